From an optimization exercise on the open Yosys and OpenROAD flow, aimed at small area, a short achievable clock period and few clock cycles; shortcuts taken in it are not production practice.
At most, simulation tests tie the RTL to the original design; equivalence was not proved.
Order is by start time. A run may have started before the one above it ended, and the first run may already hold edits.
The series may have gaps, and a smaller design here may also do less where the tests do not look.
Function not checked in runs 6, 18 and 27 to 31: the RTL went through the layout flow alone.
No activity file was given, so power comes from the tool's default toggle rates.

==> design.v <==
module DirectMappedCache #( parameter       BLOCK_SIZE = 32,
                            parameter       NUM_OF_BLOCKS_PER_LINE = 4,
                            parameter       NUM_OF_CACHE_LINES = 4,
                            parameter       ADDRESS_SIZE = 32
                            )
(
input rst_n_i, clk_i, read_i, write_i, write_line_i, read_line_i,
input [ADDRESS_SIZE - 1: 0] address_i,
input [BLOCK_SIZE - 1: 0] data_i,
input [NUM_OF_BLOCKS_PER_LINE*BLOCK_SIZE - 1 : 0] line_i,  
output reg [BLOCK_SIZE - 1: 0] data_o,
output reg [NUM_OF_BLOCKS_PER_LINE*BLOCK_SIZE - 1 : 0] line_o,
output reg [ADDRESS_SIZE - 1: 0]                        address_o,
output reg hit_o, read_flush_o, read_fetch_o, write_flush_o, write_fetch_o
);
reg rst_n_reg, read_reg, write_reg, write_line_reg, read_line_reg;
reg [ADDRESS_SIZE - 1: 0] address_reg;
reg [BLOCK_SIZE - 1: 0] data_i_reg;
reg [NUM_OF_BLOCKS_PER_LINE*BLOCK_SIZE - 1 : 0] line_i_reg;
localparam BLOCK_OFFSET_LENGTH = $clog2(NUM_OF_BLOCKS_PER_LINE);
localparam INDEX_LENGTH = $clog2(NUM_OF_CACHE_LINES);
localparam TAG_LENGTH = ADDRESS_SIZE - BLOCK_OFFSET_LENGTH - INDEX_LENGTH;
localparam DIRTY_BIT = 1'b1;  
localparam VALID_BIT = 1'b1;  
localparam CACHE_LINE_LENGTH = DIRTY_BIT + VALID_BIT + TAG_LENGTH + NUM_OF_BLOCKS_PER_LINE * BLOCK_SIZE;
localparam DIRTY_BIT_INDEX = CACHE_LINE_LENGTH - 1;
localparam VALID_BIT_INDEX = CACHE_LINE_LENGTH - 1 - DIRTY_BIT;
localparam TAG_INDEX = CACHE_LINE_LENGTH -1 - DIRTY_BIT - VALID_BIT;
wire [BLOCK_OFFSET_LENGTH - 1: 0] block_offset;
wire [INDEX_LENGTH - 1: 0] index;
wire [TAG_LENGTH - 1: 0] tag;
reg  [CACHE_LINE_LENGTH - 1: 0] cache [NUM_OF_CACHE_LINES - 1: 0];  
integer i;
assign index = address_reg[INDEX_LENGTH + BLOCK_OFFSET_LENGTH - 1 -: INDEX_LENGTH];
assign block_offset = address_reg[BLOCK_OFFSET_LENGTH - 1 -: BLOCK_OFFSET_LENGTH];
assign tag = address_reg[ADDRESS_SIZE - 1 -: TAG_LENGTH];
always @(posedge clk_i) begin
     rst_n_reg <= rst_n_i;
     read_reg <= read_i;
     write_reg <= write_i;
     write_line_reg <= write_line_i;
     read_line_reg <= read_line_i;
     address_reg <= address_i;
     data_i_reg <= data_i;
     line_i_reg <= line_i;
end
always @(posedge clk_i ) begin  
    if(!rst_n_reg) begin
        hit_o <= 0;
        read_flush_o <= 0;
        read_fetch_o <= 0;
        write_flush_o <= 0;
        write_fetch_o <= 0;
        for(i = 0; i < NUM_OF_CACHE_LINES; i = i + 1) begin
            cache[i][VALID_BIT_INDEX] <= 0;
        end
    end
    hit_o <= 0;
    read_flush_o <= 0;
    read_fetch_o <= 0;
    write_flush_o <= 0;
    write_fetch_o <= 0;
    if(read_reg) begin 
        if(cache[index][VALID_BIT_INDEX] && cache[index][TAG_INDEX -: TAG_LENGTH] == tag) begin
            hit_o <= 1;
            data_o <= cache[index][block_offset*BLOCK_SIZE + BLOCK_SIZE - 1 -: BLOCK_SIZE];
        end
        else if(cache[index][VALID_BIT_INDEX] && cache[index][DIRTY_BIT_INDEX] && !(cache[index][TAG_INDEX -: TAG_LENGTH] == tag)) begin
            read_flush_o <= 1;
        end
        else if(cache[index][VALID_BIT_INDEX] && !cache[index][DIRTY_BIT_INDEX] && !(cache[index][TAG_INDEX -: TAG_LENGTH] == tag)) begin
            read_fetch_o <= 1;
        end
        else if(!cache[index][VALID_BIT_INDEX]) begin
            read_fetch_o <= 1;
        end
    end
    if(write_reg) begin
        if(cache[index][VALID_BIT_INDEX] && cache[index][TAG_INDEX -: TAG_LENGTH] == tag) begin
            hit_o <= 1;
            read_flush_o <= 0;
            read_fetch_o <= 0;
            write_flush_o <= 0;
            write_fetch_o <= 0;
            cache[index][ DIRTY_BIT_INDEX ] <= 1;
            cache[index][ block_offset*BLOCK_SIZE + BLOCK_SIZE - 1 -: BLOCK_SIZE] <= data_i_reg;
        end
        else if(cache[index][VALID_BIT_INDEX] && cache[index][DIRTY_BIT_INDEX] && !(cache[index][TAG_INDEX -: TAG_LENGTH] == tag)) begin
            hit_o <= 0;
            read_flush_o <= 0;
            read_fetch_o <= 0;
            write_flush_o <= 1;
            write_fetch_o <= 0;
        end
        else if(cache[index][VALID_BIT_INDEX] && !cache[index][DIRTY_BIT_INDEX] && !(cache[index][TAG_INDEX -: TAG_LENGTH] == tag)) begin
            hit_o <= 0;
            read_flush_o <= 0;
            read_fetch_o <= 0;
            write_flush_o <= 0;
            write_fetch_o <= 1;
        end
        else if(!cache[index][VALID_BIT_INDEX]) begin
            hit_o <= 0;
            read_flush_o <= 0;
            read_fetch_o <= 0;
            write_flush_o <= 0;
            write_fetch_o <= 1;
        end
        else begin
            hit_o <= 0;
            read_flush_o <= 0;
            read_fetch_o <= 0;
            write_flush_o <= 0;
            write_fetch_o <= 0;
        end
    end
    if(write_line_reg) begin
        cache[index] <= {1'b0, 1'b1, tag, line_i_reg};
    end
    if(read_line_reg) begin
        hit_o <= 1;
        read_flush_o <= 0;
        read_fetch_o <= 0;
        write_flush_o <= 0;
        write_fetch_o <= 0;
        line_o <= cache[index][(TAG_INDEX - TAG_LENGTH) -: NUM_OF_BLOCKS_PER_LINE*BLOCK_SIZE];
        address_o <= { cache[index][ TAG_INDEX -: TAG_LENGTH ], index, {BLOCK_OFFSET_LENGTH{1'b0}}};
    end
end
endmodule
module DMC_Controller #(
                            parameter       BLOCK_SIZE = 32,
                            parameter       NUM_OF_BLOCKS_PER_LINE = 4,
                            parameter       NUM_OF_CACHE_LINES = 4,
                            parameter       ADDRESS_SIZE = 32
)
(
input                                                   clk_i,
input                                                   rst_n_i,
input                                                   write_i,
input                                                   read_i,
input                                                   hit_i,
input                                                   start_from_CPU_i,
input                                                   read_flush_i,
input                                                   read_fetch_i,
input                                                   write_flush_i,
input                                                   write_fetch_i,
input       [ADDRESS_SIZE - 1: 0]                       address_from_CPU_i,
input       [ADDRESS_SIZE - 1: 0]                       address_from_cache_i,
input       [BLOCK_SIZE - 1: 0]                         data_from_CPU_i,
input       [BLOCK_SIZE - 1: 0]                         data_from_cache_i,
input       [BLOCK_SIZE - 1: 0]                         data_from_memory_i,
input       [NUM_OF_BLOCKS_PER_LINE*BLOCK_SIZE - 1: 0]  line_i,
output  reg [BLOCK_SIZE - 1: 0]                         data_to_CPU_o,
output  reg [BLOCK_SIZE - 1: 0]                         data_to_cache_o,
output  reg [BLOCK_SIZE - 1: 0]                         data_to_memory_o,
output  reg [NUM_OF_BLOCKS_PER_LINE*BLOCK_SIZE - 1: 0]  line_o,
output  reg [ADDRESS_SIZE - 1: 0]                       address_to_cache_o,
output  reg [ADDRESS_SIZE - 1: 0]                       address_to_memory_o,
output  reg                                             ready_to_CPU_o,
output  reg                                             mem_read_o,
output  reg                                             mem_write_o,
output  reg                                             read_o,
output  reg                                             read_line_o,
output  reg                                             write_o,
output  reg                                             write_line_o
        );
localparam HIT = 0;
localparam READ_FLUSH = 1;
localparam READ_FETCH = 2;
localparam WRITE_FLUSH = 3;
localparam WRITE_FETCH = 4;
localparam READY = 0;
localparam READ = 1;
localparam READ_RESPONSE = 2;
localparam WRITE = 3;
localparam WRITE_RESPONSE = 4;
localparam FLUSH_CACHE_LINE = 5;
localparam READ_LINE = 6;
localparam WRITE_TO_MEM = 7;
localparam READ_FROM_MEM = 8;
localparam WAIT_MEM_READ = 9;
localparam RECEIVE_FROM_MEM = 10;
localparam WRITE_LINE = 11;
reg [$clog2(NUM_OF_BLOCKS_PER_LINE): 0] block_count;
reg [NUM_OF_BLOCKS_PER_LINE*BLOCK_SIZE - 1: 0] local_line;
reg [ADDRESS_SIZE - 1: 0] address_reg, address_from_cache_reg;
reg [BLOCK_SIZE - 1: 0] data_from_CPU_reg, data_from_cache_reg;
reg read_reg, write_reg;
reg [5:0] state;
wire [4:0] response;  
wire [ADDRESS_SIZE - 1: 0] line_address = {address_reg[ADDRESS_SIZE - 1: $clog2(NUM_OF_BLOCKS_PER_LINE)], {$clog2(NUM_OF_BLOCKS_PER_LINE){1'b0}}};
integer i;
always@(posedge clk_i) begin
    if(!rst_n_i) begin
        state <= READY;
        ready_to_CPU_o <= 0;
        mem_read_o <= 0;
        mem_write_o <= 0;
        read_o <= 0;
        read_line_o <= 0;
        write_o <= 0;
        write_line_o <= 0;
    end
    else
    case(state)
        READY: begin
            data_to_CPU_o <= data_from_cache_reg;  
            ready_to_CPU_o <= 1;
            if(start_from_CPU_i) begin
                address_reg <= address_from_CPU_i;
                data_from_CPU_reg <= data_from_CPU_i;
                read_reg <= read_i;
                write_reg <= write_i;
                ready_to_CPU_o <= 0;
                block_count <= 0;
                if(read_i) begin
                    state <= READ;
                end
                else if(write_i) begin
                    state <= WRITE;
                end
                else begin  
                    state <= READY;
                    $display("START RECEIEVED FROM CPU WITH NO INSTRUCTION");
                end
            end
        end
        READ: begin
            read_o <= 1;
            address_to_cache_o <= address_reg;
            state <= READ_RESPONSE;
            write_line_o <= 0;
        end
        READ_RESPONSE: begin
            read_o <= 0;
            if(hit_i == 1) begin
                data_from_cache_reg <= data_from_cache_i;
                state <= READY;
            end
            else if(read_flush_i == 1) begin
                state <= FLUSH_CACHE_LINE;
            end
            else if(read_fetch_i == 1) begin
                state <= READ_FROM_MEM;
            end
            else begin
                state <= READ_RESPONSE;
            end
        end
        WRITE: begin
            data_to_cache_o <= data_from_CPU_reg;
            write_o <= 1;
            address_to_cache_o <= address_reg;
            write_line_o <= 0;
            state <= WRITE_RESPONSE;
        end
        WRITE_RESPONSE: begin
            write_o <= 0;
            if(hit_i == 1) begin
                state <= READY;
            end
            else if(write_flush_i == 1) begin
                state <= FLUSH_CACHE_LINE;
            end
            else if(write_fetch_i == 1) begin
                state <= READ_FROM_MEM;
            end
            else begin
                state <= WRITE_RESPONSE;
            end
        end
        FLUSH_CACHE_LINE: begin
            address_to_cache_o <= address_reg;
            read_line_o <= 1;
            state <= READ_LINE;
        end
        READ_LINE: begin
            read_line_o <= 0;
            if(hit_i == 1) begin
                local_line <= line_i;
                address_from_cache_reg <= address_from_cache_i;
                state <= WRITE_TO_MEM;
            end
        end
        WRITE_TO_MEM: begin
            block_count <= block_count + 1;
            if(block_count < NUM_OF_BLOCKS_PER_LINE) begin  
                mem_write_o <= 1;
                data_to_memory_o <= local_line[block_count*BLOCK_SIZE + BLOCK_SIZE  - 1 -: BLOCK_SIZE];   
                address_to_memory_o <= (address_from_cache_reg + block_count);
            end
            else begin
                block_count <= 0;
                mem_write_o <= 0;
                state <= READ_FROM_MEM;
            end
        end
        READ_FROM_MEM: begin
            mem_read_o <= 1;
            address_to_memory_o <= (line_address + block_count);
            state <= WAIT_MEM_READ;
        end
        WAIT_MEM_READ: begin
            mem_read_o <= 0;
            state <= RECEIVE_FROM_MEM;
        end
        RECEIVE_FROM_MEM: begin
            if(block_count < NUM_OF_BLOCKS_PER_LINE)
                local_line[(block_count * BLOCK_SIZE) + BLOCK_SIZE - 1 -: BLOCK_SIZE]  <= data_from_memory_i;
            block_count <= block_count + 1;
            if(block_count < NUM_OF_BLOCKS_PER_LINE) begin
                state <= READ_FROM_MEM;
            end
            else begin
                block_count <= 0;
                state <= WRITE_LINE;
            end
        end
        WRITE_LINE: begin
            line_o <= local_line;
            write_line_o <= 1;
            address_to_cache_o <= address_reg;
            if(read_reg) begin
                state <= READ;
            end
            else if(write_reg) begin
                state <= WRITE;
            end
            else begin
                $display("GOT TO WRITE_LINE WITH INVALID INSTRUCTION");
                state <= READY;
            end
        end
    endcase
end
endmodule
module dmc_top (
    input         clk_i,
    input         rst_n_i,
    input         start_i,
    input         read_i,
    input         write_i,
    input  [31:0] address_i,
    input  [31:0] data_i,
    output [31:0] data_o,
    output        ready_o,
    output        mem_read_o,
    output        mem_write_o,
    output [31:0] mem_address_o,
    output [31:0] mem_data_o,
    input  [31:0] mem_data_i
);
localparam BLOCK_SIZE = 32;
localparam NUM_OF_BLOCKS_PER_LINE = 4;
localparam NUM_OF_CACHE_LINES = 4;
localparam ADDRESS_SIZE = 32;
localparam LINE_SIZE = NUM_OF_BLOCKS_PER_LINE * BLOCK_SIZE;
wire hit, read_flush, read_fetch, write_flush, write_fetch;
wire cache_read, cache_write, cache_read_line, cache_write_line;
wire [BLOCK_SIZE - 1: 0]   data_from_cache, data_to_cache;
wire [ADDRESS_SIZE - 1: 0] address_from_cache, address_to_cache;
wire [LINE_SIZE - 1: 0]    line_from_cache, line_to_cache;
DMC_Controller #(.BLOCK_SIZE(BLOCK_SIZE), .NUM_OF_BLOCKS_PER_LINE(NUM_OF_BLOCKS_PER_LINE),
                 .NUM_OF_CACHE_LINES(NUM_OF_CACHE_LINES), .ADDRESS_SIZE(ADDRESS_SIZE)) controller (
    .clk_i(clk_i),
    .rst_n_i(rst_n_i),
    .write_i(write_i),
    .read_i(read_i),
    .hit_i(hit),
    .start_from_CPU_i(start_i),
    .read_flush_i(read_flush),
    .read_fetch_i(read_fetch),
    .write_flush_i(write_flush),
    .write_fetch_i(write_fetch),
    .address_from_CPU_i(address_i),
    .address_from_cache_i(address_from_cache),
    .data_from_CPU_i(data_i),
    .data_from_cache_i(data_from_cache),
    .data_from_memory_i(mem_data_i),
    .line_i(line_from_cache),
    .data_to_CPU_o(data_o),
    .data_to_cache_o(data_to_cache),
    .data_to_memory_o(mem_data_o),
    .line_o(line_to_cache),
    .address_to_cache_o(address_to_cache),
    .address_to_memory_o(mem_address_o),
    .ready_to_CPU_o(ready_o),
    .mem_read_o(mem_read_o),
    .mem_write_o(mem_write_o),
    .read_o(cache_read),
    .read_line_o(cache_read_line),
    .write_o(cache_write),
    .write_line_o(cache_write_line)
);
DirectMappedCache #(.BLOCK_SIZE(BLOCK_SIZE), .NUM_OF_BLOCKS_PER_LINE(NUM_OF_BLOCKS_PER_LINE),
                    .NUM_OF_CACHE_LINES(NUM_OF_CACHE_LINES), .ADDRESS_SIZE(ADDRESS_SIZE)) cache (
    .rst_n_i(rst_n_i),
    .clk_i(clk_i),
    .read_i(cache_read),
    .write_i(cache_write),
    .write_line_i(cache_write_line),
    .read_line_i(cache_read_line),
    .address_i(address_to_cache),
    .data_i(data_to_cache),
    .line_i(line_to_cache),
    .data_o(data_from_cache),
    .line_o(line_from_cache),
    .address_o(address_from_cache),
    .hit_o(hit),
    .read_flush_o(read_flush),
    .read_fetch_o(read_fetch),
    .write_flush_o(write_flush),
    .write_fetch_o(write_fetch)
);
endmodule
==> run.sh <==
#!/bin/bash
# synth_recipe.tcl (not shown) runs the flow's synth.tcl, then flattens the netlist and writes it again
# the make line also repeats each setting of config.mk as NAME=value (left out here)
make -C /OpenROAD-flow-scripts/flow DESIGN_CONFIG=/design/flow/config.mk WORK_HOME=/design/flow/orfs CLKGATE_MAP_FILE= SYNTH_SCRIPT=/design/flow/synth_recipe.tcl finish
==> config.mk <==
export PLATFORM = sky130hd
export DESIGN_NAME = dmc_top
export DESIGN_NICKNAME = dmc_top
export VERILOG_FILES = /design/flow/design.v
export SDC_FILE = /design/flow/constraint.sdc
export NUM_CORES = 4
export LEC_CHECK = 0
export CAP_MARGIN = 20
export CORE_MARGIN = 2
export CORE_UTILIZATION = 40
export SLEW_MARGIN = 20
==> constraint.sdc <==
create_clock -name core_clock -period 5.0 [get_ports {clk_i}]
set_input_delay 1.0000 -clock core_clock [delete_from_list [all_inputs] [get_ports {clk_i}]]
set_output_delay 1.0000 -clock core_clock [all_outputs]
set_load 0.01 [all_outputs]
==> results of run 1 <==
[cell type report]
class,instances,area [um2]
inverter,20,75.1
sequential,1582,45400
multi-input combinational,1257,11600
fill,11830,75300
clock buffer,225,4510
timing repair buffer,298,3030
clock inverter,77,882
tap,1903,2380
antenna,2,5.00
[per-layer routing]
layer / GRT usage (%) / up-vias
met4: 5.71 / 6
met5: 0 / -
met2: 31.5 / 1279
li1: - / 12672
met3: 4.32 / 220
met1: 28.7 / 15479
[Yosys cell counts, types with 22 or more instances]
cell type | n | area share (%)
a22oi_1 | 67 | 0.88
xor2_1 | 30 | 0.46
a21oi_1 | 111 | 0.97
mux2i_1 | 64 | 1.1
and2_1 | 34 | 0.37
clkbuf_1 | 116 | 0.76
nor3_1 | 25 | 0.22
buf_1 | 25 | 0.16
nand4_1 | 22 | 0.24
nor2b_1 | 29 | 0.32
a31oi_1 | 45 | 0.49
mux4_2 | 209 | 8.2
dfxtp_1 | 217 | 7.6
nand2_1 | 128 | 0.84
nand3_1 | 32 | 0.28
nor2_1 | 163 | 1.1
edfxtp_1 | 1365 | 71
a22o_1 | 129 | 2.0
xnor2_1 | 39 | 0.59
[through the flow]
step	setup TNS (ps)	power, W	setup WS [ps]	hold slack [ps]	cells
3_5_place_dp	0	0.0190	783	327	5059
2_1_floorplan	-99050	0.0174	-774	323	3022
6_report	0	0.0308	742	299	5364
4_1_cts	0	0.0311	736	312	5361
3_3_place_gp	0	0.0190	852	324	5059
5_1_grt	0	0.0319	423	304	5362
[path summary, 6_finish.rpt]
path | slack, ps | depth (start not counted) | end | from
max reg2reg | 740 | 7 | cache.cache[2][3] | cache.address_reg[2]
min | 300 | 0 | cache.data_i_reg[9] | controller.data_to_cache_o[9]
max | 740 | 7 | cache.cache[2][3] | cache.address_reg[2]
min reg2reg | 300 | 0 | cache.data_i_reg[9] | controller.data_to_cache_o[9]
[logic make-up after synthesis]
kind of cell	after synthesis	synth area share, %
buffers and inverters	183	1.27
adder cells (fa/ha/maj)	6	0.131
flip-flops	1582	78.9
AND/OR/NAND/NOR	486	3.97
multiplexers	276	9.38
AO/OA/AOI/OAI	420	5.25
XOR/XNOR	69	1.05
[critical path: stages (launching register included)]
cell     delay, ps
dfxtp_4        720
mux4_2         600
xnor2_1        210
nand4_1        180
nor4_2         780
a31oi_2        520
nor3_2         310
buf_4          480
[layout by cell type, fill, tap and decap left out, drive strengths merged, types with 4 or more instances in the layout]
cell type      count
nand4             22
a22o             129
buf               99
and2              34
o22ai              7
nand2b            11
and3              19
dfxtp            217
clkdlybuf4s50    199
nor2             163
inv               26
a22oi             67
nor4              10
a211oi            10
nand2            128
xnor2             39
mux4             209
clkbuf           225
nor3              25
edfxtp          1365
clkinvlp          10
nand3             32
a31oi             46
a21boi             7
mux2i             64
o21a               4
xor2              30
a21o               6
bufinv            12
nor2b             29
nand3b             4
a21oi            111
clkinv            49
ha                 6
o21ai             13
[where the power goes]
part           internal (W)  switching, W  leakage (nW)
Sequential           0.0150      0.000326          14.2
Combinational       0.00123       0.00210          5.40
Clock               0.00699       0.00515          2.61
Total                0.0233       0.00758          22.2
==> flow_summary.json, run 1 <==
{
  "maxCapViolCount": 0,
  "synth_seq_cells": 1582,
  "largest_reg_flops": 632,
  "drt-wirelength-per-cell_um": 27.6,
  "tightest_slew_ps": 1100,
  "crit_arrival_ps": 4630,
  "fmax_mhz": 235,
  "cts_buffers": 161,
  "drc": 0,
  "hp-class": "reg2reg",
  "grt_max_degree": 112,
  "core_um2": 143000,
  "clk_latency_ps": 800,
  "drt-total-wl_um": 148000,
  "cts_max_level": 4,
  "syn_area_um2": 57400,
  "clkSinkCount": 1582,
  "io_buffers": 199,
  "seq_area_frac_synth_pct": 78.9,
  "ant_nets": 0,
  "powerDensity_nw_per_um2": 455,
  "routed.top_layer": "met5",
  "ys_warn_count": 2,
  "critPathRequiredTime_ps": 5380,
  "clock_path_buffers": 3,
  "grt_pass1_wl_um": 211000,
  "grt_usage_pct": 20.2,
  "die_w_um": 383,
  "wl_met1_um": 63200,
  "syn_to_final_growth_pct": 18.2,
  "syn_inst": 3022,
  "initial_core_util_pct": 40.1,
  "die_area_um2": 147000,
  "ir_drop_v": 0.000278,
  "postCtsHoldBufs": 0,
  "dp_hpwl_um": 94200,
  "gr-total-overflow": 0,
  "synth.net_count": 3129,
  "root_buffer": "clkbuf_16",
  "dr_wl_met2_um": 69500,
  "post_dp_cell_area_um2": 62400,
  "p_leak_nw": 22.2,
  "ios": 200,
  "synth_ff_type": "edfxtp_1",
  "hold_viol_final": 0,
  "utilization_pct": 47.4,
  "skew_ps": 65.1,
  "setup_viol": 0,
  "slew_headroom_pct": 27.0,
  "place.gp.congestion": 0.808,
  "synth_cell_types": 66,
  "synth_area_per_cell_um2": 19.0,
  "drive_gt1_share_pct": 17.9,
  "cts_setup_buffers": 0,
  "synthArstFlopShare_pct": 0,
  "grt_pass1_vias": 29256,
  "run_status": "no timing/DRC/antenna violations",
  "clkTransAtPathRegs_ps": 60,
  "start_kind": "register",
  "routed_via_density": 5.53,
  "crit_fanout": 26,
  "drt-initial-drc-count": 3153,
  "die_h_um": 383,
  "worstSetupEndpointType": "register",
  "rsz0062_at_grt": "no",
  "final_area_um2": 67900,
  "path_class": "reg2reg",
  "dr_wl_met3_um": 11800,
  "first_pass_iters": 5,
  "floorplan.rows": 139,
  "antenna_found_initial": 6,
  "period_needed_ps": 4260,
  "via_count": 29656,
  "slew_violations": 0,
  "synth_edf_count": 1365,
  "min_period_over_period_pct": 85.2,
  "ctsResizeCount": 0,
  "cts_tree": "done",
  "layout.nets": 3427
}
Testbench counts, summed over its fixed seeds: cycles 63,208.
==> run 2: changes to the inputs <==
==> design.v (replaced) <==
module dmc_top (
    input         clk_i,
    input         rst_n_i,
    input         start_i,
    input         read_i,
    input         write_i,
    input  [31:0] address_i,
    input  [31:0] data_i,
    output [31:0] data_o,
    output        ready_o,
    output        mem_read_o,
    output        mem_write_o,
    output [31:0] mem_address_o,
    output [31:0] mem_data_o,
    input  [31:0] mem_data_i
);
reg [31:0] store [0:15];       
reg [27:0] tag   [0:3];
reg [3:0]  pres  [0:3];        
reg [3:0]  dirty;
reg        busy;               
reg [31:0] dreg;               
reg [31:0] wdat;               
reg        byp;                
reg        pw_v;
reg [3:0]  pw_a;               
reg        pw_mem;             
reg [27:0] ra_tag;
reg [3:0]  ra_a;
reg        ra_wr;
reg [3:0]  mm;                 
reg [1:0]  wp;                 
wire [1:0]  idx = address_i[3:2];
wire [27:0] tg  = address_i[31:4];
wire        req = !busy && start_i && (read_i || write_i);
wire        rd  = read_i;
wire        wr  = !read_i;
wire        valid = |pres[idx];
wire        thit  = valid && (tag[idx] == tg);
wire        dm    = valid && !thit && dirty[idx];
wire        present = thit && pres[idx][address_i[1:0]];
wire [31:0] wbus = pw_mem ? mem_data_i : wdat;
wire        fwd  = pw_v && (pw_a == address_i[3:0]);
wire [3:0]  rsel = busy ? {ra_a[3:2], wp} : address_i[3:0];
wire [31:0] rword = store[rsel];
wire        wb_read  = busy && (mm != 4'd0);
wire        wb_write = busy && (mm == 4'd0) && !(pw_v && pw_a[1:0] == wp);
wire [1:0]  mj = mm[0] ? 2'd0 : mm[1] ? 2'd1 : mm[2] ? 2'd2 : 2'd3;
assign ready_o       = !busy;
assign data_o        = byp ? mem_data_i : dreg;
assign mem_read_o    = !busy || wb_read;
assign mem_write_o   = wb_write;
assign mem_address_o = busy ? {tag[ra_a[3:2]], ra_a[3:2], wb_read ? mj : wp} : address_i;
assign mem_data_o    = rword;
integer k;
always @(posedge clk_i) begin
    if (pw_v)
        store[pw_a] <= wbus;
    if (req && rd)
        dreg <= fwd ? wbus : rword;
    else if (byp)
        dreg <= mem_data_i;
    if (req && wr)
        wdat <= data_i;
    else if (busy && byp)
        wdat <= mem_data_i;
    byp  <= req && rd && !present;
    pw_v <= 1'b0;
    if (req) begin
        ra_tag <= tg;
        ra_a   <= address_i[3:0];
        ra_wr  <= wr;
        if (dm) begin
            busy <= 1'b1;
            mm   <= ~pres[idx];
            wp   <= 2'd0;
        end else begin
            pw_v   <= wr || !present;
            pw_a   <= address_i[3:0];
            pw_mem <= rd;
            if (!thit) begin
                tag[idx]   <= tg;
                pres[idx]  <= 4'b0001 << address_i[1:0];
                dirty[idx] <= wr;
            end else begin
                pres[idx][address_i[1:0]] <= 1'b1;
                if (wr)
                    dirty[idx] <= 1'b1;
            end
        end
    end
    if (busy) begin
        if (wb_read) begin
            mm[mj] <= 1'b0;
            pw_v   <= 1'b1;
            pw_a   <= {ra_a[3:2], mj};
            pw_mem <= 1'b1;
        end else if (wb_write) begin
            wp <= wp + 2'd1;
            if (wp == 2'd3) begin
                busy <= 1'b0;
                tag[ra_a[3:2]]   <= ra_tag;
                pres[ra_a[3:2]]  <= 4'b0001 << ra_a[1:0];
                dirty[ra_a[3:2]] <= ra_wr;
                pw_v   <= 1'b1;
                pw_a   <= ra_a;
                pw_mem <= 1'b0;
            end
        end
    end
    if (!rst_n_i) begin
        busy <= 1'b0;
        byp  <= 1'b0;
        pw_v <= 1'b0;
        for (k = 0; k < 4; k = k + 1)
            pres[k] <= 4'd0;
    end
end
endmodule
==> run 2 against run 1 <==
Net effect: fmax fell by 11%; sequential power fell by 52%; clock power fell by about 50%; worst hold slack improved by 170 ps; utilization rose by 1.3 points; worst setup slack got worse by 540 ps; cell area fell by 43%; clock skew fell by 41 ps.
==> flow_summary.json, run 2 <==
{
  "run_status": "no timing/DRC/antenna violations",
  "crit_fanout": 23,
  "drc": 0,
  "worstSetupEndpointType": "output pin",
  "cp_common_cell": "clkdlybuf4s50_1",
  "slowest_stage": "clkdlybuf4s50_1",
  "syn_inst": 1858,
  "path_class": "in2out",
  "synth_largest_area_cell": "edfxtp_1",
  "min_period_over_period_pct": 95.9,
  "dp_cells": 3080,
  "routed_via_density": 5.57,
  "core_um2": 79000,
  "gr-total-overflow": 0,
  "final.fill_count": 6583,
  "synth_cell_types": 63,
  "die_area_um2": 82200,
  "final_cell_mix": "edfxtp_1, nand2_1, clkdlybuf4s50_1",
  "crit_arrival_ps": 3790,
  "crit_chain": "clkdlybuf4s50_1, mux2i_4, buf_12, buf_4, mux4_2, nand2_1, and3_1, a31oi_1, clkdlybuf4s50_1",
  "instances_no_fill": 3238,
  "synth_seq_cells": 757,
  "grt_usage_pct": 19.6,
  "critPathRequiredTime_ps": 4000,
  "start_kind": "primary input",
  "grt_max_degree": 48,
  "synth_edf_count": 689,
  "cts_buffers": 82,
  "die_w_um": 287,
  "synth_area_per_cell_um2": 17.2,
  "maxCapViolCount": 0,
  "cts_max_level": 3,
  "via_count": 18038,
  "io_buffers": 199,
  "slew_violations": 0,
  "slew_headroom_pct": 32.7,
  "fmax_mhz": 209,
  "ys_top_cells_by_count": "edfxtp_1, nand2_1, mux4_2, mux2_2",
  "drt-initial-drc-count": 1696,
  "layout.nets": 2225,
  "initial_core_util_pct": 40.5,
  "netSwitchingPower_w": 0.00365,
  "hold_viol_final": 0,
  "grt_pass1_vias": 18735,
  "die_h_um": 287,
  "p_leak_nw": 12.9,
  "seq_power_share_pct": 48.7,
  "root_buffer": "clkbuf_16",
  "clkTransAtPathRegs_ps": 60,
  "critPathMaxStageDelay_ps": 630,
  "antenna_found_initial": 4,
  "period_needed_ps": 4790,
  "drt-wirelength-per-cell_um": 24.9,
  "ir_drop_v": 0.000264,
  "skew_ps": 23.7,
  "hp-class": "reg2reg",
  "power_frac_comb_pct": 12.1,
  "synth.net_count": 1969,
  "rsz0062_at_grt": "no",
  "cts_setup_buffers": 0,
  "clkSinkCount": 757,
  "drt-total-wl_um": 80700,
  "tns_ps": 0,
  "ys_warn_count": 1,
  "synthTopCellsByArea": "edfxtp_1, mux4_2, mux2_2",
  "swShare_pct": 23.9,
  "synthArstFlopShare_pct": 0,
  "syn_area_um2": 32000,
  "yosysTopAreaCellShare_pct": 64.7,
  "clockPowerShare_pct": 39.2,
  "setup_viol": 0,
  "drive_gt1_share_pct": 25.5,
  "intPower_w": 0.0116,
  "final_common_cell": "edfxtp_1",
  "synth_most_common_cell": "edfxtp_1",
  "largest_reg_flops": 512,
  "dp_hpwl_um": 48200,
  "clock_path_buffers": 3,
  "powerDensity_nw_per_um2": 396,
  "first_pass_iters": 6,
  "tightest_slew_ps": 1010,
  "ios": 200,
  "postCtsHoldBufs": 0,
  "floorplan.rows": 103,
  "clk_latency_ps": 640,
  "seq_area_frac_synth_pct": 69.0,
  "syn_to_final_growth_pct": 20.5,
  "place.gp.congestion": 0.797,
  "cts_tree": "done",
  "synth_ff_type": "edfxtp_1",
  "ctsResizeCount": 0,
  "grt_pass1_wl_um": 120000,
  "ant_nets": 0
}
## run 2: cell count changes in the layout (fill, tap and decap cells not counted), moves of 32 or more
cell,change
nor2_1,-138
dfxtp_1,-148
and2_1,-32
edfxtp_1,-676
a22o_1,-129
a22oi_1,-67
a21oi_1,-91
mux2_2,+122
nand2_1,+161
clkbuf_16,-80
## run 2: path summary, 6_finish.rpt
kind / slack, ps / to / cells past startpoint / from
setup / recovery: 210 / mem_data_o[29] / 9 / address_i[0]
hold / removal: 460 / pres[2][0] / 1 / pres[2][0]
setup reg to reg: 1760 / pres[1][0] / 8 / busy
hold reg to reg: 460 / pres[2][0] / 1 / pres[2][0]
## run 2: worst max-delay path: cells and delay by family
| family | cells | cell delay [ps] |
|---|---|---|
| buffers and inverters | 4 | 1680 |
| AO/OA/AOI/OAI | 1 | 60 |
| multiplexers | 2 | 800 |
| AND/OR/NAND/NOR | 2 | 230 |
## run 2: power by group through the flow
stage               combinational (W)  sequential, W  clock, W
finish                        0.00185        0.00744   0.00599
CTS                           0.00187        0.00743   0.00612
global placement              0.00182        0.00755         0
floorplan                     0.00110        0.00749         0
detailed placement            0.00187        0.00756         0
global route                  0.00200        0.00745   0.00634
## run 2: cell type report
type | instances | area, um2 | area share, %
Inverter | 18 | 67.6 | 0.175
Antenna cell | 4 | 10.0 | 0.0260
Clock buffer | 113 | 2250 | 5.84
Sequential cell | 757 | 22100 | 57.3
Tap cell | 1050 | 1310 | 3.41
Timing Repair Buffer | 279 | 2780 | 7.21
Clock inverter | 41 | 434 | 1.13
Multi-Input combinational cell | 976 | 9610 | 24.9
## run 2: logic make-up after synthesis
logic type	after synthesis	share of synthesized area, %
DFF	757	69.0
and+or+nand+nor	415	5.77
muxes	353	18.9
AOI/OAI and AO/OA	167	3.34
buffers and inverters	125	1.67
xor gates and xnor gates	31	0.920
adders and majority gates	10	0.391
## run 2: per-layer routing
metal  global-route usage, %  part of all wire, %  routed length [um]  vias to the layer above
met5                       0                    0                   0                        -
met4                    7.03                  2.9                2360                        0
met3                    3.13                  5.4                4370                      131
met2                    32.0                   49               39400                      576
met1                    26.8                   43               34600                     9405
li1                        -                    -                   -                     7926
## run 2: per-stage QoR
stage | power [W] | hold slack [ps] | cell area, um2 | utilization [%] | setup slack [ps]
after floorplan | 0.00859 | 427 | 32000 | - | 312
after global placement | 0.00937 | 442 | 35800 | 45.3 | 187
after detailed placement | 0.00943 | 450 | 35800 | 45.3 | 193
after CTS | 0.0154 | 470 | 38500 | 48.7 | 126
after global routing | 0.0158 | 490 | 38500 | 48.8 | 47.7
final | 0.0153 | 464 | 38500 | 48.8 | 206
Testbench counts for the RTL of run 2, summed over its fixed seeds: cycles 8,719.
==> run 3: changes to the inputs <==
--- a/config.mk
+++ b/config.mk
@@ -5,7 +5,9 @@
 export SDC_FILE = /design/flow/constraint.sdc
 export NUM_CORES = 4
 export LEC_CHECK = 0
+export ABC_CLOCK_PERIOD_IN_PS = 2500
 export CAP_MARGIN = 20
 export CORE_MARGIN = 2
 export CORE_UTILIZATION = 40
+export SETUP_SLACK_MARGIN = 2.5
 export SLEW_MARGIN = 20
==> run 3 against run 2 <==
Net effect: still clean on timing, DRC and antenna; final cell count rose by 6.7%; worst hold slack got worse by 3.0 ps; global-route usage grew 2.6 points; routed wire length rose by 16%; utilization is 6.3 points higher; clock power barely moved; critical path type is now reg2out; critical endpoint is now mem_data_o[19]; largest cell class unchanged; largest power group unchanged; highest routed layer is now met5.
==> flow_summary.json, run 3 <==
{
  "multi_input_area_um2": 11100,
  "cts_max_level": 3,
  "grt_max_degree": 67,
  "skew_ps": 30.7,
  "grt_usage_pct": 22.3,
  "grt_pass1_vias": 20121,
  "slew_violations": 0,
  "final.fill_count": 6060,
  "postCtsHoldBufs": 0,
  "routed_via_density": 5.66,
  "gr-total-overflow": 0,
  "power_frac_comb_pct": 16.0,
  "final_area_um2": 43500,
  "worstHoldPathCells": 1,
  "grt_pass1_wl_um": 133000,
  "syn_area_um2": 32000,
  "period_needed_ps": 3930,
  "tns_ps": 0,
  "largest_reg_flops": 512,
  "cts_tree": "done",
  "final_common_cell": "edfxtp_1",
  "crit_arrival_ps": 2930,
  "clk_latency_ps": 630,
  "netSwitchingPower_w": 0.00387,
  "fmax_mhz": 254,
  "start_kind": "register",
  "antenna_found_initial": 4,
  "place.gp.congestion": 0.795,
  "drc": 0,
  "crit_chain": "buf_12, mux2i_4, buf_6, buf_12, buf_8, buf_12, mux4_2, nand2_1, and3_4, a31oi_2, buf_2",
  "clock_path_buffers": 3,
  "hp-class": "reg2reg",
  "rsz0062_at_grt": "yes",
  "drt-total-wl_um": 93400,
  "seqCellArea_um2": 22100,
  "initial_core_util_pct": 40.5,
  "die_w_um": 287,
  "clockPowerShare_pct": 37.3,
  "synth.net_count": 1969,
  "tightest_slew_ps": 1080,
  "cp_common_cell": "buf_12",
  "drt-initial-drc-count": 1773,
  "synthArstFlopShare_pct": 0,
  "via_count": 19573,
  "first_pass_iters": 5,
  "hold_viol_final": 0,
  "clkSinkCount": 757,
  "synth_largest_area_cell": "edfxtp_1",
  "drive_gt1_share_pct": 43.6,
  "synth_edf_count": 689,
  "ir_drop_v": 0.000261,
  "yosysTopAreaCellShare_pct": 64.7,
  "drt-wirelength-per-cell_um": 27.0,
  "die_area_um2": 82200,
  "synth_seq_cells": 757,
  "floorplan.rows": 103,
  "root_buffer": "clkbuf_16",
  "syn_inst": 1858,
  "crit_fanout": 7,
  "io_buffers": 199,
  "min_period_over_period_pct": 78.6,
  "path_class": "reg2out",
  "synth_cell_types": 63,
  "dp_hpwl_um": 47200,
  "swShare_pct": 24.3,
  "synth_most_common_cell": "edfxtp_1",
  "post_dp_cell_area_um2": 36300,
  "intPower_w": 0.0121,
  "seq_area_frac_synth_pct": 69.0,
  "powerDensity_nw_per_um2": 367,
  "synth_area_per_cell_um2": 17.2,
  "maxCapViolCount": 0,
  "die_h_um": 287,
  "p_leak_nw": 15.3,
  "synthTopCellsByArea": "edfxtp_1, mux4_2, mux2_2",
  "ys_warn_count": 1,
  "ios": 200,
  "r2r_cells": 9,
  "final_cell_mix": "edfxtp_1, nand2_1, mux4_2",
  "run_status": "no timing/DRC/antenna violations",
  "layout.nets": 2450,
  "critPathMaxStageDelay_ps": 500,
  "ant_nets": 0,
  "setup_viol": 0,
  "ys_top_cells_by_count": "edfxtp_1, nand2_1, mux4_2, mux2_2",
  "core_um2": 79000,
  "critPathRequiredTime_ps": 4000,
  "slowest_stage": "mux4_2",
  "worstSetupEndpointType": "output pin",
  "synth_ff_type": "edfxtp_1",
  "clkTransAtPathRegs_ps": 60,
  "seq_power_share_pct": 46.7,
  "cts_buffers": 82,
  "syn_to_final_growth_pct": 36.2,
  "slew_headroom_pct": 27.9
}
-- run 3: cell count changes in the layout (fill, tap and decap cells not counted), moves of 25 or more --
cell / change
buf_6: +175
o21ai_0: -31
and3_4: +30
a31oi_4: +25
nand2_1: -46
mux2_4: +60
mux2_2: -60
buf_16: +44
buf_12: +35
dlygate4sd2_1: +34
nand2_2: +41
a31oi_1: -33
clkdlybuf4s50_1: -134
and3_1: -30
-- run 3: cell type report --
| type | instances | share of cell area (%) |
|---|---|---|
| inverters | 18 | 0.247 |
| flip-flops and latches | 757 | 50.7 |
| multi-input cells | 982 | 25.4 |
| repair inverters | 1 | 0.0460 |
| clock inverters | 43 | 0.894 |
| clock buffers | 107 | 5.17 |
| diodes | 1 | 0.00575 |
| repair buffers | 497 | 14.5 |
| well taps | 1050 | 3.02 |
-- run 3: path summary, 6_finish.rpt --
kind | start | endpoint | slack (ps)
worst min register to register | pres[3][0] | pres[3][0] | 460
worst max register to register | pres[3][1] | tag[0][16] | 2100
worst min-delay path | pres[3][0] | pres[3][0] | 460
worst max-delay path | busy | mem_data_o[19] | 1070
-- run 3: worst max-delay path: cells and delay by family, from the launching register on --
kind | cells | cell delay, ps
AOI/OAI and AO/OA | 1 | 50
buffers and inverters | 6 | 850
DFF | 1 | 370
muxes | 2 | 780
and+or+nand+nor | 2 | 260
-- run 3: through the flow --
stage	hold slack (ps)	setup WS [ps]	power (W)	utilization, %	cells
6_report	461	1070	0.0160	55.1	3456
5_1_grt	485	1000	0.0165	55.1	3456
4_1_cts	462	1060	0.0159	53.4	3383
3_5_place_dp	444	238	0.00951	45.9	3062
3_3_place_gp	440	240	0.00946	45.9	3062
2_1_floorplan	427	1040	0.00874	-	1858
-- run 3: routing by layer --
metal | track usage (%) | part of all wire [%] | up-vias
li1 | - | - | 8409
met1 | 28.8 | 40 | 10208
met2 | 37.2 | 50 | 788
met3 | 4.54 | 7.1 | 164
met4 | 8.10 | 3.0 | 4
met5 | 0 | 0.029 | -
-- run 3: what timing repair did --
item	4_1_cts	5_1_grt
buffers inserted	129	64
setup endpoints to repair	628	384
pin swaps	66	51
cloned	42	7
resized for setup	800	177
-- run 3: logic make-up after synthesis --
kind of cell	synth area share [%]
AO/OA/AOI/OAI	3.34
XOR/XNOR	0.920
adder cells (fa/ha/maj)	0.391
buffers and inverters	1.67
flip-flops	69.0
multiplexers	18.9
AND/OR/NAND/NOR	5.77
-- run 3: power by group through the flow --
stage / combinational (W) / sequential (W) / clock [W]
floorplan: 0.00125 / 0.00749 / 0
detailed placement: 0.00194 / 0.00757 / 0
global route: 0.00272 / 0.00746 / 0.00631
CTS: 0.00236 / 0.00745 / 0.00606
finish: 0.00256 / 0.00745 / 0.00596
global placement: 0.00190 / 0.00756 / 0
==> run 4: changes to the inputs <==
==> design.v (replaced) <==
module dmc_top (
    input         clk_i,
    input         rst_n_i,
    input         start_i,
    input         read_i,
    input         write_i,
    input  [31:0] address_i,
    input  [31:0] data_i,
    output [31:0] data_o,
    output        ready_o,
    output        mem_read_o,
    output        mem_write_o,
    output [31:0] mem_address_o,
    output [31:0] mem_data_o,
    input  [31:0] mem_data_i
);
reg [127:0] line  [0:3];       
reg [27:0]  tag   [0:3];
reg [3:0]   pres  [0:3];       
reg [3:0]   dirty;
reg        busy;               
reg [31:0] dreg;               
reg [31:0] wdat;               
reg        byp;                
reg        pw_v;
reg [3:0]  pw_a;               
reg        pw_mem;             
reg [27:0] vtag;               
reg [3:0]  ra_a;               
reg [3:0]  mm;                 
reg [3:0]  av;                 
reg [1:0]  wp;                 
reg [31:0] mdo;                
reg        mv;                 
wire [1:0]  idx = address_i[3:2];
wire [27:0] tg  = address_i[31:4];
wire        req = !busy && start_i && (read_i || write_i);
wire        rd  = read_i;
wire        wr  = !read_i;
wire        valid   = |pres[idx];
wire        thit    = valid && (tag[idx] == tg);
wire        dm      = valid && !thit && dirty[idx];
wire        present = thit && pres[idx][address_i[1:0]];
wire [31:0] wbus = pw_mem ? mem_data_i : wdat;
wire        wb_read  = busy && (mm != 4'd0);
wire        wb_write = busy && (mm == 4'd0) && mv;
wire [1:0]  mj = mm[0] ? 2'd0 : mm[1] ? 2'd1 : mm[2] ? 2'd2 : 2'd3;
wire [1:0]  wp_next = wb_write ? wp + 2'd1 : wp;
wire [1:0]   lsel  = busy ? ra_a[3:2] : idx;
wire [1:0]   wsel  = busy ? wp_next : address_i[1:0];
wire [127:0] lword = line[lsel];
wire [31:0]  rword = lword[wsel*32 +: 32];
wire [3:0]   rtgt  = busy ? {ra_a[3:2], wp_next} : address_i[3:0];
wire         rfwd  = pw_v && (pw_a == rtgt);
wire         mfwd  = pw_v && (pw_a == {lsel, busy ? wp_next : 2'd0});
assign ready_o       = !busy;
assign data_o        = byp ? mem_data_i : dreg;
assign mem_read_o    = !busy || wb_read;
assign mem_write_o   = wb_write;
assign mem_address_o = busy ? {vtag, ra_a[3:2], wb_read ? mj : wp} : address_i;
assign mem_data_o    = mdo;
integer k;
always @(posedge clk_i) begin
    if (pw_v)
        line[pw_a[3:2]][pw_a[1:0]*32 +: 32] <= wbus;
    if (req && rd)
        dreg <= rfwd ? wbus : rword;
    else if (byp)
        dreg <= mem_data_i;
    if (req && wr)
        wdat <= data_i;
    else if (busy && byp)
        wdat <= mem_data_i;
    mdo <= mfwd ? wbus : busy ? rword : lword[31:0];
    byp  <= req && rd && !present;
    pw_v <= 1'b0;
    if (!busy) begin
        vtag <= tag[idx];
        ra_a <= address_i[3:0];
        mm   <= ~pres[idx];
        av   <= pres[idx];
        wp   <= 2'd0;
        mv   <= pres[idx][0];
    end
    if (req) begin
        if (dm)
            busy <= 1'b1;
        else begin
            pw_v   <= wr || !present;
            pw_a   <= address_i[3:0];
            pw_mem <= rd;
        end
        if (!thit) begin
            tag[idx]   <= tg;
            pres[idx]  <= 4'b0001 << address_i[1:0];
            dirty[idx] <= wr;
        end else begin
            pres[idx][address_i[1:0]] <= 1'b1;
            if (wr)
                dirty[idx] <= 1'b1;
        end
    end
    if (busy) begin
        if (pw_v)
            av[pw_a[1:0]] <= 1'b1;
        mv <= av[wp_next] || (pw_v && pw_a[1:0] == wp_next);
        if (wb_read) begin
            mm[mj] <= 1'b0;
            pw_v   <= 1'b1;
            pw_a   <= {ra_a[3:2], mj};
            pw_mem <= 1'b1;
        end else if (wb_write) begin
            wp <= wp + 2'd1;
            if (wp == 2'd3) begin
                busy   <= 1'b0;
                pw_v   <= 1'b1;
                pw_a   <= ra_a;
                pw_mem <= 1'b0;
            end
        end
    end
    if (!rst_n_i) begin
        busy <= 1'b0;
        byp  <= 1'b0;
        pw_v <= 1'b0;
        for (k = 0; k < 4; k = k + 1)
            pres[k] <= 4'd0;
    end
end
endmodule
--- a/config.mk
+++ b/config.mk
@@ -9,5 +9,5 @@
 export CAP_MARGIN = 20
 export CORE_MARGIN = 2
 export CORE_UTILIZATION = 40
-export SETUP_SLACK_MARGIN = 2.5
+export SETUP_SLACK_MARGIN = 3.0
 export SLEW_MARGIN = 20
==> run 4 against run 3 <==
Net effect: via count up 28%; area after synthesis increased by 6.2%; clock skew fell by 1.9 ps; critical path depth down 5; worst setup slack better by 730 ps; critical path type unchanged.
==> flow_summary.json, run 4 <==
{
  "holdPathEnd": "pres[2][0]",
  "synth_cell_types": 65,
  "core_um2": 83800,
  "dp_hpwl_um": 58400,
  "grt_usage_pct": 26.2,
  "initial_core_util_pct": 40.5,
  "synth.net_count": 2691,
  "grt_max_degree": 127,
  "synth_ff_type": "edfxtp_1",
  "tightest_slew_ps": 984,
  "synth_seq_cells": 791,
  "die_area_um2": 87200,
  "rsz0062_at_grt": "yes",
  "crit_arrival_ps": 2200,
  "antenna_found_initial": 4,
  "clock_path_buffers": 3,
  "tns_ps": 0,
  "clkSinkCount": 791,
  "cts_tree": "done",
  "die_h_um": 295,
  "cts_max_level": 3,
  "first_pass_iters": 7,
  "crit_fanout": 4,
  "seqCellArea_um2": 22800,
  "yosysTopAreaCellShare_pct": 61.2,
  "start_kind": "register",
  "multi_input_area_um2": 12100,
  "synth_area_per_cell_um2": 13.1,
  "syn_inst": 2585,
  "postCtsHoldBufs": 0,
  "seq_area_frac_synth_pct": 67.1,
  "r2r_cells": 15,
  "final_common_cell": "edfxtp_1",
  "via_count": 24969,
  "slew_violations": 0,
  "place.gp.congestion": 0.823,
  "gr-total-overflow": 0,
  "synth_edf_count": 692,
  "hp-class": "reg2reg",
  "synthTopCellsByArea": "edfxtp_1, nand2_1, dfxtp_1",
  "critPathRequiredTime_ps": 4000,
  "post-place-ws_ps": 690,
  "worst_slack_ps": 1800,
  "run_status": "no timing/DRC/antenna violations",
  "drt-wirelength-per-cell_um": 28.3,
  "fmax_mhz": 312,
  "largest_reg_flops": 512,
  "rr_endpoint": "mdo[28]",
  "powerDensity_nw_per_um2": 366,
  "skew_ps": 28.7,
  "ys_warn_count": 1,
  "clk_latency_ps": 660,
  "path_class": "reg2out",
  "min_from": "pres[2][0]",
  "drc": 0,
  "ios": 200,
  "r2r-start": "mm[2]",
  "ant_nets": 0,
  "syn_to_final_growth_pct": 36.3,
  "clkTransAtPathRegs_ps": 70,
  "drt-initial-drc-count": 2780,
  "routed_via_density": 5.88,
  "ir_drop_v": 0.000317,
  "grt_pass1_wl_um": 167000,
  "hold_viol_final": 0,
  "ys_top_cells_by_count": "edfxtp_1, nand2_1, nor2_1, and3_1, a31oi_1",
  "grt_pass1_vias": 24457,
  "slew_headroom_pct": 32.5,
  "cts_buffers": 83,
  "synth_largest_area_cell": "edfxtp_1",
  "layout.nets": 3149,
  "root_buffer": "clkbuf_16",
  "p_leak_nw": 17.7,
  "synth_most_common_cell": "edfxtp_1",
  "floorplan.rows": 106,
  "min_period_over_period_pct": 64.0,
  "syn_area_um2": 33900,
  "final.fill_count": 6596,
  "io_buffers": 199,
  "reg2reg_slack_ps": 1900,
  "final_cell_mix": "edfxtp_1, nand2_1, nor2_1",
  "synthArstFlopShare_pct": 0,
  "die_w_um": 295,
  "worstHoldPathCells": 2,
  "worstSetupEndpointType": "output pin",
  "drive_gt1_share_pct": 33.2,
  "period_needed_ps": 3200,
  "setup_viol": 0,
  "maxCapViolCount": 0,
  "startpoint": "mm[2]",
  "drt-total-wl_um": 120000
}
==> run 4: cell count changes after synthesis, moves of 65 or more <==
cell | before | now
and3_1 | 32 | 160
a31oi_1 | 36 | 135
nor2_1 | 23 | 197
mux4_2 | 189 | 33
mux2i_1 | 40 | 105
nand2_1 | 291 | 571
==> run 4: through the flow <==
step	hold WS (ps)	cell area [um2]	util, %	instances	power (W)
5_1_grt	488	46200	55.2	4248	0.0173
3_3_place_gp	439	37800	45.0	3803	0.00974
2_1_floorplan	425	34800	-	2585	0.00893
4_1_cts	453	44300	52.9	4158	0.0166
6_report	469	46200	55.2	4249	0.0169
3_5_place_dp	444	37800	45.0	3803	0.00978
==> run 4: worst max-delay path by stage <==
| stage | depth (start not counted) | to |
|---|---|---|
| after global routing | 6 | mem_address_o[0] |
| after global placement | 9 | tag[0][18] |
| final | 6 | mem_address_o[0] |
| after floorplan | 8 | tag[0][0] |
| after CTS | 6 | mem_address_o[0] |
| after detailed placement | 8 | tag[1][25] |
==> run 4: kinds of logic after synthesis <==
logic type / Yosys count / synth area share (%)
muxes: 297 / 10.6
DFF: 791 / 67.1
buffers and inverters: 195 / 2.68
xor gates and xnor gates: 36 / 0.973
adders and majority gates: 5 / 0.184
AOI/OAI and AO/OA: 271 / 5.81
and+or+nand+nor: 990 / 12.7
==> run 4: worst max-delay path: stages (launching register included) <==
cell and delay [ps]:
dfxtp_4 350, or4_4 550, nand2_4 100, nor3_2 50, a31oi_1 220, nand2_2 140, buf_6 150
==> run 4: repair_timing <==
| action | 4_1_cts | 5_1_grt |
|---|---|---|
| hold endpoints to repair | 0 | 0 |
| endpoints found under the setup margin | 1358 | 711 |
| resized for setup | 835 | 273 |
| pin swaps | 35 | 43 |
| buffers inserted | 150 | 77 |
| cloned | 49 | 13 |
==> run 4: area by class of cell <==
| type | count | area share [%] |
|---|---|---|
| clock inverters | 41 | 1.23 |
| diodes | 1 | 0.00541 |
| well taps | 1134 | 3.07 |
| multi-input cells | 1611 | 26.2 |
| flip-flops and latches | 791 | 49.4 |
| clock buffers | 115 | 5.03 |
| repair buffers | 536 | 14.8 |
| inverters | 20 | 0.222 |
==> run 4: metal layers <==
layer	up-vias	share of wire [%]	global-route usage, %
met5	-	0.025	0
met3	295	12	5.86
li1	10472	-	-
met4	4	4.5	9.87
met1	12609	38	35.2
met2	1589	45	41.7
==> run 4: where the power goes <==
group	leakage (nW)	internal [W]	switching, W	total [W]
clock network	1.41	0.00382	0.00269	0.00651
logic	9.11	0.00122	0.00153	0.00275
registers	7.14	0.00752	0.000126	0.00764
Testbench counts for the RTL of run 4, summed over its fixed seeds: cycles 8,719.
==> run 5: changes to the inputs <==
--- a/config.mk
+++ b/config.mk
@@ -9,5 +9,5 @@
 export CAP_MARGIN = 20
 export CORE_MARGIN = 2
 export CORE_UTILIZATION = 40
-export SETUP_SLACK_MARGIN = 3.0
+export SETUP_SLACK_MARGIN = 2.5
 export SLEW_MARGIN = 20
==> run 5 against run 4 <==
Net effect: area after synthesis stayed put; clock skew is 2.0 ps higher; first-iteration DRC count grew 9.6%; worst hold slack gained 4.6 ps; critical path depth rose by 2; global-route usage is 1.0 points higher; cell area is 2.2% lower; routed wire length is 3.1% higher; sequential power is essentially flat; sequential share of layout area increased by 1.0 points; worst setup slack worse by 16 ps.
==> flow_summary.json, run 5 <==
{
  "dp_hpwl_um": 58700,
  "die_w_um": 295,
  "critPathRequiredTime_ps": 4000,
  "seq_area_frac_synth_pct": 67.1,
  "swShare_pct": 26.1,
  "skew_ps": 30.7,
  "grt_max_degree": 56,
  "synth_largest_area_cell": "edfxtp_1",
  "place.gp.congestion": 0.801,
  "powerDensity_nw_per_um2": 365,
  "clkSinkCount": 791,
  "start_kind": "register",
  "drc": 0,
  "core_um2": 83800,
  "tightest_slew_ps": 1140,
  "grt_usage_pct": 27.3,
  "synthMuxAreaShare_pct": 10.6,
  "postCtsHoldBufs": 0,
  "ys_warn_count": 1,
  "ys_top_cells_by_count": "edfxtp_1, nand2_1, nor2_1, and3_1, a31oi_1",
  "crit_end": "mem_address_o[0]",
  "first_pass_iters": 8,
  "synth.net_count": 2691,
  "hp-class": "reg2reg",
  "initial_core_util_pct": 40.5,
  "p_leak_nw": 17.2,
  "grt_pass1_wl_um": 171000,
  "tns_ps": 0,
  "synth_area_per_cell_um2": 13.1,
  "synth_ff_type": "edfxtp_1",
  "cts_max_level": 3,
  "power.total_w": 0.0165,
  "yosys.area_share.adder_pct": 0.184,
  "final_cell_mix": "edfxtp_1, nand2_1, nor2_1",
  "synth_edf_count": 692,
  "die_area_um2": 87200,
  "synth_xor_area_share_pct": 0.973,
  "gr-total-overflow": 0,
  "synthTopCellsByArea": "edfxtp_1, nand2_1, dfxtp_1",
  "maxCapViolCount": 0,
  "clock_path_buffers": 3,
  "fmax_mhz": 311,
  "drt-initial-drc-count": 3048,
  "netSwitchingPower_w": 0.00432,
  "r2r-start": "mm[0]",
  "syn_to_final_growth_pct": 33.2,
  "rr_endpoint": "dreg[10]",
  "largest_reg_flops": 512,
  "setup_viol": 0,
  "syn_area_um2": 33900,
  "syn_inst": 2585,
  "worstHoldPathCells": 2,
  "slew_violations": 0,
  "crit_fanout": 3,
  "drt-wirelength-per-cell_um": 29.4,
  "slew_headroom_pct": 21.6,
  "ant_nets": 0,
  "period_needed_ps": 3220,
  "worstSetupEndpointType": "output pin",
  "run_status": "no timing/DRC/antenna violations",
  "via_count": 25110,
  "cts_buffers": 83,
  "floorplan.rows": 106,
  "root_buffer": "clkbuf_16",
  "synth_seq_cells": 791,
  "synthArstFlopShare_pct": 0,
  "synth-compound-area-share_pct": 5.81,
  "clockPowerShare_pct": 37.8,
  "synth-simple-area-share_pct": 12.7,
  "startpoint": "mm[0]",
  "crit_arrival_ps": 2220,
  "min_period_over_period_pct": 64.4,
  "hold_viol_final": 0,
  "synth_cell_types": 65,
  "die_h_um": 295,
  "reg2reg_slack_ps": 1890,
  "drt-total-wl_um": 124000,
  "clkTransAtPathRegs_ps": 60,
  "intPower_w": 0.0122,
  "synth_top_family_by_area": "simple AND/OR/NAND/NOR gates",
  "cts_tree": "done",
  "power_frac_comb_pct": 15.9,
  "clk_latency_ps": 670,
  "path_class": "reg2out",
  "ir_drop_v": 0.000302,
  "synth_most_common_cell": "edfxtp_1",
  "antenna_found_initial": 6,
  "layout.nets": 3118,
  "drive_gt1_share_pct": 29.7,
  "grt_pass1_vias": 24486,
  "routed_via_density": 5.96,
  "yosysTopAreaCellShare_pct": 61.2,
  "seq_power_share_pct": 46.3,
  "io_buffers": 199,
  "final_common_cell": "edfxtp_1",
  "rsz0062_at_grt": "yes",
  "ios": 200,
  "r2r_cells": 15
}
## run 5: cell counts after synthesis
Identical to the previous run, type by type.
## run 5: worst min path at each step
stage               slack, ps        from          to
floorplan                 430  pres[2][3]  pres[2][3]
global placement          440  pres[2][3]  pres[2][3]
detailed placement        440  pres[2][3]  pres[2][3]
CTS                       460  pres[2][3]  pres[2][3]
global route              490  pres[3][3]  pres[3][3]
finish                    470  pres[2][3]  pres[2][3]
## run 5: area by class of cell
type | instances | area (um2)
fill | 6703 | 38600
sequential | 791 | 22800
multi-input combinational | 1617 | 11800
timing repair buffer | 497 | 6390
clock buffer | 108 | 2230
tap | 1134 | 1420
clock inverter | 45 | 512
inverter | 20 | 114
timing repair inverter | 2 | 15.0
antenna | 1 | 2.50
## run 5: cell families (layout without fill, tap and decap cells)
logic type / Yosys count / after routing
other: 0 / 1
and+or+nand+nor: 990 / 1003
DFF: 791 / 791
xor gates and xnor gates: 36 / 36
adders and majority gates: 5 / 5
buffers and inverters: 195 / 672
muxes: 297 / 297
AOI/OAI and AO/OA: 271 / 276
## run 5: through the flow
| stage | util [%] | hold WS [ps] | instance area (um2) | setup slack (ps) | instances |
|---|---|---|---|---|---|
| 6_report | 53.9 | 473 | 45200 | 1780 | 4215 |
| 2_1_floorplan | - | 425 | 34200 | 1490 | 2585 |
| 4_1_cts | 52.2 | 464 | 43700 | 1820 | 4154 |
| 3_5_place_dp | 44.5 | 443 | 37300 | 652 | 3790 |
| 3_3_place_gp | 44.5 | 437 | 37300 | 715 | 3790 |
| 5_1_grt | 53.9 | 490 | 45200 | 1770 | 4214 |
## run 5: what timing repair did
item,4_1_cts,5_1_grt
setup buffers,155,49
endpoints found under the setup margin,882,512
cloned,56,11
resized for setup,731,201
pin swaps,79,49
## run 5: power by group through the flow
stage,clock network [W],registers [W],logic [W]
floorplan,0,0.00771,0.00114
global placement,0,0.00777,0.00192
detailed placement,0,0.00777,0.00196
CTS,0.00626,0.00764,0.00237
global route,0.00653,0.00766,0.00273
finish,0.00625,0.00765,0.00263
## run 5: routing by layer
layer | wire length (um) | vias up | part of all wire, % | global-route usage (%)
met5 | 41 | - | 0.033 | 0
met4 | 4230 | 2 | 3.4 | 8.88
met3 | 15600 | 295 | 13 | 7.59
met2 | 56700 | 1728 | 46 | 43.0
met1 | 47200 | 12665 | 38 | 36.5
li1 | - | 10420 | - | -
## run 5: critical path, cell delays in order (launching register included)
cell     delay, ps
dfxtp_4        350
buf_12         120
buf_12         120
nor4_4         310
buf_4          180
buf_6          100
a31oi_1         90
nand2_2        150
buf_6          130
==> run 6: changes to the inputs <==
==> design.v (replaced) <==
module dmc_top (
    input         clk_i,
    input         rst_n_i,
    input         start_i,
    input         read_i,
    input         write_i,
    input  [31:0] address_i,
    input  [31:0] data_i,
    output [31:0] data_o,
    output        ready_o,
    output        mem_read_o,
    output        mem_write_o,
    output [31:0] mem_address_o,
    output [31:0] mem_data_o,
    input  [31:0] mem_data_i
);
reg [127:0] line  [0:3];       
reg [27:0]  tag   [0:3];
reg [3:0]   pres  [0:3];       
reg [3:0]   dirty;
reg        busy;               
reg [31:0] dreg;               
reg [31:0] wdat;               
reg        byp;                
reg        pw_v;
reg [3:0]  pw_a;               
reg        pw_mem;             
reg [27:0] vtag;               
reg [3:0]  ra_a;               
reg [3:0]  mm;                 
reg [3:0]  av;                 
reg [1:0]  wp;                 
reg [31:0] mdo;                
reg        ord, owr;           
reg [1:0]  oj;                 
wire [1:0]  idx = address_i[3:2];
wire [1:0]  off = address_i[1:0];
wire [27:0] tg  = address_i[31:4];
wire        req = !busy && start_i && (read_i || write_i);
wire        rd  = read_i;
wire        wr  = !read_i;
wire [3:0]  match;
genvar g;
generate
    for (g = 0; g < 4; g = g + 1) begin : cmp
        assign match[g] = (tag[g] == tg);
    end
endgenerate
wire [3:0]  pi      = pres[idx];
wire        valid   = |pi;
wire        thit    = valid && match[idx];
wire        dm      = valid && !match[idx] && dirty[idx];
wire        present = thit && pi[off];
wire [31:0] wbus = pw_mem ? mem_data_i : wdat;
wire [1:0]   lsel  = busy ? ra_a[3:2] : idx;
wire [1:0]   wsel  = busy ? wp : off;
wire [127:0] lword = line[lsel];
wire [31:0]  rword = lword[wsel*32 +: 32];
wire         rfwd  = pw_v && (pw_a == address_i[3:0]);
wire [3:0]   mtgt  = busy ? {ra_a[3:2], wp} : {idx, 2'd0};
wire         mfwd  = pw_v && (pw_a == mtgt);
wire [3:0]  mi   = ~pi;
wire [1:0]  mij  = mi[0] ? 2'd0 : mi[1] ? 2'd1 : mi[2] ? 2'd2 : 2'd3;
wire [1:0]  mmj  = mm[0] ? 2'd0 : mm[1] ? 2'd1 : mm[2] ? 2'd2 : 2'd3;
wire        wavail = av[wp] || (pw_v && pw_a[1:0] == wp);
wire        last   = owr && oj == 2'd3;
assign ready_o       = !busy;
assign data_o        = byp ? mem_data_i : dreg;
assign mem_read_o    = !busy || ord;
assign mem_write_o   = owr;
assign mem_address_o = busy ? {vtag, ra_a[3:2], oj} : address_i;
assign mem_data_o    = mdo;
integer k;
always @(posedge clk_i) begin
    if (pw_v)
        line[pw_a[3:2]][pw_a[1:0]*32 +: 32] <= wbus;
    if (req && rd)
        dreg <= rfwd ? wbus : rword;
    else if (byp)
        dreg <= mem_data_i;
    if (req && wr)
        wdat <= data_i;
    else if (busy && byp)
        wdat <= mem_data_i;
    mdo <= mfwd ? wbus : busy ? rword : lword[31:0];
    byp  <= req && rd && !present;
    pw_v <= 1'b0;
    if (!busy) begin
        vtag <= tag[idx];
        ra_a <= address_i[3:0];
        av   <= pi;
        ord  <= mi != 4'd0;
        owr  <= req && dm && mi == 4'd0;
        oj   <= mi != 4'd0 ? mij : 2'd0;
        mm   <= mi & ~(4'd1 << mij);
        wp   <= mi != 4'd0 ? 2'd0 : 2'd1;
    end
    if (req) begin
        tag[idx] <= tg;
        if (dm)
            busy <= 1'b1;
        else begin
            pw_v   <= wr || !present;
            pw_a   <= address_i[3:0];
            pw_mem <= rd;
        end
        pres[idx]  <= (thit ? pi : 4'd0) | (4'd1 << off);
        dirty[idx] <= (thit && dirty[idx]) || wr;
    end
    if (busy) begin
        if (pw_v)
            av[pw_a[1:0]] <= 1'b1;
        if (ord) begin
            pw_v   <= 1'b1;
            pw_a   <= {ra_a[3:2], oj};
            pw_mem <= 1'b1;
        end
        if (last) begin
            busy   <= 1'b0;
            ord    <= 1'b0;
            owr    <= 1'b0;
            pw_v   <= 1'b1;
            pw_a   <= ra_a;
            pw_mem <= 1'b0;
        end else if (mm != 4'd0) begin
            ord    <= 1'b1;
            owr    <= 1'b0;
            oj     <= mmj;
            mm     <= mm & ~(4'd1 << mmj);
        end else if (wavail) begin
            ord    <= 1'b0;
            owr    <= 1'b1;
            oj     <= wp;
            wp     <= wp + 2'd1;
        end else begin
            ord    <= 1'b0;
            owr    <= 1'b0;
        end
    end
    if (!rst_n_i) begin
        busy <= 1'b0;
        byp  <= 1'b0;
        pw_v <= 1'b0;
        owr  <= 1'b0;
        for (k = 0; k < 4; k = k + 1)
            pres[k] <= 4'd0;
    end
end
endmodule
==> run 6 against run 5 <==
Net effect: worst setup slack improved by 280 ps; area after synthesis up 2.7%; cell area rose by 1.6%; routed wire length down 16%; fmax up 9.6%; power rose by 6.5%; combinational power is 25% higher; die area grew 2.6%; global-route usage decreased by 5.1 points; synthesized cell count decreased by 11%; first-iteration DRC count decreased by 44%.
==> flow_summary.json, run 6 <==
{
  "run_status": "no timing/DRC/antenna violations",
  "initial_core_util_pct": 40.2,
  "cts_tree": "done",
  "synth.net_count": 2411,
  "drt-initial-drc-count": 1708,
  "crit_fanout": 8,
  "p_leak_nw": 17.6,
  "r2r_cells": 13,
  "clockPowerShare_pct": 36.5,
  "ios": 200,
  "via_count": 21823,
  "dp_cells": 3542,
  "clock_path_buffers": 3,
  "synth_seq_cells": 794,
  "io_buffers": 199,
  "synthTopCellsByArea": "edfxtp_1, mux2i_1, dfxtp_1",
  "antenna_cells": 0,
  "maxCapViolCount": 0,
  "ir_drop_v": 0.000266,
  "critPathTopFamily": "multiplexers",
  "post-place-ws_ps": 818,
  "intPower_w": 0.0130,
  "ys_warn_count": 1,
  "antenna_found_initial": 4,
  "power_frac_comb_pct": 18.7,
  "netSwitchingPower_w": 0.00460,
  "start_kind": "register",
  "first_pass_iters": 5,
  "grt_pass1_wl_um": 147000,
  "core_um2": 86600,
  "drc": 0,
  "cts_buffers": 86,
  "die_area_um2": 89500,
  "synth_most_common_cell": "edfxtp_1",
  "period_needed_ps": 2940,
  "power.total_w": 0.0176,
  "setup_viol": 0,
  "grt_max_degree": 55,
  "worstHoldPathCells": 2,
  "ys_top_cells_by_count": "edfxtp_1, mux2i_1, nor2_1, mux2_2, dfxtp_1",
  "grt_pass1_vias": 22156,
  "clk_latency_ps": 650,
  "die_h_um": 299,
  "cp.buffers_inverters": 6,
  "crit_arrival_ps": 3460,
  "place.gp.congestion": 0.852,
  "tns_ps": 0,
  "min_period_over_period_pct": 58.7,
  "slew_headroom_pct": 28.6,
  "crit_chain": "buf_16, mux2_8, buf_12, buf_16, buf_16, buf_12, buf_16, mux2i_1, mux2i_1, mux2i_1, mux2_4, nor2_1, o22a_1",
  "worst_slack_ps": 2060,
  "dp_hpwl_um": 56700,
  "skew_ps": 28.4,
  "slew_violations": 0,
  "clkTransAtPathRegs_ps": 60,
  "seq_power_share_pct": 44.8,
  "yosysTopAreaCellShare_pct": 59.6,
  "drt-total-wl_um": 104000,
  "postCtsHoldBufs": 0,
  "cts_max_level": 3,
  "syn_inst": 2305,
  "root_buffer": "clkbuf_16",
  "synth_ff_type": "edfxtp_1",
  "syn_area_um2": 34800,
  "final_cell_mix": "edfxtp_1, mux2i_1, buf_4",
  "synth_edf_count": 692,
  "fmax_mhz": 341,
  "rsz0062_at_grt": "yes",
  "swShare_pct": 26.2,
  "drt-wirelength-per-cell_um": 26.4,
  "synthArstFlopShare_pct": 0,
  "seq_area_frac_synth_pct": 65.5,
  "slowest_stage": "dfxtp_4",
  "hold_viol_final": 0,
  "synth_area_per_cell_um2": 15.1,
  "tightest_slew_ps": 1040,
  "gr-total-overflow": 0,
  "critPathRequiredTime_ps": 5520,
  "worstSetupEndpointType": "register",
  "critPathMaxStageDelay_ps": 470,
  "ant_nets": 0,
  "synth_cell_types": 58,
  "cp_common_cell": "buf_16",
  "final_common_cell": "edfxtp_1",
  "hp-class": "reg2reg",
  "largest_reg_flops": 512,
  "drive_gt1_share_pct": 31.4,
  "path_class": "reg2reg",
  "powerDensity_nw_per_um2": 383,
  "layout.nets": 2832,
  "grt_usage_pct": 22.2,
  "cp.depth": 13,
  "floorplan.rows": 108,
  "syn_to_final_growth_pct": 31.9,
  "routed_via_density": 5.52,
  "instances_no_fill": 3955,
  "synth_largest_area_cell": "edfxtp_1",
  "clkSinkCount": 794,
  "die_w_um": 299
}
[run 6: changes by cell type in the layout (fill, tap and decap cells not counted), sizes merged, moves of 33 or more]
cell   change
xor2      +48
and3     -156
nand2    -547
mux2i    +380
a31oi    -132
a21o      +33
xnor2     +36
[run 6: final cells by class]
| cell class | count | area, um2 |
|---|---|---|
| clock buffer | 125 | 2510 |
| fill | 6925 | 40700 |
| clock inverter | 37 | 360 |
| timing repair buffer | 491 | 5890 |
| sequential | 794 | 22800 |
| multi-input combinational | 1340 | 12900 |
| tap | 1155 | 1450 |
| inverter | 13 | 67.6 |
[run 6: stage by stage]
stage	hold slack [ps]	area [um2]	utilization [%]
after CTS	524	44200	51.0
final	523	46000	53.1
after detailed placement	508	38400	44.3
after global placement	482	38400	44.3
after global routing	553	46000	53.1
after floorplan	432	35500	-
[run 6: worst paths after layout]
kind                            startpoint       end  slack, ps
worst min register to register       av[2]     av[2]        520
worst max-delay path                  busy  dreg[10]       2060
worst min-delay path                 av[2]     av[2]        520
worst max register to register        busy  dreg[10]       2060
[run 6: metal layers]
metal  GRT usage [%]  up-vias  share of wire [%]
met4            5.89        6                2.9
li1                -     9647                  -
met3            3.74      169                5.3
met1            28.2    11277                 41
met2            39.1      724                 51
met5               0        -              0.038
[run 6: tightest hold or removal path: cells and delay by family (launching register included)]
kind,cells,cell delay [ps]
AO/OA/AOI/OAI,2,160
flip-flops,1,320
[run 6: repair_timing]
action | CTS | global route
cloned | 41 | 19
setup endpoints to repair | 752 | 396
buffers inserted | 115 | 76
pin swaps | 36 | 77
resized for setup | 769 | 219
[run 6: cells by family (layout without fill, tap and decap cells)]
| group | Yosys count | in the layout | share of synthesized area (%) |
|---|---|---|---|
| xor gates and xnor gates | 120 | 120 | 3.02 |
| buffers and inverters | 182 | 666 | 2.37 |
| muxes | 644 | 650 | 20.2 |
| adders and majority gates | 5 | 5 | 0.180 |
| and+or+nand+nor | 333 | 337 | 4.25 |
| AOI/OAI and AO/OA | 227 | 228 | 4.51 |
| DFF | 794 | 794 | 65.5 |
[run 6: power by group through the flow]
stage,registers (W),clock network [W],logic [W]
2_1_floorplan,0.00794,0,0.00161
3_3_place_gp,0.00800,0,0.00247
3_5_place_dp,0.00802,0,0.00252
4_1_cts,0.00788,0.00652,0.00302
5_1_grt,0.00791,0.00678,0.00347
6_report,0.00788,0.00642,0.00329
==> run 7: changes to the inputs <==
==> design.v (replaced) <==
module dmc_top (
    input         clk_i,
    input         rst_n_i,
    input         start_i,
    input         read_i,
    input         write_i,
    input  [31:0] address_i,
    input  [31:0] data_i,
    output [31:0] data_o,
    output        ready_o,
    output        mem_read_o,
    output        mem_write_o,
    output [31:0] mem_address_o,
    output [31:0] mem_data_o,
    input  [31:0] mem_data_i
);
reg [31:0]  store [0:15];      
reg [27:0]  tag   [0:3];
reg [3:0]   pres  [0:3];       
reg [3:0]   dirty;
reg        busy;               
reg        rdy;                
reg        mrd;                
reg [31:0] dreg;               
reg [31:0] wdat;               
reg        byp;                
reg        pw_v;
reg [3:0]  pw_a;               
reg        pw_mem;             
reg [27:0] vtag;               
reg [3:0]  ra_a;               
reg [3:0]  mm;                 
reg [3:0]  av;                 
reg [1:0]  wp;                 
reg [15:0] wsel;               
reg [31:0] mdo;                
reg        ord, owr;           
reg [1:0]  oj;                 
wire [1:0]  idx = address_i[3:2];
wire [1:0]  off = address_i[1:0];
wire [27:0] tg  = address_i[31:4];
wire        req = rdy && start_i && (read_i || write_i);
wire        rd  = read_i;
wire        wr  = !read_i;
wire [3:0]  match;
wire [15:0] asel;
wire [15:0] sel;
genvar g;
generate
    for (g = 0; g < 4; g = g + 1) begin : cmp
        assign match[g] = (tag[g] == tg);
    end
    for (g = 0; g < 16; g = g + 1) begin : dec
        assign asel[g] = address_i[3:0] == g;
        assign sel[g]  = (rdy && asel[g]) || wsel[g];
    end
endgenerate
wire [3:0]  pi      = pres[idx];
wire        valid   = |pi;
wire        thit    = valid && match[idx];
wire        dm      = valid && !match[idx] && dirty[idx];
wire        present = thit && pi[off];
wire [31:0] wbus = pw_mem ? mem_data_i : wdat;
reg  [31:0] rword;
integer k;
always @(*) begin
    rword = 32'd0;
    for (k = 0; k < 16; k = k + 1)
        rword = rword | ({32{sel[k]}} & store[k]);
end
wire        rfwd   = pw_v && (pw_a == address_i[3:0]);
wire        mfwd   = pw_v && (pw_a == {ra_a[3:2], wp});
wire [3:0]  mi     = ~pi;
wire [1:0]  mij    = mi[0] ? 2'd0 : mi[1] ? 2'd1 : mi[2] ? 2'd2 : 2'd3;
wire [1:0]  mmj    = mm[0] ? 2'd0 : mm[1] ? 2'd1 : mm[2] ? 2'd2 : 2'd3;
wire        wavail = av[wp] || (pw_v && pw_a[1:0] == wp);
wire        last   = owr && oj == 2'd3;
wire        issue_w = !last && mm == 4'd0 && wavail;
wire [1:0]  wp_n   = issue_w ? wp + 2'd1 : wp;
assign ready_o       = rdy;
assign data_o        = byp ? mem_data_i : dreg;
assign mem_read_o    = mrd;
assign mem_write_o   = owr;
assign mem_address_o = busy ? {vtag, ra_a[3:2], oj} : address_i;
assign mem_data_o    = mdo;
always @(posedge clk_i) begin
    if (pw_v)
        store[pw_a] <= wbus;
    if (req && rd)
        dreg <= rfwd ? wbus : rword;
    else if (byp)
        dreg <= mem_data_i;
    if (req && wr)
        wdat <= data_i;
    else if (busy && byp)
        wdat <= mem_data_i;
    mdo <= mfwd ? wbus : rword;
    byp  <= req && rd && !present;
    pw_v <= 1'b0;
    if (!busy) begin
        vtag <= tag[idx];
        ra_a <= address_i[3:0];
        av   <= pi;
        ord  <= mi != 4'd0;
        mrd  <= !(req && dm) || mi != 4'd0;
        owr  <= 1'b0;
        oj   <= mij;
        mm   <= mi & ~(4'd1 << mij);
        wp   <= 2'd0;
        wsel <= (req && dm) ? 16'd1 << {idx, 2'd0} : 16'd0;
    end
    if (req) begin
        tag[idx] <= tg;
        if (dm) begin
            busy <= 1'b1;
            rdy  <= 1'b0;
        end else begin
            pw_v   <= wr || !present;
            pw_a   <= address_i[3:0];
            pw_mem <= rd;
        end
        pres[idx]  <= (thit ? pi : 4'd0) | (4'd1 << off);
        dirty[idx] <= (thit && dirty[idx]) || wr;
    end
    if (busy) begin
        if (pw_v)
            av[pw_a[1:0]] <= 1'b1;
        if (ord) begin
            pw_v   <= 1'b1;
            pw_a   <= {ra_a[3:2], oj};
            pw_mem <= 1'b1;
        end
        wp   <= wp_n;
        wsel <= last ? 16'd0 : 16'd1 << {ra_a[3:2], wp_n};
        if (last) begin
            busy   <= 1'b0;
            rdy    <= 1'b1;
            mrd    <= 1'b1;
            ord    <= 1'b0;
            owr    <= 1'b0;
            pw_v   <= 1'b1;
            pw_a   <= ra_a;
            pw_mem <= 1'b0;
        end else if (mm != 4'd0) begin
            ord    <= 1'b1;
            mrd    <= 1'b1;
            owr    <= 1'b0;
            oj     <= mmj;
            mm     <= mm & ~(4'd1 << mmj);
        end else begin
            ord    <= 1'b0;
            mrd    <= 1'b0;
            owr    <= issue_w;
            oj     <= wp;
        end
    end
    if (!rst_n_i) begin
        busy <= 1'b0;
        rdy  <= 1'b1;
        mrd  <= 1'b1;
        byp  <= 1'b0;
        pw_v <= 1'b0;
        owr  <= 1'b0;
        wsel <= 16'd0;
        for (k = 0; k < 4; k = k + 1)
            pres[k] <= 4'd0;
    end
end
endmodule
==> run 7 against run 6 <==
Net effect: via count down 5.5%; synthesized cell count down 15%; sequential share of layout area up 4.1 points; clock power about the same; utilization up 0.65 points; first-iteration DRC count up 45%; final cell count down 12%; clock skew up 19 ps; sequential power up 2%; combinational power down 29%; cell area down 6.2%; power down 4.5%; largest cell class unchanged.
==> flow_summary.json, run 7 <==
{
  "run_status": "no timing/DRC/antenna violations",
  "crit_fanout": 4,
  "path_class": "reg2out",
  "synth_most_common_cell": "edfxtp_1",
  "drt-initial-drc-count": 2478,
  "fmax_mhz": 346,
  "floorplan.rows": 104,
  "power_frac_comb_pct": 14.0,
  "antenna_found_initial": 3,
  "intPower_w": 0.0126,
  "drt-wirelength-per-cell_um": 29.7,
  "clk_latency_ps": 660,
  "slew_violations": 0,
  "initial_core_util_pct": 40.3,
  "p_leak_nw": 15.4,
  "cp.buffers_inverters": 4,
  "layout.nets": 2477,
  "postCtsHoldBufs": 0,
  "final_cell_mix": "edfxtp_1, buf_4, a22o_1",
  "grt_pass1_vias": 19936,
  "ys_warn_count": 1,
  "gr-total-overflow": 0,
  "clkTransAtPathRegs_ps": 60,
  "hold_viol_final": 0,
  "yosysTopAreaCellShare_pct": 64.2,
  "cts_max_level": 3,
  "start_kind": "register",
  "period_needed_ps": 2890,
  "syn_to_final_growth_pct": 33.3,
  "powerDensity_nw_per_um2": 390,
  "die_w_um": 288,
  "place.gp.congestion": 0.849,
  "synth_largest_area_cell": "edfxtp_1",
  "hp-class": "reg2reg",
  "seq_area_frac_synth_pct": 71.7,
  "r2r-start": "tag[0][4]",
  "netSwitchingPower_w": 0.00418,
  "post_dp_cell_area_um2": 36200,
  "critPathMaxStageDelay_ps": 390,
  "io_buffers": 199,
  "clock_path_buffers": 3,
  "critPathRequiredTime_ps": 4000,
  "min_from": "av[2]",
  "synth_area_per_cell_um2": 16.5,
  "grt_max_degree": 46,
  "core_um2": 80300,
  "cts_tree": "done",
  "drc": 0,
  "syn_area_um2": 32300,
  "swShare_pct": 24.8,
  "tightest_slew_ps": 913,
  "post-place-ws_ps": 583,
  "first_pass_iters": 6,
  "die_area_um2": 83200,
  "min_period_over_period_pct": 57.9,
  "synth_edf_count": 692,
  "largest_reg_flops": 512,
  "via_count": 20632,
  "slew_headroom_pct": 39.1,
  "seqCellArea_um2": 23200,
  "seq_power_share_pct": 47.9,
  "dp_cells": 3148,
  "crit_arrival_ps": 1890,
  "drive_gt1_share_pct": 36.8,
  "clkSinkCount": 812,
  "routed_via_density": 5.90,
  "synth.net_count": 2068,
  "cts_buffers": 85,
  "ys_top_cells_by_count": "edfxtp_1, a22o_1, a221oi_1, mux2_2, dfxtp_1",
  "worstSetupEndpointType": "output pin",
  "grt_pass1_wl_um": 144000,
  "instances_no_fill": 3499,
  "ios": 200,
  "skew_ps": 47.3,
  "die_h_um": 288,
  "final.fill_count": 6276,
  "slowest_stage": "dfxtp_4",
  "synth_cell_types": 60,
  "synthArstFlopShare_pct": 0,
  "root_buffer": "clkbuf_16",
  "grt_usage_pct": 24.1,
  "dp_hpwl_um": 53800,
  "ir_drop_v": 0.000246,
  "syn_inst": 1960,
  "cp_common_cell": "buf_6",
  "crit_chain": "buf_12, buf_16, buf_6, mux2_4, buf_6",
  "multi_input_area_um2": 10500,
  "maxCapViolCount": 0,
  "worst_slack_ps": 2110,
  "critPathTopFamily": "buffers and inverters",
  "final_area_um2": 43100,
  "setup_viol": 0,
  "ant_nets": 0,
  "synth_ff_type": "edfxtp_1",
  "synthTopCellsByArea": "edfxtp_1, dfxtp_1, mux2_2",
  "drt-total-wl_um": 104000,
  "final_common_cell": "edfxtp_1",
  "synth_seq_cells": 812,
  "tns_ps": 0,
  "rsz0062_at_grt": "yes",
  "startpoint": "byp",
  "clockPowerShare_pct": 38.1
}
run 7: worst register-to-register path, stage by stage, from the launching register on:
cell	delay (ps)
edfxtp_1	430
xor2_2	220
nor4_4	370
nand4_1	230
nor4_4	410
nor3_2	70
a21o_2	260
o21a_4	270
o41ai_4	230
run 7: repair_timing:
item	4_1_cts	5_1_grt
pin swaps	68	86
endpoints found under the setup margin	651	330
cloned	21	4
resized for setup	839	166
setup buffers	121	48
endpoints found under the hold margin	0	0
run 7: cell families (layout without fill, tap and decap cells):
family,Yosys count,in the layout,synth area share [%]
fa+ha+maj,7,7,0.271
mux,228,228,8.90
other cells,0,1,0
compound gates,394,395,9.88
xor+xnor,119,119,3.22
simple gates,217,220,3.72
buf+inv,183,657,2.33
flops,812,812,71.7
run 7: area by class of cell:
class / count / area share (%)
repair buffers: 448 / 11.8
diodes: 1 / 0.00580
clock inverters: 53 / 1.40
inverters: 53 / 0.548
flip-flops and latches: 812 / 53.8
multi-input cells: 969 / 24.3
clock buffers: 103 / 5.14
well taps: 1060 / 3.08
run 7: power groups by stage:
| stage | Sequential [W] | Clock (W) | Combinational, W |
|---|---|---|---|
| 6_report | 0.00806 | 0.00640 | 0.00235 |
| 5_1_grt | 0.00808 | 0.00671 | 0.00247 |
| 4_1_cts | 0.00805 | 0.00647 | 0.00217 |
| 3_5_place_dp | 0.00819 | 0 | 0.00188 |
| 3_3_place_gp | 0.00818 | 0 | 0.00185 |
| 2_1_floorplan | 0.00810 | 0 | 0.00107 |
run 7: final timing paths:
kind	to	slack, ps	cells after the start
setup / recovery	data_o[10]	2110	5
hold / removal	av[2]	490	2
setup reg to reg	dirty[3]	2320	8
hold reg to reg	av[2]	490	2
run 7: routing by layer:
layer / routed length, um / track usage, % / up-vias / part of all wire (%)
met5: 23 / 0 / - / 0.022
met4: 3140 / 6.31 / 4 / 3.0
met3: 9210 / 3.86 / 202 / 8.9
met2: 48400 / 38.8 / 1160 / 47
met1: 43000 / 34.1 / 10608 / 41
li1: - / - / 8658 / -
run 7: through the flow:
| stage | power (W) | utilization [%] | hold slack (ps) |
|---|---|---|---|
| 2_1_floorplan | 0.00917 | - | 443 |
| 3_3_place_gp | 0.0100 | 45.1 | 460 |
| 3_5_place_dp | 0.0101 | 45.1 | 480 |
| 4_1_cts | 0.0167 | 52.0 | 492 |
| 5_1_grt | 0.0173 | 53.7 | 507 |
| 6_report | 0.0168 | 53.7 | 492 |
Testbench counts for the RTL of run 7, summed over its fixed seeds: cycles 8,771.
==> run 8: changes to the inputs <==
--- a/config.mk
+++ b/config.mk
@@ -9,5 +9,5 @@
 export CAP_MARGIN = 20
 export CORE_MARGIN = 2
 export CORE_UTILIZATION = 40
-export SETUP_SLACK_MARGIN = 2.5
+export SETUP_SLACK_MARGIN = 2.0
 export SLEW_MARGIN = 20
==> run 8 against run 7 <==
Net effect: clock skew down 22 ps; routed wire length is 8.6% lower; utilization fell by 5.3 points; synthesized cell count unchanged; global-route usage down 2.0 points; die area stayed put; area after synthesis stayed put; critical path depth is 1 lower; non-clock buffer count decreased by 168; register-to-register slack got worse by 220 ps; clock power down 11%; via count is 5.9% lower.
==> flow_summary.json, run 8 <==
{
  "synthTopCellsByArea": "edfxtp_1, dfxtp_1, mux2_2",
  "antenna_cells": 0,
  "multi_input_area_um2": 9030,
  "synth_area_per_cell_um2": 16.5,
  "dr_wl_met3_um": 7630,
  "rsz0062_at_grt": "yes",
  "ant_nets": 0,
  "post_dp_cell_area_um2": 35900,
  "syn_area_um2": 32300,
  "grt_pass1_vias": 19639,
  "p_leak_nw": 13.2,
  "synth_edf_count": 692,
  "io_buffers": 199,
  "core_um2": 80300,
  "startpoint": "address_i[3]",
  "via_count": 19415,
  "dp_hpwl_um": 55300,
  "start_kind": "primary input",
  "layout.nets": 2303,
  "drc": 0,
  "ys_top_cells_by_count": "edfxtp_1, a22o_1, a221oi_1, mux2_2, dfxtp_1",
  "synth_largest_area_cell": "edfxtp_1",
  "tns_ps": 0,
  "clkSinkCount": 812,
  "place.gp.congestion": 0.805,
  "routed.top_layer": "met5",
  "synthArstFlopShare_pct": 0,
  "drt-wirelength-per-cell_um": 28.6,
  "clock_path_buffers": 3,
  "ir_drop_v": 0.000245,
  "path_class": "in2out",
  "final_cell_mix": "edfxtp_1, a22o_1, a221oi_1",
  "min_period_over_period_pct": 60.7,
  "cts_buffers": 80,
  "critPathRequiredTime_ps": 4000,
  "synth_seq_cells": 812,
  "initial_core_util_pct": 40.3,
  "syn_inst": 1960,
  "final_area_um2": 38800,
  "min_from": "av[2]",
  "crit_fanout": 9,
  "period_needed_ps": 3040,
  "die_w_um": 288,
  "maxCapViolCount": 0,
  "grt_max_degree": 46,
  "postCtsHoldBufs": 0,
  "grt_pass1_wl_um": 134000,
  "grt_usage_pct": 22.1,
  "dr_wl_met2_um": 45000,
  "fmax_mhz": 329,
  "setup_viol": 0,
  "antenna_found_initial": 3,
  "synth_cell_types": 60,
  "drive_gt1_share_pct": 22.0,
  "synth_most_common_cell": "edfxtp_1",
  "seq_area_frac_synth_pct": 71.7,
  "clk_latency_ps": 640,
  "die_area_um2": 83200,
  "seqCellArea_um2": 23200,
  "first_pass_iters": 6,
  "crit_arrival_ps": 2040,
  "clkTransAtPathRegs_ps": 60,
  "ios": 200,
  "r2r-start": "pw_a[3]",
  "final.fill_count": 6677,
  "tightest_slew_ps": 1130,
  "drt-total-wl_um": 94900,
  "floorplan.rows": 104,
  "final_common_cell": "edfxtp_1",
  "drt-initial-drc-count": 1921,
  "largest_reg_flops": 512,
  "die_h_um": 288,
  "skew_ps": 25.7,
  "gr-total-overflow": 0,
  "cts_max_level": 3,
  "slew_headroom_pct": 24.7,
  "hold_viol_final": 0,
  "hp-class": "reg2reg",
  "ys_warn_count": 1,
  "cts_tree": "done",
  "syn_to_final_growth_pct": 20.1,
  "wl_met1_um": 39700,
  "worstSetupEndpointType": "output pin",
  "routed_via_density": 5.85,
  "yosysTopAreaCellShare_pct": 64.2,
  "synth_ff_type": "edfxtp_1",
  "powerDensity_nw_per_um2": 402,
  "run_status": "no timing/DRC/antenna violations",
  "slew_violations": 0,
  "synth.net_count": 2068,
  "root_buffer": "clkbuf_16"
}
## run 8: report_power, final
group / internal (W) / switching (W)
Sequential: 0.00787 / 0.000184
Combinational: 0.000745 / 0.00113
Clock: 0.00316 / 0.00252
## run 8: per-stage QoR
step / hold WS, ps / total power (W) / cells / worst slack, ps / utilization (%)
after floorplan: 443 / 0.00913 / 1960 / 1850 / -
final: 486 / 0.0156 / 3317 / 1960 / 48.4
after global routing: 494 / 0.0161 / 3317 / 1870 / 48.4
after detailed placement: 468 / 0.0101 / 3144 / 747 / 44.7
after CTS: 481 / 0.0157 / 3303 / 1820 / 48.1
after global placement: 464 / 0.0100 / 3143 / 732 / 44.7
## run 8: final timing paths
path / end / cells past startpoint / slack, ps
setup / recovery: mem_address_o[3] / 4 / 1960
hold / removal: av[2] / 2 / 490
setup reg to reg: store[9][8] / 3 / 2100
hold reg to reg: av[2] / 2 / 490
## run 8: cells by family after synthesis
kind of cell             share of synthesized area (%)
AO/OA/AOI/OAI                                     9.88
XOR/XNOR                                          3.22
adder cells (fa/ha/maj)                          0.271
buffers and inverters                             2.33
flip-flops                                        71.7
multiplexers                                      8.90
AND/OR/NAND/NOR                                   3.72
## run 8: critical path: stages
cell             delay [ps]
buf_2                    90
inv_1                   190
o21ai_1                 200
clkdlybuf4s50_1         550
## run 8: what timing repair did
action                                  CTS  global route
pin swaps                                 8            27
gates resized for setup                 275            72
buffers inserted                         13            10
endpoints found under the setup margin  212           103
gates cloned                              2             3
## run 8: routing by layer
metal | GRT usage [%] | up-vias
li1 | - | 8309
met1 | 30.2 | 10123
met3 | 4.37 | 141
met4 | 6.63 | 6
met5 | 0 | -
met2 | 35.8 | 836
## run 8: area by class of cell
type,instances,area share (%)
Sequential cell,812,59.7
Multi-Input combinational cell,968,23.2
Timing Repair Buffer,280,6.86
Clock buffer,119,5.77
Tap cell,1060,3.41
Inverter,53,0.522
Clock inverter,25,0.493
==> run 9: changes to the inputs <==
--- a/design.v
+++ b/design.v
@@ -24,6 +24,7 @@
 reg [31:0] dreg;               
 reg [31:0] wdat;               
 reg        byp;                
+reg        nbyp;               
 reg        pw_v;
 reg [3:0]  pw_a;               
 reg        pw_mem;             
@@ -78,10 +79,10 @@
 wire        issue_w = !last && mm == 4'd0 && wavail;
 wire [1:0]  wp_n   = issue_w ? wp + 2'd1 : wp;
 assign ready_o       = rdy;
-assign data_o        = byp ? mem_data_i : dreg;
+assign data_o        = ({32{byp}} & mem_data_i) | ({32{nbyp}} & dreg);
 assign mem_read_o    = mrd;
 assign mem_write_o   = owr;
-assign mem_address_o = busy ? {vtag, ra_a[3:2], oj} : address_i;
+assign mem_address_o = ({32{rdy}} & address_i) | ({32{busy}} & {vtag, ra_a[3:2], oj});
 assign mem_data_o    = mdo;
 always @(posedge clk_i) begin
     if (pw_v)
@@ -96,6 +97,7 @@
         wdat <= mem_data_i;
     mdo <= mfwd ? wbus : rword;
     byp  <= req && rd && !present;
+    nbyp <= !(req && rd && !present);
     pw_v <= 1'b0;
     if (!busy) begin
         vtag <= tag[idx];
@@ -111,14 +113,13 @@
     end
     if (req) begin
         tag[idx] <= tg;
+        pw_a   <= address_i[3:0];
+        pw_mem <= rd;
         if (dm) begin
             busy <= 1'b1;
             rdy  <= 1'b0;
-        end else begin
-            pw_v   <= wr || !present;
-            pw_a   <= address_i[3:0];
-            pw_mem <= rd;
-        end
+        end else
+            pw_v <= wr || !present;
         pres[idx]  <= (thit ? pi : 4'd0) | (4'd1 << off);
         dirty[idx] <= (thit && dirty[idx]) || wr;
     end
@@ -159,6 +160,7 @@
         rdy  <= 1'b1;
         mrd  <= 1'b1;
         byp  <= 1'b0;
+        nbyp <= 1'b1;
         pw_v <= 1'b0;
         owr  <= 1'b0;
         wsel <= 16'd0;
==> run 9 against run 8 <==
Net effect: final cell count grew 0.60%; area after synthesis grew 1.2%; critical path depth shrank 1.
==> flow_summary.json, run 9 <==
{
  "dp_hpwl_um": 59900,
  "crit_arrival_ps": 1980,
  "tightest_slew_ps": 1120,
  "hp-class": "reg2reg",
  "ant_nets": 0,
  "synthTopCellsByArea": "edfxtp_1, dfxtp_1, a22o_1",
  "yosysTopAreaCellShare_pct": 66.4,
  "synth_seq_cells": 813,
  "final_area_um2": 39200,
  "min_period_over_period_pct": 59.6,
  "place.gp.congestion": 0.818,
  "netSwitchingPower_w": 0.00395,
  "clockPowerShare_pct": 38.6,
  "gr-total-overflow": 0,
  "syn_area_um2": 32700,
  "powerDensity_nw_per_um2": 411,
  "io_buffers": 199,
  "start_kind": "primary input",
  "synthArstFlopShare_pct": 0,
  "slowest_stage": "clkdlybuf4s50_1",
  "seq_power_share_pct": 50.0,
  "synth.net_count": 2096,
  "synth_most_common_cell": "edfxtp_1",
  "slew_headroom_pct": 25.0,
  "largest_reg_flops": 512,
  "ios": 200,
  "fmax_mhz": 336,
  "layout.nets": 2318,
  "syn_to_final_growth_pct": 19.7,
  "synth_largest_area_cell": "edfxtp_1",
  "cts_buffers": 82,
  "hold_viol_final": 0,
  "final_common_cell": "edfxtp_1",
  "drt-initial-drc-count": 2151,
  "final_cell_mix": "edfxtp_1, a22o_1, a221oi_1",
  "path_class": "in2out",
  "synth_edf_count": 724,
  "ir_drop_v": 0.000275,
  "maxCapViolCount": 0,
  "r2r-start": "rdy",
  "floorplan.rows": 104,
  "die_h_um": 290,
  "clk_latency_ps": 640,
  "critPathMaxStageDelay_ps": 480,
  "syn_inst": 1987,
  "dp_cells": 3167,
  "crit_fanout": 4,
  "skew_ps": 23.8,
  "crit_chain": "dlygate4sd2_1, a22o_1, clkdlybuf4s50_1",
  "grt_max_degree": 51,
  "instances_no_fill": 3337,
  "period_needed_ps": 2980,
  "ys_top_cells_by_count": "edfxtp_1, a22o_1, a221oi_1, dfxtp_1, xor2_1",
  "antenna_found_initial": 2,
  "power.total_w": 0.0161,
  "drive_gt1_share_pct": 19.1,
  "min_from": "av[2]",
  "synth_area_per_cell_um2": 16.5,
  "worstSetupEndpointType": "output pin",
  "startpoint": "mem_data_i[25]",
  "drc": 0,
  "first_pass_iters": 6,
  "clock_path_buffers": 3,
  "seq_area_frac_synth_pct": 71.9,
  "swShare_pct": 24.5,
  "clkTransAtPathRegs_ps": 50,
  "tns_ps": 0,
  "grt_pass1_vias": 19865,
  "setup_viol": 0,
  "synth_ff_type": "edfxtp_1",
  "postCtsHoldBufs": 0,
  "via_count": 19945,
  "root_buffer": "clkbuf_16",
  "core_um2": 80800,
  "die_w_um": 290,
  "grt_pass1_wl_um": 141000,
  "slew_violations": 0,
  "drt-wirelength-per-cell_um": 29.5,
  "critPathRequiredTime_ps": 4000,
  "grt_usage_pct": 23.0,
  "drt-total-wl_um": 98400,
  "p_leak_nw": 13.4,
  "intPower_w": 0.0121,
  "clkSinkCount": 813,
  "die_area_um2": 84100,
  "synth_cell_types": 66,
  "cts_tree": "done",
  "run_status": "no timing/DRC/antenna violations",
  "power_frac_comb_pct": 11.4,
  "ys_warn_count": 1,
  "routed_via_density": 5.98,
  "rsz0062_at_grt": "no",
  "post_dp_cell_area_um2": 36100,
  "initial_core_util_pct": 40.5,
  "cts_max_level": 3
}
[run 9: cell types whose count changed in the layout (fill, tap and decap cells not counted), moves of 17 or more]
cell           change
a211oi_1          +17
a21oi_1           +22
a22o_1            +57
clkbuf_1          -22
dfxtp_1           -33
dlygate4sd2_1     -17
edfxtp_1          +32
mux2_2            -28
mux2_4            -28
mux2i_1           -19
o21ai_0           -17
xnor2_1           -19
xor2_1            +23
[run 9: through the flow]
| stage | utilization (%) | setup slack, ps | hold slack [ps] |
|---|---|---|---|
| 3_5_place_dp | 44.7 | 922 | 472 |
| 6_report | 48.5 | 2020 | 482 |
| 5_1_grt | 48.5 | 2000 | 508 |
| 4_1_cts | 48.3 | 1880 | 481 |
| 2_1_floorplan | - | 1820 | 439 |
| 3_3_place_gp | 44.7 | 969 | 451 |
[run 9: layout make-up]
| cell class | count | area [um2] |
|---|---|---|
| Multi-Input combinational cell | 976 | 8550 |
| Antenna cell | 2 | 5.00 |
| Timing Repair Buffer | 282 | 2820 |
| Fill cell | 6682 | 41600 |
| Inverter | 54 | 216 |
| Clock inverter | 50 | 477 |
| Clock buffer | 100 | 2230 |
| Tap cell | 1060 | 1330 |
| Sequential cell | 813 | 23500 |
[run 9: path summary, 6_finish.rpt]
kind	to	slack, ps	depth (start not counted)
worst max register to register	dreg[17]	2080	10
worst max-delay path	data_o[25]	2020	3
worst min-delay path	av[2]	480	2
worst min register to register	av[2]	480	2
[run 9: metal layers]
metal  track usage, %  wire length [um]  up-vias
li1                 -                 -     8461
met1             31.6             41600    10415
met2             36.7             46100      919
met3             4.94              8150      150
met4             6.78              2620        0
met5                0                 0        -
[run 9: critical path, delay by kind of cell]
kind	cells	cell delay, ps
buffers and inverters	2	760
AOI/OAI and AO/OA	1	220
[run 9: kinds of logic (layout without fill, tap and decap cells)]
logic type / Yosys count / in the layout / share of synthesized area, %
simple gates: 221 / 221 / 3.83
fa+ha+maj: 8 / 8 / 0.306
flops: 813 / 813 / 71.9
buf+inv: 198 / 486 / 2.85
mux: 150 / 150 / 6.08
compound gates: 480 / 480 / 11.9
xor+xnor: 117 / 117 / 3.13
other cells: 0 / 2 / 0
[run 9: power by group through the flow]
| stage | Clock (W) | Combinational, W | Sequential, W |
|---|---|---|---|
| floorplan | 0 | 0.000970 | 0.00811 |
| global route | 0.00653 | 0.00193 | 0.00807 |
| finish | 0.00621 | 0.00183 | 0.00805 |
| global placement | 0 | 0.00176 | 0.00819 |
| CTS | 0.00627 | 0.00181 | 0.00805 |
| detailed placement | 0 | 0.00178 | 0.00820 |
[run 9: what timing repair did]
item                       CTS  global route
setup endpoints to repair  243            97
setup buffers               10             5
gates cloned                 3             0
resized for setup          272            33
pin swaps                    1             1
Testbench counts for the RTL of run 9, summed over its fixed seeds: cycles 8,771.
==> run 10: changes to the inputs <==
--- a/design.v
+++ b/design.v
@@ -24,7 +24,6 @@
 reg [31:0] dreg;               
 reg [31:0] wdat;               
 reg        byp;                
-reg        nbyp;               
 reg        pw_v;
 reg [3:0]  pw_a;               
 reg        pw_mem;             
@@ -79,10 +78,10 @@
 wire        issue_w = !last && mm == 4'd0 && wavail;
 wire [1:0]  wp_n   = issue_w ? wp + 2'd1 : wp;
 assign ready_o       = rdy;
-assign data_o        = ({32{byp}} & mem_data_i) | ({32{nbyp}} & dreg);
+assign data_o        = byp ? mem_data_i : dreg;
 assign mem_read_o    = mrd;
 assign mem_write_o   = owr;
-assign mem_address_o = ({32{rdy}} & address_i) | ({32{busy}} & {vtag, ra_a[3:2], oj});
+assign mem_address_o = busy ? {vtag, ra_a[3:2], oj} : address_i;
 assign mem_data_o    = mdo;
 always @(posedge clk_i) begin
     if (pw_v)
@@ -97,7 +96,6 @@
         wdat <= mem_data_i;
     mdo <= mfwd ? wbus : rword;
     byp  <= req && rd && !present;
-    nbyp <= !(req && rd && !present);
     pw_v <= 1'b0;
     if (!busy) begin
         vtag <= tag[idx];
@@ -113,13 +111,14 @@
     end
     if (req) begin
         tag[idx] <= tg;
-        pw_a   <= address_i[3:0];
-        pw_mem <= rd;
         if (dm) begin
             busy <= 1'b1;
             rdy  <= 1'b0;
-        end else
-            pw_v <= wr || !present;
+        end else begin
+            pw_v   <= wr || !present;
+            pw_a   <= address_i[3:0];
+            pw_mem <= rd;
+        end
         pres[idx]  <= (thit ? pi : 4'd0) | (4'd1 << off);
         dirty[idx] <= (thit && dirty[idx]) || wr;
     end
@@ -160,7 +159,6 @@
         rdy  <= 1'b1;
         mrd  <= 1'b1;
         byp  <= 1'b0;
-        nbyp <= 1'b1;
         pw_v <= 1'b0;
         owr  <= 1'b0;
         wsel <= 16'd0;
--- a/config.mk
+++ b/config.mk
@@ -9,5 +9,5 @@
 export CAP_MARGIN = 20
 export CORE_MARGIN = 2
 export CORE_UTILIZATION = 40
-export SETUP_SLACK_MARGIN = 2.0
+export SETUP_SLACK_MARGIN = 1.5
 export SLEW_MARGIN = 20
==> run 10 against run 9 <==
Net effect: still clean on timing, DRC and antenna; worst setup slack lost 540 ps; clock power shrank 3.4%; power shrank 1.2%; first-iteration DRC count grew 3.1%; largest cell class unchanged.
==> flow_summary.json, run 10 <==
{
  "top_usage_layer": "met2",
  "start_kind": "primary input",
  "die_h_um": 288,
  "crit_chain": "clkdlybuf4s50_1, mux2_2, clkdlybuf4s50_1",
  "grt_usage_pct": 22.1,
  "routed_via_density": 5.80,
  "antenna_cells": 0,
  "drt-wirelength-per-cell_um": 28.3,
  "netSwitchingPower_w": 0.00384,
  "swShare_pct": 24.2,
  "clk_latency_ps": 630,
  "p_leak_nw": 12.9,
  "postCtsHoldBufs": 0,
  "gr-total-overflow": 0,
  "drt-initial-drc-count": 2218,
  "synth_edf_count": 692,
  "crit_arrival_ps": 2520,
  "clkSinkCount": 812,
  "path_class": "in2out",
  "final_cell_mix": "edfxtp_1, clkdlybuf4s50_1, a22o_1",
  "ios": 200,
  "synth_most_common_cell": "edfxtp_1",
  "ys_top_cells_by_count": "edfxtp_1, a22o_1, a221oi_1, mux2_2, dfxtp_1",
  "synth_largest_area_cell": "edfxtp_1",
  "yosysTopAreaCellShare_pct": 64.2,
  "synthTopCellsByArea": "edfxtp_1, dfxtp_1, mux2_2",
  "met2_usage_pct": 35.8,
  "cts_max_level": 3,
  "floorplan.rows": 104,
  "cp.buffers_inverters": 2,
  "initial_core_util_pct": 40.3,
  "cts_buffers": 80,
  "r2r_cells": 8,
  "power_frac_comb_pct": 11.6,
  "cts_tree": "done",
  "ir_drop_v": 0.000271,
  "rsz0062_at_grt": "no",
  "intPower_w": 0.0120,
  "skew_ps": 33.1,
  "ys_warn_count": 1,
  "die_area_um2": 83200,
  "grt_max_degree": 66,
  "synth_ff_type": "edfxtp_1",
  "cp_common_cell": "clkdlybuf4s50_1",
  "synth_cell_types": 60,
  "slew_violations": 0,
  "seq_area_frac_synth_pct": 71.7,
  "synthArstFlopShare_pct": 0,
  "fmax_mhz": 284,
  "critPathRequiredTime_ps": 4000,
  "hold_viol_final": 0,
  "worstSetupEndpointType": "output pin",
  "grt_pass1_vias": 19053,
  "synth.net_count": 2068,
  "powerDensity_nw_per_um2": 413,
  "clkTransAtPathRegs_ps": 50,
  "ant_nets": 0,
  "final_common_cell": "edfxtp_1",
  "root_buffer": "clkbuf_16",
  "syn_to_final_growth_pct": 19.1,
  "grtUsageMet3_pct": 4.36,
  "syn_inst": 1960,
  "critPathTopFamily": "buffers and inverters",
  "crit_fanout": 3,
  "syn_area_um2": 32300,
  "final.fill_count": 6723,
  "place.gp.congestion": 0.803,
  "cp.depth": 3,
  "synth_area_per_cell_um2": 16.5,
  "clockPowerShare_pct": 37.8,
  "dp_hpwl_um": 56500,
  "tns_ps": 0,
  "hp-class": "reg2reg",
  "drt-total-wl_um": 93400,
  "tightest_slew_ps": 1160,
  "grt_pass1_wl_um": 133000,
  "seq_power_share_pct": 50.6,
  "clock_path_buffers": 3,
  "via_count": 19138,
  "slowest_stage": "clkdlybuf4s50_1",
  "layout.nets": 2283,
  "setup_viol": 0,
  "largest_reg_flops": 512,
  "maxCapViolCount": 0,
  "worstHoldPathCells": 2,
  "drive_gt1_share_pct": 18.2,
  "first_pass_iters": 5,
  "core_um2": 80300,
  "antenna_found_initial": 2,
  "period_needed_ps": 3520,
  "run_status": "no timing/DRC/antenna violations",
  "grt_use_met1_pct": 30.6,
  "die_w_um": 288,
  "io_buffers": 199,
  "min_period_over_period_pct": 70.4,
  "power.total_w": 0.0159,
  "drc": 0,
  "synth_seq_cells": 812,
  "critPathMaxStageDelay_ps": 640,
  "slew_headroom_pct": 22.7
}
-- run 10: cell types whose count changed in the layout (fill, tap and decap cells not counted), moves of 24 or more --
cell	change
o21ai_0	+40
mux2_2	+60
edfxtp_1	-32
clkdlybuf4s50_1	+74
a22o_1	-57
dlygate4sd2_1	-24
dfxtp_1	+33
-- run 10: worst register-to-register path: cells and delay by family, from the launching register on --
kind	cells	cell delay, ps
AOI/OAI and AO/OA	4	1070
DFF	1	480
and+or+nand+nor	2	610
buffers and inverters	1	360
muxes	1	260
-- run 10: worst paths after layout --
check	slack, ps	end	startpoint
worst max-delay path	1480	data_o[4]	mem_data_i[4]
worst min-delay path	480	av[2]	av[2]
worst max register to register	2150	dreg[25]	rdy
worst min register to register	480	av[2]	av[2]
-- run 10: metal layers --
metal | part of all wire (%) | wire [um]
met5 | 0.086 | 80
met4 | 1.9 | 1740
met3 | 7.9 | 7410
met2 | 48 | 44800
met1 | 42 | 39400
-- run 10: cells by family (layout without fill, tap and decap cells) --
group	Yosys count	after routing	share of synthesized area, %
AO/OA/AOI/OAI	394	394	9.88
multiplexers	228	228	8.90
buffers and inverters	183	465	2.33
AND/OR/NAND/NOR	217	217	3.72
XOR/XNOR	119	119	3.22
flip-flops	812	812	71.7
adder cells (fa/ha/maj)	7	7	0.271
-- run 10: what timing repair did --
action	CTS	global route
buffers inserted	0	1
pin swaps	0	2
resized for setup	32	13
setup endpoints to repair	86	57
-- run 10: layout make-up --
cell class / count / area (um2) / area share (%)
clock buffers: 97 / 2110 / 5.47
repair buffers: 263 / 2580 / 6.69
flip-flops and latches: 812 / 23200 / 60.2
inverters: 53 / 204 / 0.530
clock inverters: 52 / 509 / 1.32
multi-input cells: 965 / 8590 / 22.3
well taps: 1060 / 1330 / 3.44
-- run 10: per-stage QoR --
step	cells	area [um2]	utilization [%]	hold WS [ps]	setup WS, ps
after floorplan	1960	32400	-	443	1580
after global placement	3152	35800	44.6	460	803
after detailed placement	3152	35800	44.6	481	758
after CTS	3301	38400	47.9	488	1290
after global routing	3302	38500	48.0	502	1510
final	3302	38500	48.0	482	1480
-- run 10: power groups by stage --
stage | combinational (W) | clock, W | sequential (W)
2_1_floorplan | 0.000988 | 0 | 0.00810
3_3_place_gp | 0.00180 | 0 | 0.00818
3_5_place_dp | 0.00183 | 0 | 0.00819
4_1_cts | 0.00183 | 0.00608 | 0.00805
5_1_grt | 0.00196 | 0.00635 | 0.00807
6_report | 0.00184 | 0.00600 | 0.00805
Testbench counts for the RTL of run 10, summed over its fixed seeds: cycles 8,771.
==> run 11: changes to the inputs <==
--- a/design.v
+++ b/design.v
@@ -24,6 +24,7 @@
 reg [31:0] dreg;               
 reg [31:0] wdat;               
 reg        byp;                
+reg        nbyp;               
 reg        pw_v;
 reg [3:0]  pw_a;               
 reg        pw_mem;             
@@ -78,10 +79,10 @@
 wire        issue_w = !last && mm == 4'd0 && wavail;
 wire [1:0]  wp_n   = issue_w ? wp + 2'd1 : wp;
 assign ready_o       = rdy;
-assign data_o        = byp ? mem_data_i : dreg;
+assign data_o        = ({32{byp}} & mem_data_i) | ({32{nbyp}} & dreg);
 assign mem_read_o    = mrd;
 assign mem_write_o   = owr;
-assign mem_address_o = busy ? {vtag, ra_a[3:2], oj} : address_i;
+assign mem_address_o = ({32{rdy}} & address_i) | ({32{busy}} & {vtag, ra_a[3:2], oj});
 assign mem_data_o    = mdo;
 always @(posedge clk_i) begin
     if (pw_v)
@@ -96,6 +97,7 @@
         wdat <= mem_data_i;
     mdo <= mfwd ? wbus : rword;
     byp  <= req && rd && !present;
+    nbyp <= !(req && rd && !present);
     pw_v <= 1'b0;
     if (!busy) begin
         vtag <= tag[idx];
@@ -111,14 +113,13 @@
     end
     if (req) begin
         tag[idx] <= tg;
+        pw_a   <= address_i[3:0];
+        pw_mem <= rd;
         if (dm) begin
             busy <= 1'b1;
             rdy  <= 1'b0;
-        end else begin
-            pw_v   <= wr || !present;
-            pw_a   <= address_i[3:0];
-            pw_mem <= rd;
-        end
+        end else
+            pw_v <= wr || !present;
         pres[idx]  <= (thit ? pi : 4'd0) | (4'd1 << off);
         dirty[idx] <= (thit && dirty[idx]) || wr;
     end
@@ -159,6 +160,7 @@
         rdy  <= 1'b1;
         mrd  <= 1'b1;
         byp  <= 1'b0;
+        nbyp <= 1'b1;
         pw_v <= 1'b0;
         owr  <= 1'b0;
         wsel <= 16'd0;
==> config.mk (replaced) <==
export PLATFORM = sky130hd
export DESIGN_NAME = dmc_top
export DESIGN_NICKNAME = dmc_top
export VERILOG_FILES = /design/flow/design.v
export SDC_FILE = /design/flow/constraint.sdc
export NUM_CORES = 4
export LEC_CHECK = 0
export CAP_MARGIN = 20
export CORE_MARGIN = 2
export CORE_UTILIZATION = 60
export SETUP_SLACK_MARGIN = 2.0
export SLEW_MARGIN = 20
==> run 11 against run 10 <==
Net effect: non-clock buffer count increased by 21; cell area increased by 0.51%; sequential power about the same; routed wire length increased by 1.2%; still clean; final cell count decreased by 10%; global-route usage increased by 12 points; fmax increased by 16%.
==> flow_summary.json, run 11 <==
{
  "crit_arrival_ps": 3370,
  "dp_hpwl_um": 55600,
  "antenna_cells": 0,
  "synthTopCellsByArea": "edfxtp_1, dfxtp_1, a22o_1",
  "ys_top_cells_by_count": "edfxtp_1, a22o_1, a221oi_1, dfxtp_1, xor2_1",
  "critPathMaxStageDelay_ps": 480,
  "p_leak_nw": 13.4,
  "powerDensity_nw_per_um2": 412,
  "seq_power_share_pct": 50.5,
  "syn_area_um2": 32700,
  "synthMuxAreaShare_pct": 6.08,
  "io_buffers": 199,
  "yosysTopAreaCellShare_pct": 66.4,
  "drt-wirelength-per-cell_um": 31.9,
  "syn_to_final_growth_pct": 18.3,
  "ant_nets": 0,
  "tightest_slew_ps": 1130,
  "grt_pass1_wl_um": 136000,
  "rr_endpoint": "store[0][25]",
  "synth_cell_types": 66,
  "synth_xor_area_share_pct": 3.13,
  "hold_viol_final": 0,
  "drc": 0,
  "startpoint": "address_i[2]",
  "final_area_um2": 38700,
  "core_um2": 53900,
  "synth_ff_type": "edfxtp_1",
  "die_w_um": 238,
  "path_class": "in2reg",
  "setup_viol": 0,
  "synth-simple-area-share_pct": 3.83,
  "cts_max_level": 3,
  "antenna_found_initial": 0,
  "ios": 200,
  "final_common_cell": "edfxtp_1",
  "clock_path_buffers": 3,
  "synth_area_per_cell_um2": 16.5,
  "die_h_um": 238,
  "seq_area_frac_synth_pct": 71.9,
  "reg2reg_slack_ps": 2070,
  "syn_inst": 1987,
  "whs_ps": 466,
  "period_needed_ps": 3020,
  "min_from": "av[3]",
  "rsz0062_at_grt": "yes",
  "holdPathEnd": "av[3]",
  "synthArstFlopShare_pct": 0,
  "start_kind": "primary input",
  "crit_fanout": 10,
  "r2r_cells": 3,
  "first_pass_iters": 8,
  "drive_gt1_share_pct": 18.7,
  "final_cell_mix": "edfxtp_1, a22o_1, a221oi_1",
  "grt_max_degree": 65,
  "r2r-start": "pw_mem",
  "critPathRequiredTime_ps": 5350,
  "worstSetupEndpointType": "register",
  "slew_headroom_pct": 24.2,
  "post_dp_cell_area_um2": 35700,
  "synth_seq_cells": 813,
  "min_period_over_period_pct": 60.4,
  "largest_reg_flops": 512,
  "via_count": 20190,
  "slew_violations": 0,
  "ys_warn_count": 1,
  "clkTransAtPathRegs_ps": 60,
  "tns_ps": 0,
  "place.gp.congestion": 0.833,
  "yosys.area_share.adder_pct": 0.306,
  "postCtsHoldBufs": 0,
  "gr-total-overflow": 0,
  "synth_top_family_by_area": "compound AO/OA/AOI/OAI gates",
  "drt-total-wl_um": 94500,
  "initial_core_util_pct": 60.7,
  "power_frac_comb_pct": 11.5,
  "clockPowerShare_pct": 38.0,
  "run_status": "no timing/DRC/antenna violations",
  "worstHoldPathCells": 2,
  "die_area_um2": 56400,
  "cts_buffers": 82,
  "hp-class": "reg2reg",
  "synth.net_count": 2096,
  "swShare_pct": 24.1,
  "synth_most_common_cell": "edfxtp_1",
  "layout.nets": 2320,
  "synth_largest_area_cell": "edfxtp_1",
  "grt_usage_pct": 33.8,
  "skew_ps": 20.2,
  "grt_pass1_vias": 19513,
  "intPower_w": 0.0121,
  "routed_via_density": 6.81,
  "maxCapViolCount": 0,
  "synth-compound-area-share_pct": 11.9,
  "drt-initial-drc-count": 2509,
  "synth_edf_count": 724,
  "crit_chain": "buf_4, clkinvlp_4, ha_2, a21o_2, a22o_1, a221oi_1, and4_1, mux2_4, o21ai_1",
  "clk_latency_ps": 630,
  "fmax_mhz": 331,
  "floorplan.rows": 85,
  "netSwitchingPower_w": 0.00385,
  "clkSinkCount": 813,
  "cts_tree": "done",
  "slowest_stage": "and4_1",
  "ir_drop_v": 0.000337,
  "root_buffer": "clkbuf_16"
}
-- run 11: cell count changes after synthesis, sizes merged, moves of 19 or more --
cell	change
xnor2	-20
buf	+29
edfxtp	+32
a21oi	+22
mux2	-56
mux2i	-19
dfxtp	-31
o21ai	-27
a22o	+60
nand2	-19
-- run 11: power groups by stage --
stage | sequential (W) | clock [W] | combinational (W)
after floorplan | 0.00811 | 0 | 0.000970
after global placement | 0.00819 | 0 | 0.00173
after detailed placement | 0.00820 | 0 | 0.00176
after CTS | 0.00805 | 0.00610 | 0.00180
after global routing | 0.00807 | 0.00637 | 0.00194
final | 0.00805 | 0.00607 | 0.00184
-- run 11: area by class of cell --
| class | instances | area [um2] |
|---|---|---|
| repair buffers | 284 | 2860 |
| well taps | 696 | 871 |
| flip-flops and latches | 813 | 23500 |
| clock buffers | 108 | 2210 |
| multi-input cells | 976 | 8590 |
| fillers | 3445 | 15200 |
| inverters | 54 | 213 |
| clock inverters | 35 | 417 |
-- run 11: how the worst max path moves through the flow --
stage / end / depth (start not counted)
after detailed placement: dreg[31] / 9
after floorplan: dreg[19] / 12
after CTS: data_o[6] / 3
final: dreg[0] / 9
after global routing: dreg[18] / 11
after global placement: dreg[31] / 9
-- run 11: logic make-up after synthesis --
family | count (synthesis)
buf+inv | 198
simple gates | 221
xor+xnor | 117
compound gates | 480
fa+ha+maj | 8
flops | 813
mux | 150
-- run 11: through the flow --
| stage | power (W) | utilization, % | cells | setup WS [ps] |
|---|---|---|---|---|
| 3_3_place_gp | 0.00992 | 66.1 | 2804 | 891 |
| 5_1_grt | 0.0164 | 71.8 | 2966 | 1950 |
| 3_5_place_dp | 0.00996 | 66.2 | 2805 | 826 |
| 2_1_floorplan | 0.00908 | - | 1987 | 1820 |
| 6_report | 0.0160 | 71.8 | 2966 | 1980 |
| 4_1_cts | 0.0160 | 71.6 | 2965 | 1890 |
-- run 11: metal layers --
metal / share of wire (%) / wire, um / GRT usage [%] / vias to the layer above
met1: 43 / 41000 / 52.9 / 10366
met5: 0 / 0 / 0 / -
met3: 13 / 11900 / 9.16 / 108
met2: 43 / 40200 / 47.3 / 1250
li1: - / - / - / 8466
met4: 1.5 / 1410 / 8.31 / 0
-- run 11: worst max-delay path: cells and delay by family --
| family | cells | cell delay, ps |
|---|---|---|
| simple gates | 1 | 480 |
| mux | 1 | 220 |
| fa+ha+maj | 1 | 250 |
| buf+inv | 2 | 380 |
| compound gates | 4 | 1010 |
-- run 11: timing repair --
action / CTS / global route
setup endpoints to repair: 155 / 84
gates resized for setup: 256 / 55
setup buffers: 13 / 1
pin swaps: 4 / 1
gates cloned: 4 / 0
Testbench counts for the RTL of run 11, summed over its fixed seeds: cycles 8,771.
==> run 12: changes to the inputs <==
--- a/config.mk
+++ b/config.mk
@@ -7,6 +7,6 @@
 export LEC_CHECK = 0
 export CAP_MARGIN = 20
 export CORE_MARGIN = 2
-export CORE_UTILIZATION = 60
+export CORE_UTILIZATION = 75
 export SETUP_SLACK_MARGIN = 2.0
 export SLEW_MARGIN = 20
==> run 12 against run 11 <==
Net effect: utilization is 17 points higher; synthesized cell count stayed put; sequential cell count stayed put; die area is 20% lower; clock skew is 7.2 ps higher; highest routed layer is now met5.
==> flow_summary.json, run 12 <==
{
  "synth_area_per_cell_um2": 16.5,
  "r2r-start": "pw_a[2]",
  "crit_chain": "buf_2, buf_4, ha_2, a21o_1, buf_6, a22o_1, a221oi_1, and4_1, mux2_2, o21ai_1",
  "drt-initial-drc-count": 4129,
  "grt_max_degree": 66,
  "postCtsHoldBufs": 0,
  "root_buffer": "clkbuf_16",
  "setup_viol": 0,
  "first_pass_iters": 10,
  "drt-wirelength-per-cell_um": 35.7,
  "core_um2": 43100,
  "synth_edf_count": 724,
  "ios": 200,
  "place.gp.congestion": 0.893,
  "crit_fanout": 32,
  "synthMuxAreaShare_pct": 6.08,
  "path_class": "in2reg",
  "rsz0062_at_grt": "yes",
  "hp-class": "reg2reg",
  "fmax_mhz": 314,
  "synthTopCellsByArea": "edfxtp_1, dfxtp_1, a22o_1",
  "synth.net_count": 2096,
  "slew_headroom_pct": 32.5,
  "synth_seq_cells": 813,
  "antenna_found_initial": 2,
  "final.fill_count": 1654,
  "cts_tree": "done",
  "drc": 0,
  "ant_nets": 0,
  "largest_reg_flops": 512,
  "yosysTopAreaCellShare_pct": 66.4,
  "synth_ff_type": "edfxtp_1",
  "syn_inst": 1987,
  "die_area_um2": 45300,
  "tns_ps": 0,
  "critPathTopFamily": "compound AO/OA/AOI/OAI gates",
  "reg2reg_slack_ps": 1980,
  "rr_endpoint": "dreg[29]",
  "via_count": 21981,
  "synthArstFlopShare_pct": 0,
  "holdPathEnd": "av[2]",
  "slowest_stage": "a221oi_1",
  "die_w_um": 213,
  "min_period_over_period_pct": 63.8,
  "dp_hpwl_um": 54000,
  "run_status": "no timing/DRC/antenna violations",
  "min_from": "av[2]",
  "cts_max_level": 3,
  "drt-total-wl_um": 101000,
  "clock_path_buffers": 3,
  "hold_viol_final": 0,
  "synth_xor_area_share_pct": 3.13,
  "maxCapViolCount": 0,
  "synth_cell_types": 66,
  "drive_gt1_share_pct": 18.6,
  "grt_usage_pct": 44.5,
  "skew_ps": 27.4,
  "p_leak_nw": 13.2,
  "initial_core_util_pct": 76.0,
  "period_needed_ps": 3190,
  "worstHoldPathCells": 2,
  "yosys.area_share.adder_pct": 0.306,
  "syn_area_um2": 32700,
  "seq_area_frac_synth_pct": 71.9,
  "floorplan.rows": 76,
  "grt_pass1_vias": 21314,
  "ys_top_cells_by_count": "edfxtp_1, a22o_1, a221oi_1, dfxtp_1, xor2_1",
  "whs_ps": 487,
  "final_cell_mix": "edfxtp_1, a22o_1, a221oi_1",
  "critPathMaxStageDelay_ps": 460,
  "powerDensity_nw_per_um2": 413,
  "worstSetupEndpointType": "register",
  "synth_top_family_by_area": "compound AO/OA/AOI/OAI gates",
  "ys_warn_count": 1,
  "final_common_cell": "edfxtp_1",
  "critPathRequiredTime_ps": 5340,
  "synth_largest_area_cell": "edfxtp_1",
  "grt_pass1_wl_um": 142000,
  "layout.nets": 2302,
  "antenna_cells": 0,
  "syn_to_final_growth_pct": 16.6,
  "gr-total-overflow": 0,
  "clkSinkCount": 813,
  "cp.buffers_inverters": 3,
  "r2r_cells": 6,
  "crit_arrival_ps": 3530,
  "io_buffers": 199,
  "clkTransAtPathRegs_ps": 70,
  "synth-compound-area-share_pct": 11.9,
  "die_h_um": 213,
  "synth-simple-area-share_pct": 3.83,
  "routed_via_density": 7.75,
  "start_kind": "primary input",
  "tightest_slew_ps": 1010,
  "cts_buffers": 76,
  "clk_latency_ps": 620,
  "slew_violations": 0,
  "synth_most_common_cell": "edfxtp_1",
  "ir_drop_v": 0.000357
}
## run 12: worst max path at each step
stage / endpoint / cells after the start / start / slack, ps
after floorplan: dreg[19] / 12 / address_i[2] / 1820
after global placement: dreg[16] / 9 / address_i[1] / 1050
after detailed placement: dreg[16] / 9 / address_i[1] / 1000
after CTS: mem_address_o[6] / 3 / address_i[6] / 1830
after global routing: dreg[8] / 10 / address_i[2] / 1840
final: dreg[9] / 10 / address_i[2] / 1810
## run 12: area by class of cell
| type | instances | area (um2) | share of cell area (%) |
|---|---|---|---|
| clock buffers | 102 | 2100 | 5.51 |
| clock inverters | 34 | 310 | 0.813 |
| inverters | 54 | 226 | 0.594 |
| multi-input cells | 976 | 8640 | 22.7 |
| flip-flops and latches | 813 | 23500 | 61.7 |
| well taps | 585 | 732 | 1.92 |
| repair buffers | 272 | 2600 | 6.81 |
## run 12: where the power goes
| part | switching (W) | internal (W) |
|---|---|---|
| logic | 0.00120 | 0.000707 |
| clock network | 0.00255 | 0.00322 |
| registers | 0.000192 | 0.00787 |
## run 12: kinds of logic (layout without fill, tap and decap cells)
logic type	after synthesis	in the layout
DFF	813	813
AOI/OAI and AO/OA	480	480
and+or+nand+nor	221	221
buffers and inverters	198	462
muxes	150	150
xor gates and xnor gates	117	117
adders and majority gates	8	8
## run 12: per-stage QoR
step / std cells / area, um2 / utilization (%) / total power [W] / worst slack (ps)
2_1_floorplan: 1987 / 32900 / - / 0.00908 / 1820
3_3_place_gp: 2687 / 35500 / 82.3 / 0.00987 / 1050
3_5_place_dp: 2687 / 35500 / 82.3 / 0.00994 / 1000
4_1_cts: 2835 / 38000 / 88.3 / 0.0155 / 1830
5_1_grt: 2836 / 38100 / 88.6 / 0.0160 / 1840
6_report: 2836 / 38100 / 88.6 / 0.0157 / 1810
## run 12: worst register-to-register path, stage by stage, from the launching register on
cell      delay, ps
dfxtp_1         750
xor2_1          150
nor3_1          300
nand3_2         520
buf_4           460
a211oi_1        550
a21o_1          160
## run 12: what timing repair did
action,4_1_cts,5_1_grt
buffers inserted,11,1
endpoints found under the setup margin,236,102
pin swaps,3,1
resized for setup,253,68
cloned,1,0
hold endpoints to repair,0,0
## run 12: per-layer routing
layer  wire, um  GRT usage, %  share of wire (%)
met5         22             0              0.022
met4       4550          20.7                4.5
met2      45000          64.8                 44
met3      18000          14.7                 18
met1      33800          61.8                 33
==> run 13: changes to the inputs <==
==> flow/run.sh (new file) <==
#!/bin/bash
# The standard layout, with the ports buffered by plain buffers instead of the
# delay cells buffer_ports picks by default.
set -euo pipefail
export BUFFER_PORTS_ARGS="-buffer_cell sky130_fd_sc_hd__buf_4"
bash standard.sh > standard.log 2>&1
==> standard.sh (new file) <==
#!/bin/bash
# synth_recipe.tcl (not shown) runs the flow's synth.tcl, then flattens the netlist and writes it again
# the make line also repeats each setting of config.mk as NAME=value (left out here)
make -C /OpenROAD-flow-scripts/flow DESIGN_CONFIG=/design/flow/config.mk WORK_HOME=/design/flow/orfs CLKGATE_MAP_FILE= SYNTH_SCRIPT=/design/flow/synth_recipe.tcl "${@:-finish}"
--- a/config.mk
+++ b/config.mk
@@ -7,6 +7,6 @@
 export LEC_CHECK = 0
 export CAP_MARGIN = 20
 export CORE_MARGIN = 2
-export CORE_UTILIZATION = 75
+export CORE_UTILIZATION = 40
 export SETUP_SLACK_MARGIN = 2.0
 export SLEW_MARGIN = 20
removed: run.sh
==> run 13 against run 12 <==
Net effect: still clean on timing, DRC and antenna; utilization is 41 points lower; critical path depth stayed put; critical path type unchanged; clock-buffer cell count is 4 lower.
==> flow_summary.json, run 13 <==
{
  "run_status": "no timing/DRC/antenna violations",
  "synth_seq_cells": 813,
  "clockPowerShare_pct": 38.4,
  "synth.net_count": 2096,
  "synth_xor_area_share_pct": 3.13,
  "p_leak_nw": 13.2,
  "grt_max_degree": 51,
  "syn_to_final_growth_pct": 17.2,
  "utilization_pct": 47.5,
  "syn_inst": 1987,
  "synth_area_per_cell_um2": 16.5,
  "skew_ps": 15.5,
  "netSwitchingPower_w": 0.00388,
  "swShare_pct": 24.4,
  "cts_buffers": 82,
  "core_um2": 80800,
  "yosys.area_share.adder_pct": 0.306,
  "seq_power_share_pct": 50.6,
  "cts_max_level": 3,
  "crit_chain": "buf_4, clkinvlp_4, ha_4, a21o_1, buf_6, a22o_1, a221oi_1, and4_2, mux2_2, o21ai_1",
  "syn_area_um2": 32700,
  "io_buffers": 199,
  "grt_usage_pct": 22.5,
  "clkTransAtPathRegs_ps": 60,
  "clk_latency_ps": 640,
  "synth_ff_type": "edfxtp_1",
  "final.fill_count": 6718,
  "grt_pass1_vias": 19487,
  "path_class": "in2reg",
  "dp_cells": 3150,
  "final_cell_mix": "edfxtp_1, buf_4, a22o_1",
  "period_needed_ps": 2920,
  "final_common_cell": "edfxtp_1",
  "seq_area_frac_synth_pct": 71.9,
  "drt-initial-drc-count": 2244,
  "synth-compound-area-share_pct": 11.9,
  "slew_headroom_pct": 24.4,
  "ios": 200,
  "setup_viol": 0,
  "start_kind": "primary input",
  "die_w_um": 290,
  "intPower_w": 0.0120,
  "critPathRequiredTime_ps": 5360,
  "synthTopCellsByArea": "edfxtp_1, dfxtp_1, a22o_1",
  "slowest_stage": "and4_2",
  "dp_hpwl_um": 56700,
  "root_buffer": "clkbuf_16",
  "drc": 0,
  "instances_no_fill": 3302,
  "drt-total-wl_um": 96300,
  "synth_top_family_by_area": "compound AO/OA/AOI/OAI gates",
  "tns_ps": 0,
  "clock_path_buffers": 3,
  "largest_reg_flops": 512,
  "gr-total-overflow": 0,
  "die_h_um": 290,
  "fmax_mhz": 342,
  "tightest_slew_ps": 1130,
  "floorplan.rows": 104,
  "hp-class": "reg2reg",
  "maxCapViolCount": 0,
  "antenna_found_initial": 3,
  "synth_largest_area_cell": "edfxtp_1",
  "powerDensity_nw_per_um2": 415,
  "critPathMaxStageDelay_ps": 340,
  "crit_arrival_ps": 3280,
  "synthMuxAreaShare_pct": 6.08,
  "ir_drop_v": 0.000235,
  "crit_fanout": 32,
  "power.total_w": 0.0159,
  "synthArstFlopShare_pct": 0,
  "cp.buffers_inverters": 3,
  "synth_most_common_cell": "edfxtp_1",
  "drive_gt1_share_pct": 23.8,
  "rsz0062_at_grt": "yes",
  "routed_via_density": 5.94,
  "hold_viol_final": 0,
  "ys_warn_count": 1,
  "cts_tree": "done",
  "min_period_over_period_pct": 58.5,
  "place.gp.congestion": 0.805,
  "final_area_um2": 38300,
  "drt-wirelength-per-cell_um": 29.2,
  "clkSinkCount": 813,
  "slew_violations": 0,
  "postCtsHoldBufs": 0,
  "yosysTopAreaCellShare_pct": 66.4,
  "critPathTopFamily": "compound AO/OA/AOI/OAI gates",
  "ys_top_cells_by_count": "edfxtp_1, a22o_1, a221oi_1, dfxtp_1, xor2_1",
  "synth_edf_count": 724,
  "synth-simple-area-share_pct": 3.83,
  "layout.nets": 2285,
  "via_count": 19611,
  "power_frac_comb_pct": 11.0,
  "post_dp_cell_area_um2": 35600,
  "initial_core_util_pct": 40.5,
  "first_pass_iters": 5,
  "grt_pass1_wl_um": 139000,
  "synth_cell_types": 66,
  "worstSetupEndpointType": "register",
  "die_area_um2": 84100,
  "ant_nets": 0
}
run 13: cell counts after synthesis:
Identical to the previous run, type by type.
run 13: cell families (layout without fill, tap and decap cells):
kind of cell / Yosys count / in the layout
buffers and inverters: 198 / 451
other: 0 / 2
XOR/XNOR: 117 / 117
flip-flops: 813 / 813
AO/OA/AOI/OAI: 480 / 480
multiplexers: 150 / 150
AND/OR/NAND/NOR: 221 / 221
adder cells (fa/ha/maj): 8 / 8
run 13: area by class of cell:
class                   count  area [um2]  area share [%]
flip-flops and latches    813       23500            61.4
diodes                      2        5.00          0.0131
clock buffers              98        2190            5.72
multi-input cells         976        8520            22.2
inverters                  54         226           0.591
repair buffers            249        2080            5.43
clock inverters            50         458            1.19
well taps                1060        1330            3.46
run 13: power groups by stage:
stage,sequential (W),clock (W),combinational [W]
3_3_place_gp,0.00817,0,0.00169
2_1_floorplan,0.00811,0,0.000970
4_1_cts,0.00804,0.00618,0.00174
6_report,0.00804,0.00611,0.00175
5_1_grt,0.00806,0.00643,0.00186
3_5_place_dp,0.00818,0,0.00172
run 13: worst paths after layout:
check	startpoint	end	cells past startpoint	slack, ps
setup / recovery	address_i[2]	dreg[31]	10	2080
hold reg to reg	av[3]	av[3]	2	480
setup reg to reg	pw_a[2]	store[7][20]	3	2110
hold / removal	av[3]	av[3]	2	480
run 13: worst register-to-register path: cells and delay by family, from the launching register on:
kind,cells,cell delay (ps)
simple gates,2,1380
flops,1,760
buf+inv,1,440
run 13: metal layers:
| layer | track usage, % | vias up | wire (um) |
|---|---|---|---|
| met2 | 35.3 | 904 | 44800 |
| met5 | 0 | - | 0 |
| li1 | - | 8392 | - |
| met3 | 4.63 | 119 | 8240 |
| met4 | 5.72 | 0 | 1730 |
| met1 | 31.9 | 10196 | 41500 |
run 13: per-stage QoR:
step | hold slack (ps) | worst slack (ps)
3_3_place_gp | 458 | 1210
3_5_place_dp | 464 | 1170
6_report | 478 | 2080
5_1_grt | 493 | 1990
2_1_floorplan | 439 | 1820
4_1_cts | 472 | 2030
run 13: repair_timing:
action / 4_1_cts / 5_1_grt
pin swaps: 0 / 1
setup endpoints to repair: 207 / 20
resized for setup: 16 / 13
buffers inserted: 2 / 0
==> run 14: changes to the inputs <==
--- a/config.mk
+++ b/config.mk
@@ -8,5 +8,5 @@
 export CAP_MARGIN = 20
 export CORE_MARGIN = 2
 export CORE_UTILIZATION = 40
-export SETUP_SLACK_MARGIN = 2.0
+export SETUP_SLACK_MARGIN = 2.3
 export SLEW_MARGIN = 20
==> run 14 against run 13 <==
Net effect: still clean; sequential cell count unchanged; sequential power barely moved; non-clock buffer count grew 76; combinational power grew 9%; critical path depth shrank 7; worst setup slack better by 89 ps; routed wire length rose by 5.0%; utilization rose by 1.9 points; cell area up 4.0%; critical path type is now reg2reg.
==> flow_summary.json, run 14 <==
{
  "run_status": "no timing/DRC/antenna violations",
  "cts_buffers": 81,
  "instances_no_fill": 3381,
  "synth_most_common_cell": "edfxtp_1",
  "critPathMaxStageDelay_ps": 940,
  "die_h_um": 290,
  "drive_gt1_share_pct": 29.5,
  "core_um2": 80800,
  "crit_chain": "nand2b_1, nor2_4, buf_4",
  "start_kind": "register",
  "ant_nets": 0,
  "ys_warn_count": 1,
  "grt_usage_pct": 22.8,
  "crit_fanout": 21,
  "synthTopCellsByArea": "edfxtp_1, dfxtp_1, a22o_1",
  "drc": 0,
  "maxCapViolCount": 0,
  "hold_viol_final": 0,
  "die_area_um2": 84100,
  "antenna_found_initial": 0,
  "cp.depth": 3,
  "dp_hpwl_um": 58100,
  "crit_arrival_ps": 3140,
  "ys_top_cells_by_count": "edfxtp_1, a22o_1, a221oi_1, dfxtp_1, xor2_1",
  "root_buffer": "clkbuf_16",
  "synthArstFlopShare_pct": 0,
  "place.gp.congestion": 0.840,
  "rsz0062_at_grt": "yes",
  "die_w_um": 290,
  "worstHoldPathCells": 2,
  "drt-total-wl_um": 101000,
  "synth.net_count": 2096,
  "synth_cell_types": 66,
  "grt_pass1_vias": 19811,
  "layout.nets": 2364,
  "syn_to_final_growth_pct": 21.8,
  "critPathRequiredTime_ps": 5310,
  "drt-wirelength-per-cell_um": 29.9,
  "synth_ff_type": "edfxtp_1",
  "min_from": "av[1]",
  "r2r_cells": 3,
  "ir_drop_v": 0.000243,
  "via_count": 20423,
  "seq_area_frac_synth_pct": 71.9,
  "routed_via_density": 6.04,
  "io_buffers": 199,
  "slew_violations": 0,
  "clock_path_buffers": 3,
  "synth_area_per_cell_um2": 16.5,
  "synth_edf_count": 724,
  "startpoint": "pw_a[2]",
  "clk_latency_ps": 640,
  "critPathTopFamily": "simple AND/OR/NAND/NOR gates",
  "first_pass_iters": 7,
  "utilization_pct": 49.3,
  "fmax_mhz": 353,
  "clkSinkCount": 813,
  "drt-initial-drc-count": 2473,
  "slowest_stage": "nor2_4",
  "syn_inst": 1987,
  "synth_largest_area_cell": "edfxtp_1",
  "worstSetupEndpointType": "register",
  "clkTransAtPathRegs_ps": 60,
  "period_needed_ps": 2830,
  "r2r-start": "pw_a[2]",
  "p_leak_nw": 14.0,
  "min_period_over_period_pct": 56.7,
  "path_class": "reg2reg",
  "gr-total-overflow": 0,
  "cts_max_level": 3,
  "yosysTopAreaCellShare_pct": 66.4,
  "floorplan.rows": 104,
  "antenna_cells": 0,
  "initial_core_util_pct": 40.5,
  "final.fill_count": 6622,
  "grt_max_degree": 51,
  "grt_pass1_wl_um": 141000,
  "syn_area_um2": 32700,
  "tightest_slew_ps": 1170,
  "tns_ps": 0,
  "setup_viol": 0,
  "final_common_cell": "edfxtp_1",
  "cp.buffers_inverters": 1,
  "largest_reg_flops": 512,
  "hp-class": "reg2reg",
  "final_cell_mix": "edfxtp_1, buf_4, a22o_1",
  "synth_seq_cells": 813,
  "cts_tree": "done",
  "powerDensity_nw_per_um2": 404,
  "dp_cells": 3160,
  "ios": 200,
  "slew_headroom_pct": 21.8,
  "skew_ps": 32.3
}
run 14: cell counts after synthesis:
No cell type changed its count.
run 14: metal layers:
metal  GRT usage [%]  vias up  routed length, um
li1                -     8579                  -
met1            32.7    10658              42900
met2            36.1     1049              47300
met3            3.93      137               8840
met4            5.92        0               2070
met5               0        -                  0
run 14: power by group:
group / switching (W) / internal, W
combinational: 0.00116 / 0.000738
sequential: 0.000179 / 0.00787
clock: 0.00262 / 0.00353
total: 0.00396 / 0.0121
run 14: kinds of logic (layout without fill, tap and decap cells):
| group | Yosys count | after routing | share of synthesized area [%] |
|---|---|---|---|
| buffers and inverters | 198 | 528 | 2.85 |
| XOR/XNOR | 117 | 117 | 3.13 |
| adder cells (fa/ha/maj) | 8 | 8 | 0.306 |
| AND/OR/NAND/NOR | 221 | 222 | 3.83 |
| AO/OA/AOI/OAI | 480 | 483 | 11.9 |
| flip-flops | 813 | 813 | 71.9 |
| multiplexers | 150 | 150 | 6.08 |
run 14: per-stage QoR:
step / area [um2] / power [W] / hold WS (ps) / worst slack, ps
6_report: 39900 / 0.0161 / 469 / 2170
5_1_grt: 39900 / 0.0165 / 507 / 2130
2_1_floorplan: 32900 / 0.00908 / 439 / 1820
3_5_place_dp: 35600 / 0.00991 / 464 / 1160
4_1_cts: 39000 / 0.0161 / 472 / 2170
3_3_place_gp: 35600 / 0.00987 / 452 / 1230
run 14: tightest hold or removal path, delay by kind of cell (launching register included):
kind / cells / cell delay (ps)
flops: 1 / 310
compound gates: 1 / 70
buf+inv: 1 / 50
run 14: what timing repair did:
action | CTS | global route
endpoints found under the setup margin | 402 | 209
cloned | 6 | 8
resized for setup | 89 | 64
hold buffers | 0 | 0
buffers inserted | 18 | 40
pin swaps | 15 | 29
run 14: path summary, 6_finish.rpt:
| path | endpoint | slack [ps] |
|---|---|---|
| max | store[7][27] | 2170 |
| max reg2reg | store[7][27] | 2170 |
| min reg2reg | av[1] | 470 |
| min | av[1] | 470 |
run 14: final cells by class:
type	instances	area (um2)	area share, %
Clock buffer	106	2260	5.68
Clock inverter	43	445	1.12
Inverter	54	262	0.656
Multi-Input combinational cell	980	9050	22.7
Sequential cell	813	23500	59.0
Tap cell	1060	1330	3.33
Timing Repair Buffer	325	2980	7.49
==> run 15: changes to the inputs <==
--- a/config.mk
+++ b/config.mk
@@ -8,5 +8,5 @@
 export CAP_MARGIN = 20
 export CORE_MARGIN = 2
 export CORE_UTILIZATION = 40
-export SETUP_SLACK_MARGIN = 2.3
+export SETUP_SLACK_MARGIN = 2.6
 export SLEW_MARGIN = 20
==> run 15 against run 14 <==
Net effect: clock power is 3% lower; routed wire length rose by 13%; clock-buffer cell count is 4 higher; synthesized cell count did not move; first-iteration DRC count is 22% higher; critical path depth increased by 1; utilization grew 3.7 points; cell area is 7.6% higher.
==> flow_summary.json, run 15 <==
{
  "slew_headroom_pct": 40.3,
  "place.gp.congestion": 0.826,
  "antenna_found_initial": 2,
  "syn_inst": 1987,
  "synth_edf_count": 724,
  "syn_area_um2": 32700,
  "r2r_cells": 10,
  "synthTopCellsByArea": "edfxtp_1, dfxtp_1, a22o_1",
  "synth_seq_cells": 813,
  "setup_viol": 0,
  "clkTransAtPathRegs_ps": 60,
  "synthArstFlopShare_pct": 0,
  "p_leak_nw": 15.1,
  "floorplan.rows": 104,
  "crit_fanout": 4,
  "powerDensity_nw_per_um2": 382,
  "via_count": 21565,
  "seq_area_frac_synth_pct": 71.9,
  "die_w_um": 290,
  "run_status": "no timing/DRC/antenna violations",
  "synth.net_count": 2096,
  "crit_arrival_ps": 1710,
  "critPathTopFamily": "flip-flops",
  "core_um2": 80800,
  "postCtsHoldBufs": 0,
  "ios": 200,
  "initial_core_util_pct": 40.5,
  "yosysTopAreaCellShare_pct": 66.4,
  "grt_usage_pct": 25.6,
  "reg2reg_slack_ps": 2310,
  "grt_pass1_vias": 20790,
  "worstHoldPathCells": 2,
  "tns_ps": 0,
  "clk_latency_ps": 650,
  "whs_ps": 466,
  "min_period_over_period_pct": 54.2,
  "synth_most_common_cell": "edfxtp_1",
  "fmax_mhz": 369,
  "crit_chain": "buf_12, buf_6, a22o_4, buf_6",
  "io_buffers": 199,
  "layout.nets": 2457,
  "grt_max_degree": 39,
  "critPathMaxStageDelay_ps": 410,
  "cts_buffers": 81,
  "slowest_stage": "dfxtp_4",
  "r2r-start": "rdy",
  "synth_cell_types": 66,
  "clock_path_buffers": 3,
  "gr-total-overflow": 0,
  "die_h_um": 290,
  "worstSetupEndpointType": "output pin",
  "multi_input_area_um2": 10200,
  "first_pass_iters": 5,
  "root_buffer": "clkbuf_16",
  "synth_ff_type": "edfxtp_1",
  "grt_pass1_wl_um": 156000,
  "final_cell_mix": "edfxtp_1, buf_4, a22o_1",
  "ant_nets": 0,
  "synth_largest_area_cell": "edfxtp_1",
  "start_kind": "register",
  "holdPathEnd": "av[3]",
  "drive_gt1_share_pct": 38.7,
  "cts_max_level": 3,
  "cts_tree": "done",
  "slew_violations": 0,
  "cts_setup_buffers": 93,
  "period_needed_ps": 2710,
  "cp.buffers_inverters": 3,
  "cp_common_cell": "buf_6",
  "hp-class": "reg2reg",
  "drt-total-wl_um": 114000,
  "hold_viol_final": 0,
  "dp_hpwl_um": 57300,
  "rr_endpoint": "dreg[29]",
  "drc": 0,
  "ys_warn_count": 1,
  "drt-initial-drc-count": 3009,
  "startpoint": "byp",
  "syn_to_final_growth_pct": 31.0,
  "critPathRequiredTime_ps": 4000,
  "path_class": "reg2out",
  "largest_reg_flops": 512,
  "maxCapViolCount": 0,
  "ys_top_cells_by_count": "edfxtp_1, a22o_1, a221oi_1, dfxtp_1, xor2_1",
  "synth_area_per_cell_um2": 16.5,
  "min_from": "av[3]",
  "rsz0062_at_grt": "yes",
  "drt-wirelength-per-cell_um": 32.9,
  "skew_ps": 39.4,
  "ctsResizeCount": 345,
  "seqCellArea_um2": 23500,
  "routed_via_density": 6.21,
  "final_common_cell": "edfxtp_1",
  "tightest_slew_ps": 894,
  "ir_drop_v": 0.000232,
  "die_area_um2": 84100,
  "clkSinkCount": 813,
  "final.fill_count": 6304
}
-- run 15: cell count changes in the layout (fill, tap and decap cells not counted), sizes merged --
| cell | change |
|---|---|
| buf | +91 |
| bufinv | -1 |
| or2 | +1 |
| clkinvlp | -1 |
| diode | +1 |
| dlymetal6s2s | -1 |
| clkbuf | +8 |
| a21o | -2 |
| clkinv | -9 |
| inv | +4 |
-- run 15: report_power, final --
| part | total (W) | internal (W) | switching, W |
|---|---|---|---|
| Combinational | 0.00232 | 0.000991 | 0.00132 |
| Clock | 0.00600 | 0.00338 | 0.00262 |
| Sequential | 0.00806 | 0.00787 | 0.000192 |
| Total | 0.0164 | 0.0122 | 0.00413 |
-- run 15: through the flow --
| stage | area, um2 | util [%] | power (W) | setup slack, ps | instances |
|---|---|---|---|---|---|
| finish | 42900 | 53.1 | 0.0164 | 2290 | 3472 |
| global route | 42900 | 53.1 | 0.0168 | 2260 | 3472 |
| detailed placement | 35700 | 44.2 | 0.00992 | 1180 | 3158 |
| floorplan | 33200 | - | 0.00911 | 1840 | 1987 |
| global placement | 35700 | 44.1 | 0.00988 | 1230 | 3157 |
| CTS | 41500 | 51.4 | 0.0162 | 2260 | 3430 |
-- run 15: layout make-up --
cell class,instances,area share [%]
clock buffers,110,5.17
repair buffers,419,11.7
well taps,1060,3.09
flip-flops and latches,813,54.9
clock inverters,36,0.782
multi-input cells,979,23.7
diodes,1,0.00583
inverters,54,0.715
-- run 15: layer usage --
layer	vias to the layer above	GRT usage, %	share of wire, %
met5	-	0	0
met4	0	8.56	3.2
met3	199	5.48	10
met2	1365	39.9	46
met1	11231	35.8	40
li1	8770	-	-
-- run 15: worst max-delay path by stage --
| stage | end | slack [ps] | cells after the start |
|---|---|---|---|
| after global placement | dreg[15] | 1230 | 10 |
| final | data_o[15] | 2290 | 4 |
| after global routing | mem_address_o[27] | 2260 | 4 |
| after detailed placement | dreg[31] | 1180 | 10 |
| after floorplan | dreg[22] | 1840 | 12 |
| after CTS | data_o[22] | 2260 | 4 |
-- run 15: worst register-to-register path: stages, from the launching register on --
cell      delay, ps
dfxtp_4         360
buf_12          150
buf_6           120
and3b_2         260
a21o_4          320
buf_12          180
a22o_1          230
a221oi_2        270
and4_1          290
a211oi_2         90
a21o_1          180
-- run 15: cells by family (layout without fill, tap and decap cells) --
| kind of cell | Yosys count | after routing | synth area share (%) |
|---|---|---|---|
| and+or+nand+nor | 221 | 223 | 3.83 |
| DFF | 813 | 813 | 71.9 |
| buffers and inverters | 198 | 619 | 2.85 |
| xor gates and xnor gates | 117 | 117 | 3.13 |
| AOI/OAI and AO/OA | 480 | 481 | 11.9 |
| muxes | 150 | 150 | 6.08 |
| other | 0 | 1 | 0 |
| adders and majority gates | 8 | 8 | 0.306 |
==> run 16: changes to the inputs <==
==> flow/run.sh (replaced) <==
#!/bin/bash
# The standard layout, with the ports buffered by plain buffers instead of the
# delay cells buffer_ports picks by default.
set -euo pipefail
export BUFFER_PORTS_ARGS="-buffer_cell sky130_fd_sc_hd__buf_2"
bash standard.sh > standard.log 2>&1
--- a/config.mk
+++ b/config.mk
@@ -8,5 +8,5 @@
 export CAP_MARGIN = 20
 export CORE_MARGIN = 2
 export CORE_UTILIZATION = 40
-export SETUP_SLACK_MARGIN = 2.6
+export SETUP_SLACK_MARGIN = 2.0
 export SLEW_MARGIN = 20
==> run 16 against run 15 <==
Net effect: first-iteration DRC count shrank 27%; highest routed layer unchanged; power shrank 2.9%; area after synthesis is the same; clock-buffer cell count grew 6; cell area shrank 12%; worst hold slack gained 12 ps; synthesized cell count is the same.
==> flow_summary.json, run 16 <==
{
  "initial_core_util_pct": 40.5,
  "worstHoldPathCells": 2,
  "synthTopCellsByArea": "edfxtp_1, dfxtp_1, a22o_1",
  "synth_ff_type": "edfxtp_1",
  "drt-total-wl_um": 94300,
  "grt_max_degree": 45,
  "clkSinkCount": 813,
  "final_common_cell": "edfxtp_1",
  "synth_area_per_cell_um2": 16.5,
  "postCtsHoldBufs": 0,
  "synth_most_common_cell": "edfxtp_1",
  "power_frac_comb_pct": 10.3,
  "whs_ps": 478,
  "ios": 200,
  "grt_pass1_vias": 19455,
  "hp-class": "reg2reg",
  "p_leak_nw": 13.0,
  "clock_path_buffers": 3,
  "post-place-ws_ps": 1090,
  "maxCapViolCount": 0,
  "first_pass_iters": 5,
  "io_buffers": 199,
  "powerDensity_nw_per_um2": 420,
  "ys_warn_count": 1,
  "start_kind": "primary input",
  "cts_buffers": 81,
  "worst_slack_ps": 2040,
  "critPathRequiredTime_ps": 5420,
  "synth_edf_count": 724,
  "routed_via_density": 5.94,
  "synth_cell_types": 66,
  "fmax_mhz": 337,
  "tightest_slew_ps": 1160,
  "drc": 0,
  "seq_area_frac_synth_pct": 71.9,
  "synth.net_count": 2096,
  "syn_area_um2": 32700,
  "synth_largest_area_cell": "edfxtp_1",
  "dp_hpwl_um": 55600,
  "run_status": "no timing/DRC/antenna violations",
  "path_class": "in2reg",
  "die_w_um": 290,
  "intPower_w": 0.0120,
  "skew_ps": 38.3,
  "swShare_pct": 24.5,
  "syn_to_final_growth_pct": 15.7,
  "drive_gt1_share_pct": 24.4,
  "slew_violations": 0,
  "floorplan.rows": 104,
  "layout.nets": 2286,
  "die_h_um": 290,
  "gr-total-overflow": 0,
  "drt-initial-drc-count": 2192,
  "grt_pass1_wl_um": 136000,
  "crit_arrival_ps": 3390,
  "place.gp.congestion": 0.827,
  "antenna_found_initial": 2,
  "tns_ps": 0,
  "ir_drop_v": 0.000262,
  "synthArstFlopShare_pct": 0,
  "clkTransAtPathRegs_ps": 60,
  "slew_headroom_pct": 22.7,
  "cts_max_level": 3,
  "synth_seq_cells": 813,
  "via_count": 19659,
  "hold_viol_final": 0,
  "grt_usage_pct": 21.8,
  "crit_fanout": 10,
  "clockPowerShare_pct": 39.1,
  "root_buffer": "clkbuf_16",
  "min_period_over_period_pct": 59.3,
  "cts_tree": "done",
  "core_um2": 80800,
  "final_cell_mix": "edfxtp_1, buf_2, a22o_1",
  "ys_top_cells_by_count": "edfxtp_1, a22o_1, a221oi_1, dfxtp_1, xor2_1",
  "netSwitchingPower_w": 0.00389,
  "yosysTopAreaCellShare_pct": 66.4,
  "drt-wirelength-per-cell_um": 28.5,
  "r2r_cells": 7,
  "clk_latency_ps": 650,
  "setup_viol": 0,
  "rsz0062_at_grt": "yes",
  "die_area_um2": 84100,
  "seq_power_share_pct": 50.6,
  "syn_inst": 1987,
  "period_needed_ps": 2960,
  "worstSetupEndpointType": "register",
  "largest_reg_flops": 512,
  "ant_nets": 0
}
run 16: cell count changes in the layout (fill, tap and decap cells not counted), sizes merged:
cell / before / now
buf: 405 / 250
bufbuf: 5 / 0
bufinv: 8 / 6
clkbuf: 119 / 117
clkinv: 25 / 27
clkinvlp: 3 / 4
diode: 1 / 2
inv: 54 / 53
nor2: 55 / 54
o32a: 2 / 1
or2: 5 / 4
run 16: per-layer routing:
layer,wire [um],GRT usage (%),up-vias
met2,44200,34.8,915
li1,-,-,8416
met3,8190,4.96,132
met1,39800,30.0,10196
met4,2170,6.36,0
met5,0,0,-
run 16: cell families after synthesis:
group / after synthesis / synth area share [%]
flip-flops: 813 / 71.9
AND/OR/NAND/NOR: 221 / 3.83
buffers and inverters: 198 / 2.85
XOR/XNOR: 117 / 3.13
AO/OA/AOI/OAI: 480 / 11.9
adder cells (fa/ha/maj): 8 / 0.306
multiplexers: 150 / 6.08
run 16: repair_timing:
item | CTS | global route
endpoints found under the setup margin | 227 | 21
resized for setup | 21 | 14
hold endpoints to repair | 0 | 0
buffers inserted | 2 | 0
pin swaps | 0 | 0
run 16: through the flow:
stage	power, W	utilization [%]	std cells	instance area, um2
detailed placement	0.00979	43.3	3150	35000
global placement	0.00975	43.3	3150	35000
global route	0.0164	46.9	3308	37900
CTS	0.0160	46.8	3304	37800
finish	0.0159	46.9	3308	37900
floorplan	0.00908	-	1987	32900
run 16: worst max-delay path: stages:
cell and delay (ps):
buf_2 190, xor2_1 180, nor4_1 540, nand4_1 200
nor4_1 500, o32a_2 420, a21boi_4 120, o41ai_2 230
run 16: power by group through the flow:
stage / logic, W / registers (W) / clock network (W)
3_5_place_dp: 0.00161 / 0.00818 / 0
3_3_place_gp: 0.00158 / 0.00817 / 0
2_1_floorplan: 0.000970 / 0.00811 / 0
5_1_grt: 0.00175 / 0.00806 / 0.00655
4_1_cts: 0.00163 / 0.00804 / 0.00631
6_report: 0.00164 / 0.00804 / 0.00622
run 16: path summary, 6_finish.rpt:
| path | start | endpoint | slack [ps] |
|---|---|---|---|
| hold reg to reg | av[0] | av[0] | 480 |
| hold / removal | av[0] | av[0] | 480 |
| setup reg to reg | rdy | dreg[31] | 2080 |
| setup / recovery | address_i[31] | dirty[3] | 2040 |
run 16: area by class of cell:
type                       count  area, um2
fill                        6813      42900
sequential                   813      23500
multi-input combinational    976       8530
clock buffer                 116       2320
timing repair buffer         251       1520
tap                         1060       1330
clock inverter                36        419
inverter                      54        226
antenna                        2       5.00
==> run 17: changes to the inputs <==
==> flow/run.sh (replaced) <==
#!/bin/bash
# The standard layout, with the ports buffered by plain buffers instead of the
# delay cells buffer_ports picks by default.
set -euo pipefail
export BUFFER_PORTS_ARGS="-buffer_cell sky130_fd_sc_hd__buf_4"
bash standard.sh > standard.log 2>&1
--- a/config.mk
+++ b/config.mk
@@ -8,5 +8,6 @@
 export CAP_MARGIN = 20
 export CORE_MARGIN = 2
 export CORE_UTILIZATION = 40
+export CTS_BUF_LIST = sky130_fd_sc_hd__clkbuf_8
 export SETUP_SLACK_MARGIN = 2.0
 export SLEW_MARGIN = 20
==> run 17 against run 16 <==
Net effect: sequential cell count is the same; fmax grew 1.8%; critical path depth fell by 5; die area stayed put; worst setup slack better by 53 ps.
==> flow_summary.json, run 17 <==
{
  "run_status": "no timing/DRC/antenna violations",
  "syn_area_um2": 32700,
  "synth_most_common_cell": "edfxtp_1",
  "ys_top_cells_by_count": "edfxtp_1, a22o_1, a221oi_1, dfxtp_1, xor2_1",
  "period_needed_ps": 2910,
  "slew_headroom_pct": 25.3,
  "core_um2": 80800,
  "synth_area_per_cell_um2": 16.5,
  "ir_drop_v": 0.000178,
  "powerDensity_nw_per_um2": 395,
  "first_pass_iters": 7,
  "tns_ps": 0,
  "drt-total-wl_um": 97200,
  "worstSetupEndpointType": "output pin",
  "crit_arrival_ps": 1910,
  "synth_largest_area_cell": "edfxtp_1",
  "root_buffer": "clkbuf_8",
  "netSwitchingPower_w": 0.00388,
  "synth_edf_count": 724,
  "rr_endpoint": "store[7][20]",
  "largest_reg_flops": 512,
  "min_from": "av[3]",
  "intPower_w": 0.0112,
  "synth_cell_types": 66,
  "r2r_cells": 3,
  "ios": 200,
  "path_class": "reg2out",
  "die_w_um": 290,
  "r2r-start": "pw_a[2]",
  "maxCapViolCount": 0,
  "drt-wirelength-per-cell_um": 28.8,
  "min_period_over_period_pct": 58.2,
  "worstHoldPathCells": 2,
  "layout.nets": 2336,
  "drive_gt1_share_pct": 24.8,
  "swShare_pct": 25.8,
  "utilization_pct": 47.0,
  "antenna_found_initial": 4,
  "skew_ps": 42.6,
  "grt_max_degree": 51,
  "fmax_mhz": 344,
  "cts_buffers": 131,
  "synthTopCellsByArea": "edfxtp_1, dfxtp_1, a22o_1",
  "post-place-ws_ps": 1170,
  "dp_hpwl_um": 56700,
  "postCtsHoldBufs": 0,
  "clkSinkCount": 813,
  "synth_ff_type": "edfxtp_1",
  "syn_to_final_growth_pct": 16.1,
  "yosysTopAreaCellShare_pct": 66.4,
  "holdPathEnd": "av[3]",
  "die_h_um": 290,
  "top_usage_layer": "met2",
  "met2_usage_pct": 35.3,
  "ys_warn_count": 1,
  "final_common_cell": "edfxtp_1",
  "synth_seq_cells": 813,
  "tightest_slew_ps": 1120,
  "final.fill_count": 6830,
  "initial_core_util_pct": 40.5,
  "seqCellArea_um2": 23500,
  "clk_latency_ps": 790,
  "seq_power_share_pct": 53.5,
  "reg2reg_slack_ps": 2100,
  "seq_area_frac_synth_pct": 71.9,
  "synthArstFlopShare_pct": 0,
  "ant_nets": 0,
  "setup_viol": 0,
  "place.gp.congestion": 0.805,
  "final_cell_mix": "edfxtp_1, buf_4, a22o_1",
  "grt_use_met1_pct": 32.1,
  "worst_slack_ps": 2090,
  "critPathRequiredTime_ps": 4000,
  "grt_pass1_wl_um": 140000,
  "grt_usage_pct": 22.7,
  "cts_tree": "done",
  "grtUsageMet3_pct": 5.14,
  "startpoint": "byp",
  "syn_inst": 1987,
  "drt-initial-drc-count": 2315,
  "gr-total-overflow": 0,
  "start_kind": "register",
  "drc": 0,
  "crit_fanout": 34,
  "clockPowerShare_pct": 34.8,
  "slew_violations": 0,
  "multi_input_area_um2": 8510,
  "routed_via_density": 5.92,
  "power_frac_comb_pct": 11.7,
  "via_count": 20012,
  "clkTransAtPathRegs_ps": 60,
  "rsz0062_at_grt": "yes",
  "cts_max_level": 4,
  "synth.net_count": 2096,
  "grt_pass1_vias": 19726,
  "floorplan.rows": 104,
  "clock_path_buffers": 3,
  "hp-class": "reg2reg",
  "die_area_um2": 84100,
  "p_leak_nw": 13.2,
  "io_buffers": 199,
  "hold_viol_final": 0
}
[run 17: cell counts after synthesis]
No cell type changed its count.
[run 17: per-stage QoR]
stage,instances,hold slack (ps),cell area (um2),total power [W]
after floorplan,1987,439,32900,0.00908
after global placement,3148,458,35500,0.00986
after detailed placement,3150,464,35600,0.00990
after CTS,3373,432,37900,0.0151
after global routing,3379,461,38000,0.0155
final,3379,477,38000,0.0150
[run 17: worst max-delay path by stage]
stage | to | slack [ps]
after global routing | pres[0][0] | 1960
after floorplan | dreg[19] | 1820
after CTS | mem_address_o[2] | 1930
final | data_o[17] | 2090
after global placement | dirty[0] | 1210
after detailed placement | dirty[0] | 1170
[run 17: critical path, cell delays in order (launching register included)]
cell     delay (ps)
dfxtp_1         310
buf_4           390
a22o_1          260
buf_4           130
[run 17: what timing repair did]
action | in CTS | in global routing
setup endpoints to repair | 203 | 23
setup buffers | 1 | 3
gates resized for setup | 9 | 8
[run 17: metal layers]
metal	part of all wire (%)	wire length (um)
met2	47	45400
met1	43	42100
met3	8.2	7930
met5	0	0
met4	1.9	1810
[run 17: cell type report]
type	count	area share [%]
Sequential cell	813	61.9
Multi-Input combinational cell	976	22.4
Timing Repair Buffer	251	5.50
Clock buffer	137	4.96
Tap cell	1060	3.49
Clock inverter	85	1.15
Inverter	54	0.596
Antenna cell	3	0.0197
[run 17: logic make-up after synthesis]
family / after synthesis / share of synthesized area (%)
DFF: 813 / 71.9
and+or+nand+nor: 221 / 3.83
buffers and inverters: 198 / 2.85
muxes: 150 / 6.08
xor gates and xnor gates: 117 / 3.13
adders and majority gates: 8 / 0.306
AOI/OAI and AO/OA: 480 / 11.9
[run 17: power by group through the flow]
| stage | combinational [W] | sequential [W] | clock, W |
|---|---|---|---|
| floorplan | 0.000970 | 0.00811 | 0 |
| global placement | 0.00169 | 0.00817 | 0 |
| detailed placement | 0.00172 | 0.00818 | 0 |
| CTS | 0.00174 | 0.00804 | 0.00531 |
| global route | 0.00186 | 0.00806 | 0.00561 |
| finish | 0.00176 | 0.00804 | 0.00523 |
==> run 18: changes to the inputs <==
--- a/design.v
+++ b/design.v
@@ -56,11 +56,18 @@
         assign sel[g]  = (rdy && asel[g]) || wsel[g];
     end
 endgenerate
+wire [3:0]  lv, lh, ld, lp;
+generate
+    for (g = 0; g < 4; g = g + 1) begin : line_state
+        assign lv[g] = |pres[g];
+        assign lh[g] = lv[g] && match[g];
+        assign ld[g] = lv[g] && !match[g] && dirty[g];
+        assign lp[g] = lh[g] && pres[g][off];
+    end
+endgenerate
 wire [3:0]  pi      = pres[idx];
-wire        valid   = |pi;
-wire        thit    = valid && match[idx];
-wire        dm      = valid && !match[idx] && dirty[idx];
-wire        present = thit && pi[off];
+wire        dm      = ld[idx];
+wire        present = lp[idx];
 wire [31:0] wbus = pw_mem ? mem_data_i : wdat;
 reg  [31:0] rword;
 integer k;
@@ -120,8 +127,11 @@
             rdy  <= 1'b0;
         end else
             pw_v <= wr || !present;
-        pres[idx]  <= (thit ? pi : 4'd0) | (4'd1 << off);
-        dirty[idx] <= (thit && dirty[idx]) || wr;
+        for (k = 0; k < 4; k = k + 1)
+            if (idx == k) begin
+                pres[k]  <= (lh[k] ? pres[k] : 4'd0) | (4'd1 << off);
+                dirty[k] <= (lh[k] && dirty[k]) || wr;
+            end
     end
     if (busy) begin
         if (pw_v)
==> run 18 against run 17 <==
Net effect: area after synthesis shrank 0.43%; final cell count grew 2.0%; utilization grew 0.34 points.
==> flow_summary.json, run 18 <==
{
  "intPower_w": 0.0110,
  "syn_to_final_growth_pct": 17.1,
  "initial_core_util_pct": 40.5,
  "drive_gt1_share_pct": 24.1,
  "worst_slack_ps": 2060,
  "yosysTopAreaCellShare_pct": 66.7,
  "syn_area_um2": 32600,
  "cts_tree": "done",
  "skew_ps": 38.0,
  "clockPowerShare_pct": 38.2,
  "setup_viol": 0,
  "cts_max_level": 4,
  "die_area_um2": 83800,
  "drt-initial-drc-count": 2405,
  "grt_max_degree": 61,
  "gr-total-overflow": 0,
  "swShare_pct": 24.7,
  "synth_cell_types": 60,
  "critPathTopFamily": "simple AND/OR/NAND/NOR gates",
  "cts_buffers": 138,
  "postCtsHoldBufs": 0,
  "via_count": 20044,
  "ant_nets": 0,
  "rsz0062_at_grt": "no",
  "synth_edf_count": 724,
  "die_h_um": 289,
  "post_dp_cell_area_um2": 35500,
  "cp.buffers_inverters": 2,
  "first_pass_iters": 5,
  "grt_pass1_wl_um": 138000,
  "power.total_w": 0.0146,
  "slew_violations": 0,
  "slowest_stage": "nor3_1",
  "dp_cells": 3192,
  "final_area_um2": 38200,
  "io_buffers": 199,
  "synthTopCellsByArea": "edfxtp_1, dfxtp_1, a22o_1",
  "drt-wirelength-per-cell_um": 27.7,
  "grt_usage_pct": 22.7,
  "antenna_found_initial": 4,
  "syn_inst": 2017,
  "critPathMaxStageDelay_ps": 440,
  "synth_seq_cells": 813,
  "worstSetupEndpointType": "register",
  "crit_arrival_ps": 3450,
  "drc": 0,
  "clkSinkCount": 813,
  "grt_pass1_vias": 20286,
  "period_needed_ps": 2940,
  "synth_largest_area_cell": "edfxtp_1",
  "synthArstFlopShare_pct": 0,
  "cp_common_cell": "buf_4",
  "run_status": "no timing/DRC/antenna violations",
  "cp.depth": 9,
  "hp-class": "reg2reg",
  "critPathRequiredTime_ps": 5510,
  "netSwitchingPower_w": 0.00360,
  "final_cell_mix": "edfxtp_1, buf_4, a22oi_1",
  "routed_via_density": 5.81,
  "ir_drop_v": 0.000217,
  "seq_area_frac_synth_pct": 72.2,
  "powerDensity_nw_per_um2": 383,
  "synth_ff_type": "edfxtp_1",
  "dp_hpwl_um": 57500,
  "r2r_cells": 7,
  "synth_most_common_cell": "edfxtp_1",
  "largest_reg_flops": 512,
  "synth.net_count": 2118,
  "slew_headroom_pct": 22.7,
  "power_frac_comb_pct": 8.5,
  "ios": 200,
  "tightest_slew_ps": 1160,
  "start_kind": "primary input",
  "core_um2": 80500,
  "hold_viol_final": 0,
  "maxCapViolCount": 0,
  "clkTransAtPathRegs_ps": 60,
  "tns_ps": 0,
  "path_class": "in2reg",
  "clock_path_buffers": 3,
  "ys_top_cells_by_count": "edfxtp_1, a22oi_1, a22o_1, xnor2_1, dfxtp_1",
  "fmax_mhz": 340,
  "crit_fanout": 26,
  "seq_power_share_pct": 53.4,
  "ys_warn_count": 2,
  "worstHoldPathCells": 2,
  "crit_chain": "buf_4, nand3b_1, o21bai_4, buf_4, a22oi_1, nand4_1, nor3_1, nand2_1, a22o_1",
  "layout.nets": 2377,
  "die_w_um": 289,
  "post-place-ws_ps": 1230,
  "floorplan.rows": 104,
  "synth_area_per_cell_um2": 16.2,
  "final_common_cell": "edfxtp_1",
  "instances_no_fill": 3448,
  "min_period_over_period_pct": 58.8,
  "p_leak_nw": 13.1,
  "place.gp.congestion": 0.815,
  "clk_latency_ps": 790,
  "drt-total-wl_um": 95600,
  "root_buffer": "clkbuf_8"
}
==> run 18: changes by cell type after synthesis, sizes merged, moves of 17 or more <==
cell    previous run  this run
o21ai             37        12
nand4             12        49
a22o             191       148
xnor2             34       114
a221oi           129        57
a21o              35         4
nor4              23         6
xor2              83         8
nand2             38        74
mux2              68        36
nor2              54        71
and4              32        14
a22oi              1       158
==> run 18: path summary, 6_finish.rpt <==
path / start / to / slack, ps
worst max-delay path: address_i[0] / dreg[23] / 2060
worst min-delay path: av[1] / av[1] / 460
worst max register to register: tag[0][6] / pw_v / 2090
worst min register to register: av[1] / av[1] / 460
==> run 18: power by group through the flow <==
stage | clock, W | sequential [W] | combinational, W
global placement | 0 | 0.00793 | 0.00120
CTS | 0.00566 | 0.00780 | 0.00123
global route | 0.00598 | 0.00781 | 0.00132
floorplan | 0 | 0.00790 | 0.000679
finish | 0.00557 | 0.00780 | 0.00124
detailed placement | 0 | 0.00794 | 0.00122
==> run 18: per-layer routing <==
| metal | vias up | part of all wire, % | global-route usage [%] |
|---|---|---|---|
| met5 | - | 0.028 | 0 |
| met4 | 4 | 2.8 | 8.58 |
| met3 | 159 | 7.4 | 3.99 |
| met2 | 937 | 49 | 37.1 |
| met1 | 10313 | 41 | 30.3 |
| li1 | 8631 | - | - |
==> run 18: repair_timing <==
action	4_1_cts	5_1_grt
resized for setup	10	4
setup buffers	4	0
pin swaps	0	1
endpoints found under the setup margin	103	6
==> run 18: stage by stage <==
stage / utilization (%) / hold slack [ps]
finish: 47.4 / 461
global route: 47.4 / 470
CTS: 47.4 / 435
detailed placement: 44.0 / 453
global placement: 44.0 / 442
floorplan: - / 431
==> run 18: cell families after synthesis <==
family	Yosys count	synth area share, %
AO/OA/AOI/OAI	473	11.4
flip-flops	813	72.2
AND/OR/NAND/NOR	287	4.63
buffers and inverters	187	2.76
XOR/XNOR	122	3.28
multiplexers	135	5.71
==> run 18: layout make-up <==
class                      count  area (um2)
multi-input combinational   1017        8450
timing repair buffer         264        2110
clock inverter               107         614
clock buffer                 143        1970
tap                         1060        1330
sequential                   813       23500
antenna                        2        5.00
inverter                      42         158
fill                        6843       42400
==> run 18: tightest hold or removal path: stages, from the launching register on <==
cell,delay [ps]
dfxtp_1,310
inv_1,50
a31oi_1,60
==> run 19: changes to the inputs <==
--- a/design.v
+++ b/design.v
@@ -87,7 +87,7 @@
 wire [1:0]  wp_n   = issue_w ? wp + 2'd1 : wp;
 assign ready_o       = rdy;
 assign data_o        = ({32{byp}} & mem_data_i) | ({32{nbyp}} & dreg);
-assign mem_read_o    = mrd;
+assign mem_read_o    = (rdy && start_i && read_i) || mrd;
 assign mem_write_o   = owr;
 assign mem_address_o = ({32{rdy}} & address_i) | ({32{busy}} & {vtag, ra_a[3:2], oj});
 assign mem_data_o    = mdo;
@@ -111,7 +111,7 @@
         ra_a <= address_i[3:0];
         av   <= pi;
         ord  <= mi != 4'd0;
-        mrd  <= !(req && dm) || mi != 4'd0;
+        mrd  <= req && dm && mi != 4'd0;
         owr  <= 1'b0;
         oj   <= mij;
         mm   <= mi & ~(4'd1 << mij);
@@ -146,7 +146,7 @@
         if (last) begin
             busy   <= 1'b0;
             rdy    <= 1'b1;
-            mrd    <= 1'b1;
+            mrd    <= 1'b0;
             ord    <= 1'b0;
             owr    <= 1'b0;
             pw_v   <= 1'b1;
@@ -168,7 +168,7 @@
     if (!rst_n_i) begin
         busy <= 1'b0;
         rdy  <= 1'b1;
-        mrd  <= 1'b1;
+        mrd  <= 1'b0;
         byp  <= 1'b0;
         nbyp <= 1'b1;
         pw_v <= 1'b0;
==> flow/run.sh (replaced) <==
#!/bin/bash
# The standard layout, with the ports buffered by plain buffers instead of the
# delay cells buffer_ports picks by default.
set -euo pipefail
export BUFFER_PORTS_ARGS="-buffer_cell sky130_fd_sc_hd__buf_2"
bash standard.sh > standard.log 2>&1
==> run 19 against run 18 <==
Net effect: register-to-register slack got worse by 80 ps; clock power is 2% higher; non-clock buffer count increased by 13; critical path depth is 5 lower; critical endpoint is now mem_address_o[2]; combinational power rose by 3%; fmax is 1.6% lower; area after synthesis about the same; sequential power increased by 0.5%; highest routed layer is now met4; die area hardly changed.
==> flow_summary.json, run 19 <==
{
  "clk_latency_ps": 810,
  "final_cell_mix": "edfxtp_1, buf_2, clkbuf_8",
  "start_kind": "primary input",
  "initial_core_util_pct": 40.5,
  "die_h_um": 289,
  "p_leak_nw": 13.0,
  "ios": 200,
  "seq_area_frac_synth_pct": 72.2,
  "rsz0062_at_grt": "yes",
  "ys_warn_count": 2,
  "drive_gt1_share_pct": 25.4,
  "clock_path_buffers": 3,
  "via_count": 20359,
  "cts_buffers": 137,
  "instances_no_fill": 3470,
  "cts_max_level": 4,
  "root_buffer": "clkbuf_8",
  "tightest_slew_ps": 1120,
  "place.gp.congestion": 0.830,
  "hold_viol_final": 0,
  "synth_seq_cells": 813,
  "fmax_mhz": 335,
  "antenna_found_initial": 2,
  "first_pass_iters": 6,
  "slowest_stage": "buf_8",
  "drt-initial-drc-count": 2506,
  "die_area_um2": 83800,
  "syn_to_final_growth_pct": 16.4,
  "clkTransAtPathRegs_ps": 50,
  "io_buffers": 199,
  "dp_cells": 3203,
  "grt_pass1_vias": 20142,
  "dp_hpwl_um": 58200,
  "synth.net_count": 2123,
  "routed_via_density": 5.87,
  "slew_violations": 0,
  "synth_edf_count": 724,
  "path_class": "in2out",
  "cts_tree": "done",
  "powerDensity_nw_per_um2": 390,
  "cp_common_cell": "buf_2",
  "syn_area_um2": 32600,
  "power.total_w": 0.0148,
  "synth_most_common_cell": "edfxtp_1",
  "crit_fanout": 34,
  "crit_chain": "buf_2, buf_8, a22o_1, buf_2",
  "clkSinkCount": 813,
  "largest_reg_flops": 512,
  "ant_nets": 0,
  "synth_ff_type": "edfxtp_1",
  "syn_inst": 2022,
  "final.fill_count": 6871,
  "cp.buffers_inverters": 3,
  "drt-total-wl_um": 97900,
  "synth_cell_types": 58,
  "synthArstFlopShare_pct": 0,
  "ys_top_cells_by_count": "edfxtp_1, a22o_1, a22oi_1, xnor2_1, nand2_1",
  "final_common_cell": "edfxtp_1",
  "tns_ps": 0,
  "layout.nets": 2403,
  "critPathTopFamily": "buffers and inverters",
  "yosysTopAreaCellShare_pct": 66.7,
  "synth_area_per_cell_um2": 16.1,
  "grt_pass1_wl_um": 138000,
  "ir_drop_v": 0.000209,
  "drc": 0,
  "synth_largest_area_cell": "edfxtp_1",
  "skew_ps": 55.7,
  "crit_arrival_ps": 1990,
  "period_needed_ps": 2990,
  "critPathMaxStageDelay_ps": 410,
  "gr-total-overflow": 0,
  "setup_viol": 0,
  "floorplan.rows": 104,
  "die_w_um": 289,
  "slew_headroom_pct": 25.2,
  "critPathRequiredTime_ps": 4000,
  "maxCapViolCount": 0,
  "synthTopCellsByArea": "edfxtp_1, dfxtp_1, a22o_1",
  "min_period_over_period_pct": 59.7,
  "grt_usage_pct": 22.8,
  "grt_max_degree": 43,
  "drt-wirelength-per-cell_um": 28.2,
  "hp-class": "reg2reg",
  "core_um2": 80500,
  "run_status": "no timing/DRC/antenna violations",
  "worstSetupEndpointType": "output pin"
}
[run 19: path summary, 6_finish.rpt]
path,startpoint,end,slack (ps),cells past startpoint
worst max-delay path,address_i[2],mem_address_o[2],2010,4
worst min-delay path,av[0],av[0],460,2
worst max register to register,tag[3][13],mrd,2010,7
worst min register to register,av[0],av[0],460,2
[run 19: per-layer routing]
layer | track usage (%) | vias to the layer above | routed length (um)
met2 | 36.7 | 989 | 47200
met5 | 0 | - | 0
met3 | 4.35 | 178 | 7390
met4 | 7.58 | 0 | 2710
met1 | 31.0 | 10492 | 40600
li1 | - | 8700 | -
[run 19: timing repair]
action,4_1_cts,5_1_grt
pin swaps,0,6
gates resized for setup,19,14
setup endpoints to repair,181,15
hold buffers,0,0
gates cloned,0,3
buffers inserted,9,8
[run 19: cells by family (layout without fill, tap and decap cells)]
kind of cell	after synthesis	count (layout)	share of synthesized area, %
mux	166	166	6.77
flops	813	813	72.2
simple gates	307	307	4.86
xor+xnor	122	122	3.28
other cells	0	2	0
buf+inv	184	567	2.47
compound gates	430	433	10.4
[run 19: cell type report]
| type | instances | area (um2) | area share [%] |
|---|---|---|---|
| clock inverter | 104 | 663 | 1.75 |
| multi-input combinational | 1028 | 8630 | 22.7 |
| clock buffer | 141 | 1940 | 5.11 |
| antenna | 2 | 5.00 | 0.0132 |
| tap | 1060 | 1330 | 3.50 |
| timing repair buffer | 277 | 1680 | 4.42 |
| inverter | 45 | 169 | 0.445 |
| sequential | 813 | 23500 | 62.0 |
[run 19: per-stage QoR]
| stage | util, % | hold slack, ps | setup WS (ps) | area [um2] |
|---|---|---|---|---|
| detailed placement | 43.4 | 456 | 964 | 35000 |
| global placement | 43.4 | 441 | 942 | 35000 |
| finish | 47.1 | 464 | 2010 | 37900 |
| CTS | 46.9 | 439 | 1900 | 37800 |
| floorplan | - | 431 | 1370 | 32600 |
| global route | 47.1 | 462 | 1930 | 37900 |
[run 19: worst register-to-register path, cell delays in order (launching register included)]
cell and delay [ps]:
edfxtp_1 400, xnor2_1 320, nand4_1 220, nor4_1 840, a21oi_1 190, or4_4 620, nand2_2 130, a21oi_1 110
[run 19: power by group]
| part | leakage, nW | internal [W] | total (W) | switching, W |
|---|---|---|---|---|
| Clock | 1.51 | 0.00288 | 0.00567 | 0.00278 |
| Sequential | 7.34 | 0.00772 | 0.00784 | 0.000117 |
| Combinational | 4.18 | 0.000435 | 0.00128 | 0.000844 |
Testbench counts for the RTL of run 19, summed over its fixed seeds: cycles 8,771.
==> run 20: changes to the inputs <==
==> flow/run.sh (replaced) <==
#!/bin/bash
# The standard layout, with the ports buffered by plain buffers instead of the
# delay cells buffer_ports picks by default.
set -euo pipefail
export BUFFER_PORTS_ARGS="-buffer_cell sky130_fd_sc_hd__buf_4"
bash standard.sh > standard.log 2>&1
==> run 20 against run 19 <==
Net effect: clock skew fell by 8.2 ps; critical path depth is 5 higher; sequential cell count unchanged; power down 0.73%; synthesized cell count stayed put; largest power group unchanged; highest routed layer is now met5; critical endpoint is now dreg[13]; critical path type is now in2reg; via count fell by 1.4%; still clean.
==> flow_summary.json, run 20 <==
{
  "run_status": "no timing/DRC/antenna violations",
  "setup_viol": 0,
  "p_leak_nw": 13.1,
  "tightest_slew_ps": 1200,
  "synth_largest_area_cell": "edfxtp_1",
  "fmax_mhz": 329,
  "routed_via_density": 5.81,
  "syn_area_um2": 32600,
  "io_buffers": 199,
  "period_needed_ps": 3040,
  "grt_usage_pct": 22.9,
  "drt-initial-drc-count": 2374,
  "cp_common_cell": "buf_4",
  "synth.net_count": 2123,
  "instances_no_fill": 3459,
  "seq_area_frac_synth_pct": 72.2,
  "clock_path_buffers": 3,
  "clkTransAtPathRegs_ps": 60,
  "dp_hpwl_um": 58500,
  "drt-wirelength-per-cell_um": 28.0,
  "root_buffer": "clkbuf_8",
  "critPathRequiredTime_ps": 5620,
  "grt_max_degree": 62,
  "gr-total-overflow": 0,
  "critPathMaxStageDelay_ps": 920,
  "core_um2": 80500,
  "ys_warn_count": 2,
  "seq_power_share_pct": 53.4,
  "synth_cell_types": 58,
  "slew_violations": 0,
  "floorplan.rows": 104,
  "synth_area_per_cell_um2": 16.1,
  "post-place-ws_ps": 1140,
  "clk_latency_ps": 800,
  "first_pass_iters": 6,
  "start_kind": "primary input",
  "crit_chain": "buf_4, nor2_2, a31o_2, buf_4, a22o_1, a221oi_1, and4_1, mux2_2, o21ai_1",
  "drc": 0,
  "slowest_stage": "a31o_2",
  "synth_edf_count": 724,
  "dp_cells": 3198,
  "intPower_w": 0.0110,
  "drt-total-wl_um": 96900,
  "netSwitchingPower_w": 0.00368,
  "grt_pass1_vias": 19950,
  "die_area_um2": 83800,
  "clockPowerShare_pct": 37.6,
  "worst_slack_ps": 1960,
  "utilization_pct": 47.5,
  "path_class": "in2reg",
  "synth_most_common_cell": "edfxtp_1",
  "whs_ps": 465,
  "syn_to_final_growth_pct": 17.3,
  "cts_buffers": 138,
  "via_count": 20081,
  "tns_ps": 0,
  "synthTopCellsByArea": "edfxtp_1, dfxtp_1, a22o_1",
  "cts_max_level": 4,
  "final_common_cell": "edfxtp_1",
  "syn_inst": 2022,
  "die_w_um": 289,
  "ant_nets": 0,
  "slew_headroom_pct": 19.9,
  "powerDensity_nw_per_um2": 384,
  "postCtsHoldBufs": 0,
  "final_cell_mix": "edfxtp_1, buf_4, clkbuf_8",
  "worstSetupEndpointType": "register",
  "synth_ff_type": "edfxtp_1",
  "die_h_um": 289,
  "initial_core_util_pct": 40.5,
  "clkSinkCount": 813,
  "hold_viol_final": 0,
  "skew_ps": 47.5,
  "maxCapViolCount": 0,
  "ys_top_cells_by_count": "edfxtp_1, a22o_1, a22oi_1, xnor2_1, nand2_1",
  "cts_tree": "done",
  "rsz0062_at_grt": "yes",
  "yosysTopAreaCellShare_pct": 66.7,
  "grt_pass1_wl_um": 139000,
  "antenna_found_initial": 2,
  "ir_drop_v": 0.000199,
  "hp-class": "reg2reg",
  "drive_gt1_share_pct": 25.0,
  "layout.nets": 2391,
  "crit_arrival_ps": 3660,
  "swShare_pct": 25.1,
  "ios": 200,
  "place.gp.congestion": 0.863,
  "synthArstFlopShare_pct": 0,
  "power_frac_comb_pct": 9.0,
  "min_period_over_period_pct": 60.8,
  "synth_seq_cells": 813,
  "largest_reg_flops": 512,
  "crit_fanout": 26
}
==> run 20: cell counts after synthesis <==
Identical to the previous run, type by type.
==> run 20: what timing repair did <==
| action | in CTS | in global routing |
|---|---|---|
| cloned | 1 | 0 |
| setup endpoints to repair | 101 | 39 |
| pin swaps | 4 | 0 |
| setup buffers | 10 | 1 |
| resized for setup | 16 | 6 |
==> run 20: cell type report <==
class	count	area (um2)
diodes	1	2.50
clock buffers	142	1950
clock inverters	106	577
fillers	6841	42300
inverters	45	169
multi-input cells	1026	8550
flip-flops and latches	813	23500
well taps	1060	1330
repair buffers	266	2110
==> run 20: power groups by stage <==
stage / combinational, W / sequential (W) / clock, W
2_1_floorplan: 0.000721 / 0.00794 / 0
3_3_place_gp: 0.00128 / 0.00798 / 0
3_5_place_dp: 0.00130 / 0.00799 / 0
4_1_cts: 0.00131 / 0.00784 / 0.00562
5_1_grt: 0.00140 / 0.00786 / 0.00591
6_report: 0.00132 / 0.00784 / 0.00552
==> run 20: logic make-up after synthesis <==
group | synth area share [%]
xor gates and xnor gates | 3.28
and+or+nand+nor | 4.86
buffers and inverters | 2.47
DFF | 72.2
AOI/OAI and AO/OA | 10.4
muxes | 6.77
==> run 20: path summary, 6_finish.rpt <==
kind | to | startpoint | slack [ps] | cells past startpoint
max reg2reg | mrd | tag[0][15] | 2140 | 7
max | dreg[13] | address_i[3] | 1960 | 9
min reg2reg | av[1] | av[1] | 460 | 2
min | av[1] | av[1] | 460 | 2
==> run 20: layer usage <==
metal,up-vias,track usage [%],wire (um)
met3,117,4.72,8090
met5,-,0,11
met1,10309,32.1,41000
met4,2,6.20,1860
met2,999,36.2,45900
li1,8654,-,-
==> run 20: through the flow <==
| stage | power, W | cell area [um2] |
|---|---|---|
| after floorplan | 0.00866 | 32600 |
| after global placement | 0.00926 | 35500 |
| after detailed placement | 0.00928 | 35500 |
| after CTS | 0.0148 | 38200 |
| after global routing | 0.0152 | 38200 |
| final | 0.0147 | 38200 |
==> run 20: critical path, delay by kind of cell <==
kind / cells / cell delay, ps
muxes: 1 / 270
buffers and inverters: 2 / 500
and+or+nand+nor: 2 / 620
AOI/OAI and AO/OA: 4 / 1240
==> run 21: changes to the inputs <==
--- a/config.mk
+++ b/config.mk
@@ -8,6 +8,5 @@
 export CAP_MARGIN = 20
 export CORE_MARGIN = 2
 export CORE_UTILIZATION = 40
-export CTS_BUF_LIST = sky130_fd_sc_hd__clkbuf_8
 export SETUP_SLACK_MARGIN = 2.0
 export SLEW_MARGIN = 20
==> run 21 against run 20 <==
Net effect: clock power rose by 18%; power increased by 7.0%; sequential share of layout area decreased by 0.70 points; clock skew fell by 5.0 ps; non-clock buffer count rose by 2; global-route usage down 0.19 points; cell area grew 1.1%; register-to-register slack got worse by 50 ps; combinational power hardly changed; clock-buffer cell count is 33 lower; sequential cell count stayed put.
==> flow_summary.json, run 21 <==
{
  "run_status": "no timing/DRC/antenna violations",
  "cts_max_level": 3,
  "instances_no_fill": 3373,
  "die_h_um": 289,
  "start_kind": "primary input",
  "ir_drop_v": 0.000272,
  "rsz0062_at_grt": "yes",
  "powerDensity_nw_per_um2": 406,
  "place.gp.congestion": 0.863,
  "critPathRequiredTime_ps": 5340,
  "drt-wirelength-per-cell_um": 28.6,
  "drc": 0,
  "swShare_pct": 23.4,
  "p_leak_nw": 13.0,
  "utilization_pct": 48.0,
  "largest_reg_flops": 512,
  "dp_cells": 3198,
  "antenna_found_initial": 0,
  "final_common_cell": "edfxtp_1",
  "dp_hpwl_um": 58500,
  "gr-total-overflow": 0,
  "synth_cell_types": 58,
  "grt_pass1_vias": 19510,
  "synth_largest_area_cell": "edfxtp_1",
  "synthArstFlopShare_pct": 0,
  "syn_area_um2": 32600,
  "ys_warn_count": 2,
  "die_area_um2": 83800,
  "tns_ps": 0,
  "synth_ff_type": "edfxtp_1",
  "intPower_w": 0.0120,
  "worstSetupEndpointType": "register",
  "hold_viol_final": 0,
  "clock_path_buffers": 3,
  "min_period_over_period_pct": 59.7,
  "grt_max_degree": 62,
  "hp-class": "reg2reg",
  "syn_inst": 2022,
  "clockPowerShare_pct": 41.6,
  "via_count": 19931,
  "antenna_cells": 0,
  "crit_fanout": 14,
  "netSwitchingPower_w": 0.00368,
  "skew_ps": 42.5,
  "first_pass_iters": 6,
  "synth_seq_cells": 813,
  "worst_slack_ps": 2010,
  "root_buffer": "clkbuf_16",
  "crit_arrival_ps": 3330,
  "path_class": "in2reg",
  "seq_power_share_pct": 49.9,
  "synth.net_count": 2123,
  "ios": 200,
  "die_w_um": 289,
  "setup_viol": 0,
  "syn_to_final_growth_pct": 18.6,
  "clkTransAtPathRegs_ps": 60,
  "slew_headroom_pct": 20.4,
  "drt-total-wl_um": 96400,
  "synth_area_per_cell_um2": 16.1,
  "slew_violations": 0,
  "final.fill_count": 6734,
  "seq_area_frac_synth_pct": 72.2,
  "maxCapViolCount": 0,
  "synth_most_common_cell": "edfxtp_1",
  "clk_latency_ps": 660,
  "fmax_mhz": 335,
  "floorplan.rows": 104,
  "drive_gt1_share_pct": 24.3,
  "period_needed_ps": 2990,
  "ys_top_cells_by_count": "edfxtp_1, a22o_1, a22oi_1, xnor2_1, nand2_1",
  "layout.nets": 2341,
  "grt_pass1_wl_um": 137000,
  "cts_tree": "done",
  "ant_nets": 0,
  "post-place-ws_ps": 1140,
  "power_frac_comb_pct": 8.4,
  "initial_core_util_pct": 40.5,
  "synthTopCellsByArea": "edfxtp_1, dfxtp_1, a22o_1",
  "final_cell_mix": "edfxtp_1, buf_4, a22o_1, a22oi_1, xnor2_1",
  "core_um2": 80500,
  "clkSinkCount": 813,
  "routed_via_density": 5.91,
  "io_buffers": 199,
  "grt_usage_pct": 22.7,
  "cts_buffers": 86,
  "tightest_slew_ps": 1190,
  "drt-initial-drc-count": 2384,
  "synth_edf_count": 724,
  "yosysTopAreaCellShare_pct": 66.7
}
[run 21: cell counts after synthesis]
Identical to the previous run, type by type.
[run 21: worst paths after layout]
| path | startpoint | endpoint | slack (ps) | cells past startpoint |
|---|---|---|---|---|
| worst max-delay path | address_i[3] | dreg[26] | 2010 | 10 |
| worst min-delay path | av[1] | av[1] | 460 | 2 |
| worst max register to register | rdy | dreg[31] | 2090 | 8 |
| worst min register to register | av[1] | av[1] | 460 | 2 |
[run 21: cells by family after synthesis]
kind of cell    Yosys count  share of synthesized area (%)
xor+xnor                122                           3.28
simple gates            307                           4.86
buf+inv                 184                           2.47
flops                   813                           72.2
compound gates          430                           10.4
mux                     166                           6.77
[run 21: critical path: stages]
cell      delay (ps)
buf_4            210
nand2b_2         410
o21bai_4         120
buf_12           170
buf_4            160
a22oi_1          200
nand4_1          130
nor3_1           570
mux2_2           290
o21ai_1           50
[run 21: timing repair]
item / in CTS / in global routing
endpoints found under the setup margin: 119 / 40
buffers inserted: 13 / 0
hold buffers: 0 / 0
resized for setup: 12 / 12
pin swaps: 5 / 0
cloned: 1 / 0
[run 21: power by group through the flow]
| stage | clock, W | sequential (W) | combinational, W |
|---|---|---|---|
| 5_1_grt | 0.00688 | 0.00786 | 0.00141 |
| 3_3_place_gp | 0 | 0.00798 | 0.00128 |
| 6_report | 0.00654 | 0.00784 | 0.00132 |
| 2_1_floorplan | 0 | 0.00794 | 0.000721 |
| 4_1_cts | 0.00662 | 0.00784 | 0.00132 |
| 3_5_place_dp | 0 | 0.00799 | 0.00130 |
[run 21: layer usage]
metal | up-vias | global-route usage, % | wire [um]
met4 | 0 | 7.06 | 2890
met1 | 10210 | 32.0 | 40200
met3 | 173 | 4.32 | 8130
met2 | 1014 | 35.6 | 45200
met5 | - | 0 | 0
li1 | 8534 | - | -
[run 21: through the flow]
step           hold WS, ps  total power, W  cell area [um2]
2_1_floorplan          431         0.00866            32600
3_3_place_gp           446         0.00926            35500
3_5_place_dp           464         0.00928            35500
4_1_cts                471          0.0158            38600
5_1_grt                491          0.0161            38700
6_report               464          0.0157            38700
[run 21: final cells by class]
class / instances / area [um2] / area share [%]
clock buffers: 109 / 2330 / 6.03
clock inverters: 52 / 583 / 1.51
inverters: 45 / 173 / 0.447
multi-input cells: 1026 / 8580 / 22.2
flip-flops and latches: 813 / 23500 / 60.9
well taps: 1060 / 1330 / 3.43
repair buffers: 268 / 2130 / 5.52
==> run 22: changes to the inputs <==
--- a/config.mk
+++ b/config.mk
@@ -8,5 +8,6 @@
 export CAP_MARGIN = 20
 export CORE_MARGIN = 2
 export CORE_UTILIZATION = 40
-export SETUP_SLACK_MARGIN = 2.0
+export CTS_BUF_LIST = sky130_fd_sc_hd__clkbuf_8
+export SETUP_SLACK_MARGIN = 2.1
 export SLEW_MARGIN = 20
==> run 22 against run 21 <==
Net effect: clock-buffer cell count up 33; highest routed layer unchanged; cell area down 0.76%; still clean on timing, DRC and antenna; largest power group unchanged; largest cell class unchanged; via count up 1.7%; global-route usage up 0.32 points; worst hold slack about the same; non-clock buffer count up 5; synthesized cell count unchanged; routed wire length up 1.1%.
==> flow_summary.json, run 22 <==
{
  "run_status": "no timing/DRC/antenna violations",
  "place.gp.congestion": 0.863,
  "synth_area_per_cell_um2": 16.1,
  "antenna_found_initial": 1,
  "dp_hpwl_um": 58500,
  "final.fill_count": 6821,
  "die_area_um2": 83800,
  "period_needed_ps": 2870,
  "drt-wirelength-per-cell_um": 28.1,
  "ant_nets": 0,
  "synth_most_common_cell": "edfxtp_1",
  "fmax_mhz": 349,
  "routed_via_density": 5.84,
  "via_count": 20262,
  "min_period_over_period_pct": 57.3,
  "synth_edf_count": 724,
  "ys_warn_count": 2,
  "grt_pass1_vias": 20019,
  "floorplan.rows": 104,
  "synth_largest_area_cell": "edfxtp_1",
  "gr-total-overflow": 0,
  "hold_viol_final": 0,
  "rsz0062_at_grt": "yes",
  "yosysTopAreaCellShare_pct": 66.7,
  "root_buffer": "clkbuf_8",
  "grt_usage_pct": 23.0,
  "setup_viol": 0,
  "drt-initial-drc-count": 2410,
  "grt_max_degree": 62,
  "io_buffers": 199,
  "cts_tree": "done",
  "hp-class": "reg2reg",
  "ys_top_cells_by_count": "edfxtp_1, a22o_1, a22oi_1, xnor2_1, nand2_1",
  "slowest_stage": "buf_6",
  "critPathTopFamily": "buffers and inverters",
  "powerDensity_nw_per_um2": 383,
  "layout.nets": 2398,
  "critPathRequiredTime_ps": 4000,
  "slew_violations": 0,
  "path_class": "in2out",
  "cts_buffers": 138,
  "synth_cell_types": 58,
  "start_kind": "primary input",
  "power.total_w": 0.0147,
  "final_cell_mix": "edfxtp_1, buf_4, clkbuf_8",
  "slew_headroom_pct": 21.3,
  "p_leak_nw": 13.2,
  "synth.net_count": 2123,
  "die_w_um": 289,
  "synth_ff_type": "edfxtp_1",
  "critPathMaxStageDelay_ps": 350,
  "synth_seq_cells": 813,
  "initial_core_util_pct": 40.5,
  "synthArstFlopShare_pct": 0,
  "syn_inst": 2022,
  "clkSinkCount": 813,
  "final_common_cell": "edfxtp_1",
  "whs_ps": 464,
  "clkTransAtPathRegs_ps": 60,
  "cts_max_level": 4,
  "drc": 0,
  "skew_ps": 46.3,
  "synthTopCellsByArea": "edfxtp_1, dfxtp_1, a22o_1",
  "die_h_um": 289,
  "first_pass_iters": 6,
  "syn_area_um2": 32600,
  "cp.buffers_inverters": 3,
  "cp_common_cell": "buf_4",
  "worstSetupEndpointType": "output pin",
  "crit_chain": "buf_4, buf_6, a22o_1, buf_4",
  "drt-total-wl_um": 97400,
  "core_um2": 80500,
  "grt_pass1_wl_um": 139000,
  "postCtsHoldBufs": 0,
  "seq_area_frac_synth_pct": 72.2,
  "utilization_pct": 47.6,
  "crit_fanout": 30,
  "clk_latency_ps": 800,
  "maxCapViolCount": 0,
  "tightest_slew_ps": 1180,
  "clock_path_buffers": 3,
  "syn_to_final_growth_pct": 17.7,
  "ir_drop_v": 0.000207,
  "largest_reg_flops": 512,
  "drive_gt1_share_pct": 25.3,
  "ios": 200,
  "crit_arrival_ps": 1870,
  "tns_ps": 0
}
## run 22: cell count changes in the layout (fill, tap and decap cells not counted), sizes merged
cell	before	now
bufinv	9	2
clkbuf	109	142
clkinvlp	1	0
buf	268	272
inv	51	114
clkinv	36	35
diode	0	3
bufbuf	0	1
## run 22: report_power, final
| part | switching [W] | internal, W |
|---|---|---|
| Sequential | 0.000120 | 0.00772 |
| Combinational | 0.000830 | 0.000501 |
| Clock | 0.00273 | 0.00278 |
## run 22: worst register-to-register path, cell delays in order (launching register included)
cell and delay, ps:
dfxtp_1 740, nand2_1 390, nor2_4 860, buf_4 460
## run 22: layer usage
| metal | GRT usage [%] | vias up | share of wire [%] |
|---|---|---|---|
| met5 | 0 | - | 0 |
| met2 | 36.3 | 1028 | 47 |
| met1 | 32.2 | 10427 | 42 |
| met4 | 6.34 | 0 | 2.2 |
| met3 | 4.97 | 141 | 8.4 |
| li1 | - | 8666 | - |
## run 22: path summary, 6_finish.rpt
| path | start | endpoint | slack [ps] | cells after the start |
|---|---|---|---|---|
| setup reg to reg | pw_a[3] | store[14][0] | 2200 | 3 |
| setup / recovery | address_i[3] | mem_address_o[3] | 2130 | 4 |
| hold / removal | av[1] | av[1] | 460 | 2 |
| hold reg to reg | av[1] | av[1] | 460 | 2 |
## run 22: cell families after synthesis
logic type / after synthesis / share of synthesized area [%]
flops: 813 / 72.2
compound gates: 430 / 10.4
simple gates: 307 / 4.86
buf+inv: 184 / 2.47
mux: 166 / 6.77
xor+xnor: 122 / 3.28
## run 22: what timing repair did
action	4_1_cts	5_1_grt
pin swaps	3	0
gates cloned	2	0
buffers inserted	15	2
gates resized for setup	21	9
endpoints found under the setup margin	183	25
## run 22: per-stage QoR
| step | area (um2) | cells | worst slack (ps) |
|---|---|---|---|
| 5_1_grt | 38400 | 3466 | 2100 |
| 6_report | 38400 | 3468 | 2130 |
| 2_1_floorplan | 32600 | 2022 | 1370 |
| 4_1_cts | 38300 | 3463 | 2040 |
| 3_3_place_gp | 35500 | 3198 | 1210 |
| 3_5_place_dp | 35500 | 3198 | 1140 |
## run 22: final cells by class
| type | instances | area, um2 | share of cell area (%) |
|---|---|---|---|
| Antenna cell | 3 | 7.51 | 0.0196 |
| Clock buffer | 142 | 1950 | 5.09 |
| Clock inverter | 106 | 577 | 1.50 |
| Inverter | 45 | 169 | 0.440 |
| Multi-Input combinational cell | 1026 | 8580 | 22.4 |
| Sequential cell | 813 | 23500 | 61.3 |
| Tap cell | 1060 | 1330 | 3.46 |
| Timing Repair Buffer | 273 | 2220 | 5.79 |
==> run 23: changes to the inputs <==
--- a/design.v
+++ b/design.v
@@ -28,14 +28,15 @@
 reg        pw_v;
 reg [3:0]  pw_a;               
 reg        pw_mem;             
+reg        pw_dreg;            
 reg [27:0] vtag;               
 reg [3:0]  ra_a;               
+reg        ra_rd;              
 reg [3:0]  mm;                 
 reg [3:0]  av;                 
 reg [1:0]  wp;                 
-reg [15:0] wsel;               
 reg [31:0] mdo;                
-reg        ord, owr;           
+reg        owr;                
 reg [1:0]  oj;                 
 wire [1:0]  idx = address_i[3:2];
 wire [1:0]  off = address_i[1:0];
@@ -45,6 +46,7 @@
 wire        wr  = !read_i;
 wire [3:0]  match;
 wire [15:0] asel;
+wire [15:0] wsel;
 wire [15:0] sel;
 genvar g;
 generate
@@ -53,6 +55,7 @@
     end
     for (g = 0; g < 16; g = g + 1) begin : dec
         assign asel[g] = address_i[3:0] == g;
+        assign wsel[g] = busy && {ra_a[3:2], wp} == g;
         assign sel[g]  = (rdy && asel[g]) || wsel[g];
     end
 endgenerate
@@ -68,7 +71,7 @@
 wire [3:0]  pi      = pres[idx];
 wire        dm      = ld[idx];
 wire        present = lp[idx];
-wire [31:0] wbus = pw_mem ? mem_data_i : wdat;
+wire [31:0] wbus = pw_mem ? mem_data_i : pw_dreg ? dreg : wdat;
 reg  [31:0] rword;
 integer k;
 always @(*) begin
@@ -100,8 +103,6 @@
         dreg <= mem_data_i;
     if (req && wr)
         wdat <= data_i;
-    else if (busy && byp)
-        wdat <= mem_data_i;
     mdo <= mfwd ? wbus : rword;
     byp  <= req && rd && !present;
     nbyp <= !(req && rd && !present);
@@ -109,19 +110,19 @@
     if (!busy) begin
         vtag <= tag[idx];
         ra_a <= address_i[3:0];
+        ra_rd <= rd;
         av   <= pi;
-        ord  <= mi != 4'd0;
         mrd  <= req && dm && mi != 4'd0;
         owr  <= 1'b0;
         oj   <= mij;
         mm   <= mi & ~(4'd1 << mij);
         wp   <= 2'd0;
-        wsel <= (req && dm) ? 16'd1 << {idx, 2'd0} : 16'd0;
     end
     if (req) begin
         tag[idx] <= tg;
         pw_a   <= address_i[3:0];
         pw_mem <= rd;
+        pw_dreg <= 1'b0;
         if (dm) begin
             busy <= 1'b1;
             rdy  <= 1'b0;
@@ -136,30 +137,27 @@
     if (busy) begin
         if (pw_v)
             av[pw_a[1:0]] <= 1'b1;
-        if (ord) begin
+        if (mrd) begin
             pw_v   <= 1'b1;
             pw_a   <= {ra_a[3:2], oj};
             pw_mem <= 1'b1;
         end
         wp   <= wp_n;
-        wsel <= last ? 16'd0 : 16'd1 << {ra_a[3:2], wp_n};
         if (last) begin
             busy   <= 1'b0;
             rdy    <= 1'b1;
             mrd    <= 1'b0;
-            ord    <= 1'b0;
             owr    <= 1'b0;
             pw_v   <= 1'b1;
             pw_a   <= ra_a;
             pw_mem <= 1'b0;
+            pw_dreg <= ra_rd;
         end else if (mm != 4'd0) begin
-            ord    <= 1'b1;
             mrd    <= 1'b1;
             owr    <= 1'b0;
             oj     <= mmj;
             mm     <= mm & ~(4'd1 << mmj);
         end else begin
-            ord    <= 1'b0;
             mrd    <= 1'b0;
             owr    <= issue_w;
             oj     <= wp;
@@ -173,7 +171,6 @@
         nbyp <= 1'b1;
         pw_v <= 1'b0;
         owr  <= 1'b0;
-        wsel <= 16'd0;
         for (k = 0; k < 4; k = k + 1)
             pres[k] <= 4'd0;
     end
==> run 23 against run 22 <==
Net effect: still clean; final cell count is 0.37% higher; register-to-register slack got worse by 50 ps; clock power grew 1%; die area down 1.3%; clock skew is 1.8 ps lower; critical path type is now reg2out; largest cell class unchanged; largest power group unchanged; highest routed layer unchanged.
==> flow_summary.json, run 23 <==
{
  "run_status": "no timing/DRC/antenna violations",
  "ys_warn_count": 2,
  "initial_core_util_pct": 40.6,
  "grt_pass1_wl_um": 143000,
  "ios": 200,
  "drc": 0,
  "hold_viol_final": 0,
  "seq_area_frac_synth_pct": 72.2,
  "die_w_um": 288,
  "drive_gt1_share_pct": 25.1,
  "synth_seq_cells": 798,
  "via_count": 20497,
  "postCtsHoldBufs": 0,
  "first_pass_iters": 7,
  "syn_to_final_growth_pct": 19.8,
  "utilization_pct": 48.6,
  "start_kind": "register",
  "maxCapViolCount": 0,
  "grt_max_degree": 59,
  "synth.net_count": 2131,
  "drt-wirelength-per-cell_um": 29.2,
  "synthTopCellsByArea": "edfxtp_1, dfxtp_1, a22oi_1",
  "clkTransAtPathRegs_ps": 60,
  "synth_ff_type": "edfxtp_1",
  "gr-total-overflow": 0,
  "die_h_um": 288,
  "synth_most_common_cell": "edfxtp_1",
  "cts_max_level": 4,
  "yosysTopAreaCellShare_pct": 67.7,
  "synthArstFlopShare_pct": 0,
  "final_common_cell": "edfxtp_1",
  "slew_headroom_pct": 25.2,
  "syn_inst": 2026,
  "place.gp.congestion": 0.844,
  "drt-initial-drc-count": 2559,
  "powerDensity_nw_per_um2": 381,
  "p_leak_nw": 13.1,
  "slew_violations": 0,
  "final_area_um2": 38500,
  "path_class": "reg2out",
  "io_buffers": 199,
  "die_area_um2": 82700,
  "syn_area_um2": 32200,
  "post_dp_cell_area_um2": 35200,
  "period_needed_ps": 2860,
  "synth_cell_types": 60,
  "synth_largest_area_cell": "edfxtp_1",
  "ant_nets": 0,
  "clock_path_buffers": 3,
  "core_um2": 79300,
  "setup_viol": 0,
  "root_buffer": "clkbuf_8",
  "critPathRequiredTime_ps": 4000,
  "grt_usage_pct": 24.1,
  "ys_top_cells_by_count": "edfxtp_1, a22oi_1, a22o_1, nor2_1, nand2_1",
  "rsz0062_at_grt": "yes",
  "synth_edf_count": 725,
  "skew_ps": 44.6,
  "cts_buffers": 136,
  "clkSinkCount": 798,
  "final.fill_count": 6751,
  "tightest_slew_ps": 1120,
  "layout.nets": 2431,
  "final_cell_mix": "edfxtp_1, buf_4, a22oi_1",
  "antenna_found_initial": 6,
  "cts_tree": "done",
  "clk_latency_ps": 790,
  "worstSetupEndpointType": "output pin",
  "hp-class": "in2reg",
  "ir_drop_v": 0.000284,
  "crit_arrival_ps": 1860,
  "dp_hpwl_um": 58500,
  "synth_area_per_cell_um2": 15.9,
  "largest_reg_flops": 512,
  "crit_fanout": 5,
  "drt-total-wl_um": 102000,
  "floorplan.rows": 103,
  "fmax_mhz": 349,
  "min_period_over_period_pct": 57.3,
  "grt_pass1_vias": 20524,
  "tns_ps": 0,
  "routed_via_density": 5.89
}
## run 23: layout make-up
class	count	area [um2]	area share, %
Clock buffer	149	2050	5.32
Multi-Input combinational cell	1046	8480	22.0
Antenna cell	4	10.0	0.0260
Inverter	41	154	0.399
Tap cell	1050	1310	3.41
Clock inverter	90	500	1.30
Timing Repair Buffer	303	2770	7.18
Sequential cell	798	23300	60.3
## run 23: worst paths after layout
kind,depth (start not counted),endpoint,from,slack (ps)
hold / removal,1,wdat[7],data_i[7],380
setup / recovery,4,mem_address_o[25],rdy,2140
hold reg to reg,2,av[0],av[0],490
setup reg to reg,8,dreg[1],ra_a[3],2150
## run 23: worst max-delay path: stages, from the launching register on
cell and delay (ps):
dfxtp_4 370, buf_12 150, buf_12 140, a22o_1 250, buf_4 160
## run 23: metrics by stage
step,power [W],setup slack [ps],cells,hold slack (ps)
after detailed placement,0.00914,1130,3193,461
after floorplan,0.00851,1980,2026,439
after global routing,0.0152,2090,3480,348
after CTS,0.0147,1990,3458,312
after global placement,0.00912,1100,3191,455
final,0.0147,2140,3481,384
## run 23: repair_timing
item	in CTS	in global routing
endpoints found under the hold margin	0	0
gates resized for setup	23	16
buffers inserted	21	14
endpoints found under the setup margin	167	104
pin swaps	5	8
gates cloned	5	5
## run 23: logic make-up (layout without fill, tap and decap cells)
logic type                 Yosys count  after routing  share of synthesized area [%]
DFF                                798            798                           72.2
muxes                              122            122                           5.30
xor gates and xnor gates           121            121                           3.29
other                                0              4                              0
buffers and inverters              184            583                           2.64
adders and majority gates            4              4                          0.156
and+or+nand+nor                    322            323                           5.07
AOI/OAI and AO/OA                  475            476                           11.3
## run 23: layer usage
layer | track usage [%] | part of all wire [%] | vias up
met5 | 0 | 0 | -
li1 | - | - | 8723
met4 | 7.93 | 2.4 | 0
met1 | 33.2 | 41 | 10322
met2 | 36.1 | 45 | 1280
met3 | 7.60 | 11 | 172
## run 23: power breakdown
part | internal, W | switching (W)
registers | 0.00761 | 0.000136
logic | 0.000503 | 0.000849
clock network | 0.00294 | 0.00266
Testbench counts for the RTL of run 23, summed over its fixed seeds: cycles 8,771.
==> run 24: changes to the inputs <==
--- a/config.mk
+++ b/config.mk
@@ -8,6 +8,8 @@
 export CAP_MARGIN = 20
 export CORE_MARGIN = 2
 export CORE_UTILIZATION = 40
-export CTS_BUF_LIST = sky130_fd_sc_hd__clkbuf_8
-export SETUP_SLACK_MARGIN = 2.1
+export CTS_BUF_LIST = sky130_fd_sc_hd__clkbuf_16
+export CTS_CLUSTER_DIAMETER = 60
+export CTS_CLUSTER_SIZE = 24
+export SETUP_SLACK_MARGIN = 2.3
 export SLEW_MARGIN = 20
==> run 24 against run 23 <==
Net effect: critical path type is now reg2reg; first-iteration DRC count is 11% lower; still clean on timing, DRC and antenna; sequential share of layout area down 0.42 points; worst hold slack better by 98 ps; routed wire length fell by 4.8%; clock power down 4.8%; via count is 2.8% lower; highest routed layer is now met5.
==> flow_summary.json, run 24 <==
{
  "routed.top_layer": "met5",
  "dr_wl_met3_um": 9930,
  "place.gp.congestion": 0.834,
  "netSwitchingPower_w": 0.00364,
  "tns_ps": 0,
  "crit_fanout": 22,
  "synth_area_per_cell_um2": 15.9,
  "run_status": "no timing/DRC/antenna violations",
  "syn_to_final_growth_pct": 20.6,
  "final_cell_mix": "edfxtp_1, buf_4, a22oi_1",
  "maxCapViolCount": 0,
  "drc": 0,
  "crit_chain": "nand2b_1, nor2_4, buf_4",
  "ys_top_cells_by_count": "edfxtp_1, a22oi_1, a22o_1, nor2_1, nand2_1",
  "fmax_mhz": 359,
  "ant_nets": 0,
  "critPathMaxStageDelay_ps": 900,
  "skew_ps": 47.5,
  "drive_gt1_share_pct": 26.4,
  "dp_hpwl_um": 56400,
  "dr_wl_met2_um": 44100,
  "critPathRequiredTime_ps": 5310,
  "die_area_um2": 82700,
  "slowest_stage": "nor2_4",
  "setup_viol": 0,
  "synth_ff_type": "edfxtp_1",
  "final_common_cell": "edfxtp_1",
  "tightest_slew_ps": 1080,
  "synth_edf_count": 725,
  "gr-total-overflow": 0,
  "largest_reg_flops": 512,
  "die_w_um": 288,
  "synth_seq_cells": 798,
  "io_buffers": 199,
  "synthTopCellsByArea": "edfxtp_1, dfxtp_1, a22oi_1",
  "grt_max_degree": 46,
  "r2r_cells": 3,
  "post-place-ws_ps": 1190,
  "crit_arrival_ps": 3100,
  "r2r-start": "pw_a[2]",
  "drt-total-wl_um": 96800,
  "dp_cells": 3199,
  "p_leak_nw": 13.1,
  "synthArstFlopShare_pct": 0,
  "worstHoldPathCells": 2,
  "utilization_pct": 49.0,
  "cts_max_level": 2,
  "first_pass_iters": 5,
  "synth.net_count": 2131,
  "synth_largest_area_cell": "edfxtp_1",
  "clkTransAtPathRegs_ps": 90,
  "whs_ps": 482,
  "clk_latency_ps": 660,
  "min_period_over_period_pct": 55.7,
  "routed_via_density": 5.87,
  "wl_met1_um": 40200,
  "start_kind": "register",
  "rsz0062_at_grt": "yes",
  "drt-initial-drc-count": 2278,
  "slew_headroom_pct": 27.8,
  "startpoint": "pw_a[2]",
  "seq_area_frac_synth_pct": 72.2,
  "cts_buffers": 58,
  "period_needed_ps": 2790,
  "antenna_found_initial": 2,
  "ys_warn_count": 2,
  "power_frac_comb_pct": 9.7,
  "syn_area_um2": 32200,
  "seq_power_share_pct": 53.3,
  "grt_usage_pct": 22.9,
  "synth_cell_types": 60,
  "initial_core_util_pct": 40.6,
  "ir_drop_v": 0.000266,
  "clkSinkCount": 798,
  "ios": 200,
  "min_from": "av[0]",
  "root_buffer": "clkbuf_16",
  "via_count": 19919,
  "grt_pass1_vias": 19675,
  "clock_path_buffers": 3,
  "hold_viol_final": 0,
  "antenna_cells": 0,
  "core_um2": 79300,
  "slew_violations": 0,
  "worstSetupEndpointType": "register",
  "instances_no_fill": 3391,
  "grt_pass1_wl_um": 138000,
  "hp-class": "reg2reg",
  "intPower_w": 0.0108,
  "yosysTopAreaCellShare_pct": 67.7,
  "path_class": "reg2reg",
  "floorplan.rows": 103,
  "reg2reg_slack_ps": 2210,
  "synth_most_common_cell": "edfxtp_1",
  "postCtsHoldBufs": 0,
  "die_h_um": 288,
  "layout.nets": 2397,
  "drt-wirelength-per-cell_um": 28.5,
  "powerDensity_nw_per_um2": 372,
  "syn_inst": 2026,
  "worst_slack_ps": 2210,
  "swShare_pct": 25.2,
  "cts_tree": "done",
  "clockPowerShare_pct": 36.9
}
[run 24: path summary, 6_finish.rpt]
path                                      to
worst min register to register         av[0]
worst min-delay path                   av[0]
worst max-delay path            store[7][19]
worst max register to register  store[7][19]
[run 24: what timing repair did]
action	CTS	global route
gates cloned	7	2
endpoints found under the setup margin	224	99
gates resized for setup	38	25
pin swaps	15	9
setup buffers	46	28
hold endpoints to repair	0	0
[run 24: critical path: cells and delay by family, from the launching register on]
kind / cells / cell delay, ps
AND/OR/NAND/NOR: 2 / 1280
buffers and inverters: 1 / 420
flip-flops: 1 / 710
[run 24: area by class of cell]
type | instances | area (um2)
flip-flops and latches | 798 | 23300
clock buffers | 58 | 1450
well taps | 1050 | 1310
multi-input cells | 1046 | 8750
clock inverters | 51 | 734
repair buffers | 347 | 3150
fillers | 6596 | 40400
inverters | 41 | 154
[run 24: kinds of logic (layout without fill, tap and decap cells)]
group / count (synthesis) / after routing / synth area share [%]
compound gates: 475 / 476 / 11.3
xor+xnor: 121 / 121 / 3.29
fa+ha+maj: 4 / 4 / 0.156
buf+inv: 184 / 497 / 2.64
flops: 798 / 798 / 72.2
mux: 122 / 122 / 5.30
simple gates: 322 / 323 / 5.07
[run 24: metal layers]
layer	vias up	global-route usage, %
met5	-	0
met4	2	6.05
met3	151	5.08
met2	1083	35.5
met1	10047	32.7
li1	8636	-
[run 24: metrics by stage]
step	area [um2]	power, W
floorplan	32600	0.00855
global placement	35400	0.00913
detailed placement	35400	0.00915
CTS	38400	0.0145
global route	38800	0.0149
finish	38800	0.0144
[run 24: power groups by stage]
stage	sequential, W	clock (W)	combinational (W)
floorplan	0.00782	0	0.000725
global placement	0.00786	0	0.00127
detailed placement	0.00786	0	0.00129
CTS	0.00770	0.00542	0.00137
global route	0.00772	0.00565	0.00150
finish	0.00770	0.00533	0.00141
==> run 25: changes to the inputs <==
--- a/config.mk
+++ b/config.mk
@@ -9,7 +9,7 @@
 export CORE_MARGIN = 2
 export CORE_UTILIZATION = 40
 export CTS_BUF_LIST = sky130_fd_sc_hd__clkbuf_16
-export CTS_CLUSTER_DIAMETER = 60
-export CTS_CLUSTER_SIZE = 24
-export SETUP_SLACK_MARGIN = 2.3
+export CTS_CLUSTER_DIAMETER = 70
+export CTS_CLUSTER_SIZE = 30
+export SETUP_SLACK_MARGIN = 2.1
 export SLEW_MARGIN = 20
==> run 25 against run 24 <==
Net effect: power fell by 6.0%; worst setup slack got worse by 150 ps; cell area fell by 3.3%; highest routed layer is now met4.
==> flow_summary.json, run 25 <==
{
  "synth_top_family_by_area": "compound AO/OA/AOI/OAI gates",
  "floorplan.rows": 103,
  "grt_pass1_vias": 19569,
  "first_pass_iters": 5,
  "cts_max_level": 2,
  "die_w_um": 288,
  "fmax_mhz": 340,
  "synthArstFlopShare_pct": 0,
  "dp_hpwl_um": 58500,
  "tightest_slew_ps": 1060,
  "worst_slack_ps": 2060,
  "clkTransAtPathRegs_ps": 100,
  "synth.net_count": 2131,
  "run_status": "no timing/DRC/antenna violations",
  "slew_headroom_pct": 28.8,
  "cts_tree": "done",
  "skew_ps": 48.7,
  "drive_gt1_share_pct": 22.6,
  "die_area_um2": 82700,
  "syn_to_final_growth_pct": 16.6,
  "worstSetupEndpointType": "output pin",
  "die_h_um": 288,
  "crit_arrival_ps": 1940,
  "clk_latency_ps": 650,
  "synth-simple-area-share_pct": 5.07,
  "rsz0062_at_grt": "yes",
  "whs_ps": 493,
  "synth_largest_area_cell": "edfxtp_1",
  "cts_buffers": 46,
  "synth_edf_count": 725,
  "gr-total-overflow": 0,
  "hp-class": "reg2reg",
  "synth-compound-area-share_pct": 11.3,
  "seq_area_frac_synth_pct": 72.2,
  "grt_usage_pct": 23.2,
  "antenna_found_initial": 4,
  "slew_violations": 0,
  "root_buffer": "clkbuf_16",
  "ys_top_cells_by_count": "edfxtp_1, a22oi_1, a22o_1, nor2_1, nand2_1",
  "drc": 0,
  "initial_core_util_pct": 40.6,
  "setup_viol": 0,
  "io_buffers": 199,
  "synth_ff_type": "edfxtp_1",
  "ant_nets": 0,
  "start_kind": "register",
  "synth_seq_cells": 798,
  "final_common_cell": "edfxtp_1",
  "hold_viol_final": 0,
  "syn_inst": 2026,
  "period_needed_ps": 2940,
  "path_class": "reg2out",
  "grt_pass1_wl_um": 139000,
  "postCtsHoldBufs": 0,
  "layout.nets": 2338,
  "min_period_over_period_pct": 58.8,
  "ios": 200,
  "drt-wirelength-per-cell_um": 29.5,
  "synth_xor_area_share_pct": 3.29,
  "yosysTopAreaCellShare_pct": 67.7,
  "syn_area_um2": 32200,
  "largest_reg_flops": 512,
  "ys_warn_count": 2,
  "drt-total-wl_um": 98000,
  "clkSinkCount": 798,
  "drt-initial-drc-count": 2474,
  "yosys.area_share.adder_pct": 0.156,
  "ir_drop_v": 0.000364,
  "tns_ps": 0,
  "crit_fanout": 46,
  "synth_cell_types": 60,
  "routed_via_density": 5.99,
  "p_leak_nw": 12.4,
  "post-place-ws_ps": 1130,
  "via_count": 19920,
  "clock_path_buffers": 3,
  "final_cell_mix": "edfxtp_1, buf_4, a22oi_1",
  "synthTopCellsByArea": "edfxtp_1, dfxtp_1, a22oi_1",
  "synth_most_common_cell": "edfxtp_1",
  "grt_max_degree": 59,
  "critPathRequiredTime_ps": 4000,
  "core_um2": 79300,
  "synth_area_per_cell_um2": 15.9,
  "place.gp.congestion": 0.844,
  "maxCapViolCount": 0,
  "synthMuxAreaShare_pct": 5.30,
  "powerDensity_nw_per_um2": 362
}
-- run 25: cell counts after synthesis --
Identical to the previous run, type by type.
-- run 25: kinds of logic (layout without fill, tap and decap cells) --
kind of cell / count (synthesis) / count (layout)
xor gates and xnor gates: 121 / 121
buffers and inverters: 184 / 425
other: 0 / 3
adders and majority gates: 4 / 4
and+or+nand+nor: 322 / 324
DFF: 798 / 798
AOI/OAI and AO/OA: 475 / 476
muxes: 122 / 122
-- run 25: worst max-delay path, stage by stage (launching register included) --
cell and delay, ps:
dfxtp_4 410, buf_12 170, nand3_4 130, buf_8 300
nand2_1 90, buf_4 160
-- run 25: final cells by class --
class                   count  area [um2]
flip-flops and latches    798       23200
multi-input cells        1047        8480
repair buffers            299        2590
clock inverters            39         563
inverters                  41         154
clock buffers              46        1150
well taps                1050        1310
fillers                  6761       41700
diodes                      3        7.51
-- run 25: repair_timing --
item	4_1_cts	5_1_grt
setup buffers	18	19
setup endpoints to repair	184	70
gates resized for setup	19	16
pin swaps	9	6
gates cloned	3	2
-- run 25: metal layers --
layer,track usage (%),vias up,wire (um)
li1,-,8498,-
met1,32.8,10193,41200
met2,35.7,1075,44300
met3,5.87,154,9910
met4,6.32,0,2540
met5,0,-,0
-- run 25: path summary, 6_finish.rpt --
| kind | from | endpoint | slack (ps) | cells past startpoint |
|---|---|---|---|---|
| max | rdy | mem_read_o | 2060 | 5 |
| min | av[0] | av[0] | 490 | 2 |
| max reg2reg | pw_a[3] | store[13][9] | 2140 | 3 |
| min reg2reg | av[0] | av[0] | 490 | 2 |
-- run 25: through the flow --
stage          instances  util (%)  power, W  area (um2)
2_1_floorplan       2026         -   0.00851       32200
4_1_cts             3299      47.0    0.0136       37300
6_report            3323      47.3    0.0136       37500
3_5_place_dp        3193      44.4   0.00914       35200
5_1_grt             3322      47.3    0.0140       37500
3_3_place_gp        3191      44.3   0.00912       35200
-- run 25: power by group --
part           internal (W)  total (W)  switching [W]
clock network       0.00192    0.00452        0.00260
logic              0.000487    0.00132       0.000833
registers           0.00759    0.00773       0.000140
total                0.0100     0.0136        0.00357
==> run 26: changes to the inputs <==
--- a/config.mk
+++ b/config.mk
@@ -9,7 +9,7 @@
 export CORE_MARGIN = 2
 export CORE_UTILIZATION = 40
 export CTS_BUF_LIST = sky130_fd_sc_hd__clkbuf_16
-export CTS_CLUSTER_DIAMETER = 70
-export CTS_CLUSTER_SIZE = 30
+export CTS_CLUSTER_DIAMETER = 60
+export CTS_CLUSTER_SIZE = 24
 export SETUP_SLACK_MARGIN = 2.1
 export SLEW_MARGIN = 20
==> run 26 against run 25 <==
Net effect: worst hold slack lost 14 ps; non-clock buffer count grew 6; highest routed layer unchanged; largest power group unchanged; global-route usage grew 0.083 points; area after synthesis is the same.
==> flow_summary.json, run 26 <==
{
  "min_period_over_period_pct": 57.6,
  "die_w_um": 288,
  "syn_inst": 2026,
  "hold_viol_final": 0,
  "seqCellArea_um2": 23200,
  "yosysTopAreaCellShare_pct": 67.7,
  "whs_ps": 478,
  "worstHoldPathCells": 2,
  "fmax_mhz": 347,
  "reg2reg_slack_ps": 2170,
  "syn_area_um2": 32200,
  "tns_ps": 0,
  "powerDensity_nw_per_um2": 379,
  "critPathRequiredTime_ps": 4000,
  "cts_tree": "done",
  "antenna_found_initial": 4,
  "synth_most_common_cell": "edfxtp_1",
  "seq_area_frac_synth_pct": 72.2,
  "r2r-start": "pw_a[2]",
  "slowest_stage": "dfxtp_4",
  "place.gp.congestion": 0.844,
  "core_um2": 79300,
  "initial_core_util_pct": 40.6,
  "clk_latency_ps": 680,
  "rr_endpoint": "store[15][27]",
  "start_kind": "register",
  "synth_largest_area_cell": "edfxtp_1",
  "postCtsHoldBufs": 0,
  "routed_via_density": 5.98,
  "netSwitchingPower_w": 0.00378,
  "critPathMaxStageDelay_ps": 640,
  "seq_power_share_pct": 53.5,
  "r2r_cells": 3,
  "clkTransAtPathRegs_ps": 80,
  "synthTopCellsByArea": "edfxtp_1, dfxtp_1, a22oi_1",
  "wl_met1_um": 41800,
  "synthArstFlopShare_pct": 0,
  "io_buffers": 199,
  "via_count": 20076,
  "power_frac_comb_pct": 9.2,
  "drc": 0,
  "layout.nets": 2357,
  "skew_ps": 30.7,
  "swShare_pct": 26.2,
  "drt-wirelength-per-cell_um": 29.6,
  "maxCapViolCount": 0,
  "hp-class": "reg2reg",
  "holdPathEnd": "av[2]",
  "grt_usage_pct": 23.3,
  "worstSetupEndpointType": "output pin",
  "cp.buffers_inverters": 1,
  "cts_buffers": 60,
  "drt-total-wl_um": 99200,
  "ios": 200,
  "drive_gt1_share_pct": 23.6,
  "multi_input_area_um2": 8460,
  "synth_ff_type": "edfxtp_1",
  "floorplan.rows": 103,
  "dr_wl_met3_um": 10200,
  "crit_arrival_ps": 1880,
  "synth_seq_cells": 798,
  "largest_reg_flops": 512,
  "clock_path_buffers": 3,
  "tightest_slew_ps": 1140,
  "slew_headroom_pct": 24.0,
  "routed.top_layer": "met4",
  "dp_hpwl_um": 58500,
  "synth_cell_types": 60,
  "die_h_um": 288,
  "min_from": "av[2]",
  "synth.net_count": 2131,
  "first_pass_iters": 6,
  "grt_max_degree": 59,
  "synth_area_per_cell_um2": 15.9,
  "syn_to_final_growth_pct": 18.5,
  "ys_top_cells_by_count": "edfxtp_1, a22oi_1, a22o_1, nor2_1, nand2_1",
  "post-place-ws_ps": 1130,
  "cts_max_level": 2,
  "worst_slack_ps": 2120,
  "drt-initial-drc-count": 2432,
  "setup_viol": 0,
  "grt_pass1_wl_um": 139000,
  "path_class": "reg2out",
  "clockPowerShare_pct": 37.3,
  "final_common_cell": "edfxtp_1",
  "critPathTopFamily": "flip-flops",
  "crit_chain": "a22o_2, buf_4",
  "period_needed_ps": 2880,
  "crit_fanout": 18,
  "grt_pass1_vias": 19626,
  "final.fill_count": 6727,
  "ir_drop_v": 0.000347,
  "p_leak_nw": 12.7,
  "ant_nets": 0,
  "synth_edf_count": 725,
  "dr_wl_met2_um": 44800,
  "intPower_w": 0.0107,
  "run_status": "no timing/DRC/antenna violations",
  "gr-total-overflow": 0,
  "ys_warn_count": 2,
  "rsz0062_at_grt": "yes",
  "die_area_um2": 82700,
  "clkSinkCount": 798,
  "slew_violations": 0,
  "final_cell_mix": "edfxtp_1, buf_4, a22oi_1",
  "root_buffer": "clkbuf_16"
}
==> run 26: cell families (layout without fill, tap and decap cells) <==
family          Yosys count  after routing  synth area share (%)
xor+xnor                121            121                  3.29
buf+inv                 184            460                  2.64
flops                   798            798                  72.2
other cells               0              3                     0
mux                     122            122                  5.30
fa+ha+maj                 4              4                 0.156
simple gates            322            323                  5.07
compound gates          475            476                  11.3
==> run 26: per-layer routing <==
metal  up-vias  global-route usage, %
met1     10279                   33.1
met4         0                   6.55
li1       8564                      -
met3       140                   5.68
met5         -                      0
met2      1093                   35.7
==> run 26: worst max-delay path by stage <==
stage / cells after the start / from / to
final: 2 / byp / data_o[26]
after global routing: 3 / pw_a[2] / store[15][27]
after CTS: 5 / rdy / mem_read_o
after detailed placement: 9 / address_i[0] / dreg[25]
after global placement: 9 / address_i[0] / dreg[25]
after floorplan: 7 / address_i[3] / pres[1][3]
==> run 26: worst reg2reg max path, cell delays in order, from the launching register on <==
cell     delay, ps
dfxtp_1        720
nand2_1        390
nor2_4         950
buf_4          450
==> run 26: stage by stage <==
| step | power [W] | area, um2 | instances | utilization (%) |
|---|---|---|---|---|
| floorplan | 0.00851 | 32200 | 2026 | - |
| global placement | 0.00912 | 35200 | 3191 | 44.3 |
| detailed placement | 0.00914 | 35200 | 3193 | 44.4 |
| CTS | 0.0145 | 37800 | 3328 | 47.7 |
| global route | 0.0149 | 38100 | 3356 | 48.1 |
| finish | 0.0145 | 38100 | 3357 | 48.1 |
==> run 26: area by class of cell <==
type / instances / area share, %
diodes: 3 / 0.0197
clock buffers: 60 / 3.94
clock inverters: 54 / 1.96
inverters: 41 / 0.404
multi-input cells: 1046 / 22.2
flip-flops and latches: 798 / 61.0
well taps: 1050 / 3.45
repair buffers: 305 / 7.06
==> run 26: what timing repair did <==
| item | in CTS | in global routing |
|---|---|---|
| buffers inserted | 18 | 23 |
| resized for setup | 22 | 8 |
| endpoints found under the setup margin | 184 | 70 |
| gates cloned | 3 | 3 |
| pin swaps | 10 | 7 |
==> run 26: power groups by stage <==
stage | combinational, W | clock (W) | sequential [W]
3_3_place_gp | 0.00124 | 0 | 0.00788
5_1_grt | 0.00143 | 0.00569 | 0.00775
4_1_cts | 0.00129 | 0.00547 | 0.00773
2_1_floorplan | 0.000695 | 0 | 0.00782
3_5_place_dp | 0.00126 | 0 | 0.00789
6_report | 0.00134 | 0.00539 | 0.00773
==> run 27: changes to the inputs <==
--- a/design.v
+++ b/design.v
@@ -27,6 +27,7 @@
 reg        nbyp;               
 reg        pw_v;
 reg [3:0]  pw_a;               
+reg [15:0] pwe;                
 reg        pw_mem;             
 reg        pw_dreg;            
 reg [27:0] vtag;               
@@ -95,8 +96,9 @@
 assign mem_address_o = ({32{rdy}} & address_i) | ({32{busy}} & {vtag, ra_a[3:2], oj});
 assign mem_data_o    = mdo;
 always @(posedge clk_i) begin
-    if (pw_v)
-        store[pw_a] <= wbus;
+    for (k = 0; k < 16; k = k + 1)
+        if (pwe[k])
+            store[k] <= wbus;
     if (req && rd)
         dreg <= rfwd ? wbus : rword;
     else if (byp)
@@ -107,6 +109,7 @@
     byp  <= req && rd && !present;
     nbyp <= !(req && rd && !present);
     pw_v <= 1'b0;
+    pwe  <= 16'd0;
     if (!busy) begin
         vtag <= tag[idx];
         ra_a <= address_i[3:0];
@@ -126,8 +129,10 @@
         if (dm) begin
             busy <= 1'b1;
             rdy  <= 1'b0;
-        end else
+        end else begin
             pw_v <= wr || !present;
+            pwe  <= (wr || !present) ? asel : 16'd0;
+        end
         for (k = 0; k < 4; k = k + 1)
             if (idx == k) begin
                 pres[k]  <= (lh[k] ? pres[k] : 4'd0) | (4'd1 << off);
@@ -139,6 +144,7 @@
             av[pw_a[1:0]] <= 1'b1;
         if (mrd) begin
             pw_v   <= 1'b1;
+            pwe    <= 16'd1 << {ra_a[3:2], oj};
             pw_a   <= {ra_a[3:2], oj};
             pw_mem <= 1'b1;
         end
@@ -149,6 +155,7 @@
             mrd    <= 1'b0;
             owr    <= 1'b0;
             pw_v   <= 1'b1;
+            pwe    <= 16'd1 << ra_a;
             pw_a   <= ra_a;
             pw_mem <= 1'b0;
             pw_dreg <= ra_rd;
@@ -170,6 +177,7 @@
         byp  <= 1'b0;
         nbyp <= 1'b1;
         pw_v <= 1'b0;
+        pwe  <= 16'd0;
         owr  <= 1'b0;
         for (k = 0; k < 4; k = k + 1)
             pres[k] <= 4'd0;
--- a/config.mk
+++ b/config.mk
@@ -11,5 +11,5 @@
 export CTS_BUF_LIST = sky130_fd_sc_hd__clkbuf_16
 export CTS_CLUSTER_DIAMETER = 60
 export CTS_CLUSTER_SIZE = 24
-export SETUP_SLACK_MARGIN = 2.1
+export SETUP_SLACK_MARGIN = 2.4
 export SLEW_MARGIN = 20
==> run 27 against run 26 <==
Net effect: first-iteration DRC count up 28%; final cell count up 3.8%; still clean on timing, DRC and antenna; largest power group unchanged; sequential share of layout area down 2.7 points; highest routed layer unchanged; sequential power up 1%.
==> flow_summary.json, run 27 <==
{
  "largest_reg_flops": 512,
  "die_w_um": 290,
  "reg2reg_slack_ps": 2310,
  "syn_to_final_growth_pct": 23.4,
  "tns_ps": 0,
  "fmax_mhz": 361,
  "r2r-start": "ra_a[2]",
  "r2r_cells": 10,
  "synth_cell_types": 59,
  "holdPathEnd": "av[0]",
  "antenna_found_initial": 4,
  "critPathMaxStageDelay_ps": 380,
  "grt_pass1_vias": 20832,
  "min_period_over_period_pct": 55.4,
  "ys_warn_count": 3,
  "start_kind": "register",
  "via_count": 21737,
  "yosysTopAreaCellShare_pct": 66.4,
  "yosys.area_share.adder_pct": 0.153,
  "ys_top_cells_by_count": "edfxtp_1, a22oi_1, a22o_1, xnor2_1, nand2_1",
  "synth_area_per_cell_um2": 15.7,
  "grt_pass1_wl_um": 155000,
  "initial_core_util_pct": 40.6,
  "crit_arrival_ps": 1770,
  "ant_nets": 0,
  "synth.net_count": 2189,
  "cts_max_level": 2,
  "post-place-ws_ps": 963,
  "drt-initial-drc-count": 3109,
  "skew_ps": 44.9,
  "slowest_stage": "dfxtp_4",
  "slew_violations": 0,
  "critPathRequiredTime_ps": 4000,
  "ir_drop_v": 0.000268,
  "clkSinkCount": 814,
  "seq_area_frac_synth_pct": 71.9,
  "die_area_um2": 84200,
  "final_cell_mix": "edfxtp_1, buf_4, a22o_1",
  "path_class": "reg2out",
  "setup_viol": 0,
  "hold_viol_final": 0,
  "final_common_cell": "edfxtp_1",
  "dp_hpwl_um": 61900,
  "synth_seq_cells": 814,
  "synthTopCellsByArea": "edfxtp_1, dfxtp_1, a22o_1",
  "hp-class": "reg2reg",
  "core_um2": 80800,
  "min_from": "av[0]",
  "synth_ff_type": "edfxtp_1",
  "ios": 200,
  "power.total_w": 0.0140,
  "synth-compound-area-share_pct": 11.7,
  "rsz0062_at_grt": "yes",
  "synth_largest_area_cell": "edfxtp_1",
  "grt_max_degree": 39,
  "drt-total-wl_um": 111000,
  "syn_area_um2": 32800,
  "crit_fanout": 5,
  "powerDensity_nw_per_um2": 345,
  "cts_tree": "done",
  "layout.nets": 2488,
  "worstHoldPathCells": 2,
  "tightest_slew_ps": 983,
  "maxCapViolCount": 0,
  "drc": 0,
  "die_h_um": 290,
  "synthMuxAreaShare_pct": 4.38,
  "p_leak_nw": 13.8,
  "run_status": "no timing/DRC/antenna violations",
  "synth-simple-area-share_pct": 5.56,
  "gr-total-overflow": 0,
  "rr_endpoint": "dreg[12]",
  "drive_gt1_share_pct": 30.7,
  "clock_path_buffers": 3,
  "clkTransAtPathRegs_ps": 80,
  "cp_common_cell": "buf_12",
  "first_pass_iters": 5,
  "place.gp.congestion": 0.843,
  "slew_headroom_pct": 34.4,
  "period_needed_ps": 2770,
  "io_buffers": 199,
  "synth_xor_area_share_pct": 3.46,
  "routed_via_density": 6.24,
  "synth_edf_count": 725,
  "synth_top_family_by_area": "compound AO/OA/AOI/OAI gates",
  "startpoint": "rdy",
  "root_buffer": "clkbuf_16",
  "drt-wirelength-per-cell_um": 31.9,
  "floorplan.rows": 104,
  "synth_most_common_cell": "edfxtp_1",
  "cp.buffers_inverters": 4,
  "syn_inst": 2084,
  "worst_slack_ps": 2230,
  "worstSetupEndpointType": "output pin",
  "cts_buffers": 51,
  "synthArstFlopShare_pct": 0,
  "crit_chain": "buf_12, buf_12, buf_16, a22o_1, buf_4",
  "clk_latency_ps": 660,
  "grt_usage_pct": 25.5,
  "critPathTopFamily": "buffers and inverters"
}
-- run 27: changes by cell type in the layout (fill, tap and decap cells not counted), moves of 23 or more --
| cell | delta |
|---|---|
| a22oi_1 | -47 |
| mux2_2 | -27 |
| a221oi_2 | +30 |
| a221oi_1 | -26 |
| buf_6 | +73 |
| o21ai_1 | -24 |
| xor2_1 | -44 |
| xnor2_2 | +23 |
| a22oi_2 | +37 |
-- run 27: what timing repair did --
| action | in CTS | in global routing |
|---|---|---|
| pin swaps | 63 | 63 |
| gates cloned | 18 | 3 |
| endpoints found under the setup margin | 344 | 128 |
| hold buffers | 0 | 0 |
| buffers inserted | 79 | 35 |
| gates resized for setup | 172 | 92 |
-- run 27: cells by family (layout without fill, tap and decap cells) --
logic type,after synthesis,count (layout)
buf+inv,192,529
mux,97,97
xor+xnor,121,121
simple gates,343,343
fa+ha+maj,4,4
compound gates,513,516
flops,814,814
other cells,0,2
-- run 27: layer usage --
layer	vias up	global-route usage, %	share of wire (%)
li1	8966	-	-
met5	-	0	0
met4	0	8.74	3.2
met3	201	4.56	10
met1	11151	35.8	40
met2	1419	40.1	47
-- run 27: cell type report --
type	count	area, um2
well taps	1060	1330
inverters	42	158
clock buffers	52	1300
repair buffers	393	4050
multi-input cells	1081	9580
clock inverters	42	433
diodes	2	5.00
flip-flops and latches	814	23600
fillers	6668	40400
-- run 27: worst min-delay path: cells and delay by family (launching register included) --
kind             cells  cell delay, ps
AO/OA/AOI/OAI        1              90
AND/OR/NAND/NOR      1              70
flip-flops           1             330
-- run 27: worst max-delay path by stage --
stage,slack (ps),end,cells after the start
2_1_floorplan,2260,pwe[14],9
3_3_place_gp,1150,dreg[9],9
3_5_place_dp,960,pwe[11],8
4_1_cts,2210,mem_address_o[14],5
5_1_grt,2190,mem_address_o[14],5
6_report,2230,mem_address_o[14],5
-- run 27: metrics by stage --
stage / hold slack, ps / area, um2 / cells / utilization, %
detailed placement: 497 / 35900 / 3255 / 44.5
global placement: 473 / 35900 / 3254 / 44.4
floorplan: 439 / 33600 / 2084 / -
finish: 514 / 40500 / 3486 / 50.1
CTS: 503 / 39600 / 3446 / 49.0
global route: 507 / 40500 / 3486 / 50.1
-- run 27: power by group --
group	internal, W	switching (W)
Sequential	0.00769	0.000126
Clock	0.00208	0.00252
Combinational	0.000623	0.000934
Total	0.0104	0.00358
==> run 28: changes to the inputs <==
--- a/config.mk
+++ b/config.mk
@@ -11,5 +11,5 @@
 export CTS_BUF_LIST = sky130_fd_sc_hd__clkbuf_16
 export CTS_CLUSTER_DIAMETER = 60
 export CTS_CLUSTER_SIZE = 24
-export SETUP_SLACK_MARGIN = 2.4
+export SETUP_SLACK_MARGIN = 2.1
 export SLEW_MARGIN = 20
==> run 28 against run 27 <==
Net effect: synthesized cell count unchanged; routed wire length down 6.7%; sequential power about the same; final cell count down 2.2%; power down 0.68%; non-clock buffer count down 71; die area unchanged; first-iteration DRC count down 16%; global-route usage down 1.5 points; worst setup slack worse by 89 ps; critical path type unchanged; utilization down 2.8 points.
==> flow_summary.json, run 28 <==
{
  "rsz0062_at_grt": "no",
  "r2r_cells": 6,
  "dp_cells": 3269,
  "synth_seq_cells": 814,
  "slew_headroom_pct": 25.1,
  "ios": 200,
  "setup_viol": 0,
  "synth_most_common_cell": "edfxtp_1",
  "reg2reg_slack_ps": 2230,
  "final.fill_count": 6908,
  "cp_common_cell": "buf_4",
  "ys_warn_count": 3,
  "initial_core_util_pct": 40.6,
  "grt_max_degree": 59,
  "fmax_mhz": 350,
  "multi_input_area_um2": 8660,
  "instances_no_fill": 3411,
  "crit_fanout": 12,
  "crit_chain": "buf_12, buf_4, a22o_1, buf_4",
  "post_dp_cell_area_um2": 35700,
  "via_count": 20847,
  "drt-wirelength-per-cell_um": 30.5,
  "worst_slack_ps": 2140,
  "post-place-ws_ps": 974,
  "hold_viol_final": 0,
  "die_w_um": 290,
  "die_h_um": 290,
  "clock_path_buffers": 3,
  "drc": 0,
  "clkSinkCount": 814,
  "r2r-start": "ra_a[3]",
  "gr-total-overflow": 0,
  "antenna_cells": 0,
  "cts_tree": "done",
  "final_cell_mix": "edfxtp_1, buf_4, a22oi_1",
  "syn_inst": 2084,
  "start_kind": "register",
  "postCtsHoldBufs": 0,
  "critPathRequiredTime_ps": 4000,
  "crit_arrival_ps": 1860,
  "drive_gt1_share_pct": 23.2,
  "critPathMaxStageDelay_ps": 450,
  "rr_endpoint": "mdo[22]",
  "drt-total-wl_um": 104000,
  "hp-class": "in2reg",
  "worstSetupEndpointType": "output pin",
  "synth_largest_area_cell": "edfxtp_1",
  "seq_area_frac_synth_pct": 71.9,
  "maxCapViolCount": 0,
  "min_from": "data_i[31]",
  "min_period_over_period_pct": 57.1,
  "drt-initial-drc-count": 2610,
  "ant_nets": 0,
  "synth_area_per_cell_um2": 15.7,
  "synth_edf_count": 725,
  "first_pass_iters": 5,
  "final_area_um2": 38200,
  "die_area_um2": 84200,
  "grt_pass1_vias": 20658,
  "clk_latency_ps": 650,
  "path_class": "reg2out",
  "tightest_slew_ps": 1120,
  "run_status": "no timing/DRC/antenna violations",
  "floorplan.rows": 104,
  "slew_violations": 0,
  "ir_drop_v": 0.000258,
  "syn_area_um2": 32800,
  "grt_usage_pct": 24.0,
  "grt_pass1_wl_um": 148000,
  "synth_ff_type": "edfxtp_1",
  "skew_ps": 58.8,
  "worstHoldPathCells": 1,
  "antenna_found_initial": 1,
  "yosysTopAreaCellShare_pct": 66.4,
  "cts_buffers": 51,
  "synthArstFlopShare_pct": 0,
  "holdPathEnd": "wdat[31]",
  "place.gp.congestion": 0.843,
  "core_um2": 80800,
  "synthTopCellsByArea": "edfxtp_1, dfxtp_1, a22o_1",
  "seqCellArea_um2": 23600,
  "p_leak_nw": 12.8,
  "period_needed_ps": 2860,
  "cts_max_level": 2,
  "routed_via_density": 6.11,
  "largest_reg_flops": 512,
  "synth.net_count": 2189,
  "syn_to_final_growth_pct": 16.4,
  "slowest_stage": "dfxtp_4",
  "final_common_cell": "edfxtp_1",
  "io_buffers": 199,
  "clkTransAtPathRegs_ps": 90,
  "synth_cell_types": 59,
  "tns_ps": 0,
  "root_buffer": "clkbuf_16",
  "ys_top_cells_by_count": "edfxtp_1, a22oi_1, a22o_1, xnor2_1, nand2_1",
  "dp_hpwl_um": 63500,
  "layout.nets": 2416,
  "powerDensity_nw_per_um2": 364
}
-- run 28: layout make-up --
cell class | count | share of cell area (%)
clock inverter | 40 | 1.24
timing repair buffer | 322 | 6.91
clock buffer | 53 | 3.48
tap | 1060 | 3.48
inverter | 42 | 0.413
sequential | 814 | 61.8
multi-input combinational | 1080 | 22.7
-- run 28: how the worst max path moves through the flow --
stage	endpoint	slack (ps)	startpoint	cells after the start
3_3_place_gp	dreg[19]	950	address_i[0]	9
4_1_cts	mem_read_o	2030	rdy	5
2_1_floorplan	mem_read_o	2130	read_i	4
3_5_place_dp	dreg[19]	970	address_i[0]	9
5_1_grt	dreg[21]	2100	wp[0]	10
6_report	mem_address_o[17]	2140	rdy	4
-- run 28: logic make-up (layout without fill, tap and decap cells) --
kind of cell | Yosys count | count (layout) | share of synthesized area, %
and+or+nand+nor | 343 | 343 | 5.56
buffers and inverters | 192 | 457 | 2.88
xor gates and xnor gates | 121 | 121 | 3.46
DFF | 814 | 814 | 71.9
adders and majority gates | 4 | 4 | 0.153
AOI/OAI and AO/OA | 513 | 515 | 11.7
muxes | 97 | 97 | 4.38
-- run 28: per-stage QoR --
step | util (%) | power (W) | hold slack (ps)
after global routing | 47.2 | 0.0143 | 496
after global placement | 44.1 | 0.00922 | 460
final | 47.2 | 0.0139 | 516
after detailed placement | 44.2 | 0.00925 | 499
after floorplan | - | 0.00859 | 439
after CTS | 47.0 | 0.0139 | 489
-- run 28: routing by layer --
layer  track usage [%]  routed length, um  share of wire [%]  vias up
li1                  -                  -                  -     8778
met1              32.6              41800                 40    10717
met2              38.1              48700                 47     1163
met3              5.32               9850                9.5      187
met4              8.35               3570                3.4        2
met5                 0                 11              0.011        -
-- run 28: what timing repair did --
| item | in CTS | in global routing |
|---|---|---|
| gates resized for setup | 26 | 20 |
| setup endpoints to repair | 154 | 83 |
| pin swaps | 10 | 1 |
| cloned | 2 | 1 |
| buffers inserted | 38 | 8 |
-- run 28: report_power, final --
group	internal (W)	leakage [nW]	total (W)	switching [W]
registers	0.00769	7.38	0.00782	0.000133
clock network	0.00220	0.859	0.00472	0.00251
logic	0.000486	4.51	0.00133	0.000845
total	0.0104	12.8	0.0139	0.00349
-- run 28: critical path: cells and delay by family (launching register included) --
family,cells,cell delay [ps]
buf+inv,3,520
flops,1,450
compound gates,1,270
==> run 29: changes to the inputs <==
--- a/design.v
+++ b/design.v
@@ -27,7 +27,6 @@
 reg        nbyp;               
 reg        pw_v;
 reg [3:0]  pw_a;               
-reg [15:0] pwe;                
 reg        pw_mem;             
 reg        pw_dreg;            
 reg [27:0] vtag;               
@@ -45,6 +44,8 @@
 wire        req = rdy && start_i && (read_i || write_i);
 wire        rd  = read_i;
 wire        wr  = !read_i;
+wire [27:0] ti = tag[idx];
+wire        tmatch = ti == tg;
 wire [3:0]  match;
 wire [15:0] asel;
 wire [15:0] wsel;
@@ -52,7 +53,7 @@
 genvar g;
 generate
     for (g = 0; g < 4; g = g + 1) begin : cmp
-        assign match[g] = (tag[g] == tg);
+        assign match[g] = tmatch;    
     end
     for (g = 0; g < 16; g = g + 1) begin : dec
         assign asel[g] = address_i[3:0] == g;
@@ -96,9 +97,8 @@
 assign mem_address_o = ({32{rdy}} & address_i) | ({32{busy}} & {vtag, ra_a[3:2], oj});
 assign mem_data_o    = mdo;
 always @(posedge clk_i) begin
-    for (k = 0; k < 16; k = k + 1)
-        if (pwe[k])
-            store[k] <= wbus;
+    if (pw_v)
+        store[pw_a] <= wbus;
     if (req && rd)
         dreg <= rfwd ? wbus : rword;
     else if (byp)
@@ -109,9 +109,8 @@
     byp  <= req && rd && !present;
     nbyp <= !(req && rd && !present);
     pw_v <= 1'b0;
-    pwe  <= 16'd0;
     if (!busy) begin
-        vtag <= tag[idx];
+        vtag <= ti;
         ra_a <= address_i[3:0];
         ra_rd <= rd;
         av   <= pi;
@@ -129,10 +128,8 @@
         if (dm) begin
             busy <= 1'b1;
             rdy  <= 1'b0;
-        end else begin
+        end else
             pw_v <= wr || !present;
-            pwe  <= (wr || !present) ? asel : 16'd0;
-        end
         for (k = 0; k < 4; k = k + 1)
             if (idx == k) begin
                 pres[k]  <= (lh[k] ? pres[k] : 4'd0) | (4'd1 << off);
@@ -144,7 +141,6 @@
             av[pw_a[1:0]] <= 1'b1;
         if (mrd) begin
             pw_v   <= 1'b1;
-            pwe    <= 16'd1 << {ra_a[3:2], oj};
             pw_a   <= {ra_a[3:2], oj};
             pw_mem <= 1'b1;
         end
@@ -155,7 +151,6 @@
             mrd    <= 1'b0;
             owr    <= 1'b0;
             pw_v   <= 1'b1;
-            pwe    <= 16'd1 << ra_a;
             pw_a   <= ra_a;
             pw_mem <= 1'b0;
             pw_dreg <= ra_rd;
@@ -177,7 +172,6 @@
         byp  <= 1'b0;
         nbyp <= 1'b1;
         pw_v <= 1'b0;
-        pwe  <= 16'd0;
         owr  <= 1'b0;
         for (k = 0; k < 4; k = k + 1)
             pres[k] <= 4'd0;
==> run 29 against run 28 <==
Net effect: critical endpoint is now mem_address_o[3]; final cell count shrank 5.5%; critical path depth is the same; routed wire length shrank 15%; highest routed layer unchanged; via count shrank 10%; sequential cell count shrank 16; combinational power is essentially flat.
==> flow_summary.json, run 29 <==
{
  "run_status": "no timing/DRC/antenna violations",
  "initial_core_util_pct": 40.3,
  "drc": 0,
  "synthArstFlopShare_pct": 0,
  "skew_ps": 30.6,
  "fmax_mhz": 352,
  "utilization_pct": 47.5,
  "top_usage_layer": "met2",
  "core_um2": 77200,
  "floorplan.rows": 102,
  "synth_area_per_cell_um2": 16.4,
  "final_cell_mix": "edfxtp_1, buf_4, a22oi_1",
  "start_kind": "primary input",
  "die_h_um": 283,
  "largest_reg_flops": 512,
  "grt_pass1_wl_um": 126000,
  "synth_largest_area_cell": "edfxtp_1",
  "maxCapViolCount": 0,
  "drt-total-wl_um": 88100,
  "drt-initial-drc-count": 2148,
  "gr-total-overflow": 0,
  "die_area_um2": 80000,
  "clk_latency_ps": 640,
  "grt_max_degree": 60,
  "die_w_um": 283,
  "yosysTopAreaCellShare_pct": 70.0,
  "drt-wirelength-per-cell_um": 27.3,
  "hold_viol_final": 0,
  "synth_edf_count": 725,
  "slew_violations": 0,
  "ios": 200,
  "cts_max_level": 2,
  "ys_top_cells_by_count": "edfxtp_1, a22oi_1, a22o_1, nand2_1",
  "seq_area_frac_synth_pct": 74.7,
  "grtUsageMet3_pct": 4.47,
  "crit_arrival_ps": 1840,
  "final_common_cell": "edfxtp_1",
  "ant_nets": 0,
  "synth_cell_types": 60,
  "antenna_found_initial": 3,
  "layout.nets": 2240,
  "final.fill_count": 6530,
  "clkSinkCount": 798,
  "hp-class": "reg2reg",
  "slew_headroom_pct": 28.0,
  "root_buffer": "clkbuf_16",
  "cts_tree": "done",
  "met2_usage_pct": 35.5,
  "grt_usage_pct": 21.7,
  "grt_use_met1_pct": 29.6,
  "setup_viol": 0,
  "ys_warn_count": 2,
  "via_count": 18754,
  "period_needed_ps": 2840,
  "crit_fanout": 26,
  "p_leak_nw": 12.2,
  "dp_hpwl_um": 51000,
  "grt_pass1_vias": 18440,
  "tns_ps": 0,
  "drive_gt1_share_pct": 24.0,
  "syn_inst": 1901,
  "synth.net_count": 2006,
  "path_class": "in2out",
  "syn_area_um2": 31100,
  "ir_drop_v": 0.000288,
  "synth_most_common_cell": "edfxtp_1",
  "io_buffers": 199,
  "routed_via_density": 5.82,
  "rsz0062_at_grt": "yes",
  "clkTransAtPathRegs_ps": 70,
  "synthTopCellsByArea": "edfxtp_1, dfxtp_1, a22oi_1",
  "place.gp.congestion": 0.810,
  "tightest_slew_ps": 1080,
  "min_period_over_period_pct": 56.8,
  "powerDensity_nw_per_um2": 383,
  "synth_seq_cells": 798,
  "clock_path_buffers": 3,
  "seqCellArea_um2": 23200,
  "worstSetupEndpointType": "output pin",
  "cts_buffers": 55,
  "first_pass_iters": 8,
  "multi_input_area_um2": 7550,
  "critPathRequiredTime_ps": 4000,
  "syn_to_final_growth_pct": 17.9,
  "synth_ff_type": "edfxtp_1"
}
-- run 29: changes by cell type after synthesis, moves of 19 or more --
| cell | delta |
|---|---|
| mux2_2 | +30 |
| nand4_1 | -34 |
| xnor2_1 | -74 |
| a21oi_1 | -20 |
| o21ai_1 | +27 |
| nor2_1 | +19 |
| a22o_1 | -33 |
-- run 29: path summary, 6_finish.rpt --
check / from / endpoint / slack [ps] / cells past startpoint
max: address_i[3] / mem_address_o[3] / 2160 / 4
min: av[3] / av[3] / 470 / 2
max reg2reg: pw_a[3] / store[14][1] / 2190 / 3
min reg2reg: av[3] / av[3] / 470 / 2
-- run 29: critical path, stage by stage --
cell and delay (ps):
buf_6 250, inv_1 170, o21ai_0 210, buf_4 170
-- run 29: layout make-up --
cell class	count	share of cell area, %
tap	1040	3.55
sequential	798	63.4
clock inverter	46	1.54
clock buffer	56	3.82
timing repair buffer	293	6.56
inverter	49	0.522
antenna	2	0.0136
multi-input combinational	938	20.6
-- run 29: per-stage QoR --
step           hold slack [ps]  setup slack [ps]  cells  power (W)  cell area (um2)
2_1_floorplan              439              2090   1901    0.00858            31300
3_3_place_gp               451               909   3078    0.00919            34200
3_5_place_dp               454               861   3078    0.00922            34200
4_1_cts                    468              2110   3213     0.0141            36500
5_1_grt                    490              2090   3221     0.0145            36700
6_report                   467              2160   3222     0.0140            36700
-- run 29: cell families (layout without fill, tap and decap cells) --
family | after synthesis | after routing | share of synthesized area [%]
flops | 798 | 798 | 74.7
compound gates | 482 | 483 | 11.6
simple gates | 289 | 290 | 4.61
buf+inv | 167 | 444 | 2.33
mux | 127 | 127 | 5.65
xor+xnor | 34 | 34 | 0.957
fa+ha+maj | 4 | 4 | 0.161
other cells | 0 | 2 | 0
-- run 29: repair_timing --
item	4_1_cts	5_1_grt
setup endpoints to repair	232	25
cloned	1	2
pin swaps	10	1
hold endpoints to repair	0	0
buffers inserted	32	4
hold buffers	0	0
resized for setup	21	15
-- run 29: power breakdown --
part | internal [W] | switching (W) | total (W) | leakage (nW)
combinational | 0.000505 | 0.000853 | 0.00136 | 4.01
sequential | 0.00763 | 0.000128 | 0.00776 | 7.24
clock | 0.00239 | 0.00252 | 0.00491 | 0.957
-- run 29: layer usage --
layer  vias to the layer above  part of all wire [%]
li1                       8164                     -
met1                      9648                    41
met2                       825                    48
met3                       115                   8.3
met4                         2                   2.2
met5                         -                 0.015
==> run 30: changes to the inputs <==
--- a/config.mk
+++ b/config.mk
@@ -11,5 +11,5 @@
 export CTS_BUF_LIST = sky130_fd_sc_hd__clkbuf_16
 export CTS_CLUSTER_DIAMETER = 60
 export CTS_CLUSTER_SIZE = 24
-export SETUP_SLACK_MARGIN = 2.1
+export SETUP_SLACK_MARGIN = 2.0
 export SLEW_MARGIN = 20
==> run 30 against run 29 <==
Net effect: register-to-register slack got worse by 50 ps; routed wire length decreased by 3.1%; die area unchanged; first-iteration DRC count increased by 0.74%; critical endpoint is now mem_address_o[17]; highest routed layer is now met4; power increased by 3.6%; still clean; clock skew about the same.
==> flow_summary.json, run 30 <==
{
  "run_status": "no timing/DRC/antenna violations",
  "crit_fanout": 59,
  "tns_ps": 0,
  "grt_usage_pct": 21.2,
  "yosysTopAreaCellShare_pct": 70.0,
  "ys_warn_count": 2,
  "cts_tree": "done",
  "cts_buffers": 61,
  "drt-total-wl_um": 85300,
  "grt_pass1_wl_um": 125000,
  "dp_hpwl_um": 50700,
  "place.gp.congestion": 0.820,
  "initial_core_util_pct": 40.3,
  "worstSetupEndpointType": "output pin",
  "maxCapViolCount": 0,
  "gr-total-overflow": 0,
  "drt-initial-drc-count": 2164,
  "synth_seq_cells": 798,
  "via_count": 18643,
  "period_needed_ps": 2940,
  "rsz0062_at_grt": "yes",
  "final_cell_mix": "edfxtp_1, buf_4, a22oi_1",
  "first_pass_iters": 5,
  "min_from": "ra_rd",
  "slew_violations": 0,
  "cts_max_level": 2,
  "r2r-start": "wp[1]",
  "postCtsHoldBufs": 0,
  "antenna_found_initial": 1,
  "final.fill_count": 6491,
  "skew_ps": 30.2,
  "crit_arrival_ps": 1940,
  "r2r_cells": 10,
  "worstHoldPathCells": 2,
  "synth_edf_count": 725,
  "hold_viol_final": 0,
  "fmax_mhz": 340,
  "drc": 0,
  "rr_endpoint": "dreg[21]",
  "reg2reg_slack_ps": 2140,
  "clkSinkCount": 798,
  "ios": 200,
  "synth_cell_types": 60,
  "clk_latency_ps": 680,
  "synth_most_common_cell": "edfxtp_1",
  "syn_to_final_growth_pct": 18.1,
  "holdPathEnd": "pw_dreg",
  "wl_met1_um": 36100,
  "powerDensity_nw_per_um2": 396,
  "whs_ps": 472,
  "antenna_cells": 0,
  "routed_via_density": 5.81,
  "drive_gt1_share_pct": 23.6,
  "largest_reg_flops": 512,
  "clock_path_buffers": 3,
  "synth_ff_type": "edfxtp_1",
  "setup_viol": 0,
  "utilization_pct": 47.6,
  "syn_inst": 1901,
  "synthArstFlopShare_pct": 0,
  "clkTransAtPathRegs_ps": 80,
  "layout.nets": 2224,
  "floorplan.rows": 102,
  "start_kind": "register",
  "instances_no_fill": 3210,
  "final_common_cell": "edfxtp_1",
  "seq_area_frac_synth_pct": 74.7,
  "ant_nets": 0,
  "dp_cells": 3083,
  "grt_max_degree": 60,
  "dr_wl_met3_um": 7530,
  "post-place-ws_ps": 842,
  "path_class": "reg2out",
  "routed.top_layer": "met4",
  "ys_top_cells_by_count": "edfxtp_1, a22oi_1, a22o_1, nand2_1",
  "synthTopCellsByArea": "edfxtp_1, dfxtp_1, a22oi_1",
  "min_period_over_period_pct": 58.8,
  "critPathRequiredTime_ps": 4000,
  "synth.net_count": 2006,
  "syn_area_um2": 31100,
  "drt-wirelength-per-cell_um": 26.6,
  "die_area_um2": 80000,
  "ir_drop_v": 0.000294,
  "die_w_um": 283,
  "io_buffers": 199,
  "synth_area_per_cell_um2": 16.4,
  "worst_slack_ps": 2060,
  "slew_headroom_pct": 26.0,
  "tightest_slew_ps": 1110,
  "die_h_um": 283,
  "grt_pass1_vias": 18452,
  "dr_wl_met2_um": 40200,
  "hp-class": "reg2reg",
  "core_um2": 77200,
  "p_leak_nw": 12.2,
  "root_buffer": "clkbuf_16",
  "synth_largest_area_cell": "edfxtp_1"
}
## run 30: cell counts after synthesis
Identical to the previous run, type by type.
## run 30: kinds of logic (layout without fill, tap and decap cells)
group                      Yosys count  after routing  synth area share (%)
AOI/OAI and AO/OA                  482            482                  11.6
xor gates and xnor gates            34             34                 0.957
adders and majority gates            4              4                 0.161
buffers and inverters              167            436                  2.33
DFF                                798            798                  74.7
muxes                              127            127                  5.65
and+or+nand+nor                    289            289                  4.61
## run 30: per-stage QoR
step | cell area [um2] | total power [W]
floorplan | 31100 | 0.00857
global placement | 34200 | 0.00918
detailed placement | 34300 | 0.00922
CTS | 36700 | 0.0146
global route | 36700 | 0.0150
finish | 36700 | 0.0145
## run 30: area by class of cell
| type | instances | area, um2 | share of cell area, % |
|---|---|---|---|
| clock buffers | 62 | 1550 | 4.22 |
| multi-input cells | 936 | 7510 | 20.4 |
| repair buffers | 273 | 2210 | 6.00 |
| flip-flops and latches | 798 | 23200 | 63.3 |
| well taps | 1040 | 1300 | 3.54 |
| inverters | 49 | 184 | 0.501 |
| clock inverters | 52 | 737 | 2.01 |
## run 30: how the worst max path moves through the flow
stage,start,to,slack [ps],cells after the start
floorplan,address_i[0],dreg[27],2030,11
global placement,address_i[2],dreg[25],890,9
detailed placement,address_i[2],dreg[25],840,9
CTS,address_i[3],mem_address_o[3],1940,5
global route,busy,mem_address_o[17],2000,3
finish,busy,mem_address_o[17],2060,3
## run 30: what timing repair did
action,4_1_cts,5_1_grt
hold endpoints to repair,0,0
resized for setup,19,12
setup buffers,8,5
pin swaps,5,2
setup endpoints to repair,166,21
## run 30: critical path, stage by stage (launching register included)
cell,delay [ps]
dfxtp_2,400
buf_6,410
a22o_1,270
buf_4,140
## run 30: metal layers
| layer | vias up | track usage (%) |
|---|---|---|
| met5 | - | 0 |
| met4 | 0 | 4.71 |
| met3 | 105 | 3.66 |
| met2 | 864 | 33.8 |
| met1 | 9557 | 30.4 |
| li1 | 8117 | - |
## run 30: power by group
group	leakage (nW)	internal [W]	switching (W)	total [W]
Sequential	7.24	0.00763	0.000106	0.00774
Clock	1.10	0.00262	0.00284	0.00546
Combinational	3.89	0.000494	0.000851	0.00135
==> run 31: changes to the inputs <==
--- a/config.mk
+++ b/config.mk
@@ -11,5 +11,5 @@
 export CTS_BUF_LIST = sky130_fd_sc_hd__clkbuf_16
 export CTS_CLUSTER_DIAMETER = 60
 export CTS_CLUSTER_SIZE = 24
-export SETUP_SLACK_MARGIN = 2.0
+export SETUP_SLACK_MARGIN = 2.3
 export SLEW_MARGIN = 20
==> run 31 against run 30 <==
Net effect: clock power is 7.0% lower; largest power group unchanged; final cell count is 1.9% higher; critical endpoint is now mem_address_o[1]; die area stayed put; sequential power hardly changed; area after synthesis stayed put; via count is 2.7% higher; clock skew is 6.0 ps higher; largest cell class unchanged; worst hold slack better by 7.3 ps; global-route usage is 1.2 points higher; combinational power is 12% higher.
==> flow_summary.json, run 31 <==
{
  "final_common_cell": "edfxtp_1",
  "maxCapViolCount": 0,
  "clkSinkCount": 798,
  "crit_fanout": 6,
  "dp_cells": 3089,
  "cts_max_level": 2,
  "clock_path_buffers": 3,
  "first_pass_iters": 5,
  "seq_power_share_pct": 54.1,
  "path_class": "reg2out",
  "hp-class": "reg2reg",
  "min_period_over_period_pct": 54.3,
  "postCtsHoldBufs": 0,
  "intPower_w": 0.0107,
  "core_um2": 77200,
  "die_h_um": 283,
  "drc": 0,
  "ys_warn_count": 2,
  "worstHoldPathCells": 2,
  "start_kind": "register",
  "clk_latency_ps": 660,
  "ant_nets": 0,
  "worstSetupEndpointType": "output pin",
  "antenna_cells": 0,
  "hold_viol_final": 0,
  "ys_top_cells_by_count": "edfxtp_1, a22oi_1, a22o_1, nand2_1",
  "netSwitchingPower_w": 0.00361,
  "floorplan.rows": 102,
  "synthArstFlopShare_pct": 0,
  "met2_usage_pct": 36.1,
  "drt-total-wl_um": 91700,
  "slew_violations": 0,
  "syn_area_um2": 31100,
  "critPathTopFamily": "buffers and inverters",
  "instances_no_fill": 3272,
  "yosysTopAreaCellShare_pct": 70.0,
  "synth_most_common_cell": "edfxtp_1",
  "grt_usage_pct": 22.4,
  "swShare_pct": 25.2,
  "initial_core_util_pct": 40.3,
  "fmax_mhz": 369,
  "rsz0062_at_grt": "yes",
  "cts_buffers": 57,
  "rr_endpoint": "store[9][2]",
  "reg2reg_slack_ps": 2330,
  "crit_chain": "buf_12, buf_6, buf_6, a22o_4, buf_6",
  "die_w_um": 283,
  "synth.net_count": 2006,
  "r2r_cells": 4,
  "dp_hpwl_um": 53500,
  "slowest_stage": "dfxtp_4",
  "power_frac_comb_pct": 10.5,
  "drt-wirelength-per-cell_um": 28.0,
  "final_cell_mix": "edfxtp_1, buf_4, a22oi_1",
  "grt_pass1_wl_um": 130000,
  "cts_tree": "done",
  "grt_pass1_vias": 18787,
  "synth_ff_type": "edfxtp_1",
  "routed_via_density": 5.85,
  "top_usage_layer": "met2",
  "largest_reg_flops": 512,
  "place.gp.congestion": 0.807,
  "utilization_pct": 49.2,
  "p_leak_nw": 12.8,
  "r2r-start": "pw_a[1]",
  "root_buffer": "clkbuf_16",
  "layout.nets": 2289,
  "drive_gt1_share_pct": 27.7,
  "io_buffers": 199,
  "holdPathEnd": "av[3]",
  "slew_headroom_pct": 25.4,
  "seq_area_frac_synth_pct": 74.7,
  "synth_cell_types": 60,
  "cp.buffers_inverters": 4,
  "antenna_found_initial": 2,
  "synth_edf_count": 725,
  "tns_ps": 0,
  "grt_max_degree": 37,
  "synth_largest_area_cell": "edfxtp_1",
  "via_count": 19154,
  "clkTransAtPathRegs_ps": 90,
  "crit_arrival_ps": 1710,
  "ios": 200,
  "period_needed_ps": 2710,
  "run_status": "no timing/DRC/antenna violations",
  "critPathRequiredTime_ps": 4000,
  "min_from": "av[3]",
  "powerDensity_nw_per_um2": 377,
  "syn_inst": 1901,
  "die_area_um2": 80000,
  "synth_area_per_cell_um2": 16.4,
  "whs_ps": 479,
  "grtUsageMet3_pct": 3.73,
  "critPathMaxStageDelay_ps": 370,
  "ir_drop_v": 0.000280,
  "synth_seq_cells": 798,
  "syn_to_final_growth_pct": 22.2,
  "cp_common_cell": "buf_6",
  "grt_use_met1_pct": 31.3,
  "tightest_slew_ps": 1120,
  "drt-initial-drc-count": 1980,
  "setup_viol": 0,
  "gr-total-overflow": 0,
  "skew_ps": 36.2,
  "clockPowerShare_pct": 35.4,
  "synthTopCellsByArea": "edfxtp_1, dfxtp_1, a22oi_1"
}
==> run 31: power by group through the flow <==
stage	combinational [W]	sequential, W	clock, W
3_5_place_dp	0.00136	0.00791	0
2_1_floorplan	0.000767	0.00786	0
5_1_grt	0.00161	0.00777	0.00538
3_3_place_gp	0.00133	0.00791	0
6_report	0.00151	0.00775	0.00508
4_1_cts	0.00146	0.00775	0.00516
==> run 31: worst max-delay path by stage <==
stage	start	endpoint	slack, ps	cells after the start
finish	rdy	mem_address_o[1]	2290	5
detailed placement	address_i[2]	mrd	1000	9
global placement	address_i[2]	mrd	1060	9
global route	rdy	mem_read_o	2220	6
CTS	rdy	mem_read_o	2170	5
floorplan	address_i[2]	mrd	2080	8
==> run 31: cells by family (layout without fill, tap and decap cells) <==
family	count (synthesis)	after routing	share of synthesized area, %
AOI/OAI and AO/OA	482	484	11.6
DFF	798	798	74.7
adders and majority gates	4	4	0.161
xor gates and xnor gates	34	34	0.957
buffers and inverters	167	496	2.33
and+or+nand+nor	289	289	4.61
muxes	127	127	5.65
==> run 31: worst register-to-register path, stage by stage (launching register included) <==
cell     delay, ps
dfxtp_1        370
inv_1          150
nand3_1        420
nor2_4         870
buf_4          520
==> run 31: what timing repair did <==
action	in CTS	in global routing
pin swaps	22	22
gates cloned	11	5
gates resized for setup	60	39
setup endpoints to repair	456	136
setup buffers	37	23
==> run 31: final cells by class <==
class                           count  area (um2)
Timing Repair Buffer              336        3290
Tap cell                         1040        1300
Multi-Input combinational cell    938        7880
Clock inverter                     48         586
Clock buffer                       59        1480
Sequential cell                   798       23300
Fill cell                        6382       39200
Timing Repair inverter              4        30.0
Inverter                           49         199
==> run 31: layer usage <==
layer | wire length, um | vias to the layer above
li1 | - | 8264
met1 | 38500 | 9882
met2 | 43200 | 851
met3 | 7200 | 157
met4 | 2800 | 0
met5 | 0 | -
==> run 31: per-stage QoR <==
stage	power (W)	setup slack, ps	cell area (um2)
global placement	0.00924	1060	34500
CTS	0.0144	2170	37500
floorplan	0.00862	2080	31700
detailed placement	0.00927	1000	34600
global route	0.0148	2220	38000
finish	0.0143	2290	38000
==> run 32: changes to the inputs <==
--- a/design.v
+++ b/design.v
@@ -74,15 +74,16 @@
 wire        dm      = ld[idx];
 wire        present = lp[idx];
 wire [31:0] wbus = pw_mem ? mem_data_i : pw_dreg ? dreg : wdat;
+wire        rfwd   = pw_v && (pw_a == address_i[3:0]);
+wire        mfwd   = pw_v && (pw_a == {ra_a[3:2], wp});
+wire        fsel   = (rdy && rfwd) || (busy && mfwd);
 reg  [31:0] rword;
 integer k;
 always @(*) begin
-    rword = 32'd0;
+    rword = {32{fsel}} & wbus;
     for (k = 0; k < 16; k = k + 1)
-        rword = rword | ({32{sel[k]}} & store[k]);
+        rword = rword | ({32{sel[k] && !(pw_v && pw_a == k)}} & store[k]);
 end
-wire        rfwd   = pw_v && (pw_a == address_i[3:0]);
-wire        mfwd   = pw_v && (pw_a == {ra_a[3:2], wp});
 wire [3:0]  mi     = ~pi;
 wire [1:0]  mij    = mi[0] ? 2'd0 : mi[1] ? 2'd1 : mi[2] ? 2'd2 : 2'd3;
 wire [1:0]  mmj    = mm[0] ? 2'd0 : mm[1] ? 2'd1 : mm[2] ? 2'd2 : 2'd3;
@@ -100,12 +101,12 @@
     if (pw_v)
         store[pw_a] <= wbus;
     if (req && rd)
-        dreg <= rfwd ? wbus : rword;
+        dreg <= rword;
     else if (byp)
         dreg <= mem_data_i;
     if (req && wr)
         wdat <= data_i;
-    mdo <= mfwd ? wbus : rword;
+    mdo <= rword;
     byp  <= req && rd && !present;
     nbyp <= !(req && rd && !present);
     pw_v <= 1'b0;
--- a/config.mk
+++ b/config.mk
@@ -11,5 +11,5 @@
 export CTS_BUF_LIST = sky130_fd_sc_hd__clkbuf_16
 export CTS_CLUSTER_DIAMETER = 60
 export CTS_CLUSTER_SIZE = 24
-export SETUP_SLACK_MARGIN = 2.3
+export SETUP_SLACK_MARGIN = 2.1
 export SLEW_MARGIN = 20
==> run 32 against run 31 <==
Net effect: still clean; fmax down 4.1%; sequential power shrank 1%; via count fell by 2.9%; utilization is 2.0 points lower; power fell by 5.1%; clock-buffer cell count is 7 lower; non-clock buffer count decreased by 43; critical path depth rose by 1; global-route usage shrank 0.68 points; largest cell class unchanged.
==> flow_summary.json, run 32 <==
{
  "run_status": "no timing/DRC/antenna violations",
  "tns_ps": 0,
  "die_area_um2": 79200,
  "drt-wirelength-per-cell_um": 27.7,
  "p_leak_nw": 11.7,
  "synth_area_per_cell_um2": 16.5,
  "synth_most_common_cell": "edfxtp_1",
  "antenna_found_initial": 3,
  "grt_pass1_vias": 18351,
  "floorplan.rows": 101,
  "core_um2": 76100,
  "syn_inst": 1870,
  "clkSinkCount": 798,
  "clk_latency_ps": 650,
  "layout.nets": 2195,
  "fmax_mhz": 354,
  "period_needed_ps": 2830,
  "crit_arrival_ps": 3070,
  "ant_nets": 0,
  "postCtsHoldBufs": 0,
  "power.total_w": 0.0136,
  "tightest_slew_ps": 1060,
  "die_h_um": 281,
  "rsz0062_at_grt": "yes",
  "synth_ff_type": "edfxtp_1",
  "slowest_stage": "or2_2",
  "final.fill_count": 6520,
  "ios": 200,
  "die_w_um": 281,
  "clock_path_buffers": 3,
  "worstSetupEndpointType": "register",
  "final_area_um2": 35900,
  "start_kind": "primary input",
  "grt_usage_pct": 21.7,
  "cp_common_cell": "buf_4",
  "setup_viol": 0,
  "cp.buffers_inverters": 4,
  "syn_area_um2": 30800,
  "largest_reg_flops": 512,
  "final_common_cell": "edfxtp_1",
  "drt-initial-drc-count": 2326,
  "synth_cell_types": 59,
  "seq_area_frac_synth_pct": 75.5,
  "seqCellArea_um2": 23200,
  "skew_ps": 52.4,
  "critPathMaxStageDelay_ps": 620,
  "via_count": 18604,
  "root_buffer": "clkbuf_16",
  "ys_warn_count": 2,
  "syn_to_final_growth_pct": 16.7,
  "hp-class": "reg2reg",
  "synthArstFlopShare_pct": 0,
  "first_pass_iters": 8,
  "place.gp.congestion": 0.835,
  "synthTopCellsByArea": "edfxtp_1, a22oi_1, dfxtp_1",
  "ir_drop_v": 0.000246,
  "instances_no_fill": 3161,
  "drt-total-wl_um": 87500,
  "slew_violations": 0,
  "initial_core_util_pct": 40.5,
  "drive_gt1_share_pct": 20.8,
  "powerDensity_nw_per_um2": 379,
  "ys_top_cells_by_count": "edfxtp_1, a22oi_1, nand2_1, clkbuf_1, dfxtp_1",
  "grt_pass1_wl_um": 125000,
  "cts_tree": "done",
  "synth.net_count": 1975,
  "io_buffers": 199,
  "dp_hpwl_um": 48400,
  "clkTransAtPathRegs_ps": 100,
  "synth_largest_area_cell": "edfxtp_1",
  "crit_chain": "buf_4, and3_4, buf_12, buf_4, or2_2, buf_4",
  "final_cell_mix": "edfxtp_1, buf_4, a22oi_1",
  "min_period_over_period_pct": 56.6,
  "critPathRequiredTime_ps": 5240,
  "yosysTopAreaCellShare_pct": 70.7,
  "dp_cells": 3054,
  "synth_seq_cells": 798,
  "post_dp_cell_area_um2": 33800,
  "slew_headroom_pct": 29.4,
  "hold_viol_final": 0,
  "antenna_cells": 0,
  "critPathTopFamily": "buffers and inverters",
  "routed_via_density": 5.89,
  "gr-total-overflow": 0,
  "path_class": "in2reg",
  "synth_edf_count": 725,
  "crit_fanout": 17,
  "cts_max_level": 2,
  "drc": 0,
  "maxCapViolCount": 0,
  "multi_input_area_um2": 6950,
  "grt_max_degree": 66,
  "cts_buffers": 52
}
[run 32: cell types whose count changed after synthesis, sizes merged, moves of 30 or more]
cell / before / now
clkbuf: 53 / 103
a41oi: 0 / 32
a221oi: 49 / 1
a21oi: 43 / 13
buf: 65 / 24
a22oi: 160 / 256
a22o: 111 / 64
nand3: 13 / 44
and4: 12 / 64
[run 32: final cells by class]
| cell class | count | area share (%) |
|---|---|---|
| sequential | 798 | 64.7 |
| tap | 1030 | 3.59 |
| timing repair buffer | 293 | 6.82 |
| clock inverter | 43 | 1.61 |
| multi-input combinational | 918 | 19.3 |
| inverter | 27 | 0.313 |
| clock buffer | 52 | 3.62 |
[run 32: worst register-to-register path: cells and delay by family (launching register included)]
| family | cells | cell delay, ps |
|---|---|---|
| and+or+nand+nor | 2 | 850 |
| DFF | 1 | 400 |
| buffers and inverters | 4 | 1100 |
[run 32: per-stage QoR]
stage	hold slack, ps	util [%]	setup WS (ps)
2_1_floorplan	439	-	2040
5_1_grt	501	47.2	2090
4_1_cts	491	47.1	2060
6_report	493	47.2	2170
3_3_place_gp	476	44.4	1000
3_5_place_dp	476	44.4	1070
[run 32: final timing paths]
check	from	endpoint	slack, ps	cells past startpoint
min	pres[2][3]	pres[2][3]	490	2
max	read_i	dreg[21]	2170	6
min reg2reg	pres[2][3]	pres[2][3]	490	2
max reg2reg	rdy	dreg[21]	2210	6
[run 32: what timing repair did]
item,in CTS,in global routing
resized for setup,24,12
cloned,3,0
setup endpoints to repair,249,96
buffers inserted,5,4
pin swaps,1,2
[run 32: cell families after synthesis]
logic type / synth area share, %
buf+inv: 2.06
simple gates: 5.89
xor+xnor: 1.05
mux: 4.04
flops: 75.5
fa+ha+maj: 0.163
compound gates: 11.3
[run 32: power by group]
| group | switching (W) | internal (W) |
|---|---|---|
| combinational | 0.000723 | 0.000443 |
| sequential | 0.0000904 | 0.00758 |
| clock | 0.00250 | 0.00228 |
| total | 0.00331 | 0.0103 |
[run 32: routing by layer]
| layer | global-route usage (%) | vias up | part of all wire (%) |
|---|---|---|---|
| met1 | 30.1 | 9577 | 41 |
| met5 | 0 | - | 0 |
| li1 | - | 8021 | - |
| met4 | 5.93 | 0 | 2.6 |
| met3 | 3.61 | 115 | 8.2 |
| met2 | 35.6 | 891 | 48 |
Testbench counts for the RTL of run 32, summed over its fixed seeds: cycles 8,771.
==> run 33: changes to the inputs <==
--- a/config.mk
+++ b/config.mk
@@ -11,5 +11,5 @@
 export CTS_BUF_LIST = sky130_fd_sc_hd__clkbuf_16
 export CTS_CLUSTER_DIAMETER = 60
 export CTS_CLUSTER_SIZE = 24
-export SETUP_SLACK_MARGIN = 2.1
+export SETUP_SLACK_MARGIN = 2.3
 export SLEW_MARGIN = 20
==> run 33 against run 32 <==
Net effect: still clean; utilization up 0.77 points; sequential share of layout area down 1.0 points; final cell count up 1.0%; critical path depth down 1; worst hold slack better by 18 ps; global-route usage up 0.59 points; clock skew up 8.9 ps; critical endpoint is now mem_read_o; largest cell class unchanged; highest routed layer unchanged.
==> flow_summary.json, run 33 <==
{
  "run_status": "no timing/DRC/antenna violations",
  "cts_max_level": 2,
  "clkSinkCount": 798,
  "core_um2": 76100,
  "die_h_um": 281,
  "synth_xor_area_share_pct": 1.05,
  "clkTransAtPathRegs_ps": 90,
  "tns_ps": 0,
  "skew_ps": 61.3,
  "netSwitchingPower_w": 0.00346,
  "synth-compound-area-share_pct": 11.3,
  "gr-total-overflow": 0,
  "antenna_found_initial": 0,
  "grt_pass1_vias": 18508,
  "synth-simple-area-share_pct": 5.89,
  "crit_arrival_ps": 1760,
  "synth_most_common_cell": "edfxtp_1",
  "syn_area_um2": 30800,
  "first_pass_iters": 5,
  "slew_violations": 0,
  "min_period_over_period_pct": 55.2,
  "hp-class": "in2reg",
  "place.gp.congestion": 0.824,
  "synthArstFlopShare_pct": 0,
  "grt_max_degree": 48,
  "seq_power_share_pct": 54.1,
  "seqCellArea_um2": 23300,
  "powerDensity_nw_per_um2": 389,
  "dp_hpwl_um": 47300,
  "ir_drop_v": 0.000301,
  "crit_fanout": 3,
  "swShare_pct": 24.3,
  "hold_viol_final": 0,
  "synthTopCellsByArea": "edfxtp_1, a22oi_1, dfxtp_1",
  "tightest_slew_ps": 1040,
  "ys_warn_count": 2,
  "fmax_mhz": 363,
  "largest_reg_flops": 512,
  "start_kind": "primary input",
  "syn_to_final_growth_pct": 18.6,
  "routed_via_density": 5.89,
  "utilization_pct": 48.0,
  "yosysTopAreaCellShare_pct": 70.7,
  "synth.net_count": 1975,
  "synth_ff_type": "edfxtp_1",
  "io_buffers": 199,
  "via_count": 18808,
  "die_w_um": 281,
  "drt-initial-drc-count": 2335,
  "synth_cell_types": 59,
  "power_frac_comb_pct": 8.3,
  "cts_buffers": 58,
  "final_cell_mix": "edfxtp_1, buf_4, a22oi_1",
  "final.fill_count": 6471,
  "synth_seq_cells": 798,
  "clockPowerShare_pct": 37.6,
  "clk_latency_ps": 660,
  "worstSetupEndpointType": "output pin",
  "drt-total-wl_um": 89900,
  "cts_tree": "done",
  "rsz0062_at_grt": "yes",
  "seq_area_frac_synth_pct": 75.5,
  "synth_largest_area_cell": "edfxtp_1",
  "ant_nets": 0,
  "synth_top_family_by_area": "compound AO/OA/AOI/OAI gates",
  "floorplan.rows": 101,
  "setup_viol": 0,
  "grt_pass1_wl_um": 129000,
  "antenna_cells": 0,
  "grt_usage_pct": 22.3,
  "intPower_w": 0.0107,
  "multi_input_area_um2": 6950,
  "drc": 0,
  "synth_area_per_cell_um2": 16.5,
  "maxCapViolCount": 0,
  "ys_top_cells_by_count": "edfxtp_1, a22oi_1, nand2_1, clkbuf_1, dfxtp_1",
  "drive_gt1_share_pct": 22.3,
  "postCtsHoldBufs": 0,
  "synth_edf_count": 725,
  "critPathRequiredTime_ps": 4000,
  "p_leak_nw": 12.0,
  "root_buffer": "clkbuf_16",
  "layout.nets": 2219,
  "synthMuxAreaShare_pct": 4.04,
  "final_common_cell": "edfxtp_1",
  "clock_path_buffers": 3,
  "slew_headroom_pct": 30.8,
  "die_area_um2": 79200,
  "initial_core_util_pct": 40.5,
  "drt-wirelength-per-cell_um": 28.2,
  "period_needed_ps": 2760,
  "yosys.area_share.adder_pct": 0.163,
  "ios": 200,
  "path_class": "in2out",
  "syn_inst": 1870
}
run 33: cells by family (layout without fill, tap and decap cells):
family	count (synthesis)	count (layout)
adder cells (fa/ha/maj)	4	4
flip-flops	798	798
multiplexers	72	72
AO/OA/AOI/OAI	471	471
AND/OR/NAND/NOR	334	334
buffers and inverters	154	447
XOR/XNOR	37	37
run 33: cell type report:
type	count	share of cell area [%]
inverters	27	0.339
multi-input cells	918	19.0
clock buffers	58	3.97
clock inverters	51	2.12
flip-flops and latches	798	63.7
repair buffers	307	7.26
repair inverters	4	0.0822
well taps	1030	3.53
run 33: per-layer routing:
metal	global-route usage (%)	up-vias	share of wire, %
met2	35.7	965	47
met5	0	-	0
li1	-	8078	-
met3	4.33	145	8.9
met1	31.2	9620	41
met4	6.21	0	2.5
run 33: path summary, 6_finish.rpt:
kind | startpoint | slack (ps) | depth (start not counted) | end
max | start_i | 2240 | 5 | mem_read_o
min reg2reg | pres[2][2] | 530 | 2 | pres[2][2]
max reg2reg | rdy | 2360 | 8 | dreg[9]
min | data_i[13] | 510 | 1 | wdat[13]
run 33: what timing repair did:
| action | 4_1_cts | 5_1_grt |
|---|---|---|
| setup endpoints to repair | 341 | 113 |
| gates resized for setup | 33 | 20 |
| pin swaps | 3 | 2 |
| buffers inserted | 18 | 4 |
| cloned | 8 | 1 |
run 33: per-stage QoR:
step                      cells  hold slack, ps  worst slack [ps]  total power [W]  cell area, um2
after CTS                  3188             475              2140           0.0143           36400
after detailed placement   3053             469               971          0.00895           33700
after global placement     3053             450              1020          0.00893           33700
final                      3193             510              2240           0.0142           36500
after global routing       3193             488              2230           0.0146           36500
after floorplan            1870             439              2040          0.00838           30900
run 33: critical path, cell delays in order:
cell and delay (ps):
buf_6 90, and3_4 180, clkbuf_16 140, or2_4 220
buf_6 120
run 33: power groups by stage:
stage               Sequential (W)  Combinational, W  Clock, W
floorplan                  0.00781          0.000574         0
global placement           0.00784           0.00109         0
detailed placement         0.00784           0.00111         0
CTS                        0.00768           0.00117   0.00541
global route               0.00770           0.00127   0.00564
finish                     0.00768           0.00118   0.00534
==> run 34: changes to the inputs <==
--- a/config.mk
+++ b/config.mk
@@ -11,5 +11,5 @@
 export CTS_BUF_LIST = sky130_fd_sc_hd__clkbuf_16
 export CTS_CLUSTER_DIAMETER = 60
 export CTS_CLUSTER_SIZE = 24
-export SETUP_SLACK_MARGIN = 2.3
+export SETUP_SLACK_MARGIN = 2.5
 export SLEW_MARGIN = 20
==> run 34 against run 33 <==
Net effect: sequential cell count unchanged; utilization up 2.1 points; worst hold slack lost 2.7 ps; clock power shrank 11%; final cell count is 1.8% higher; largest cell class unchanged; largest power group unchanged; highest routed layer unchanged.
==> flow_summary.json, run 34 <==
{
  "synth_area_per_cell_um2": 16.5,
  "fmax_mhz": 372,
  "grt_pass1_vias": 18740,
  "critPathRequiredTime_ps": 4000,
  "ir_drop_v": 0.000268,
  "die_area_um2": 79200,
  "cts_buffers": 54,
  "power.total_w": 0.0138,
  "clkSinkCount": 798,
  "grt_use_met1_pct": 32.2,
  "grtUsageMet3_pct": 3.78,
  "layout.nets": 2280,
  "drt-wirelength-per-cell_um": 28.7,
  "synth_largest_area_cell": "edfxtp_1",
  "syn_to_final_growth_pct": 23.8,
  "grt_max_degree": 69,
  "syn_inst": 1870,
  "slew_violations": 0,
  "maxCapViolCount": 0,
  "slowest_stage": "dfxtp_4",
  "min_period_over_period_pct": 53.8,
  "grt_pass1_wl_um": 131000,
  "worst_slack_ps": 2310,
  "core_um2": 76100,
  "final_common_cell": "edfxtp_1",
  "tns_ps": 0,
  "tightest_slew_ps": 926,
  "via_count": 19362,
  "synthTopCellsByArea": "edfxtp_1, a22oi_1, dfxtp_1",
  "synth_cell_types": 59,
  "rsz0062_at_grt": "yes",
  "ys_top_cells_by_count": "edfxtp_1, a22oi_1, nand2_1, clkbuf_1, dfxtp_1",
  "antenna_found_initial": 0,
  "post-place-ws_ps": 995,
  "crit_fanout": 16,
  "routed_via_density": 5.96,
  "crit_chain": "buf_12, a22o_1, buf_4",
  "r2r_cells": 10,
  "io_buffers": 199,
  "dp_hpwl_um": 47400,
  "cts_max_level": 2,
  "drt-total-wl_um": 93400,
  "run_status": "no timing/DRC/antenna violations",
  "clock_path_buffers": 3,
  "powerDensity_nw_per_um2": 362,
  "cts_tree": "done",
  "critPathMaxStageDelay_ps": 480,
  "largest_reg_flops": 512,
  "synth.net_count": 1975,
  "synth_edf_count": 725,
  "setup_viol": 0,
  "place.gp.congestion": 0.861,
  "die_w_um": 281,
  "met2_usage_pct": 36.9,
  "ant_nets": 0,
  "ios": 200,
  "period_needed_ps": 2690,
  "antenna_cells": 0,
  "clkTransAtPathRegs_ps": 90,
  "worstSetupEndpointType": "output pin",
  "synth_ff_type": "edfxtp_1",
  "gr-total-overflow": 0,
  "start_kind": "register",
  "worstHoldPathCells": 1,
  "synth_most_common_cell": "edfxtp_1",
  "drive_gt1_share_pct": 31.7,
  "final_cell_mix": "edfxtp_1, buf_4, a22oi_1",
  "drt-initial-drc-count": 2267,
  "first_pass_iters": 5,
  "grt_usage_pct": 22.8,
  "clk_latency_ps": 660,
  "synthArstFlopShare_pct": 0,
  "syn_area_um2": 30800,
  "crit_arrival_ps": 1690,
  "hp-class": "in2reg",
  "floorplan.rows": 101,
  "postCtsHoldBufs": 0,
  "root_buffer": "clkbuf_16",
  "slew_headroom_pct": 37.7,
  "hold_viol_final": 0,
  "top_usage_layer": "met2",
  "die_h_um": 281,
  "path_class": "reg2out",
  "ys_warn_count": 2,
  "drc": 0,
  "synth_seq_cells": 798,
  "p_leak_nw": 12.5,
  "seq_area_frac_synth_pct": 75.5,
  "skew_ps": 60.0,
  "initial_core_util_pct": 40.5,
  "yosysTopAreaCellShare_pct": 70.7
}
## run 34: cell counts after synthesis
Identical to the previous run, type by type.
## run 34: power breakdown
| group | switching (W) | internal, W | total, W |
|---|---|---|---|
| sequential | 0.000109 | 0.00758 | 0.00769 |
| combinational | 0.000771 | 0.000571 | 0.00134 |
| clock | 0.00259 | 0.00216 | 0.00476 |
## run 34: worst paths after layout
kind | slack [ps] | end | from
setup / recovery | 2310 | data_o[14] | byp
setup reg to reg | 2320 | dreg[0] | rdy
hold reg to reg | 520 | pw_dreg | ra_rd
hold / removal | 510 | wdat[24] | data_i[24]
## run 34: layer usage
| layer | vias to the layer above | wire [um] | share of wire [%] |
|---|---|---|---|
| li1 | 8216 | - | - |
| met1 | 9987 | 38300 | 41 |
| met2 | 1028 | 44400 | 47 |
| met3 | 131 | 8660 | 9.3 |
| met4 | 0 | 2110 | 2.3 |
| met5 | - | 0 | 0 |
## run 34: what timing repair did
action	CTS	global route
gates resized for setup	127	216
cloned	12	10
buffers inserted	30	46
pin swaps	21	103
endpoints found under the setup margin	457	223
## run 34: area by class of cell
type | instances | area, um2
timing repair inverter | 4 | 30.0
timing repair buffer | 372 | 3770
clock buffer | 54 | 1350
sequential | 798 | 23300
multi-input combinational | 918 | 7750
clock inverter | 47 | 524
inverter | 27 | 143
tap | 1030 | 1290
fill | 6335 | 38000
## run 34: cell families (layout without fill, tap and decap cells)
family,after synthesis,after routing,share of synthesized area (%)
AND/OR/NAND/NOR,334,334,5.89
buffers and inverters,154,504,2.06
adder cells (fa/ha/maj),4,4,0.163
XOR/XNOR,37,37,1.05
AO/OA/AOI/OAI,471,471,11.3
flip-flops,798,798,75.5
multiplexers,72,72,4.04
## run 34: stage by stage
step	util (%)	area, um2	hold slack [ps]	cells
floorplan	-	31000	439	1870
global placement	44.3	33700	456	3051
detailed placement	44.3	33700	475	3051
CTS	48.1	36600	478	3194
global route	50.1	38100	487	3250
finish	50.1	38100	508	3250
## run 34: critical path, delay by kind of cell, from the launching register on
family / cells / cell delay, ps
DFF: 1 / 480
buffers and inverters: 2 / 350
AOI/OAI and AO/OA: 1 / 180
==> run 35: changes to the inputs <==
--- a/config.mk
+++ b/config.mk
@@ -9,7 +9,7 @@
 export CORE_MARGIN = 2
 export CORE_UTILIZATION = 40
 export CTS_BUF_LIST = sky130_fd_sc_hd__clkbuf_16
-export CTS_CLUSTER_DIAMETER = 60
-export CTS_CLUSTER_SIZE = 24
-export SETUP_SLACK_MARGIN = 2.5
+export CTS_CLUSTER_DIAMETER = 70
+export CTS_CLUSTER_SIZE = 30
+export SETUP_SLACK_MARGIN = 2.3
 export SLEW_MARGIN = 20
==> run 35 against run 34 <==
Net effect: critical endpoint is now mem_read_o; sequential share of layout area up 3.9 points; global-route usage down 0.54 points; routed wire length down 4.1%; die area unchanged; clock-buffer cell count down 8; cell area down 6.0%; power down 5.0%; fmax down 2.9%; via count down 3.1%; clock skew down 9.6 ps; still clean.
==> flow_summary.json, run 35 <==
{
  "core_um2": 76100,
  "powerDensity_nw_per_um2": 366,
  "critPathRequiredTime_ps": 4000,
  "gr-total-overflow": 0,
  "worstHoldPathCells": 2,
  "slew_headroom_pct": 33.4,
  "grt_usage_pct": 22.2,
  "place.gp.congestion": 0.824,
  "hold_viol_final": 0,
  "synth_seq_cells": 798,
  "syn_to_final_growth_pct": 16.4,
  "drt-initial-drc-count": 2221,
  "grt_pass1_wl_um": 128000,
  "skew_ps": 50.4,
  "path_class": "in2out",
  "intPower_w": 0.00987,
  "die_w_um": 281,
  "cts_tree": "done",
  "tns_ps": 0,
  "final_common_cell": "edfxtp_1",
  "io_buffers": 199,
  "clkTransAtPathRegs_ps": 110,
  "synth_area_per_cell_um2": 16.5,
  "power_frac_comb_pct": 9.0,
  "rr_endpoint": "dreg[10]",
  "synth_edf_count": 725,
  "first_pass_iters": 5,
  "yosysTopAreaCellShare_pct": 70.7,
  "period_needed_ps": 2770,
  "seq_power_share_pct": 58.7,
  "cts_buffers": 43,
  "floorplan.rows": 101,
  "routed_via_density": 5.94,
  "crit_arrival_ps": 1770,
  "reg2reg_slack_ps": 2350,
  "antenna_found_initial": 0,
  "postCtsHoldBufs": 0,
  "post-place-ws_ps": 971,
  "ant_nets": 0,
  "final_cell_mix": "edfxtp_1, buf_4, a22oi_1",
  "via_count": 18771,
  "worst_slack_ps": 2230,
  "root_buffer": "clkbuf_16",
  "final.fill_count": 6521,
  "initial_core_util_pct": 40.5,
  "r2r_cells": 8,
  "worstSetupEndpointType": "output pin",
  "swShare_pct": 24.6,
  "ir_drop_v": 0.000230,
  "r2r-start": "rdy",
  "die_h_um": 281,
  "syn_inst": 1870,
  "clkSinkCount": 798,
  "clockPowerShare_pct": 32.3,
  "grt_pass1_vias": 18322,
  "dp_hpwl_um": 47300,
  "ios": 200,
  "tightest_slew_ps": 998,
  "holdPathEnd": "pres[2][2]",
  "drc": 0,
  "drive_gt1_share_pct": 20.9,
  "die_area_um2": 79200,
  "grt_max_degree": 48,
  "ys_warn_count": 2,
  "synth_largest_area_cell": "edfxtp_1",
  "layout.nets": 2200,
  "synth_cell_types": 59,
  "hp-class": "reg2reg",
  "ys_top_cells_by_count": "edfxtp_1, a22oi_1, nand2_1, clkbuf_1, dfxtp_1",
  "synth.net_count": 1975,
  "drt-wirelength-per-cell_um": 28.3,
  "p_leak_nw": 11.6,
  "seq_area_frac_synth_pct": 75.5,
  "clk_latency_ps": 630,
  "cts_max_level": 2,
  "largest_reg_flops": 512,
  "run_status": "no timing/DRC/antenna violations",
  "clock_path_buffers": 3,
  "syn_area_um2": 30800,
  "netSwitchingPower_w": 0.00323,
  "whs_ps": 536,
  "synth_most_common_cell": "edfxtp_1",
  "min_from": "pres[2][2]",
  "crit_fanout": 3,
  "synthTopCellsByArea": "edfxtp_1, a22oi_1, dfxtp_1",
  "synth_ff_type": "edfxtp_1",
  "setup_viol": 0,
  "fmax_mhz": 361,
  "power.total_w": 0.0131,
  "slew_violations": 0,
  "start_kind": "primary input",
  "maxCapViolCount": 0,
  "synthArstFlopShare_pct": 0,
  "min_period_over_period_pct": 55.5,
  "rsz0062_at_grt": "yes",
  "drt-total-wl_um": 89600
}
## run 35: changes by cell type in the layout (fill, tap and decap cells not counted), sizes merged, moves of 2 or more
cell / change
buf: -66
clkbuf: -13
inv: -7
clkinvlp: -5
bufbuf: +2
clkinv: -2
## run 35: power by group through the flow
stage               Combinational [W]  Clock [W]  Sequential [W]
detailed placement            0.00111          0         0.00784
floorplan                    0.000574          0         0.00781
global placement              0.00109          0         0.00784
finish                        0.00118    0.00423         0.00768
global route                  0.00126    0.00452         0.00770
CTS                           0.00117    0.00430         0.00768
## run 35: cells by family after synthesis
group	share of synthesized area [%]
xor gates and xnor gates	1.05
and+or+nand+nor	5.89
muxes	4.04
adders and majority gates	0.163
DFF	75.5
buffers and inverters	2.06
AOI/OAI and AO/OA	11.3
## run 35: timing repair
action	CTS	global route
gates cloned	8	1
pin swaps	2	1
endpoints found under the setup margin	341	86
buffers inserted	17	1
resized for setup	34	20
## run 35: area by class of cell
type                            instances  area (um2)  area share [%]
Tap cell                             1030        1290            3.60
Clock buffer                           46        1150            3.21
Clock inverter                         33         408            1.14
Multi-Input combinational cell        918        6950            19.4
Inverter                               27         124           0.346
Antenna cell                            1        2.50         0.00698
Timing Repair Buffer                  303        2620            7.30
Timing Repair inverter                  4        30.0          0.0838
Sequential cell                       798       23300            64.9
## run 35: layer usage
layer,part of all wire [%],track usage [%]
met1,42,31.5
met4,2.6,6.40
met3,8.4,4.07
met2,47,35.2
met5,0,0
## run 35: critical path, cell delays in order
cell and delay [ps]:
buf_4 110, and3_4 190, buf_16 120, or2_4 220
buf_6 120
## run 35: worst max path at each step
stage | startpoint | end | slack [ps] | cells past startpoint
2_1_floorplan | address_i[2] | byp | 2040 | 9
5_1_grt | start_i | mem_read_o | 2210 | 5
3_5_place_dp | address_i[2] | pres[0][0] | 970 | 7
6_report | start_i | mem_read_o | 2230 | 5
3_3_place_gp | address_i[2] | pres[0][0] | 1020 | 7
4_1_cts | read_i | mem_read_o | 2140 | 5
## run 35: through the flow
stage / cell area (um2) / std cells / util [%]
3_5_place_dp: 33700 / 3053 / 44.3
5_1_grt: 35800 / 3159 / 47.1
2_1_floorplan: 30900 / 1870 / -
6_report: 35800 / 3160 / 47.1
3_3_place_gp: 33700 / 3053 / 44.3
4_1_cts: 35700 / 3157 / 47.0
==> run 36: changes to the inputs <==
==> flow/run.sh (replaced) <==
#!/bin/bash
# The standard layout, with the ports buffered by plain buffers instead of the
# delay cells buffer_ports picks by default.
set -euo pipefail
export BUFFER_PORTS_ARGS="-buffer_cell sky130_fd_sc_hd__buf_2"
bash standard.sh > standard.log 2>&1
--- a/config.mk
+++ b/config.mk
@@ -9,7 +9,7 @@
 export CORE_MARGIN = 2
 export CORE_UTILIZATION = 40
 export CTS_BUF_LIST = sky130_fd_sc_hd__clkbuf_16
-export CTS_CLUSTER_DIAMETER = 70
-export CTS_CLUSTER_SIZE = 30
+export CTS_CLUSTER_DIAMETER = 60
+export CTS_CLUSTER_SIZE = 24
 export SETUP_SLACK_MARGIN = 2.3
 export SLEW_MARGIN = 20
==> run 36 against run 35 <==
Net effect: cell area is 0.56% higher; final cell count up 1.2%; highest routed layer is now met5; die area stayed put; largest cell class unchanged; clock-buffer cell count rose by 10.
==> flow_summary.json, run 36 <==
{
  "post_dp_cell_area_um2": 33200,
  "r2r_cells": 7,
  "worstSetupEndpointType": "output pin",
  "holdPathEnd": "wdat[26]",
  "slew_violations": 0,
  "setup_viol": 0,
  "ir_drop_v": 0.000252,
  "ys_warn_count": 2,
  "die_area_um2": 79200,
  "crit_fanout": 2,
  "synthArstFlopShare_pct": 0,
  "syn_to_final_growth_pct": 17.0,
  "clk_latency_ps": 660,
  "synth_largest_area_cell": "edfxtp_1",
  "floorplan.rows": 101,
  "fmax_mhz": 362,
  "met2_usage_pct": 35.8,
  "powerDensity_nw_per_um2": 382,
  "seq_area_frac_synth_pct": 75.5,
  "tightest_slew_ps": 932,
  "first_pass_iters": 8,
  "hold_viol_final": 0,
  "final_common_cell": "edfxtp_1",
  "drt-total-wl_um": 89700,
  "io_buffers": 199,
  "grt_pass1_vias": 18429,
  "grt_max_degree": 41,
  "maxCapViolCount": 0,
  "synth_cell_types": 59,
  "grt_pass1_wl_um": 127000,
  "cts_tree": "done",
  "start_kind": "primary input",
  "dp_cells": 3054,
  "ant_nets": 0,
  "die_w_um": 281,
  "grt_usage_pct": 22.2,
  "dp_hpwl_um": 47500,
  "p_leak_nw": 11.8,
  "routed_via_density": 5.91,
  "drc": 0,
  "ios": 200,
  "synth_area_per_cell_um2": 16.5,
  "cts_buffers": 55,
  "layout.nets": 2221,
  "gr-total-overflow": 0,
  "die_h_um": 281,
  "clkSinkCount": 798,
  "path_class": "in2out",
  "drt-initial-drc-count": 2416,
  "run_status": "no timing/DRC/antenna violations",
  "synthTopCellsByArea": "edfxtp_1, a22oi_1, dfxtp_1",
  "drt-wirelength-per-cell_um": 28.0,
  "rsz0062_at_grt": "yes",
  "clkTransAtPathRegs_ps": 90,
  "slew_headroom_pct": 37.3,
  "core_um2": 76100,
  "r2r-start": "pw_a[1]",
  "top_usage_layer": "met2",
  "ys_top_cells_by_count": "edfxtp_1, a22oi_1, nand2_1, clkbuf_1, dfxtp_1",
  "root_buffer": "clkbuf_16",
  "min_period_over_period_pct": 55.3,
  "utilization_pct": 47.4,
  "min_from": "data_i[26]",
  "syn_inst": 1870,
  "synth.net_count": 1975,
  "synth_most_common_cell": "edfxtp_1",
  "drive_gt1_share_pct": 22.3,
  "instances_no_fill": 3197,
  "skew_ps": 49.6,
  "yosysTopAreaCellShare_pct": 70.7,
  "whs_ps": 512,
  "worstHoldPathCells": 1,
  "grt_use_met1_pct": 30.4,
  "synth_seq_cells": 798,
  "antenna_found_initial": 6,
  "place.gp.congestion": 0.870,
  "grtUsageMet3_pct": 4.77,
  "synth_ff_type": "edfxtp_1",
  "final_cell_mix": "edfxtp_1, a22oi_1, buf_2",
  "critPathRequiredTime_ps": 4000,
  "postCtsHoldBufs": 0,
  "synth_edf_count": 725,
  "initial_core_util_pct": 40.5,
  "tns_ps": 0,
  "cts_max_level": 2,
  "final_area_um2": 36000,
  "largest_reg_flops": 512,
  "via_count": 18885,
  "crit_arrival_ps": 1770,
  "reg2reg_slack_ps": 2380,
  "syn_area_um2": 30800,
  "clock_path_buffers": 3,
  "period_needed_ps": 2770,
  "rr_endpoint": "dreg[3]",
  "hp-class": "in2reg"
}
-- run 36: cell types whose count changed in the layout (fill, tap and decap cells not counted), sizes merged --
cell / previous run / this run
buf: 298 / 308
inv: 39 / 49
clkbuf: 49 / 57
diode: 1 / 4
bufbuf: 2 / 4
bufinv: 0 / 2
clkinv: 14 / 15
clkinvlp: 11 / 12
-- run 36: repair_timing --
item	4_1_cts	5_1_grt
pin swaps	3	2
resized for setup	55	28
endpoints found under the setup margin	291	109
setup buffers	12	14
gates cloned	9	0
-- run 36: cell families after synthesis --
group	count (synthesis)	synth area share [%]
flops	798	75.5
compound gates	471	11.3
simple gates	334	5.89
buf+inv	154	2.06
mux	72	4.04
xor+xnor	37	1.05
fa+ha+maj	4	0.163
-- run 36: worst max-delay path: stages --
cell    delay, ps
buf_2         110
and3_4        190
buf_16        120
or2_4         220
buf_6         120
-- run 36: metal layers --
metal	vias to the layer above	wire length (um)	share of wire, %
li1	8089	-	-
met1	9678	36200	40
met2	971	42800	48
met3	145	8270	9.2
met4	2	2380	2.7
met5	-	13	0.014
-- run 36: metrics by stage --
step,setup WS [ps],power (W)
after floorplan,2040,0.00838
after global placement,1160,0.00886
after detailed placement,1130,0.00888
after CTS,2150,0.0138
after global routing,2210,0.0142
final,2230,0.0138
-- run 36: area by class of cell --
cell class,instances,area (um2)
inverters,27,124
diodes,4,10.0
clock buffers,56,1400
repair inverters,3,22.5
fillers,6481,40000
flip-flops and latches,798,23300
multi-input cells,918,6960
well taps,1030,1290
clock inverters,48,606
repair buffers,313,2360
-- run 36: power by group --
| group | switching (W) | total [W] | internal, W |
|---|---|---|---|
| logic | 0.000725 | 0.00113 | 0.000406 |
| registers | 0.000101 | 0.00768 | 0.00758 |
| clock network | 0.00262 | 0.00496 | 0.00234 |
-- run 36: worst max path at each step --
stage / slack, ps / end / startpoint / cells after the start
CTS: 2150 / mem_read_o / read_i / 5
detailed placement: 1130 / mrd / address_i[2] / 8
global placement: 1160 / pres[0][0] / address_i[2] / 8
floorplan: 2040 / byp / address_i[2] / 9
global route: 2210 / dreg[0] / pw_a[1] / 7
finish: 2230 / mem_read_o / start_i / 5
==> run 37: changes to the inputs <==
--- a/config.mk
+++ b/config.mk
@@ -9,7 +9,7 @@
 export CORE_MARGIN = 2
 export CORE_UTILIZATION = 40
 export CTS_BUF_LIST = sky130_fd_sc_hd__clkbuf_16
-export CTS_CLUSTER_DIAMETER = 60
-export CTS_CLUSTER_SIZE = 24
+export CTS_CLUSTER_DIAMETER = 70
+export CTS_CLUSTER_SIZE = 30
 export SETUP_SLACK_MARGIN = 2.3
 export SLEW_MARGIN = 20
==> run 37 against run 36 <==
Net effect: non-clock buffer count is 2 higher; clock-buffer cell count is 12 lower; synthesized cell count stayed put; area after synthesis stayed put; first-iteration DRC count is 1.2% higher; sequential cell count stayed put; still clean; routed wire length is 0.60% higher; utilization is 0.40 points lower.
==> flow_summary.json, run 37 <==
{
  "die_h_um": 281,
  "die_area_um2": 79200,
  "clock_path_buffers": 3,
  "rsz0062_at_grt": "yes",
  "dp_hpwl_um": 47500,
  "synthMuxAreaShare_pct": 4.04,
  "setup_viol": 0,
  "drt-initial-drc-count": 2445,
  "syn_to_final_growth_pct": 16.1,
  "synth_edf_count": 725,
  "period_needed_ps": 2760,
  "synth_xor_area_share_pct": 1.05,
  "powerDensity_nw_per_um2": 367,
  "ys_warn_count": 2,
  "syn_area_um2": 30800,
  "synth.net_count": 1975,
  "synth_most_common_cell": "edfxtp_1",
  "via_count": 18916,
  "slew_violations": 0,
  "synth_ff_type": "edfxtp_1",
  "ir_drop_v": 0.000316,
  "antenna_found_initial": 6,
  "place.gp.congestion": 0.870,
  "first_pass_iters": 5,
  "grt_pass1_vias": 18401,
  "io_buffers": 199,
  "root_buffer": "clkbuf_16",
  "yosys.area_share.adder_pct": 0.163,
  "post_dp_cell_area_um2": 33200,
  "cts_tree": "done",
  "clkTransAtPathRegs_ps": 80,
  "dp_cells": 3054,
  "synth_cell_types": 59,
  "min_period_over_period_pct": 55.3,
  "drive_gt1_share_pct": 21.7,
  "ios": 200,
  "grt_pass1_wl_um": 127000,
  "syn_inst": 1870,
  "drt-wirelength-per-cell_um": 28.4,
  "ant_nets": 0,
  "final_area_um2": 35700,
  "tightest_slew_ps": 880,
  "die_w_um": 281,
  "ys_top_cells_by_count": "edfxtp_1, a22oi_1, nand2_1, clkbuf_1, dfxtp_1",
  "fmax_mhz": 362,
  "floorplan.rows": 101,
  "instances_no_fill": 3175,
  "critPathRequiredTime_ps": 4000,
  "path_class": "in2out",
  "synth-simple-area-share_pct": 5.89,
  "cts_buffers": 43,
  "synthArstFlopShare_pct": 0,
  "tns_ps": 0,
  "synth_seq_cells": 798,
  "seq_area_frac_synth_pct": 75.5,
  "p_leak_nw": 11.6,
  "drt-total-wl_um": 90200,
  "synthTopCellsByArea": "edfxtp_1, a22oi_1, dfxtp_1",
  "drc": 0,
  "grt_max_degree": 41,
  "cts_max_level": 2,
  "crit_fanout": 2,
  "crit_arrival_ps": 1760,
  "synth_largest_area_cell": "edfxtp_1",
  "maxCapViolCount": 0,
  "clk_latency_ps": 640,
  "slew_headroom_pct": 40.8,
  "hold_viol_final": 0,
  "synth-compound-area-share_pct": 11.3,
  "grt_usage_pct": 22.0,
  "whs_ps": 526,
  "hp-class": "reg2reg",
  "clkSinkCount": 798,
  "gr-total-overflow": 0,
  "initial_core_util_pct": 40.5,
  "skew_ps": 54.4,
  "run_status": "no timing/DRC/antenna violations",
  "worstSetupEndpointType": "output pin",
  "largest_reg_flops": 512,
  "final_cell_mix": "edfxtp_1, a22oi_1, buf_2",
  "synth_top_family_by_area": "compound AO/OA/AOI/OAI gates",
  "start_kind": "primary input",
  "reg2reg_slack_ps": 2370,
  "yosysTopAreaCellShare_pct": 70.7,
  "layout.nets": 2211,
  "routed_via_density": 5.96,
  "core_um2": 76100,
  "final_common_cell": "edfxtp_1",
  "synth_area_per_cell_um2": 16.5
}
run 37: cell types whose count changed in the layout (fill, tap and decap cells not counted), sizes merged:
cell      previous run  this run
bufinv               2         3
clkinv              15        20
clkbuf              57        51
buf                308       304
inv                 49        32
clkinvlp            12        11
run 37: worst max-delay path, cell delays in order:
cell and delay [ps]:
buf_2 110, and3_4 190, buf_16 120, or2_4 220, buf_6 120
run 37: per-layer routing:
layer / vias up / track usage [%] / wire, um
met5: - / 0 / 0
met4: 0 / 6.37 / 2250
met3: 134 / 3.57 / 7510
met2: 982 / 35.7 / 43000
met1: 9766 / 30.9 / 37500
li1: 8034 / - / -
run 37: what timing repair did:
item | 4_1_cts | 5_1_grt
cloned | 9 | 4
gates resized for setup | 53 | 42
pin swaps | 3 | 3
setup endpoints to repair | 291 | 147
buffers inserted | 12 | 12
hold buffers | 0 | 0
run 37: final timing paths:
path | start | end | cells past startpoint
min reg2reg | pres[3][2] | pres[3][2] | 2
min | pres[3][2] | pres[3][2] | 2
max reg2reg | rdy | dreg[16] | 8
max | start_i | mem_read_o | 5
run 37: area by class of cell:
cell class	instances	area (um2)
diodes	4	10.0
clock buffers	44	1100
clock inverters	36	504
fillers	6530	40400
inverters	27	124
multi-input cells	918	6990
flip-flops and latches	798	23300
well taps	1030	1290
repair buffers	315	2430
repair inverters	3	22.5
run 37: power breakdown:
| group | internal [W] | switching (W) |
|---|---|---|
| sequential | 0.00758 | 0.000102 |
| combinational | 0.000409 | 0.000727 |
| clock | 0.00191 | 0.00237 |
| total | 0.00990 | 0.00320 |
run 37: logic make-up after synthesis:
family / after synthesis
AND/OR/NAND/NOR: 334
XOR/XNOR: 37
multiplexers: 72
buffers and inverters: 154
adder cells (fa/ha/maj): 4
AO/OA/AOI/OAI: 471
flip-flops: 798
run 37: through the flow:
| step | worst slack [ps] | utilization (%) | total power [W] |
|---|---|---|---|
| 4_1_cts | 2150 | 46.5 | 0.0131 |
| 6_report | 2240 | 47.0 | 0.0131 |
| 5_1_grt | 2210 | 47.0 | 0.0135 |
| 3_3_place_gp | 1160 | 43.6 | 0.00886 |
| 2_1_floorplan | 2040 | - | 0.00838 |
| 3_5_place_dp | 1130 | 43.7 | 0.00888 |
==> run 38: changes to the inputs <==
--- a/config.mk
+++ b/config.mk
@@ -11,5 +11,6 @@
 export CTS_BUF_LIST = sky130_fd_sc_hd__clkbuf_16
 export CTS_CLUSTER_DIAMETER = 70
 export CTS_CLUSTER_SIZE = 30
+export PLACE_DENSITY = 0.75
 export SETUP_SLACK_MARGIN = 2.3
 export SLEW_MARGIN = 20
==> run 38 against run 37 <==
Net effect: sequential share of layout area increased by 1.2 points; still clean; die area unchanged; clock power is 14% lower.
==> flow_summary.json, run 38 <==
{
  "run_status": "no timing/DRC/antenna violations",
  "ys_warn_count": 2,
  "r2r_cells": 4,
  "grt_max_degree": 47,
  "hp-class": "reg2reg",
  "hold_viol_final": 0,
  "dp_hpwl_um": 46800,
  "clk_latency_ps": 630,
  "rr_endpoint": "store[4][22]",
  "drt-wirelength-per-cell_um": 27.4,
  "floorplan.rows": 101,
  "path_class": "in2out",
  "synthArstFlopShare_pct": 0,
  "p_leak_nw": 11.4,
  "clkSinkCount": 798,
  "final.fill_count": 6413,
  "final_area_um2": 35100,
  "critPathTopFamily": "simple AND/OR/NAND/NOR gates",
  "root_buffer": "clkbuf_16",
  "layout.nets": 2195,
  "die_w_um": 281,
  "synth_cell_types": 59,
  "post_dp_cell_area_um2": 33200,
  "ys_top_cells_by_count": "edfxtp_1, a22oi_1, nand2_1, clkbuf_1, dfxtp_1",
  "crit_arrival_ps": 1820,
  "start_kind": "primary input",
  "rsz0062_at_grt": "yes",
  "reg2reg_slack_ps": 2320,
  "antenna_found_initial": 11,
  "grt_pass1_wl_um": 123000,
  "drt-total-wl_um": 86300,
  "r2r-start": "pw_a[0]",
  "synth_edf_count": 725,
  "synth_area_per_cell_um2": 16.5,
  "synth.net_count": 1975,
  "drc": 0,
  "critPathMaxStageDelay_ps": 230,
  "maxCapViolCount": 0,
  "first_pass_iters": 5,
  "skew_ps": 41.0,
  "place.gp.congestion": 0.868,
  "crit_chain": "buf_12, and3_4, buf_16, or2_4, buf_6",
  "grt_pass1_vias": 18781,
  "largest_reg_flops": 512,
  "min_period_over_period_pct": 56.3,
  "post-place-ws_ps": 814,
  "cts_max_level": 2,
  "die_h_um": 281,
  "seqCellArea_um2": 23200,
  "synth_ff_type": "edfxtp_1",
  "syn_to_final_growth_pct": 14.0,
  "final_common_cell": "edfxtp_1",
  "yosysTopAreaCellShare_pct": 70.7,
  "slowest_stage": "or2_4",
  "drive_gt1_share_pct": 20.1,
  "slew_headroom_pct": 35.2,
  "min_from": "pres[2][3]",
  "drt-initial-drc-count": 2671,
  "clock_path_buffers": 3,
  "period_needed_ps": 2820,
  "fmax_mhz": 355,
  "gr-total-overflow": 0,
  "worst_slack_ps": 2180,
  "multi_input_area_um2": 6960,
  "ir_drop_v": 0.000231,
  "synth_largest_area_cell": "edfxtp_1",
  "worstSetupEndpointType": "output pin",
  "powerDensity_nw_per_um2": 355,
  "crit_fanout": 3,
  "cts_tree": "done",
  "routed_via_density": 6.05,
  "syn_area_um2": 30800,
  "worstHoldPathCells": 2,
  "syn_inst": 1870,
  "via_count": 19092,
  "io_buffers": 199,
  "core_um2": 76100,
  "grt_usage_pct": 21.2,
  "ios": 200,
  "holdPathEnd": "pres[2][3]",
  "tightest_slew_ps": 971,
  "seq_area_frac_synth_pct": 75.5,
  "slew_violations": 0,
  "die_area_um2": 79200,
  "cts_buffers": 37,
  "clkTransAtPathRegs_ps": 90,
  "setup_viol": 0,
  "critPathRequiredTime_ps": 4000,
  "tns_ps": 0,
  "synth_most_common_cell": "edfxtp_1",
  "ant_nets": 0,
  "initial_core_util_pct": 40.5,
  "cp.buffers_inverters": 3,
  "final_cell_mix": "edfxtp_1, a22oi_1, buf_2",
  "synth_seq_cells": 798,
  "synthTopCellsByArea": "edfxtp_1, a22oi_1, dfxtp_1"
}
## run 38: cell counts after synthesis
No cell type changed its count.
## run 38: cell type report
| class | instances | share of cell area [%] |
|---|---|---|
| Sequential cell | 798 | 66.3 |
| Multi-Input combinational cell | 919 | 19.8 |
| Timing Repair Buffer | 303 | 6.28 |
| Tap cell | 1030 | 3.67 |
| Clock buffer | 37 | 2.64 |
| Clock inverter | 31 | 0.845 |
| Inverter | 27 | 0.332 |
| Timing Repair inverter | 4 | 0.0856 |
| Antenna cell | 5 | 0.0357 |
## run 38: worst max-delay path by stage
stage,start,endpoint,slack (ps),cells after the start
after floorplan,address_i[2],byp,2040,9
after global placement,address_i[2],pres[0][0],950,8
after detailed placement,address_i[2],dirty[3],810,8
after CTS,read_i,mem_read_o,2160,5
after global routing,read_i,mem_read_o,2170,5
final,read_i,mem_read_o,2180,5
## run 38: worst register-to-register path, cell delays in order, from the launching register on
cell	delay, ps
dfxtp_1	470
nor2_1	490
nand2_1	150
inv_1	730
buf_4	500
## run 38: timing repair
item / in CTS / in global routing
pin swaps: 4 / 1
hold endpoints to repair: 0 / 0
setup buffers: 18 / 1
gates cloned: 9 / 1
gates resized for setup: 42 / 22
setup endpoints to repair: 327 / 67
hold buffers: 0 / 0
## run 38: cell families after synthesis
group	synth area share (%)
DFF	75.5
AOI/OAI and AO/OA	11.3
and+or+nand+nor	5.89
buffers and inverters	2.06
muxes	4.04
xor gates and xnor gates	1.05
adders and majority gates	0.163
## run 38: metrics by stage
stage | hold slack, ps | total power, W | utilization (%) | std cells
final | 511 | 0.0125 | 46.1 | 3154
after global routing | 518 | 0.0128 | 46.1 | 3153
after CTS | 503 | 0.0125 | 45.9 | 3147
after detailed placement | 490 | 0.00887 | 43.7 | 3052
after global placement | 476 | 0.00883 | 43.7 | 3052
after floorplan | 439 | 0.00838 | - | 1870
## run 38: metal layers
metal	part of all wire [%]	track usage, %	vias to the layer above
met3	10	3.88	225
li1	-	-	8014
met4	4.4	9.00	0
met2	49	36.0	1267
met5	0	0	-
met1	36	26.6	9586
## run 38: power by group
group	total [W]	switching [W]	internal, W
Sequential	0.00768	0.0000932	0.00758
Clock	0.00366	0.00216	0.00151
Combinational	0.00112	0.000724	0.000399
==> run 39: changes to the inputs <==
--- a/config.mk
+++ b/config.mk
@@ -11,6 +11,5 @@
 export CTS_BUF_LIST = sky130_fd_sc_hd__clkbuf_16
 export CTS_CLUSTER_DIAMETER = 70
 export CTS_CLUSTER_SIZE = 30
-export PLACE_DENSITY = 0.75
-export SETUP_SLACK_MARGIN = 2.3
+export SETUP_SLACK_MARGIN = 2.2
 export SLEW_MARGIN = 20
==> run 39 against run 38 <==
Net effect: sequential power is essentially flat; area after synthesis unchanged; worst setup slack improved by 30 ps; global-route usage up 1.3 points; power increased by 5.4%; critical path type unchanged; critical endpoint unchanged; largest power group unchanged; highest routed layer is now met5.
==> flow_summary.json, run 39 <==
{
  "run_status": "no timing/DRC/antenna violations",
  "drc": 0,
  "die_h_um": 281,
  "clk_latency_ps": 640,
  "synth_most_common_cell": "edfxtp_1",
  "ys_top_cells_by_count": "edfxtp_1, a22oi_1, nand2_1, clkbuf_1, dfxtp_1",
  "seq_area_frac_synth_pct": 75.5,
  "cts_tree": "done",
  "hold_viol_final": 0,
  "grt_pass1_wl_um": 129000,
  "ir_drop_v": 0.000298,
  "hp-class": "reg2reg",
  "postCtsHoldBufs": 0,
  "r2r-start": "ra_a[2]",
  "synth_ff_type": "edfxtp_1",
  "antenna_found_initial": 3,
  "worstSetupEndpointType": "output pin",
  "syn_to_final_growth_pct": 14.5,
  "final_area_um2": 35200,
  "drt-initial-drc-count": 2439,
  "clkTransAtPathRegs_ps": 110,
  "die_area_um2": 79200,
  "floorplan.rows": 101,
  "tns_ps": 0,
  "ant_nets": 0,
  "synth_edf_count": 725,
  "synth_seq_cells": 798,
  "netSwitchingPower_w": 0.00329,
  "swShare_pct": 25.1,
  "ios": 200,
  "synth_cell_types": 59,
  "crit_end": "mem_read_o",
  "gr-total-overflow": 0,
  "utilization_pct": 46.3,
  "dp_hpwl_um": 48400,
  "slew_violations": 0,
  "reg2reg_slack_ps": 2280,
  "place.gp.congestion": 0.898,
  "largest_reg_flops": 512,
  "skew_ps": 46.0,
  "critPathRequiredTime_ps": 4000,
  "first_pass_iters": 5,
  "rr_endpoint": "dreg[10]",
  "final_common_cell": "edfxtp_1",
  "drive_gt1_share_pct": 20.7,
  "syn_inst": 1870,
  "synthArstFlopShare_pct": 0,
  "p_leak_nw": 11.4,
  "min_period_over_period_pct": 55.7,
  "cts_buffers": 43,
  "synth.net_count": 1975,
  "start_kind": "primary input",
  "intPower_w": 0.00984,
  "clock_path_buffers": 3,
  "die_w_um": 281,
  "initial_core_util_pct": 40.5,
  "powerDensity_nw_per_um2": 373,
  "routed_via_density": 5.98,
  "final_cell_mix": "edfxtp_1, a22oi_1, buf_2",
  "grt_pass1_vias": 18513,
  "synthTopCellsByArea": "edfxtp_1, a22oi_1, dfxtp_1",
  "crit_fanout": 5,
  "slew_headroom_pct": 30.2,
  "tightest_slew_ps": 1050,
  "ys_warn_count": 2,
  "path_class": "in2out",
  "worst_slack_ps": 2210,
  "root_buffer": "clkbuf_16",
  "seq_power_share_pct": 58.6,
  "fmax_mhz": 359,
  "cts_max_level": 2,
  "synth_largest_area_cell": "edfxtp_1",
  "r2r_cells": 7,
  "drt-wirelength-per-cell_um": 28.5,
  "layout.nets": 2189,
  "rsz0062_at_grt": "yes",
  "period_needed_ps": 2790,
  "core_um2": 76100,
  "power_frac_comb_pct": 8.4,
  "worstHoldPathCells": 2,
  "via_count": 18835,
  "clkSinkCount": 798,
  "post-place-ws_ps": 1230,
  "yosysTopAreaCellShare_pct": 70.7,
  "synth_area_per_cell_um2": 16.5,
  "clockPowerShare_pct": 33.0,
  "grt_max_degree": 57,
  "grt_usage_pct": 22.4,
  "io_buffers": 199,
  "maxCapViolCount": 0,
  "crit_arrival_ps": 1790,
  "startpoint": "read_i",
  "post_dp_cell_area_um2": 33200,
  "setup_viol": 0,
  "drt-total-wl_um": 89600,
  "syn_area_um2": 30800
}
[run 39: cell counts after synthesis]
Identical to the previous run, type by type.
[run 39: cell type report]
class | instances | area (um2)
fillers | 6609 | 40800
flip-flops and latches | 798 | 23200
multi-input cells | 918 | 6950
repair buffers | 295 | 2030
well taps | 1030 | 1290
clock buffers | 43 | 1080
clock inverters | 37 | 526
inverters | 27 | 116
repair inverters | 1 | 7.51
diodes | 1 | 2.50
[run 39: cells by family after synthesis]
group           after synthesis  share of synthesized area (%)
simple gates                334                           5.89
fa+ha+maj                     4                          0.163
compound gates              471                           11.3
xor+xnor                     37                           1.05
mux                          72                           4.04
buf+inv                     154                           2.06
flops                       798                           75.5
[run 39: stage by stage]
step           power (W)  cells  hold slack [ps]
2_1_floorplan    0.00838   1870              439
3_3_place_gp     0.00887   3052              496
3_5_place_dp     0.00889   3052              467
4_1_cts           0.0132   3143              490
5_1_grt           0.0135   3149              508
6_report          0.0131   3150              511
[run 39: how the worst min path moves through the flow]
stage / from / end / slack, ps
6_report: ra_rd / pw_dreg / 510
2_1_floorplan: ra_rd / pw_dreg / 440
4_1_cts: ra_rd / pw_dreg / 490
3_3_place_gp: pres[1][3] / pres[1][3] / 500
3_5_place_dp: ra_rd / pw_dreg / 470
5_1_grt: data_i[17] / wdat[17] / 510
[run 39: power by group through the flow]
| stage | Sequential, W | Clock, W | Combinational [W] |
|---|---|---|---|
| final | 0.00770 | 0.00434 | 0.00110 |
| after global routing | 0.00772 | 0.00463 | 0.00118 |
| after CTS | 0.00770 | 0.00441 | 0.00109 |
| after detailed placement | 0.00785 | 0 | 0.00104 |
| after global placement | 0.00785 | 0 | 0.00102 |
| after floorplan | 0.00781 | 0 | 0.000570 |
[run 39: worst max-delay path, cell delays in order]
cell and delay (ps):
buf_12 110, and3_4 170, clkbuf_16 140, or2_4 240
buf_6 120
[run 39: layer usage]
layer	track usage (%)	wire [um]
met3	3.23	8050
met4	4.84	1840
met5	0	8
met1	32.0	36700
met2	36.7	43100
[run 39: repair_timing]
action | CTS | global route
setup endpoints to repair | 246 | 137
buffers inserted | 7 | 5
cloned | 4 | 1
pin swaps | 2 | 5
gates resized for setup | 29 | 34
==> run 40: changes to the inputs <==
--- a/config.mk
+++ b/config.mk
@@ -11,5 +11,5 @@
 export CTS_BUF_LIST = sky130_fd_sc_hd__clkbuf_16
 export CTS_CLUSTER_DIAMETER = 70
 export CTS_CLUSTER_SIZE = 30
-export SETUP_SLACK_MARGIN = 2.2
+export SETUP_SLACK_MARGIN = 2.4
 export SLEW_MARGIN = 20
==> run 40 against run 39 <==
Net effect: non-clock buffer count is 40 higher; critical endpoint is now mem_address_o[19]; worst hold slack better by 7.1 ps; via count is 1.5% higher; die area stayed put; first-iteration DRC count is 8.7% higher; largest cell class unchanged.
==> flow_summary.json, run 40 <==
{
  "synth_cell_types": 59,
  "grt_max_degree": 69,
  "drive_gt1_share_pct": 24.0,
  "synth.net_count": 1975,
  "ir_drop_v": 0.000312,
  "post-place-ws_ps": 1110,
  "slew_headroom_pct": 41.8,
  "start_kind": "register",
  "synthTopCellsByArea": "edfxtp_1, a22oi_1, dfxtp_1",
  "drt-total-wl_um": 93300,
  "place.gp.congestion": 0.855,
  "die_w_um": 281,
  "path_class": "reg2out",
  "drt-wirelength-per-cell_um": 29.2,
  "largest_reg_flops": 512,
  "crit_arrival_ps": 1710,
  "synth_ff_type": "edfxtp_1",
  "syn_area_um2": 30800,
  "synthArstFlopShare_pct": 0,
  "run_status": "no timing/DRC/antenna violations",
  "min_period_over_period_pct": 54.2,
  "final_common_cell": "edfxtp_1",
  "die_area_um2": 79200,
  "gr-total-overflow": 0,
  "ant_nets": 0,
  "rsz0062_at_grt": "yes",
  "fmax_mhz": 369,
  "powerDensity_nw_per_um2": 366,
  "layout.nets": 2233,
  "dp_hpwl_um": 48200,
  "drt-initial-drc-count": 2650,
  "routed_via_density": 5.99,
  "utilization_pct": 47.7,
  "first_pass_iters": 6,
  "ys_top_cells_by_count": "edfxtp_1, a22oi_1, nand2_1, clkbuf_1, dfxtp_1",
  "initial_core_util_pct": 40.5,
  "cts_tree": "done",
  "postCtsHoldBufs": 0,
  "seq_area_frac_synth_pct": 75.5,
  "clkTransAtPathRegs_ps": 100,
  "root_buffer": "clkbuf_16",
  "crit_fanout": 6,
  "antenna_cells": 0,
  "grt_pass1_vias": 18293,
  "maxCapViolCount": 0,
  "synth_most_common_cell": "edfxtp_1",
  "p_leak_nw": 11.9,
  "via_count": 19126,
  "synth_seq_cells": 798,
  "synth_largest_area_cell": "edfxtp_1",
  "hold_viol_final": 0,
  "grt_pass1_wl_um": 129000,
  "setup_viol": 0,
  "yosysTopAreaCellShare_pct": 70.7,
  "slew_violations": 0,
  "hp-class": "reg2reg",
  "clk_latency_ps": 640,
  "cts_max_level": 2,
  "core_um2": 76100,
  "antenna_found_initial": 3,
  "syn_inst": 1870,
  "reg2reg_slack_ps": 2380,
  "worst_slack_ps": 2290,
  "tightest_slew_ps": 865,
  "critPathRequiredTime_ps": 4000,
  "syn_to_final_growth_pct": 17.9,
  "tns_ps": 0,
  "cts_buffers": 44,
  "clock_path_buffers": 3,
  "synth_area_per_cell_um2": 16.5,
  "drc": 0,
  "period_needed_ps": 2710,
  "io_buffers": 199,
  "skew_ps": 59.0,
  "grt_usage_pct": 22.6,
  "worstSetupEndpointType": "output pin",
  "floorplan.rows": 101,
  "synth_edf_count": 725,
  "die_h_um": 281,
  "ios": 200,
  "ys_warn_count": 2,
  "clkSinkCount": 798,
  "final_cell_mix": "edfxtp_1, a22oi_1, buf_2"
}
## run 40: cell types whose count changed in the layout (fill, tap and decap cells not counted), sizes merged
| cell | previous run | this run |
|---|---|---|
| clkinv | 14 | 18 |
| nand2 | 115 | 116 |
| bufinv | 2 | 3 |
| clkbuf | 44 | 55 |
| diode | 1 | 0 |
| clkinvlp | 7 | 10 |
| inv | 42 | 32 |
| buf | 292 | 323 |
| bufbuf | 2 | 3 |
## run 40: per-layer routing
metal	GRT usage (%)	part of all wire [%]	vias up
met1	31.2	40	9808
met2	36.3	47	1086
met4	7.32	3.0	0
met5	0	0	-
met3	4.31	9.7	141
li1	-	-	8091
## run 40: worst paths after layout
path | startpoint | end | cells past startpoint
worst max-delay path | rdy | mem_address_o[19] | 4
worst min-delay path | pres[2][1] | pres[2][1] | 2
worst max register to register | rdy | dreg[23] | 10
worst min register to register | pres[2][1] | pres[2][1] | 2
## run 40: through the flow
stage,hold slack (ps),cells,cell area (um2),total power (W)
2_1_floorplan,439,1870,30900,0.00839
3_3_place_gp,452,3053,33200,0.00887
3_5_place_dp,459,3053,33200,0.00890
4_1_cts,503,3174,35800,0.0133
5_1_grt,512,3191,36300,0.0137
6_report,518,3191,36300,0.0133
## run 40: area by class of cell
class,count,area (um2)
fillers,6442,39800
repair inverters,3,22.5
repair buffers,335,2840
flip-flops and latches,798,23300
inverters,27,128
clock buffers,46,1150
clock inverters,33,510
multi-input cells,919,7090
well taps,1030,1290
## run 40: power by group
group	total, W	leakage [nW]	internal [W]	switching, W
combinational	0.00119	3.84	0.000440	0.000750
clock	0.00441	0.806	0.00199	0.00241
sequential	0.00769	7.24	0.00758	0.000103
## run 40: logic make-up after synthesis
| group | synth area share (%) |
|---|---|
| adders and majority gates | 0.163 |
| AOI/OAI and AO/OA | 11.3 |
| buffers and inverters | 2.06 |
| xor gates and xnor gates | 1.05 |
| muxes | 4.04 |
| DFF | 75.5 |
| and+or+nand+nor | 5.89 |
## run 40: critical path: stages (launching register included)
cell and delay, ps:
dfxtp_4 410, buf_12 160, buf_12 130, a22o_1 230
buf_2 150
## run 40: what timing repair did
| item | in CTS | in global routing |
|---|---|---|
| gates cloned | 13 | 7 |
| buffers inserted | 29 | 10 |
| pin swaps | 25 | 32 |
| setup endpoints to repair | 392 | 162 |
| resized for setup | 88 | 71 |
| hold endpoints to repair | 0 | 0 |
==> run 41: changes to the inputs <==
--- a/config.mk
+++ b/config.mk
@@ -11,5 +11,6 @@
 export CTS_BUF_LIST = sky130_fd_sc_hd__clkbuf_16
 export CTS_CLUSTER_DIAMETER = 70
 export CTS_CLUSTER_SIZE = 30
+export PLACE_DENSITY = 0.75
 export SETUP_SLACK_MARGIN = 2.4
 export SLEW_MARGIN = 20
==> run 41 against run 40 <==
Net effect: critical endpoint is now mem_read_o; sequential cell count is the same; area after synthesis is the same; fmax up 0.16%; worst hold slack better by 15 ps; worst setup slack better by 4.3 ps; via count increased by 0.52%; global-route usage fell by 1.9 points; clock skew down 19 ps; first-iteration DRC count increased by 6.0%.
==> flow_summary.json, run 41 <==
{
  "run_status": "no timing/DRC/antenna violations",
  "grt_max_degree": 49,
  "die_w_um": 281,
  "period_needed_ps": 2700,
  "critPathRequiredTime_ps": 4000,
  "synth_seq_cells": 798,
  "dp_hpwl_um": 45200,
  "hp-class": "reg2reg",
  "path_class": "in2out",
  "die_h_um": 281,
  "cts_max_level": 2,
  "utilization_pct": 46.4,
  "root_buffer": "clkbuf_16",
  "syn_area_um2": 30800,
  "setup_viol": 0,
  "rsz0062_at_grt": "yes",
  "critPathMaxStageDelay_ps": 250,
  "maxCapViolCount": 0,
  "drt-total-wl_um": 86300,
  "postCtsHoldBufs": 0,
  "synthTopCellsByArea": "edfxtp_1, a22oi_1, dfxtp_1",
  "synth_area_per_cell_um2": 16.5,
  "synth.net_count": 1975,
  "crit_fanout": 9,
  "crit_chain": "buf_8, and3_4, or2_4, buf_6",
  "drive_gt1_share_pct": 20.7,
  "skew_ps": 39.9,
  "via_count": 19225,
  "grt_usage_pct": 20.8,
  "gr-total-overflow": 0,
  "first_pass_iters": 8,
  "tns_ps": 0,
  "min_period_over_period_pct": 54.1,
  "antenna_found_initial": 4,
  "cp.buffers_inverters": 2,
  "clkTransAtPathRegs_ps": 100,
  "core_um2": 76100,
  "worstSetupEndpointType": "output pin",
  "hold_viol_final": 0,
  "clk_latency_ps": 600,
  "ir_drop_v": 0.000212,
  "die_area_um2": 79200,
  "powerDensity_nw_per_um2": 351,
  "p_leak_nw": 11.4,
  "grt_pass1_vias": 18730,
  "post_dp_cell_area_um2": 33100,
  "initial_core_util_pct": 40.5,
  "ys_top_cells_by_count": "edfxtp_1, a22oi_1, nand2_1, clkbuf_1, dfxtp_1",
  "syn_to_final_growth_pct": 14.6,
  "final_area_um2": 35300,
  "slew_violations": 0,
  "fmax_mhz": 370,
  "synth_cell_types": 59,
  "floorplan.rows": 101,
  "critPathTopFamily": "simple AND/OR/NAND/NOR gates",
  "final_cell_mix": "edfxtp_1, a22oi_1, buf_2",
  "ios": 200,
  "start_kind": "primary input",
  "clock_path_buffers": 3,
  "synth_ff_type": "edfxtp_1",
  "drc": 0,
  "routed_via_density": 6.11,
  "synth_largest_area_cell": "edfxtp_1",
  "slew_headroom_pct": 34.3,
  "cts_tree": "done",
  "io_buffers": 199,
  "slowest_stage": "or2_4",
  "synth_edf_count": 725,
  "crit_arrival_ps": 1700,
  "synthArstFlopShare_pct": 0,
  "ys_warn_count": 2,
  "drt-initial-drc-count": 2810,
  "cts_buffers": 36,
  "syn_inst": 1870,
  "synth_most_common_cell": "edfxtp_1",
  "largest_reg_flops": 512,
  "grt_pass1_wl_um": 121000,
  "tightest_slew_ps": 986,
  "ant_nets": 0,
  "yosysTopAreaCellShare_pct": 70.7,
  "place.gp.congestion": 0.870,
  "drt-wirelength-per-cell_um": 27.4,
  "final_common_cell": "edfxtp_1",
  "layout.nets": 2194,
  "clkSinkCount": 798,
  "seq_area_frac_synth_pct": 75.5
}
run 41: repair_timing:
action | in CTS | in global routing
endpoints found under the setup margin | 339 | 114
pin swaps | 9 | 6
setup buffers | 19 | 2
gates resized for setup | 78 | 34
gates cloned | 9 | 5
run 41: layer usage:
layer,wire [um],GRT usage [%],up-vias
met5,0,0,-
met2,41800,35.0,1382
met3,9280,3.68,234
met1,31200,26.0,9605
met4,4060,9.77,0
li1,-,-,8004
run 41: final cells by class:
type	instances	area, um2
Antenna cell	3	7.51
Clock buffer	37	926
Clock inverter	28	251
Fill cell	6359	40800
Inverter	27	120
Multi-Input combinational cell	919	7010
Sequential cell	798	23300
Tap cell	1030	1290
Timing Repair Buffer	303	2390
Timing Repair inverter	4	30.0
run 41: cells by family after synthesis:
| logic type | Yosys count | share of synthesized area, % |
|---|---|---|
| flip-flops | 798 | 75.5 |
| AND/OR/NAND/NOR | 334 | 5.89 |
| XOR/XNOR | 37 | 1.05 |
| adder cells (fa/ha/maj) | 4 | 0.163 |
| buffers and inverters | 154 | 2.06 |
| multiplexers | 72 | 4.04 |
| AO/OA/AOI/OAI | 471 | 11.3 |
run 41: worst paths after layout:
check | start | end | slack, ps | cells past startpoint
max reg2reg | pw_a[0] | dreg[25] | 2450 | 7
max | read_i | mem_read_o | 2300 | 4
min reg2reg | pres[1][3] | pres[1][3] | 530 | 2
min | pres[1][3] | pres[1][3] | 530 | 2
run 41: worst min-delay path, cell delays in order (launching register included):
cell	delay, ps
dfxtp_1	360
nand2_1	70
o22ai_1	60
run 41: report_power, final:
part,switching [W],internal [W],leakage [nW],total [W]
clock,0.00209,0.00148,0.620,0.00358
sequential,0.0000912,0.00758,7.24,0.00768
combinational,0.000730,0.000408,3.59,0.00114
run 41: through the flow:
stage	hold slack (ps)	total power, W	cells	worst slack (ps)
floorplan	439	0.00839	1870	2040
global placement	482	0.00882	3046	867
detailed placement	500	0.00887	3046	830
CTS	514	0.0124	3139	2280
global route	545	0.0127	3149	2280
finish	533	0.0124	3149	2300
==> run 42: changes to the inputs <==
--- a/config.mk
+++ b/config.mk
@@ -11,6 +11,6 @@
 export CTS_BUF_LIST = sky130_fd_sc_hd__clkbuf_16
 export CTS_CLUSTER_DIAMETER = 70
 export CTS_CLUSTER_SIZE = 30
-export PLACE_DENSITY = 0.75
+export PLACE_DENSITY = 0.88
 export SETUP_SLACK_MARGIN = 2.4
 export SLEW_MARGIN = 20
==> run 42 against run 41 <==
Net effect: still clean; routed wire length grew 4.4%; worst hold slack lost 24 ps; clock-buffer cell count stayed put; fmax fell by 5.3%; via count grew 4.3%; sequential cell count stayed put; combinational power hardly changed; die area is the same; largest power group unchanged; highest routed layer is now met5.
==> flow_summary.json, run 42 <==
{
  "synth_largest_area_cell": "edfxtp_1",
  "crit_chain": "buf_4, or2_2, o22ai_1, and2_1, buf_8, a22oi_1, and4_2, a41oi_1",
  "final_area_um2": 35400,
  "cts_buffers": 36,
  "final_common_cell": "edfxtp_1",
  "skew_ps": 41.5,
  "drc": 0,
  "clkSinkCount": 798,
  "maxCapViolCount": 0,
  "via_count": 20061,
  "cts_tree": "done",
  "grt_usage_pct": 21.6,
  "routed_via_density": 6.36,
  "slew_headroom_pct": 26.0,
  "die_h_um": 281,
  "final_cell_mix": "edfxtp_1, a22oi_1, buf_2",
  "min_period_over_period_pct": 57.1,
  "largest_reg_flops": 512,
  "first_pass_iters": 8,
  "drt-total-wl_um": 90200,
  "drt-initial-drc-count": 3429,
  "core_um2": 76100,
  "p_leak_nw": 11.5,
  "syn_to_final_growth_pct": 14.9,
  "worstSetupEndpointType": "register",
  "rsz0062_at_grt": "yes",
  "synth_ff_type": "edfxtp_1",
  "period_needed_ps": 2850,
  "ys_top_cells_by_count": "edfxtp_1, a22oi_1, nand2_1, clkbuf_1, dfxtp_1",
  "seq_area_frac_synth_pct": 75.5,
  "synthTopCellsByArea": "edfxtp_1, a22oi_1, dfxtp_1",
  "io_buffers": 199,
  "place.gp.congestion": 0.859,
  "critPathTopFamily": "compound AO/OA/AOI/OAI gates",
  "rr_endpoint": "dreg[12]",
  "worst_slack_ps": 2150,
  "post-place-ws_ps": 1020,
  "initial_core_util_pct": 40.5,
  "synth_most_common_cell": "edfxtp_1",
  "run_status": "no timing/DRC/antenna violations",
  "die_w_um": 281,
  "hp-class": "reg2reg",
  "ir_drop_v": 0.000212,
  "reg2reg_slack_ps": 2290,
  "critPathMaxStageDelay_ps": 450,
  "grt_max_degree": 45,
  "synth_area_per_cell_um2": 16.5,
  "syn_area_um2": 30800,
  "root_buffer": "clkbuf_16",
  "floorplan.rows": 101,
  "r2r_cells": 7,
  "grt_pass1_wl_um": 127000,
  "setup_viol": 0,
  "tightest_slew_ps": 1100,
  "crit_end": "dreg[12]",
  "synth_seq_cells": 798,
  "yosysTopAreaCellShare_pct": 70.7,
  "drt-wirelength-per-cell_um": 28.6,
  "critPathRequiredTime_ps": 5330,
  "clk_latency_ps": 580,
  "crit_fanout": 32,
  "grt_pass1_vias": 19753,
  "layout.nets": 2200,
  "r2r-start": "ra_a[2]",
  "clkTransAtPathRegs_ps": 110,
  "gr-total-overflow": 0,
  "syn_inst": 1870,
  "slew_violations": 0,
  "powerDensity_nw_per_um2": 350,
  "ys_warn_count": 2,
  "startpoint": "address_i[1]",
  "fmax_mhz": 350,
  "synth_edf_count": 725,
  "path_class": "in2reg",
  "hold_viol_final": 0,
  "synth_cell_types": 59,
  "dp_hpwl_um": 48300,
  "die_area_um2": 79200,
  "post_dp_cell_area_um2": 33100,
  "slowest_stage": "a41oi_1",
  "ios": 200,
  "clock_path_buffers": 3,
  "drive_gt1_share_pct": 21.4,
  "cp.buffers_inverters": 2,
  "cp.depth": 8,
  "start_kind": "primary input",
  "tns_ps": 0,
  "crit_arrival_ps": 3180,
  "antenna_found_initial": 10,
  "synth.net_count": 1975,
  "cts_max_level": 2,
  "synthArstFlopShare_pct": 0,
  "ant_nets": 0,
  "postCtsHoldBufs": 0
}
## run 42: cell types whose count changed in the layout (fill, tap and decap cells not counted), sizes merged
cell	before	now
clkinvlp	10	12
buf	294	304
inv	41	38
diode	3	6
bufbuf	4	1
clkinv	7	6
clkbuf	42	41
## run 42: metrics by stage
stage / hold slack (ps) / utilization [%] / total power [W] / cells
global placement: 448 / 43.5 / 0.00881 / 3041
detailed placement: 485 / 43.6 / 0.00887 / 3042
finish: 508 / 46.5 / 0.0124 / 3156
global route: 533 / 46.5 / 0.0127 / 3156
floorplan: 439 / - / 0.00839 / 1870
CTS: 508 / 46.1 / 0.0123 / 3138
## run 42: worst min-delay path by stage
stage	end	from	slack, ps	cells past startpoint
2_1_floorplan	pw_dreg	ra_rd	440	2
3_3_place_gp	pw_dreg	ra_rd	450	2
3_5_place_dp	pw_dreg	ra_rd	480	2
4_1_cts	pw_dreg	ra_rd	510	2
5_1_grt	pw_dreg	ra_rd	530	2
6_report	pw_dreg	ra_rd	510	2
## run 42: final cells by class
type / count / area [um2]
clock inverter: 26 / 244
antenna: 6 / 15.0
sequential: 798 / 23300
clock buffer: 37 / 926
multi-input combinational: 919 / 7080
tap: 1030 / 1290
timing repair inverter: 4 / 30.0
fill: 6126 / 40700
timing repair buffer: 309 / 2400
inverter: 27 / 124
## run 42: kinds of logic (layout without fill, tap and decap cells)
kind of cell / after synthesis / after routing / share of synthesized area, %
flip-flops: 798 / 798 / 75.5
AO/OA/AOI/OAI: 471 / 471 / 11.3
AND/OR/NAND/NOR: 334 / 335 / 5.89
buffers and inverters: 154 / 403 / 2.06
multiplexers: 72 / 72 / 4.04
XOR/XNOR: 37 / 37 / 1.05
adder cells (fa/ha/maj): 4 / 4 / 0.163
other: 0 / 6 / 0
## run 42: power breakdown
group,internal [W],total [W],switching (W)
sequential,0.00759,0.00770,0.000109
combinational,0.000410,0.00116,0.000750
clock,0.00148,0.00354,0.00206
## run 42: worst min-delay path: cells and delay by family (launching register included)
kind,cells,cell delay [ps]
flops,1,350
simple gates,2,140
## run 42: per-layer routing
metal | vias up | GRT usage (%) | part of all wire (%)
li1 | 8016 | - | -
met1 | 9711 | 26.8 | 34
met2 | 1917 | 35.7 | 47
met3 | 415 | 3.87 | 12
met4 | 2 | 12.6 | 6.8
met5 | - | 0 | 0.014
## run 42: repair_timing
action | CTS | global route
gates resized for setup | 74 | 54
gates cloned | 9 | 4
pin swaps | 7 | 17
setup endpoints to repair | 337 | 176
buffers inserted | 24 | 8
==> run 43: changes to the inputs <==
--- a/config.mk
+++ b/config.mk
@@ -11,6 +11,6 @@
 export CTS_BUF_LIST = sky130_fd_sc_hd__clkbuf_16
 export CTS_CLUSTER_DIAMETER = 70
 export CTS_CLUSTER_SIZE = 30
-export PLACE_DENSITY = 0.88
+export PLACE_DENSITY = 0.68
 export SETUP_SLACK_MARGIN = 2.4
 export SLEW_MARGIN = 20
==> run 43 against run 42 <==
Net effect: register-to-register slack improved by 220 ps; utilization rose by 0.21 points; critical path type is now in2out; still clean on timing, DRC and antenna; combinational power fell by 3%.
==> flow_summary.json, run 43 <==
{
  "rr_endpoint": "dreg[14]",
  "hp-class": "reg2reg",
  "dp_hpwl_um": 47200,
  "initial_core_util_pct": 40.5,
  "synthTopCellsByArea": "edfxtp_1, a22oi_1, dfxtp_1",
  "p_leak_nw": 11.6,
  "final.fill_count": 6444,
  "crit_chain": "buf_12, and3_4, or2_4, buf_6",
  "tns_ps": 0,
  "grt_usage_pct": 21.3,
  "die_h_um": 281,
  "synth_largest_area_cell": "edfxtp_1",
  "crit_fanout": 8,
  "gr-total-overflow": 0,
  "syn_area_um2": 30800,
  "hold_viol_final": 0,
  "syn_to_final_growth_pct": 15.4,
  "syn_inst": 1870,
  "cts_max_level": 2,
  "worstSetupEndpointType": "output pin",
  "via_count": 18941,
  "slowest_stage": "or2_4",
  "start_kind": "primary input",
  "grtUsageMet3_pct": 2.79,
  "antenna_found_initial": 1,
  "floorplan.rows": 101,
  "maxCapViolCount": 0,
  "ios": 200,
  "clkTransAtPathRegs_ps": 100,
  "skew_ps": 51.8,
  "io_buffers": 199,
  "drt-initial-drc-count": 2820,
  "critPathTopFamily": "simple AND/OR/NAND/NOR gates",
  "min_period_over_period_pct": 52.6,
  "drt-total-wl_um": 86900,
  "ant_nets": 0,
  "cp.buffers_inverters": 2,
  "run_status": "no timing/DRC/antenna violations",
  "cp.depth": 4,
  "period_needed_ps": 2630,
  "largest_reg_flops": 512,
  "synth_edf_count": 725,
  "first_pass_iters": 6,
  "crit_end": "mem_read_o",
  "synthArstFlopShare_pct": 0,
  "die_w_um": 281,
  "die_area_um2": 79200,
  "rsz0062_at_grt": "yes",
  "slew_headroom_pct": 25.7,
  "layout.nets": 2203,
  "cts_buffers": 41,
  "cts_tree": "done",
  "crit_arrival_ps": 1630,
  "tightest_slew_ps": 1110,
  "grt_pass1_wl_um": 123000,
  "grt_max_degree": 68,
  "clock_path_buffers": 3,
  "reg2reg_slack_ps": 2510,
  "grt_pass1_vias": 18342,
  "path_class": "in2out",
  "r2r-start": "pw_dreg",
  "place.gp.congestion": 0.819,
  "synth.net_count": 1975,
  "startpoint": "read_i",
  "critPathMaxStageDelay_ps": 220,
  "synth_ff_type": "edfxtp_1",
  "drc": 0,
  "ir_drop_v": 0.000245,
  "powerDensity_nw_per_um2": 365,
  "slew_violations": 0,
  "yosysTopAreaCellShare_pct": 70.7,
  "final_common_cell": "edfxtp_1",
  "ys_top_cells_by_count": "edfxtp_1, a22oi_1, nand2_1, clkbuf_1, dfxtp_1",
  "synth_most_common_cell": "edfxtp_1",
  "synth_seq_cells": 798,
  "clk_latency_ps": 620,
  "drive_gt1_share_pct": 21.5,
  "final_cell_mix": "edfxtp_1, a22oi_1, buf_2",
  "synth_area_per_cell_um2": 16.5,
  "seqCellArea_um2": 23300,
  "critPathRequiredTime_ps": 4000,
  "fmax_mhz": 380,
  "drt-wirelength-per-cell_um": 27.5,
  "routed_via_density": 5.99,
  "top_usage_layer": "met2",
  "grt_use_met1_pct": 29.4,
  "clkSinkCount": 798,
  "setup_viol": 0,
  "r2r_cells": 6,
  "seq_area_frac_synth_pct": 75.5,
  "synth_cell_types": 59,
  "multi_input_area_um2": 7030,
  "root_buffer": "clkbuf_16",
  "met2_usage_pct": 35.0,
  "whs_ps": 507,
  "ys_warn_count": 2,
  "core_um2": 76100
}
## run 43: area by class of cell
cell class / instances / area share [%]
diodes: 2 / 0.0141
clock buffers: 42 / 2.96
clock inverters: 32 / 1.25
inverters: 27 / 0.338
multi-input cells: 918 / 19.8
flip-flops and latches: 798 / 65.5
well taps: 1030 / 3.63
repair buffers: 309 / 6.49
repair inverters: 3 / 0.0634
## run 43: cell families (layout without fill, tap and decap cells)
| family | count (synthesis) | after routing | share of synthesized area, % |
|---|---|---|---|
| AND/OR/NAND/NOR | 334 | 334 | 5.89 |
| other | 0 | 2 | 0 |
| adder cells (fa/ha/maj) | 4 | 4 | 0.163 |
| AO/OA/AOI/OAI | 471 | 471 | 11.3 |
| buffers and inverters | 154 | 413 | 2.06 |
| multiplexers | 72 | 72 | 4.04 |
| XOR/XNOR | 37 | 37 | 1.05 |
| flip-flops | 798 | 798 | 75.5 |
## run 43: worst min path at each step
stage	startpoint	to	slack, ps	cells after the start
5_1_grt	data_i[24]	wdat[24]	520	1
4_1_cts	ra_rd	pw_dreg	500	2
2_1_floorplan	ra_rd	pw_dreg	440	2
3_5_place_dp	ra_rd	pw_dreg	470	2
6_report	ra_rd	pw_dreg	510	2
3_3_place_gp	ra_rd	pw_dreg	450	2
## run 43: worst register-to-register path: stages, from the launching register on
cell and delay (ps):
dfxtp_2 900, buf_4 470, mux2i_1 270, o21ai_0 110, buf_4 210, nand2_1 100, a41oi_1 120
## run 43: stage by stage
step / instances / util (%) / cell area (um2) / setup WS (ps) / power [W]
after floorplan: 1870 / - / 30900 / 2040 / 0.00839
after global placement: 3061 / 43.8 / 33300 / 1030 / 0.00885
after detailed placement: 3063 / 43.8 / 33300 / 1050 / 0.00888
after CTS: 3152 / 46.4 / 35300 / 2350 / 0.0130
after global routing: 3160 / 46.7 / 35500 / 2350 / 0.0133
final: 3161 / 46.7 / 35500 / 2370 / 0.0129
## run 43: metal layers
| metal | part of all wire (%) | up-vias |
|---|---|---|
| met2 | 49 | 1097 |
| li1 | - | 8016 |
| met1 | 39 | 9683 |
| met5 | 0 | - |
| met3 | 9.1 | 145 |
| met4 | 3.0 | 0 |
## run 43: what timing repair did
action | 4_1_cts | 5_1_grt
cloned | 3 | 6
hold buffers | 0 | 0
pin swaps | 3 | 2
endpoints found under the setup margin | 282 | 181
resized for setup | 61 | 29
buffers inserted | 12 | 1
## run 43: power by group
part	internal (W)	total, W	switching [W]
Combinational	0.000405	0.00112	0.000713
Sequential	0.00758	0.00768	0.0000994
Clock	0.00183	0.00415	0.00232
==> run 44: changes to the inputs <==
--- a/config.mk
+++ b/config.mk
@@ -9,8 +9,8 @@
 export CORE_MARGIN = 2
 export CORE_UTILIZATION = 40
 export CTS_BUF_LIST = sky130_fd_sc_hd__clkbuf_16
-export CTS_CLUSTER_DIAMETER = 70
-export CTS_CLUSTER_SIZE = 30
+export CTS_CLUSTER_DIAMETER = 60
+export CTS_CLUSTER_SIZE = 24
 export PLACE_DENSITY = 0.68
 export SETUP_SLACK_MARGIN = 2.4
 export SLEW_MARGIN = 20
==> run 44 against run 43 <==
Net effect: critical path depth shrank 1; power grew 4.6%; die area is the same; largest cell class unchanged.
==> flow_summary.json, run 44 <==
{
  "reg2reg_slack_ps": 2450,
  "synthTopCellsByArea": "edfxtp_1, a22oi_1, dfxtp_1",
  "die_w_um": 281,
  "ir_drop_v": 0.000262,
  "grt_max_degree": 68,
  "run_status": "no timing/DRC/antenna violations",
  "grt_pass1_wl_um": 123000,
  "hold_viol_final": 0,
  "rr_endpoint": "tag[2][18]",
  "final_common_cell": "edfxtp_1",
  "period_needed_ps": 2650,
  "final_cell_mix": "edfxtp_1, a22oi_1, buf_2",
  "synth_top_family_by_area": "compound AO/OA/AOI/OAI gates",
  "start_kind": "register",
  "worstSetupEndpointType": "output pin",
  "yosysTopAreaCellShare_pct": 70.7,
  "synth_edf_count": 725,
  "slew_violations": 0,
  "synth-compound-area-share_pct": 11.3,
  "powerDensity_nw_per_um2": 377,
  "slew_headroom_pct": 27.8,
  "via_count": 18906,
  "drc": 0,
  "r2r_cells": 6,
  "hp-class": "reg2reg",
  "core_um2": 76100,
  "min_period_over_period_pct": 53.0,
  "dp_hpwl_um": 47200,
  "instances_no_fill": 3188,
  "ys_warn_count": 2,
  "synth-simple-area-share_pct": 5.89,
  "io_buffers": 199,
  "seq_area_frac_synth_pct": 75.5,
  "drt-total-wl_um": 86400,
  "clk_latency_ps": 640,
  "synth.net_count": 1975,
  "crit_end": "mem_address_o[7]",
  "clkSinkCount": 798,
  "drt-wirelength-per-cell_um": 27.1,
  "antenna_found_initial": 2,
  "synth_xor_area_share_pct": 1.05,
  "tns_ps": 0,
  "ios": 200,
  "syn_area_um2": 30800,
  "root_buffer": "clkbuf_16",
  "startpoint": "busy",
  "synth_area_per_cell_um2": 16.5,
  "initial_core_util_pct": 40.5,
  "r2r-start": "rdy",
  "clkTransAtPathRegs_ps": 80,
  "synthArstFlopShare_pct": 0,
  "crit_fanout": 7,
  "critPathRequiredTime_ps": 4000,
  "netSwitchingPower_w": 0.00327,
  "synth_ff_type": "edfxtp_1",
  "tightest_slew_ps": 1080,
  "synth_largest_area_cell": "edfxtp_1",
  "cts_tree": "done",
  "seq_power_share_pct": 56.8,
  "power_frac_comb_pct": 8.3,
  "synth_cell_types": 59,
  "skew_ps": 53.9,
  "syn_to_final_growth_pct": 16.7,
  "path_class": "reg2out",
  "postCtsHoldBufs": 0,
  "cts_buffers": 52,
  "place.gp.congestion": 0.819,
  "floorplan.rows": 101,
  "routed_via_density": 5.93,
  "die_h_um": 281,
  "largest_reg_flops": 512,
  "crit_arrival_ps": 1650,
  "setup_viol": 0,
  "clock_path_buffers": 3,
  "power.total_w": 0.0135,
  "synth_most_common_cell": "edfxtp_1",
  "ys_top_cells_by_count": "edfxtp_1, a22oi_1, nand2_1, clkbuf_1, dfxtp_1",
  "ant_nets": 0,
  "syn_inst": 1870,
  "whs_ps": 502,
  "rsz0062_at_grt": "yes",
  "grt_pass1_vias": 18440,
  "dp_cells": 3063,
  "layout.nets": 2218,
  "synthMuxAreaShare_pct": 4.04,
  "yosys.area_share.adder_pct": 0.163,
  "clockPowerShare_pct": 35.0,
  "die_area_um2": 79200,
  "drt-initial-drc-count": 2758,
  "fmax_mhz": 378,
  "drive_gt1_share_pct": 22.3,
  "grt_usage_pct": 21.4,
  "cts_max_level": 2,
  "gr-total-overflow": 0,
  "swShare_pct": 24.1,
  "p_leak_nw": 11.8,
  "synth_seq_cells": 798,
  "first_pass_iters": 6,
  "maxCapViolCount": 0,
  "intPower_w": 0.0103
}
## run 44: cell type report
class                   count  area [um2]
clock buffers              53        1330
fillers                  6424       40200
diodes                      2        5.00
repair inverters            2        15.0
inverters                  27         116
well taps                1030        1290
clock inverters            44         534
multi-input cells         918        7030
flip-flops and latches    798       23300
repair buffers            314        2340
## run 44: cell families (layout without fill, tap and decap cells)
kind of cell               Yosys count  in the layout
muxes                               72             72
AOI/OAI and AO/OA                  471            471
DFF                                798            798
other                                0              2
xor gates and xnor gates            37             37
adders and majority gates            4              4
and+or+nand+nor                    334            334
buffers and inverters              154            440
## run 44: power by group through the flow
stage               clock network, W  logic (W)  registers, W
floorplan                          0   0.000577       0.00781
global placement                   0    0.00101       0.00784
detailed placement                 0    0.00104       0.00784
CTS                          0.00479    0.00110       0.00768
global route                 0.00501    0.00119       0.00770
finish                       0.00474    0.00112       0.00768
## run 44: how the worst min path moves through the flow
stage           from      end  slack [ps]  depth (start not counted)
6_report       ra_rd  pw_dreg         500                          2
5_1_grt        ra_rd  pw_dreg         510                          2
4_1_cts        ra_rd  pw_dreg         490                          2
3_5_place_dp   ra_rd  pw_dreg         470                          2
3_3_place_gp   ra_rd  pw_dreg         450                          2
2_1_floorplan  ra_rd  pw_dreg         440                          2
## run 44: timing repair
item / CTS / global route
setup endpoints to repair: 284 / 153
resized for setup: 61 / 29
cloned: 4 / 4
pin swaps: 3 / 6
buffers inserted: 13 / 5
endpoints found under the hold margin: 0 / 0
## run 44: metal layers
metal / routed length, um / up-vias / track usage, %
met5: 0 / - / 0
met4: 2970 / 0 / 7.86
met3: 7510 / 152 / 3.33
met2: 41800 / 1016 / 34.8
met1: 34200 / 9668 / 29.0
li1: - / 8070 / -
## run 44: through the flow
| stage | area, um2 | util [%] | setup slack [ps] |
|---|---|---|---|
| finish | 35900 | 47.2 | 2350 |
| global route | 35900 | 47.2 | 2330 |
| CTS | 35700 | 46.9 | 2350 |
| detailed placement | 33300 | 43.8 | 1050 |
| global placement | 33300 | 43.8 | 1030 |
| floorplan | 30900 | - | 2040 |
## run 44: critical path: stages (launching register included)
cell,delay [ps]
dfxtp_4,480
clkbuf_16,200
a22o_1,170
buf_2,140
==> run 45: changes to the inputs <==
--- a/config.mk
+++ b/config.mk
@@ -12,5 +12,5 @@
 export CTS_CLUSTER_DIAMETER = 60
 export CTS_CLUSTER_SIZE = 24
 export PLACE_DENSITY = 0.68
-export SETUP_SLACK_MARGIN = 2.4
+export SETUP_SLACK_MARGIN = 2.5
 export SLEW_MARGIN = 20
==> run 45 against run 44 <==
Net effect: still clean on timing, DRC and antenna; via count grew 1.1%; die area is the same; cell area up 0.13%; area after synthesis unchanged; critical path depth rose by 1; sequential power about the same; routed wire length rose by 2.2%; global-route usage decreased by 0.23 points; final cell count down 0.16%; non-clock buffer count rose by 9; largest power group unchanged.
==> flow_summary.json, run 45 <==
{
  "worstSetupEndpointType": "output pin",
  "min_from": "ra_rd",
  "drt-wirelength-per-cell_um": 27.8,
  "gr-total-overflow": 0,
  "largest_reg_flops": 512,
  "critPathRequiredTime_ps": 4000,
  "io_buffers": 199,
  "yosysTopAreaCellShare_pct": 70.7,
  "via_count": 19107,
  "reg2reg_slack_ps": 2460,
  "crit_chain": "buf_16, buf_12, a22o_1, buf_2",
  "setup_viol": 0,
  "hp-class": "reg2reg",
  "syn_area_um2": 30800,
  "crit_arrival_ps": 1620,
  "die_h_um": 281,
  "synth_edf_count": 725,
  "clk_latency_ps": 630,
  "fmax_mhz": 381,
  "synth_most_common_cell": "edfxtp_1",
  "period_needed_ps": 2620,
  "floorplan.rows": 101,
  "slowest_stage": "a22o_1",
  "dp_hpwl_um": 45900,
  "ys_top_cells_by_count": "edfxtp_1, a22oi_1, nand2_1, clkbuf_1, dfxtp_1",
  "drc": 0,
  "routed_via_density": 6.00,
  "r2r_cells": 5,
  "syn_inst": 1870,
  "clock_path_buffers": 3,
  "place.gp.congestion": 0.889,
  "rr_endpoint": "tag[1][12]",
  "synth_cell_types": 59,
  "die_w_um": 281,
  "synth_largest_area_cell": "edfxtp_1",
  "seqCellArea_um2": 23300,
  "path_class": "in2out",
  "cp.buffers_inverters": 3,
  "final.fill_count": 6406,
  "syn_to_final_growth_pct": 16.8,
  "final_area_um2": 36000,
  "grt_max_degree": 69,
  "worstHoldPathCells": 2,
  "power.total_w": 0.0130,
  "die_area_um2": 79200,
  "r2r-start": "rdy",
  "tns_ps": 0,
  "ys_warn_count": 2,
  "initial_core_util_pct": 40.5,
  "grt_pass1_vias": 18529,
  "synth_ff_type": "edfxtp_1",
  "synthTopCellsByArea": "edfxtp_1, a22oi_1, dfxtp_1",
  "slew_violations": 0,
  "start_kind": "primary input",
  "run_status": "no timing/DRC/antenna violations",
  "layout.nets": 2222,
  "multi_input_area_um2": 7190,
  "critPathMaxStageDelay_ps": 180,
  "p_leak_nw": 11.7,
  "first_pass_iters": 6,
  "drt-total-wl_um": 88300,
  "ir_drop_v": 0.000234,
  "slew_headroom_pct": 29.4,
  "grt_usage_pct": 21.1,
  "final_common_cell": "edfxtp_1",
  "core_um2": 76100,
  "synth_seq_cells": 798,
  "synth_area_per_cell_um2": 16.5,
  "skew_ps": 35.2,
  "hold_viol_final": 0,
  "synthArstFlopShare_pct": 0,
  "crit_fanout": 14,
  "rsz0062_at_grt": "yes",
  "maxCapViolCount": 0,
  "grt_pass1_wl_um": 123000,
  "synth.net_count": 1975,
  "drt-initial-drc-count": 2626,
  "clkTransAtPathRegs_ps": 80,
  "final_cell_mix": "edfxtp_1, a22oi_1, buf_2",
  "tightest_slew_ps": 1060,
  "cts_buffers": 46,
  "min_period_over_period_pct": 52.5,
  "ant_nets": 0,
  "postCtsHoldBufs": 0,
  "root_buffer": "clkbuf_16",
  "antenna_found_initial": 5,
  "cts_tree": "done",
  "post_dp_cell_area_um2": 33200,
  "powerDensity_nw_per_um2": 361,
  "critPathTopFamily": "buffers and inverters",
  "clkSinkCount": 798,
  "cts_max_level": 2,
  "holdPathEnd": "pw_dreg",
  "drive_gt1_share_pct": 23.3,
  "seq_area_frac_synth_pct": 75.5,
  "ios": 200
}
[run 45: changes by cell type in the layout (fill, tap and decap cells not counted), sizes merged]
cell,change
buf,+3
bufbuf,-1
bufinv,-3
clkbuf,+1
clkinv,-3
clkinvlp,+1
inv,-4
nand2,+1
[run 45: through the flow]
stage / instances / utilization (%) / worst slack [ps] / hold slack (ps)
floorplan: 1870 / - / 2040 / 439
global placement: 3050 / 43.6 / 1220 / 485
detailed placement: 3050 / 43.6 / 1100 / 493
CTS: 3162 / 46.5 / 2350 / 504
global route: 3182 / 47.3 / 2350 / 520
finish: 3183 / 47.3 / 2380 / 517
[run 45: logic make-up (layout without fill, tap and decap cells)]
group           Yosys count  after routing  synth area share [%]
xor+xnor                 37             37                  1.05
flops                   798            798                  75.5
mux                      72             72                  4.04
simple gates            334            335                  5.89
buf+inv                 154            434                  2.06
fa+ha+maj                 4              4                 0.163
compound gates          471            471                  11.3
other cells               0              2                     0
[run 45: power breakdown]
group	internal, W	leakage, nW	switching [W]	total, W
registers	0.00758	7.24	0.0000981	0.00768
clock network	0.00186	0.769	0.00229	0.00414
logic	0.000424	3.70	0.000727	0.00115
total	0.00986	11.7	0.00311	0.0130
[run 45: cell type report]
class | count | area share, %
timing repair buffer | 323 | 7.19
inverter | 27 | 0.334
multi-input combinational | 919 | 20.0
antenna | 2 | 0.0139
timing repair inverter | 2 | 0.0417
clock inverter | 35 | 0.908
clock buffer | 47 | 3.27
tap | 1030 | 3.58
sequential | 798 | 64.7
[run 45: repair_timing]
| action | 4_1_cts | 5_1_grt |
|---|---|---|
| resized for setup | 90 | 71 |
| setup endpoints to repair | 267 | 166 |
| pin swaps | 17 | 18 |
| gates cloned | 4 | 11 |
| buffers inserted | 26 | 8 |
[run 45: worst max-delay path by stage]
stage                      start                 to  slack [ps]  depth (start not counted)
floorplan           address_i[2]                byp        2040                          9
global placement    address_i[2]         pres[0][0]        1220                          8
detailed placement  address_i[2]           dirty[3]        1100                          8
CTS                 address_i[3]   mem_address_o[3]        2350                          4
global route                 rdy  mem_address_o[30]        2350                          3
finish              address_i[2]   mem_address_o[2]        2380                          4
[run 45: layer usage]
metal	vias up	track usage [%]	share of wire [%]
met5	-	0	0
met4	0	7.13	3.3
met3	157	3.90	9.2
met2	1118	35.5	49
met1	9776	27.7	38
li1	8056	-	-
[run 45: worst register-to-register path, cell delays in order, from the launching register on]
cell        delay (ps)
dfxtp_4            420
buf_4              160
nand3_1            260
nand2b_4           160
nand3b_1           480
clkinvlp_4         630
==> run 46: changes to the inputs <==
--- a/config.mk
+++ b/config.mk
@@ -11,6 +11,7 @@
 export CTS_BUF_LIST = sky130_fd_sc_hd__clkbuf_16
 export CTS_CLUSTER_DIAMETER = 60
 export CTS_CLUSTER_SIZE = 24
+export GPL_ROUTABILITY_DRIVEN = 0
 export PLACE_DENSITY = 0.68
-export SETUP_SLACK_MARGIN = 2.5
+export SETUP_SLACK_MARGIN = 2.4
 export SLEW_MARGIN = 20
==> run 46 against run 45 <==
Net effect: still clean; via count up 0.68%; cell area down 0.19%; non-clock buffer count fell by 5; first-iteration DRC count fell by 0.53%; sequential cell count did not move; global-route usage is 0.57 points higher; die area unchanged; critical path type unchanged; largest power group unchanged.
==> flow_summary.json, run 46 <==
{
  "run_status": "no timing/DRC/antenna violations",
  "clkSinkCount": 798,
  "ys_top_cells_by_count": "edfxtp_1, a22oi_1, nand2_1, clkbuf_1, dfxtp_1",
  "ir_drop_v": 0.000258,
  "grt_max_degree": 69,
  "clkTransAtPathRegs_ps": 90,
  "dp_hpwl_um": 47600,
  "synth_area_per_cell_um2": 16.5,
  "io_buffers": 199,
  "hp-class": "reg2reg",
  "clockPowerShare_pct": 33.4,
  "synth.net_count": 1975,
  "p_leak_nw": 11.7,
  "synth_top_family_by_area": "compound AO/OA/AOI/OAI gates",
  "initial_core_util_pct": 40.5,
  "die_area_um2": 79200,
  "drt-wirelength-per-cell_um": 27.7,
  "dp_cells": 3058,
  "drive_gt1_share_pct": 22.6,
  "min_from": "ra_rd",
  "cts_tree": "done",
  "grt_usage_pct": 21.7,
  "rsz0062_at_grt": "yes",
  "netSwitchingPower_w": 0.00318,
  "fmax_mhz": 368,
  "setup_viol": 0,
  "ant_nets": 0,
  "synth_most_common_cell": "edfxtp_1",
  "grt_pass1_wl_um": 126000,
  "die_w_um": 281,
  "min_period_over_period_pct": 54.4,
  "clk_latency_ps": 630,
  "slew_headroom_pct": 32.0,
  "synth-compound-area-share_pct": 11.3,
  "tns_ps": 0,
  "final_cell_mix": "edfxtp_1, a22oi_1, buf_2",
  "power_frac_comb_pct": 8.6,
  "swShare_pct": 24.0,
  "largest_reg_flops": 512,
  "synth_edf_count": 725,
  "die_h_um": 281,
  "slew_violations": 0,
  "hold_viol_final": 0,
  "drt-initial-drc-count": 2612,
  "synth_largest_area_cell": "edfxtp_1",
  "synthTopCellsByArea": "edfxtp_1, a22oi_1, dfxtp_1",
  "syn_area_um2": 30800,
  "period_needed_ps": 2720,
  "worstSetupEndpointType": "output pin",
  "final_common_cell": "edfxtp_1",
  "intPower_w": 0.0101,
  "synthMuxAreaShare_pct": 4.04,
  "synth_cell_types": 59,
  "gr-total-overflow": 0,
  "syn_to_final_growth_pct": 16.6,
  "synth-simple-area-share_pct": 5.89,
  "powerDensity_nw_per_um2": 369,
  "cts_max_level": 2,
  "synth_xor_area_share_pct": 1.05,
  "skew_ps": 48.0,
  "r2r_cells": 10,
  "start_kind": "primary input",
  "yosysTopAreaCellShare_pct": 70.7,
  "tightest_slew_ps": 1020,
  "drc": 0,
  "reg2reg_slack_ps": 2420,
  "layout.nets": 2221,
  "drt-total-wl_um": 88300,
  "crit_fanout": 30,
  "synth_ff_type": "edfxtp_1",
  "clock_path_buffers": 3,
  "via_count": 19237,
  "core_um2": 76100,
  "cts_buffers": 49,
  "r2r-start": "rdy",
  "routed_via_density": 6.04,
  "seq_area_frac_synth_pct": 75.5,
  "seq_power_share_pct": 58.0,
  "maxCapViolCount": 0,
  "ios": 200,
  "root_buffer": "clkbuf_16",
  "ys_warn_count": 2,
  "holdPathEnd": "pw_dreg",
  "antenna_found_initial": 4,
  "yosys.area_share.adder_pct": 0.163,
  "instances_no_fill": 3186,
  "grt_pass1_vias": 18646,
  "critPathRequiredTime_ps": 4000,
  "first_pass_iters": 5,
  "syn_inst": 1870,
  "path_class": "in2out",
  "worstHoldPathCells": 2,
  "synth_seq_cells": 798,
  "crit_arrival_ps": 1720,
  "floorplan.rows": 101,
  "rr_endpoint": "dreg[12]",
  "synthArstFlopShare_pct": 0
}
## run 46: worst max path at each step
stage / slack, ps / start / end / depth (start not counted)
after detailed placement: 1170 / address_i[2] / dreg[29] / 8
after CTS: 2160 / address_i[3] / mem_address_o[3] / 4
after floorplan: 2040 / address_i[2] / byp / 9
final: 2280 / address_i[3] / mem_address_o[3] / 4
after global placement: 1200 / address_i[3] / dreg[29] / 8
after global routing: 2260 / address_i[3] / mem_address_o[3] / 4
## run 46: kinds of logic after synthesis
family          after synthesis
flops                       798
compound gates              471
simple gates                334
buf+inv                     154
mux                          72
xor+xnor                     37
fa+ha+maj                     4
## run 46: through the flow
stage	util, %	hold slack, ps	setup WS, ps	power [W]	cell area (um2)
after detailed placement	43.7	473	1170	0.00888	33200
after global routing	47.2	521	2260	0.0136	35900
after CTS	46.8	497	2160	0.0133	35600
after floorplan	-	439	2040	0.00839	30900
final	47.2	514	2280	0.0133	35900
after global placement	43.7	449	1200	0.00885	33200
## run 46: final cells by class
class | instances | area [um2]
Fill cell | 6439 | 40200
Sequential cell | 798 | 23300
Multi-Input combinational cell | 918 | 7070
Timing Repair Buffer | 318 | 2440
Tap cell | 1030 | 1290
Clock buffer | 51 | 1280
Clock inverter | 38 | 404
Inverter | 27 | 131
Timing Repair inverter | 4 | 30.0
Antenna cell | 2 | 5.00
## run 46: routing by layer
| metal | wire (um) | track usage, % |
|---|---|---|
| met2 | 43900 | 36.8 |
| met5 | 12 | 0 |
| met4 | 2090 | 5.62 |
| met3 | 7500 | 2.46 |
| met1 | 34700 | 29.9 |
## run 46: what timing repair did
item,CTS,global route
setup buffers,17,8
setup endpoints to repair,398,201
cloned,7,5
pin swaps,8,8
gates resized for setup,73,38
hold buffers,0,0
## run 46: worst max-delay path, stage by stage
cell and delay, ps:
buf_12 190, buf_12 200, a22o_1 140, buf_2 170
## run 46: power by group through the flow
stage                     combinational (W)  clock, W  sequential, W
after CTS                           0.00111   0.00448        0.00768
after global placement              0.00101         0        0.00784
after detailed placement            0.00104         0        0.00784
after floorplan                    0.000577         0        0.00781
final                               0.00114   0.00443        0.00768
after global routing                0.00121   0.00470        0.00770
==> run 47: changes to the inputs <==
--- a/config.mk
+++ b/config.mk
@@ -11,7 +11,7 @@
 export CTS_BUF_LIST = sky130_fd_sc_hd__clkbuf_16
 export CTS_CLUSTER_DIAMETER = 60
 export CTS_CLUSTER_SIZE = 24
-export GPL_ROUTABILITY_DRIVEN = 0
+export GPL_TIMING_DRIVEN = 0
 export PLACE_DENSITY = 0.68
 export SETUP_SLACK_MARGIN = 2.4
 export SLEW_MARGIN = 20
==> run 47 against run 46 <==
Net effect: register-to-register slack lost 160 ps; worst hold slack gained 14 ps; clock skew decreased by 11 ps; sequential share of layout area decreased by 6.0 points; clock-buffer cell count is 2 lower; largest cell class unchanged; largest power group unchanged; highest routed layer unchanged.
==> flow_summary.json, run 47 <==
{
  "grt_use_met1_pct": 34.2,
  "drc": 0,
  "grt_pass1_wl_um": 144000,
  "grt_max_degree": 33,
  "die_area_um2": 79200,
  "clock_path_buffers": 3,
  "ys_top_cells_by_count": "edfxtp_1, a22oi_1, nand2_1, clkbuf_1, dfxtp_1",
  "grt_usage_pct": 25.8,
  "ant_nets": 0,
  "syn_inst": 1870,
  "synth-simple-area-share_pct": 5.89,
  "die_w_um": 281,
  "crit_arrival_ps": 1920,
  "initial_core_util_pct": 40.5,
  "synth-compound-area-share_pct": 11.3,
  "dp_cells": 3122,
  "utilization_pct": 52.0,
  "gr-total-overflow": 0,
  "tns_ps": 0,
  "yosys.area_share.adder_pct": 0.163,
  "yosysTopAreaCellShare_pct": 70.7,
  "cts_buffers": 49,
  "synthMuxAreaShare_pct": 4.04,
  "drt-wirelength-per-cell_um": 32.3,
  "crit_chain": "buf_2, and3_4, buf_8, clkbuf_16, or2_4, buf_6",
  "synth_seq_cells": 798,
  "routed_via_density": 6.26,
  "p_leak_nw": 13.2,
  "fmax_mhz": 343,
  "top_usage_layer": "met2",
  "skew_ps": 36.6,
  "grtUsageMet3_pct": 6.73,
  "slew_headroom_pct": 23.1,
  "synthArstFlopShare_pct": 0,
  "startpoint": "start_i",
  "critPathRequiredTime_ps": 4000,
  "reg2reg_slack_ps": 2260,
  "hp-class": "in2reg",
  "synth_cell_types": 59,
  "worst_slack_ps": 2080,
  "antenna_found_initial": 2,
  "synth_ff_type": "edfxtp_1",
  "maxCapViolCount": 0,
  "power.total_w": 0.0136,
  "post-place-ws_ps": 612,
  "r2r-start": "rdy",
  "dp_hpwl_um": 62800,
  "layout.nets": 2365,
  "largest_reg_flops": 512,
  "clkSinkCount": 798,
  "drt-initial-drc-count": 3270,
  "grt_pass1_vias": 19545,
  "clkTransAtPathRegs_ps": 90,
  "instances_no_fill": 3332,
  "synth_area_per_cell_um2": 16.5,
  "run_status": "no timing/DRC/antenna violations",
  "ir_drop_v": 0.000278,
  "syn_to_final_growth_pct": 28.5,
  "synth_largest_area_cell": "edfxtp_1",
  "synth_edf_count": 725,
  "powerDensity_nw_per_um2": 344,
  "syn_area_um2": 30800,
  "ios": 200,
  "min_period_over_period_pct": 58.3,
  "drive_gt1_share_pct": 37.0,
  "hold_viol_final": 0,
  "seq_area_frac_synth_pct": 75.5,
  "die_h_um": 281,
  "worstSetupEndpointType": "output pin",
  "clk_latency_ps": 650,
  "place.gp.congestion": 0.871,
  "ys_warn_count": 2,
  "start_kind": "primary input",
  "setup_viol": 0,
  "drt-total-wl_um": 108000,
  "crit_fanout": 2,
  "core_um2": 76100,
  "synth_most_common_cell": "edfxtp_1",
  "io_buffers": 199,
  "synth_top_family_by_area": "compound AO/OA/AOI/OAI gates",
  "synth.net_count": 1975,
  "period_needed_ps": 2920,
  "path_class": "in2out",
  "root_buffer": "clkbuf_16",
  "slowest_stage": "or2_4",
  "floorplan.rows": 101,
  "synth_xor_area_share_pct": 1.05,
  "via_count": 20843,
  "cts_max_level": 2,
  "met2_usage_pct": 40.2,
  "tightest_slew_ps": 1150,
  "cp.buffers_inverters": 4,
  "min_from": "data_i[25]",
  "cts_tree": "done",
  "critPathMaxStageDelay_ps": 230,
  "synthTopCellsByArea": "edfxtp_1, a22oi_1, dfxtp_1",
  "final_common_cell": "edfxtp_1",
  "slew_violations": 0,
  "first_pass_iters": 7,
  "rsz0062_at_grt": "yes",
  "critPathTopFamily": "buffers and inverters",
  "final_cell_mix": "edfxtp_1, buf_2, a22oi_1"
}
## run 47: cell counts after synthesis
Identical to the previous run, type by type.
## run 47: per-layer routing
layer | part of all wire, % | vias up
met3 | 13 | 300
met1 | 36 | 10521
li1 | - | 8388
met4 | 4.8 | 4
met5 | 0.041 | -
met2 | 46 | 1630
## run 47: path summary, 6_finish.rpt
check             depth (start not counted)         end
setup / recovery                          6  mem_read_o
setup reg to reg                          7    dreg[11]
hold reg to reg                           2  pres[2][0]
hold / removal                            1    wdat[25]
## run 47: per-stage QoR
step	cell area, um2	hold WS (ps)
floorplan	30900	439
global placement	33200	491
detailed placement	33700	496
CTS	37900	511
global route	39500	519
finish	39500	529
## run 47: cells by family (layout without fill, tap and decap cells)
| kind of cell | Yosys count | count (layout) |
|---|---|---|
| other cells | 0 | 4 |
| simple gates | 334 | 334 |
| fa+ha+maj | 4 | 4 |
| compound gates | 471 | 471 |
| flops | 798 | 798 |
| xor+xnor | 37 | 37 |
| buf+inv | 154 | 582 |
| mux | 72 | 72 |
## run 47: cell type report
cell class | count | area [um2]
Multi-Input combinational cell | 918 | 8220
Sequential cell | 798 | 23200
Inverter | 27 | 120
Timing Repair Buffer | 335 | 3030
Tap cell | 1030 | 1290
Timing Repair inverter | 4 | 30.0
Antenna cell | 4 | 10.0
Clock buffer | 49 | 1230
Clock inverter | 40 | 408
Fill cell | 5978 | 36500
Buffer | 127 | 1960
## run 47: worst register-to-register path: stages, from the launching register on
cell and delay (ps):
dfxtp_4 370, clkbuf_16 140, and3_4 180, buf_8 100
clkbuf_16 120, buf_4 290, buf_1 900, a41oi_2 310
## run 47: report_power, final
part | internal (W) | total (W) | switching [W]
clock network | 0.00197 | 0.00443 | 0.00246
registers | 0.00759 | 0.00766 | 0.0000755
logic | 0.000590 | 0.00152 | 0.000927
total | 0.0101 | 0.0136 | 0.00346
## run 47: timing repair
action | 4_1_cts | 5_1_grt
cloned | 18 | 16
gates resized for setup | 415 | 279
endpoints found under the setup margin | 777 | 191
setup buffers | 54 | 29
hold buffers | 0 | 0
pin swaps | 63 | 121
==> run 48: changes to the inputs <==
==> flow/run.sh (replaced) <==
#!/bin/bash
# The standard layout, with the ports buffered by plain buffers instead of the
# delay cells buffer_ports picks by default.
set -euo pipefail
export BUFFER_PORTS_ARGS="-buffer_cell sky130_fd_sc_hd__buf_1"
bash standard.sh > standard.log 2>&1
--- a/config.mk
+++ b/config.mk
@@ -11,7 +11,6 @@
 export CTS_BUF_LIST = sky130_fd_sc_hd__clkbuf_16
 export CTS_CLUSTER_DIAMETER = 60
 export CTS_CLUSTER_SIZE = 24
-export GPL_TIMING_DRIVEN = 0
 export PLACE_DENSITY = 0.68
 export SETUP_SLACK_MARGIN = 2.4
 export SLEW_MARGIN = 20
==> run 48 against run 47 <==
Net effect: power shrank 1.6%; synthesized cell count unchanged; largest cell class unchanged; die area did not move; cell area down 7.1%; critical path depth fell by 1; first-iteration DRC count shrank 25%; highest routed layer is now met4; still clean.
==> flow_summary.json, run 48 <==
{
  "path_class": "in2out",
  "crit_arrival_ps": 1750,
  "setup_viol": 0,
  "rsz0062_at_grt": "yes",
  "drc": 0,
  "grt_usage_pct": 22.1,
  "startpoint": "address_i[2]",
  "gr-total-overflow": 0,
  "tightest_slew_ps": 1050,
  "final_common_cell": "edfxtp_1",
  "slew_headroom_pct": 29.8,
  "critPathRequiredTime_ps": 4000,
  "final_cell_mix": "edfxtp_1, a22oi_1, buf_1",
  "start_kind": "primary input",
  "tns_ps": 0,
  "synth_area_per_cell_um2": 16.5,
  "io_buffers": 199,
  "cts_buffers": 49,
  "fmax_mhz": 364,
  "drt-initial-drc-count": 2442,
  "period_needed_ps": 2750,
  "synth_ff_type": "edfxtp_1",
  "synth_seq_cells": 798,
  "core_um2": 76100,
  "syn_to_final_growth_pct": 19.4,
  "synth_largest_area_cell": "edfxtp_1",
  "first_pass_iters": 5,
  "maxCapViolCount": 0,
  "ios": 200,
  "largest_reg_flops": 512,
  "layout.nets": 2253,
  "post-place-ws_ps": 918,
  "synth.net_count": 1975,
  "worstSetupEndpointType": "output pin",
  "clock_path_buffers": 3,
  "cts_tree": "done",
  "ir_drop_v": 0.000275,
  "min_from": "ra_rd",
  "clkTransAtPathRegs_ps": 80,
  "ant_nets": 0,
  "slew_violations": 0,
  "syn_area_um2": 30800,
  "drive_gt1_share_pct": 20.4,
  "worst_slack_ps": 2250,
  "root_buffer": "clkbuf_16",
  "cts_max_level": 2,
  "synthTopCellsByArea": "edfxtp_1, a22oi_1, dfxtp_1",
  "via_count": 19320,
  "initial_core_util_pct": 40.5,
  "run_status": "no timing/DRC/antenna violations",
  "grt_max_degree": 69,
  "die_area_um2": 79200,
  "floorplan.rows": 101,
  "syn_inst": 1870,
  "powerDensity_nw_per_um2": 364,
  "ys_warn_count": 2,
  "utilization_pct": 48.3,
  "dp_hpwl_um": 45600,
  "die_w_um": 281,
  "min_period_over_period_pct": 54.9,
  "place.gp.congestion": 0.857,
  "p_leak_nw": 11.7,
  "synth_edf_count": 725,
  "synth_most_common_cell": "edfxtp_1",
  "power.total_w": 0.0134,
  "crit_fanout": 16,
  "grt_pass1_wl_um": 128000,
  "die_h_um": 281,
  "skew_ps": 56.1,
  "ys_top_cells_by_count": "edfxtp_1, a22oi_1, nand2_1, clkbuf_1, dfxtp_1",
  "hp-class": "reg2reg",
  "whs_ps": 505,
  "seqCellArea_um2": 23300,
  "drt-total-wl_um": 90000,
  "yosysTopAreaCellShare_pct": 70.7,
  "grt_pass1_vias": 18673,
  "hold_viol_final": 0,
  "clkSinkCount": 798,
  "r2r-start": "rdy",
  "antenna_found_initial": 2,
  "routed_via_density": 6.00,
  "synth_cell_types": 59,
  "final.fill_count": 6331,
  "seq_area_frac_synth_pct": 75.5,
  "clk_latency_ps": 650,
  "multi_input_area_um2": 7390,
  "drt-wirelength-per-cell_um": 27.9,
  "synthArstFlopShare_pct": 0
}
==> run 48: cell counts after synthesis <==
Identical to the previous run, type by type.
==> run 48: power by group <==
part / total, W / switching (W) / internal (W) / leakage, nW
clock network: 0.00450 / 0.00240 / 0.00209 / 0.884
logic: 0.00120 / 0.000758 / 0.000443 / 3.62
registers: 0.00768 / 0.000100 / 0.00758 / 7.24
==> run 48: path summary, 6_finish.rpt <==
| check | endpoint | slack [ps] | depth (start not counted) |
|---|---|---|---|
| hold reg to reg | pw_dreg | 500 | 2 |
| setup / recovery | mem_address_o[2] | 2250 | 5 |
| hold / removal | pw_dreg | 500 | 2 |
| setup reg to reg | dreg[15] | 2400 | 10 |
==> run 48: what timing repair did <==
action | CTS | global route
resized for setup | 158 | 120
setup buffers | 37 | 16
hold endpoints to repair | 0 | 0
pin swaps | 27 | 61
hold buffers | 0 | 0
setup endpoints to repair | 328 | 188
gates cloned | 20 | 3
==> run 48: area by class of cell <==
type | count | share of cell area (%)
clock inverters | 41 | 1.24
clock buffers | 51 | 3.47
flip-flops and latches | 798 | 63.3
repair buffers | 351 | 7.95
diodes | 2 | 0.0136
multi-input cells | 918 | 20.1
repair inverters | 3 | 0.0613
inverters | 27 | 0.358
well taps | 1030 | 3.51
==> run 48: per-stage QoR <==
step | std cells | instance area, um2
after floorplan | 1870 | 30900
after global placement | 3050 | 32900
after detailed placement | 3051 | 32900
after CTS | 3200 | 36100
after global routing | 3221 | 36700
final | 3221 | 36700
==> run 48: worst max-delay path, cell delays in order <==
cell	delay, ps
clkbuf_16	140
buf_12	130
buf_12	140
a22o_1	190
buf_6	130
==> run 48: cells by family after synthesis <==
group                    after synthesis  synth area share [%]
adder cells (fa/ha/maj)                4                 0.163
AND/OR/NAND/NOR                      334                  5.89
flip-flops                           798                  75.5
AO/OA/AOI/OAI                        471                  11.3
XOR/XNOR                              37                  1.05
multiplexers                          72                  4.04
buffers and inverters                154                  2.06
==> run 48: routing by layer <==
layer  track usage (%)  routed length (um)  up-vias
li1                  -                   -     8148
met1              30.1               34800     9818
met2              36.0               43200     1184
met3              3.81                8920      170
met4              7.64                3050        0
met5                 0                   0        -

## port drivers added, routing unchanged
The flow's constraints put no driver on any port. The routed layouts listed below were extracted and timed again, unchanged, in two steps.
Step 1, drivers: a clkbuf_16 drives clk_i and a buf_2 each remaining input, both assumed.
Step 2 times the ports against the registers' clock, not the clock port: input delays grow and output delays shrink by t, the midpoint of the rising clock arrivals with the driver on.
Three values: ideal ports, drivers, drivers and shift; two values: the first two.
| run | t (ns) | setup slack, ns | worst setup path at the end | latest minus earliest clock arrival (ns) | slew at the worst register clock pin (ns) |
|---|---|---|---|---|---|
| run 1 | 0.847 | 0.742 / 0.742 / 0.742 | register to register | 0.069 / 0.069 | 0.07 / 0.07 |
| run 2 | 0.689 | 0.206 / 0.156 / 0.178 | input to output | 0.029 / 0.029 | 0.06 / 0.06 |
| run 3 | 0.680 | 1.070 / 1.002 / 1.054 | input to output | 0.038 / 0.038 | 0.06 / 0.06 |
| run 4 | 0.712 | 1.798 / 1.731 / 1.089 | input to register | 0.035 / 0.035 | 0.07 / 0.07 |
| run 5 | 0.718 | 1.782 / 1.714 / 1.022 | input to register | 0.033 / 0.032 | 0.07 / 0.07 |
| run 6 | 0.702 | 2.064 / 2.010 / 1.490 | input to register | 0.029 / 0.029 | 0.06 / 0.06 |
| run 7 | 0.707 | 2.107 / 2.038 / 1.613 | input to register | 0.048 / 0.047 | 0.07 / 0.07 |
| run 8 | 0.698 | 1.965 / 1.922 / 1.348 | input to register | 0.028 / 0.027 | 0.06 / 0.06 |
| run 9 | 0.691 | 2.021 / 1.958 / 1.388 | input to register | 0.024 / 0.025 | 0.07 / 0.07 |
| run 10 | 0.677 | 1.480 / 1.440 / 0.910 | input to register | 0.037 / 0.036 | 0.07 / 0.07 |
| run 11 | 0.689 | 1.978 / 1.960 / 1.329 | input to register | 0.023 / 0.024 | 0.06 / 0.06 |
| run 12 | 0.666 | 1.812 / 1.840 / 1.174 | input to register | 0.028 / 0.028 | 0.08 / 0.08 |
| run 13 | 0.698 | 2.077 / 2.030 / 1.409 | input to register | 0.017 / 0.017 | 0.07 / 0.07 |
| run 14 | 0.692 | 2.167 / 2.167 / 1.637 | input to register | 0.034 / 0.034 | 0.07 / 0.07 |
| run 15 | 0.691 | 2.292 / 2.230 / 1.626 | input to register | 0.041 / 0.041 | 0.07 / 0.07 |
| run 16 | 0.692 | 2.036 / 2.038 / 1.356 | input to register | 0.039 / 0.039 | 0.07 / 0.07 |
| run 17 | 0.826 | 2.089 / 2.027 / 1.286 | input to register | 0.047 / 0.047 | 0.07 / 0.07 |
| run 18 | 0.831 | 2.062 / 1.996 / 1.170 | input to register | 0.055 / 0.056 | 0.06 / 0.06 |
| run 19 | 0.849 | 2.013 / 1.968 / 1.211 | input to register | 0.060 / 0.059 | 0.07 / 0.07 |
| run 20 | 0.835 | 1.961 / 2.002 / 1.168 | input to register | 0.063 / 0.063 | 0.07 / 0.07 |
| run 21 | 0.704 | 2.013 / 2.019 / 1.340 | input to register | 0.046 / 0.046 | 0.07 / 0.07 |
| run 22 | 0.842 | 2.134 / 2.099 / 1.365 | input to register | 0.058 / 0.059 | 0.07 / 0.07 |
| run 23 | 0.837 | 2.137 / 2.073 / 1.392 | input to register | 0.050 / 0.050 | 0.07 / 0.07 |
| run 24 | 0.706 | 2.213 / 2.213 / 1.663 | input to register | 0.049 / 0.049 | 0.09 / 0.09 |
| run 25 | 0.690 | 2.058 / 1.993 / 1.575 | input to register | 0.052 / 0.052 | 0.11 / 0.11 |
| run 26 | 0.724 | 2.119 / 2.054 / 1.517 | input to register | 0.036 / 0.036 | 0.09 / 0.09 |
| run 27 | 0.690 | 2.232 / 2.172 / 1.692 | input to register | 0.054 / 0.054 | 0.10 / 0.10 |
| run 28 | 0.691 | 2.143 / 2.079 / 1.544 | input to register | 0.065 / 0.065 | 0.10 / 0.10 |
| run 29 | 0.692 | 2.161 / 2.125 / 1.521 | input to register | 0.034 / 0.034 | 0.10 / 0.10 |
| run 30 | 0.728 | 2.061 / 1.996 / 1.336 | input to register | 0.030 / 0.031 | 0.10 / 0.10 |
| run 31 | 0.707 | 2.287 / 2.138 / 1.432 | input to register | 0.042 / 0.041 | 0.10 / 0.10 |
| run 32 | 0.692 | 2.172 / 2.119 / 1.512 | input to register | 0.055 / 0.055 | 0.10 / 0.10 |
| run 33 | 0.700 | 2.242 / 2.195 / 1.568 | input to register | 0.061 / 0.061 | 0.09 / 0.09 |
| run 34 | 0.704 | 2.308 / 2.239 / 1.730 | input to register | 0.064 / 0.064 | 0.10 / 0.10 |
| run 35 | 0.667 | 2.227 / 2.201 / 1.611 | input to register | 0.051 / 0.050 | 0.11 / 0.11 |
| run 36 | 0.704 | 2.235 / 2.203 / 1.711 | input to register | 0.051 / 0.052 | 0.09 / 0.09 |
| run 37 | 0.681 | 2.236 / 2.204 / 1.671 | input to register | 0.055 / 0.055 | 0.11 / 0.11 |
| run 38 | 0.670 | 2.184 / 2.125 / 1.618 | input to register | 0.048 / 0.048 | 0.11 / 0.11 |
| run 39 | 0.687 | 2.214 / 2.165 / 1.591 | input to register | 0.059 / 0.060 | 0.11 / 0.11 |
| run 40 | 0.676 | 2.292 / 2.229 / 1.726 | input to register | 0.061 / 0.061 | 0.12 / 0.12 |
| run 41 | 0.643 | 2.296 / 2.256 / 1.717 | input to register | 0.047 / 0.047 | 0.12 / 0.12 |
| run 42 | 0.614 | 2.146 / 2.012 / 1.398 | input to register | 0.046 / 0.046 | 0.12 / 0.12 |
| run 43 | 0.660 | 2.371 / 2.295 / 1.717 | input to register | 0.056 / 0.056 | 0.11 / 0.11 |
| run 44 | 0.677 | 2.351 / 2.268 / 1.730 | input to register | 0.059 / 0.059 | 0.10 / 0.10 |
| run 45 | 0.668 | 2.375 / 2.274 / 1.739 | input to register | 0.042 / 0.042 | 0.10 / 0.10 |
| run 46 | 0.662 | 2.281 / 2.220 / 1.679 | input to register | 0.048 / 0.048 | 0.10 / 0.10 |
| run 47 | 0.695 | 2.083 / 2.023 / 1.493 | input to register | 0.046 / 0.047 | 0.11 / 0.11 |
| run 48 | 0.682 | 2.253 / 2.199 / 1.746 | input to register | 0.056 / 0.056 | 0.10 / 0.10 |
After both steps setup and hold are still met in every run listed. The setup slack of run 18, which loses most, moves by -0.066 ns with the drivers and by -0.892 ns with both steps.
